From an optimization exercise on the open Yosys and OpenROAD flow, aimed at small area; shortcuts taken in it are not production practice. Where RTL was checked, it was by simulation tests only, not by an equivalence proof against the original. The runs stand in the order in which they began. Some may have run side by side, so a run need not build on the results above it, and the first need not be the original design. The series may have gaps, and a smaller design here may also do less where the tests do not look. The RTL of runs 1 and 5 to 12 was laid out without a check of its function.

==> design/flow/config.mk <==
export PLATFORM = sky130hd
export DESIGN_NAME = menu
export DESIGN_NICKNAME = menu
export VERILOG_FILES = /design/flow/design.v
export SDC_FILE = /design/flow/constraint.sdc
export NUM_CORES = 4
export LEC_CHECK = 0
export CAP_MARGIN = 20
export CORE_MARGIN = 2
export CORE_UTILIZATION = 40
export SLEW_MARGIN = 20
==> design/flow/constraint.sdc <==
create_clock -name core_clock -period 25.0 [get_ports {CLOCK_50}]
set_input_delay 5.0000 -clock core_clock [delete_from_list [all_inputs] [get_ports {CLOCK_50}]]
set_output_delay 5.0000 -clock core_clock [all_outputs]
set_load 0.01 [all_outputs]
==> design/flow/design.v <==
module jumpgame(CLOCK_50, SW, LEDR, LEDG, KEY, HEX0, HEX1, HEX2, HEX3, HEX4, HEX5, HEX6, HEX7, toggle, highscoreoutput, reset);
input reset;
input [17:0] SW;
input [3:0] KEY;
output reg [6:0] HEX0, HEX1, HEX2, HEX3, HEX4, HEX5, HEX6, HEX7;
input CLOCK_50;
input toggle;
output reg [17:0] LEDR;
output reg [7:0] LEDG;
integer timer;
reg[27:0] clk_wall;
reg[27:0] clk_sjump;
reg[27:0] clk_ljump;
integer wall_move;
integer wall_move2;
integer s_move;
integer l_move;
integer s_jump;
integer l_jump;
integer s_collision;
integer l_collision;
integer loss;
integer win;
integer win1;
integer highscore;
integer visit;
integer choose_jump;
integer choose_wall;
output reg [10:0]highscoreoutput;
reg [27:0] clkrng, difficulty;
reg newpress;
always @ (posedge CLOCK_50) begin
	if(reset) begin  
	timer = 80;
	clk_wall = 0;
	clk_sjump = 0;
	clk_ljump = 0;
	wall_move = 0;
	wall_move2 = 0;
	s_move = 0;
	l_move = 0;
	s_jump = 0;
	l_jump = 0;
	s_collision = 1;
	l_collision = 1;
	loss = 0;
	win = 0;
	win1 = 0;
	highscore = 0;
	visit = 0;
	choose_jump = 0;
	choose_wall = 0;
	clkrng <= 0;
	difficulty <= 0;
	newpress <= 0;
	highscoreoutput <= 0;
	HEX0 <= 0; HEX1 <= 0; HEX2 <= 0; HEX3 <= 0;
	HEX4 <= 0; HEX5 <= 0; HEX6 <= 0; HEX7 <= 0;
	LEDR <= 0;
	LEDG <= 0;
	end else begin
	highscoreoutput <= highscore;
	if(toggle) begin  
	HEX0 <= 7'b1111111;
	HEX1 <= 7'b1111111;
	HEX2 <= 7'b1111111;
	HEX3 <= 7'b1111111;
	HEX4 <= 7'b1111111;
	HEX5 <= 7'b1111111;
	HEX6 <= 7'b1111111;
	HEX7 <= 7'b1111111;
	LEDR <= 18'b000000000000000000;
	LEDG <= 8'b00000000;
	if(loss == 0) begin
		clk_wall = clk_wall + 1;
	end
	if(clk_wall >= timer) begin
		wall_move = wall_move + 1;
		clk_wall = 0;
	end
	if(wall_move > 15) begin
		wall_move = 0;
	end
	clkrng <= clkrng + 1;
	if(clkrng > difficulty) begin
		clkrng <= 0;
	end
	if(clkrng > 1000 && visit == 1) begin
		choose_wall = 1;
	end else if(visit == 1) begin
		choose_wall = 0;
	end
	if(win > 30) begin
		timer = 55;
		difficulty = 4000;
	end else if(win == 25) begin
		timer = 60;
		difficulty = 3500;
	end else if(win == 20) begin
		timer = 65;
		difficulty = 3000;
	end else if(win == 15) begin
		timer = 70;
		difficulty = 2500;
	end else if(win == 10) begin
		timer = 75;
		difficulty = 1750;
	end else if(win == 5) begin
		timer = 78;
		difficulty = 1500;
	end else if(win == 5) begin
		timer = 78;
		difficulty = 1250;
	end
	case(choose_wall)
	0: begin
		case(wall_move) 
			0: begin
				HEX0[2] <= 0;
				visit = 0;
			end
			1: HEX0[4] <= 0;
			2: HEX1[2] <= 0;
			3: HEX1[4] <= 0;
			4: HEX2[2] <= 0;
			5: HEX2[4] <= 0;
			6: HEX3[2] <= 0;
			7: HEX3[4] <= 0;
			8: HEX4[2] <= 0;
			9: HEX4[4] <= 0;
			10: HEX5[2] <= 0;
			11: HEX5[4] <= 0;
			12: HEX6[2] <= 0;
			13: HEX6[4] <= 0;
			14: HEX7[2] <= 0;
			15: begin
					HEX7[4] <= 0;
					if(visit == 0) begin
						if(s_collision == 1) begin
							loss = 1;
						end else begin
							win = win + 1;
						end
					end
					visit = 1;
				end
		endcase
	end
	1: begin
		case(wall_move) 
			0: begin
				HEX0[2] <= 0;
				HEX0[1] <= 0;
				visit = 0;
			end
			1: begin
				HEX0[4] <= 0;
				HEX0[5] <= 0;
			end
			2: begin
				HEX1[2] <= 0;
				HEX1[1] <= 0;
			end
			3: begin
				HEX1[4] <= 0;
				HEX1[5] <= 0;
			end
			4: begin
				HEX2[2] <= 0;
				HEX2[1] <= 0;
			end
			5: begin
				HEX2[4] <= 0;
				HEX2[5] <= 0;
			end
			6: begin
				HEX3[2] <= 0;
				HEX3[1] <= 0;
			end
			7: begin
				HEX3[4] <= 0;
				HEX3[5] <= 0;
			end
			8: begin
				HEX4[2] <= 0;
				HEX4[1] <= 0;
			end
			9: begin
				HEX4[4] <= 0;
				HEX4[5] <= 0;
			end
			10: begin
				HEX5[2] <= 0;
				HEX5[1] <= 0;
			end
			11: begin
				HEX5[4] <= 0;
				HEX5[5] <= 0;
			end
			12: begin
				HEX6[2] <= 0;
				HEX6[1] <= 0;
			end
			13: begin
				HEX6[4] <= 0;
				HEX6[5] <= 0;
			end
			14: begin
				HEX7[2] <= 0;
				HEX7[1] <= 0;
			end
			15: begin
					HEX7[4] <= 0;
					HEX7[5] <= 0;
					if(visit == 0) begin
						if(l_collision == 1 || s_collision == 1) begin
							loss = 1;
						end else begin
							win = win + 1;
						end
					end
					visit = 1;
				end
		endcase
	end
	endcase
	if (~KEY[1] && s_jump == 0 && loss == 0 && l_jump == 0) begin
		s_jump = 1 ; 
	end
	if (~KEY[2] && l_jump == 0 && loss == 0 && s_jump == 0) begin
		l_jump = 1 ; 
	end
	if(s_jump > 0) begin
		choose_jump = 1;
	end else if (l_jump > 0) begin
		choose_jump = 2;
	end else begin
		HEX7[4] <= 0;
		s_collision = 1;
		l_collision = 1;
		choose_jump = 0;
	end
	case(choose_jump)
		1: begin
		if(s_jump == 1) begin
			clk_sjump = clk_sjump + 1;
		end
		if(clk_sjump > 100) begin
			s_move = s_move + 1;
			clk_sjump = 0;
		end
		if(s_move > 6) begin
			s_move = 0;
			s_jump = 2;
		end
		case(s_move) 
			0,5,6: begin
				HEX7[4] <= 0;
				s_collision = 1;
				l_collision = 1;
			end
			1,2,3,4: begin
				if(loss == 0) begin
					HEX7[5] <= 0;
					s_collision = 0;
					l_collision = 1;
				end
			end
		endcase
		if (KEY[1] && s_jump == 2) begin
			s_jump = 0 ; 
			choose_jump = 0;
		end
	end
	2: begin
		if(l_jump == 1) begin
			clk_ljump = clk_ljump + 1;
		end
		if(clk_ljump > 100) begin
			l_move = l_move + 1;
			clk_ljump = 0;
		end
		if(l_move > 9) begin
			l_move = 0;
			l_jump = 2;
		end
		case(l_move) 
			0,6,7,8,9: begin
				HEX7[4] <= 0;
				s_collision = 1;
				l_collision = 1;
			end
			1,5: begin
				if(loss == 0) begin
					HEX7[5] <= 0;
					s_collision = 0;
					l_collision = 1;
				end
			end
			2,3,4: begin
				if(loss == 0) begin
					HEX7[0] <= 0;
					l_collision = 0;
					s_collision = 0;
				end
			end
		endcase
		if (KEY[2] && l_jump == 2) begin
			l_jump = 0 ; 
			choose_jump = 0;
		end
	end
	endcase
	if (~KEY[0]) begin
		wall_move = 0;
		s_move = 0;
		l_move = 0;
		s_jump = 0;
		l_jump = 0;
		s_collision = 1;
		l_collision = 1;
		loss = 0;
		win = 0;
		visit = 0;
		choose_jump = 0;
		choose_wall = 0;
		timer = 80;
		difficulty <= 0;
	end
	win1 = win%10;
	 case(win1)
		0: LEDR <= 18'b000000000000000000;
		1: LEDR <= 18'b100000000000000000;
		2: LEDR <= 18'b110000000000000000;
		3: LEDR <= 18'b111000000000000000;
		4: LEDR <= 18'b111100000000000000;
		5: LEDR <= 18'b111110000000000000;
		6: LEDR <= 18'b111111000000000000;
		7: LEDR <= 18'b111111100000000000;
		8: LEDR <= 18'b111111110000000000;
		9: LEDR <= 18'b111111111000000000;
	 endcase
	 case(win)
		0: LEDG <= 8'b00000000;
		10,11,12,13,14,15,16,17,18,19: LEDG <= 8'b10000000;
		20,21,22,23,24,25,26,27,28,29: LEDG <= 8'b11000000;
		30,31,32,33,34,35,36,37,38,39: LEDG <= 8'b11100000;
		40,41,42,43,44,45,46,47,48,49: LEDG <= 8'b11110000;
		50,51,52,53,54,55,56,57,58,59: LEDG <= 8'b11111000;
	 endcase
	if(win >= highscore && win > 0) begin
		highscore = win;
		case(wall_move)
			0,1,2,3,8,9,10,11: begin
				LEDG[0] <= 1;
				LEDG[1] <= 0;
				LEDG[2] <= 1;
			end
			4,5,6,7,12,13,14,15: begin
				LEDG[0] <= 0;
				LEDG[1] <= 1;
				LEDG[2] <= 0;
			end
		endcase
	end
	if(loss == 1) begin
		LEDG <= 8'b11111111;
		case(win1)
			0: HEX4 <= 7'b1000000;
			1: HEX4 <= 7'b1111001;
			2: HEX4 <= 7'b0100100;
			3: HEX4 <= 7'b0110000;
			4: HEX4 <= 7'b0011001;
			5: HEX4 <= 7'b0010010;
			6: HEX4 <= 7'b0000010;
			7: HEX4 <= 7'b1111000;
			8: HEX4 <= 7'b0000000;
			9: HEX4 <= 7'b0010000;
		endcase
		if(win >= 50) begin
			HEX5 <= 7'b0010010;
		end else if (win >= 40) begin
			HEX5 <= 7'b0011001;
		end else if (win >= 30) begin
			HEX5 <= 7'b0110000;
		end else if (win >= 20) begin
			HEX5 <= 7'b0100100;
		end else if (win >= 10) begin
			HEX5 <= 7'b1111001;
		end else if (win >= 0) begin
			HEX5 <= 7'b1000000;
		end
		HEX3 <= 7'b0001001;  
		HEX2 <= 7'b0110111;
		case(highscore%10)
			0: HEX0 <= 7'b1000000;
			1: HEX0 <= 7'b1111001;
			2: HEX0 <= 7'b0100100;
			3: HEX0 <= 7'b0110000;
			4: HEX0 <= 7'b0011001;
			5: HEX0 <= 7'b0010010;
			6: HEX0 <= 7'b0000010;
			7: HEX0 <= 7'b1111000;
			8: HEX0 <= 7'b0000000;
			9: HEX0 <= 7'b0010000;
		endcase
		if(highscore >= 50) begin
			HEX1 <= 7'b0010010;
		end else if (highscore >= 40) begin
			HEX1 <= 7'b0011001;
		end else if (highscore >= 30) begin
			HEX1 <= 7'b0110000;
		end else if (highscore >= 20) begin
			HEX1 <= 7'b0100100;
		end else if (highscore >= 10) begin
			HEX1 <= 7'b1111001;
		end else if (highscore >= 0) begin
			HEX1 <= 7'b1000000;
		end
	end
	end  
	end  
end
endmodule
module zapsgame(CLOCK_50, SW, LEDR, LEDG, KEY, HEX0, HEX1, HEX2, HEX3, HEX4, HEX5, HEX6, HEX7, toggle, highscoreoutput, reset);
input reset;
input [17:0] SW;
input [3:0] KEY;
input toggle;
output reg [6:0] HEX0, HEX1, HEX2, HEX3, HEX4, HEX5, HEX6, HEX7;
input CLOCK_50;
output reg [17:0] LEDR;
output reg [7:0] LEDG;
integer timer;
integer timer2;
reg[27:0] Q;
reg[27:0] R;
integer S;
integer on;	
integer next;
integer win;
integer winnum;
integer winnum2;
integer highscore;
integer highscore2;
integer newhighscore;
integer T;
integer N;
output reg [10:0]highscoreoutput;
always @ (posedge CLOCK_50) begin
	if(reset) begin  
	timer <= 80;
	timer2 <= 50;
	Q <= 0;
	R <= 0;
	S <= 0;
	on <= 0;
	next <= 0;
	win <= 0;
	winnum <= 0;
	winnum2 <= 0;
	highscore <= 0;
	highscore2 <= 0;
	newhighscore <= 0;
	T <= 18;
	N <= 0;
	highscoreoutput <= 0;
	HEX0 <= 0; HEX1 <= 0; HEX2 <= 0; HEX3 <= 0;
	HEX4 <= 0; HEX5 <= 0; HEX6 <= 0; HEX7 <= 0;
	LEDR <= 0;
	LEDG <= 0;
	end else begin
	highscoreoutput <= highscore;
	if(toggle) begin  
	Q = Q + 1;
	if(Q >= timer && T > 0) begin
		if (on == 0) begin
			T <= T - 1;
		end
		Q <= 0;
	end
	if(timer > 40) begin
		timer <= 80 - (win * 2);
	end
	if(winnum > 9) begin
		winnum <= 0;
		winnum2 <= winnum2 + 1;
	end
	case(winnum)
		0: HEX4 <= 7'b1000000;
		1: HEX4 <= 7'b1111001;
		2: HEX4 <= 7'b0100100;
		3: HEX4 <= 7'b0110000;
		4: HEX4 <= 7'b0011001;
		5: HEX4 <= 7'b0010010;
		6: HEX4 <= 7'b0000010;
		7: HEX4 <= 7'b1111000;
		8: HEX4 <= 7'b0000000;
		9: HEX4 <= 7'b0010000;
		default: HEX4 <= 7'b0010000;
	endcase
	case(winnum2)
		0: HEX5 <= 7'b1000000;
		1: HEX5 <= 7'b1111001;
		2: HEX5 <= 7'b0100100;
		3: HEX5 <= 7'b0110000;
		4: HEX5 <= 7'b0011001;
		5: HEX5 <= 7'b0010010;
		6: HEX5 <= 7'b0000010;
		7: HEX5 <= 7'b1111000;
		8: HEX5 <= 7'b0000000;
		9: HEX5 <= 7'b0010000;
		default: HEX5 <= 7'b0010000;
	endcase
	if(winnum2 > highscore2) begin
		highscore <= winnum;
		highscore2 <= winnum2;
		newhighscore <= 1;
	end else if (winnum2 == highscore2) begin
		if(winnum > highscore && win > 0) begin
			highscore <= winnum;
			highscore2 <= winnum2;
			newhighscore <= 1;
		end
	end
		case(highscore)
		0: HEX0 <= 7'b1000000;
		1: HEX0 <= 7'b1111001;
		2: HEX0 <= 7'b0100100;
		3: HEX0 <= 7'b0110000;
		4: HEX0 <= 7'b0011001;
		5: HEX0 <= 7'b0010010;
		6: HEX0 <= 7'b0000010;
		7: HEX0 <= 7'b1111000;
		8: HEX0 <= 7'b0000000;
		9: HEX0 <= 7'b0010000;
		default: HEX0 <= 7'b0010000;
	endcase
	case(highscore2)
		0: HEX1 <= 7'b1000000;
		1: HEX1 <= 7'b1111001;
		2: HEX1 <= 7'b0100100;
		3: HEX1 <= 7'b0110000;
		4: HEX1 <= 7'b0011001;
		5: HEX1 <= 7'b0010010;
		6: HEX1 <= 7'b0000010;
		7: HEX1 <= 7'b1111000;
		8: HEX1 <= 7'b0000000;
		9: HEX1 <= 7'b0010000;
		default: HEX1 <= 7'b0010000;
	endcase
	R = R + 1;
	if(R >= timer2 && S < 100) begin
		if (win > 7) begin
			S <= S + 1;
		end else begin
			S <= 0;
		end
		R <= 0;
	end
	if (win > 20) begin
		timer2 <= 25;
	end else begin
		timer2 <= 45;
	end
	if (win > 0 && win < 8) begin
		case(win)
		1: LEDG <= 8'b10000000;
		2:	LEDG <= 8'b11000000;
		3:	LEDG <= 8'b11100000;
		4:	LEDG <= 8'b11110000;
		5:	LEDG <= 8'b11111000;
		6:	LEDG <= 8'b11111100;
		7:	LEDG <= 8'b11111110;
		endcase
	end
	if (win > 7) begin
		case(S)
		1:	LEDG <= 8'b00000000;
		2: LEDG <= 8'b10000000;
		3:	LEDG <= 8'b11000000;
		4:	LEDG <= 8'b11100000;
		5:	LEDG <= 8'b11110000;
		6:	LEDG <= 8'b11111000;
		7:	LEDG <= 8'b11111100;
		8:	LEDG <= 8'b11111110;
		9:	LEDG <= 8'b11111111;
		10:LEDG <= 8'b01111111;
		11:LEDG <= 8'b00111111;
		12:LEDG <= 8'b00011111;
		13:LEDG <= 8'b00001111;
		14:LEDG <= 8'b00000111;
		15:LEDG <= 8'b00000011;
		16:LEDG <= 8'b00000001;
		endcase
	end
	if (~KEY[1]) begin
		on <= 1; 
	end
	if (~KEY[0] && KEY[1]) begin
		on <= 0;
		next <= 0;
	end
	if (T < 1) begin
		T <= 18;
	end
	if (S > 17) begin
		S <= 1;
	end
	LEDR <= 18'b000000000000000000;
	if (T < 18) LEDR[T] <= 1;
	if (T < 18 && SW[T] == 1 && on == 1) begin
		if (next == 0)begin
			win <= win + 1;
			winnum <= winnum + 1;
			next <= 1;
		end
	end else if (on == 1) begin
		win <= 0;
		winnum <= 0;
		winnum2 <= 0;
		newhighscore <= 0;
		timer <= 80;
		LEDG <= 8'b00000000;
	end
	HEX6 <= 7'b0111111;
	HEX7 <= 7'b0111111;
	HEX3 <= 7'b0001001;
	HEX2 <= 7'b0110111;
	end  
	end  
end
endmodule
module timegame(CLOCK_50, SW, LEDR, LEDG, KEY, HEX0, HEX1, HEX2, HEX3, HEX4, HEX5, HEX6, HEX7, toggle, highscoreoutput, reset);
input reset;
input[3:0] KEY;
input[17:0] SW;
input toggle;
input CLOCK_50;
output reg [7:0] LEDG;
output reg [17:0] LEDR;
output reg[6:0] HEX0, HEX1, HEX2, HEX3, HEX4, HEX5, HEX6, HEX7;
wire [4:0] rng;
integer pattern;
output reg [10:0] highscoreoutput;
integer next;
integer highscore;
reg [29:0] value, psec, pmsec, ptotal;
reg [29:0] rngclk, clk, clks, clkms, clktotal;
reg start;
reg run;
integer win;
reg [5:0] timer;
reg game;
integer loss;
reg [2:0] state;
parameter IDLE = 0, START = 1, TIMING = 2, END = 3; 
always @ (posedge CLOCK_50) begin
	if(reset) begin  
	pattern <= 0;
	next <= 0;
	highscore <= 0;
	value <= 0; psec <= 0; pmsec <= 0; ptotal <= 0;
	rngclk <= 5; clk <= 0; clks <= 0; clkms <= 0; clktotal <= 0;
	start <= 1;
	run <= 0;
	win <= 0;
	timer <= 0;
	game <= 0;
	loss <= 0;
	state <= 0;
	highscoreoutput <= 0;
	HEX0 <= 0; HEX1 <= 0; HEX2 <= 0; HEX3 <= 0;
	HEX4 <= 0; HEX5 <= 0; HEX6 <= 0; HEX7 <= 0;
	LEDR <= 0;
	LEDG <= 0;
	end else begin
	highscoreoutput <= highscore;
	if(toggle) begin
	rngclk <= rngclk + 1;
	if(rngclk > 16) begin
		rngclk <= 5;
	end
	case(state)
		IDLE: begin
			LEDR <= 0;
			HEX7 <= 7'b1000000;
			HEX6 <= 7'b1000000;
			HEX5 <= 7'b1000000;
			HEX4 <= 7'b1000000;
			HEX3 <= 7'b1000000;
			HEX2 <= 7'b1000000;
			HEX1 <= 7'b1000000;
			HEX0 <= 7'b1000000;
			game <= 0;
			if(~KEY[2]) begin
				clk <= 0;
				if(rngclk < 6) begin
					value <= 5;
				end else if(rngclk < 7) begin
					value <= 6;
				end else if(rngclk < 8) begin
					value <= 7;
				end else if(rngclk < 9) begin
					value <= 8;
				end else if(rngclk < 10) begin
					value <= 9;
				end else if(rngclk < 11) begin
					value <= 10;
				end else if(rngclk < 12) begin
					value <= 11;
				end else if(rngclk < 13) begin
					value <= 12;
				end else if(rngclk < 14) begin
					value <= 13;
				end else if(rngclk < 15) begin
					value <= 14;
				end else if(rngclk < 16) begin
					value <= 15;
				end else begin
					value <= 5;
				end
				state <= START;
			end
		end
		START: begin
			clk <= clk + 1;
			if(clk < 1000) begin
				LEDG <= 8'b11111111;
			end else if (clk < 2000) begin
				LEDG <= 8'b11111100;
			end else if (clk < 3000) begin
				LEDG <= 8'b11110000;
			end else if(clk < 4000) begin
				LEDG <= 8'b11000000;
			end else begin
				LEDG <= 8'b00000000;
				state <= TIMING;
				clk <= 0;
				clks <= 0;
				clkms <= 0;
				clktotal <= 0;
				psec <= 0;
				pmsec <= 0;
				ptotal <= 0;
			end
			HEX5 <= 7'b1000000;
			HEX4 <= 7'b1000000;
			case(value)
				5: begin
					HEX7 <= 7'b1000000;
					HEX6 <= 7'b0010010;
				end
				6: begin
					HEX7 <= 7'b1000000;
					HEX6 <= 7'b0000010;
				end
				7: begin
					HEX7 <= 7'b1000000;
					HEX6 <= 7'b1111000;
				end
				8: begin
					HEX7 <= 7'b1000000;
					HEX6 <= 7'b0000000;
				end
				9: begin
					HEX7 <= 7'b1000000;
					HEX6 <= 7'b0010000;	
				end
				10: begin
					HEX7 <= 7'b1111001;
					HEX6 <= 7'b1000000;
				end
				11: begin
					HEX7 <= 7'b1111001;
					HEX6 <= 7'b1111001;
				end
				12: begin
					HEX7 <= 7'b1111001;
					HEX6 <= 7'b0100100;
				end
				13: begin
					HEX7 <= 7'b1111001;
					HEX6 <= 7'b0110000;
				end
				14: begin
					HEX7 <= 7'b1111001;
					HEX6 <= 7'b0011001;
				end
				15: begin
					HEX7 <= 7'b1111001;
					HEX6 <= 7'b0010010;
				end
			endcase
		end
		TIMING: begin
			clk <= clk + 1;
			if(clk >= 100 && clkms < 10) begin
				clkms <= clkms + 1;
				clk <= 0;
			end
			if(clkms > 9) begin
				clks <= clks + 1;
				clkms <= 0;
			end
			if(clks > 19) begin
				state <= END;
				psec <= 0;
				pmsec <= 0;
			end
			if(~KEY[1]) begin
				state <= END;
				psec <= clks;
				pmsec <= clkms;
			end
		end
		END: begin
			if(psec < 10)begin
				HEX3 <= 7'b1000000;
			end else begin
				HEX3 <= 7'b1111001;
			end
			case(psec%10) 
				0: HEX2 <= 7'b1000000;
				1: HEX2 <= 7'b1111001;
				2: HEX2 <= 7'b0100100;
				3: HEX2 <= 7'b0110000;
				4: HEX2 <= 7'b0011001;
				5: HEX2 <= 7'b0010010;
				6: HEX2 <= 7'b0000010;
				7: HEX2 <= 7'b1111000;
				8: HEX2 <= 7'b0000000;
				9: HEX2 <= 7'b0010000;
			endcase
			HEX1 <= 7'b1111011;
			case(pmsec)
				0: HEX0 <= 7'b1000000;
				1: HEX0 <= 7'b1111001;
				2: HEX0 <= 7'b0100100;
				3: HEX0 <= 7'b0110000;
				4: HEX0 <= 7'b0011001;
				5: HEX0 <= 7'b0010010;
				6: HEX0 <= 7'b0000010;
				7: HEX0 <= 7'b1111000;
				8: HEX0 <= 7'b0000000;
				9: HEX0 <= 7'b0010000;
			endcase
			if(((psec == value && pmsec < 5) || (psec == value - 1 && pmsec >= 5)) && game == 0) begin
				game <= 1;
				win <= win + 1;
			end else if (game == 0) begin 
				win <= 0;
				game <= 1;
			end	
			if(~KEY[2]) begin
				state <= IDLE;
			end
		end
	endcase
	case(win)
		0: HEX4 <= 7'b1000000;
		1: HEX4 <= 7'b1111001;
		2: HEX4 <= 7'b0100100;
		3: HEX4 <= 7'b0110000;
		4: HEX4 <= 7'b0011001;
		5: HEX4 <= 7'b0010010;
		6: HEX4 <= 7'b0000010;
		7: HEX4 <= 7'b1111000;
		8: HEX4 <= 7'b0000000;
		9: HEX4 <= 7'b0010000;
	endcase
	if(win >= highscore) begin
		highscore <= win;
	end
	end  
	end  
end
endmodule
module menu(CLOCK_50, LEDG, LEDR, KEY, SW, HEX0, HEX1, HEX2, HEX3, HEX4, HEX5, HEX6, HEX7, reset);
input reset;
input [3:0] KEY;
input [17:0] SW;
input CLOCK_50;
output reg [6:0] HEX0, HEX1, HEX2, HEX3, HEX4, HEX5, HEX6, HEX7;
output reg [7:0] LEDG;
output reg [17:0] LEDR;
parameter JUMP = 0, ZAPS = 1, BEAT = 2, TIME = 3;  
integer jumpEN, zapsEN, beatEN, timeEN;  
integer forset, backset;
integer state;
reg menuon;
reg press1, press2;
wire [7:0]ledgj;
wire [17:0]ledrj;
wire [6:0] hex0j, hex1j, hex2j, hex3j, hex4j, hex5j, hex6j, hex7j;
wire [7:0]ledgz;
wire [17:0]ledrz;
wire [6:0] hex0z, hex1z, hex2z, hex3z, hex4z, hex5z, hex6z, hex7z;
wire [7:0]ledgb;
wire [17:0]ledrb;
wire [6:0] hex0b, hex1b, hex2b, hex3b, hex4b, hex5b, hex6b, hex7b;
wire [7:0]ledgt;
wire [17:0]ledrt;
wire [6:0] hex0t, hex1t, hex2t, hex3t, hex4t, hex5t, hex6t, hex7t;
wire [10:0]highscorej;
wire [10:0]highscorez;
wire [10:0]highscoreb;
wire [10:0]highscoret;
always @(posedge CLOCK_50) begin
	if(reset) begin  
	jumpEN <= 0; zapsEN <= 0; beatEN <= 0; timeEN <= 0;
	forset <= 0; backset <= 0;
	state <= 0;
	menuon <= 1;
	press1 <= 0; press2 <= 0;
	HEX0 <= 0; HEX1 <= 0; HEX2 <= 0; HEX3 <= 0;
	HEX4 <= 0; HEX5 <= 0; HEX6 <= 0; HEX7 <= 0;
	LEDR <= 0;
	LEDG <= 0;
	end else begin
	if(~KEY[3] && ~KEY[2] && ~KEY[1] && ~menuon) begin
		forset <= 1;
		backset <= 1;
		menuon <= 1;
		jumpEN <= 0;
		zapsEN <= 0;
		beatEN <= 0;
		timeEN <= 0;
	end
	if(KEY[1]) begin  
		forset <= 0;
	end
	if(KEY[2]) begin  
		backset <= 0;
	end
	if(menuon) begin
		case(state)
			JUMP: begin
				LEDR <= 18'b00000000000000000;
				LEDG <= 8'b00001000;
				HEX3 <= 7'b1110001;
				HEX2 <= 7'b1000001;
				HEX1 <= 7'b1001000;
				HEX0 <= 7'b0001100;
				HEX7 <= 7'b0001001;
				HEX6 <= 7'b0110111;
				case(highscorej/10)
					0: HEX5 <= 7'b1000000;
					1: HEX5 <= 7'b1111001;
					2: HEX5 <= 7'b0100100;
					3: HEX5 <= 7'b0110000;
					4: HEX5 <= 7'b0011001;
					5: HEX4 <= 7'b0010010;
					6: HEX4 <= 7'b0000010;
					7: HEX4 <= 7'b1111000;
					8: HEX4 <= 7'b0000000;
					9: HEX4 <= 7'b0010000;
				endcase
				case(highscorej%10)
					0: HEX4 <= 7'b1000000;
					1: HEX4 <= 7'b1111001;
					2: HEX4 <= 7'b0100100;
					3: HEX4 <= 7'b0110000;
					4: HEX4 <= 7'b0011001;
					5: HEX4 <= 7'b0010010;
					6: HEX4 <= 7'b0000010;
					7: HEX4 <= 7'b1111000;
					8: HEX4 <= 7'b0000000;
					9: HEX4 <= 7'b0010000;
				endcase
				if(~KEY[2] && forset == 0 && backset == 0) begin  
					state <= TIME;
					backset <= 1;
				end
				if(~KEY[1] && forset == 0 && backset == 0) begin  
					state <= ZAPS;
					forset <= 1;
				end
				if(~KEY[0]) begin  
					menuon <= 0;
					jumpEN <= 1;
				end
			end
			ZAPS: begin
				LEDR <= 18'b00000000000000000;
				LEDG <= 8'b00000100;
				HEX3 <= 7'b0100100;
				HEX2 <= 7'b0001000;
				HEX1 <= 7'b0001100;
				HEX0 <= 7'b0010010;
				HEX7 <= 7'b0001001;
				HEX6 <= 7'b0110111;
				case(highscorez/10)
					0: HEX5 <= 7'b1000000;
					1: HEX5 <= 7'b1111001;
					2: HEX5 <= 7'b0100100;
					3: HEX5 <= 7'b0110000;
					4: HEX5 <= 7'b0011001;
					5: HEX4 <= 7'b0010010;
					6: HEX4 <= 7'b0000010;
					7: HEX4 <= 7'b1111000;
					8: HEX4 <= 7'b0000000;
					9: HEX4 <= 7'b0010000;
				endcase
				case(highscorez%10)
					0: HEX4 <= 7'b1000000;
					1: HEX4 <= 7'b1111001;
					2: HEX4 <= 7'b0100100;
					3: HEX4 <= 7'b0110000;
					4: HEX4 <= 7'b0011001;
					5: HEX4 <= 7'b0010010;
					6: HEX4 <= 7'b0000010;
					7: HEX4 <= 7'b1111000;
					8: HEX4 <= 7'b0000000;
					9: HEX4 <= 7'b0010000;
				endcase
				if(~KEY[2] && forset == 0 && backset == 0) begin  
					state <= JUMP;
					backset <= 1;
				end
				if(~KEY[1] && forset == 0 && backset == 0) begin  
					state <= BEAT;
					forset <= 1;
				end
				if(~KEY[0]) begin  
					menuon <= 0;
					zapsEN <= 1;
				end
			end
			BEAT: begin
				LEDR <= 18'b00000000000000000;
				LEDG <= 8'b00000010;
				HEX3 <= 7'b0000000;
				HEX2 <= 7'b0000110;
				HEX1 <= 7'b0001000;
				HEX0 <= 7'b1111000;
				HEX7 <= 7'b0001001;
				HEX6 <= 7'b0110111;
				case(highscoreb/10)
					0: HEX5 <= 7'b1000000;
					1: HEX5 <= 7'b1111001;
					2: HEX5 <= 7'b0100100;
					3: HEX5 <= 7'b0110000;
					4: HEX5 <= 7'b0011001;
					5: HEX4 <= 7'b0010010;
					6: HEX4 <= 7'b0000010;
					7: HEX4 <= 7'b1111000;
					8: HEX4 <= 7'b0000000;
					9: HEX4 <= 7'b0010000;
				endcase
				case(highscoreb%10)
					0: HEX4 <= 7'b1000000;
					1: HEX4 <= 7'b1111001;
					2: HEX4 <= 7'b0100100;
					3: HEX4 <= 7'b0110000;
					4: HEX4 <= 7'b0011001;
					5: HEX4 <= 7'b0010010;
					6: HEX4 <= 7'b0000010;
					7: HEX4 <= 7'b1111000;
					8: HEX4 <= 7'b0000000;
					9: HEX4 <= 7'b0010000;
				endcase
				if(~KEY[2] && forset == 0 && backset == 0) begin  
					state <= ZAPS;
					backset <= 1;
				end
				if(~KEY[1] && forset == 0 && backset == 0) begin  
					state <= TIME;
					forset <= 1;
				end
				if(~KEY[0]) begin  
					menuon <= 0;
					beatEN <= 1;
				end
			end
			TIME: begin
				LEDR <= 18'b00000000000000000;
				LEDG <= 8'b00000001;
				HEX3 <= 7'b1111000;
				HEX2 <= 7'b1111001;
				HEX1 <= 7'b1001000;
				HEX0 <= 7'b0000110;
				HEX7 <= 7'b0001001;
				HEX6 <= 7'b0110111;
				case(highscoret/10)
					0: HEX5 <= 7'b1000000;
					1: HEX5 <= 7'b1111001;
					2: HEX5 <= 7'b0100100;
					3: HEX5 <= 7'b0110000;
					4: HEX5 <= 7'b0011001;
					5: HEX4 <= 7'b0010010;
					6: HEX4 <= 7'b0000010;
					7: HEX4 <= 7'b1111000;
					8: HEX4 <= 7'b0000000;
					9: HEX4 <= 7'b0010000;
				endcase
				case(highscoret%10)
					0: HEX4 <= 7'b1000000;
					1: HEX4 <= 7'b1111001;
					2: HEX4 <= 7'b0100100;
					3: HEX4 <= 7'b0110000;
					4: HEX4 <= 7'b0011001;
					5: HEX4 <= 7'b0010010;
					6: HEX4 <= 7'b0000010;
					7: HEX4 <= 7'b1111000;
					8: HEX4 <= 7'b0000000;
					9: HEX4 <= 7'b0010000;
				endcase
				if(~KEY[2] && forset == 0 && backset == 0) begin  
					state <= BEAT;
					backset <= 1;
				end
				if(~KEY[1] && forset == 0 && backset == 0) begin  
					state <= JUMP;
					forset <= 1;
				end
				if(~KEY[0]) begin  
					menuon <= 0;
					timeEN <= 1;
				end
			end
		endcase
	end
	if(jumpEN) begin
		LEDG <= ledgj;
		LEDR <= ledrj;
		HEX0 <= hex0j;
		HEX1 <= hex1j;
		HEX2 <= hex2j;
		HEX3 <= hex3j;
		HEX4 <= hex4j;
		HEX5 <= hex5j;
		HEX6 <= hex6j;
		HEX7 <= hex7j;
	end else if(zapsEN) begin
		LEDG <= ledgz;
		LEDR <= ledrz;
		HEX0 <= hex0z;
		HEX1 <= hex1z;
		HEX2 <= hex2z;
		HEX3 <= hex3z;
		HEX4 <= hex4z;
		HEX5 <= hex5z;
		HEX6 <= hex6z;
		HEX7 <= hex7z;
	end else if (beatEN) begin
		LEDG <= ledgb;
		LEDR <= ledrb;
		HEX0 <= hex0b;
		HEX1 <= hex1b;
		HEX2 <= hex2b;
		HEX3 <= hex3b;
		HEX4 <= hex4b;
		HEX5 <= hex5b;
		HEX6 <= hex6b;
		HEX7 <= hex7b;
	end else if (timeEN) begin
		LEDG <= ledgt;
		LEDR <= ledrt;
		HEX0 <= hex0t;
		HEX1 <= hex1t;
		HEX2 <= hex2t;
		HEX3 <= hex3t;
		HEX4 <= hex4t;
		HEX5 <= hex5t;
		HEX6 <= hex6t;
		HEX7 <= hex7t;
	end
	end  
end
jumpgame runjump(CLOCK_50, SW, ledrj, ledgj, KEY, hex0j, hex1j, hex2j, hex3j, hex4j, hex5j, hex6j, hex7j, jumpEN, highscorej, reset);
zapsgame runzaps(CLOCK_50, SW, ledrz, ledgz, KEY, hex0z, hex1z, hex2z, hex3z, hex4z, hex5z, hex6z, hex7z, zapsEN, highscorez, reset);
assign ledrb = 18'b0;
assign ledgb = 8'b0;
assign {hex0b, hex1b, hex2b, hex3b, hex4b, hex5b, hex6b, hex7b} = 56'b0;
assign highscoreb = 11'b0;
timegame runtime(CLOCK_50, SW, ledrt, ledgt, KEY, hex0t, hex1t, hex2t, hex3t, hex4t, hex5t, hex6t, hex7t, timeEN, highscoret, reset);
endmodule
==> design/flow/run.sh <==
#!/bin/bash
# synth_recipe.tcl (not shown) runs the flow's synth.tcl, then flattens the netlist and writes it again
# the make line also repeats each setting of config.mk as NAME=value (left out here)
make -C /OpenROAD-flow-scripts/flow DESIGN_CONFIG=/design/flow/config.mk WORK_HOME=/design/flow/orfs CLKGATE_MAP_FILE= SYNTH_SCRIPT=/design/flow/synth_recipe.tcl finish
==> key figures, run 1 <==
STA
  • Worst slew pin tran: roughly 1.2 ns
  • Fmax achieved: roughly 43 MHz
  • Tcrit/Tclk final: just over 90%
  • Post-route minimum period: around 23 ns
  • Clk_skew: ~0.044 ns
  • Final setup fails: 0
  • Setup TNS: 0 ns
  • Max-slew violations: 0
  • RSZ-0062 raised after global routing: false
  • Headroom to the max-slew limit: 21.3%
  • Fin. Hold Viols: 0

Worst setup path
  • Type of origin of the critical path: flip-flop
  • Buf/Inv on CP: 2
  • Slowest CP cell: or4_4
  • Critical Path Fanout Max: 48
  • Arrival time worst endpoint: about 24 ns
  • Reg2Reg Setup Slack: ~1.7 ns
  • Worst path max stage delay: between 0.7 and 0.8 ns
  • Reg2Reg Launch Point: runjump.loss[1]$_SDFFE_PP0P_
  • R2R cell count: between 80 and 90
  • RR Endpoint: runjump.HEX0[4]$_SDFFE_PP0P_
  • Worst Setup End Kind: flip-flop
  • Crit path max-delay family: compound AO/OA/AOI/OAI gates
  • Worst EP required: around 26 ns
  • CP Class: flip-flop to flip-flop

Yosys
  • Seq/Total Area, Yosys: 34.4%
  • Avg Cell Area, Syn: 7.72 µm²
  • Ys Warns: 7
  • Asr flop ratio synth: 0%
  • Synth top area share: 34.4%
  • Largest cells by area after synthesis: dfxtp_1 (34%), nor2_1 (6.5%), a21oi_1 (5.2%), nand2_1 (4.0%), ha_1 (3.8%)
  • Number of distinct library cells after synthesis: 158
  • Top post-synthesis cells by count: nor2_1 (1,591), dfxtp_1 (1,573), nand2_1 (982)
  • Number of synthesized flops with an enable pin: 0
  • Synthesized cell area: between 90,000 and 100,000 µm²
  • Synthesized flop and latch total: around 1,600
  • Mapped Nets: 12,158
  • Synth Instances: 11,857
  • Count leader, synth: nor2_1
  • Main synth FF type: dfxtp_1
  • Post-synth top area cell: dfxtp_1

Floorplanning
  • Initial core utilization: ~40%
  • Core region area: ~230,000 µm²
  • # rows: between 150 and 200
  • Die Span Y: between 400 and 500 µm
  • Die Width: 482 µm
  • Die ar.: ~230,000 µm²
  • Num ports: 106

CTS
  • Cts hold-fix bufs: 0
  • Clock Pin Slew Worst Setup and Hold Paths: approximately 0.06 ns
  • H-Tree Depth: 4
  • Clock sinks: about 1,600
  • CTS Buffer Depth: 3
  • Clk root buf: clkbuf_16
  • Num CTS Buffers: roughly 180
  • Worst-Skew Late Latency: between 0.8 and 0.9 ns
  • CTS tree: done

Min path
  • HP Start: runtime.HEX7[6]$_SDFFE_PP0P_
  • Min-delay worst type: flip-flop to flip-flop
  • Hold Crit Depth: 2
  • WHS Endpoint: runtime.HEX7[6]$_SDFFE_PP0P_

Layout
  • Sequential standard cell area: ~31,000 µm²
  • Area of the multi-input gates: ~56,000 µm²
  • NumNets Final: about 12,000
  • Total of fill cells in the finished design: ~22,000
  • Share of cells above drive strength 1: ~6.6%
  • Synthesis-to-layout area growth: 10.8%
  • Final Non-Filler Cells: about 15,000
  • Final instance area: approximately 100,000 µm²

Routing
  • Detailed Route WL: 268 mm
  • # DRC: 0
  • Final ANT Viol Nets: 0
  • Vias/cell: between 5 and 6
  • Initial DRC count: 6,741
  • Via count: 85,435
  • DRT Pass-1 Iters: 9
  • Routed wire per std cell: 18.1 µm

Status
  • Status: finished clean

Global route
  • Largest net degree at the start of global routing: about 170
  • Total gr overflow: 0
  • Vias in the first global route: ~80,000
  • Antenna violations before repair: 5
  • GRT Overall Usage: 22.2%
  • First-pass GRT wire length: between 400 and 500 mm

Flow run
  • MaxCap Viol Count: 0

Placement
  • Number of port buffers: 105
  • Final GP Congestion: about 1
  • Post-DP HPWL: approximately 190 mm
  • Placed cell areas: between 90,000 and 100,000 µm²
  • Cells after DPL: around 14,000
[final cells by class]
class                   count  share of cell area, %
diodes                      5                 0.0123
clock buffers             247                   5.06
clock inverters            79                   1.22
inverters                 379                   1.41
multi-input cells        9230                   55.3
flip-flops and latches   1573                   31.1
well taps                3009                   3.71
repair buffers            256                   2.22
[how the worst max path moves through the flow]
stage                                       startpoint                            to  slack [ns]  depth (start not counted)
final                     runjump.loss[1]$_SDFFE_PP0P_  runjump.HEX0[4]$_SDFFE_PP0P_        1.67                         83
after global routing      runjump.loss[8]$_SDFFE_PP0P_  runjump.HEX0[1]$_SDFFE_PP0P_        0.02                         83
after CTS                 runjump.loss[1]$_SDFFE_PP0P_  runjump.HEX0[4]$_SDFFE_PP0P_        0.22                         83
after detailed placement  runjump.loss[4]$_SDFFE_PP0P_  runjump.HEX0[4]$_SDFFE_PP0P_        0.28                         83
after global placement    runjump.loss[1]$_SDFFE_PP0P_  runjump.HEX0[4]$_SDFFE_PP0P_        0.74                         83
after floorplan                                 KEY[0]  runjump.HEX0[4]$_SDFFE_PP0P_        3.64                         75
[cell usage in the layout, fill, tap and decap left out, drive strengths merged, types with 99 or more instances in the layout]
| cell | n |
|---|---|
| a21oi | 951 |
| nand3 | 387 |
| nor2b | 99 |
| a22oi | 115 |
| and3 | 322 |
| and2 | 494 |
| nand4 | 188 |
| dfxtp | 1573 |
| or3 | 130 |
| nor3 | 348 |
| nor2 | 1595 |
| mux2i | 139 |
| a211oi | 106 |
| xnor2 | 307 |
| ha | 277 |
| inv | 385 |
| nor4 | 334 |
| clkbuf | 249 |
| o21ai | 686 |
| buf | 151 |
| nand2b | 109 |
| nand2 | 987 |
| clkdlybuf4s50 | 103 |
| a31oi | 144 |
| xor2 | 262 |
[repair_timing]
action | in CTS | in global routing
gates resized for setup | 0 | 21
setup endpoints to repair | 0 | 7
buffers inserted | 0 | 6
[through the flow]
step                worst slack, ns  utilization, %  hold WS, ns
finish                         1.67            44.6        0.445
global route                 0.0228            44.6        0.468
CTS                           0.219            44.5        0.445
detailed placement            0.280            41.7        0.436
global placement              0.741            41.6        0.430
floorplan                      3.64               -        0.412
[routing by layer]
metal	GRT usage, %	part of all wire [%]	vias to the layer above
li1	-	-	42148
met1	29.1	45	40571
met2	36.0	45	2161
met3	2.82	4.7	549
met4	11.0	5.0	6
met5	0	0.016	-
[worst reg2reg max path: cells and delay by family (launching register included)]
family / cells / cell delay (ns)
xor gates and xnor gates: 3 / 0.86
AOI/OAI and AO/OA: 40 / 9.50
and+or+nand+nor: 30 / 9.16
buffers and inverters: 2 / 0.52
DFF: 1 / 0.32
muxes: 5 / 1.81
adders and majority gates: 3 / 1.01
[logic make-up after synthesis]
group                      share of synthesized area (%)
DFF                                                 34.4
xor gates and xnor gates                            5.50
muxes                                               2.06
and+or+nand+nor                                     29.6
adders and majority gates                           4.01
AOI/OAI and AO/OA                                   19.7
buffers and inverters                               4.72
Power of run 1 is not shown: the default activity estimate is doubtful for this run.
==> run 2: changes to the inputs <==
--- a/design/flow/design.v
+++ b/design/flow/design.v
@@ -7,28 +7,26 @@
 input toggle;
 output reg [17:0] LEDR;
 output reg [7:0] LEDG;
-integer timer;
-reg[27:0] clk_wall;
-reg[27:0] clk_sjump;
-reg[27:0] clk_ljump;
-integer wall_move;
-integer wall_move2;
-integer s_move;
-integer l_move;
-integer s_jump;
-integer l_jump;
-integer s_collision;
-integer l_collision;
-integer loss;
-integer win;
-integer win1;
-integer highscore;
-integer visit;
-integer choose_jump;
-integer choose_wall;
+reg [6:0] timer;
+reg [6:0] clk_wall;
+reg [6:0] clk_sjump;
+reg [6:0] clk_ljump;
+reg [4:0] wall_move;
+reg [2:0] s_move;
+reg [3:0] l_move;
+reg [1:0] s_jump;
+reg [1:0] l_jump;
+reg s_collision;
+reg l_collision;
+reg loss;
+reg [14:0] win;
+reg [3:0] win1;
+reg [14:0] highscore;
+reg visit;
+reg [1:0] choose_jump;
+reg choose_wall;
 output reg [10:0]highscoreoutput;
-reg [27:0] clkrng, difficulty;
-reg newpress;
+reg [11:0] clkrng, difficulty;
 always @ (posedge CLOCK_50) begin
 	if(reset) begin  
 	timer = 80;
@@ -36,7 +34,6 @@
 	clk_sjump = 0;
 	clk_ljump = 0;
 	wall_move = 0;
-	wall_move2 = 0;
 	s_move = 0;
 	l_move = 0;
 	s_jump = 0;
@@ -52,7 +49,6 @@
 	choose_wall = 0;
 	clkrng <= 0;
 	difficulty <= 0;
-	newpress <= 0;
 	highscoreoutput <= 0;
 	HEX0 <= 0; HEX1 <= 0; HEX2 <= 0; HEX3 <= 0;
 	HEX4 <= 0; HEX5 <= 0; HEX6 <= 0; HEX7 <= 0;
@@ -431,21 +427,19 @@
 input CLOCK_50;
 output reg [17:0] LEDR;
 output reg [7:0] LEDG;
-integer timer;
-integer timer2;
-reg[27:0] Q;
-reg[27:0] R;
-integer S;
-integer on;	
-integer next;
-integer win;
-integer winnum;
-integer winnum2;
-integer highscore;
-integer highscore2;
-integer newhighscore;
-integer T;
-integer N;
+reg [6:0] timer;
+reg [5:0] timer2;
+reg [6:0] Q;
+reg [5:0] R;
+reg [4:0] S;
+reg on;	
+reg next;
+reg [4:0] win;
+reg [3:0] winnum;
+reg [19:0] winnum2;
+reg [3:0] highscore;
+reg [19:0] highscore2;
+reg [4:0] T;
 output reg [10:0]highscoreoutput;
 always @ (posedge CLOCK_50) begin
 	if(reset) begin  
@@ -461,9 +455,7 @@
 	winnum2 <= 0;
 	highscore <= 0;
 	highscore2 <= 0;
-	newhighscore <= 0;
 	T <= 18;
-	N <= 0;
 	highscoreoutput <= 0;
 	HEX0 <= 0; HEX1 <= 0; HEX2 <= 0; HEX3 <= 0;
 	HEX4 <= 0; HEX5 <= 0; HEX6 <= 0; HEX7 <= 0;
@@ -515,12 +507,10 @@
 	if(winnum2 > highscore2) begin
 		highscore <= winnum;
 		highscore2 <= winnum2;
-		newhighscore <= 1;
 	end else if (winnum2 == highscore2) begin
 		if(winnum > highscore && win > 0) begin
 			highscore <= winnum;
 			highscore2 <= winnum2;
-			newhighscore <= 1;
 		end
 	end
 		case(highscore)
@@ -611,7 +601,7 @@
 	if (T < 18) LEDR[T] <= 1;
 	if (T < 18 && SW[T] == 1 && on == 1) begin
 		if (next == 0)begin
-			win <= win + 1;
+			if (win != 5'd31) win <= win + 1;
 			winnum <= winnum + 1;
 			next <= 1;
 		end
@@ -619,7 +609,6 @@
 		win <= 0;
 		winnum <= 0;
 		winnum2 <= 0;
-		newhighscore <= 0;
 		timer <= 80;
 		LEDG <= 8'b00000000;
 	end
@@ -641,33 +630,21 @@
 output reg [17:0] LEDR;
 output reg[6:0] HEX0, HEX1, HEX2, HEX3, HEX4, HEX5, HEX6, HEX7;
 wire [4:0] rng;
-integer pattern;
 output reg [10:0] highscoreoutput;
-integer next;
-integer highscore;
-reg [29:0] value, psec, pmsec, ptotal;
-reg [29:0] rngclk, clk, clks, clkms, clktotal;
-reg start;
-reg run;
-integer win;
-reg [5:0] timer;
+reg [12:0] highscore;
+reg [3:0] value; reg [4:0] psec; reg [3:0] pmsec;
+reg [4:0] rngclk; reg [11:0] clk; reg [4:0] clks; reg [3:0] clkms;
+reg [12:0] win;
 reg game;
-integer loss;
-reg [2:0] state;
+reg [1:0] state;
 parameter IDLE = 0, START = 1, TIMING = 2, END = 3; 
 always @ (posedge CLOCK_50) begin
 	if(reset) begin  
-	pattern <= 0;
-	next <= 0;
 	highscore <= 0;
-	value <= 0; psec <= 0; pmsec <= 0; ptotal <= 0;
-	rngclk <= 5; clk <= 0; clks <= 0; clkms <= 0; clktotal <= 0;
-	start <= 1;
-	run <= 0;
+	value <= 0; psec <= 0; pmsec <= 0;
+	rngclk <= 5; clk <= 0; clks <= 0; clkms <= 0;
 	win <= 0;
-	timer <= 0;
 	game <= 0;
-	loss <= 0;
 	state <= 0;
 	highscoreoutput <= 0;
 	HEX0 <= 0; HEX1 <= 0; HEX2 <= 0; HEX3 <= 0;
@@ -739,10 +716,8 @@
 				clk <= 0;
 				clks <= 0;
 				clkms <= 0;
-				clktotal <= 0;
 				psec <= 0;
 				pmsec <= 0;
-				ptotal <= 0;
 			end
 			HEX5 <= 7'b1000000;
 			HEX4 <= 7'b1000000;
@@ -885,11 +860,10 @@
 output reg [7:0] LEDG;
 output reg [17:0] LEDR;
 parameter JUMP = 0, ZAPS = 1, BEAT = 2, TIME = 3;  
-integer jumpEN, zapsEN, beatEN, timeEN;  
-integer forset, backset;
-integer state;
+reg jumpEN, zapsEN, beatEN, timeEN;  
+reg forset, backset;
+reg [1:0] state;
 reg menuon;
-reg press1, press2;
 wire [7:0]ledgj;
 wire [17:0]ledrj;
 wire [6:0] hex0j, hex1j, hex2j, hex3j, hex4j, hex5j, hex6j, hex7j;
@@ -912,7 +886,6 @@
 	forset <= 0; backset <= 0;
 	state <= 0;
 	menuon <= 1;
-	press1 <= 0; press2 <= 0;
 	HEX0 <= 0; HEX1 <= 0; HEX2 <= 0; HEX3 <= 0;
 	HEX4 <= 0; HEX5 <= 0; HEX6 <= 0; HEX7 <= 0;
 	LEDR <= 0;
==> key figures, run 2 <==
Worst setup path
  • Slowest CP cell: xnor2_1 (was or4_4)
  • R2R cell count: 61 (was 83)
  • Reg2Reg Setup Slack: 6.93 ns (was 1.67 ns)
  • Buf/Inv on CP: 6 (was 2)
  • Critical Path Fanout Max: 35 (was 48)
  • Worst EP required: 25.57 ns (was 25.72 ns)
  • Worst Setup End Kind: flip-flop (unchanged)
  • Worst Setup SP: KEY[0] (was runjump.loss[1]$_SDFFE_PP0P_)
  • Crit path max-delay family: compound AO/OA/AOI/OAI gates (unchanged)
  • Worst path max stage delay: 0.79 ns (about the same)
  • RR Endpoint: runjump.HEX0[5]$_SDFFE_PP0P_ (was runjump.HEX0[4]$_SDFFE_PP0P_)
  • CP Class: input pin to flip-flop (was flip-flop to flip-flop)
  • Reg2Reg Launch Point: runjump.clk_wall[0]$_SDFFE_PP0P_ (was runjump.loss[1]$_SDFFE_PP0P_)
  • Type of origin of the critical path: input pin (was flip-flop)
  • Arrival time worst endpoint: 20.06 ns (was 24.05 ns)

Yosys
  • Number of distinct library cells after synthesis: 135 (was 158)
  • Synth Instances: 5,384 (was 11,857)
  • Top post-synthesis cells by count: nor2_1 (781), dfxtp_1 (542), nand2_1 (504) (was nor2_1 (1,591), dfxtp_1 (1,573), nand2_1 (982))
  • Avg Cell Area, Syn: 7.37 µm² (was 7.72 µm²)
  • Synthesized cell area: 39,700 µm² (was 91,500 µm²)
  • Synthesized flop and latch total: 542 (was 1,573)
  • Mapped Nets: 5,581 (was 12,158)
  • Synth top area share: 27.4% (was 34.4%)
  • Asr flop ratio synth: 0% (unchanged)
  • Largest cells by area after synthesis: dfxtp_1 (27%), nor2_1 (7.4%), a21oi_1 (5.6%), ha_1 (5.5%), nand2_1 (4.8%) (was dfxtp_1 (34%), nor2_1 (6.5%), a21oi_1 (5.2%), nand2_1 (4.0%), ha_1 (3.8%))
  • Number of synthesized flops with an enable pin: 0 (unchanged)
  • Count leader, synth: nor2_1 (unchanged)
  • Ys Warns: 4 (was 7)
  • Main synth FF type: dfxtp_1 (unchanged)
  • Seq/Total Area, Yosys: 27.4% (was 34.4%)
  • Post-synth top area cell: dfxtp_1 (unchanged)

CTS
  • H-Tree Depth: 2 (was 4)
  • Worst-Skew Late Latency: 0.66 ns (was 0.85 ns)
  • Num CTS Buffers: 60 (was 177)
  • CTS tree: done (unchanged)
  • Clk root buf: clkbuf_16 (unchanged)
  • Cts hold-fix bufs: 0 (unchanged)
  • Post-CTS setup buffers: 0 (unchanged)
  • Clock sinks: 542 (was 1,573)
  • CTS Buffer Depth: 3 (unchanged)
  • Post_cts resized: 0 (unchanged)
  • Clock Pin Slew Worst Setup and Hold Paths: 0.06 ns (about the same)

Min path
  • WHS Endpoint: runzaps.HEX1[4]$_SDFFE_PP0P_ (was runtime.HEX7[6]$_SDFFE_PP0P_)
  • Hold Crit Depth: 2 (unchanged)
  • Min-delay worst type: flip-flop to flip-flop (unchanged)

STA
  • Fin. Hold Viols: 0 (unchanged)
  • Tcrit/Tclk final: 78.0% (was 93.3%)
  • Fmax achieved: 51.3 MHz (was 42.9 MHz)
  • Post-route minimum period: 19.49 ns (was 23.33 ns)
  • Headroom to the max-slew limit: 22.4% (was 21.3%)
  • RSZ-0062 raised after global routing: false (unchanged)
  • Max-slew violations: 0 (unchanged)
  • Clk_skew: 0.0242 ns (was 0.0436 ns)
  • Setup TNS: 0 ns (unchanged)
  • Worst slew pin tran: 1.16 ns (was 1.18 ns)
  • Final setup fails: 0 (unchanged)

Routing
  • DRT Pass-1 Iters: 6 (was 9)
  • Vias/cell: 5.98 (was 5.78)
  • Final ANT Viol Nets: 0 (unchanged)
  • Detailed Route WL: 127 mm (was 268 mm)
  • Routed wire per std cell: 19.2 µm (was 18.1 µm)
  • Initial DRC count: 3,555 (was 6,741)
  • # DRC: 0 (unchanged)
  • Via count: 39,583 (was 85,435)

Global route
  • First-pass GRT wire length: 202 mm (was 430 mm)
  • Total gr overflow: 0 (unchanged)
  • Antenna violations before repair: 2 (was 5)
  • GRT Overall Usage: 24.0% (was 22.2%)
  • Largest net degree at the start of global routing: 206 (was 169)
  • Vias in the first global route: 36,095 (was 79,640)

Layout
  • NumNets Final: 5,479 (was 11,918)
  • Share of cells above drive strength 1: 6.66% (was 6.65%)
  • Ant. Diodes: 0 (was 5)
  • Finished Core Util: 44.5% (was 44.6%)
  • Top Registers: runzaps.highscore2 (20), runzaps.winnum2 (20)
  • Commonest non-fill, non-tap cell in the layout: nor2_1 (unchanged)
  • Total of fill cells in the finished design: 9,955 (was 22,271)
  • Sequential standard cell area: 10,900 µm² (was 31,500 µm²)
  • Final instance area: 43,700 µm² (was 101,000 µm²)
  • Area of the multi-input gates: 26,800 µm² (was 56,100 µm²)
  • Synthesis-to-layout area growth: 10.2% (was 10.8%)
  • Most frequent cells in the layout: nor2_1 (778), dfxtp_1 (539), nand2_1 (504) (was nor2_1 (1,581), dfxtp_1 (1,571), nand2_1 (979))

Status
  • Status: finished clean (unchanged)

Floorplanning
  • # rows: 115 (was 175)
  • Die ar.: 102,000 µm² (was 233,000 µm²)
  • Initial core utilization: 40.4% (was 40.2%)
  • Core region area: 98,300 µm² (was 227,000 µm²)
  • Num ports: 106 (unchanged)
  • Die Width: 319 µm (was 482 µm)
  • Die Span Y: 319 µm (was 482 µm)

Placement
  • Post-DP HPWL: 92.6 mm (was 194 mm)
  • Number of port buffers: 105 (unchanged)
  • Placed cell areas: 41,500 µm² (was 94,800 µm²)
  • Final GP Congestion: 0.950 (was 1.00)

Flow run
  • MaxCap Viol Count: 0 (unchanged)
-- run 2: area by class of cell --
class	count	area share, %
clock buffers	74	3.81
clock inverters	39	1.17
inverters	208	1.79
multi-input cells	4313	61.3
flip-flops and latches	542	24.8
well taps	1287	3.68
repair buffers	157	3.38
-- run 2: cells by family after synthesis --
family | Yosys count | synth area share [%]
buffers and inverters | 529 | 5.20
AND/OR/NAND/NOR | 2215 | 26.7
flip-flops | 542 | 27.4
adder cells (fa/ha/maj) | 193 | 5.96
AO/OA/AOI/OAI | 1566 | 26.6
multiplexers | 113 | 3.09
XOR/XNOR | 226 | 5.10
-- run 2: worst max-delay path by stage --
stage | to | slack, ns | depth (start not counted)
after floorplan | runjump.HEX0[5]$_SDFFE_PP0P_ | 7.75 | 57
after global placement | runjump.HEX0[5]$_SDFFE_PP0P_ | 5.38 | 50
after detailed placement | runjump.HEX0[5]$_SDFFE_PP0P_ | 5.11 | 50
after CTS | runjump.HEX0[5]$_SDFFE_PP0P_ | 5.77 | 50
after global routing | runjump.HEX0[5]$_SDFFE_PP0P_ | 4.15 | 50
final | runjump.HEX0[5]$_SDFFE_PP0P_ | 5.51 | 50
-- run 2: routing by layer --
layer / share of wire (%) / routed length, µm / GRT usage, % / vias to the layer above
met4: 2.5 / 3130 / 6.03 / 2
met2: 44 / 56000 / 38.0 / 1175
li1: - / - / - / 19410
met3: 6.3 / 7980 / 2.96 / 188
met5: 0.0071 / 9 / 0 / -
met1: 47 / 60000 / 34.3 / 18808
-- run 2: stage by stage --
| stage | instances | hold slack, ns | setup WS, ns |
|---|---|---|---|
| floorplan | 5384 | 0.416 | 7.75 |
| global placement | 6506 | 0.421 | 5.38 |
| detailed placement | 6506 | 0.423 | 5.11 |
| CTS | 6619 | 0.433 | 5.77 |
| global route | 6620 | 0.458 | 4.15 |
| finish | 6620 | 0.428 | 5.51 |
-- run 2: worst register-to-register path, delay by kind of cell, from the launching register on --
kind / cells / cell delay, ns
AO/OA/AOI/OAI: 27 / 7.11
adder cells (fa/ha/maj): 6 / 1.98
buffers and inverters: 3 / 0.64
AND/OR/NAND/NOR: 18 / 4.83
XOR/XNOR: 4 / 1.82
multiplexers: 3 / 1.22
flip-flops: 1 / 0.43
Power of run 2 is not shown: the default activity estimate is doubtful for this run.
==> run 3: changes to the inputs <==
==> design/flow/design.v (replaced) <==
module jumpgame(CLOCK_50, reset, toggle, KEY, sel_prev,
                LEDR, LEDG, HEX0, HEX1, HEX2, HEX3, HEX4, HEX5, HEX6, HEX7, hv_t, hv_o);
input CLOCK_50, reset, toggle, sel_prev;
input [3:0] KEY;
output reg [17:0] LEDR;
output reg [7:0] LEDG;
output reg [6:0] HEX0, HEX1, HEX2, HEX3, HEX4, HEX5, HEX6, HEX7;
output [7:0] hv_t;    
output [3:0] hv_o;    
reg [6:0] clk_wall;
reg [3:0] wall_move;
reg [2:0] lvl;         
reg [11:0] clkrng;
reg visit, choose_wall;
reg [1:0] s_jump, l_jump;
reg [6:0] clk_s, clk_l;
reg [2:0] s_move;
reg [3:0] l_move;
reg loss;
reg [3:0] wk, wo, wq, hk, ho, hq;
reg [7:0] wt, ht;
reg k0, k1, k2;
reg on;                
reg [6:0] clk_wall_n;
reg [3:0] wall_move_n;
reg [2:0] lvl_n;
reg [11:0] clkrng_n;
reg visit_n, choose_wall_n;
reg [1:0] s_jump_n, l_jump_n;
reg [6:0] clk_s_n, clk_l_n;
reg [2:0] s_move_n;
reg [3:0] l_move_n;
reg loss_n;
reg [3:0] wk_n, wo_n, wq_n, hk_n, ho_n, hq_n;
reg [7:0] wt_n, ht_n;
reg s_col, l_col;
reg [6:0] timer;
reg [11:0] difficulty;
reg [1:0] choose_jump;
reg winz, hs_ge5, w_ge5;
reg [6:0] d_hex0, d_hex1, d_hex2, d_hex3, d_hex4, d_hex5, d_hex6, d_hex7;
reg [17:0] d_ledr;
reg [7:0] d_ledg;
function [6:0] seg;
	input [3:0] d;
	reg [69:0] tab;
	begin
		tab = 70'b0010000_0000000_1111000_0000010_0010010_0011001_0110000_0100100_1111001_1000000;
		seg = (d > 9) ? 7'b0010000 : tab[d*7 +: 7];
	end
endfunction
always @* begin
	clk_wall_n = clk_wall; wall_move_n = wall_move; lvl_n = lvl; clkrng_n = clkrng;
	visit_n = visit; choose_wall_n = choose_wall;
	s_jump_n = s_jump; l_jump_n = l_jump; clk_s_n = clk_s; clk_l_n = clk_l;
	s_move_n = s_move; l_move_n = l_move; loss_n = loss;
	wk_n = wk; wt_n = wt; wo_n = wo; wq_n = wq;
	hk_n = hk; ht_n = ht; ho_n = ho; hq_n = hq;
	if (s_jump != 0) begin
		s_col = !(s_move >= 1 && s_move <= 4);
		l_col = 1;
	end else if (l_jump != 0) begin
		s_col = !(l_move >= 1 && l_move <= 5);
		l_col = !(l_move >= 2 && l_move <= 4);
	end else begin
		s_col = 1;
		l_col = 1;
	end
	case(lvl)
		1: begin timer = 78; difficulty = 1500; end
		2: begin timer = 75; difficulty = 1750; end
		3: begin timer = 70; difficulty = 2500; end
		4: begin timer = 65; difficulty = 3000; end
		5: begin timer = 60; difficulty = 3500; end
		6: begin timer = 55; difficulty = 4000; end
		default: begin timer = 80; difficulty = 0; end
	endcase
	d_hex0 = 7'b1111111; d_hex1 = 7'b1111111; d_hex2 = 7'b1111111; d_hex3 = 7'b1111111;
	d_hex4 = 7'b1111111; d_hex5 = 7'b1111111; d_hex6 = 7'b1111111; d_hex7 = 7'b1111111;
	if (loss == 0) clk_wall_n = clk_wall_n + 1;
	if (clk_wall_n >= timer) begin
		wall_move_n = wall_move_n + 1;    
		clk_wall_n = 0;
	end
	clkrng_n = (clkrng > difficulty) ? 12'd0 : clkrng + 1;
	if (visit) choose_wall_n = (clkrng > 1000);
	if (wk != 0 || wt > 3 || (wt == 3 && wo != 0)) lvl_n = 6;
	else if (wt == 2 && wo == 5) lvl_n = 5;
	else if (wt == 2 && wo == 0) lvl_n = 4;
	else if (wt == 1 && wo == 5) lvl_n = 3;
	else if (wt == 1 && wo == 0) lvl_n = 2;
	else if (wt == 0 && wo == 5) lvl_n = 1;
	case(wall_move_n)
		0: d_hex0[2] = 0;
		1: d_hex0[4] = 0;
		2: d_hex1[2] = 0;
		3: d_hex1[4] = 0;
		4: d_hex2[2] = 0;
		5: d_hex2[4] = 0;
		6: d_hex3[2] = 0;
		7: d_hex3[4] = 0;
		8: d_hex4[2] = 0;
		9: d_hex4[4] = 0;
		10: d_hex5[2] = 0;
		11: d_hex5[4] = 0;
		12: d_hex6[2] = 0;
		13: d_hex6[4] = 0;
		14: d_hex7[2] = 0;
		15: d_hex7[4] = 0;
	endcase
	if (choose_wall_n) case(wall_move_n)
		0: d_hex0[1] = 0;
		1: d_hex0[5] = 0;
		2: d_hex1[1] = 0;
		3: d_hex1[5] = 0;
		4: d_hex2[1] = 0;
		5: d_hex2[5] = 0;
		6: d_hex3[1] = 0;
		7: d_hex3[5] = 0;
		8: d_hex4[1] = 0;
		9: d_hex4[5] = 0;
		10: d_hex5[1] = 0;
		11: d_hex5[5] = 0;
		12: d_hex6[1] = 0;
		13: d_hex6[5] = 0;
		14: d_hex7[1] = 0;
		15: d_hex7[5] = 0;
	endcase
	if (wall_move_n == 0) visit_n = 0;
	if (wall_move_n == 15) begin
		if (visit == 0) begin
			if (s_col || (choose_wall_n && l_col)) begin
				loss_n = 1;
			end else begin
				wq_n = (wq == 9) ? 4'd0 : wq + 1;
				if (wt == 204 && wo == 7) begin
					wk_n = wk + 1; wt_n = 0; wo_n = 0;
				end else if (wo == 9) begin
					wt_n = wt + 1; wo_n = 0;
				end else begin
					wo_n = wo + 1;
				end
			end
		end
		visit_n = 1;
	end
	if (!k1 && s_jump_n == 0 && loss_n == 0 && l_jump_n == 0) s_jump_n = 1;
	if (!k2 && l_jump_n == 0 && loss_n == 0 && s_jump_n == 0) l_jump_n = 1;
	if (s_jump_n != 0) choose_jump = 1;
	else if (l_jump_n != 0) choose_jump = 2;
	else begin
		d_hex7[4] = 0;
		choose_jump = 0;
	end
	case(choose_jump)
		1: begin
			if (s_jump_n == 1) clk_s_n = clk_s_n + 1;
			if (clk_s_n > 100) begin
				s_move_n = s_move_n + 1;
				clk_s_n = 0;
			end
			if (s_move_n > 6) begin
				s_move_n = 0;
				s_jump_n = 2;
			end
			case(s_move_n)
				1, 2, 3, 4: if (loss_n == 0) d_hex7[5] = 0;
				default: d_hex7[4] = 0;
			endcase
			if (k1 && s_jump_n == 2) s_jump_n = 0;
		end
		2: begin
			if (l_jump_n == 1) clk_l_n = clk_l_n + 1;
			if (clk_l_n > 100) begin
				l_move_n = l_move_n + 1;
				clk_l_n = 0;
			end
			if (l_move_n > 9) begin
				l_move_n = 0;
				l_jump_n = 2;
			end
			case(l_move_n)
				1, 5: if (loss_n == 0) d_hex7[5] = 0;
				2, 3, 4: if (loss_n == 0) d_hex7[0] = 0;
				default: d_hex7[4] = 0;
			endcase
			if (k2 && l_jump_n == 2) l_jump_n = 0;
		end
		default: ;
	endcase
	if (!k0) begin
		wall_move_n = 0;
		s_move_n = 0;
		l_move_n = 0;
		s_jump_n = 0;
		l_jump_n = 0;
		loss_n = 0;
		wk_n = 0; wt_n = 0; wo_n = 0; wq_n = 0;
		visit_n = 0;
		choose_wall_n = 0;
		lvl_n = 0;
	end
	d_ledr = 18'd0;
	if (wq_n > 0) d_ledr[17] = 1;
	if (wq_n > 1) d_ledr[16] = 1;
	if (wq_n > 2) d_ledr[15] = 1;
	if (wq_n > 3) d_ledr[14] = 1;
	if (wq_n > 4) d_ledr[13] = 1;
	if (wq_n > 5) d_ledr[12] = 1;
	if (wq_n > 6) d_ledr[11] = 1;
	if (wq_n > 7) d_ledr[10] = 1;
	if (wq_n > 8) d_ledr[9] = 1;
	d_ledg = 8'd0;
	if (wk_n == 0) case(wt_n)
		1: d_ledg = 8'b10000000;
		2: d_ledg = 8'b11000000;
		3: d_ledg = 8'b11100000;
		4: d_ledg = 8'b11110000;
		5: d_ledg = 8'b11111000;
		default: ;
	endcase
	winz = (wk_n == 0 && wt_n == 0 && wo_n == 0);
	if ({wk_n, wt_n, wo_n} >= {hk, ht, ho} && !winz) begin
		hk_n = wk_n; ht_n = wt_n; ho_n = wo_n; hq_n = wq_n;
		if (wall_move_n[2]) begin
			d_ledg[0] = 0; d_ledg[1] = 1; d_ledg[2] = 0;
		end else begin
			d_ledg[0] = 1; d_ledg[1] = 0; d_ledg[2] = 1;
		end
	end
	w_ge5 = (wk_n != 0 || wt_n >= 5);
	hs_ge5 = (hk_n != 0 || ht_n >= 5);
	if (loss_n) begin
		d_ledg = 8'b11111111;
		d_hex4 = seg(wq_n);
		d_hex5 = seg(w_ge5 ? 4'd5 : wt_n[3:0]);
		d_hex3 = 7'b0001001;
		d_hex2 = 7'b0110111;
		d_hex0 = seg(hq_n);
		d_hex1 = seg(hs_ge5 ? 4'd5 : ht_n[3:0]);
	end
	if (!on) begin
		d_hex0 = 0; d_hex1 = 0; d_hex2 = 0; d_hex3 = 0;
		d_hex4 = 0; d_hex5 = 0; d_hex6 = 0; d_hex7 = 0;
		d_ledr = 0; d_ledg = 0;
	end
	LEDR = d_ledr; LEDG = d_ledg;
	HEX0 = d_hex0; HEX1 = d_hex1; HEX2 = d_hex2; HEX3 = d_hex3;
	HEX4 = d_hex4; HEX5 = d_hex5; HEX6 = d_hex6; HEX7 = d_hex7;
end
assign hv_t = sel_prev ? ht : ht_n;
assign hv_o = sel_prev ? ho : ho_n;
always @(posedge CLOCK_50) begin
	if (reset) begin
		clk_wall <= 0; wall_move <= 0; lvl <= 0; clkrng <= 0;
		visit <= 0; choose_wall <= 0;
		s_jump <= 0; l_jump <= 0; clk_s <= 0; clk_l <= 0;
		s_move <= 0; l_move <= 0; loss <= 0;
		wk <= 0; wt <= 0; wo <= 0; wq <= 0;
		hk <= 0; ht <= 0; ho <= 0; hq <= 0;
		k0 <= 1; k1 <= 1; k2 <= 1;
		on <= 0;
	end else if (toggle) begin
		k0 <= KEY[0]; k1 <= KEY[1]; k2 <= KEY[2];
		on <= 1;
		if (on) begin
			clk_wall <= clk_wall_n; wall_move <= wall_move_n; lvl <= lvl_n; clkrng <= clkrng_n;
			visit <= visit_n; choose_wall <= choose_wall_n;
			s_jump <= s_jump_n; l_jump <= l_jump_n; clk_s <= clk_s_n; clk_l <= clk_l_n;
			s_move <= s_move_n; l_move <= l_move_n; loss <= loss_n;
			wk <= wk_n; wt <= wt_n; wo <= wo_n; wq <= wq_n;
			hk <= hk_n; ht <= ht_n; ho <= ho_n; hq <= hq_n;
		end
	end
end
endmodule
module zapsgame(CLOCK_50, reset, toggle, KEY, SW, sel_prev,
                LEDR, LEDG, HEX0, HEX1, HEX4, HEX5, on, hs_view);
input CLOCK_50, reset, toggle, sel_prev;
input [3:0] KEY;
input [17:0] SW;
output reg [17:0] LEDR;
output reg [7:0] LEDG;
output reg [6:0] HEX0, HEX1, HEX4, HEX5;    
output reg on;                               
output [3:0] hs_view;                        
reg [6:0] Q;
reg [5:0] th;           
reg [4:0] T;
reg lit, nxt;           
reg [4:0] win;          
reg [3:0] winnum, hs;
reg [19:0] winnum2, hs2;
reg [5:0] R;
reg [4:0] S;
reg fast;               
reg [3:0] gcode;        
reg k0, k1, swb;
reg [6:0] Q_n;
reg [5:0] th_n;
reg [4:0] T_n;
reg lit_n, nxt_n;
reg [4:0] win_n;
reg [3:0] winnum_n, hs_n;
reg [19:0] winnum2_n, hs2_n;
reg [5:0] R_n;
reg [4:0] S_n;
reg fast_n;
reg [3:0] gcode_n;
reg [6:0] Q1;
reg [5:0] R1;
reg [4:0] Tload;
function [6:0] seg;
	input [3:0] d;
	reg [69:0] tab;
	begin
		tab = 70'b0010000_0000000_1111000_0000010_0010010_0011001_0110000_0100100_1111001_1000000;
		seg = (d > 9) ? 7'b0010000 : tab[d*7 +: 7];
	end
endfunction
integer i;
always @* begin
	Q_n = Q; th_n = th; T_n = T; lit_n = lit; nxt_n = nxt; win_n = win;
	winnum_n = winnum; hs_n = hs; winnum2_n = winnum2; hs2_n = hs2;
	R_n = R; S_n = S; fast_n = fast; gcode_n = gcode;
	Q1 = Q + 1;
	if (Q1 >= {th, 1'b0} && T > 0) begin
		if (lit == 0) T_n = T - 1;
		Q_n = 0;
	end else begin
		Q_n = Q1;
	end
	if (th > 20) th_n = 6'd40 - win;
	if (winnum > 9) begin
		winnum_n = 0;
		winnum2_n = winnum2 + 1;
	end
	if (winnum2 > hs2) begin
		hs_n = winnum;
		hs2_n = winnum2;
	end else if (winnum2 == hs2) begin
		if (winnum > hs && win > 0) begin
			hs_n = winnum;
			hs2_n = winnum2;
		end
	end
	R1 = R + 1;
	if (R1 >= (fast ? 6'd25 : 6'd45)) begin
		S_n = (win > 7) ? S + 1 : 5'd0;
		R_n = 0;
	end else begin
		R_n = R1;
	end
	fast_n = (win > 20);
	if (win > 0 && win < 8) gcode_n = win[3:0];
	if (win > 7 && S >= 1 && S <= 16) gcode_n = S - 1;
	if (!k1) lit_n = 1;
	if (!k0 && k1) begin
		lit_n = 0;
		nxt_n = 0;
	end
	if (T < 1) T_n = 18;
	if (S > 17) S_n = 1;
	if (T < 18 && swb && lit) begin
		if (nxt == 0) begin
			if (win != 31) win_n = win + 1;
			winnum_n = winnum + 1;
			nxt_n = 1;
		end
	end else if (lit) begin
		win_n = 0;
		winnum_n = 0;
		winnum2_n = 0;
		th_n = 40;
		gcode_n = 0;
	end
	HEX4 = seg(winnum);
	HEX5 = seg(winnum2 > 9 ? 4'd9 : winnum2[3:0]);
	HEX0 = seg(hs);
	HEX1 = seg(hs2 > 9 ? 4'd9 : hs2[3:0]);
	LEDR = 0;
	for (i = 0; i < 18; i = i + 1)
		if (T == i) LEDR[i] = 1;
	for (i = 0; i < 8; i = i + 1)
		LEDG[7-i] = (gcode_n >= 1 && gcode_n <= 8 && i < gcode_n) || (gcode_n >= 9 && i + 8 >= gcode_n);
	if (!on) begin
		HEX0 = 0; HEX1 = 0; HEX4 = 0; HEX5 = 0; LEDR = 0; LEDG = 0;
	end
	Tload = on ? T_n : T;
end
assign hs_view = sel_prev ? hs : hs_n;
always @(posedge CLOCK_50) begin
	if (reset) begin
		Q <= 0; th <= 40; T <= 18; lit <= 0; nxt <= 0; win <= 0;
		winnum <= 0; hs <= 0; winnum2 <= 0; hs2 <= 0;
		R <= 0; S <= 0; fast <= 0; gcode <= 0;
		k0 <= 1; k1 <= 1; swb <= 0;
		on <= 0;
	end else if (toggle) begin
		k0 <= KEY[0]; k1 <= KEY[1];
		swb <= (Tload < 18) ? SW[Tload] : 1'b0;
		on <= 1;
		if (on) begin
			Q <= Q_n; th <= th_n; T <= T_n; lit <= lit_n; nxt <= nxt_n; win <= win_n;
			winnum <= winnum_n; hs <= hs_n; winnum2 <= winnum2_n; hs2 <= hs2_n;
			R <= R_n; S <= S_n; fast <= fast_n; gcode <= gcode_n;
		end
	end
end
endmodule
module timegame(CLOCK_50, reset, toggle, KEY, sel_prev,
                LEDG, HEX0, HEX1, HEX2, HEX3, HEX4, HEX6, HEX7, on, hv_t, hv_o);
input CLOCK_50, reset, toggle, sel_prev;
input [3:0] KEY;
output reg [7:0] LEDG;                        
output reg [6:0] HEX0, HEX1, HEX2, HEX3, HEX4, HEX6, HEX7;
output reg on;                                
output reg [7:0] hv_t;                        
output reg [3:0] hv_o;                        
parameter IDLE = 0, START = 1, TIMING = 2, END = 3;
reg [1:0] state;
reg game;
reg [3:0] rng;         
reg [3:0] value;
reg [11:0] clk;
reg [3:0] clkms;
reg [4:0] clks;
reg [4:0] psec;
reg [3:0] pmsec;
reg [1:0] wk, hk;
reg [7:0] wt, ht;
reg [3:0] wo, ho;
reg hinc;              
reg [3:0] d4;          
function [6:0] seg;
	input [3:0] d;
	reg [69:0] tab;
	begin
		tab = 70'b0010000_0000000_1111000_0000010_0010010_0011001_0110000_0100100_1111001_1000000;
		seg = (d > 9) ? 7'b0010000 : tab[d*7 +: 7];
	end
endfunction
wire wsmall = (wk == 0 && wt == 0);           
wire hit = ((psec == value && pmsec < 5) || (psec == value - 1 && pmsec >= 5));
always @(posedge CLOCK_50) begin
	if (reset) begin
		state <= IDLE; game <= 0; rng <= 0; value <= 0;
		clk <= 0; clkms <= 0; clks <= 0; psec <= 0; pmsec <= 0;
		wk <= 0; wt <= 0; wo <= 0; hk <= 0; ht <= 0; ho <= 0;
		hinc <= 0; d4 <= 0; on <= 0;
	end else if (toggle) begin
		on <= 1;
		rng <= (rng > 11) ? 4'd0 : rng + 1;
		case(state)
			IDLE: begin
				game <= 0;
				d4 <= wsmall ? wo : 4'd0;
				if (!KEY[2]) begin
					clk <= 0;
					value <= (rng >= 1 && rng <= 10) ? rng + 5 : 4'd5;
					state <= START;
				end
			end
			START: begin
				d4 <= wsmall ? wo : 4'd0;
				clk <= clk + 1;
				if (clk >= 4000) begin
					state <= TIMING;
					clk <= 0;
					clks <= 0;
					clkms <= 0;
					psec <= 0;
					pmsec <= 0;
				end
			end
			TIMING: begin
				if (wsmall) d4 <= wo;
				clk <= clk + 1;
				if (clk >= 100 && clkms < 10) begin
					clkms <= clkms + 1;
					clk <= 0;
				end
				if (clkms > 9) begin
					clks <= clks + 1;
					clkms <= 0;
				end
				if (clks > 19) begin
					state <= END;
					psec <= 0;
					pmsec <= 0;
				end
				if (!KEY[1]) begin
					state <= END;
					psec <= clks;
					pmsec <= clkms;
				end
			end
			END: begin
				if (wsmall) d4 <= wo;
				if (game == 0) begin
					game <= 1;
					if (hit) begin
						if (wt == 204 && wo == 7) begin
							wk <= wk + 1; wt <= 0; wo <= 0;
						end else if (wo == 9) begin
							wt <= wt + 1; wo <= 0;
						end else begin
							wo <= wo + 1;
						end
					end else begin
						wk <= 0; wt <= 0; wo <= 0;
					end
				end
				if (!KEY[2]) state <= IDLE;
			end
		endcase
		hinc <= 0;
		if ({wk, wt, wo} >= {hk, ht, ho}) begin
			hk <= wk; ht <= wt; ho <= wo;
			hinc <= ({wk, wt, wo} != {hk, ht, ho});
		end
	end
end
reg showval, showend;
always @* begin
	showval = (state == TIMING) || (state == END) || (state == START && clk != 0) || (state == IDLE && game);
	showend = (state == END || state == IDLE) && game;
	LEDG = 0;
	if (state == START && clk != 0) begin
		if (clk <= 1000) LEDG = 8'b11111111;
		else if (clk <= 2000) LEDG = 8'b11111100;
		else if (clk <= 3000) LEDG = 8'b11110000;
		else LEDG = 8'b11000000;
	end
	HEX7 = 7'b1000000;
	HEX6 = 7'b1000000;
	if (showval) begin
		if (value >= 10) begin
			HEX7 = 7'b1111001;
			HEX6 = seg(value - 10);
		end else begin
			HEX6 = seg(value);
		end
	end
	HEX4 = seg(d4);
	HEX3 = 7'b1000000; HEX2 = 7'b1000000; HEX1 = 7'b1000000; HEX0 = 7'b1000000;
	if (showend) begin
		HEX3 = (psec < 10) ? 7'b1000000 : 7'b1111001;
		HEX2 = seg(psec >= 20 ? psec - 20 : psec >= 10 ? psec - 10 : psec);
		HEX1 = 7'b1111011;
		HEX0 = seg(pmsec > 9 ? 4'd0 : pmsec);
	end
	if (!on) begin
		LEDG = 0; HEX7 = 0; HEX6 = 0; HEX4 = 0; HEX3 = 0; HEX2 = 0; HEX1 = 0; HEX0 = 0;
	end
	hv_t = ht; hv_o = ho;
	if (sel_prev && hinc) begin
		if (ho != 0) hv_o = ho - 1;
		else begin
			hv_o = 9;
			if (ht != 0) hv_t = ht - 1;
			else begin hv_t = 204; hv_o = 7; end
		end
	end
end
endmodule
module menu(CLOCK_50, LEDG, LEDR, KEY, SW, HEX0, HEX1, HEX2, HEX3, HEX4, HEX5, HEX6, HEX7, reset);
input reset;
input [3:0] KEY;
input [17:0] SW;
input CLOCK_50;
output reg [6:0] HEX0, HEX1, HEX2, HEX3, HEX4, HEX5, HEX6, HEX7;
output reg [7:0] LEDG;
output reg [17:0] LEDR;
parameter JUMP = 0, ZAPS = 1, BEAT = 2, TIME = 3;  
reg [1:0] state;
reg [1:0] game;        
reg menuon;
reg forset, backset;
reg left;              
wire [17:0] ledrj, ledrz;
wire [7:0] ledgj, ledgz, ledgt;
wire [6:0] hex0j, hex1j, hex2j, hex3j, hex4j, hex5j, hex6j, hex7j;
wire [6:0] hex0z, hex1z, hex4z, hex5z;
wire [6:0] hex0t, hex1t, hex2t, hex3t, hex4t, hex6t, hex7t;
wire zon, ton;
wire [7:0] hvj_t, hvt_t;
wire [3:0] hvj_o, hvt_o, hvz;
function [6:0] seg;
	input [3:0] d;
	reg [69:0] tab;
	begin
		tab = 70'b0010000_0000000_1111000_0000010_0010010_0011001_0110000_0100100_1111001_1000000;
		seg = (d > 9) ? 7'b0010000 : tab[d*7 +: 7];
	end
endfunction
reg [7:0] hs_t;
reg [3:0] hs_o;
always @* begin
	case(state)
		JUMP: begin hs_t = hvj_t; hs_o = hvj_o; end
		ZAPS: begin hs_t = (hvz == 10) ? 8'd1 : 8'd0; hs_o = (hvz == 10) ? 4'd0 : hvz; end
		TIME: begin hs_t = hvt_t; hs_o = hvt_o; end
		default: begin hs_t = 0; hs_o = 0; end
	endcase
end
always @(posedge CLOCK_50) begin
	if(reset) begin
		forset <= 0; backset <= 0;
		state <= 0; game <= 0;
		menuon <= 1; left <= 0;
		HEX0 <= 0; HEX1 <= 0; HEX2 <= 0; HEX3 <= 0;
		HEX4 <= 0; HEX5 <= 0; HEX6 <= 0; HEX7 <= 0;
		LEDR <= 0;
		LEDG <= 0;
	end else begin
		left <= ~menuon;
		if(~KEY[3] && ~KEY[2] && ~KEY[1] && ~menuon) begin
			forset <= 1;
			backset <= 1;
			menuon <= 1;
		end
		if(KEY[1]) forset <= 0;
		if(KEY[2]) backset <= 0;
		if(menuon) begin
			LEDR <= 0;
			case(state)
				JUMP: begin
					LEDG <= 8'b00001000;
					HEX3 <= 7'b1110001; HEX2 <= 7'b1000001; HEX1 <= 7'b1001000; HEX0 <= 7'b0001100;
				end
				ZAPS: begin
					LEDG <= 8'b00000100;
					HEX3 <= 7'b0100100; HEX2 <= 7'b0001000; HEX1 <= 7'b0001100; HEX0 <= 7'b0010010;
				end
				BEAT: begin
					LEDG <= 8'b00000010;
					HEX3 <= 7'b0000000; HEX2 <= 7'b0000110; HEX1 <= 7'b0001000; HEX0 <= 7'b1111000;
				end
				TIME: begin
					LEDG <= 8'b00000001;
					HEX3 <= 7'b1111000; HEX2 <= 7'b1111001; HEX1 <= 7'b1001000; HEX0 <= 7'b0000110;
				end
			endcase
			HEX7 <= 7'b0001001;
			HEX6 <= 7'b0110111;
			if (hs_t < 5) HEX5 <= seg(hs_t[3:0]);
			HEX4 <= seg(hs_o);
			if(~KEY[2] && forset == 0 && backset == 0) begin  
				state <= state - 1;
				backset <= 1;
			end
			if(~KEY[1] && forset == 0 && backset == 0) begin  
				state <= state + 1;
				forset <= 1;
			end
			if(~KEY[0]) begin  
				menuon <= 0;
				game <= state;
			end
		end else begin
			case(game)
				JUMP: begin
					LEDG <= ledgj; LEDR <= ledrj;
					HEX0 <= hex0j; HEX1 <= hex1j; HEX2 <= hex2j; HEX3 <= hex3j;
					HEX4 <= hex4j; HEX5 <= hex5j; HEX6 <= hex6j; HEX7 <= hex7j;
				end
				ZAPS: begin
					LEDG <= ledgz; LEDR <= ledrz;
					HEX0 <= hex0z; HEX1 <= hex1z;
					HEX2 <= zon ? 7'b0110111 : 7'b0; HEX3 <= zon ? 7'b0001001 : 7'b0;
					HEX4 <= hex4z; HEX5 <= hex5z;
					HEX6 <= zon ? 7'b0111111 : 7'b0; HEX7 <= zon ? 7'b0111111 : 7'b0;
				end
				BEAT: begin
					LEDG <= 0; LEDR <= 0;
					HEX0 <= 0; HEX1 <= 0; HEX2 <= 0; HEX3 <= 0;
					HEX4 <= 0; HEX5 <= 0; HEX6 <= 0; HEX7 <= 0;
				end
				TIME: begin
					LEDG <= ledgt; LEDR <= 0;
					HEX0 <= hex0t; HEX1 <= hex1t; HEX2 <= hex2t; HEX3 <= hex3t;
					HEX4 <= hex4t; HEX5 <= ton ? 7'b1000000 : 7'b0; HEX6 <= hex6t; HEX7 <= hex7t;
				end
			endcase
		end
	end
end
jumpgame runjump(.CLOCK_50(CLOCK_50), .reset(reset), .toggle(~menuon && game == JUMP), .KEY(KEY),
	.sel_prev(left && game == JUMP),
	.LEDR(ledrj), .LEDG(ledgj), .HEX0(hex0j), .HEX1(hex1j), .HEX2(hex2j), .HEX3(hex3j),
	.HEX4(hex4j), .HEX5(hex5j), .HEX6(hex6j), .HEX7(hex7j), .hv_t(hvj_t), .hv_o(hvj_o));
zapsgame runzaps(.CLOCK_50(CLOCK_50), .reset(reset), .toggle(~menuon && game == ZAPS), .KEY(KEY), .SW(SW),
	.sel_prev(left && game == ZAPS),
	.LEDR(ledrz), .LEDG(ledgz), .HEX0(hex0z), .HEX1(hex1z), .HEX4(hex4z), .HEX5(hex5z),
	.on(zon), .hs_view(hvz));
timegame runtime(.CLOCK_50(CLOCK_50), .reset(reset), .toggle(~menuon && game == TIME), .KEY(KEY),
	.sel_prev(left && game == TIME),
	.LEDG(ledgt), .HEX0(hex0t), .HEX1(hex1t), .HEX2(hex2t), .HEX3(hex3t), .HEX4(hex4t),
	.HEX6(hex6t), .HEX7(hex7t), .on(ton), .hv_t(hvt_t), .hv_o(hvt_o));
endmodule
==> key figures, run 3 <==
Status
  • Status: finished clean (unchanged)

STA
  • Max-slew violations: 0 (unchanged)
  • Fmax achieved: 108 MHz (was 51.3 MHz)
  • Worst slew pin tran: 1.05 ns (was 1.16 ns)
  • RSZ-0062 raised after global routing: false (unchanged)
  • Final setup fails: 0 (unchanged)
  • Setup TNS: 0 ns (unchanged)
  • Post-route minimum period: 9.23 ns (was 19.49 ns)
  • Tcrit/Tclk final: 36.9% (was 78.0%)
  • Fin. Hold Viols: 0 (unchanged)
  • Headroom to the max-slew limit: 27.9% (was 22.4%)
  • Clk_skew: 0.0207 ns (was 0.0242 ns)

Global route
  • Vias in the first global route: 21,983 (was 36,095)
  • First-pass GRT wire length: 124 mm (was 202 mm)
  • Largest net degree at the start of global routing: 150 (was 206)
  • Antenna violations before repair: 1 (was 2)
  • Total gr overflow: 0 (unchanged)
  • GRT Overall Usage: 24.6% (was 24.0%)

Routing
  • # DRC: 0 (unchanged)
  • Vias/cell: 5.80 (was 5.98)
  • Via count: 23,682 (was 39,583)
  • Routed wire per std cell: 19.4 µm (was 19.2 µm)
  • Detailed Route WL: 79.2 mm (was 127 mm)
  • Final ANT Viol Nets: 0 (unchanged)
  • Initial DRC count: 2,114 (was 3,555)
  • DRT Pass-1 Iters: 6 (unchanged)

Yosys
  • Main synth FF type: dfxtp_1 (unchanged)
  • Synthesized flop and latch total: 356 (was 542)
  • Synth top area share: 29.2% (was 27.4%)
  • Synth Area in Adders: 11.7% (was 5.96%)
  • Number of synthesized flops with an enable pin: 0 (unchanged)
  • Post-synthesis mux area share: 3.77% (was 3.09%)
  • Post-synth top area cell: dfxtp_1 (unchanged)
  • Ys Warns: 4 (unchanged)
  • Seq/Total Area, Yosys: 29.2% (was 27.4%)
  • Count leader, synth: nor2_1 (unchanged)
  • Post-synthesis simple-gate area fraction: 23.9% (was 26.7%)
  • Top post-synthesis cells by count: nor2_1 (366), dfxtp_1 (356), nand2_1 (338) (was nor2_1 (781), dfxtp_1 (542), nand2_1 (504))
  • Compound-Gate Fraction of Synth Area: 22.8% (was 26.6%)
  • Synth Instances: 3,221 (was 5,384)
  • Number of distinct library cells after synthesis: 97 (was 135)
  • Synthesized cell area: 24,400 µm² (was 39,700 µm²)
  • Mapped Nets: 3,473 (was 5,581)
  • Main combinational cell family by area after synthesis: simple AND/OR/NAND/NOR gates (unchanged)
  • Avg Cell Area, Syn: 7.58 µm² (was 7.37 µm²)
  • Asr flop ratio synth: 0% (unchanged)
  • Xor/xnor share of the synthesized area: 3.34% (was 5.10%)
  • Largest cells by area after synthesis: dfxtp_1 (29%), ha_1 (12%), a21oi_1 (6.4%), nor2_1 (5.6%), nand2_1 (5.2%) (was dfxtp_1 (27%), nor2_1 (7.4%), a21oi_1 (5.6%), ha_1 (5.5%), nand2_1 (4.8%))

Layout
  • Top Registers: runzaps.hs2 (20), runzaps.winnum2 (20), LEDR (18) (was runzaps.highscore2 (20), runzaps.winnum2 (20))
  • Ant. Diodes: 0 (unchanged)
  • Synthesis-to-layout area growth: 14.1% (was 10.2%)
  • NumNets Final: 3,513 (was 5,479)
  • Most frequent cells in the layout: nor2_1 (365), dfxtp_1 (356), nand2_1 (338) (was nor2_1 (778), dfxtp_1 (539), nand2_1 (504))
  • Share of cells above drive strength 1: 5.52% (was 6.66%)
  • Commonest non-fill, non-tap cell in the layout: nor2_1 (unchanged)
  • Finished Core Util: 46.1% (was 44.5%)

Worst setup path
  • Arrival time worst endpoint: 9.72 ns (was 20.06 ns)
  • Number of stages on the worst setup path: 28 (was 50)
  • Critical Path Fanout Max: 17 (was 35)
  • Type of origin of the critical path: flip-flop (was input pin)
  • Worst Setup SP: runjump.lvl[1]$_SDFFE_PP0P_ (was KEY[0])
  • R2R cell count: 28 (was 61)
  • Worst Setup End Kind: flip-flop (unchanged)
  • Worst EP required: 25.49 ns (was 25.57 ns)
  • CP Class: flip-flop to flip-flop (was input pin to flip-flop)
  • Crit path max-delay family: compound AO/OA/AOI/OAI gates (unchanged)
  • Worst path max stage delay: 0.87 ns (was 0.79 ns)
  • Critical path capture point: HEX5[2]$_SDFFE_PP0P_ (was runjump.HEX0[5]$_SDFFE_PP0P_)
  • Reg2Reg Setup Slack: 15.77 ns (was 6.93 ns)
  • Reg2Reg Launch Point: runjump.lvl[1]$_SDFFE_PP0P_ (was runjump.clk_wall[0]$_SDFFE_PP0P_)
  • RR Endpoint: HEX5[2]$_SDFFE_PP0P_ (was runjump.HEX0[5]$_SDFFE_PP0P_)
  • Buf/Inv on CP: 1 (was 6)
  • Slowest CP cell: o41ai_2 (was xnor2_1)

CTS
  • Clk root buf: clkbuf_16 (unchanged)
  • Worst-Skew Late Latency: 0.59 ns (was 0.66 ns)
  • Post_cts resized: 0 (unchanged)
  • CTS Buffer Depth: 3 (unchanged)
  • H-Tree Depth: 2 (unchanged)
  • Num CTS Buffers: 46 (was 60)
  • Cts hold-fix bufs: 0 (unchanged)
  • Clock Pin Slew Worst Setup and Hold Paths: 0.07 ns (was 0.06 ns)
  • Clock sinks: 356 (was 542)
  • CTS tree: done (unchanged)
  • Post-CTS setup buffers: 0 (unchanged)

Floorplanning
  • Die ar.: 63,000 µm² (was 102,000 µm²)
  • Num ports: 106 (unchanged)
  • # rows: 90 (was 115)
  • Die Span Y: 251 µm (was 319 µm)
  • Initial core utilization: 40.4% (about the same)
  • Die Width: 251 µm (was 319 µm)
  • Core region area: 60,400 µm² (was 98,300 µm²)

Flow run
  • MaxCap Viol Count: 0 (unchanged)

Min path
  • Min-delay worst type: flip-flop to flip-flop (unchanged)
  • HP Start: runjump.hk[2]$_SDFFE_PP0P_

Placement
  • Number of port buffers: 105 (unchanged)
  • Post-DP HPWL: 58.0 mm (was 92.6 mm)
  • Final GP Congestion: 0.969 (was 0.950)
[run 3: metrics by stage]
| step | instance area (µm²) | setup WS [ns] | std cells | hold WS (ns) |
|---|---|---|---|---|
| 2_1_floorplan | 24400 | 17.97 | 3221 | 0.436 |
| 3_3_place_gp | 26200 | 16.18 | 3994 | 0.443 |
| 3_5_place_dp | 26200 | 15.94 | 3994 | 0.447 |
| 4_1_cts | 27800 | 15.91 | 4080 | 0.454 |
| 5_1_grt | 27800 | 14.67 | 4081 | 0.479 |
| 6_report | 27800 | 15.77 | 4081 | 0.453 |
[run 3: kinds of logic (layout without fill, tap and decap cells)]
group                      after synthesis  count (layout)
AOI/OAI and AO/OA                      881             881
and+or+nand+nor                       1236            1236
xor gates and xnor gates                93              93
DFF                                    356             356
adders and majority gates              228             228
buffers and inverters                  338             416
muxes                                   89              89
[run 3: how the worst min path moves through the flow]
stage | to | slack (ns) | cells after the start
after floorplan | runjump.hk[0]$_SDFFE_PP0P_ | 0.44 | 2
after global placement | runjump.ht[3]$_SDFFE_PP0P_ | 0.44 | 2
after detailed placement | runjump.ht[5]$_SDFFE_PP0P_ | 0.45 | 2
after CTS | runjump.ht[5]$_SDFFE_PP0P_ | 0.45 | 2
after global routing | runjump.hk[0]$_SDFFE_PP0P_ | 0.48 | 2
final | runjump.hk[2]$_SDFFE_PP0P_ | 0.45 | 2
[run 3: per-layer routing]
layer  global-route usage, %  share of wire [%]
met5                       0              0.011
met4                    9.76                3.8
met3                    3.12                5.9
met2                    38.3                 43
met1                    34.5                 47
[run 3: worst min-delay path, delay by kind of cell, from the launching register on]
| family | cells | cell delay [ns] |
|---|---|---|
| compound gates | 1 | 0.05 |
| flops | 1 | 0.30 |
| simple gates | 1 | 0.05 |
[run 3: area by class of cell]
cell class	instances	area, µm²
fill	6073	32500
sequential	356	7130
inverter	191	717
timing repair buffer	139	1320
clock buffer	70	1460
multi-input combinational	2527	16000
tap	782	978
clock inverter	16	211
Power of run 3 is not shown: the default activity estimate is doubtful for this run.
==> run 4: changes to the inputs <==
--- a/design/flow/design.v
+++ b/design/flow/design.v
@@ -17,8 +17,8 @@
 reg [2:0] s_move;
 reg [3:0] l_move;
 reg loss;
-reg [3:0] wk, wo, wq, hk, ho, hq;
-reg [7:0] wt, ht;
+reg [3:0] wo, ho;
+reg [2:0] wt, ht;
 reg k0, k1, k2;
 reg on;                
 reg [6:0] clk_wall_n;
@@ -31,11 +31,10 @@
 reg [2:0] s_move_n;
 reg [3:0] l_move_n;
 reg loss_n;
-reg [3:0] wk_n, wo_n, wq_n, hk_n, ho_n, hq_n;
-reg [7:0] wt_n, ht_n;
+reg [3:0] wo_n, ho_n;
+reg [2:0] wt_n, ht_n;
 reg s_col, l_col;
-reg [6:0] timer;
-reg [11:0] difficulty;
+reg wall_step, rng_wrap;
 reg [1:0] choose_jump;
 reg winz, hs_ge5, w_ge5;
 reg [6:0] d_hex0, d_hex1, d_hex2, d_hex3, d_hex4, d_hex5, d_hex6, d_hex7;
@@ -54,8 +53,8 @@
 	visit_n = visit; choose_wall_n = choose_wall;
 	s_jump_n = s_jump; l_jump_n = l_jump; clk_s_n = clk_s; clk_l_n = clk_l;
 	s_move_n = s_move; l_move_n = l_move; loss_n = loss;
-	wk_n = wk; wt_n = wt; wo_n = wo; wq_n = wq;
-	hk_n = hk; ht_n = ht; ho_n = ho; hq_n = hq;
+	wt_n = wt; wo_n = wo;
+	ht_n = ht; ho_n = ho;
 	if (s_jump != 0) begin
 		s_col = !(s_move >= 1 && s_move <= 4);
 		l_col = 1;
@@ -66,25 +65,34 @@
 		s_col = 1;
 		l_col = 1;
 	end
-	case(lvl)
-		1: begin timer = 78; difficulty = 1500; end
-		2: begin timer = 75; difficulty = 1750; end
-		3: begin timer = 70; difficulty = 2500; end
-		4: begin timer = 65; difficulty = 3000; end
-		5: begin timer = 60; difficulty = 3500; end
-		6: begin timer = 55; difficulty = 4000; end
-		default: begin timer = 80; difficulty = 0; end
-	endcase
 	d_hex0 = 7'b1111111; d_hex1 = 7'b1111111; d_hex2 = 7'b1111111; d_hex3 = 7'b1111111;
 	d_hex4 = 7'b1111111; d_hex5 = 7'b1111111; d_hex6 = 7'b1111111; d_hex7 = 7'b1111111;
 	if (loss == 0) clk_wall_n = clk_wall_n + 1;
-	if (clk_wall_n >= timer) begin
+	case(lvl)
+		1: wall_step = (clk_wall_n >= 78);
+		2: wall_step = (clk_wall_n >= 75);
+		3: wall_step = (clk_wall_n >= 70);
+		4: wall_step = (clk_wall_n >= 65);
+		5: wall_step = (clk_wall_n >= 60);
+		6: wall_step = (clk_wall_n >= 55);
+		default: wall_step = (clk_wall_n >= 80);
+	endcase
+	if (wall_step) begin
 		wall_move_n = wall_move_n + 1;    
 		clk_wall_n = 0;
 	end
-	clkrng_n = (clkrng > difficulty) ? 12'd0 : clkrng + 1;
+	case(lvl)
+		1: rng_wrap = (clkrng > 1500);
+		2: rng_wrap = (clkrng > 1750);
+		3: rng_wrap = (clkrng > 2500);
+		4: rng_wrap = (clkrng > 3000);
+		5: rng_wrap = (clkrng > 3500);
+		6: rng_wrap = (clkrng > 4000);
+		default: rng_wrap = (clkrng != 0);
+	endcase
+	clkrng_n = rng_wrap ? 12'd0 : clkrng + 1;
 	if (visit) choose_wall_n = (clkrng > 1000);
-	if (wk != 0 || wt > 3 || (wt == 3 && wo != 0)) lvl_n = 6;
+	if (wt > 3 || (wt == 3 && wo != 0)) lvl_n = 6;
 	else if (wt == 2 && wo == 5) lvl_n = 5;
 	else if (wt == 2 && wo == 0) lvl_n = 4;
 	else if (wt == 1 && wo == 5) lvl_n = 3;
@@ -132,10 +140,7 @@
 			if (s_col || (choose_wall_n && l_col)) begin
 				loss_n = 1;
 			end else begin
-				wq_n = (wq == 9) ? 4'd0 : wq + 1;
-				if (wt == 204 && wo == 7) begin
-					wk_n = wk + 1; wt_n = 0; wo_n = 0;
-				end else if (wo == 9) begin
+				if (wo == 9) begin
 					wt_n = wt + 1; wo_n = 0;
 				end else begin
 					wo_n = wo + 1;
@@ -195,23 +200,23 @@
 		s_jump_n = 0;
 		l_jump_n = 0;
 		loss_n = 0;
-		wk_n = 0; wt_n = 0; wo_n = 0; wq_n = 0;
+		wt_n = 0; wo_n = 0;
 		visit_n = 0;
 		choose_wall_n = 0;
 		lvl_n = 0;
 	end
 	d_ledr = 18'd0;
-	if (wq_n > 0) d_ledr[17] = 1;
-	if (wq_n > 1) d_ledr[16] = 1;
-	if (wq_n > 2) d_ledr[15] = 1;
-	if (wq_n > 3) d_ledr[14] = 1;
-	if (wq_n > 4) d_ledr[13] = 1;
-	if (wq_n > 5) d_ledr[12] = 1;
-	if (wq_n > 6) d_ledr[11] = 1;
-	if (wq_n > 7) d_ledr[10] = 1;
-	if (wq_n > 8) d_ledr[9] = 1;
+	if (wo_n > 0) d_ledr[17] = 1;
+	if (wo_n > 1) d_ledr[16] = 1;
+	if (wo_n > 2) d_ledr[15] = 1;
+	if (wo_n > 3) d_ledr[14] = 1;
+	if (wo_n > 4) d_ledr[13] = 1;
+	if (wo_n > 5) d_ledr[12] = 1;
+	if (wo_n > 6) d_ledr[11] = 1;
+	if (wo_n > 7) d_ledr[10] = 1;
+	if (wo_n > 8) d_ledr[9] = 1;
 	d_ledg = 8'd0;
-	if (wk_n == 0) case(wt_n)
+	case(wt_n)
 		1: d_ledg = 8'b10000000;
 		2: d_ledg = 8'b11000000;
 		3: d_ledg = 8'b11100000;
@@ -219,25 +224,25 @@
 		5: d_ledg = 8'b11111000;
 		default: ;
 	endcase
-	winz = (wk_n == 0 && wt_n == 0 && wo_n == 0);
-	if ({wk_n, wt_n, wo_n} >= {hk, ht, ho} && !winz) begin
-		hk_n = wk_n; ht_n = wt_n; ho_n = wo_n; hq_n = wq_n;
+	winz = (wt_n == 0 && wo_n == 0);
+	if ({wt_n, wo_n} >= {ht, ho} && !winz) begin
+		ht_n = wt_n; ho_n = wo_n;
 		if (wall_move_n[2]) begin
 			d_ledg[0] = 0; d_ledg[1] = 1; d_ledg[2] = 0;
 		end else begin
 			d_ledg[0] = 1; d_ledg[1] = 0; d_ledg[2] = 1;
 		end
 	end
-	w_ge5 = (wk_n != 0 || wt_n >= 5);
-	hs_ge5 = (hk_n != 0 || ht_n >= 5);
+	w_ge5 = (wt_n >= 5);
+	hs_ge5 = (ht_n >= 5);
 	if (loss_n) begin
 		d_ledg = 8'b11111111;
-		d_hex4 = seg(wq_n);
-		d_hex5 = seg(w_ge5 ? 4'd5 : wt_n[3:0]);
+		d_hex4 = seg(wo_n);
+		d_hex5 = seg(w_ge5 ? 4'd5 : {1'b0, wt_n});
 		d_hex3 = 7'b0001001;
 		d_hex2 = 7'b0110111;
-		d_hex0 = seg(hq_n);
-		d_hex1 = seg(hs_ge5 ? 4'd5 : ht_n[3:0]);
+		d_hex0 = seg(ho_n);
+		d_hex1 = seg(hs_ge5 ? 4'd5 : {1'b0, ht_n});
 	end
 	if (!on) begin
 		d_hex0 = 0; d_hex1 = 0; d_hex2 = 0; d_hex3 = 0;
@@ -248,7 +253,7 @@
 	HEX0 = d_hex0; HEX1 = d_hex1; HEX2 = d_hex2; HEX3 = d_hex3;
 	HEX4 = d_hex4; HEX5 = d_hex5; HEX6 = d_hex6; HEX7 = d_hex7;
 end
-assign hv_t = sel_prev ? ht : ht_n;
+assign hv_t = {5'd0, sel_prev ? ht : ht_n};
 assign hv_o = sel_prev ? ho : ho_n;
 always @(posedge CLOCK_50) begin
 	if (reset) begin
@@ -256,8 +261,8 @@
 		visit <= 0; choose_wall <= 0;
 		s_jump <= 0; l_jump <= 0; clk_s <= 0; clk_l <= 0;
 		s_move <= 0; l_move <= 0; loss <= 0;
-		wk <= 0; wt <= 0; wo <= 0; wq <= 0;
-		hk <= 0; ht <= 0; ho <= 0; hq <= 0;
+		wt <= 0; wo <= 0;
+		ht <= 0; ho <= 0;
 		k0 <= 1; k1 <= 1; k2 <= 1;
 		on <= 0;
 	end else if (toggle) begin
@@ -268,8 +273,8 @@
 			visit <= visit_n; choose_wall <= choose_wall_n;
 			s_jump <= s_jump_n; l_jump <= l_jump_n; clk_s <= clk_s_n; clk_l <= clk_l_n;
 			s_move <= s_move_n; l_move <= l_move_n; loss <= loss_n;
-			wk <= wk_n; wt <= wt_n; wo <= wo_n; wq <= wq_n;
-			hk <= hk_n; ht <= ht_n; ho <= ho_n; hq <= hq_n;
+			wt <= wt_n; wo <= wo_n;
+			ht <= ht_n; ho <= ho_n;
 		end
 	end
 end
@@ -424,10 +429,7 @@
 reg [3:0] value;
 reg [11:0] clk;
 reg [3:0] clkms;
-reg [4:0] clks;
-reg [4:0] psec;
-reg [3:0] pmsec;
-reg [1:0] wk, hk;
+reg [4:0] clks;        
 reg [7:0] wt, ht;
 reg [3:0] wo, ho;
 reg hinc;              
@@ -440,13 +442,13 @@
 		seg = (d > 9) ? 7'b0010000 : tab[d*7 +: 7];
 	end
 endfunction
-wire wsmall = (wk == 0 && wt == 0);           
-wire hit = ((psec == value && pmsec < 5) || (psec == value - 1 && pmsec >= 5));
+wire wsmall = (wt == 0);                      
+wire hit = ((clks == value && clkms < 5) || (clks == value - 1 && clkms >= 5));
 always @(posedge CLOCK_50) begin
 	if (reset) begin
 		state <= IDLE; game <= 0; rng <= 0; value <= 0;
-		clk <= 0; clkms <= 0; clks <= 0; psec <= 0; pmsec <= 0;
-		wk <= 0; wt <= 0; wo <= 0; hk <= 0; ht <= 0; ho <= 0;
+		clk <= 0; clkms <= 0; clks <= 0;
+		wt <= 0; wo <= 0; ht <= 0; ho <= 0;
 		hinc <= 0; d4 <= 0; on <= 0;
 	end else if (toggle) begin
 		on <= 1;
@@ -469,8 +471,6 @@
 					clk <= 0;
 					clks <= 0;
 					clkms <= 0;
-					psec <= 0;
-					pmsec <= 0;
 				end
 			end
 			TIMING: begin
@@ -486,13 +486,13 @@
 				end
 				if (clks > 19) begin
 					state <= END;
-					psec <= 0;
-					pmsec <= 0;
+					clks <= 0;
+					clkms <= 0;
 				end
 				if (!KEY[1]) begin
 					state <= END;
-					psec <= clks;
-					pmsec <= clkms;
+					clks <= clks;
+					clkms <= clkms;
 				end
 			end
 			END: begin
@@ -500,24 +500,22 @@
 				if (game == 0) begin
 					game <= 1;
 					if (hit) begin
-						if (wt == 204 && wo == 7) begin
-							wk <= wk + 1; wt <= 0; wo <= 0;
-						end else if (wo == 9) begin
+						if (wo == 9) begin
 							wt <= wt + 1; wo <= 0;
 						end else begin
 							wo <= wo + 1;
 						end
 					end else begin
-						wk <= 0; wt <= 0; wo <= 0;
+						wt <= 0; wo <= 0;
 					end
 				end
 				if (!KEY[2]) state <= IDLE;
 			end
 		endcase
 		hinc <= 0;
-		if ({wk, wt, wo} >= {hk, ht, ho}) begin
-			hk <= wk; ht <= wt; ho <= wo;
-			hinc <= ({wk, wt, wo} != {hk, ht, ho});
+		if ({wt, wo} >= {ht, ho}) begin
+			ht <= wt; ho <= wo;
+			hinc <= ({wt, wo} != {ht, ho});
 		end
 	end
 end
@@ -545,10 +543,10 @@
 	HEX4 = seg(d4);
 	HEX3 = 7'b1000000; HEX2 = 7'b1000000; HEX1 = 7'b1000000; HEX0 = 7'b1000000;
 	if (showend) begin
-		HEX3 = (psec < 10) ? 7'b1000000 : 7'b1111001;
-		HEX2 = seg(psec >= 20 ? psec - 20 : psec >= 10 ? psec - 10 : psec);
+		HEX3 = (clks < 10) ? 7'b1000000 : 7'b1111001;
+		HEX2 = seg(clks >= 20 ? clks - 20 : clks >= 10 ? clks - 10 : clks);
 		HEX1 = 7'b1111011;
-		HEX0 = seg(pmsec > 9 ? 4'd0 : pmsec);
+		HEX0 = seg(clkms > 9 ? 4'd0 : clkms);
 	end
 	if (!on) begin
 		LEDG = 0; HEX7 = 0; HEX6 = 0; HEX4 = 0; HEX3 = 0; HEX2 = 0; HEX1 = 0; HEX0 = 0;
@@ -558,8 +556,7 @@
 		if (ho != 0) hv_o = ho - 1;
 		else begin
 			hv_o = 9;
-			if (ht != 0) hv_t = ht - 1;
-			else begin hv_t = 204; hv_o = 7; end
+			hv_t = ht - 1;
 		end
 	end
 end
--- a/design/flow/config.mk
+++ b/design/flow/config.mk
@@ -5,6 +5,7 @@
 export SDC_FILE = /design/flow/constraint.sdc
 export NUM_CORES = 4
 export LEC_CHECK = 0
+export ABC_AREA = 1
 export CAP_MARGIN = 20
 export CORE_MARGIN = 2
 export CORE_UTILIZATION = 40
==> key figures, run 4 <==
STA
  • Worst slew pin tran: 0.934 ns (was 1.05 ns)
  • Fmax achieved: 147 MHz (was 108 MHz)
  • Headroom to the max-slew limit: 37.0% (was 27.9%)
  • Setup TNS: 0 ns (unchanged)
  • Clk_skew: 0.0195 ns (was 0.0207 ns)
  • Fin. Hold Viols: 0 (unchanged)
  • Post-route minimum period: 6.82 ns (was 9.23 ns)
  • Tcrit/Tclk final: 27.3% (was 36.9%)
  • RSZ-0062 raised after global routing: false (unchanged)
  • Final setup fails: 0 (unchanged)
  • Max-slew violations: 0 (unchanged)

Layout
  • Top Registers: runzaps.hs2 (20), runzaps.winnum2 (20), LEDR (18) (unchanged)
  • Area of the multi-input gates: 12,900 µm² (was 16,000 µm²)
  • Synthesis-to-layout area growth: 14.4% (was 14.1%)
  • Most frequent cells in the layout: nand2_1 (555), inv_1 (461), dfxtp_1 (317) (was nor2_1 (365), dfxtp_1 (356), nand2_1 (338))
  • Total of fill cells in the finished design: 5,360 (was 6,073)
  • Sequential standard cell area: 6350 µm² (was 7130 µm²)
  • NumNets Final: 3,435 (was 3,513)
  • Finished Core Util: 46.4% (was 46.1%)
  • Commonest non-fill, non-tap cell in the layout: nand2_1 (was nor2_1)
  • Share of cells above drive strength 1: 6.41% (was 5.52%)

Worst setup path
  • Slowest CP cell: buf_4 (was o41ai_2)
  • Buf/Inv on CP: 5 (was 1)
  • Worst Setup End Kind: flip-flop (unchanged)
  • Worst path max stage delay: 0.70 ns (was 0.87 ns)
  • Critical Path Fanout Max: 56 (was 17)
  • Crit path max-delay family: buffers and inverters (was compound AO/OA/AOI/OAI gates)
  • Worst EP required: 25.50 ns (was 25.49 ns)
  • Arrival time worst endpoint: 7.32 ns (was 9.72 ns)
  • CP Class: input pin to flip-flop (was flip-flop to flip-flop)
  • Crit path cell chain: buf_4 > inv_2 > buf_4 > nand2_1 > inv_1 > nand3_1 > inv_1
  • Type of origin of the critical path: input pin (was flip-flop)

Routing
  • Routed wire per std cell: 17.0 µm (was 19.4 µm)
  • Final ANT Viol Nets: 0 (unchanged)
  • # DRC: 0 (unchanged)
  • DRT Pass-1 Iters: 5 (was 6)
  • Vias/cell: 5.37 (was 5.80)
  • Detailed Route WL: 66.9 mm (was 79.2 mm)
  • Via count: 21,136 (was 23,682)
  • Initial DRC count: 1,423 (was 2,114)

Yosys
  • Post-synth top area cell: dfxtp_1 (unchanged)
  • Seq/Total Area, Yosys: 29.7% (was 29.2%)
  • Synth Instances: 3,127 (was 3,221)
  • Synthesized cell area: 21,400 µm² (was 24,400 µm²)
  • Synthesized flop and latch total: 317 (was 356)
  • Ys Warns: 4 (unchanged)
  • Asr flop ratio synth: 0% (unchanged)
  • Count leader, synth: nand2_1 (was nor2_1)
  • Main synth FF type: dfxtp_1 (unchanged)
  • Number of synthesized flops with an enable pin: 0 (unchanged)
  • Largest cells by area after synthesis: dfxtp_1 (30%), ha_1 (12%), nand2_1 (9.7%), inv_1 (8.1%), a21oi_1 (6.2%) (was dfxtp_1 (29%), ha_1 (12%), a21oi_1 (6.4%), nor2_1 (5.6%), nand2_1 (5.2%))
  • Synth top area share: 29.7% (was 29.2%)
  • Mapped Nets: 3,348 (was 3,473)
  • Top post-synthesis cells by count: nand2_1 (555), inv_1 (462), dfxtp_1 (317) (was nor2_1 (366), dfxtp_1 (356), nand2_1 (338))
  • Number of distinct library cells after synthesis: 73 (was 97)
  • Avg Cell Area, Syn: 6.84 µm² (was 7.58 µm²)

Floorplanning
  • Core region area: 52,800 µm² (was 60,400 µm²)
  • Initial core utilization: 40.5% (was 40.4%)
  • Num ports: 106 (unchanged)
  • # rows: 84 (was 90)
  • Die ar.: 55,300 µm² (was 63,000 µm²)
  • Die Span Y: 235 µm (was 251 µm)
  • Die Width: 235 µm (was 251 µm)

Status
  • Status: finished clean (unchanged)

CTS
  • Clk root buf: clkbuf_16 (unchanged)
  • CTS Buffer Depth: 3 (unchanged)
  • CTS tree: done (unchanged)
  • H-Tree Depth: 2 (unchanged)
  • Num CTS Buffers: 40 (was 46)
  • Worst-Skew Late Latency: 0.57 ns (was 0.59 ns)
  • Clock sinks: 317 (was 356)
  • Clock Pin Slew Worst Setup and Hold Paths: 0.06 ns (was 0.07 ns)
  • Post_cts resized: 0 (unchanged)
  • Post-CTS setup buffers: 0 (unchanged)
  • Cts hold-fix bufs: 0 (unchanged)

Global route
  • First-pass GRT wire length: 106 mm (was 124 mm)
  • GRT Overall Usage: 23.5% (was 24.6%)
  • Antenna violations before repair: 0 (was 1)
  • Largest net degree at the start of global routing: 70 (was 150)
  • Total gr overflow: 0 (unchanged)
  • Vias in the first global route: 19,938 (was 21,983)

Flow run
  • MaxCap Viol Count: 0 (unchanged)

Placement
  • Final GP Congestion: 0.954 (was 0.969)
  • Post-DP HPWL: 50.7 mm (was 58.0 mm)
  • Number of port buffers: 105 (unchanged)

Min path
  • Min-delay worst type: flip-flop to flip-flop (unchanged)
-- run 4: cell types whose count changed after synthesis, moves of 63 or more --
cell	before	now
clkbuf_1	129	66
inv_1	188	462
mux2i_1	76	2
nand2_1	338	555
nor2_1	366	296
o21ai_0	182	249
-- run 4: metal layers --
layer | part of all wire (%) | track usage [%] | vias up
met5 | 0 | 0 | -
met4 | 3.8 | 9.40 | 0
met3 | 6.1 | 4.01 | 121
met2 | 46 | 39.2 | 596
met1 | 44 | 30.1 | 9820
li1 | - | - | 10599
-- run 4: cells by family (layout without fill, tap and decap cells) --
group                    after synthesis  after routing  synth area share, %
AO/OA/AOI/OAI                        742            742                 20.1
AND/OR/NAND/NOR                     1261           1261                 26.6
buffers and inverters                558            676                 10.0
multiplexers                           2              2               0.0936
other                                  0              1                    0
adder cells (fa/ha/maj)              197            197                 11.5
flip-flops                           317            317                 29.7
XOR/XNOR                              50             50                 2.05
-- run 4: path summary, 6_finish.rpt --
check / start / end / cells past startpoint / slack, ns
worst min-delay path: runjump.choose_wall$_SDFFE_PP0P_ / runjump.choose_wall$_SDFFE_PP0P_ / 2 / 0.47
worst max-delay path: reset / runjump.clkrng[7]$_SDFFE_PP0P_ / 7 / 18.18
worst min register to register: runjump.choose_wall$_SDFFE_PP0P_ / runjump.choose_wall$_SDFFE_PP0P_ / 2 / 0.47
worst max register to register: runjump.clk_wall[0]$_SDFFE_PP0P_ / HEX4[0]$_SDFF_PP0_ / 32 / 18.62
-- run 4: area by class of cell --
type	count	share of cell area [%]
flip-flops and latches	317	25.9
clock inverters	18	0.936
repair buffers	124	4.87
inverters	479	7.38
well taps	688	3.52
multi-input cells	2252	52.7
clock buffers	55	4.61
diodes	1	0.0102
-- run 4: worst reg2reg max path, delay by kind of cell, from the launching register on --
kind,cells,cell delay [ns]
simple gates,19,2.50
flops,1,0.41
compound gates,6,1.86
fa+ha+maj,3,0.83
buf+inv,4,0.63
-- run 4: per-stage QoR --
stage	hold slack, ns	setup WS (ns)	instances	area, µm²
after floorplan	0.429	18.72	3127	21400
after global placement	0.447	17.64	3860	23100
after detailed placement	0.453	17.57	3860	23100
after CTS	0.460	18.18	3933	24500
after global routing	0.488	17.92	3933	24500
final	0.467	18.18	3934	24500
Power of run 4 is not shown: the default activity estimate is doubtful for this run.
==> run 5: changes to the inputs <==
--- a/design/flow/design.v
+++ b/design/flow/design.v
@@ -1,10 +1,13 @@
 module jumpgame(CLOCK_50, reset, toggle, KEY, sel_prev,
-                LEDR, LEDG, HEX0, HEX1, HEX2, HEX3, HEX4, HEX5, HEX6, HEX7, hv_t, hv_o);
+                LEDR, LEDG, HEX0, HEX1, HEX2, HEX3, HEX4, HEX5, HEX6, HEX7,
+                on, lost, dig0, dig1, dig4, dig5, hv_t, hv_o);
 input CLOCK_50, reset, toggle, sel_prev;
 input [3:0] KEY;
 output reg [17:0] LEDR;
 output reg [7:0] LEDG;
-output reg [6:0] HEX0, HEX1, HEX2, HEX3, HEX4, HEX5, HEX6, HEX7;
+output reg [6:0] HEX0, HEX1, HEX2, HEX3, HEX4, HEX5, HEX6, HEX7;   
+output reg lost;                           
+output reg [3:0] dig0, dig1, dig4, dig5;
 output [7:0] hv_t;    
 output [3:0] hv_o;    
 reg [6:0] clk_wall;
@@ -20,7 +23,7 @@
 reg [3:0] wo, ho;
 reg [2:0] wt, ht;
 reg k0, k1, k2;
-reg on;                
+output reg on;         
 reg [6:0] clk_wall_n;
 reg [3:0] wall_move_n;
 reg [2:0] lvl_n;
@@ -40,14 +43,6 @@
 reg [6:0] d_hex0, d_hex1, d_hex2, d_hex3, d_hex4, d_hex5, d_hex6, d_hex7;
 reg [17:0] d_ledr;
 reg [7:0] d_ledg;
-function [6:0] seg;
-	input [3:0] d;
-	reg [69:0] tab;
-	begin
-		tab = 70'b0010000_0000000_1111000_0000010_0010010_0011001_0110000_0100100_1111001_1000000;
-		seg = (d > 9) ? 7'b0010000 : tab[d*7 +: 7];
-	end
-endfunction
 always @* begin
 	clk_wall_n = clk_wall; wall_move_n = wall_move; lvl_n = lvl; clkrng_n = clkrng;
 	visit_n = visit; choose_wall_n = choose_wall;
@@ -237,18 +232,14 @@
 	hs_ge5 = (ht_n >= 5);
 	if (loss_n) begin
 		d_ledg = 8'b11111111;
-		d_hex4 = seg(wo_n);
-		d_hex5 = seg(w_ge5 ? 4'd5 : {1'b0, wt_n});
 		d_hex3 = 7'b0001001;
 		d_hex2 = 7'b0110111;
-		d_hex0 = seg(ho_n);
-		d_hex1 = seg(hs_ge5 ? 4'd5 : {1'b0, ht_n});
-	end
-	if (!on) begin
-		d_hex0 = 0; d_hex1 = 0; d_hex2 = 0; d_hex3 = 0;
-		d_hex4 = 0; d_hex5 = 0; d_hex6 = 0; d_hex7 = 0;
-		d_ledr = 0; d_ledg = 0;
 	end
+	lost = loss_n;
+	dig4 = wo_n;
+	dig5 = w_ge5 ? 4'd5 : {1'b0, wt_n};
+	dig0 = ho_n;
+	dig1 = hs_ge5 ? 4'd5 : {1'b0, ht_n};
 	LEDR = d_ledr; LEDG = d_ledg;
 	HEX0 = d_hex0; HEX1 = d_hex1; HEX2 = d_hex2; HEX3 = d_hex3;
 	HEX4 = d_hex4; HEX5 = d_hex5; HEX6 = d_hex6; HEX7 = d_hex7;
@@ -280,13 +271,13 @@
 end
 endmodule
 module zapsgame(CLOCK_50, reset, toggle, KEY, SW, sel_prev,
-                LEDR, LEDG, HEX0, HEX1, HEX4, HEX5, on, hs_view);
+                LEDR, LEDG, dig0, dig1, dig4, dig5, on, hs_view);
 input CLOCK_50, reset, toggle, sel_prev;
 input [3:0] KEY;
 input [17:0] SW;
 output reg [17:0] LEDR;
 output reg [7:0] LEDG;
-output reg [6:0] HEX0, HEX1, HEX4, HEX5;    
+output reg [3:0] dig0, dig1, dig4, dig5;    
 output reg on;                               
 output [3:0] hs_view;                        
 reg [6:0] Q;
@@ -315,14 +306,6 @@
 reg [6:0] Q1;
 reg [5:0] R1;
 reg [4:0] Tload;
-function [6:0] seg;
-	input [3:0] d;
-	reg [69:0] tab;
-	begin
-		tab = 70'b0010000_0000000_1111000_0000010_0010010_0011001_0110000_0100100_1111001_1000000;
-		seg = (d > 9) ? 7'b0010000 : tab[d*7 +: 7];
-	end
-endfunction
 integer i;
 always @* begin
 	Q_n = Q; th_n = th; T_n = T; lit_n = lit; nxt_n = nxt; win_n = win;
@@ -379,18 +362,15 @@
 		th_n = 40;
 		gcode_n = 0;
 	end
-	HEX4 = seg(winnum);
-	HEX5 = seg(winnum2 > 9 ? 4'd9 : winnum2[3:0]);
-	HEX0 = seg(hs);
-	HEX1 = seg(hs2 > 9 ? 4'd9 : hs2[3:0]);
+	dig4 = winnum;
+	dig5 = winnum2 > 9 ? 4'd9 : winnum2[3:0];
+	dig0 = hs;
+	dig1 = hs2 > 9 ? 4'd9 : hs2[3:0];
 	LEDR = 0;
 	for (i = 0; i < 18; i = i + 1)
 		if (T == i) LEDR[i] = 1;
 	for (i = 0; i < 8; i = i + 1)
 		LEDG[7-i] = (gcode_n >= 1 && gcode_n <= 8 && i < gcode_n) || (gcode_n >= 9 && i + 8 >= gcode_n);
-	if (!on) begin
-		HEX0 = 0; HEX1 = 0; HEX4 = 0; HEX5 = 0; LEDR = 0; LEDG = 0;
-	end
 	Tload = on ? T_n : T;
 end
 assign hs_view = sel_prev ? hs : hs_n;
@@ -414,11 +394,12 @@
 end
 endmodule
 module timegame(CLOCK_50, reset, toggle, KEY, sel_prev,
-                LEDG, HEX0, HEX1, HEX2, HEX3, HEX4, HEX6, HEX7, on, hv_t, hv_o);
+                LEDG, showval, showend, value, clks, clkms, d4, on, hv_t, hv_o);
 input CLOCK_50, reset, toggle, sel_prev;
 input [3:0] KEY;
 output reg [7:0] LEDG;                        
-output reg [6:0] HEX0, HEX1, HEX2, HEX3, HEX4, HEX6, HEX7;
+output reg showval;                           
+output reg showend;                           
 output reg on;                                
 output reg [7:0] hv_t;                        
 output reg [3:0] hv_o;                        
@@ -426,22 +407,14 @@
 reg [1:0] state;
 reg game;
 reg [3:0] rng;         
-reg [3:0] value;
+output reg [3:0] value;
 reg [11:0] clk;
-reg [3:0] clkms;
-reg [4:0] clks;        
+output reg [3:0] clkms;
+output reg [4:0] clks;        
 reg [7:0] wt, ht;
 reg [3:0] wo, ho;
 reg hinc;              
-reg [3:0] d4;          
-function [6:0] seg;
-	input [3:0] d;
-	reg [69:0] tab;
-	begin
-		tab = 70'b0010000_0000000_1111000_0000010_0010010_0011001_0110000_0100100_1111001_1000000;
-		seg = (d > 9) ? 7'b0010000 : tab[d*7 +: 7];
-	end
-endfunction
+output reg [3:0] d4;          
 wire wsmall = (wt == 0);                      
 wire hit = ((clks == value && clkms < 5) || (clks == value - 1 && clkms >= 5));
 always @(posedge CLOCK_50) begin
@@ -519,7 +492,6 @@
 		end
 	end
 end
-reg showval, showend;
 always @* begin
 	showval = (state == TIMING) || (state == END) || (state == START && clk != 0) || (state == IDLE && game);
 	showend = (state == END || state == IDLE) && game;
@@ -530,27 +502,6 @@
 		else if (clk <= 3000) LEDG = 8'b11110000;
 		else LEDG = 8'b11000000;
 	end
-	HEX7 = 7'b1000000;
-	HEX6 = 7'b1000000;
-	if (showval) begin
-		if (value >= 10) begin
-			HEX7 = 7'b1111001;
-			HEX6 = seg(value - 10);
-		end else begin
-			HEX6 = seg(value);
-		end
-	end
-	HEX4 = seg(d4);
-	HEX3 = 7'b1000000; HEX2 = 7'b1000000; HEX1 = 7'b1000000; HEX0 = 7'b1000000;
-	if (showend) begin
-		HEX3 = (clks < 10) ? 7'b1000000 : 7'b1111001;
-		HEX2 = seg(clks >= 20 ? clks - 20 : clks >= 10 ? clks - 10 : clks);
-		HEX1 = 7'b1111011;
-		HEX0 = seg(clkms > 9 ? 4'd0 : clkms);
-	end
-	if (!on) begin
-		LEDG = 0; HEX7 = 0; HEX6 = 0; HEX4 = 0; HEX3 = 0; HEX2 = 0; HEX1 = 0; HEX0 = 0;
-	end
 	hv_t = ht; hv_o = ho;
 	if (sel_prev && hinc) begin
 		if (ho != 0) hv_o = ho - 1;
@@ -577,19 +528,24 @@
 reg left;              
 wire [17:0] ledrj, ledrz;
 wire [7:0] ledgj, ledgz, ledgt;
-wire [6:0] hex0j, hex1j, hex2j, hex3j, hex4j, hex5j, hex6j, hex7j;
-wire [6:0] hex0z, hex1z, hex4z, hex5z;
-wire [6:0] hex0t, hex1t, hex2t, hex3t, hex4t, hex6t, hex7t;
-wire zon, ton;
+wire [6:0] rawj0, rawj1, rawj2, rawj3, rawj4, rawj5, rawj6, rawj7;
+wire lostj;
+wire [3:0] dj0, dj1, dj4, dj5, dz0, dz1, dz4, dz5;
+wire jon, zon, ton, tval, tend;
+wire [3:0] tvalue, tms, td4;
+wire [4:0] tsec;
 wire [7:0] hvj_t, hvt_t;
 wire [3:0] hvj_o, hvt_o, hvz;
+localparam [15:0] SA = 16'h0012, SB = 16'h0060, SC = 16'h0004, SD = 16'h0092,
+                  SE = 16'hfeba, SF = 16'h008e, SG = 16'h0083;
 function [6:0] seg;
 	input [3:0] d;
-	reg [69:0] tab;
-	begin
-		tab = 70'b0010000_0000000_1111000_0000010_0010010_0011001_0110000_0100100_1111001_1000000;
-		seg = (d > 9) ? 7'b0010000 : tab[d*7 +: 7];
-	end
+	seg = {SG[d], SF[d], SE[d], SD[d], SC[d], SB[d], SA[d]};
+endfunction
+localparam [31:0] M0 = 32'haaaaaaaa, M1 = 32'h0cc330cc, M2 = 32'h0f03c0f0, M3 = 32'h300c0300;
+function [3:0] mod10;
+	input [4:0] x;
+	mod10 = {M3[x], M2[x], M1[x], M0[x]};
 endfunction
 reg [7:0] hs_t;
 reg [3:0] hs_o;
@@ -601,6 +557,76 @@
 		default: begin hs_t = 0; hs_o = 0; end
 	endcase
 end
+reg [6:0] r0, r1, r2, r3, r4, r5, r6, r7;
+reg g0, g1, g2, g3, g4, g5, g6, g7, keep5;
+reg [3:0] b0, b1, b2, b3, b4, b5, b6, b7;
+reg [17:0] nledr;
+reg [7:0] nledg;
+always @* begin
+	{r0, r1, r2, r3, r4, r5, r6, r7} = 0;
+	{g0, g1, g2, g3, g4, g5, g6, g7} = 0;
+	{b0, b1, b2, b3, b4, b5, b6, b7} = 0;
+	keep5 = 0;
+	nledr = 0; nledg = 0;
+	if (menuon) begin
+		case(state)
+			JUMP: begin
+				nledg = 8'b00001000;
+				r3 = 7'b1110001; r2 = 7'b1000001; r1 = 7'b1001000; r0 = 7'b0001100;
+			end
+			ZAPS: begin
+				nledg = 8'b00000100;
+				r3 = 7'b0100100; r2 = 7'b0001000; r1 = 7'b0001100; r0 = 7'b0010010;
+			end
+			BEAT: begin
+				nledg = 8'b00000010;
+				r3 = 7'b0000000; r2 = 7'b0000110; r1 = 7'b0001000; r0 = 7'b1111000;
+			end
+			TIME: begin
+				nledg = 8'b00000001;
+				r3 = 7'b1111000; r2 = 7'b1111001; r1 = 7'b1001000; r0 = 7'b0000110;
+			end
+		endcase
+		r7 = 7'b0001001;
+		r6 = 7'b0110111;
+		g4 = 1; b4 = hs_o;
+		if (hs_t < 5) begin g5 = 1; b5 = hs_t[3:0]; end
+		else keep5 = 1;
+	end else begin
+		case(game)
+			JUMP: if (jon) begin
+				nledg = ledgj; nledr = ledrj;
+				r0 = rawj0; r1 = rawj1; r2 = rawj2; r3 = rawj3;
+				r4 = rawj4; r5 = rawj5; r6 = rawj6; r7 = rawj7;
+				g0 = lostj; g1 = lostj; g4 = lostj; g5 = lostj;
+				b0 = dj0; b1 = dj1; b4 = dj4; b5 = dj5;
+			end
+			ZAPS: if (zon) begin
+				nledg = ledgz; nledr = ledrz;
+				g0 = 1; g1 = 1; g4 = 1; g5 = 1;
+				b0 = dz0; b1 = dz1; b4 = dz4; b5 = dz5;
+				r2 = 7'b0110111; r3 = 7'b0001001;
+				r6 = 7'b0111111; r7 = 7'b0111111;
+			end
+			TIME: if (ton) begin
+				nledg = ledgt;
+				{g0, g1, g2, g3, g4, g5, g6, g7} = 8'b11111111;
+				if (tend) begin
+					g1 = 0; r1 = 7'b1111011;
+					b0 = (tms > 9) ? 4'd0 : tms;
+					b2 = (tsec >= 20) ? tsec - 20 : (tsec >= 10) ? tsec - 10 : tsec;
+					b3 = (tsec >= 10) ? 4'd1 : 4'd0;
+				end
+				b4 = td4;
+				if (tval) begin
+					b6 = (tvalue >= 10) ? tvalue - 10 : tvalue;
+					b7 = (tvalue >= 10) ? 4'd1 : 4'd0;
+				end
+			end
+			default: ;
+		endcase
+	end
+end
 always @(posedge CLOCK_50) begin
 	if(reset) begin
 		forset <= 0; backset <= 0;
@@ -619,30 +645,17 @@
 		end
 		if(KEY[1]) forset <= 0;
 		if(KEY[2]) backset <= 0;
+		LEDR <= nledr;
+		LEDG <= nledg;
+		HEX0 <= g0 ? seg(b0) : r0;
+		HEX1 <= g1 ? seg(b1) : r1;
+		HEX2 <= g2 ? seg(b2) : r2;
+		HEX3 <= g3 ? seg(b3) : r3;
+		HEX4 <= g4 ? seg(b4) : r4;
+		if (!keep5) HEX5 <= g5 ? seg(b5) : r5;
+		HEX6 <= g6 ? seg(b6) : r6;
+		HEX7 <= g7 ? seg(b7) : r7;
 		if(menuon) begin
-			LEDR <= 0;
-			case(state)
-				JUMP: begin
-					LEDG <= 8'b00001000;
-					HEX3 <= 7'b1110001; HEX2 <= 7'b1000001; HEX1 <= 7'b1001000; HEX0 <= 7'b0001100;
-				end
-				ZAPS: begin
-					LEDG <= 8'b00000100;
-					HEX3 <= 7'b0100100; HEX2 <= 7'b0001000; HEX1 <= 7'b0001100; HEX0 <= 7'b0010010;
-				end
-				BEAT: begin
-					LEDG <= 8'b00000010;
-					HEX3 <= 7'b0000000; HEX2 <= 7'b0000110; HEX1 <= 7'b0001000; HEX0 <= 7'b1111000;
-				end
-				TIME: begin
-					LEDG <= 8'b00000001;
-					HEX3 <= 7'b1111000; HEX2 <= 7'b1111001; HEX1 <= 7'b1001000; HEX0 <= 7'b0000110;
-				end
-			endcase
-			HEX7 <= 7'b0001001;
-			HEX6 <= 7'b0110111;
-			if (hs_t < 5) HEX5 <= seg(hs_t[3:0]);
-			HEX4 <= seg(hs_o);
 			if(~KEY[2] && forset == 0 && backset == 0) begin  
 				state <= state - 1;
 				backset <= 1;
@@ -655,44 +668,20 @@
 				menuon <= 0;
 				game <= state;
 			end
-		end else begin
-			case(game)
-				JUMP: begin
-					LEDG <= ledgj; LEDR <= ledrj;
-					HEX0 <= hex0j; HEX1 <= hex1j; HEX2 <= hex2j; HEX3 <= hex3j;
-					HEX4 <= hex4j; HEX5 <= hex5j; HEX6 <= hex6j; HEX7 <= hex7j;
-				end
-				ZAPS: begin
-					LEDG <= ledgz; LEDR <= ledrz;
-					HEX0 <= hex0z; HEX1 <= hex1z;
-					HEX2 <= zon ? 7'b0110111 : 7'b0; HEX3 <= zon ? 7'b0001001 : 7'b0;
-					HEX4 <= hex4z; HEX5 <= hex5z;
-					HEX6 <= zon ? 7'b0111111 : 7'b0; HEX7 <= zon ? 7'b0111111 : 7'b0;
-				end
-				BEAT: begin
-					LEDG <= 0; LEDR <= 0;
-					HEX0 <= 0; HEX1 <= 0; HEX2 <= 0; HEX3 <= 0;
-					HEX4 <= 0; HEX5 <= 0; HEX6 <= 0; HEX7 <= 0;
-				end
-				TIME: begin
-					LEDG <= ledgt; LEDR <= 0;
-					HEX0 <= hex0t; HEX1 <= hex1t; HEX2 <= hex2t; HEX3 <= hex3t;
-					HEX4 <= hex4t; HEX5 <= ton ? 7'b1000000 : 7'b0; HEX6 <= hex6t; HEX7 <= hex7t;
-				end
-			endcase
 		end
 	end
 end
 jumpgame runjump(.CLOCK_50(CLOCK_50), .reset(reset), .toggle(~menuon && game == JUMP), .KEY(KEY),
 	.sel_prev(left && game == JUMP),
-	.LEDR(ledrj), .LEDG(ledgj), .HEX0(hex0j), .HEX1(hex1j), .HEX2(hex2j), .HEX3(hex3j),
-	.HEX4(hex4j), .HEX5(hex5j), .HEX6(hex6j), .HEX7(hex7j), .hv_t(hvj_t), .hv_o(hvj_o));
+	.LEDR(ledrj), .LEDG(ledgj), .HEX0(rawj0), .HEX1(rawj1), .HEX2(rawj2), .HEX3(rawj3),
+	.HEX4(rawj4), .HEX5(rawj5), .HEX6(rawj6), .HEX7(rawj7),
+	.on(jon), .lost(lostj), .dig0(dj0), .dig1(dj1), .dig4(dj4), .dig5(dj5), .hv_t(hvj_t), .hv_o(hvj_o));
 zapsgame runzaps(.CLOCK_50(CLOCK_50), .reset(reset), .toggle(~menuon && game == ZAPS), .KEY(KEY), .SW(SW),
 	.sel_prev(left && game == ZAPS),
-	.LEDR(ledrz), .LEDG(ledgz), .HEX0(hex0z), .HEX1(hex1z), .HEX4(hex4z), .HEX5(hex5z),
+	.LEDR(ledrz), .LEDG(ledgz), .dig0(dz0), .dig1(dz1), .dig4(dz4), .dig5(dz5),
 	.on(zon), .hs_view(hvz));
 timegame runtime(.CLOCK_50(CLOCK_50), .reset(reset), .toggle(~menuon && game == TIME), .KEY(KEY),
 	.sel_prev(left && game == TIME),
-	.LEDG(ledgt), .HEX0(hex0t), .HEX1(hex1t), .HEX2(hex2t), .HEX3(hex3t), .HEX4(hex4t),
-	.HEX6(hex6t), .HEX7(hex7t), .on(ton), .hv_t(hvt_t), .hv_o(hvt_o));
+	.LEDG(ledgt), .showval(tval), .showend(tend), .value(tvalue), .clks(tsec), .clkms(tms), .d4(td4),
+	.on(ton), .hv_t(hvt_t), .hv_o(hvt_o));
 endmodule
--- a/design/flow/config.mk
+++ b/design/flow/config.mk
@@ -9,4 +9,5 @@
 export CAP_MARGIN = 20
 export CORE_MARGIN = 2
 export CORE_UTILIZATION = 40
+export CTS_BUF_LIST = sky130_fd_sc_hd__clkbuf_4
 export SLEW_MARGIN = 20
==> key figures, run 5 <==
Status
  • Status: finished clean (unchanged)

Floorplanning
  • Initial core utilization: 40.3% (was 40.5%)
  • Die ar.: 52,100 µm² (was 55,300 µm²)
  • Num ports: 106 (unchanged)
  • Die Width: 228 µm (was 235 µm)
  • # rows: 82 (was 84)
  • Core region area: 49,900 µm² (was 52,800 µm²)
  • Die Span Y: 228 µm (was 235 µm)

Placement
  • Post-DP HPWL: 45.4 mm (was 50.7 mm)
  • Number of port buffers: 105 (unchanged)
  • Cells after DPL: 3,660 (was 3,860)
  • Placed cell areas: 21,800 µm² (was 23,100 µm²)
  • Final GP Congestion: 0.956 (was 0.954)
  • Pre-CTS setup slack: 17.21 ns (was 17.57 ns)

Yosys
  • Mapped Nets: 3,127 (was 3,348)
  • Main synth FF type: dfxtp_1 (unchanged)
  • Synth top area share: 31.6% (was 29.7%)
  • Largest cells by area after synthesis: dfxtp_1 (32%), nand2_1 (10%), ha_1 (10%), inv_1 (8.0%), a21oi_1 (6.6%) (was dfxtp_1 (30%), ha_1 (12%), nand2_1 (9.7%), inv_1 (8.1%), a21oi_1 (6.2%))
  • Seq/Total Area, Yosys: 31.6% (was 29.7%)
  • Count leader, synth: nand2_1 (unchanged)
  • Number of distinct library cells after synthesis: 66 (was 73)
  • Ys Warns: 4 (unchanged)
  • Asr flop ratio synth: 0% (unchanged)
  • Synthesized cell area: 20,100 µm² (was 21,400 µm²)
  • Number of synthesized flops with an enable pin: 0 (unchanged)
  • Top post-synthesis cells by count: nand2_1 (559), inv_1 (428), dfxtp_1 (317) (was nand2_1 (555), inv_1 (462), dfxtp_1 (317))
  • Avg Cell Area, Syn: 6.84 µm² (about the same)
  • Synthesized flop and latch total: 317 (unchanged)
  • Synth Instances: 2,942 (was 3,127)
  • Post-synth top area cell: dfxtp_1 (unchanged)

CTS
  • CTS Buffer Depth: 3 (unchanged)
  • CTS tree: done (unchanged)
  • Clock sinks: 317 (unchanged)
  • Post-CTS setup buffers: 0 (unchanged)
  • H-Tree Depth: 3 (was 2)
  • Clk root buf: clkbuf_4 (was clkbuf_16)
  • Clock Pin Slew Worst Setup and Hold Paths: 0.07 ns (was 0.06 ns)
  • Num CTS Buffers: 91 (was 40)
  • Worst-Skew Late Latency: 0.85 ns (was 0.57 ns)
  • Post_cts resized: 0 (unchanged)
  • Cts hold-fix bufs: 0 (unchanged)

Global route
  • GRT Overall Usage: 22.8% (was 23.5%)
  • Antenna violations before repair: 2 (was 0)
  • First-pass GRT wire length: 98.1 mm (was 106 mm)
  • Total gr overflow: 0 (unchanged)
  • Vias in the first global route: 19,113 (was 19,938)
  • Largest net degree at the start of global routing: 67 (was 70)

Layout
  • Synthesis-to-layout area growth: 14.5% (was 14.4%)
  • Commonest non-fill, non-tap cell in the layout: nand2_1 (unchanged)
  • Area of the multi-input gates: 11,800 µm² (was 12,900 µm²)
  • Top Registers: runzaps.hs2 (20), runzaps.winnum2 (20), LEDR (18) (unchanged)
  • Final instance area: 23,000 µm² (was 24,500 µm²)
  • NumNets Final: 3,266 (was 3,435)
  • Sequential standard cell area: 6350 µm² (unchanged)
  • Share of cells above drive strength 1: 7.50% (was 6.41%)
  • Final Non-Filler Cells: 3,823 (was 3,934)
  • Most frequent cells in the layout: nand2_1 (559), inv_1 (427), dfxtp_1 (317) (was nand2_1 (555), inv_1 (461), dfxtp_1 (317))
  • Total of fill cells in the finished design: 5,194 (was 5,360)

Worst setup path
  • RR Endpoint: HEX5[1]$_SDFFE_PP0N_ (was HEX4[0]$_SDFF_PP0_)
  • Slowest CP cell: clkdlybuf4s50_1 (was buf_4)
  • Type of origin of the critical path: flip-flop (was input pin)
  • R2R cell count: 35 (was 32)
  • Reg2Reg Setup Slack: 18.93 ns (was 18.62 ns)
  • Worst Setup End Kind: output port (was flip-flop)
  • Buf/Inv on CP: 1 (was 5)
  • Arrival time worst endpoint: 1.80 ns (was 7.32 ns)
  • Worst EP required: 20.00 ns (was 25.50 ns)
  • Crit path cell chain: clkdlybuf4s50_1 (was buf_4 > inv_2 > buf_4 > nand2_1 > inv_1 > nand3_1 > inv_1)
  • CP Class: flip-flop to output port (was input pin to flip-flop)
  • Worst path max stage delay: 0.56 ns (was 0.70 ns)
  • Reg2Reg Launch Point: runjump.clkrng[9]$_SDFFE_PP0P_ (was runjump.clk_wall[0]$_SDFFE_PP0P_)
  • Critical Path Fanout Max: 1 (was 56)
  • Crit path max-delay family: buffers and inverters (unchanged)

STA
  • RSZ-0062 raised after global routing: false (unchanged)
  • Tcrit/Tclk final: 27.2% (was 27.3%)
  • Post-route minimum period: 6.80 ns (was 6.82 ns)
  • Clk_skew: 0.0661 ns (was 0.0195 ns)
  • Headroom to the max-slew limit: 22.9% (was 37.0%)
  • Fin. Hold Viols: 0 (unchanged)
  • Setup TNS: 0 ns (unchanged)
  • Fmax achieved: 147 MHz (about the same)
  • Final setup fails: 0 (unchanged)
  • Max-slew violations: 0 (unchanged)
  • Final worst setup slack: 18.20 ns (was 18.18 ns)
  • Worst slew pin tran: 1.14 ns (was 0.934 ns)

Flow run
  • MaxCap Viol Count: 0 (unchanged)

Routing
  • Routed wire per std cell: 15.7 µm (was 17.0 µm)
  • Initial DRC count: 1,418 (was 1,423)
  • Vias/cell: 5.27 (was 5.37)
  • Via count: 20,144 (was 21,136)
  • Final ANT Viol Nets: 0 (unchanged)
  • DRT Pass-1 Iters: 5 (unchanged)
  • Detailed Route WL: 60.1 mm (was 66.9 mm)
  • # DRC: 0 (unchanged)

Min path
  • WHS Endpoint: runjump.l_jump[0]$_SDFFE_PP0P_ (was runjump.choose_wall$_SDFFE_PP0P_)
  • Hold Crit Depth: 2 (unchanged)
  • HP Start: runjump.l_jump[0]$_SDFFE_PP0P_ (was runjump.choose_wall$_SDFFE_PP0P_)
  • Min-delay worst type: flip-flop to flip-flop (unchanged)
[run 5: worst register-to-register path: cells and delay by family, from the launching register on]
family	cells	cell delay (ns)
adders and majority gates	2	0.58
and+or+nand+nor	16	2.09
buffers and inverters	3	0.57
DFF	1	0.50
AOI/OAI and AO/OA	14	2.26
[run 5: final cells by class]
type | count | share of cell area, %
inverter | 443 | 7.24
tap | 672 | 3.65
sequential | 317 | 27.6
clock buffer | 124 | 4.04
multi-input combinational | 2112 | 51.4
antenna | 5 | 0.0543
timing repair buffer | 116 | 4.91
clock inverter | 34 | 1.18
[run 5: kinds of logic after synthesis]
family,after synthesis,share of synthesized area (%)
compound gates,686,19.6
fa+ha+maj,161,10.0
flops,317,31.6
mux,1,0.0498
xor+xnor,47,2.05
simple gates,1217,27.0
buf+inv,513,9.71
[run 5: per-layer routing]
| metal | wire length [µm] | global-route usage [%] | vias to the layer above |
|---|---|---|---|
| li1 | - | - | 10172 |
| met1 | 26600 | 29.0 | 9241 |
| met2 | 28200 | 38.7 | 598 |
| met3 | 3280 | 4.14 | 133 |
| met4 | 1940 | 8.25 | 0 |
| met5 | 0 | 0 | - |
[run 5: metrics by stage]
stage | util [%] | hold slack, ns
after floorplan | - | 0.430
after global placement | 43.7 | 0.453
after detailed placement | 43.7 | 0.457
after CTS | 46.1 | 0.468
after global routing | 46.2 | 0.486
final | 46.2 | 0.469
[run 5: how the worst max path moves through the flow]
| stage | startpoint | to | slack, ns | cells past startpoint |
|---|---|---|---|---|
| 2_1_floorplan | reset | runjump.k0$_SDFFE_PP1P_ | 18.72 | 6 |
| 3_3_place_gp | reset | runzaps.th[4]$_SDFFE_PP0P_ | 17.31 | 6 |
| 5_1_grt | reset | runtime.wt[4]$_SDFFE_PP0P_ | 18.08 | 7 |
| 3_5_place_dp | reset | runzaps.winnum2[18]$_SDFFE_PP0P_ | 17.21 | 6 |
| 4_1_cts | reset | runzaps.winnum2[18]$_SDFFE_PP0P_ | 18.11 | 6 |
| 6_report | HEX1[3]$_SDFF_PP0_ | HEX1[3] | 18.20 | 1 |
Power of run 5 is not shown: the default activity estimate is doubtful for this run.
==> run 6: changes to the inputs <==
--- a/design/flow/config.mk
+++ b/design/flow/config.mk
@@ -9,5 +9,4 @@
 export CAP_MARGIN = 20
 export CORE_MARGIN = 2
 export CORE_UTILIZATION = 40
-export CTS_BUF_LIST = sky130_fd_sc_hd__clkbuf_4
 export SLEW_MARGIN = 20
==> key figures, run 6 <==
Worst setup path
  • Worst EP required: 25.49 ns (was 20.00 ns)
  • Reg2Reg Launch Point: runjump.clkrng[9]$_SDFFE_PP0P_ (unchanged)
  • Worst Setup End Kind: flip-flop (was output port)
  • CP Class: input pin to flip-flop (was flip-flop to output port)
  • Type of origin of the critical path: input pin (was flip-flop)
  • Worst Setup SP: reset (was HEX1[3]$_SDFF_PP0_)
  • Critical Path Fanout Max: 66 (was 1)
  • Arrival time worst endpoint: 7.51 ns (was 1.80 ns)

Floorplanning
  • Die Span Y: 228 µm (unchanged)
  • # rows: 82 (unchanged)
  • Die ar.: 52,100 µm² (unchanged)
  • Die Width: 228 µm (unchanged)
  • Initial core utilization: 40.3% (unchanged)
  • Core region area: 49,900 µm² (unchanged)
  • Num ports: 106 (unchanged)

STA
  • Fmax achieved: 142 MHz (was 147 MHz)
  • Post-route minimum period: 7.02 ns (was 6.80 ns)
  • Fin. Hold Viols: 0 (unchanged)
  • Setup TNS: 0 ns (unchanged)
  • Max-slew violations: 0 (unchanged)
  • RSZ-0062 raised after global routing: false (unchanged)
  • Worst slew pin tran: 1.14 ns (about the same)
  • Clk_skew: 0.0331 ns (was 0.0661 ns)
  • Final setup fails: 0 (unchanged)
  • Tcrit/Tclk final: 28.1% (was 27.2%)
  • Headroom to the max-slew limit: 23.1% (was 22.9%)

CTS
  • Cts hold-fix bufs: 0 (unchanged)
  • Num CTS Buffers: 40 (was 91)
  • Post_cts resized: 0 (unchanged)
  • Worst-Skew Late Latency: 0.58 ns (was 0.85 ns)
  • Clock Pin Slew Worst Setup and Hold Paths: 0.06 ns (was 0.07 ns)
  • CTS Buffer Depth: 3 (unchanged)
  • Clock sinks: 317 (unchanged)
  • Clk root buf: clkbuf_16 (was clkbuf_4)
  • CTS tree: done (unchanged)
  • H-Tree Depth: 2 (was 3)
  • Post-CTS setup buffers: 0 (unchanged)

Placement
  • Placed cell areas: 21,800 µm² (unchanged)
  • Number of port buffers: 105 (unchanged)
  • Post-DP HPWL: 45.4 mm (unchanged)
  • Final GP Congestion: 0.956 (unchanged)
  • Cells after DPL: 3,660 (unchanged)

Global route
  • First-pass GRT wire length: 97.3 mm (was 98.1 mm)
  • Largest net degree at the start of global routing: 67 (unchanged)
  • Antenna violations before repair: 0 (was 2)
  • GRT Overall Usage: 22.6% (was 22.8%)
  • Vias in the first global route: 18,748 (was 19,113)
  • Total gr overflow: 0 (unchanged)

Min path
  • HP Start: runjump.l_jump[0]$_SDFFE_PP0P_ (unchanged)
  • Min-delay worst type: flip-flop to flip-flop (unchanged)

Yosys
  • Ys Warns: 4 (unchanged)
  • Synth top area share: 31.6% (unchanged)
  • Top post-synthesis cells by count: nand2_1 (559), inv_1 (428), dfxtp_1 (317) (unchanged)
  • Main combinational cell family by area after synthesis: simple AND/OR/NAND/NOR gates (unchanged)
  • Synthesized cell area: 20,100 µm² (unchanged)
  • Seq/Total Area, Yosys: 31.6% (unchanged)
  • Avg Cell Area, Syn: 6.84 µm² (unchanged)
  • Post-synthesis simple-gate area fraction: 27.0% (unchanged)
  • Count leader, synth: nand2_1 (unchanged)
  • Asr flop ratio synth: 0% (unchanged)
  • Compound-Gate Fraction of Synth Area: 19.6% (unchanged)
  • Main synth FF type: dfxtp_1 (unchanged)
  • Number of synthesized flops with an enable pin: 0 (unchanged)
  • Synth Area in Adders: 10.0% (unchanged)
  • Largest cells by area after synthesis: dfxtp_1 (32%), nand2_1 (10%), ha_1 (10%), inv_1 (8.0%), a21oi_1 (6.6%) (unchanged)
  • Post-synthesis mux area share: 0.0498% (unchanged)
  • Synth Instances: 2,942 (unchanged)
  • Number of distinct library cells after synthesis: 66 (unchanged)
  • Post-synth top area cell: dfxtp_1 (unchanged)
  • Synthesized flop and latch total: 317 (unchanged)
  • Xor/xnor share of the synthesized area: 2.05% (unchanged)
  • Mapped Nets: 3,127 (unchanged)

Layout
  • Share of cells above drive strength 1: 5.49% (was 7.50%)
  • NumNets Final: 3,215 (was 3,266)
  • Top Registers: runzaps.hs2 (20), runzaps.winnum2 (20), LEDR (18) (unchanged)
  • Finished Core Util: 46.5% (was 46.2%)
  • Ant. Diodes: 0 (was 5)
  • Most frequent cells in the layout: nand2_1 (559), inv_1 (427), dfxtp_1 (317) (unchanged)
  • Final instance area: 23,200 µm² (was 23,000 µm²)
  • Final Non-Filler Cells: 3,733 (was 3,823)
  • Commonest non-fill, non-tap cell in the layout: nand2_1 (unchanged)
  • Synthesis-to-layout area growth: 15.2% (was 14.5%)

Routing
  • Final ANT Viol Nets: 0 (unchanged)
  • DRT Pass-1 Iters: 7 (was 5)
  • Initial DRC count: 1,405 (was 1,418)
  • # DRC: 0 (unchanged)
  • Via count: 19,748 (was 20,144)
  • Detailed Route WL: 59.8 mm (was 60.1 mm)
  • Routed wire per std cell: 16.0 µm (was 15.7 µm)
  • Vias/cell: 5.29 (was 5.27)

Status
  • Status: finished clean (unchanged)

Flow run
  • MaxCap Viol Count: 0 (unchanged)
## run 6: cell counts after synthesis
No cell type changed its count.
## run 6: cell families (layout without fill, tap and decap cells)
family | Yosys count | in the layout
and+or+nand+nor | 1217 | 1217
adders and majority gates | 161 | 161
DFF | 317 | 317
xor gates and xnor gates | 47 | 47
AOI/OAI and AO/OA | 686 | 686
muxes | 1 | 1
buffers and inverters | 513 | 632
## run 6: cell type report
| type | count | area [µm²] |
|---|---|---|
| fillers | 5125 | 26700 |
| multi-input cells | 2112 | 11800 |
| flip-flops and latches | 317 | 6350 |
| inverters | 443 | 1670 |
| clock buffers | 55 | 1160 |
| repair buffers | 116 | 1130 |
| well taps | 672 | 841 |
| clock inverters | 18 | 199 |
## run 6: path summary, 6_finish.rpt
path | endpoint | slack (ns) | depth (start not counted)
setup reg to reg | HEX5[1]$_SDFFE_PP0N_ | 18.95 | 35
hold / removal | runjump.l_jump[0]$_SDFFE_PP0P_ | 0.47 | 2
hold reg to reg | runjump.l_jump[0]$_SDFFE_PP0P_ | 0.47 | 2
setup / recovery | runtime.wt[4]$_SDFFE_PP0P_ | 17.98 | 7
## run 6: routing by layer
metal | GRT usage, % | vias to the layer above | share of wire (%)
li1 | - | 10006 | -
met1 | 29.1 | 9117 | 44
met2 | 38.9 | 516 | 47
met3 | 2.73 | 109 | 5.2
met4 | 8.07 | 0 | 3.1
met5 | 0 | - | 0
## run 6: worst max-delay path, stage by stage
cell and delay, ns:
buf_4 0.30, inv_2 0.67, buf_4 0.66, o21ai_0 0.39, nor2_1 0.15, o21ai_0 0.09, a31oi_1 0.14
## run 6: through the flow
stage                     setup WS [ns]  hold WS, ns
after floorplan                   18.72        0.430
after global placement            17.31        0.453
after detailed placement          17.21        0.457
after CTS                         17.80        0.467
after global routing              17.76        0.485
final                             17.98        0.467
Power of run 6 is not shown: the default activity estimate is doubtful for this run.
==> run 7: changes to the inputs <==
--- a/design/flow/config.mk
+++ b/design/flow/config.mk
@@ -8,5 +8,7 @@
 export ABC_AREA = 1
 export CAP_MARGIN = 20
 export CORE_MARGIN = 2
-export CORE_UTILIZATION = 40
+export CORE_UTILIZATION = 70
+export CTS_CLUSTER_DIAMETER = 150
+export CTS_CLUSTER_SIZE = 30
 export SLEW_MARGIN = 20
==> key figures, run 7 <==
Yosys
  • Top post-synthesis cells by count: nand2_1 (559), inv_1 (428), dfxtp_1 (317) (unchanged)
  • Post-synthesis simple-gate area fraction: 27.0% (unchanged)
  • Asr flop ratio synth: 0% (unchanged)
  • Number of distinct library cells after synthesis: 66 (unchanged)
  • Synthesized cell area: 20,100 µm² (unchanged)
  • Compound-Gate Fraction of Synth Area: 19.6% (unchanged)
  • Mapped Nets: 3,127 (unchanged)
  • Largest cells by area after synthesis: dfxtp_1 (32%), nand2_1 (10%), ha_1 (10%), inv_1 (8.0%), a21oi_1 (6.6%) (unchanged)
  • Count leader, synth: nand2_1 (unchanged)
  • Synth Instances: 2,942 (unchanged)
  • Xor/xnor share of the synthesized area: 2.05% (unchanged)
  • Main combinational cell family by area after synthesis: simple AND/OR/NAND/NOR gates (unchanged)
  • Number of synthesized flops with an enable pin: 0 (unchanged)
  • Seq/Total Area, Yosys: 31.6% (unchanged)
  • Post-synthesis mux area share: 0.0498% (unchanged)
  • Main synth FF type: dfxtp_1 (unchanged)
  • Ys Warns: 4 (unchanged)
  • Post-synth top area cell: dfxtp_1 (unchanged)
  • Synthesized flop and latch total: 317 (unchanged)
  • Synth Area in Adders: 10.0% (unchanged)
  • Synth top area share: 31.6% (unchanged)
  • Avg Cell Area, Syn: 6.84 µm² (unchanged)

Floorplanning
  • Core region area: 28,500 µm² (was 49,900 µm²)
  • Die Span Y: 174 µm (was 228 µm)
  • # rows: 62 (was 82)
  • Num ports: 106 (unchanged)
  • Die Width: 174 µm (was 228 µm)
  • Initial core utilization: 70.6% (was 40.3%)
  • Die ar.: 30,100 µm² (was 52,100 µm²)

CTS
  • Clock Pin Slew Worst Setup and Hold Paths: 0.12 ns (was 0.06 ns)
  • Post_cts resized: 0 (unchanged)
  • Post-CTS setup buffers: 0 (unchanged)
  • Num CTS Buffers: 14 (was 40)
  • H-Tree Depth: 1 (was 2)
  • Cts hold-fix bufs: 0 (unchanged)
  • Worst-Skew Late Latency: 0.53 ns (was 0.58 ns)
  • CTS Buffer Depth: 3 (unchanged)
  • Clk root buf: clkbuf_16 (unchanged)
  • Clock sinks: 317 (unchanged)
  • CTS tree: done (unchanged)

Min path
  • Min-delay worst type: flip-flop to flip-flop (unchanged)
  • HP Start: runtime.d4[2]$_SDFFE_PP0P_ (was runjump.l_jump[0]$_SDFFE_PP0P_)
  • WHS Endpoint: runtime.d4[2]$_SDFFE_PP0P_ (was runjump.l_jump[0]$_SDFFE_PP0P_)
  • Hold Crit Depth: 2 (unchanged)

Worst setup path
  • Reg2Reg Setup Slack: 19.13 ns (was 18.95 ns)
  • Type of origin of the critical path: input pin (unchanged)
  • Arrival time worst endpoint: 7.28 ns (was 7.51 ns)
  • CP Class: input pin to flip-flop (unchanged)
  • Critical Path Fanout Max: 90 (was 66)
  • Worst Setup End Kind: flip-flop (unchanged)
  • Reg2Reg Launch Point: runjump.clkrng[10]$_SDFFE_PP0P_ (was runjump.clkrng[9]$_SDFFE_PP0P_)
  • R2R cell count: 35 (unchanged)
  • RR Endpoint: HEX5[1]$_SDFFE_PP0N_ (unchanged)
  • Worst EP required: 25.46 ns (was 25.49 ns)

Routing
  • Final ANT Viol Nets: 0 (unchanged)
  • Vias/cell: 6.05 (was 5.29)
  • Routed wire per std cell: 16.8 µm (was 16.0 µm)
  • # DRC: 0 (unchanged)
  • Initial DRC count: 1,848 (was 1,405)
  • DRT Pass-1 Iters: 6 (was 7)
  • Detailed Route WL: 57.1 mm (was 59.8 mm)
  • Via count: 20,487 (was 19,748)

Global route
  • Total gr overflow: 0 (unchanged)
  • Antenna violations before repair: 0 (unchanged)
  • Vias in the first global route: 19,340 (was 18,748)
  • GRT Overall Usage: 36.8% (was 22.6%)
  • First-pass GRT wire length: 92.9 mm (was 97.3 mm)
  • Largest net degree at the start of global routing: 91 (was 67)

Layout
  • Share of cells above drive strength 1: 3.89% (was 5.49%)
  • Most frequent cells in the layout: nand2_1 (559), inv_1 (427), dfxtp_1 (317) (unchanged)
  • Synthesis-to-layout area growth: 8.56% (was 15.2%)
  • Ant. Diodes: 0 (unchanged)
  • Commonest non-fill, non-tap cell in the layout: nand2_1 (unchanged)
  • Total of fill cells in the finished design: 2,257 (was 5,125)
  • NumNets Final: 3,189 (was 3,215)
  • Top Registers: runzaps.hs2 (20), runzaps.winnum2 (20), LEDR (18) (unchanged)

Status
  • Status: finished clean (unchanged)

STA
  • Fmax achieved: 146 MHz (was 142 MHz)
  • Final setup fails: 0 (unchanged)
  • Headroom to the max-slew limit: 31.6% (was 23.1%)
  • RSZ-0062 raised after global routing: false (unchanged)
  • Max-slew violations: 0 (unchanged)
  • Setup TNS: 0 ns (unchanged)
  • Tcrit/Tclk final: 27.3% (was 28.1%)
  • Clk_skew: 0.0398 ns (was 0.0331 ns)
  • Fin. Hold Viols: 0 (unchanged)
  • Worst slew pin tran: 1.03 ns (was 1.14 ns)
  • Post-route minimum period: 6.83 ns (was 7.02 ns)

Placement
  • Final GP Congestion: 0.993 (was 0.956)
  • Post-DP HPWL: 43.4 mm (was 45.4 mm)
  • Number of port buffers: 105 (unchanged)

Flow run
  • MaxCap Viol Count: 0 (unchanged)
==> run 7: cell families after synthesis <==
| logic type | count (synthesis) |
|---|---|
| flops | 317 |
| mux | 1 |
| xor+xnor | 47 |
| buf+inv | 513 |
| compound gates | 686 |
| simple gates | 1217 |
| fa+ha+maj | 161 |
==> run 7: final cells by class <==
| cell class | instances | area, µm² | share of cell area [%] |
|---|---|---|---|
| clock buffers | 15 | 375 | 1.72 |
| repair buffers | 116 | 1130 | 5.18 |
| multi-input cells | 2112 | 11800 | 54.1 |
| clock inverters | 2 | 17.5 | 0.0802 |
| well taps | 384 | 480 | 2.20 |
| inverters | 443 | 1670 | 7.64 |
| flip-flops and latches | 317 | 6350 | 29.1 |
==> run 7: stage by stage <==
step                      utilization, %  setup slack, ns  std cells  instance area [µm²]  hold slack (ns)
final                               76.7            18.17       3389                21800            0.470
after floorplan                        -            18.72       2942                20100            0.430
after global routing                76.7            17.98       3389                21800            0.504
after global placement              75.3            17.85       3372                21400            0.447
after detailed placement            75.3            17.75       3372                21400            0.451
after CTS                           76.7            18.30       3389                21800            0.467
==> run 7: per-layer routing <==
metal  vias to the layer above  track usage (%)  part of all wire [%]
li1                       9892                -                     -
met1                      9499             45.9                    40
met2                       931             63.3                    48
met3                       165             5.24                   8.2
met4                         0             16.1                   4.3
met5                         -                0                     0
==> run 7: how the worst max path moves through the flow <==
stage | from | end | cells after the start
after global placement | reset | runtime.wt[4]$_SDFFE_PP0P_ | 7
after detailed placement | reset | runtime.wt[4]$_SDFFE_PP0P_ | 7
after CTS | reset | runtime.wt[4]$_SDFFE_PP0P_ | 7
final | reset | runtime.wt[4]$_SDFFE_PP0P_ | 7
after global routing | reset | runtime.wt[4]$_SDFFE_PP0P_ | 7
after floorplan | reset | runjump.k0$_SDFFE_PP1P_ | 6
==> run 7: worst max-delay path: stages <==
cell and delay, ns:
buf_4 0.28, inv_2 0.25, buf_4 0.72, o21ai_0 0.46, nor2_1 0.17, o21ai_0 0.09
a31oi_1 0.14
Power of run 7 is not shown: the default activity estimate is doubtful for this run.
==> run 8: changes to the inputs <==
--- a/design/flow/config.mk
+++ b/design/flow/config.mk
@@ -8,7 +8,7 @@
 export ABC_AREA = 1
 export CAP_MARGIN = 20
 export CORE_MARGIN = 2
-export CORE_UTILIZATION = 70
+export CORE_UTILIZATION = 40
 export CTS_CLUSTER_DIAMETER = 150
-export CTS_CLUSTER_SIZE = 30
+export CTS_CLUSTER_SIZE = 22
 export SLEW_MARGIN = 20
==> key figures, run 8 <==
Status
  • Status: finished clean (unchanged)

STA
  • Tcrit/Tclk final: 28.2% (was 27.3%)
  • Max-slew violations: 0 (unchanged)
  • Worst slew pin tran: 1.14 ns (was 1.03 ns)
  • Post-route minimum period: 7.05 ns (was 6.83 ns)
  • Fin. Hold Viols: 0 (unchanged)
  • Headroom to the max-slew limit: 23.3% (was 31.6%)
  • Setup TNS: 0 ns (unchanged)
  • Clk_skew: 0.0416 ns (was 0.0398 ns)
  • Fmax achieved: 142 MHz (was 146 MHz)
  • Final setup fails: 0 (unchanged)
  • RSZ-0062 raised after global routing: false (unchanged)

Yosys
  • Number of distinct library cells after synthesis: 66 (unchanged)
  • Synth Instances: 2,942 (unchanged)
  • Top post-synthesis cells by count: nand2_1 (559), inv_1 (428), dfxtp_1 (317) (unchanged)
  • Count leader, synth: nand2_1 (unchanged)
  • Avg Cell Area, Syn: 6.84 µm² (unchanged)
  • Asr flop ratio synth: 0% (unchanged)
  • Main synth FF type: dfxtp_1 (unchanged)
  • Largest cells by area after synthesis: dfxtp_1 (32%), nand2_1 (10%), ha_1 (10%), inv_1 (8.0%), a21oi_1 (6.6%) (unchanged)
  • Number of synthesized flops with an enable pin: 0 (unchanged)
  • Synthesized flop and latch total: 317 (unchanged)
  • Mapped Nets: 3,127 (unchanged)
  • Synth top area share: 31.6% (unchanged)
  • Synthesized cell area: 20,100 µm² (unchanged)
  • Ys Warns: 4 (unchanged)
  • Post-synth top area cell: dfxtp_1 (unchanged)
  • Seq/Total Area, Yosys: 31.6% (unchanged)

CTS
  • CTS tree: done (unchanged)
  • Clock sinks: 317 (unchanged)
  • Post_cts resized: 0 (unchanged)
  • H-Tree Depth: 1 (unchanged)
  • Cts hold-fix bufs: 0 (unchanged)
  • Worst-Skew Late Latency: 0.56 ns (was 0.53 ns)
  • CTS Buffer Depth: 3 (unchanged)
  • Clock Pin Slew Worst Setup and Hold Paths: 0.09 ns (was 0.12 ns)
  • Clk root buf: clkbuf_16 (unchanged)
  • Num CTS Buffers: 18 (was 14)
  • Post-CTS setup buffers: 0 (unchanged)

Routing
  • Routed wire per std cell: 16.1 µm (was 16.8 µm)
  • Detailed Route WL: 59.1 mm (was 57.1 mm)
  • Vias/cell: 5.31 (was 6.05)
  • Via count: 19,558 (was 20,487)
  • # DRC: 0 (unchanged)
  • Final ANT Viol Nets: 0 (unchanged)
  • DRT Pass-1 Iters: 9 (was 6)
  • Initial DRC count: 1,443 (was 1,848)

Layout
  • Ant. Diodes: 0 (unchanged)
  • Top Registers: runzaps.hs2 (20), runzaps.winnum2 (20), LEDR (18) (unchanged)
  • Most frequent cells in the layout: nand2_1 (559), inv_1 (427), dfxtp_1 (317) (unchanged)
  • Share of cells above drive strength 1: 4.06% (was 3.89%)
  • Synthesis-to-layout area growth: 10.9% (was 8.56%)
  • Commonest non-fill, non-tap cell in the layout: nand2_1 (unchanged)
  • NumNets Final: 3,193 (was 3,189)
  • Finished Core Util: 44.7% (was 76.7%)

Placement
  • Final GP Congestion: 0.956 (was 0.993)
  • Number of port buffers: 105 (unchanged)
  • Post-DP HPWL: 45.4 mm (was 43.4 mm)

Floorplanning
  • Die ar.: 52,100 µm² (was 30,100 µm²)
  • Num ports: 106 (unchanged)
  • Die Width: 228 µm (was 174 µm)
  • # rows: 82 (was 62)
  • Initial core utilization: 40.3% (was 70.6%)
  • Core region area: 49,900 µm² (was 28,500 µm²)
  • Die Span Y: 228 µm (was 174 µm)

Global route
  • Antenna violations before repair: 0 (unchanged)
  • Vias in the first global route: 18,488 (was 19,340)
  • Total gr overflow: 0 (unchanged)
  • First-pass GRT wire length: 96.2 mm (was 92.9 mm)
  • Largest net degree at the start of global routing: 67 (was 91)
  • GRT Overall Usage: 22.2% (was 36.8%)

Min path
  • Min-delay worst type: flip-flop to flip-flop (unchanged)

Worst setup path
  • CP Class: input pin to flip-flop (unchanged)
  • Worst EP required: 25.48 ns (was 25.46 ns)
  • Arrival time worst endpoint: 7.53 ns (was 7.28 ns)
  • Type of origin of the critical path: input pin (unchanged)
  • Critical Path Fanout Max: 66 (was 90)
  • Worst Setup End Kind: flip-flop (unchanged)

Flow run
  • MaxCap Viol Count: 0 (unchanged)
==> run 8: cell counts after synthesis <==
No cell type changed its count.
==> run 8: through the flow <==
stage / setup slack, ns / hold slack, ns / instance area (µm²) / cells
after floorplan: 18.72 / 0.430 / 20100 / 2942
after global placement: 17.31 / 0.453 / 21800 / 3660
after detailed placement: 17.21 / 0.457 / 21800 / 3660
after CTS: 17.79 / 0.472 / 22300 / 3680
after global routing: 17.76 / 0.492 / 22300 / 3680
final: 17.95 / 0.471 / 22300 / 3680
==> run 8: worst paths after layout <==
| path | start | endpoint | slack [ns] | cells after the start |
|---|---|---|---|---|
| worst max register to register | runjump.clkrng[9]$_SDFFE_PP0P_ | HEX5[1]$_SDFFE_PP0N_ | 18.99 | 35 |
| worst max-delay path | reset | runtime.wt[4]$_SDFFE_PP0P_ | 17.95 | 7 |
| worst min register to register | runjump.l_jump[0]$_SDFFE_PP0P_ | runjump.l_jump[0]$_SDFFE_PP0P_ | 0.47 | 2 |
| worst min-delay path | runjump.l_jump[0]$_SDFFE_PP0P_ | runjump.l_jump[0]$_SDFFE_PP0P_ | 0.47 | 2 |
==> run 8: cells by family after synthesis <==
family | share of synthesized area (%)
XOR/XNOR | 2.05
adder cells (fa/ha/maj) | 10.0
flip-flops | 31.6
buffers and inverters | 9.71
AO/OA/AOI/OAI | 19.6
multiplexers | 0.0498
AND/OR/NAND/NOR | 27.0
==> run 8: layout make-up <==
| type | count | area [µm²] |
|---|---|---|
| well taps | 672 | 841 |
| repair buffers | 116 | 1130 |
| flip-flops and latches | 317 | 6350 |
| clock buffers | 18 | 450 |
| clock inverters | 2 | 32.5 |
| multi-input cells | 2112 | 11800 |
| fillers | 5201 | 27600 |
| inverters | 443 | 1670 |
==> run 8: worst max-delay path: stages <==
cell	delay, ns
buf_4	0.30
inv_2	0.67
buf_4	0.67
o21ai_0	0.39
nor2_1	0.15
o21ai_0	0.09
a31oi_1	0.14
==> run 8: per-layer routing <==
metal | global-route usage [%] | routed length (µm) | part of all wire (%) | vias to the layer above
li1 | - | - | - | 9910
met5 | 0 | 0 | 0 | -
met2 | 38.6 | 28000 | 47 | 497
met3 | 2.15 | 2990 | 5.1 | 87
met1 | 29.3 | 26500 | 45 | 9064
met4 | 5.98 | 1580 | 2.7 | 0
Power of run 8 is not shown: the default activity estimate is doubtful for this run.
==> run 9: changes to the inputs <==
--- a/design/flow/config.mk
+++ b/design/flow/config.mk
@@ -9,6 +9,6 @@
 export CAP_MARGIN = 20
 export CORE_MARGIN = 2
 export CORE_UTILIZATION = 40
-export CTS_CLUSTER_DIAMETER = 150
-export CTS_CLUSTER_SIZE = 22
+export CTS_CLUSTER_DIAMETER = 100
+export CTS_CLUSTER_SIZE = 26
 export SLEW_MARGIN = 20
==> key figures, run 9 <==
STA
  • Post-route minimum period: 7.04 ns (was 7.05 ns)
  • Max-slew violations: 0 (unchanged)
  • Headroom to the max-slew limit: 22.9% (was 23.3%)
  • RSZ-0062 raised after global routing: false (unchanged)
  • Clk_skew: 0.0371 ns (was 0.0416 ns)
  • Final setup fails: 0 (unchanged)
  • Worst slew pin tran: 1.14 ns (about the same)
  • Hold WS: 0.473 ns (was 0.471 ns)
  • Setup TNS: 0 ns (unchanged)
  • Tcrit/Tclk final: 28.2% (about the same)
  • Fin. Hold Viols: 0 (unchanged)
  • Fmax achieved: 142 MHz (about the same)

Yosys
  • Seq/Total Area, Yosys: 31.6% (unchanged)
  • Mapped Nets: 3,127 (unchanged)
  • Synthesized cell area: 20,100 µm² (unchanged)
  • Ys Warns: 4 (unchanged)
  • Top post-synthesis cells by count: nand2_1 (559), inv_1 (428), dfxtp_1 (317) (unchanged)
  • Main synth FF type: dfxtp_1 (unchanged)
  • Number of distinct library cells after synthesis: 66 (unchanged)
  • Post-synth top area cell: dfxtp_1 (unchanged)
  • Synthesized flop and latch total: 317 (unchanged)
  • Avg Cell Area, Syn: 6.84 µm² (unchanged)
  • Asr flop ratio synth: 0% (unchanged)
  • Number of synthesized flops with an enable pin: 0 (unchanged)
  • Largest cells by area after synthesis: dfxtp_1 (32%), nand2_1 (10%), ha_1 (10%), inv_1 (8.0%), a21oi_1 (6.6%) (unchanged)
  • Count leader, synth: nand2_1 (unchanged)
  • Synth Instances: 2,942 (unchanged)
  • Synth top area share: 31.6% (unchanged)

CTS
  • CTS Buffer Depth: 3 (unchanged)
  • Clock Pin Slew Worst Setup and Hold Paths: 0.10 ns (was 0.09 ns)
  • CTS tree: done (unchanged)
  • H-Tree Depth: 1 (unchanged)
  • Clk root buf: clkbuf_16 (unchanged)
  • Post-CTS setup buffers: 0 (unchanged)
  • Post_cts resized: 0 (unchanged)
  • Cts hold-fix bufs: 0 (unchanged)
  • Num CTS Buffers: 17 (was 18)
  • Worst-Skew Late Latency: 0.55 ns (was 0.56 ns)
  • Clock sinks: 317 (unchanged)

Global route
  • Antenna violations before repair: 0 (unchanged)
  • Total gr overflow: 0 (unchanged)
  • Largest net degree at the start of global routing: 67 (unchanged)
  • GRT Overall Usage: 22.2% (about the same)
  • First-pass GRT wire length: 96.0 mm (was 96.2 mm)
  • Vias in the first global route: 18,440 (was 18,488)

Layout
  • Top Registers: runzaps.hs2 (20), runzaps.winnum2 (20), LEDR (18) (unchanged)
  • NumNets Final: 3,192 (was 3,193)
  • Share of cells above drive strength 1: 4.15% (was 4.06%)
  • Ant. Diodes: 0 (unchanged)
  • Most frequent cells in the layout: nand2_1 (559), inv_1 (427), dfxtp_1 (317) (unchanged)
  • Synthesis-to-layout area growth: 11.0% (was 10.9%)
  • Commonest non-fill, non-tap cell in the layout: nand2_1 (unchanged)
  • Total of fill cells in the finished design: 5,193 (was 5,201)

Status
  • Status: finished clean (unchanged)

Floorplanning
  • Die ar.: 52,100 µm² (unchanged)
  • Die Width: 228 µm (unchanged)
  • Die Span Y: 228 µm (unchanged)
  • Initial core utilization: 40.3% (unchanged)
  • Num ports: 106 (unchanged)
  • Core region area: 49,900 µm² (unchanged)
  • # rows: 82 (unchanged)

Worst setup path
  • Slowest CP cell: inv_2 (unchanged)
  • Arrival time worst endpoint: 7.51 ns (was 7.53 ns)
  • Crit path cell chain: buf_4 > inv_2 > buf_4 > o21ai_0 > nor2_1 > o21ai_0 > a31oi_1 (unchanged)
  • Reg2Reg Setup Slack: 19.00 ns (was 18.99 ns)
  • Type of origin of the critical path: input pin (unchanged)
  • Worst Setup End Kind: flip-flop (unchanged)
  • Worst EP required: 25.47 ns (was 25.48 ns)
  • Buf/Inv on CP: 3 (unchanged)
  • Worst path max stage delay: 0.67 ns (about the same)
  • Critical Path Fanout Max: 66 (unchanged)
  • Crit path max-delay family: buffers and inverters (unchanged)
  • CP Class: input pin to flip-flop (unchanged)

Routing
  • Initial DRC count: 1,468 (was 1,443)
  • Via count: 19,530 (was 19,558)
  • Final ANT Viol Nets: 0 (unchanged)
  • Vias/cell: 5.30 (was 5.31)
  • # DRC: 0 (unchanged)
  • DRT Pass-1 Iters: 6 (was 9)
  • Detailed Route WL: 59.1 mm (about the same)
  • Routed wire per std cell: 16.1 µm (about the same)

Placement
  • Final GP Congestion: 0.956 (unchanged)
  • Number of port buffers: 105 (unchanged)
  • Post-DP HPWL: 45.4 mm (unchanged)

Flow run
  • MaxCap Viol Count: 0 (unchanged)

Min path
  • Min-delay worst type: flip-flop to flip-flop (unchanged)
==> run 9: per-layer routing <==
layer | global-route usage (%) | up-vias | share of wire [%] | routed length (µm)
li1 | - | 9920 | - | -
met1 | 29.1 | 9078 | 46 | 27100
met2 | 38.4 | 450 | 47 | 28000
met3 | 2.13 | 82 | 4.3 | 2530
met4 | 6.60 | 0 | 2.6 | 1560
met5 | 0 | - | 0 | 0
==> run 9: layout make-up <==
| class | count | area, µm² | area share [%] |
|---|---|---|---|
| clock buffers | 18 | 439 | 1.97 |
| clock inverters | 5 | 78.8 | 0.353 |
| inverters | 443 | 1670 | 7.47 |
| multi-input cells | 2112 | 11800 | 53.0 |
| flip-flops and latches | 317 | 6350 | 28.4 |
| well taps | 672 | 841 | 3.77 |
| repair buffers | 116 | 1130 | 5.07 |
==> run 9: through the flow <==
step	setup slack [ns]	instances	util (%)	instance area, µm²
after floorplan	18.72	2942	-	20100
after global placement	17.31	3660	43.7	21800
after detailed placement	17.21	3660	43.7	21800
after CTS	17.79	3683	44.8	22300
after global routing	17.75	3683	44.8	22300
final	17.96	3683	44.8	22300
==> run 9: worst paths after layout <==
kind,start,to,cells after the start
setup / recovery,reset,runtime.wt[4]$_SDFFE_PP0P_,7
hold reg to reg,runjump.l_jump[0]$_SDFFE_PP0P_,runjump.l_jump[0]$_SDFFE_PP0P_,2
hold / removal,runjump.l_jump[0]$_SDFFE_PP0P_,runjump.l_jump[0]$_SDFFE_PP0P_,2
setup reg to reg,runjump.clkrng[9]$_SDFFE_PP0P_,HEX5[1]$_SDFFE_PP0N_,35
==> run 9: kinds of logic (layout without fill, tap and decap cells) <==
| family | count (synthesis) | in the layout | share of synthesized area (%) |
|---|---|---|---|
| fa+ha+maj | 161 | 161 | 10.0 |
| xor+xnor | 47 | 47 | 2.05 |
| compound gates | 686 | 686 | 19.6 |
| simple gates | 1217 | 1217 | 27.0 |
| flops | 317 | 317 | 31.6 |
| mux | 1 | 1 | 0.0498 |
| buf+inv | 513 | 582 | 9.71 |
==> run 9: worst reg2reg max path: cells and delay by family, from the launching register on <==
| family | cells | cell delay, ns |
|---|---|---|
| flops | 1 | 0.49 |
| fa+ha+maj | 2 | 0.58 |
| simple gates | 16 | 2.06 |
| compound gates | 14 | 2.26 |
| buf+inv | 3 | 0.55 |
Power of run 9 is not shown: the default activity estimate is doubtful for this run.
==> run 10: changes to the inputs <==
==> design/flow/flow/run.sh (new file) <==
#!/bin/bash
# The standard layout, except that the port buffers use the smallest buffer cell.
set -e
export BUFFER_PORTS_ARGS="-buffer_cell sky130_fd_sc_hd__buf_1"
bash standard.sh > standard.log 2>&1
==> design/flow/standard.sh (new file) <==
#!/bin/bash
# synth_recipe.tcl (not shown) runs the flow's synth.tcl, then flattens the netlist and writes it again
# the make line also repeats each setting of config.mk as NAME=value (left out here)
make -C /OpenROAD-flow-scripts/flow DESIGN_CONFIG=/design/flow/config.mk WORK_HOME=/design/flow/orfs CLKGATE_MAP_FILE= SYNTH_SCRIPT=/design/flow/synth_recipe.tcl "${@:-finish}"
--- a/design/flow/config.mk
+++ b/design/flow/config.mk
@@ -9,6 +9,6 @@
 export CAP_MARGIN = 20
 export CORE_MARGIN = 2
 export CORE_UTILIZATION = 40
-export CTS_CLUSTER_DIAMETER = 100
-export CTS_CLUSTER_SIZE = 26
+export CTS_CLUSTER_DIAMETER = 150
+export CTS_CLUSTER_SIZE = 22
 export SLEW_MARGIN = 20
removed: design/flow/run.sh
==> key figures, run 10 <==
Status
  • Status: finished clean (unchanged)

Worst setup path
  • Type of origin of the critical path: input pin (unchanged)
  • Crit path cell chain: clkbuf_4 > inv_2 > buf_4 > buf_4 > o21ai_0 > nor2_1 > o21ai_0 > a31oi_1 (was buf_4 > inv_2 > buf_4 > o21ai_0 > nor2_1 > o21ai_0 > a31oi_1)
  • CP Class: input pin to flip-flop (unchanged)
  • Arrival time worst endpoint: 7.31 ns (was 7.51 ns)
  • Critical Path Fanout Max: 62 (was 66)
  • Worst Setup End Kind: flip-flop (unchanged)
  • R2R cell count: 35 (unchanged)
  • Worst EP required: 25.48 ns (was 25.47 ns)
  • Worst path max stage delay: 0.59 ns (was 0.67 ns)
  • Slowest CP cell: buf_4 (was inv_2)

STA
  • Tcrit/Tclk final: 27.3% (was 28.2%)
  • RSZ-0062 raised after global routing: false (unchanged)
  • Max-slew violations: 0 (unchanged)
  • Worst slew pin tran: 1.02 ns (was 1.14 ns)
  • Setup TNS: 0 ns (unchanged)
  • Fmax achieved: 146 MHz (was 142 MHz)
  • Fin. Hold Viols: 0 (unchanged)
  • Clk_skew: 0.0293 ns (was 0.0371 ns)
  • Final setup fails: 0 (unchanged)
  • Post-route minimum period: 6.83 ns (was 7.04 ns)
  • Headroom to the max-slew limit: 31.0% (was 22.9%)

CTS
  • Clk root buf: clkbuf_16 (unchanged)
  • Worst-Skew Late Latency: 0.55 ns (about the same)
  • H-Tree Depth: 1 (unchanged)
  • Post_cts resized: 0 (unchanged)
  • Post-CTS setup buffers: 0 (unchanged)
  • Clock sinks: 317 (unchanged)
  • Clock Pin Slew Worst Setup and Hold Paths: 0.10 ns (about the same)
  • Cts hold-fix bufs: 0 (unchanged)
  • CTS tree: done (unchanged)
  • Num CTS Buffers: 18 (was 17)
  • CTS Buffer Depth: 3 (unchanged)

Routing
  • Via count: 19,546 (was 19,530)
  • Routed wire per std cell: 15.9 µm (was 16.1 µm)
  • Final ANT Viol Nets: 0 (unchanged)
  • # DRC: 0 (unchanged)
  • DRT Pass-1 Iters: 5 (was 6)
  • Detailed Route WL: 58.5 mm (was 59.1 mm)
  • Vias/cell: 5.31 (was 5.30)
  • Initial DRC count: 1,380 (was 1,468)

Layout
  • Sequential standard cell area: 6350 µm² (unchanged)
  • Top Registers: runzaps.hs2 (20), runzaps.winnum2 (20), LEDR (18) (unchanged)
  • Area of the multi-input gates: 11,800 µm² (about the same)
  • Ant. Diodes: 0 (unchanged)
  • Synthesis-to-layout area growth: 7.70% (was 11.0%)
  • Share of cells above drive strength 1: 4.09% (was 4.15%)
  • Commonest non-fill, non-tap cell in the layout: nand2_1 (unchanged)
  • Most frequent cells in the layout: nand2_1 (559), inv_1 (427), dfxtp_1 (317) (unchanged)
  • Total of fill cells in the finished design: 5,220 (was 5,193)
  • NumNets Final: 3,195 (was 3,192)

Yosys
  • Synthesized flop and latch total: 317 (unchanged)
  • Ys Warns: 4 (unchanged)
  • Number of distinct library cells after synthesis: 66 (unchanged)
  • Synthesized cell area: 20,100 µm² (unchanged)
  • Synth Instances: 2,942 (unchanged)
  • Synth top area share: 31.6% (unchanged)
  • Main synth FF type: dfxtp_1 (unchanged)
  • Post-synth top area cell: dfxtp_1 (unchanged)
  • Count leader, synth: nand2_1 (unchanged)
  • Number of synthesized flops with an enable pin: 0 (unchanged)
  • Mapped Nets: 3,127 (unchanged)
  • Avg Cell Area, Syn: 6.84 µm² (unchanged)
  • Seq/Total Area, Yosys: 31.6% (unchanged)
  • Largest cells by area after synthesis: dfxtp_1 (32%), nand2_1 (10%), ha_1 (10%), inv_1 (8.0%), a21oi_1 (6.6%) (unchanged)
  • Asr flop ratio synth: 0% (unchanged)
  • Top post-synthesis cells by count: nand2_1 (559), inv_1 (428), dfxtp_1 (317) (unchanged)

Flow run
  • MaxCap Viol Count: 0 (unchanged)

Global route
  • First-pass GRT wire length: 94.0 mm (was 96.0 mm)
  • Largest net degree at the start of global routing: 77 (was 67)
  • Total gr overflow: 0 (unchanged)
  • Antenna violations before repair: 0 (unchanged)
  • Vias in the first global route: 18,387 (was 18,440)
  • GRT Overall Usage: 21.8% (was 22.2%)

Floorplanning
  • Die Width: 228 µm (unchanged)
  • # rows: 82 (unchanged)
  • Die Span Y: 228 µm (unchanged)
  • Initial core utilization: 40.3% (unchanged)
  • Die ar.: 52,100 µm² (unchanged)
  • Num ports: 106 (unchanged)
  • Core region area: 49,900 µm² (unchanged)

Placement
  • Post-DP HPWL: 45.4 mm (about the same)
  • Final GP Congestion: 0.920 (was 0.956)
  • Number of port buffers: 105 (unchanged)

Min path
  • Min-delay worst type: flip-flop to flip-flop (unchanged)
  • Hold Crit Depth: 2 (unchanged)
==> run 10: cell counts after synthesis <==
Identical to the previous run, type by type.
==> run 10: worst paths after layout <==
path         slack [ns]                        startpoint                               end
max               18.17                             reset        runtime.wt[4]$_SDFFE_PP0P_
min                0.47  runjump.choose_wall$_SDFFE_PP0P_  runjump.choose_wall$_SDFFE_PP0P_
max reg2reg       19.06    runjump.clkrng[9]$_SDFFE_PP0P_              HEX5[1]$_SDFFE_PP0N_
min reg2reg        0.47  runjump.choose_wall$_SDFFE_PP0P_  runjump.choose_wall$_SDFFE_PP0P_
==> run 10: cells by family (layout without fill, tap and decap cells) <==
| group | Yosys count | in the layout | synth area share, % |
|---|---|---|---|
| DFF | 317 | 317 | 31.6 |
| and+or+nand+nor | 1217 | 1217 | 27.0 |
| muxes | 1 | 1 | 0.0498 |
| xor gates and xnor gates | 47 | 47 | 2.05 |
| AOI/OAI and AO/OA | 686 | 686 | 19.6 |
| adders and majority gates | 161 | 161 | 10.0 |
| buffers and inverters | 513 | 581 | 9.71 |
==> run 10: worst max-delay path: cells and delay by family <==
kind	cells	cell delay (ns)
buffers and inverters	4	1.44
and+or+nand+nor	1	0.18
AOI/OAI and AO/OA	3	0.62
==> run 10: cell type report <==
class                   count  share of cell area (%)
well taps                 672                    3.88
repair buffers            118                    2.29
flip-flops and latches    317                    29.3
inverters                 443                    7.70
multi-input cells        2112                    54.6
clock buffers              19                    2.20
clock inverters             1                  0.0751
==> run 10: routing by layer <==
metal | global-route usage (%) | up-vias | wire length, µm
met3 | 2.20 | 87 | 2560
met4 | 6.88 | 0 | 1650
met1 | 28.8 | 9084 | 27100
li1 | - | 9909 | -
met2 | 37.2 | 466 | 27200
met5 | 0 | - | 0
==> run 10: per-stage QoR <==
stage | area, µm² | setup slack [ns] | util [%] | cells | hold slack [ns]
CTS | 21700 | 18.20 | 43.4 | 3682 | 0.478
global placement | 21200 | 17.73 | 42.4 | 3662 | 0.450
global route | 21700 | 17.95 | 43.4 | 3682 | 0.501
finish | 21700 | 18.17 | 43.4 | 3682 | 0.474
detailed placement | 21200 | 17.64 | 42.5 | 3662 | 0.460
floorplan | 20100 | 18.72 | - | 2942 | 0.430
Power of run 10 is not shown: the default activity estimate is doubtful for this run.
==> run 11: changes to the inputs <==
==> design/flow/flow/run.sh (replaced) <==
#!/bin/bash
# The standard layout, except: the port buffers use the smallest buffer cell,
# the clock tree gets no dummy loads, and gates off the critical paths are
# downsized after global routing.
set -e
export BUFFER_PORTS_ARGS="-buffer_cell sky130_fd_sc_hd__buf_1"
export CTS_ARGS="-sink_clustering_enable -repair_clock_nets -sink_clustering_size 22 -sink_clustering_max_diameter 150 -dont_use_dummy_load"
export RECOVER_POWER=100
bash standard.sh > standard.log 2>&1
==> key figures, run 11 <==
Status
  • Status: finished with violations (was finished clean)
  • Fail Reasons: max-capacitance violations, max-slew violations

Yosys
  • Ys Warns: 4 (unchanged)
  • Asr flop ratio synth: 0% (unchanged)
  • Synthesized flop and latch total: 317 (unchanged)
  • Main synth FF type: dfxtp_1 (unchanged)
  • Seq/Total Area, Yosys: 31.6% (unchanged)
  • Avg Cell Area, Syn: 6.84 µm² (unchanged)
  • Number of distinct library cells after synthesis: 66 (unchanged)
  • Top post-synthesis cells by count: nand2_1 (559), inv_1 (428), dfxtp_1 (317) (unchanged)
  • Largest cells by area after synthesis: dfxtp_1 (32%), nand2_1 (10%), ha_1 (10%), inv_1 (8.0%), a21oi_1 (6.6%) (unchanged)
  • Synth top area share: 31.6% (unchanged)
  • Number of synthesized flops with an enable pin: 0 (unchanged)
  • Post-synth top area cell: dfxtp_1 (unchanged)
  • Count leader, synth: nand2_1 (unchanged)
  • Synth Instances: 2,942 (unchanged)
  • Synthesized cell area: 20,100 µm² (unchanged)
  • Mapped Nets: 3,127 (unchanged)

Layout
  • Share of cells above drive strength 1: 3.76% (was 4.09%)
  • NumNets Final: 3,195 (unchanged)
  • Commonest non-fill, non-tap cell in the layout: nand2_1 (unchanged)
  • Total of fill cells in the finished design: 5,236 (was 5,220)
  • Most frequent cells in the layout: nand2_1 (559), inv_1 (427), dfxtp_1 (317) (unchanged)
  • Area of the multi-input gates: 11,800 µm² (about the same)
  • Ant. Diodes: 0 (unchanged)
  • Sequential standard cell area: 6350 µm² (unchanged)
  • Synthesis-to-layout area growth: 7.37% (was 7.70%)
  • Top Registers: runzaps.hs2 (20), runzaps.winnum2 (20), LEDR (18) (unchanged)

Floorplanning
  • Die ar.: 52,100 µm² (unchanged)
  • Initial core utilization: 40.3% (unchanged)
  • # rows: 82 (unchanged)
  • Die Span Y: 228 µm (unchanged)
  • Core region area: 49,900 µm² (unchanged)
  • Num ports: 106 (unchanged)
  • Die Width: 228 µm (unchanged)

CTS
  • Clock sinks: 317 (unchanged)
  • Clock Pin Slew Worst Setup and Hold Paths: 0.10 ns (about the same)
  • H-Tree Depth: 1 (unchanged)
  • Num CTS Buffers: 18 (unchanged)
  • Post-CTS setup buffers: 0 (unchanged)
  • Cts hold-fix bufs: 0 (unchanged)
  • Worst-Skew Late Latency: 0.55 ns (about the same)
  • Post_cts resized: 0 (unchanged)
  • CTS tree: done (unchanged)
  • Clk root buf: clkbuf_16 (unchanged)
  • CTS Buffer Depth: 3 (unchanged)

Worst setup path
  • Worst path max stage delay: 1.86 ns (was 0.59 ns)
  • Buf/Inv on CP: 4 (unchanged)
  • CP Class: input pin to flip-flop (unchanged)
  • Crit path cell chain: clkbuf_1 > clkinv_1 > clkbuf_1 > clkbuf_1 > o21ai_0 > a211oi_1 (was clkbuf_4 > inv_2 > buf_4 > buf_4 > o21ai_0 > nor2_1 > o21ai_0 > a31oi_1)
  • Arrival time worst endpoint: 10.70 ns (was 7.31 ns)
  • Worst Setup End Kind: flip-flop (unchanged)
  • Type of origin of the critical path: input pin (unchanged)
  • Critical Path Fanout Max: 62 (unchanged)
  • Slowest CP cell: clkbuf_1 (was buf_4)
  • Most used cell, CP: clkbuf_1
  • Crit path max-delay family: buffers and inverters (unchanged)
  • Worst EP required: 25.42 ns (was 25.48 ns)

Global route
  • Largest net degree at the start of global routing: 77 (unchanged)
  • Antenna violations before repair: 0 (unchanged)
  • Total gr overflow: 0 (unchanged)
  • Vias in the first global route: 18,381 (was 18,387)
  • GRT Overall Usage: 21.7% (was 21.8%)
  • First-pass GRT wire length: 94.0 mm (about the same)

Routing
  • # DRC: 0 (unchanged)
  • Vias/cell: 5.31 (about the same)
  • Final ANT Viol Nets: 0 (unchanged)
  • Via count: 19,541 (was 19,546)
  • Detailed Route WL: 58.4 mm (was 58.5 mm)
  • DRT Pass-1 Iters: 5 (unchanged)
  • Initial DRC count: 1,436 (was 1,380)
  • Routed wire per std cell: 15.9 µm (about the same)

Placement
  • Number of port buffers: 105 (unchanged)
  • Final GP Congestion: 0.920 (unchanged)
  • Post-DP HPWL: 45.4 mm (unchanged)

STA
  • Max-slew violations: 259 (was 0)
  • Post-route minimum period: 10.27 ns (was 6.83 ns)
  • Tcrit/Tclk final: 41.1% (was 27.3%)
  • Fin. Hold Viols: 0 (unchanged)
  • Clk_skew: 0.0448 ns (was 0.0293 ns)
  • Headroom to the max-slew limit: -133% (was 31.0%)
  • Fmax achieved: 97.4 MHz (was 146 MHz)
  • Setup TNS: 0 ns (unchanged)
  • RSZ-0062 raised after global routing: false (unchanged)
  • Final setup fails: 0 (unchanged)
  • Worst slew pin tran: 3.49 ns (was 1.02 ns)

Flow run
  • MaxCap Viol Count: 6 (was 0)

Min path
  • Min-delay worst type: flip-flop to flip-flop (unchanged)
[run 11: worst paths after layout]
check / from / end / slack, ns / cells after the start
hold / removal: runjump.choose_wall$_SDFFE_PP0P_ / runjump.choose_wall$_SDFFE_PP0P_ / 0.47 / 2
hold reg to reg: runjump.choose_wall$_SDFFE_PP0P_ / runjump.choose_wall$_SDFFE_PP0P_ / 0.47 / 2
setup reg to reg: runjump.clkrng[7]$_SDFFE_PP0P_ / HEX5[1]$_SDFFE_PP0N_ / 19.06 / 35
setup / recovery: reset / runtime.clk[9]$_SDFFE_PP0P_ / 14.73 / 6
[run 11: kinds of logic (layout without fill, tap and decap cells)]
family | after synthesis | after routing | synth area share [%]
AO/OA/AOI/OAI | 686 | 686 | 19.6
XOR/XNOR | 47 | 47 | 2.05
adder cells (fa/ha/maj) | 161 | 161 | 10.0
buffers and inverters | 513 | 579 | 9.71
flip-flops | 317 | 317 | 31.6
multiplexers | 1 | 1 | 0.0498
AND/OR/NAND/NOR | 1217 | 1217 | 27.0
[run 11: worst reg2reg max path, delay by kind of cell, from the launching register on]
| kind | cells | cell delay [ns] |
|---|---|---|
| compound gates | 14 | 2.28 |
| fa+ha+maj | 2 | 0.58 |
| buf+inv | 3 | 0.53 |
| flops | 1 | 0.44 |
| simple gates | 16 | 2.02 |
[run 11: routing by layer]
metal  wire length, µm  GRT usage, %  share of wire (%)  vias up
met5                 0             0                  0        -
met4              1660          6.74                2.8        0
met3              2600          2.19                4.5       88
met2             27000          37.2                 46      476
met1             27100          28.8                 46     9075
li1                  -             -                  -     9902
[run 11: metrics by stage]
stage / hold slack, ns / instance area [µm²] / worst slack [ns] / instances / utilization [%]
final: 0.474 / 21600 / 14.73 / 3680 / 43.3
after global routing: 0.501 / 21600 / 14.22 / 3680 / 43.3
after CTS: 0.478 / 21600 / 18.19 / 3680 / 43.4
after detailed placement: 0.460 / 21200 / 17.64 / 3662 / 42.5
after global placement: 0.450 / 21200 / 17.73 / 3662 / 42.4
after floorplan: 0.430 / 20100 / 18.72 / 2942 / -
[run 11: layout make-up]
type                       count  share of cell area, %
tap                          672                   3.89
inverter                     443                   7.72
clock buffer                  18                   2.09
multi-input combinational   2112                   54.7
sequential                   317                   29.4
timing repair buffer         118                   2.21
Power of run 11 is not shown: the default activity estimate is doubtful for this run.
==> run 12: changes to the inputs <==
==> design/flow/flow/run.sh (replaced) <==
#!/bin/bash
# The standard layout, except: the port buffers use the smallest buffer cell,
# and the gates that synthesis sized up are put back to their smallest size
# before floorplanning (the resizer sizes up again where slew or load needs it).
set -e
here=$(pwd)
export BUFFER_PORTS_ARGS="-buffer_cell sky130_fd_sc_hd__buf_1"
bash standard.sh synth > standard_synth.log 2>&1
odb=$(ls orfs/results/*/*/*/1_synth.odb)
sed -e "s#@ODB@#$here/$odb#" flow/downsize.tcl > downsize_run.tcl
openroad -no_init -exit downsize_run.tcl > downsize.log 2>&1
bash standard.sh > standard.log 2>&1
==> design/flow/flow/downsize.tcl (new file) <==
# Swap every combinational cell of drive strength 2 or more for its drive-1
# version (same pins); flip-flops and clock buffers are left as they are.
read_db @ODB@
set db [ord::get_db]
set block [[$db getChip] getBlock]
set n 0
foreach inst [$block getInsts] {
  set name [[$inst getMaster] getName]
  if {[regexp {^(sky130_fd_sc_hd__[a-z0-9]+)_([0-9]+)$} $name -> base drive]} {
    if {$drive <= 1 || [string match "*df*" $base] || [string match "*clkbuf*" $base] || [string match "*dl*" $base]} { continue }
    set m [$db findMaster "${base}_1"]
    if {$m == "NULL" || $m == ""} { continue }
    $inst swapMaster $m
    incr n
  }
}
puts "downsized $n cells"
write_db @ODB@
==> key figures, run 12 <==
Status
  • Status: finished clean (was finished with violations)

STA
  • Clk_skew: 0.0283 ns (was 0.0448 ns)
  • Worst slew pin tran: 1.01 ns (was 3.49 ns)
  • Tcrit/Tclk final: 28.1% (was 41.1%)
  • Setup TNS: 0 ns (unchanged)
  • Fin. Hold Viols: 0 (unchanged)
  • Final setup fails: 0 (unchanged)
  • Fmax achieved: 142 MHz (was 97.4 MHz)
  • Headroom to the max-slew limit: 32.5% (was -133%)
  • Max-slew violations: 0 (was 259)
  • Post-route minimum period: 7.03 ns (was 10.27 ns)
  • RSZ-0062 raised after global routing: false (unchanged)

Layout
  • Most frequent cells in the layout: nand2_1 (592), inv_1 (435), dfxtp_1 (317) (was nand2_1 (559), inv_1 (427), dfxtp_1 (317))
  • Ant. Diodes: 0 (unchanged)
  • Total of fill cells in the finished design: 5,128 (was 5,236)
  • NumNets Final: 3,196 (was 3,195)
  • Top Registers: runzaps.hs2 (20), runzaps.winnum2 (20), LEDR (18) (unchanged)
  • Sequential standard cell area: 6350 µm² (unchanged)
  • Share of cells above drive strength 1: 1.26% (was 3.76%)
  • Commonest non-fill, non-tap cell in the layout: nand2_1 (unchanged)
  • Synthesis-to-layout area growth: 7.96% (was 7.37%)
  • Area of the multi-input gates: 11,500 µm² (was 11,800 µm²)

Worst setup path
  • Type of origin of the critical path: input pin (unchanged)
  • Critical Path Fanout Max: 68 (was 62)
  • Worst EP required: 25.47 ns (was 25.42 ns)
  • Worst Setup End Kind: flip-flop (unchanged)
  • Arrival time worst endpoint: 7.50 ns (was 10.70 ns)
  • CP Class: input pin to flip-flop (unchanged)
  • R2R cell count: 36 (was 35)

Floorplanning
  • Die Width: 226 µm (was 228 µm)
  • Core region area: 48,800 µm² (was 49,900 µm²)
  • Num ports: 106 (unchanged)
  • Die ar.: 51,100 µm² (was 52,100 µm²)
  • # rows: 81 (was 82)
  • Die Span Y: 226 µm (was 228 µm)
  • Initial core utilization: 40.4% (was 40.3%)

Yosys
  • Synthesized cell area: 19,700 µm² (was 20,100 µm²)
  • Synth Instances: 2,942 (unchanged)
  • Avg Cell Area, Syn: 6.71 µm² (was 6.84 µm²)
  • Mapped Nets: 3,127 (unchanged)
  • Ys Warns: 4 (unchanged)

Flow run
  • MaxCap Viol Count: 0 (was 6)

Placement
  • Final GP Congestion: 0.924 (was 0.920)
  • Post-DP HPWL: 45.5 mm (was 45.4 mm)
  • Number of port buffers: 105 (unchanged)

Min path
  • Hold Crit Depth: 2 (unchanged)
  • Min-delay worst type: flip-flop to flip-flop (unchanged)

CTS
  • Num CTS Buffers: 18 (unchanged)
  • Clock sinks: 317 (unchanged)
  • Post-CTS setup buffers: 0 (unchanged)
  • Worst-Skew Late Latency: 0.55 ns (about the same)
  • H-Tree Depth: 1 (unchanged)
  • Clock Pin Slew Worst Setup and Hold Paths: 0.09 ns (was 0.10 ns)
  • Post_cts resized: 0 (unchanged)
  • CTS Buffer Depth: 3 (unchanged)
  • Cts hold-fix bufs: 0 (unchanged)
  • CTS tree: done (unchanged)
  • Clk root buf: clkbuf_16 (unchanged)

Global route
  • Antenna violations before repair: 0 (unchanged)
  • Total gr overflow: 0 (unchanged)
  • First-pass GRT wire length: 95.3 mm (was 94.0 mm)
  • Vias in the first global route: 18,465 (was 18,381)
  • Largest net degree at the start of global routing: 69 (was 77)
  • GRT Overall Usage: 22.9% (was 21.7%)

Routing
  • Detailed Route WL: 59.2 mm (was 58.4 mm)
  • Final ANT Viol Nets: 0 (unchanged)
  • DRT Pass-1 Iters: 6 (was 5)
  • Routed wire per std cell: 16.1 µm (was 15.9 µm)
  • Vias/cell: 5.34 (was 5.31)
  • Via count: 19,633 (was 19,541)
  • # DRC: 0 (unchanged)
  • Initial DRC count: 1,599 (was 1,436)
==> run 12: cell type report <==
class | instances | share of cell area, %
Clock buffer | 19 | 2.23
Clock inverter | 1 | 0.0763
Inverter | 443 | 7.80
Multi-Input combinational cell | 2112 | 53.9
Sequential cell | 317 | 29.8
Tap cell | 664 | 3.90
Timing Repair Buffer | 119 | 2.36
==> run 12: path summary, 6_finish.rpt <==
kind	slack, ns	end	start
worst min-delay path	0.47	runjump.l_jump[0]$_SDFFE_PP0P_	runjump.l_jump[0]$_SDFFE_PP0P_
worst min register to register	0.47	runjump.l_jump[0]$_SDFFE_PP0P_	runjump.l_jump[0]$_SDFFE_PP0P_
worst max-delay path	17.97	runtime.wt[4]$_SDFFE_PP0P_	reset
worst max register to register	18.12	HEX5[1]$_SDFFE_PP0N_	runjump.loss$_SDFFE_PP0P_
==> run 12: stage by stage <==
stage          cells  hold WS (ns)  setup WS, ns  cell area (µm²)  utilization, %
2_1_floorplan   2942         0.430         18.72            19700               -
6_report        3675         0.471         17.97            21300            43.6
5_1_grt         3675         0.495         17.31            21300            43.6
3_5_place_dp    3655         0.459         17.40            20800            42.6
4_1_cts         3675         0.474         17.96            21300            43.6
3_3_place_gp    3655         0.451         17.49            20800            42.6
==> run 12: critical path, stage by stage <==
cell      delay, ns
clkbuf_4       0.32
inv_2          0.63
buf_4          0.66
o21ai_0        0.43
nor2_1         0.16
o21ai_0        0.09
a31oi_1        0.13
==> run 12: per-layer routing <==
layer	GRT usage (%)	vias up	wire (µm)	part of all wire [%]
met5	0	-	0	0
li1	-	9904	-	-
met4	7.92	0	1930	3.3
met1	30.0	9139	27000	46
met3	2.47	105	2590	4.4
met2	39.1	485	27600	47
Power of run 12 is not shown: the default activity estimate is doubtful for this run.
==> run 13: changes to the inputs <==
--- a/design/flow/design.v
+++ b/design/flow/design.v
@@ -15,10 +15,8 @@
 reg [2:0] lvl;         
 reg [11:0] clkrng;
 reg visit, choose_wall;
-reg [1:0] s_jump, l_jump;
+reg [4:0] js;          
 reg [6:0] clk_s, clk_l;
-reg [2:0] s_move;
-reg [3:0] l_move;
 reg loss;
 reg [3:0] wo, ho;
 reg [2:0] wt, ht;
@@ -29,16 +27,13 @@
 reg [2:0] lvl_n;
 reg [11:0] clkrng_n;
 reg visit_n, choose_wall_n;
-reg [1:0] s_jump_n, l_jump_n;
+reg [4:0] js_n;
 reg [6:0] clk_s_n, clk_l_n;
-reg [2:0] s_move_n;
-reg [3:0] l_move_n;
 reg loss_n;
 reg [3:0] wo_n, ho_n;
 reg [2:0] wt_n, ht_n;
 reg s_col, l_col;
 reg wall_step, rng_wrap;
-reg [1:0] choose_jump;
 reg winz, hs_ge5, w_ge5;
 reg [6:0] d_hex0, d_hex1, d_hex2, d_hex3, d_hex4, d_hex5, d_hex6, d_hex7;
 reg [17:0] d_ledr;
@@ -46,16 +41,16 @@
 always @* begin
 	clk_wall_n = clk_wall; wall_move_n = wall_move; lvl_n = lvl; clkrng_n = clkrng;
 	visit_n = visit; choose_wall_n = choose_wall;
-	s_jump_n = s_jump; l_jump_n = l_jump; clk_s_n = clk_s; clk_l_n = clk_l;
-	s_move_n = s_move; l_move_n = l_move; loss_n = loss;
+	js_n = js; clk_s_n = clk_s; clk_l_n = clk_l;
+	loss_n = loss;
 	wt_n = wt; wo_n = wo;
 	ht_n = ht; ho_n = ho;
-	if (s_jump != 0) begin
-		s_col = !(s_move >= 1 && s_move <= 4);
+	if (js >= 1 && js <= 8) begin
+		s_col = !(js >= 2 && js <= 5);
 		l_col = 1;
-	end else if (l_jump != 0) begin
-		s_col = !(l_move >= 1 && l_move <= 5);
-		l_col = !(l_move >= 2 && l_move <= 4);
+	end else if (js >= 9) begin
+		s_col = !(js >= 10 && js <= 14);
+		l_col = !(js >= 11 && js <= 13);
 	end else begin
 		s_col = 1;
 		l_col = 1;
@@ -144,56 +139,36 @@
 		end
 		visit_n = 1;
 	end
-	if (!k1 && s_jump_n == 0 && loss_n == 0 && l_jump_n == 0) s_jump_n = 1;
-	if (!k2 && l_jump_n == 0 && loss_n == 0 && s_jump_n == 0) l_jump_n = 1;
-	if (s_jump_n != 0) choose_jump = 1;
-	else if (l_jump_n != 0) choose_jump = 2;
-	else begin
+	if (!k1 && js_n == 0 && loss_n == 0) js_n = 1;
+	if (!k2 && js_n == 0 && loss_n == 0) js_n = 9;
+	if (js_n == 0) begin
 		d_hex7[4] = 0;
-		choose_jump = 0;
-	end
-	case(choose_jump)
-		1: begin
-			if (s_jump_n == 1) clk_s_n = clk_s_n + 1;
-			if (clk_s_n > 100) begin
-				s_move_n = s_move_n + 1;
-				clk_s_n = 0;
-			end
-			if (s_move_n > 6) begin
-				s_move_n = 0;
-				s_jump_n = 2;
-			end
-			case(s_move_n)
-				1, 2, 3, 4: if (loss_n == 0) d_hex7[5] = 0;
-				default: d_hex7[4] = 0;
-			endcase
-			if (k1 && s_jump_n == 2) s_jump_n = 0;
+	end else if (js_n <= 8) begin
+		if (js_n <= 7) clk_s_n = clk_s_n + 1;
+		if (clk_s_n > 100) begin
+			js_n = js_n + 1;
+			clk_s_n = 0;
 		end
-		2: begin
-			if (l_jump_n == 1) clk_l_n = clk_l_n + 1;
-			if (clk_l_n > 100) begin
-				l_move_n = l_move_n + 1;
-				clk_l_n = 0;
-			end
-			if (l_move_n > 9) begin
-				l_move_n = 0;
-				l_jump_n = 2;
-			end
-			case(l_move_n)
-				1, 5: if (loss_n == 0) d_hex7[5] = 0;
-				2, 3, 4: if (loss_n == 0) d_hex7[0] = 0;
-				default: d_hex7[4] = 0;
-			endcase
-			if (k2 && l_jump_n == 2) l_jump_n = 0;
+		if (js_n >= 2 && js_n <= 5) begin
+			if (loss_n == 0) d_hex7[5] = 0;
+		end else d_hex7[4] = 0;
+		if (k1 && js_n == 8) js_n = 0;
+	end else begin
+		if (js_n <= 18) clk_l_n = clk_l_n + 1;
+		if (clk_l_n > 100) begin
+			js_n = js_n + 1;
+			clk_l_n = 0;
 		end
-		default: ;
-	endcase
+		if (js_n == 10 || js_n == 14) begin
+			if (loss_n == 0) d_hex7[5] = 0;
+		end else if (js_n >= 11 && js_n <= 13) begin
+			if (loss_n == 0) d_hex7[0] = 0;
+		end else d_hex7[4] = 0;
+		if (k2 && js_n == 19) js_n = 0;
+	end
 	if (!k0) begin
 		wall_move_n = 0;
-		s_move_n = 0;
-		l_move_n = 0;
-		s_jump_n = 0;
-		l_jump_n = 0;
+		js_n = 0;
 		loss_n = 0;
 		wt_n = 0; wo_n = 0;
 		visit_n = 0;
@@ -250,8 +225,8 @@
 	if (reset) begin
 		clk_wall <= 0; wall_move <= 0; lvl <= 0; clkrng <= 0;
 		visit <= 0; choose_wall <= 0;
-		s_jump <= 0; l_jump <= 0; clk_s <= 0; clk_l <= 0;
-		s_move <= 0; l_move <= 0; loss <= 0;
+		js <= 0; clk_s <= 0; clk_l <= 0;
+		loss <= 0;
 		wt <= 0; wo <= 0;
 		ht <= 0; ho <= 0;
 		k0 <= 1; k1 <= 1; k2 <= 1;
@@ -262,8 +237,8 @@
 		if (on) begin
 			clk_wall <= clk_wall_n; wall_move <= wall_move_n; lvl <= lvl_n; clkrng <= clkrng_n;
 			visit <= visit_n; choose_wall <= choose_wall_n;
-			s_jump <= s_jump_n; l_jump <= l_jump_n; clk_s <= clk_s_n; clk_l <= clk_l_n;
-			s_move <= s_move_n; l_move <= l_move_n; loss <= loss_n;
+			js <= js_n; clk_s <= clk_s_n; clk_l <= clk_l_n;
+			loss <= loss_n;
 			wt <= wt_n; wo <= wo_n;
 			ht <= ht_n; ho <= ho_n;
 		end
@@ -408,7 +383,7 @@
 reg game;
 reg [3:0] rng;         
 output reg [3:0] value;
-reg [11:0] clk;
+reg [6:0] clk;         
 output reg [3:0] clkms;
 output reg [4:0] clks;        
 reg [7:0] wt, ht;
@@ -432,14 +407,26 @@
 				d4 <= wsmall ? wo : 4'd0;
 				if (!KEY[2]) begin
 					clk <= 0;
+					clkms <= 0;
+					clks <= 0;
 					value <= (rng >= 1 && rng <= 10) ? rng + 5 : 4'd5;
 					state <= START;
 				end
 			end
 			START: begin
 				d4 <= wsmall ? wo : 4'd0;
-				clk <= clk + 1;
-				if (clk >= 4000) begin
+				if (clk == 99) begin
+					clk <= 0;
+					if (clkms == 9) begin
+						clkms <= 0;
+						clks <= clks + 1;
+					end else begin
+						clkms <= clkms + 1;
+					end
+				end else begin
+					clk <= clk + 1;
+				end
+				if (clks >= 4) begin
 					state <= TIMING;
 					clk <= 0;
 					clks <= 0;
@@ -492,14 +479,16 @@
 		end
 	end
 end
+reg started;
 always @* begin
-	showval = (state == TIMING) || (state == END) || (state == START && clk != 0) || (state == IDLE && game);
+	started = (clk != 0 || clkms != 0 || clks != 0);    
+	showval = (state == TIMING) || (state == END) || (state == START && started) || (state == IDLE && game);
 	showend = (state == END || state == IDLE) && game;
 	LEDG = 0;
-	if (state == START && clk != 0) begin
-		if (clk <= 1000) LEDG = 8'b11111111;
-		else if (clk <= 2000) LEDG = 8'b11111100;
-		else if (clk <= 3000) LEDG = 8'b11110000;
+	if (state == START && started) begin
+		if (clks == 0 || (clks == 1 && clkms == 0 && clk == 0)) LEDG = 8'b11111111;
+		else if (clks == 1 || (clks == 2 && clkms == 0 && clk == 0)) LEDG = 8'b11111100;
+		else if (clks == 2 || (clks == 3 && clkms == 0 && clk == 0)) LEDG = 8'b11110000;
 		else LEDG = 8'b11000000;
 	end
 	hv_t = ht; hv_o = ho;
==> key figures, run 13 <==
Status
  • Status: finished clean (unchanged)

STA
  • Final setup fails: 0 (unchanged)
  • Tcrit/Tclk final: 29.5% (was 28.1%)
  • Hold WS: 0.471 ns (about the same)
  • RSZ-0062 raised after global routing: false (unchanged)
  • Setup TNS: 0 ns (unchanged)
  • Worst slew pin tran: 0.852 ns (was 1.01 ns)
  • Max-slew violations: 0 (unchanged)
  • Headroom to the max-slew limit: 43.2% (was 32.5%)
  • Clk_skew: 0.0167 ns (was 0.0283 ns)
  • Post-route minimum period: 7.37 ns (was 7.03 ns)
  • Final worst setup slack: 17.63 ns (was 17.97 ns)
  • Fmax achieved: 136 MHz (was 142 MHz)
  • Fin. Hold Viols: 0 (unchanged)

Routing
  • Vias/cell: 5.37 (was 5.34)
  • Initial DRC count: 1,472 (was 1,599)
  • DRT Pass-1 Iters: 6 (unchanged)
  • Detailed Route WL: 57.5 mm (was 59.2 mm)
  • # DRC: 0 (unchanged)
  • Via count: 19,058 (was 19,633)
  • Final ANT Viol Nets: 0 (unchanged)
  • Routed wire per std cell: 16.2 µm (was 16.1 µm)

Placement
  • Final GP Congestion: 0.958 (was 0.924)
  • Number of port buffers: 105 (unchanged)
  • Pre-CTS setup slack: 17.23 ns (was 17.40 ns)
  • Post-DP HPWL: 44.0 mm (was 45.5 mm)

Worst setup path
  • Worst path max stage delay: 0.42 ns (was 0.66 ns)
  • Buf/Inv on CP: 4 (was 3)
  • Arrival time worst endpoint: 7.79 ns (was 7.50 ns)
  • Crit path max-delay family: simple AND/OR/NAND/NOR gates (was buffers and inverters)
  • Slowest CP cell: nand3_1 (was buf_4)
  • Worst Setup End Kind: flip-flop (unchanged)
  • Critical Path Fanout Max: 13 (was 68)
  • CP Class: flip-flop to flip-flop (was input pin to flip-flop)
  • Most used cell, CP: nand2_1 (was o21ai_0)
  • Type of origin of the critical path: flip-flop (was input pin)
  • Worst EP required: 25.42 ns (was 25.47 ns)

Floorplanning
  • Die ar.: 50,000 µm² (was 51,100 µm²)
  • Core region area: 47,600 µm² (was 48,800 µm²)
  • Initial core utilization: 40.5% (was 40.4%)
  • Num ports: 106 (unchanged)
  • Die Width: 224 µm (was 226 µm)
  • # rows: 80 (was 81)
  • Die Span Y: 224 µm (was 226 µm)

CTS
  • Clock Pin Slew Worst Setup and Hold Paths: 0.10 ns (was 0.09 ns)
  • Num CTS Buffers: 17 (was 18)
  • Cts hold-fix bufs: 0 (unchanged)
  • Worst-Skew Late Latency: 0.54 ns (was 0.55 ns)
  • CTS Buffer Depth: 3 (unchanged)
  • Clock sinks: 306 (was 317)
  • H-Tree Depth: 1 (unchanged)
  • Clk root buf: clkbuf_16 (unchanged)
  • Post-CTS setup buffers: 0 (unchanged)
  • CTS tree: done (unchanged)
  • Post_cts resized: 0 (unchanged)

Yosys
  • Mapped Nets: 3,055 (was 3,127)
  • Synth Instances: 2,871 (was 2,942)
  • Synthesized cell area: 19,300 µm² (was 19,700 µm²)
  • Avg Cell Area, Syn: 6.72 µm² (was 6.71 µm²)
  • Ys Warns: 4 (unchanged)

Min path
  • Min-delay worst type: flip-flop to flip-flop (unchanged)

Global route
  • Antenna violations before repair: 0 (unchanged)
  • First-pass GRT wire length: 91.4 mm (was 95.3 mm)
  • GRT Overall Usage: 22.3% (was 22.9%)
  • Largest net degree at the start of global routing: 74 (was 69)
  • Vias in the first global route: 17,651 (was 18,465)
  • Total gr overflow: 0 (unchanged)

Layout
  • Most frequent cells in the layout: nand2_1 (578), inv_1 (437), dfxtp_1 (306) (was nand2_1 (592), inv_1 (435), dfxtp_1 (317))
  • NumNets Final: 3,118 (was 3,196)
  • Top Registers: runzaps.hs2 (20), runzaps.winnum2 (20), LEDR (18) (unchanged)
  • Ant. Diodes: 0 (unchanged)
  • Finished Core Util: 43.5% (was 43.6%)
  • Commonest non-fill, non-tap cell in the layout: nand2_1 (unchanged)
  • Share of cells above drive strength 1: 1.09% (was 1.26%)
  • Synthesis-to-layout area growth: 7.39% (was 7.96%)

Flow run
  • MaxCap Viol Count: 0 (unchanged)
## run 13: final cells by class
class                      instances  area, µm²
clock buffer                      18        439
clock inverter                     1       8.76
fill                            5064      26900
inverter                         446       1670
multi-input combinational       2048      11200
sequential                       306       6130
tap                              615        769
timing repair buffer             115        473
## run 13: through the flow
stage	cells	cell area [µm²]
after floorplan	2871	19300
after global placement	3530	20300
after detailed placement	3530	20300
after CTS	3549	20700
after global routing	3549	20700
final	3549	20700
## run 13: worst paths after layout
kind                               startpoint  cells past startpoint  slack [ns]                                to
max reg2reg         runjump.loss$_SDFFE_PP0P_                     39       17.63        runjump.js[1]$_SDFFE_PP0P_
max                 runjump.loss$_SDFFE_PP0P_                     39       17.63        runjump.js[1]$_SDFFE_PP0P_
min reg2reg  runjump.choose_wall$_SDFFE_PP0P_                      2        0.47  runjump.choose_wall$_SDFFE_PP0P_
min          runjump.choose_wall$_SDFFE_PP0P_                      2        0.47  runjump.choose_wall$_SDFFE_PP0P_
## run 13: layer usage
metal,track usage (%),share of wire [%]
met1,29.6,46
met2,38.0,46
met3,2.79,5.2
met4,6.24,2.8
met5,0,0
## run 13: tightest hold or removal path, cell delays in order (launching register included)
cell,delay (ns)
dfxtp_1,0.31
nand2_1,0.06
a21oi_1,0.06
Power of run 13 is not shown: the default activity estimate is doubtful for this run.
==> run 14: changes to the inputs <==
==> design/flow/flow/run.sh (replaced) <==
#!/bin/bash
# The standard layout, except: after the standard synthesis the combinational
# logic is re-mapped for area (OpenROAD restructure) and gates left sized up
# are put back to drive 1 (the resizer sizes up again where slew or load needs
# it); the port buffers use the smallest buffer cell.
set -e
here=$(pwd)
export BUFFER_PORTS_ARGS="-buffer_cell sky130_fd_sc_hd__buf_1"
bash standard.sh synth > standard_synth.log 2>&1
res=$(dirname $(ls orfs/results/*/*/*/1_synth.odb))
lib=$here/restructure_lib.lib
python3 flow/libfilter.py $FLOW_HOME/platforms/sky130hd/lib/sky130_fd_sc_hd__tt_025C_1v80.lib $lib > libfilter.log 2>&1
mkdir -p restructure_work
sed -e "s#@LIB@#$lib#g" -e "s#@ODB@#$here/$res/1_synth.odb#g" -e "s#@SDC@#$here/$res/1_synth.sdc#g" \
    -e "s#@WORK@#$here/restructure_work#g" flow/restructure.tcl > restructure_run.tcl
openroad -no_init -exit restructure_run.tcl > restructure.log 2>&1
sed -e "s#@ODB@#$here/$res/1_synth.odb#" flow/downsize.tcl > downsize_run.tcl
openroad -no_init -exit downsize_run.tcl > downsize.log 2>&1
bash standard.sh > standard.log 2>&1
==> design/flow/flow/libfilter.py (new file) <==
#!/usr/bin/env python3
# Copy a liberty file without the cells that the platform marks don't-use
# (sky130hd: the lpflow_* cells and the probe cells), so that restructure's
# ABC mapping can not pick them.
import re, sys
src, dst = sys.argv[1], sys.argv[2]
text = open(src).read()
out = []
pos = 0
for m in re.finditer(r'\n\s*cell\s*\(\s*"?([A-Za-z0-9_]+)"?\s*\)\s*\{', text):
    if m.start() < pos:
        continue
    name = m.group(1)
    # find the end of this cell group by brace matching
    depth = 0
    i = m.end() - 1
    while True:
        c = text[i]
        if c == '{':
            depth += 1
        elif c == '}':
            depth -= 1
            if depth == 0:
                break
        i += 1
    if re.search(r'lpflow_|probe_p_|probec_p_', name):
        out.append(text[pos:m.start()])
        pos = i + 1
out.append(text[pos:])
open(dst, 'w').write(''.join(out))
==> design/flow/flow/restructure.tcl (new file) <==
# Re-map the combinational logic of the synthesized netlist for area with
# OpenROAD's restructure (ABC); flip-flops and ports are not touched.
read_liberty @LIB@
read_db @ODB@
read_sdc @SDC@
restructure -liberty_file @LIB@ -target area \
  -tielo_port sky130_fd_sc_hd__conb_1/LO -tiehi_port sky130_fd_sc_hd__conb_1/HI \
  -work_dir @WORK@
write_db @ODB@
==> key figures, run 14 <==
Status
  • Status: finished clean (unchanged)

Floorplanning
  • Die Width: 202 µm (was 224 µm)
  • Die Span Y: 202 µm (was 224 µm)
  • # rows: 72 (was 80)
  • Initial core utilization: 40.5% (about the same)
  • Num ports: 106 (unchanged)
  • Die ar.: 40,700 µm² (was 50,000 µm²)
  • Core region area: 38,600 µm² (was 47,600 µm²)

Routing
  • # DRC: 0 (unchanged)
  • Routed wire per std cell: 18.3 µm (was 16.2 µm)
  • Detailed Route WL: 49.9 mm (was 57.5 mm)
  • DRT Pass-1 Iters: 6 (unchanged)
  • Via count: 16,122 (was 19,058)
  • Initial DRC count: 1,418 (was 1,472)
  • Vias/cell: 5.91 (was 5.37)
  • Final ANT Viol Nets: 0 (unchanged)

STA
  • Headroom to the max-slew limit: 28.0% (was 43.2%)
  • Fin. Hold Viols: 0 (unchanged)
  • RSZ-0062 raised after global routing: false (unchanged)
  • Fmax achieved: 115 MHz (was 136 MHz)
  • Final setup fails: 0 (unchanged)
  • Worst slew pin tran: 1.08 ns (was 0.852 ns)
  • Max-slew violations: 0 (unchanged)
  • Hold WS: 0.466 ns (was 0.471 ns)
  • Clk_skew: 0.0218 ns (was 0.0167 ns)
  • Setup TNS: 0 ns (unchanged)
  • Post-route minimum period: 8.69 ns (was 7.37 ns)
  • Final worst setup slack: 16.31 ns (was 17.63 ns)
  • Tcrit/Tclk final: 34.8% (was 29.5%)

Layout
  • Most frequent cells in the layout: clkinv_1 (353), nor2_1 (337), dfxtp_1 (306) (was nand2_1 (578), inv_1 (437), dfxtp_1 (306))
  • Commonest non-fill, non-tap cell in the layout: clkinv_1 (was nand2_1)
  • Ant. Diodes: 0 (unchanged)
  • Synthesis-to-layout area growth: 10.5% (was 7.39%)
  • Top Registers: runzaps.hs2 (20), runzaps.winnum2 (20), LEDR (18) (unchanged)
  • NumNets Final: 2,234 (was 3,118)
  • Finished Core Util: 44.8% (was 43.5%)
  • Share of cells above drive strength 1: 1.90% (was 1.09%)

Global route
  • First-pass GRT wire length: 79.2 mm (was 91.4 mm)
  • Largest net degree at the start of global routing: 90 (was 74)
  • Total gr overflow: 0 (unchanged)
  • Vias in the first global route: 14,358 (was 17,651)
  • GRT Overall Usage: 23.9% (was 22.3%)
  • Antenna violations before repair: 0 (unchanged)

Worst setup path
  • Type of origin of the critical path: flip-flop (unchanged)
  • Reg2Reg Launch Point: runjump.clk_wall[0]$_SDFFE_PP0P_ (was runjump.loss$_SDFFE_PP0P_)
  • Slowest CP cell: nor3_1 (was nand3_1)
  • Worst Setup SP: runjump.clk_wall[0]$_SDFFE_PP0P_ (was runjump.loss$_SDFFE_PP0P_)
  • CP Class: flip-flop to flip-flop (unchanged)
  • R2R cell count: 33 (was 39)
  • Worst path max stage delay: 0.56 ns (was 0.42 ns)
  • Critical Path Fanout Max: 14 (was 13)
  • Arrival time worst endpoint: 9.16 ns (was 7.79 ns)
  • RR Endpoint: HEX5[0]$_SDFFE_PP0N_ (was runjump.js[1]$_SDFFE_PP0P_)
  • Most used cell, CP: clkinv_1 (was nand2_1)
  • Worst EP required: 25.47 ns (was 25.42 ns)
  • Worst Setup End Kind: flip-flop (unchanged)
  • Reg2Reg Setup Slack: 16.31 ns (was 17.63 ns)

CTS
  • Worst-Skew Late Latency: 0.53 ns (was 0.54 ns)
  • Clock sinks: 306 (unchanged)
  • Num CTS Buffers: 17 (unchanged)
  • H-Tree Depth: 1 (unchanged)
  • Cts hold-fix bufs: 0 (unchanged)
  • CTS Buffer Depth: 3 (unchanged)
  • CTS tree: done (unchanged)
  • Clock Pin Slew Worst Setup and Hold Paths: 0.10 ns (about the same)
  • Post_cts resized: 0 (unchanged)
  • Post-CTS setup buffers: 0 (unchanged)
  • Clk root buf: clkbuf_16 (unchanged)

Yosys
  • Synthesized cell area: 15,600 µm² (was 19,300 µm²)
  • Avg Cell Area, Syn: 7.55 µm² (was 6.72 µm²)
  • Ys Warns: 4 (unchanged)
  • Synth Instances: 2,069 (was 2,871)
  • Mapped Nets: 2,093 (was 3,055)

Min path
  • WHS Endpoint: runzaps.Q[0]$_SDFFE_PP0P_ (was runjump.choose_wall$_SDFFE_PP0P_)
  • HP Start: runzaps.Q[0]$_SDFFE_PP0P_ (was runjump.choose_wall$_SDFFE_PP0P_)
  • Hold Crit Depth: 1 (was 2)
  • Min-delay worst type: flip-flop to flip-flop (unchanged)

Flow run
  • MaxCap Viol Count: 0 (unchanged)

Placement
  • Final GP Congestion: 0.946 (was 0.958)
  • Number of port buffers: 105 (unchanged)
  • Pre-CTS setup slack: 16.17 ns (was 17.23 ns)
  • Post-DP HPWL: 37.5 mm (was 44.0 mm)
[run 14: metal layers]
layer  part of all wire (%)  vias up  global-route usage (%)
li1                       -     7915                       -
met1                     47     7603                    33.8
met5                      0        -                       0
met3                    5.9       57                    2.61
met4                    2.4        0                    6.64
met2                     45      547                    38.7
[run 14: through the flow]
| step | std cells | cell area [µm²] |
|---|---|---|
| floorplan | 2069 | 15600 |
| global placement | 2709 | 16800 |
| detailed placement | 2709 | 16800 |
| CTS | 2728 | 17300 |
| global route | 2728 | 17300 |
| finish | 2728 | 17300 |
[run 14: worst max-delay path: cells and delay by family (launching register included)]
| kind | cells | cell delay [ns] |
|---|---|---|
| AO/OA/AOI/OAI | 16 | 4.45 |
| AND/OR/NAND/NOR | 9 | 2.50 |
| buffers and inverters | 8 | 1.33 |
| flip-flops | 1 | 0.34 |
[run 14: worst max-delay path by stage]
stage / slack (ns) / cells after the start / end
5_1_grt: 15.36 / 34 / HEX5[6]$_SDFFE_PP0N_
2_1_floorplan: 17.51 / 33 / HEX5[5]$_SDFFE_PP0N_
6_report: 16.31 / 33 / HEX5[0]$_SDFFE_PP0N_
4_1_cts: 16.07 / 33 / HEX5[0]$_SDFFE_PP0N_
3_3_place_gp: 16.53 / 34 / HEX5[5]$_SDFFE_PP0N_
3_5_place_dp: 16.17 / 33 / HEX5[0]$_SDFFE_PP0N_
[run 14: area by class of cell]
type	instances	area (µm²)
multi-input cells	1409	8190
well taps	518	648
repair buffers	122	526
fillers	3996	21300
flip-flops and latches	306	6130
clock buffers	18	439
inverters	354	1330
clock inverters	1	8.76
Power of run 14 is not shown: the default activity estimate is doubtful for this run.
==> run 15: changes to the inputs <==
--- a/design/flow/design.v
+++ b/design/flow/design.v
@@ -12,7 +12,7 @@
 output [3:0] hv_o;    
 reg [6:0] clk_wall;
 reg [3:0] wall_move;
-reg [2:0] lvl;         
+reg winc;              
 reg [11:0] clkrng;
 reg visit, choose_wall;
 reg [4:0] js;          
@@ -24,7 +24,8 @@
 output reg on;         
 reg [6:0] clk_wall_n;
 reg [3:0] wall_move_n;
-reg [2:0] lvl_n;
+reg winc_n;
+reg [2:0] lvl;         
 reg [11:0] clkrng_n;
 reg visit_n, choose_wall_n;
 reg [4:0] js_n;
@@ -39,12 +40,20 @@
 reg [17:0] d_ledr;
 reg [7:0] d_ledg;
 always @* begin
-	clk_wall_n = clk_wall; wall_move_n = wall_move; lvl_n = lvl; clkrng_n = clkrng;
+	clk_wall_n = clk_wall; wall_move_n = wall_move; clkrng_n = clkrng; winc_n = 0;
 	visit_n = visit; choose_wall_n = choose_wall;
 	js_n = js; clk_s_n = clk_s; clk_l_n = clk_l;
 	loss_n = loss;
 	wt_n = wt; wo_n = wo;
 	ht_n = ht; ho_n = ho;
+	case(wt)
+		0: lvl = (wo >= 5) ? 3'd1 : 3'd0;
+		1: lvl = (wo >= 5) ? 3'd3 : 3'd2;
+		2: lvl = (wo >= 5) ? 3'd5 : 3'd4;
+		3: lvl = (wo != 0) ? 3'd6 : 3'd5;
+		default: lvl = 6;
+	endcase
+	if (winc && ((wo == 5 && wt <= 2) || (wo == 0 && (wt == 1 || wt == 2)) || (wo == 1 && wt == 3))) lvl = lvl - 1;
 	if (js >= 1 && js <= 8) begin
 		s_col = !(js >= 2 && js <= 5);
 		l_col = 1;
@@ -82,12 +91,6 @@
 	endcase
 	clkrng_n = rng_wrap ? 12'd0 : clkrng + 1;
 	if (visit) choose_wall_n = (clkrng > 1000);
-	if (wt > 3 || (wt == 3 && wo != 0)) lvl_n = 6;
-	else if (wt == 2 && wo == 5) lvl_n = 5;
-	else if (wt == 2 && wo == 0) lvl_n = 4;
-	else if (wt == 1 && wo == 5) lvl_n = 3;
-	else if (wt == 1 && wo == 0) lvl_n = 2;
-	else if (wt == 0 && wo == 5) lvl_n = 1;
 	case(wall_move_n)
 		0: d_hex0[2] = 0;
 		1: d_hex0[4] = 0;
@@ -130,6 +133,7 @@
 			if (s_col || (choose_wall_n && l_col)) begin
 				loss_n = 1;
 			end else begin
+				winc_n = 1;
 				if (wo == 9) begin
 					wt_n = wt + 1; wo_n = 0;
 				end else begin
@@ -173,7 +177,7 @@
 		wt_n = 0; wo_n = 0;
 		visit_n = 0;
 		choose_wall_n = 0;
-		lvl_n = 0;
+		winc_n = 0;
 	end
 	d_ledr = 18'd0;
 	if (wo_n > 0) d_ledr[17] = 1;
@@ -223,7 +227,7 @@
 assign hv_o = sel_prev ? ho : ho_n;
 always @(posedge CLOCK_50) begin
 	if (reset) begin
-		clk_wall <= 0; wall_move <= 0; lvl <= 0; clkrng <= 0;
+		clk_wall <= 0; wall_move <= 0; winc <= 0; clkrng <= 0;
 		visit <= 0; choose_wall <= 0;
 		js <= 0; clk_s <= 0; clk_l <= 0;
 		loss <= 0;
@@ -235,7 +239,7 @@
 		k0 <= KEY[0]; k1 <= KEY[1]; k2 <= KEY[2];
 		on <= 1;
 		if (on) begin
-			clk_wall <= clk_wall_n; wall_move <= wall_move_n; lvl <= lvl_n; clkrng <= clkrng_n;
+			clk_wall <= clk_wall_n; wall_move <= wall_move_n; winc <= winc_n; clkrng <= clkrng_n;
 			visit <= visit_n; choose_wall <= choose_wall_n;
 			js <= js_n; clk_s <= clk_s_n; clk_l <= clk_l_n;
 			loss <= loss_n;
@@ -256,7 +260,7 @@
 output reg on;                               
 output [3:0] hs_view;                        
 reg [6:0] Q;
-reg [5:0] th;           
+reg incl;               
 reg [4:0] T;
 reg lit, nxt;           
 reg [4:0] win;          
@@ -268,7 +272,9 @@
 reg [3:0] gcode;        
 reg k0, k1, swb;
 reg [6:0] Q_n;
-reg [5:0] th_n;
+reg incl_n;
+reg [4:0] wprev;
+reg [4:0] wmin;
 reg [4:0] T_n;
 reg lit_n, nxt_n;
 reg [4:0] win_n;
@@ -283,17 +289,18 @@
 reg [4:0] Tload;
 integer i;
 always @* begin
-	Q_n = Q; th_n = th; T_n = T; lit_n = lit; nxt_n = nxt; win_n = win;
+	Q_n = Q; incl_n = 0; T_n = T; lit_n = lit; nxt_n = nxt; win_n = win;
 	winnum_n = winnum; hs_n = hs; winnum2_n = winnum2; hs2_n = hs2;
 	R_n = R; S_n = S; fast_n = fast; gcode_n = gcode;
 	Q1 = Q + 1;
-	if (Q1 >= {th, 1'b0} && T > 0) begin
+	wprev = win - incl;
+	wmin = (wprev > 20) ? 5'd20 : wprev;
+	if (Q1 + {wmin, 1'b0} >= 80 && T > 0) begin
 		if (lit == 0) T_n = T - 1;
 		Q_n = 0;
 	end else begin
 		Q_n = Q1;
 	end
-	if (th > 20) th_n = 6'd40 - win;
 	if (winnum > 9) begin
 		winnum_n = 0;
 		winnum2_n = winnum2 + 1;
@@ -326,7 +333,10 @@
 	if (S > 17) S_n = 1;
 	if (T < 18 && swb && lit) begin
 		if (nxt == 0) begin
-			if (win != 31) win_n = win + 1;
+			if (win != 31) begin
+				win_n = win + 1;
+				incl_n = 1;
+			end
 			winnum_n = winnum + 1;
 			nxt_n = 1;
 		end
@@ -334,7 +344,6 @@
 		win_n = 0;
 		winnum_n = 0;
 		winnum2_n = 0;
-		th_n = 40;
 		gcode_n = 0;
 	end
 	dig4 = winnum;
@@ -351,7 +360,7 @@
 assign hs_view = sel_prev ? hs : hs_n;
 always @(posedge CLOCK_50) begin
 	if (reset) begin
-		Q <= 0; th <= 40; T <= 18; lit <= 0; nxt <= 0; win <= 0;
+		Q <= 0; incl <= 0; T <= 18; lit <= 0; nxt <= 0; win <= 0;
 		winnum <= 0; hs <= 0; winnum2 <= 0; hs2 <= 0;
 		R <= 0; S <= 0; fast <= 0; gcode <= 0;
 		k0 <= 1; k1 <= 1; swb <= 0;
@@ -361,7 +370,7 @@
 		swb <= (Tload < 18) ? SW[Tload] : 1'b0;
 		on <= 1;
 		if (on) begin
-			Q <= Q_n; th <= th_n; T <= T_n; lit <= lit_n; nxt <= nxt_n; win <= win_n;
+			Q <= Q_n; incl <= incl_n; T <= T_n; lit <= lit_n; nxt <= nxt_n; win <= win_n;
 			winnum <= winnum_n; hs <= hs_n; winnum2 <= winnum2_n; hs2 <= hs2_n;
 			R <= R_n; S <= S_n; fast <= fast_n; gcode <= gcode_n;
 		end
==> key figures, run 15 <==
Status
  • Status: finished clean (unchanged)

Routing
  • DRT Pass-1 Iters: 6 (unchanged)
  • Initial DRC count: 1,436 (was 1,418)
  • Vias/cell: 5.91 (about the same)
  • # DRC: 0 (unchanged)
  • Routed wire per std cell: 18.3 µm (about the same)
  • Via count: 15,981 (was 16,122)
  • Final ANT Viol Nets: 0 (unchanged)
  • Detailed Route WL: 49.3 mm (was 49.9 mm)

CTS
  • H-Tree Depth: 1 (unchanged)
  • Post-CTS setup buffers: 0 (unchanged)
  • Post_cts resized: 0 (unchanged)
  • Clk root buf: clkbuf_16 (unchanged)
  • CTS Buffer Depth: 3 (unchanged)
  • Clock sinks: 299 (was 306)
  • Cts hold-fix bufs: 0 (unchanged)
  • Clock Pin Slew Worst Setup and Hold Paths: 0.10 ns (about the same)
  • Worst-Skew Late Latency: 0.53 ns (about the same)
  • CTS tree: done (unchanged)
  • Num CTS Buffers: 17 (unchanged)

Global route
  • First-pass GRT wire length: 79.8 mm (was 79.2 mm)
  • Largest net degree at the start of global routing: 66 (was 90)
  • Total gr overflow: 0 (unchanged)
  • Antenna violations before repair: 0 (unchanged)
  • GRT Overall Usage: 24.0% (was 23.9%)
  • Vias in the first global route: 14,911 (was 14,358)

Placement
  • Final GP Congestion: 0.976 (was 0.946)
  • Placed cell areas: 16,600 µm² (was 16,800 µm²)
  • Number of port buffers: 105 (unchanged)
  • Post-DP HPWL: 37.0 mm (was 37.5 mm)

Floorplanning
  • Die Width: 200 µm (was 202 µm)
  • Die ar.: 40,200 µm² (was 40,700 µm²)
  • Die Span Y: 200 µm (was 202 µm)
  • # rows: 71 (was 72)
  • Num ports: 106 (unchanged)
  • Core region area: 37,800 µm² (was 38,600 µm²)
  • Initial core utilization: 40.8% (was 40.5%)

STA
  • Post-route minimum period: 9.98 ns (was 8.69 ns)
  • Fmax achieved: 100 MHz (was 115 MHz)
  • Headroom to the max-slew limit: 34.9% (was 28.0%)
  • Fin. Hold Viols: 0 (unchanged)
  • Max-slew violations: 0 (unchanged)
  • Final setup fails: 0 (unchanged)
  • Worst slew pin tran: 0.973 ns (was 1.08 ns)
  • RSZ-0062 raised after global routing: false (unchanged)
  • Setup TNS: 0 ns (unchanged)
  • Tcrit/Tclk final: 39.9% (was 34.8%)
  • Clk_skew: 0.0218 ns (about the same)

Yosys
  • Avg Cell Area, Syn: 7.53 µm² (was 7.55 µm²)
  • Synth Instances: 2,051 (was 2,069)
  • Ys Warns: 4 (unchanged)
  • Mapped Nets: 2,075 (was 2,093)
  • Synthesized cell area: 15,400 µm² (was 15,600 µm²)

Layout
  • Commonest non-fill, non-tap cell in the layout: clkinv_1 (unchanged)
  • Final instance area: 17,000 µm² (was 17,300 µm²)
  • Most frequent cells in the layout: clkinv_1 (343), nor2_1 (323), dfxtp_1 (299) (was clkinv_1 (353), nor2_1 (337), dfxtp_1 (306))
  • NumNets Final: 2,216 (was 2,234)
  • Top Registers: runzaps.hs2 (20), runzaps.winnum2 (20), LEDR (18) (unchanged)
  • Ant. Diodes: 0 (unchanged)
  • Share of cells above drive strength 1: 1.78% (was 1.90%)
  • Synthesis-to-layout area growth: 10.4% (was 10.5%)

Worst setup path
  • Slowest CP cell: o21ai_0 (was nor3_1)
  • Type of origin of the critical path: flip-flop (unchanged)
  • Worst EP required: 25.43 ns (was 25.47 ns)
  • Critical Path Fanout Max: 9 (was 14)
  • Most used cell, CP: clkinv_1 (unchanged)
  • Worst Setup SP: runjump.wo[2]$_SDFFE_PP0P_ (was runjump.clk_wall[0]$_SDFFE_PP0P_)
  • Reg2Reg Launch Point: runjump.wo[2]$_SDFFE_PP0P_ (was runjump.clk_wall[0]$_SDFFE_PP0P_)
  • Arrival time worst endpoint: 10.41 ns (was 9.16 ns)
  • Worst path max stage delay: 0.61 ns (was 0.56 ns)
  • Reg2Reg Setup Slack: 15.02 ns (was 16.31 ns)
  • Worst Setup End Kind: flip-flop (unchanged)
  • CP Class: flip-flop to flip-flop (unchanged)

Min path
  • HP Start: runtime.wt[7]$_SDFFE_PP0P_ (was runzaps.Q[0]$_SDFFE_PP0P_)
  • Min-delay worst type: flip-flop to flip-flop (unchanged)

Flow run
  • MaxCap Viol Count: 0 (unchanged)
## run 15: metrics by stage
stage / instances / util, % / setup WS (ns) / hold WS, ns
2_1_floorplan: 2051 / - / 16.70 / 0.429
3_5_place_dp: 2684 / 43.9 / 15.29 / 0.447
3_3_place_gp: 2684 / 43.9 / 15.59 / 0.446
4_1_cts: 2702 / 45.0 / 15.21 / 0.461
5_1_grt: 2702 / 45.0 / 13.91 / 0.491
6_report: 2702 / 45.0 / 15.02 / 0.458
## run 15: cell type report
cell class	count	area, µm²
clock buffers	17	425
clock inverters	1	11.3
fillers	3871	20800
inverters	344	1290
multi-input cells	1408	8170
flip-flops and latches	299	5990
well taps	511	639
repair buffers	122	526
## run 15: path summary, 6_finish.rpt
kind,depth (start not counted),to
worst min register to register,1,runtime.wt[7]$_SDFFE_PP0P_
worst max-delay path,37,HEX5[0]$_SDFFE_PP0N_
worst min-delay path,1,runtime.wt[7]$_SDFFE_PP0P_
worst max register to register,37,HEX5[0]$_SDFFE_PP0N_
## run 15: critical path, delay by kind of cell, from the launching register on
kind	cells	cell delay, ns
AO/OA/AOI/OAI	17	4.36
AND/OR/NAND/NOR	15	3.92
buffers and inverters	5	1.24
flip-flops	1	0.37
## run 15: layer usage
layer  vias up  wire, µm  GRT usage (%)
met5         -         0              0
met4         0      1280           6.75
met3        78      2910           2.60
met2       536     22300           39.6
met1      7503     22800           33.1
li1       7864         -              -
Power of run 15 is not shown: the default activity estimate is doubtful for this run.
==> run 16: changes to the inputs <==
--- a/design/flow/config.mk
+++ b/design/flow/config.mk
@@ -9,6 +9,6 @@
 export CAP_MARGIN = 20
 export CORE_MARGIN = 2
 export CORE_UTILIZATION = 40
-export CTS_CLUSTER_DIAMETER = 150
-export CTS_CLUSTER_SIZE = 22
+export CTS_CLUSTER_DIAMETER = 80
+export CTS_CLUSTER_SIZE = 30
 export SLEW_MARGIN = 20
==> key figures, run 16 <==
Worst setup path
  • Buf/Inv on CP: 5 (unchanged)
  • Crit path max-delay family: compound AO/OA/AOI/OAI gates (unchanged)
  • Worst path max stage delay: 0.62 ns (was 0.61 ns)
  • Most used cell, CP: clkinv_1 (unchanged)
  • Critical Path Fanout Max: 9 (unchanged)
  • R2R cell count: 37 (unchanged)
  • Worst Setup End Kind: flip-flop (unchanged)
  • Type of origin of the critical path: flip-flop (unchanged)
  • Arrival time worst endpoint: 10.46 ns (was 10.41 ns)
  • CP Class: flip-flop to flip-flop (unchanged)
  • Number of stages on the worst setup path: 37 (unchanged)
  • Slowest CP cell: o21ai_0 (unchanged)
  • Worst EP required: 25.44 ns (was 25.43 ns)

STA
  • Headroom to the max-slew limit: 32.9% (was 34.9%)
  • Max-slew violations: 0 (unchanged)
  • Post-route minimum period: 10.02 ns (was 9.98 ns)
  • Clk_skew: 0.0209 ns (was 0.0218 ns)
  • RSZ-0062 raised after global routing: false (unchanged)
  • Worst slew pin tran: 0.981 ns (was 0.973 ns)
  • Fmax achieved: 99.8 MHz (was 100 MHz)
  • Setup TNS: 0 ns (unchanged)
  • Fin. Hold Viols: 0 (unchanged)
  • Tcrit/Tclk final: 40.1% (was 39.9%)
  • Final setup fails: 0 (unchanged)
  • Final worst setup slack: 14.98 ns (was 15.02 ns)

CTS
  • Post-CTS setup buffers: 0 (unchanged)
  • Clk root buf: clkbuf_16 (unchanged)
  • Worst-Skew Late Latency: 0.55 ns (was 0.53 ns)
  • Cts hold-fix bufs: 0 (unchanged)
  • Clock sinks: 299 (unchanged)
  • Post_cts resized: 0 (unchanged)
  • H-Tree Depth: 1 (unchanged)
  • CTS Buffer Depth: 3 (unchanged)
  • CTS tree: done (unchanged)
  • Num CTS Buffers: 20 (was 17)
  • Clock Pin Slew Worst Setup and Hold Paths: 0.09 ns (was 0.10 ns)

Yosys
  • Mapped Nets: 2,075 (unchanged)
  • Synth Instances: 2,051 (unchanged)
  • Ys Warns: 4 (unchanged)
  • Avg Cell Area, Syn: 7.53 µm² (unchanged)
  • Synthesized cell area: 15,400 µm² (unchanged)

Global route
  • First-pass GRT wire length: 79.7 mm (was 79.8 mm)
  • Antenna violations before repair: 0 (unchanged)
  • Total gr overflow: 0 (unchanged)
  • Vias in the first global route: 14,975 (was 14,911)
  • GRT Overall Usage: 24.0% (about the same)
  • Largest net degree at the start of global routing: 66 (unchanged)

Layout
  • Top Registers: runzaps.hs2 (20), runzaps.winnum2 (20), LEDR (18) (unchanged)
  • Share of cells above drive strength 1: 2.49% (was 1.78%)
  • Total of fill cells in the finished design: 3,838 (was 3,871)
  • NumNets Final: 2,219 (was 2,216)
  • Finished Core Util: 45.8% (was 45.0%)
  • Commonest non-fill, non-tap cell in the layout: clkinv_1 (unchanged)
  • Synthesis-to-layout area growth: 12.4% (was 10.4%)
  • Most frequent cells in the layout: clkinv_1 (343), nor2_1 (323), dfxtp_1 (299) (unchanged)

Floorplanning
  • Initial core utilization: 40.8% (unchanged)
  • Num ports: 106 (unchanged)
  • # rows: 71 (unchanged)
  • Die ar.: 40,200 µm² (unchanged)
  • Die Span Y: 200 µm (unchanged)
  • Core region area: 37,800 µm² (unchanged)
  • Die Width: 200 µm (unchanged)

Routing
  • Via count: 16,024 (was 15,981)
  • # DRC: 0 (unchanged)
  • Detailed Route WL: 49.4 mm (was 49.3 mm)
  • DRT Pass-1 Iters: 7 (was 6)
  • Final ANT Viol Nets: 0 (unchanged)
  • Routed wire per std cell: 18.2 µm (was 18.3 µm)
  • Vias/cell: 5.89 (was 5.91)
  • Initial DRC count: 1,450 (was 1,436)

Placement
  • Post-DP HPWL: 37.0 mm (unchanged)
  • Number of port buffers: 105 (unchanged)
  • Pre-CTS setup slack: 15.29 ns (unchanged)
  • Final GP Congestion: 0.976 (unchanged)

Status
  • Status: finished clean (unchanged)

Flow run
  • MaxCap Viol Count: 0 (unchanged)

Min path
  • Min-delay worst type: flip-flop to flip-flop (unchanged)
  • Hold Crit Depth: 1 (unchanged)
==> run 16: metal layers <==
metal  vias up  global-route usage, %  routed length (µm)
li1       7907                      -                   -
met1      7523                   32.9               22800
met2       517                   39.5               22200
met3        77                   3.00                3110
met4         0                   7.01                1300
met5         -                      0                   0
==> run 16: stage by stage <==
stage	area (µm²)	instances	hold WS, ns
2_1_floorplan	15400	2051	0.429
3_3_place_gp	16600	2684	0.446
3_5_place_dp	16600	2684	0.447
4_1_cts	17300	2719	0.460
5_1_grt	17300	2719	0.490
6_report	17300	2720	0.458
==> run 16: worst paths after layout <==
check,startpoint,slack (ns),end
hold / removal,runtime.wt[7]$_SDFFE_PP0P_,0.46,runtime.wt[7]$_SDFFE_PP0P_
setup reg to reg,runjump.wo[2]$_SDFFE_PP0P_,14.98,HEX5[0]$_SDFFE_PP0N_
hold reg to reg,runtime.wt[7]$_SDFFE_PP0P_,0.46,runtime.wt[7]$_SDFFE_PP0P_
setup / recovery,runjump.wo[2]$_SDFFE_PP0P_,14.98,HEX5[0]$_SDFFE_PP0N_
==> run 16: cell type report <==
type | instances | area (µm²) | share of cell area [%]
antenna | 1 | 2.50 | 0.0144
clock buffer | 22 | 529 | 3.05
clock inverter | 13 | 209 | 1.20
inverter | 344 | 1290 | 7.44
multi-input combinational | 1408 | 8170 | 47.1
sequential | 299 | 5990 | 34.5
tap | 511 | 639 | 3.69
timing repair buffer | 122 | 526 | 3.03
==> run 16: worst register-to-register path, delay by kind of cell (launching register included) <==
family	cells	cell delay (ns)
AO/OA/AOI/OAI	17	4.39
AND/OR/NAND/NOR	15	3.91
buffers and inverters	5	1.26
flip-flops	1	0.37
Power of run 16 is not shown: the default activity estimate is doubtful for this run.
==> run 17: changes to the inputs <==
--- a/design/flow/design.v
+++ b/design/flow/design.v
@@ -225,6 +225,10 @@
 end
 assign hv_t = {5'd0, sel_prev ? ht : ht_n};
 assign hv_o = sel_prev ? ho : ho_n;
+always @(posedge CLOCK_50)
+	if (toggle) begin
+		k0 <= KEY[0]; k1 <= KEY[1]; k2 <= KEY[2];
+	end
 always @(posedge CLOCK_50) begin
 	if (reset) begin
 		clk_wall <= 0; wall_move <= 0; winc <= 0; clkrng <= 0;
@@ -233,10 +237,8 @@
 		loss <= 0;
 		wt <= 0; wo <= 0;
 		ht <= 0; ho <= 0;
-		k0 <= 1; k1 <= 1; k2 <= 1;
 		on <= 0;
 	end else if (toggle) begin
-		k0 <= KEY[0]; k1 <= KEY[1]; k2 <= KEY[2];
 		on <= 1;
 		if (on) begin
 			clk_wall <= clk_wall_n; wall_move <= wall_move_n; winc <= winc_n; clkrng <= clkrng_n;
@@ -358,16 +360,18 @@
 	Tload = on ? T_n : T;
 end
 assign hs_view = sel_prev ? hs : hs_n;
+always @(posedge CLOCK_50)
+	if (toggle) begin
+		k0 <= KEY[0]; k1 <= KEY[1];
+		swb <= (Tload < 18) ? SW[Tload] : 1'b0;
+	end
 always @(posedge CLOCK_50) begin
 	if (reset) begin
 		Q <= 0; incl <= 0; T <= 18; lit <= 0; nxt <= 0; win <= 0;
 		winnum <= 0; hs <= 0; winnum2 <= 0; hs2 <= 0;
 		R <= 0; S <= 0; fast <= 0; gcode <= 0;
-		k0 <= 1; k1 <= 1; swb <= 0;
 		on <= 0;
 	end else if (toggle) begin
-		k0 <= KEY[0]; k1 <= KEY[1];
-		swb <= (Tload < 18) ? SW[Tload] : 1'b0;
 		on <= 1;
 		if (on) begin
 			Q <= Q_n; incl <= incl_n; T <= T_n; lit <= lit_n; nxt <= nxt_n; win <= win_n;
--- a/design/flow/config.mk
+++ b/design/flow/config.mk
@@ -9,6 +9,6 @@
 export CAP_MARGIN = 20
 export CORE_MARGIN = 2
 export CORE_UTILIZATION = 40
-export CTS_CLUSTER_DIAMETER = 80
-export CTS_CLUSTER_SIZE = 30
+export CTS_CLUSTER_DIAMETER = 150
+export CTS_CLUSTER_SIZE = 22
 export SLEW_MARGIN = 20
==> key figures, run 17 <==
Global route
  • Largest net degree at the start of global routing: 71 (was 66)
  • Vias in the first global route: 14,018 (was 14,975)
  • Total gr overflow: 0 (unchanged)
  • GRT Overall Usage: 23.7% (was 24.0%)
  • Antenna violations before repair: 0 (unchanged)
  • First-pass GRT wire length: 75.9 mm (was 79.7 mm)

Worst setup path
  • Arrival time worst endpoint: 10.02 ns (was 10.46 ns)
  • Slowest CP cell: o22ai_1 (was o21ai_0)
  • CP Class: flip-flop to flip-flop (unchanged)
  • Reg2Reg Setup Slack: 15.43 ns (was 14.98 ns)
  • R2R cell count: 38 (was 37)
  • Type of origin of the critical path: flip-flop (unchanged)
  • Reg2Reg Launch Point: runjump.clk_wall[0]$_SDFFE_PP0P_ (was runjump.wo[2]$_SDFFE_PP0P_)
  • Worst path max stage delay: 0.54 ns (was 0.62 ns)
  • Critical Path Fanout Max: 10 (was 9)
  • RR Endpoint: HEX5[5]$_SDFFE_PP0N_ (was HEX5[0]$_SDFFE_PP0N_)
  • Critical path capture point: HEX5[5]$_SDFFE_PP0N_ (was HEX5[0]$_SDFFE_PP0N_)
  • Worst Setup SP: runjump.clk_wall[0]$_SDFFE_PP0P_ (was runjump.wo[2]$_SDFFE_PP0P_)
  • Worst Setup End Kind: flip-flop (unchanged)
  • Worst EP required: 25.45 ns (was 25.44 ns)

Layout
  • Final Non-Filler Cells: 2,677 (was 2,720)
  • Synthesis-to-layout area growth: 10.8% (was 12.4%)
  • NumNets Final: 2,187 (was 2,219)
  • Top Registers: runzaps.hs2 (20), runzaps.winnum2 (20), LEDR (18) (unchanged)
  • Most frequent cells in the layout: nor2_1 (334), clkinv_1 (320), dfxtp_1 (293) (was clkinv_1 (343), nor2_1 (323), dfxtp_1 (299))
  • Ant. Diodes: 0 (was 1)
  • Total of fill cells in the finished design: 3,905 (was 3,838)
  • Commonest non-fill, non-tap cell in the layout: nor2_1 (was clkinv_1)
  • Final instance area: 16,900 µm² (was 17,300 µm²)
  • Share of cells above drive strength 1: 2.03% (was 2.49%)

Floorplanning
  • Initial core utilization: 40.6% (was 40.8%)
  • Die ar.: 39,800 µm² (was 40,200 µm²)
  • Die Span Y: 199 µm (was 200 µm)
  • Num ports: 106 (unchanged)
  • Core region area: 37,700 µm² (was 37,800 µm²)
  • # rows: 71 (unchanged)
  • Die Width: 199 µm (was 200 µm)

STA
  • Fmax achieved: 105 MHz (was 99.8 MHz)
  • Clk_skew: 0.0195 ns (was 0.0209 ns)
  • RSZ-0062 raised after global routing: false (unchanged)
  • Final setup fails: 0 (unchanged)
  • Tcrit/Tclk final: 38.3% (was 40.1%)
  • Fin. Hold Viols: 0 (unchanged)
  • Headroom to the max-slew limit: 35.5% (was 32.9%)
  • Setup TNS: 0 ns (unchanged)
  • Max-slew violations: 0 (unchanged)
  • Post-route minimum period: 9.57 ns (was 10.02 ns)
  • Worst slew pin tran: 0.966 ns (was 0.981 ns)

CTS
  • Post-CTS setup buffers: 0 (unchanged)
  • CTS tree: done (unchanged)
  • H-Tree Depth: 1 (unchanged)
  • Clock sinks: 299 (unchanged)
  • CTS Buffer Depth: 3 (unchanged)
  • Worst-Skew Late Latency: 0.53 ns (was 0.55 ns)
  • Num CTS Buffers: 17 (was 20)
  • Cts hold-fix bufs: 0 (unchanged)
  • Clk root buf: clkbuf_16 (unchanged)
  • Post_cts resized: 0 (unchanged)
  • Clock Pin Slew Worst Setup and Hold Paths: 0.10 ns (was 0.09 ns)

Routing
  • Final ANT Viol Nets: 0 (unchanged)
  • Initial DRC count: 1,426 (was 1,450)
  • DRT Pass-1 Iters: 6 (was 7)
  • Routed wire per std cell: 18.0 µm (was 18.2 µm)
  • Via count: 15,717 (was 16,024)
  • Vias/cell: 5.87 (was 5.89)
  • # DRC: 0 (unchanged)
  • Detailed Route WL: 48.2 mm (was 49.4 mm)

Placement
  • Placed cell areas: 16,500 µm² (was 16,600 µm²)
  • Number of port buffers: 105 (unchanged)
  • Final GP Congestion: 0.940 (was 0.976)
  • Cells after DPL: 2,655 (was 2,684)
  • Post-DP HPWL: 35.9 mm (was 37.0 mm)

Yosys
  • Avg Cell Area, Syn: 7.57 µm² (was 7.53 µm²)
  • Mapped Nets: 2,042 (was 2,075)
  • Synthesized cell area: 15,300 µm² (was 15,400 µm²)
  • Synth Instances: 2,018 (was 2,051)
  • Ys Warns: 4 (unchanged)

Min path
  • HP Start: runzaps.Q[0]$_SDFFE_PP0P_ (was runtime.wt[7]$_SDFFE_PP0P_)
  • Min-delay worst type: flip-flop to flip-flop (unchanged)

Flow run
  • MaxCap Viol Count: 0 (unchanged)

Status
  • Status: finished clean (unchanged)
[run 17: worst max-delay path, delay by kind of cell (launching register included)]
family | cells | cell delay, ns
AOI/OAI and AO/OA | 15 | 4.04
buffers and inverters | 8 | 1.64
DFF | 1 | 0.34
and+or+nand+nor | 15 | 3.46
[run 17: per-layer routing]
layer	vias to the layer above	GRT usage [%]	routed length, µm
li1	7769	-	-
met1	7356	33.0	22200
met2	503	38.2	21400
met3	89	2.57	2770
met4	0	8.26	1770
met5	-	0	0
[run 17: final cells by class]
cell class / count / area (µm²) / area share, %
inverters: 321 / 1200 / 7.11
flip-flops and latches: 299 / 6050 / 35.7
clock inverters: 1 / 11.3 / 0.0665
repair buffers: 126 / 556 / 3.28
multi-input cells: 1398 / 8040 / 47.5
clock buffers: 21 / 440 / 2.60
well taps: 511 / 639 / 3.77
[run 17: through the flow]
stage	hold WS (ns)	util, %	setup WS, ns
after global routing	0.487	45.0	14.26
after detailed placement	0.454	43.8	15.68
final	0.459	45.0	15.43
after CTS	0.466	45.0	15.63
after global placement	0.445	43.8	16.08
after floorplan	0.429	-	17.18
[run 17: how the worst min path moves through the flow]
| stage | cells after the start | slack [ns] | to |
|---|---|---|---|
| 4_1_cts | 1 | 0.47 | runzaps.Q[0]$_SDFFE_PP0P_ |
| 5_1_grt | 1 | 0.49 | runtime.wt[7]$_SDFFE_PP0P_ |
| 6_report | 1 | 0.46 | runzaps.Q[0]$_SDFFE_PP0P_ |
| 3_5_place_dp | 1 | 0.45 | runzaps.Q[0]$_SDFFE_PP0P_ |
| 3_3_place_gp | 1 | 0.44 | runtime.wt[7]$_SDFFE_PP0P_ |
| 2_1_floorplan | 1 | 0.43 | runzaps.Q[0]$_SDFFE_PP0P_ |
Power of run 17 is not shown: the default activity estimate is doubtful for this run.
==> run 18: changes to the inputs <==
--- a/design/flow/config.mk
+++ b/design/flow/config.mk
@@ -6,9 +6,9 @@
 export NUM_CORES = 4
 export LEC_CHECK = 0
 export ABC_AREA = 1
-export CAP_MARGIN = 20
+export CAP_MARGIN = 5
 export CORE_MARGIN = 2
 export CORE_UTILIZATION = 40
 export CTS_CLUSTER_DIAMETER = 150
 export CTS_CLUSTER_SIZE = 22
-export SLEW_MARGIN = 20
+export SLEW_MARGIN = 5
==> key figures, run 18 <==
Layout
  • NumNets Final: 2,187 (unchanged)
  • Share of cells above drive strength 1: 2.03% (unchanged)
  • Ant. Diodes: 0 (unchanged)
  • Top Registers: runzaps.hs2 (20), runzaps.winnum2 (20), LEDR (18) (unchanged)
  • Most frequent cells in the layout: nor2_1 (334), clkinv_1 (320), dfxtp_1 (293) (unchanged)
  • Commonest non-fill, non-tap cell in the layout: nor2_1 (unchanged)
  • Synthesis-to-layout area growth: 10.8% (unchanged)

Routing
  • Routed wire per std cell: 18.0 µm (unchanged)
  • # DRC: 0 (unchanged)
  • Vias/cell: 5.87 (unchanged)
  • Initial DRC count: 1,426 (unchanged)
  • DRT Pass-1 Iters: 6 (unchanged)
  • Via count: 15,717 (unchanged)
  • Final ANT Viol Nets: 0 (unchanged)
  • Detailed Route WL: 48.2 mm (unchanged)

CTS
  • Clock Pin Slew Worst Setup and Hold Paths: 0.10 ns (about the same)
  • Num CTS Buffers: 17 (unchanged)
  • Cts hold-fix bufs: 0 (unchanged)
  • Clk root buf: clkbuf_16 (unchanged)
  • Post-CTS setup buffers: 0 (unchanged)
  • CTS tree: done (unchanged)
  • H-Tree Depth: 1 (unchanged)
  • Clock sinks: 299 (unchanged)
  • Worst-Skew Late Latency: 0.53 ns (about the same)
  • Post_cts resized: 0 (unchanged)
  • CTS Buffer Depth: 3 (unchanged)

Floorplanning
  • Num ports: 106 (unchanged)
  • Initial core utilization: 40.6% (unchanged)
  • Die Width: 199 µm (unchanged)
  • Core region area: 37,700 µm² (unchanged)
  • # rows: 71 (unchanged)
  • Die Span Y: 199 µm (unchanged)
  • Die ar.: 39,800 µm² (unchanged)

Yosys
  • Avg Cell Area, Syn: 7.57 µm² (unchanged)
  • Ys Warns: 4 (unchanged)
  • Synthesized cell area: 15,300 µm² (unchanged)
  • Mapped Nets: 2,042 (unchanged)
  • Synth Instances: 2,018 (unchanged)

STA
  • Post-route minimum period: 9.57 ns (unchanged)
  • Fin. Hold Viols: 0 (unchanged)
  • Final setup fails: 0 (unchanged)
  • Fmax achieved: 105 MHz (unchanged)
  • RSZ-0062 raised after global routing: false (unchanged)
  • Headroom to the max-slew limit: 35.5% (unchanged)
  • Worst slew pin tran: 0.966 ns (unchanged)
  • Final worst setup slack: 15.43 ns (unchanged)
  • Setup TNS: 0 ns (unchanged)
  • Max-slew violations: 0 (unchanged)
  • Clk_skew: 0.0195 ns (unchanged)
  • Tcrit/Tclk final: 38.3% (unchanged)

Flow run
  • MaxCap Viol Count: 0 (unchanged)

Placement
  • Pre-CTS setup slack: 15.68 ns (unchanged)
  • Post-DP HPWL: 35.9 mm (unchanged)
  • Final GP Congestion: 0.940 (unchanged)
  • Number of port buffers: 105 (unchanged)

Worst setup path
  • Critical Path Fanout Max: 10 (unchanged)
  • Type of origin of the critical path: flip-flop (unchanged)
  • Worst Setup End Kind: flip-flop (unchanged)
  • Reg2Reg Setup Slack: 15.43 ns (about the same)
  • Arrival time worst endpoint: 10.02 ns (about the same)
  • CP Class: flip-flop to flip-flop (unchanged)
  • Worst EP required: 25.45 ns (about the same)
  • Slowest CP cell: o22ai_1 (unchanged)
  • Worst path max stage delay: 0.54 ns (about the same)

Status
  • Status: finished clean (unchanged)

Global route
  • First-pass GRT wire length: 75.9 mm (unchanged)
  • Total gr overflow: 0 (unchanged)
  • Vias in the first global route: 14,018 (unchanged)
  • Antenna violations before repair: 0 (unchanged)
  • GRT Overall Usage: 23.7% (unchanged)
  • Largest net degree at the start of global routing: 71 (unchanged)

Min path
  • Min-delay worst type: flip-flop to flip-flop (unchanged)
run 18: cell counts in the layout (fill, tap and decap cells not counted):
Identical to the previous run, type by type.
run 18: worst max-delay path, delay by kind of cell, from the launching register on:
| kind | cells | cell delay, ns |
|---|---|---|
| DFF | 1 | 0.34 |
| AOI/OAI and AO/OA | 15 | 4.04 |
| buffers and inverters | 8 | 1.64 |
| and+or+nand+nor | 15 | 3.46 |
run 18: through the flow:
stage | instance area, µm² | util (%) | cells | hold slack [ns]
floorplan | 15300 | - | 2018 | 0.429
global placement | 16500 | 43.8 | 2655 | 0.445
detailed placement | 16500 | 43.8 | 2655 | 0.454
CTS | 16900 | 45.0 | 2677 | 0.466
global route | 16900 | 45.0 | 2677 | 0.487
finish | 16900 | 45.0 | 2677 | 0.459
run 18: final cells by class:
| class | count | area [µm²] |
|---|---|---|
| inverters | 321 | 1200 |
| fillers | 3905 | 20700 |
| flip-flops and latches | 299 | 6050 |
| repair buffers | 126 | 556 |
| well taps | 511 | 639 |
| clock buffers | 21 | 440 |
| multi-input cells | 1398 | 8040 |
| clock inverters | 1 | 11.3 |
run 18: path summary, 6_finish.rpt:
kind,from,to,cells past startpoint
worst min-delay path,runzaps.Q[0]$_SDFFE_PP0P_,runzaps.Q[0]$_SDFFE_PP0P_,1
worst max-delay path,runjump.clk_wall[0]$_SDFFE_PP0P_,HEX5[5]$_SDFFE_PP0N_,38
worst min register to register,runzaps.Q[0]$_SDFFE_PP0P_,runzaps.Q[0]$_SDFFE_PP0P_,1
worst max register to register,runjump.clk_wall[0]$_SDFFE_PP0P_,HEX5[5]$_SDFFE_PP0N_,38
run 18: routing by layer:
layer	vias up	wire length, µm	global-route usage, %
met4	0	1770	8.26
li1	7769	-	-
met2	503	21400	38.2
met1	7356	22200	33.0
met3	89	2770	2.57
met5	-	0	0
Power of run 18 is not shown: the default activity estimate is doubtful for this run.
==> run 19: changes to the inputs <==
==> design/flow/flow/restructure.tcl (replaced) <==
# Re-map the combinational logic of the synthesized netlist for area with
# OpenROAD's restructure (ABC); flip-flops and ports are not touched.
# Then remove the buffers it leaves.
read_liberty @LIB@
read_db @ODB@
read_sdc @SDC@
restructure -liberty_file @LIB@ -target area \
  -tielo_port sky130_fd_sc_hd__conb_1/LO -tiehi_port sky130_fd_sc_hd__conb_1/HI \
  -work_dir @WORK@
# drop the buffers ABC left; repair_design adds back what slew and load need
remove_buffers
write_db @ODB@
--- a/design/flow/config.mk
+++ b/design/flow/config.mk
@@ -6,9 +6,9 @@
 export NUM_CORES = 4
 export LEC_CHECK = 0
 export ABC_AREA = 1
-export CAP_MARGIN = 5
+export CAP_MARGIN = 20
 export CORE_MARGIN = 2
 export CORE_UTILIZATION = 40
 export CTS_CLUSTER_DIAMETER = 150
 export CTS_CLUSTER_SIZE = 22
-export SLEW_MARGIN = 5
+export SLEW_MARGIN = 20
==> key figures, run 19 <==
Floorplanning
  • Die Span Y: 199 µm (unchanged)
  • Core region area: 37,700 µm² (unchanged)
  • Die ar.: 39,800 µm² (unchanged)
  • Num ports: 106 (unchanged)
  • Die Width: 199 µm (unchanged)
  • Initial core utilization: 40.6% (unchanged)
  • # rows: 71 (unchanged)

Worst setup path
  • Worst Setup End Kind: flip-flop (unchanged)
  • R2R cell count: 39 (was 38)
  • Critical Path Fanout Max: 10 (unchanged)
  • Worst path max stage delay: 0.55 ns (was 0.54 ns)
  • Slowest CP cell: o22ai_1 (unchanged)
  • Arrival time worst endpoint: 10.16 ns (was 10.02 ns)
  • Type of origin of the critical path: flip-flop (unchanged)
  • Worst EP required: 25.45 ns (about the same)
  • CP Class: flip-flop to flip-flop (unchanged)
  • Reg2Reg Setup Slack: 15.29 ns (was 15.43 ns)

CTS
  • Post_cts resized: 0 (unchanged)
  • CTS tree: done (unchanged)
  • H-Tree Depth: 1 (unchanged)
  • Clock sinks: 299 (unchanged)
  • Clk root buf: clkbuf_16 (unchanged)
  • Num CTS Buffers: 17 (unchanged)
  • Worst-Skew Late Latency: 0.53 ns (about the same)
  • Cts hold-fix bufs: 0 (unchanged)
  • Clock Pin Slew Worst Setup and Hold Paths: 0.09 ns (was 0.10 ns)
  • CTS Buffer Depth: 3 (unchanged)
  • Post-CTS setup buffers: 0 (unchanged)

Layout
  • Top Registers: runzaps.hs2 (20), runzaps.winnum2 (20), LEDR (18) (unchanged)
  • Final Non-Filler Cells: 2,677 (unchanged)
  • Total of fill cells in the finished design: 3,905 (unchanged)
  • Synthesis-to-layout area growth: 10.8% (unchanged)
  • Area of the multi-input gates: 8040 µm² (unchanged)
  • Ant. Diodes: 0 (unchanged)
  • Sequential standard cell area: 6050 µm² (unchanged)
  • Finished Core Util: 45.0% (unchanged)
  • Share of cells above drive strength 1: 2.03% (unchanged)
  • Commonest non-fill, non-tap cell in the layout: nor2_1 (unchanged)
  • Most frequent cells in the layout: nor2_1 (334), clkinv_1 (320), dfxtp_1 (293) (unchanged)
  • NumNets Final: 2,187 (unchanged)

STA
  • Worst slew pin tran: 0.976 ns (was 0.966 ns)
  • Fin. Hold Viols: 0 (unchanged)
  • Tcrit/Tclk final: 38.8% (was 38.3%)
  • Clk_skew: 0.0213 ns (was 0.0195 ns)
  • Post-route minimum period: 9.71 ns (was 9.57 ns)
  • Headroom to the max-slew limit: 34.8% (was 35.5%)
  • RSZ-0062 raised after global routing: false (unchanged)
  • Final worst setup slack: 15.29 ns (was 15.43 ns)
  • Final setup fails: 0 (unchanged)
  • Fmax achieved: 103 MHz (was 105 MHz)
  • Max-slew violations: 0 (unchanged)
  • Setup TNS: 0 ns (unchanged)

Min path
  • Hold Crit Depth: 1 (unchanged)
  • Min-delay worst type: flip-flop to flip-flop (unchanged)

Routing
  • DRT Pass-1 Iters: 6 (unchanged)
  • Detailed Route WL: 48.3 mm (was 48.2 mm)
  • Routed wire per std cell: 18.1 µm (was 18.0 µm)
  • Vias/cell: 5.90 (was 5.87)
  • Via count: 15,803 (was 15,717)
  • Initial DRC count: 1,531 (was 1,426)
  • Final ANT Viol Nets: 0 (unchanged)
  • # DRC: 0 (unchanged)

Flow run
  • MaxCap Viol Count: 0 (unchanged)

Global route
  • Antenna violations before repair: 0 (unchanged)
  • Total gr overflow: 0 (unchanged)
  • Largest net degree at the start of global routing: 71 (unchanged)
  • Vias in the first global route: 14,018 (unchanged)
  • First-pass GRT wire length: 75.9 mm (unchanged)
  • GRT Overall Usage: 23.7% (unchanged)

Yosys
  • Synthesized cell area: 15,300 µm² (unchanged)
  • Mapped Nets: 2,042 (unchanged)
  • Synth Instances: 2,018 (unchanged)
  • Ys Warns: 4 (unchanged)
  • Avg Cell Area, Syn: 7.57 µm² (unchanged)

Placement
  • Pre-CTS setup slack: 15.68 ns (unchanged)
  • Number of port buffers: 105 (unchanged)
  • Post-DP HPWL: 35.9 mm (unchanged)
  • Cells after DPL: 2,655 (unchanged)
  • Final GP Congestion: 0.940 (unchanged)

Status
  • Status: finished clean (unchanged)
## run 19: cell counts in the layout (fill, tap and decap cells not counted)
No cell type changed its count.
## run 19: layout make-up
type | instances | share of cell area, %
Clock buffer | 21 | 2.60
Clock inverter | 1 | 0.0665
Inverter | 321 | 7.11
Multi-Input combinational cell | 1398 | 47.5
Sequential cell | 299 | 35.7
Tap cell | 511 | 3.77
Timing Repair Buffer | 126 | 3.28
## run 19: through the flow
step / cell area, µm² / hold WS, ns
after floorplan: 15300 / 0.429
after global placement: 16500 / 0.445
after detailed placement: 16500 / 0.454
after CTS: 16900 / 0.466
after global routing: 16900 / 0.487
final: 16900 / 0.459
## run 19: critical path: cells and delay by family (launching register included)
family                 cells  cell delay, ns
AOI/OAI and AO/OA         15            3.93
buffers and inverters      8            1.67
and+or+nand+nor           16            3.65
DFF                        1            0.34
## run 19: worst paths after layout
| kind | start | to |
|---|---|---|
| worst max-delay path | runjump.clk_wall[0]$_SDFFE_PP0P_ | HEX5[5]$_SDFFE_PP0N_ |
| worst min-delay path | runzaps.Q[0]$_SDFFE_PP0P_ | runzaps.Q[0]$_SDFFE_PP0P_ |
| worst min register to register | runzaps.Q[0]$_SDFFE_PP0P_ | runzaps.Q[0]$_SDFFE_PP0P_ |
| worst max register to register | runjump.clk_wall[0]$_SDFFE_PP0P_ | HEX5[5]$_SDFFE_PP0N_ |
## run 19: per-layer routing
| layer | track usage [%] | up-vias | wire [µm] |
|---|---|---|---|
| met5 | 0 | - | 0 |
| met4 | 8.26 | 0 | 1820 |
| met3 | 2.57 | 90 | 3070 |
| met2 | 38.2 | 559 | 21500 |
| met1 | 33.0 | 7383 | 22000 |
| li1 | - | 7771 | - |
Power of run 19 is not shown: the default activity estimate is doubtful for this run.
==> run 20: changes to the inputs <==
==> design/flow/flow/restructure.tcl (replaced) <==
# Re-map the combinational logic of the synthesized netlist for area with
# OpenROAD's restructure (ABC); flip-flops and ports are not touched.
read_liberty @LIB@
read_db @ODB@
read_sdc @SDC@
restructure -liberty_file @LIB@ -target area \
  -tielo_port sky130_fd_sc_hd__conb_1/LO -tiehi_port sky130_fd_sc_hd__conb_1/HI \
  -work_dir @WORK@
write_db @ODB@
--- a/design/flow/config.mk
+++ b/design/flow/config.mk
@@ -8,7 +8,8 @@
 export ABC_AREA = 1
 export CAP_MARGIN = 20
 export CORE_MARGIN = 2
-export CORE_UTILIZATION = 40
+export CORE_UTILIZATION = 60
 export CTS_CLUSTER_DIAMETER = 150
 export CTS_CLUSTER_SIZE = 22
+export GPL_TIMING_DRIVEN = 0
 export SLEW_MARGIN = 20
==> key figures, run 20 <==
STA
  • RSZ-0062 raised after global routing: false (unchanged)
  • Tcrit/Tclk final: 41.5% (was 38.8%)
  • Post-route minimum period: 10.38 ns (was 9.71 ns)
  • Max-slew violations: 0 (unchanged)
  • Clk_skew: 0.0169 ns (was 0.0213 ns)
  • Final setup fails: 0 (unchanged)
  • Setup TNS: 0 ns (unchanged)
  • Fin. Hold Viols: 0 (unchanged)
  • Worst slew pin tran: 1.10 ns (was 0.976 ns)
  • Fmax achieved: 96.4 MHz (was 103 MHz)
  • Headroom to the max-slew limit: 26.4% (was 34.8%)

CTS
  • Clk root buf: clkbuf_16 (unchanged)
  • Post-CTS setup buffers: 0 (unchanged)
  • Worst-Skew Late Latency: 0.51 ns (was 0.53 ns)
  • Num CTS Buffers: 17 (unchanged)
  • CTS Buffer Depth: 3 (unchanged)
  • Clock Pin Slew Worst Setup and Hold Paths: 0.09 ns (about the same)
  • Clock sinks: 299 (unchanged)
  • Post_cts resized: 0 (unchanged)
  • H-Tree Depth: 1 (unchanged)
  • CTS tree: done (unchanged)
  • Cts hold-fix bufs: 0 (unchanged)

Global route
  • Antenna violations before repair: 0 (unchanged)
  • GRT met1 Usage: 42.7% (was 33.0%)
  • First-pass GRT wire length: 69.8 mm (was 75.9 mm)
  • Most Crowded Layer GR: met2 (unchanged)
  • Vias in the first global route: 13,997 (was 14,018)
  • Largest net degree at the start of global routing: 93 (was 71)
  • Met3 usage: 4.24% (was 2.57%)
  • GRT Overall Usage: 31.7% (was 23.7%)
  • Total gr overflow: 0 (unchanged)
  • Met2 Use GR: 52.3% (was 38.2%)

Min path
  • HP Start: runzaps.gcode[0]$_SDFFE_PP0P_ (was runzaps.Q[0]$_SDFFE_PP0P_)
  • Hold Crit Depth: 2 (was 1)
  • Min-delay worst type: flip-flop to flip-flop (unchanged)

Worst setup path
  • R2R cell count: 37 (was 39)
  • RR Endpoint: HEX5[2]$_SDFFE_PP0N_ (was HEX5[5]$_SDFFE_PP0N_)
  • Critical path capture point: HEX5[2]$_SDFFE_PP0N_ (was HEX5[5]$_SDFFE_PP0N_)
  • Buf/Inv on CP: 7 (was 8)
  • Worst Setup SP: runjump.clk_wall[0]$_SDFFE_PP0P_ (unchanged)
  • Worst EP required: 25.44 ns (was 25.45 ns)
  • Worst Setup End Kind: flip-flop (unchanged)
  • Reg2Reg Launch Point: runjump.clk_wall[0]$_SDFFE_PP0P_ (unchanged)
  • Slowest CP cell: a211oi_1 (was o22ai_1)
  • Worst path max stage delay: 0.79 ns (was 0.55 ns)
  • Arrival time worst endpoint: 10.82 ns (was 10.16 ns)
  • Reg2Reg Setup Slack: 14.62 ns (was 15.29 ns)
  • Number of stages on the worst setup path: 37 (was 39)
  • Critical Path Fanout Max: 10 (unchanged)
  • Crit path max-delay family: compound AO/OA/AOI/OAI gates (unchanged)
  • Type of origin of the critical path: flip-flop (unchanged)
  • CP Class: flip-flop to flip-flop (unchanged)

Layout
  • Commonest non-fill, non-tap cell in the layout: nor2_1 (unchanged)
  • Area of the multi-input gates: 8070 µm² (was 8040 µm²)
  • Ant. Diodes: 0 (unchanged)
  • Synthesis-to-layout area growth: 9.29% (was 10.8%)
  • Top Registers: runzaps.hs2 (20), runzaps.winnum2 (20), LEDR (18) (unchanged)
  • Sequential standard cell area: 6050 µm² (about the same)
  • NumNets Final: 2,174 (was 2,187)
  • Most frequent cells in the layout: nor2_1 (334), clkinv_1 (320), dfxtp_1 (292) (was nor2_1 (334), clkinv_1 (320), dfxtp_1 (293))
  • Total of fill cells in the finished design: 2,245 (was 3,905)
  • Share of cells above drive strength 1: 1.62% (was 2.03%)

Routing
  • Routed wire per std cell: 17.9 µm (was 18.1 µm)
  • Detailed Route WL: 44.4 mm (was 48.3 mm)
  • Initial DRC count: 1,524 (was 1,531)
  • Final ANT Viol Nets: 0 (unchanged)
  • Vias/cell: 6.39 (was 5.90)
  • DRT Pass-1 Iters: 6 (unchanged)
  • Via count: 15,874 (was 15,803)
  • # DRC: 0 (unchanged)

Floorplanning
  • Die ar.: 26,800 µm² (was 39,800 µm²)
  • # rows: 58 (was 71)
  • Num ports: 106 (unchanged)
  • Core region area: 25,100 µm² (was 37,700 µm²)
  • Initial core utilization: 60.9% (was 40.6%)
  • Die Span Y: 164 µm (was 199 µm)
  • Die Width: 164 µm (was 199 µm)

Placement
  • Post-DP HPWL: 32.8 mm (was 35.9 mm)
  • Final GP Congestion: 1.00 (was 0.940)
  • Number of port buffers: 105 (unchanged)

Yosys
  • Mapped Nets: 2,042 (unchanged)
  • Avg Cell Area, Syn: 7.57 µm² (unchanged)
  • Synth Instances: 2,018 (unchanged)
  • Synthesized cell area: 15,300 µm² (unchanged)
  • Ys Warns: 4 (unchanged)

Status
  • Status: finished clean (unchanged)

Flow run
  • MaxCap Viol Count: 0 (unchanged)
[run 20: cell types whose count changed in the layout (fill, tap and decap cells not counted), moves of 2 or more]
cell      change
nor2_2        -2
nor3_1        -3
nor3_2        +3
buf_12        +4
buf_4        -19
o311ai_1      +2
buf_2         +2
nor2_4        +2
o311ai_0      -2
[run 20: layout make-up]
type | instances | share of cell area (%)
tap | 330 | 2.47
multi-input combinational | 1398 | 48.3
clock inverter | 1 | 0.0674
inverter | 321 | 7.24
sequential | 299 | 36.2
clock buffer | 22 | 2.66
timing repair buffer | 113 | 3.06
[run 20: through the flow]
step                      instance area [µm²]  instances  setup slack (ns)  hold WS, ns  util, %
after detailed placement                16200       2460             15.10        0.459     64.6
after global placement                  16100       2453              9.55        0.445     64.1
after floorplan                         15300       2018             17.18        0.429        -
after global routing                    16700       2484             13.95        0.491     66.5
final                                   16700       2484             14.62        0.470     66.5
after CTS                               16700       2483             15.03        0.471     66.4
[run 20: tightest hold or removal path, stage by stage, from the launching register on]
cell,delay [ns]
dfxtp_1,0.31
clkinv_1,0.05
a221oi_1,0.06
[run 20: layer usage]
metal  share of wire (%)  up-vias
li1                    -     7751
met1                  44     7390
met2                  46      643
met3                 7.5       90
met4                 3.4        0
met5                   0        -
[run 20: how the worst min path moves through the flow]
stage,end,slack [ns]
4_1_cts,runzaps.gcode[0]$_SDFFE_PP0P_,0.47
6_report,runzaps.gcode[0]$_SDFFE_PP0P_,0.47
3_5_place_dp,runzaps.Q[0]$_SDFFE_PP0P_,0.46
3_3_place_gp,runtime.wt[7]$_SDFFE_PP0P_,0.45
2_1_floorplan,runzaps.Q[0]$_SDFFE_PP0P_,0.43
5_1_grt,runzaps.gcode[0]$_SDFFE_PP0P_,0.49
Power of run 20 is not shown: the default activity estimate is doubtful for this run.
==> run 21: changes to the inputs <==
--- a/design/flow/config.mk
+++ b/design/flow/config.mk
@@ -8,7 +8,7 @@
 export ABC_AREA = 1
 export CAP_MARGIN = 20
 export CORE_MARGIN = 2
-export CORE_UTILIZATION = 60
+export CORE_UTILIZATION = 40
 export CTS_CLUSTER_DIAMETER = 150
 export CTS_CLUSTER_SIZE = 22
 export GPL_TIMING_DRIVEN = 0
==> key figures, run 21 <==
Status
  • Status: finished clean (unchanged)

Placement
  • Number of port buffers: 105 (unchanged)
  • Final GP Congestion: 0.917 (was 1.00)
  • Post-DP HPWL: 35.2 mm (was 32.8 mm)

Floorplanning
  • Die Width: 199 µm (was 164 µm)
  • Num ports: 106 (unchanged)
  • Initial core utilization: 40.6% (was 60.9%)
  • Core region area: 37,700 µm² (was 25,100 µm²)
  • Die Span Y: 199 µm (was 164 µm)
  • Die ar.: 39,800 µm² (was 26,800 µm²)
  • # rows: 71 (was 58)

Layout
  • Most frequent cells in the layout: nor2_1 (334), clkinv_1 (320), dfxtp_1 (292) (unchanged)
  • Synthesis-to-layout area growth: 10.7% (was 9.29%)
  • Ant. Diodes: 0 (unchanged)
  • Share of cells above drive strength 1: 1.58% (was 1.62%)
  • Total of fill cells in the finished design: 3,906 (was 2,245)
  • Commonest non-fill, non-tap cell in the layout: nor2_1 (unchanged)
  • NumNets Final: 2,174 (unchanged)
  • Top Registers: runzaps.hs2 (20), runzaps.winnum2 (20), LEDR (18) (unchanged)

Worst setup path
  • Worst path max stage delay: 0.83 ns (was 0.79 ns)
  • Slowest CP cell: a211oi_1 (unchanged)
  • Critical Path Fanout Max: 10 (unchanged)
  • RR Endpoint: HEX5[2]$_SDFFE_PP0N_ (unchanged)
  • Reg2Reg Setup Slack: 14.42 ns (was 14.62 ns)
  • Worst Setup SP: runjump.clk_wall[0]$_SDFFE_PP0P_ (unchanged)
  • Worst EP required: 25.44 ns (about the same)
  • Arrival time worst endpoint: 11.02 ns (was 10.82 ns)
  • R2R cell count: 37 (unchanged)
  • Type of origin of the critical path: flip-flop (unchanged)
  • Critical path capture point: HEX5[2]$_SDFFE_PP0N_ (unchanged)
  • Reg2Reg Launch Point: runjump.clk_wall[0]$_SDFFE_PP0P_ (unchanged)
  • Worst Setup End Kind: flip-flop (unchanged)
  • CP Class: flip-flop to flip-flop (unchanged)

CTS
  • Post_cts resized: 0 (unchanged)
  • Num CTS Buffers: 17 (unchanged)
  • CTS Buffer Depth: 3 (unchanged)
  • Post-CTS setup buffers: 0 (unchanged)
  • Clock sinks: 299 (unchanged)
  • Cts hold-fix bufs: 0 (unchanged)
  • Clock Pin Slew Worst Setup and Hold Paths: 0.09 ns (about the same)
  • CTS tree: done (unchanged)
  • H-Tree Depth: 1 (unchanged)
  • Clk root buf: clkbuf_16 (unchanged)
  • Worst-Skew Late Latency: 0.51 ns (about the same)

Global route
  • Most Crowded Layer GR: met2 (unchanged)
  • Total gr overflow: 0 (unchanged)
  • Antenna violations before repair: 0 (unchanged)
  • GRT Overall Usage: 23.0% (was 31.7%)
  • Met3 usage: 3.00% (was 4.24%)
  • First-pass GRT wire length: 74.0 mm (was 69.8 mm)
  • Largest net degree at the start of global routing: 93 (unchanged)
  • GRT met1 Usage: 31.8% (was 42.7%)
  • Vias in the first global route: 14,096 (was 13,997)
  • Met2 Use GR: 37.0% (was 52.3%)

STA
  • Fin. Hold Viols: 0 (unchanged)
  • RSZ-0062 raised after global routing: false (unchanged)
  • Clk_skew: 0.0230 ns (was 0.0169 ns)
  • Tcrit/Tclk final: 42.3% (was 41.5%)
  • Hold WS: 0.466 ns (was 0.470 ns)
  • Worst slew pin tran: 1.12 ns (was 1.10 ns)
  • Headroom to the max-slew limit: 25.1% (was 26.4%)
  • Max-slew violations: 0 (unchanged)
  • Final setup fails: 0 (unchanged)
  • Post-route minimum period: 10.58 ns (was 10.38 ns)
  • Fmax achieved: 94.5 MHz (was 96.4 MHz)
  • Setup TNS: 0 ns (unchanged)

Routing
  • Final ANT Viol Nets: 0 (unchanged)
  • Detailed Route WL: 46.5 mm (was 44.4 mm)
  • DRT Pass-1 Iters: 7 (was 6)
  • Routed wire per std cell: 17.5 µm (was 17.9 µm)
  • Initial DRC count: 1,345 (was 1,524)
  • # DRC: 0 (unchanged)
  • Via count: 15,567 (was 15,874)
  • Vias/cell: 5.85 (was 6.39)

Flow run
  • MaxCap Viol Count: 0 (unchanged)

Yosys
  • Synth Instances: 2,018 (unchanged)
  • Synthesized cell area: 15,300 µm² (unchanged)
  • Mapped Nets: 2,042 (unchanged)
  • Ys Warns: 4 (unchanged)
  • Avg Cell Area, Syn: 7.57 µm² (unchanged)

Min path
  • Min-delay worst type: flip-flop to flip-flop (unchanged)
==> run 21: stage by stage <==
stage | instance area (µm²) | utilization, % | std cells | worst slack (ns)
2_1_floorplan | 15300 | - | 2018 | 17.18
3_3_place_gp | 16300 | 43.3 | 2634 | 8.94
3_5_place_dp | 16500 | 43.7 | 2641 | 14.74
4_1_cts | 16900 | 44.9 | 2661 | 14.65
5_1_grt | 16900 | 44.9 | 2662 | 13.54
6_report | 16900 | 44.9 | 2662 | 14.42
==> run 21: area by class of cell <==
class / count / area (µm²) / share of cell area, %
clock buffer: 19 / 433 / 2.56
tap: 511 / 639 / 3.78
sequential: 299 / 6050 / 35.7
inverter: 321 / 1210 / 7.15
timing repair buffer: 113 / 514 / 3.04
clock inverter: 1 / 11.3 / 0.0666
multi-input combinational: 1398 / 8060 / 47.7
==> run 21: metal layers <==
metal	part of all wire (%)	wire (µm)
met5	0	0
met4	3.4	1580
met3	6.1	2810
met2	45	20900
met1	46	21200
==> run 21: worst max-delay path: cells and delay by family (launching register included) <==
| family | cells | cell delay, ns |
|---|---|---|
| AOI/OAI and AO/OA | 14 | 4.66 |
| buffers and inverters | 7 | 1.83 |
| DFF | 1 | 0.35 |
| and+or+nand+nor | 16 | 3.69 |
==> run 21: worst min-delay path by stage <==
stage	slack [ns]	cells after the start	from	end
after floorplan	0.43	1	runzaps.Q[0]$_SDFFE_PP0P_	runzaps.Q[0]$_SDFFE_PP0P_
after global placement	0.45	1	runtime.wt[7]$_SDFFE_PP0P_	runtime.wt[7]$_SDFFE_PP0P_
after detailed placement	0.45	1	runzaps.Q[0]$_SDFFE_PP0P_	runzaps.Q[0]$_SDFFE_PP0P_
after CTS	0.47	1	runzaps.Q[0]$_SDFFE_PP0P_	runzaps.Q[0]$_SDFFE_PP0P_
after global routing	0.49	1	runzaps.Q[0]$_SDFFE_PP0P_	runzaps.Q[0]$_SDFFE_PP0P_
final	0.47	1	runzaps.Q[0]$_SDFFE_PP0P_	runzaps.Q[0]$_SDFFE_PP0P_
Power of run 21 is not shown: the default activity estimate is doubtful for this run.
==> run 22: changes to the inputs <==
==> design/flow/flow/run.sh (replaced) <==
#!/bin/bash
# The standard layout, except: after the standard synthesis its combinational
# logic is re-mapped for area with Yosys/ABC (the registers are kept as they
# are), gates left sized up are put back to drive 1 (the resizer sizes up
# again where slew or load needs it), and the port buffers use the smallest
# buffer cell.
set -e
here=$(pwd)
export BUFFER_PORTS_ARGS="-buffer_cell sky130_fd_sc_hd__buf_1"
bash standard.sh synth > standard_synth.log 2>&1
res=$(dirname $(ls orfs/results/*/*/*/1_synth.odb))
mkdir -p remap
python3 flow/libsplit.py $FLOW_HOME/platforms/sky130hd/lib/sky130_fd_sc_hd__tt_025C_1v80.lib $here/remap > remap/libsplit.log 2>&1
cp $res/1_2_yosys.v remap/1_2_yosys_standard.v
sed -e "s#@DIR@#$here/remap#g" -e "s#@NETLIST@#$here/$res/1_2_yosys.v#g" -e "s#@TOP@#$FLOW_TOP#g" flow/remap.ys > remap/remap_run.ys
yosys -q -l remap/remap.log -s remap/remap_run.ys > remap/remap_stdout.log 2>&1
# rebuild the synthesis database from the re-mapped netlist
rm -f $res/1_synth.odb $res/1_synth.sdc
bash standard.sh synth > standard_synth2.log 2>&1
sed -e "s#@ODB@#$here/$res/1_synth.odb#" flow/downsize.tcl > downsize_run.tcl
openroad -no_init -exit downsize_run.tcl > downsize.log 2>&1
bash standard.sh > standard.log 2>&1
==> design/flow/flow/libsplit.py (new file) <==
#!/usr/bin/env python3
# Split the platform's liberty file for the re-mapping step:
#   comb.lib     combinational cells (read as logic so they can be re-mapped)
#   seq.lib      sequential cells (read as black boxes: the registers stay as they are)
#   abc.lib      the single-output combinational cells ABC may map to
# Cells the platform marks don't-use (sky130hd: lpflow_*, probe*) are left out of all three.
import re, sys
src, outdir = sys.argv[1], sys.argv[2]
text = open(src).read()
ms = list(re.finditer(r'\n\s*cell\s*\(\s*"?([A-Za-z0-9_]+)"?\s*\)\s*\{', text))
header = text[:ms[0].start()]
comb, seq, abc = [], [], []
last = ms[0].start()
for m in ms:
    if m.start() < last:
        continue
    depth = 0
    i = m.end() - 1
    while True:
        c = text[i]
        if c == '{':
            depth += 1
        elif c == '}':
            depth -= 1
            if depth == 0:
                break
        i += 1
    body = text[m.start():i + 1]
    last = i + 1
    name = m.group(1)
    if re.search(r'lpflow_|probe_p_|probec_p_', name):
        continue
    if re.search(r'\b(ff|latch|statetable)\s*\(', body):
        seq.append(body)
        continue
    comb.append(body)
    if len(re.findall(r'direction\s*:\s*"?output', body)) == 1:
        abc.append(body)
footer = text[last:]
for fn, cells in (('comb.lib', comb), ('seq.lib', seq), ('abc.lib', abc)):
    open(outdir + '/' + fn, 'w').write(header + ''.join(cells) + footer)
print(len(comb), len(seq), len(abc))
==> design/flow/flow/remap.ys (new file) <==
# Re-map the combinational logic of the standard synthesis for area with ABC.
# The registers are black boxes here, so they keep their cells and names.
read_liberty -lib @DIR@/seq.lib
read_liberty -ignore_miss_func @DIR@/comb.lib
read_verilog @NETLIST@
hierarchy -top @TOP@
flatten
opt_clean
abc -liberty @DIR@/abc.lib -script "+strash;dc2;resub;rewrite;balance;resub;rewrite;resub,-z;rewrite,-z;refactor,-z;dch,-f;amap"
opt_clean -purge
setundef -zero
splitnets
opt_clean -purge
hilomap -singleton -hicell sky130_fd_sc_hd__conb_1 HI -locell sky130_fd_sc_hd__conb_1 LO
insbuf -buf sky130_fd_sc_hd__buf_4 A X
rename -enumerate
stat -liberty @DIR@/comb.lib -liberty @DIR@/seq.lib
write_verilog -noattr -nohex -nodec @NETLIST@
--- a/design/flow/config.mk
+++ b/design/flow/config.mk
@@ -11,5 +11,4 @@
 export CORE_UTILIZATION = 40
 export CTS_CLUSTER_DIAMETER = 150
 export CTS_CLUSTER_SIZE = 22
-export GPL_TIMING_DRIVEN = 0
 export SLEW_MARGIN = 20
removed: design/flow/flow/libfilter.py
removed: design/flow/flow/restructure.tcl
==> key figures, run 22 <==
Layout
  • Most frequent cells in the layout: nor2_1 (463), dfxtp_1 (293), clkinv_1 (290) (was nor2_1 (334), clkinv_1 (320), dfxtp_1 (292))
  • Commonest non-fill, non-tap cell in the layout: nor2_1 (unchanged)
  • NumNets Final: 2,231 (was 2,174)
  • Ant. Diodes: 0 (unchanged)
  • Area of the multi-input gates: 7830 µm² (was 8060 µm²)
  • Finished Core Util: 44.9% (about the same)
  • Synthesis-to-layout area growth: 10.2% (was 10.7%)
  • Sequential standard cell area: 6050 µm² (about the same)
  • Top Registers: runzaps.hs2 (20), runzaps.winnum2 (20), LEDR (18) (unchanged)
  • Share of cells above drive strength 1: 1.67% (was 1.58%)
  • Total of fill cells in the finished design: 3,759 (was 3,906)

Yosys
  • Synthesized cell area: 15,000 µm² (was 15,300 µm²)
  • Avg Cell Area, Syn: 7.23 µm² (was 7.57 µm²)
  • Ys Warns: 4 (unchanged)
  • Mapped Nets: 2,098 (was 2,042)
  • Synth Instances: 2,074 (was 2,018)

Routing
  • # DRC: 0 (unchanged)
  • Final ANT Viol Nets: 0 (unchanged)
  • Detailed Route WL: 48.3 mm (was 46.5 mm)
  • DRT Pass-1 Iters: 7 (unchanged)
  • Vias/cell: 5.83 (was 5.85)
  • Via count: 15,607 (was 15,567)
  • Initial DRC count: 1,354 (was 1,345)
  • Routed wire per std cell: 18.0 µm (was 17.5 µm)

CTS
  • Clock sinks: 299 (unchanged)
  • Worst-Skew Late Latency: 0.53 ns (was 0.51 ns)
  • Clk root buf: clkbuf_16 (unchanged)
  • Num CTS Buffers: 17 (unchanged)
  • Post_cts resized: 0 (unchanged)
  • Clock Pin Slew Worst Setup and Hold Paths: 0.10 ns (was 0.09 ns)
  • Post-CTS setup buffers: 0 (unchanged)
  • H-Tree Depth: 1 (unchanged)
  • Cts hold-fix bufs: 0 (unchanged)
  • CTS tree: done (unchanged)
  • CTS Buffer Depth: 3 (unchanged)

Placement
  • Pre-CTS setup slack: 15.27 ns (was 14.74 ns)
  • Number of port buffers: 105 (unchanged)
  • Final GP Congestion: 1.00 (was 0.917)
  • Post-DP HPWL: 37.3 mm (was 35.2 mm)

STA
  • Fin. Hold Viols: 0 (unchanged)
  • Worst slew pin tran: 1.05 ns (was 1.12 ns)
  • Setup TNS: 0 ns (unchanged)
  • Tcrit/Tclk final: 39.7% (was 42.3%)
  • RSZ-0062 raised after global routing: false (unchanged)
  • Max-slew violations: 0 (unchanged)
  • Final worst setup slack: 15.07 ns (was 14.42 ns)
  • Hold WS: 0.446 ns (was 0.466 ns)
  • Post-route minimum period: 9.93 ns (was 10.58 ns)
  • Headroom to the max-slew limit: 30.0% (was 25.1%)
  • Final setup fails: 0 (unchanged)
  • Fmax achieved: 101 MHz (was 94.5 MHz)
  • Clk_skew: 0.0181 ns (was 0.0230 ns)

Worst setup path
  • Critical Path Fanout Max: 9 (was 10)
  • RR Endpoint: HEX5[3]$_SDFFE_PP0N_ (was HEX5[2]$_SDFFE_PP0N_)
  • Reg2Reg Setup Slack: 15.07 ns (was 14.42 ns)
  • R2R cell count: 44 (was 37)
  • Worst Setup SP: runjump.wt[1]$_SDFFE_PP0P_ (was runjump.clk_wall[0]$_SDFFE_PP0P_)
  • Most used cell, CP: nor2_1
  • CP Class: flip-flop to flip-flop (unchanged)
  • Type of origin of the critical path: flip-flop (unchanged)
  • Reg2Reg Launch Point: runjump.wt[1]$_SDFFE_PP0P_ (was runjump.clk_wall[0]$_SDFFE_PP0P_)
  • Critical path capture point: HEX5[3]$_SDFFE_PP0N_ (was HEX5[2]$_SDFFE_PP0N_)
  • Worst path max stage delay: 0.70 ns (was 0.83 ns)
  • Worst Setup End Kind: flip-flop (unchanged)
  • Arrival time worst endpoint: 10.35 ns (was 11.02 ns)
  • Slowest CP cell: o21ai_0 (was a211oi_1)
  • Worst EP required: 25.42 ns (was 25.44 ns)

Global route
  • Total gr overflow: 0 (unchanged)
  • First-pass GRT wire length: 76.2 mm (was 74.0 mm)
  • Largest net degree at the start of global routing: 57 (was 93)
  • GRT Overall Usage: 24.3% (was 23.0%)
  • Vias in the first global route: 14,138 (was 14,096)
  • Antenna violations before repair: 0 (unchanged)

Floorplanning
  • Die Width: 198 µm (was 199 µm)
  • Core region area: 36,800 µm² (was 37,700 µm²)
  • # rows: 70 (was 71)
  • Die ar.: 39,000 µm² (was 39,800 µm²)
  • Num ports: 106 (unchanged)
  • Die Span Y: 198 µm (was 199 µm)
  • Initial core utilization: 40.8% (was 40.6%)

Flow run
  • MaxCap Viol Count: 0 (unchanged)

Min path
  • Min-delay worst type: flip-flop to flip-flop (unchanged)

Status
  • Status: finished clean (unchanged)
## run 22: critical path: cells and delay by family, from the launching register on
family,cells,cell delay (ns)
AO/OA/AOI/OAI,18,5.11
flip-flops,1,0.37
AND/OR/NAND/NOR,20,3.04
buffers and inverters,6,1.29
## run 22: metal layers
layer,vias up,GRT usage [%],part of all wire (%)
met2,561,40.0,45
li1,7727,-,-
met4,0,8.10,3.6
met3,105,3.04,6.6
met5,-,0,0
met1,7214,33.0,45
## run 22: stage by stage
stage / std cells / instance area (µm²)
2_1_floorplan: 2074 / 15000
3_3_place_gp: 2655 / 16100
3_5_place_dp: 2655 / 16100
4_1_cts: 2677 / 16500
5_1_grt: 2678 / 16500
6_report: 2678 / 16500
## run 22: layout make-up
class                   count  share of cell area [%]
repair buffers            121                    3.12
clock inverters             2                   0.121
well taps                 468                    3.54
clock buffers              20                    2.64
inverters                 290                    6.59
flip-flops and latches    299                    36.6
multi-input cells        1478                    47.4
## run 22: how the worst min path moves through the flow
stage                                  startpoint                       to  slack, ns  cells after the start
final                     runtime.on$_SDFFE_PP0P_  runtime.on$_SDFFE_PP0P_       0.45                      2
after CTS                 runtime.on$_SDFFE_PP0P_  runtime.on$_SDFFE_PP0P_       0.45                      2
after floorplan           runtime.on$_SDFFE_PP0P_  runtime.on$_SDFFE_PP0P_       0.41                      2
after global routing      runtime.on$_SDFFE_PP0P_  runtime.on$_SDFFE_PP0P_       0.47                      2
after detailed placement  runtime.on$_SDFFE_PP0P_  runtime.on$_SDFFE_PP0P_       0.44                      2
after global placement    runtime.on$_SDFFE_PP0P_  runtime.on$_SDFFE_PP0P_       0.43                      2
Power of run 22 is not shown: the default activity estimate is doubtful for this run.
==> run 23: changes to the inputs <==
--- a/design/flow/flow/remap.ys
+++ b/design/flow/flow/remap.ys
@@ -6,7 +6,7 @@
 hierarchy -top @TOP@
 flatten
 opt_clean
-abc -liberty @DIR@/abc.lib -script "+strash;dc2;resub;rewrite;balance;resub;rewrite;resub,-z;rewrite,-z;refactor,-z;dch,-f;amap"
+abc -liberty @DIR@/abc.lib -script "+strash;dc2;resub;rewrite;balance;resub;rewrite;resub,-z;rewrite,-z;refactor,-z;strash;dc2;resub;rewrite;balance;resub;rewrite;resub,-z;rewrite,-z;refactor,-z;strash;dc2;resub;rewrite;balance;resub;rewrite;resub,-z;rewrite,-z;refactor,-z;strash;dc2;resub,-K,8;rewrite;resub,-K,10,-N,2;rewrite,-z;refactor,-z;resub,-K,12,-z;strash;dc2;resub,-K,8;rewrite;resub,-K,10,-N,2;rewrite,-z;refactor,-z;resub,-K,12,-z;strash;dc2;resub,-K,8;rewrite;resub,-K,10,-N,2;rewrite,-z;refactor,-z;resub,-K,12,-z;dch,-f;amap;strash;strash;dc2;resub;rewrite;balance;resub;rewrite;resub,-z;rewrite,-z;refactor,-z;strash;dc2;resub;rewrite;balance;resub;rewrite;resub,-z;rewrite,-z;refactor,-z;strash;dc2;resub,-K,8;rewrite;resub,-K,10,-N,2;rewrite,-z;refactor,-z;resub,-K,12,-z;strash;dc2;resub,-K,8;rewrite;resub,-K,10,-N,2;rewrite,-z;refactor,-z;resub,-K,12,-z;dch,-f;amap"
 opt_clean -purge
 setundef -zero
 splitnets
==> key figures, run 23 <==
Routing
  • Final ANT Viol Nets: 0 (unchanged)
  • Via count: 14,755 (was 15,607)
  • Routed wire per std cell: 17.9 µm (was 18.0 µm)
  • DRT Pass-1 Iters: 7 (unchanged)
  • Initial DRC count: 1,118 (was 1,354)
  • Vias/cell: 5.77 (was 5.83)
  • Detailed Route WL: 45.7 mm (was 48.3 mm)
  • # DRC: 0 (unchanged)

Status
  • Status: finished clean (unchanged)

Yosys
  • Mapped Nets: 1,988 (was 2,098)
  • Synth Instances: 1,964 (was 2,074)
  • Ys Warns: 4 (unchanged)
  • Synthesized cell area: 14,400 µm² (was 15,000 µm²)
  • Avg Cell Area, Syn: 7.31 µm² (was 7.23 µm²)

Global route
  • GRT Overall Usage: 23.7% (was 24.3%)
  • Antenna violations before repair: 0 (unchanged)
  • Vias in the first global route: 13,777 (was 14,138)
  • Total gr overflow: 0 (unchanged)
  • First-pass GRT wire length: 73.4 mm (was 76.2 mm)
  • Largest net degree at the start of global routing: 70 (was 57)

Placement
  • Cells after DPL: 2,535 (was 2,655)
  • Final GP Congestion: 0.937 (was 1.00)
  • Post-DP HPWL: 35.1 mm (was 37.3 mm)
  • Number of port buffers: 105 (unchanged)

STA
  • Final setup fails: 0 (unchanged)
  • Setup TNS: 0 ns (unchanged)
  • Max-slew violations: 0 (unchanged)
  • Tcrit/Tclk final: 35.5% (was 39.7%)
  • Headroom to the max-slew limit: 39.3% (was 30.0%)
  • Clk_skew: 0.0304 ns (was 0.0181 ns)
  • Fmax achieved: 113 MHz (was 101 MHz)
  • Post-route minimum period: 8.87 ns (was 9.93 ns)
  • Fin. Hold Viols: 0 (unchanged)
  • RSZ-0062 raised after global routing: false (unchanged)
  • Worst slew pin tran: 0.902 ns (was 1.05 ns)

Worst setup path
  • Most used cell, CP: nor2_1 (unchanged)
  • Arrival time worst endpoint: 9.31 ns (was 10.35 ns)
  • Critical Path Fanout Max: 7 (was 9)
  • Type of origin of the critical path: flip-flop (unchanged)
  • Worst Setup End Kind: flip-flop (unchanged)
  • CP Class: flip-flop to flip-flop (unchanged)
  • Worst path max stage delay: 0.61 ns (was 0.70 ns)
  • Worst EP required: 25.44 ns (was 25.42 ns)
  • Slowest CP cell: a211oi_1 (was o21ai_0)

Floorplanning
  • Die Span Y: 194 µm (was 198 µm)
  • # rows: 69 (was 70)
  • Die ar.: 37,400 µm² (was 39,000 µm²)
  • Initial core utilization: 40.5% (was 40.8%)
  • Num ports: 106 (unchanged)
  • Core region area: 35,500 µm² (was 36,800 µm²)
  • Die Width: 194 µm (was 198 µm)

Layout
  • Commonest non-fill, non-tap cell in the layout: nor2_1 (unchanged)
  • Share of cells above drive strength 1: 1.53% (was 1.67%)
  • Top Registers: runzaps.hs2 (20), runzaps.winnum2 (20), LEDR (18) (unchanged)
  • Most frequent cells in the layout: nor2_1 (407), dfxtp_1 (293), clkinv_1 (283) (was nor2_1 (463), dfxtp_1 (293), clkinv_1 (290))
  • Final Non-Filler Cells: 2,557 (was 2,678)
  • NumNets Final: 2,117 (was 2,231)
  • Synthesis-to-layout area growth: 10.5% (was 10.2%)
  • Ant. Diodes: 0 (unchanged)
  • Finished Core Util: 44.7% (was 44.9%)

CTS
  • Clock sinks: 299 (unchanged)
  • CTS tree: done (unchanged)
  • Clock Pin Slew Worst Setup and Hold Paths: 0.09 ns (was 0.10 ns)
  • Clk root buf: clkbuf_16 (unchanged)
  • Post-CTS setup buffers: 0 (unchanged)
  • Num CTS Buffers: 17 (unchanged)
  • CTS Buffer Depth: 3 (unchanged)
  • H-Tree Depth: 1 (unchanged)
  • Worst-Skew Late Latency: 0.53 ns (about the same)
  • Post_cts resized: 0 (unchanged)
  • Cts hold-fix bufs: 0 (unchanged)

Min path
  • Min-delay worst type: flip-flop to flip-flop (unchanged)

Flow run
  • MaxCap Viol Count: 0 (unchanged)
[run 23: worst paths after layout]
check | from | end | slack, ns | cells past startpoint
hold reg to reg | runtime.on$_SDFFE_PP0P_ | runtime.on$_SDFFE_PP0P_ | 0.45 | 2
setup / recovery | runjump.wt[2]$_SDFFE_PP0P_ | HEX5[5]$_SDFFE_PP0N_ | 16.13 | 45
hold / removal | runtime.on$_SDFFE_PP0P_ | runtime.on$_SDFFE_PP0P_ | 0.45 | 2
setup reg to reg | runjump.wt[2]$_SDFFE_PP0P_ | HEX5[5]$_SDFFE_PP0N_ | 16.13 | 45
[run 23: area by class of cell]
| class | instances | area (µm²) |
|---|---|---|
| Sequential cell | 299 | 6050 |
| Multi-Input combinational cell | 1375 | 7240 |
| Clock inverter | 1 | 11.3 |
| Inverter | 283 | 1060 |
| Clock buffer | 21 | 440 |
| Fill cell | 3668 | 19600 |
| Timing Repair Buffer | 117 | 488 |
| Tap cell | 461 | 577 |
[run 23: through the flow]
step	setup WS, ns	cell area, µm²	hold WS (ns)
after floorplan	17.87	14400	0.415
after global placement	16.78	15400	0.429
after detailed placement	16.41	15400	0.433
after CTS	16.35	15900	0.447
after global routing	14.96	15900	0.462
final	16.13	15900	0.445
[run 23: worst max-delay path: cells and delay by family, from the launching register on]
family          cells  cell delay, ns
compound gates     17            3.84
buf+inv             6            1.12
flops               1            0.39
simple gates       22            3.43
[run 23: metal layers]
metal | part of all wire, % | GRT usage [%] | up-vias
li1 | - | - | 7297
met1 | 45 | 31.5 | 6875
met2 | 46 | 40.4 | 473
met3 | 5.5 | 2.62 | 110
met4 | 3.4 | 7.27 | 0
met5 | 0 | 0 | -
Power of run 23 is not shown: the default activity estimate is doubtful for this run.
==> run 24: changes to the inputs <==
--- a/design/flow/config.mk
+++ b/design/flow/config.mk
@@ -11,4 +11,5 @@
 export CORE_UTILIZATION = 40
 export CTS_CLUSTER_DIAMETER = 150
 export CTS_CLUSTER_SIZE = 22
+export GPL_TIMING_DRIVEN = 0
 export SLEW_MARGIN = 20
==> key figures, run 24 <==
Floorplanning
  • Core region area: 35,500 µm² (unchanged)
  • Die Width: 194 µm (unchanged)
  • Die Span Y: 194 µm (unchanged)
  • Num ports: 106 (unchanged)
  • Die ar.: 37,400 µm² (unchanged)
  • Initial core utilization: 40.5% (unchanged)
  • # rows: 69 (unchanged)

Status
  • Status: finished clean (unchanged)

Layout
  • Ant. Diodes: 0 (unchanged)
  • Area of the multi-input gates: 7240 µm² (about the same)
  • Commonest non-fill, non-tap cell in the layout: nor2_1 (unchanged)
  • Synthesis-to-layout area growth: 10.8% (was 10.5%)
  • Sequential standard cell area: 6050 µm² (unchanged)
  • Top Registers: runzaps.hs2 (20), runzaps.winnum2 (20), LEDR (18) (unchanged)
  • NumNets Final: 2,118 (was 2,117)
  • Most frequent cells in the layout: nor2_1 (405), dfxtp_1 (293), clkinv_1 (282) (was nor2_1 (407), dfxtp_1 (293), clkinv_1 (283))
  • Total of fill cells in the finished design: 3,617 (was 3,668)
  • Share of cells above drive strength 1: 1.38% (was 1.53%)

CTS
  • CTS tree: done (unchanged)
  • Post_cts resized: 0 (unchanged)
  • Clock sinks: 299 (unchanged)
  • Cts hold-fix bufs: 0 (unchanged)
  • Num CTS Buffers: 17 (unchanged)
  • CTS Buffer Depth: 3 (unchanged)
  • H-Tree Depth: 1 (unchanged)
  • Post-CTS setup buffers: 0 (unchanged)
  • Worst-Skew Late Latency: 0.52 ns (was 0.53 ns)
  • Clock Pin Slew Worst Setup and Hold Paths: 0.09 ns (about the same)
  • Clk root buf: clkbuf_16 (unchanged)

Routing
  • Detailed Route WL: 44.8 mm (was 45.7 mm)
  • # DRC: 0 (unchanged)
  • Routed wire per std cell: 17.5 µm (was 17.9 µm)
  • Via count: 14,656 (was 14,755)
  • Vias/cell: 5.73 (was 5.77)
  • Initial DRC count: 1,058 (was 1,118)
  • Final ANT Viol Nets: 0 (unchanged)
  • DRT Pass-1 Iters: 7 (unchanged)

STA
  • RSZ-0062 raised after global routing: false (unchanged)
  • Clk_skew: 0.0205 ns (was 0.0304 ns)
  • Setup TNS: 0 ns (unchanged)
  • Headroom to the max-slew limit: 25.6% (was 39.3%)
  • Worst slew pin tran: 1.11 ns (was 0.902 ns)
  • Max-slew violations: 0 (unchanged)
  • Final setup fails: 0 (unchanged)
  • Tcrit/Tclk final: 38.4% (was 35.5%)
  • Fin. Hold Viols: 0 (unchanged)
  • Post-route minimum period: 9.61 ns (was 8.87 ns)
  • Fmax achieved: 104 MHz (was 113 MHz)

Worst setup path
  • Arrival time worst endpoint: 10.06 ns (was 9.31 ns)
  • CP Class: flip-flop to flip-flop (unchanged)
  • Type of origin of the critical path: flip-flop (unchanged)
  • Worst Setup SP: runjump.wt[2]$_SDFFE_PP0P_ (unchanged)
  • R2R cell count: 40 (was 45)
  • Slowest CP cell: nor4_1 (was a211oi_1)
  • Worst path max stage delay: 0.66 ns (was 0.61 ns)
  • Crit path max-delay family: compound AO/OA/AOI/OAI gates (unchanged)
  • Worst Setup End Kind: flip-flop (unchanged)
  • Reg2Reg Launch Point: runjump.wt[2]$_SDFFE_PP0P_ (unchanged)
  • Critical Path Fanout Max: 7 (unchanged)
  • Number of stages on the worst setup path: 40 (was 45)
  • Buf/Inv on CP: 4 (was 6)
  • Worst EP required: 25.45 ns (was 25.44 ns)

Placement
  • Number of port buffers: 105 (unchanged)
  • Final GP Congestion: 0.957 (was 0.937)
  • Post-DP HPWL: 34.8 mm (was 35.1 mm)

Yosys
  • Synth Instances: 1,964 (unchanged)
  • Synthesized cell area: 14,400 µm² (unchanged)
  • Ys Warns: 4 (unchanged)
  • Avg Cell Area, Syn: 7.31 µm² (unchanged)
  • Mapped Nets: 1,988 (unchanged)

Min path
  • Hold Crit Depth: 2 (unchanged)
  • Min-delay worst type: flip-flop to flip-flop (unchanged)
  • HP Start: runtime.on$_SDFFE_PP0P_ (unchanged)

Flow run
  • MaxCap Viol Count: 0 (unchanged)

Global route
  • GRT Overall Usage: 23.2% (was 23.7%)
  • Largest net degree at the start of global routing: 35 (was 70)
  • Antenna violations before repair: 0 (unchanged)
  • First-pass GRT wire length: 72.4 mm (was 73.4 mm)
  • Vias in the first global route: 13,849 (was 13,777)
  • Total gr overflow: 0 (unchanged)
[run 24: stage by stage]
| stage | hold slack (ns) | util, % | cells | worst slack [ns] | area (µm²) |
|---|---|---|---|---|---|
| 2_1_floorplan | 0.415 | - | 1964 | 17.87 | 14400 |
| 3_3_place_gp | 0.430 | 43.2 | 2530 | 11.18 | 15300 |
| 3_5_place_dp | 0.437 | 43.6 | 2536 | 15.63 | 15500 |
| 4_1_cts | 0.451 | 44.8 | 2558 | 15.56 | 15900 |
| 5_1_grt | 0.469 | 44.8 | 2558 | 14.02 | 15900 |
| 6_report | 0.450 | 44.8 | 2558 | 15.39 | 15900 |
[run 24: worst paths after layout]
check	to	slack, ns
setup reg to reg	HEX4[0]$_SDFF_PP0_	15.39
hold reg to reg	runtime.on$_SDFFE_PP0P_	0.45
setup / recovery	HEX4[0]$_SDFF_PP0_	15.39
hold / removal	runtime.on$_SDFFE_PP0P_	0.45
[run 24: area by class of cell]
class	count	area share, %
multi-input combinational	1375	45.5
sequential	299	38.0
inverter	283	6.68
tap	461	3.63
timing repair buffer	111	3.19
clock buffer	21	2.77
buffer	7	0.165
clock inverter	1	0.0708
[run 24: metal layers]
layer | global-route usage (%) | up-vias | part of all wire [%]
met5 | 0 | - | 0
met4 | 8.23 | 0 | 3.9
met3 | 2.89 | 107 | 5.7
met2 | 39.0 | 486 | 46
met1 | 30.8 | 6779 | 44
li1 | - | 7284 | -
[run 24: worst register-to-register path: cells and delay by family (launching register included)]
| family | cells | cell delay [ns] |
|---|---|---|
| buf+inv | 4 | 0.90 |
| compound gates | 18 | 4.74 |
| simple gates | 18 | 3.53 |
| flops | 1 | 0.40 |
Power of run 24 is not shown: the default activity estimate is doubtful for this run.

## static timing again, ports no longer ideal
How much do the figures lean on ideal ports? The routed layouts below were timed once more, with nothing changed but the port constraints. Step 1, drivers: a clkbuf_16 drives CLOCK_50 and a buf_2 each remaining input, both assumed. Step 2 moves the port delays by t, midway between the first and last clock arrival at a register: inputs arrive t later, outputs are due t later. That takes back most of the time a late clock gives input paths. Slacks: ideal / step 1 / step 2; pairs: ideal / step 1.
run | shift t [ns] | setup WS [ns] | latest minus earliest clock arrival (ns) | worst data-port slew with drivers (ns)
run 1 | 0.919 | 1.674 / 1.674 / 1.674 | 0.046 / 0.046 | 0.19
run 2 | 0.717 | 5.508 / 5.520 / 4.803 | 0.026 / 0.026 | 0.06
run 3 | 0.645 | 15.767 / 15.767 / 15.767 | 0.021 / 0.021 | 0.06
run 4 | 0.623 | 18.179 / 18.218 / 17.595 | 0.020 / 0.021 | 0.06
run 5 | 0.870 | 18.197 / 18.147 / 17.367 | 0.068 / 0.068 | 0.04
run 6 | 0.615 | 17.977 / 18.012 / 17.397 | 0.033 / 0.033 | 0.04
run 7 | 0.569 | 18.172 / 18.197 / 17.629 | 0.042 / 0.041 | 0.05
run 8 | 0.592 | 17.953 / 17.989 / 17.397 | 0.042 / 0.042 | 0.04
run 9 | 0.587 | 17.961 / 17.997 / 17.410 | 0.038 / 0.037 | 0.04
run 10 | 0.593 | 18.167 / 18.202 / 17.609 | 0.029 / 0.029 | 0.03
run 11 | 0.584 | 14.729 / 14.766 / 14.182 | 0.045 / 0.045 | 0.03
run 12 | 0.594 | 17.968 / 18.003 / 17.409 | 0.028 / 0.028 | 0.04
run 13 | 0.581 | 17.628 / 17.628 / 17.153 | 0.017 / 0.017 | 0.04
run 14 | 0.582 | 16.310 / 16.310 / 16.310 | 0.022 / 0.022 | 0.04
run 15 | 0.569 | 15.022 / 15.022 / 15.022 | 0.022 / 0.022 | 0.05
run 16 | 0.592 | 14.983 / 14.983 / 14.983 | 0.023 / 0.022 | 0.05
run 17 | 0.572 | 15.433 / 15.433 / 15.433 | 0.020 / 0.020 | 0.04
run 18 | 0.572 | 15.433 / 15.433 / 15.433 | 0.020 / 0.020 | 0.04
run 19 | 0.573 | 15.292 / 15.292 / 15.292 | 0.022 / 0.021 | 0.04
run 20 | 0.558 | 14.622 / 14.622 / 14.622 | 0.017 / 0.017 | 0.03
run 21 | 0.558 | 14.421 / 14.421 / 14.421 | 0.024 / 0.024 | 0.03
run 22 | 0.574 | 15.071 / 15.071 / 15.071 | 0.018 / 0.018 | 0.03
run 23 | 0.565 | 16.134 / 16.134 / 16.134 | 0.030 / 0.031 | 0.03
run 24 | 0.560 | 15.389 / 15.389 / 15.389 | 0.021 / 0.021 | 0.03
For run 5, which loses most, drivers alone change the setup slack by -0.050 ns; drivers and shift together by -0.830 ns.
